This is an optimization exercise on Yosys and OpenROAD, whose aim is small area and a short achievable clock period, not a production implementation. At most, simulation tests tie the RTL to the original design; equivalence was not proved. The runs stand in the order in which they began. Some may have run side by side, so a run need not build on the results above it, and the first need not be the original design. The series may have gaps, and a smaller design here may also do less where the tests do not look. No functional check of the RTL was part of runs 12 and 21.

<file path="design/flow/config.mk">
export PLATFORM = sky130hd
export DESIGN_NAME = ROTATING_VECTORING
export DESIGN_NICKNAME = ROTATING_VECTORING
export VERILOG_FILES = /design/flow/design.v
export SDC_FILE = /design/flow/constraint.sdc
export NUM_CORES = 4
export LEC_CHECK = 0
export CAP_MARGIN = 20
export CORE_MARGIN = 2
export CORE_UTILIZATION = 40
export SLEW_MARGIN = 20
</file>
<file path="design/flow/constraint.sdc">
create_clock -name core_clock -period 12.0 [get_ports {clk}]
set_input_delay 2.4000 -clock core_clock [delete_from_list [all_inputs] [get_ports {clk}]]
set_output_delay 2.4000 -clock core_clock [all_outputs]
set_load 0.01 [all_outputs]
</file>
<file path="design/flow/design.v">
module ROTATING_VECTORING(clk,xi,yi,xf,yf);
 input clk;
 input [15:0]xi,yi; 
 output [15:0] xf,yf;
 wire [15:0]theta,norm;
 VECTORING first(clk,xi,yi,theta,norm);
 ROTATING second(xi,yi,theta,xf,yf,clk);
endmodule
module ROTATING(x0, y0, theta, xf, yf, clk);
  input clk;
  input [15:0] x0, y0;
  input [15:0] theta;
  output [15:0] xf, yf;
  wire [15:0] xi [0:7]; 
  wire [15:0] yi [0:7];
  reg [2:0] stage;
  wire [15:0] outangle [0:7];
  cordics r0(clk, 3'd0, x0, y0, theta, 16'd45_00, 16'd0, xi[0], yi[0], outangle[0]);
  cordics r1(clk, 3'd1, xi[0], yi[0], theta, 16'd26_57, outangle[0], xi[1], yi[1], outangle[1]);
  cordics r2(clk, 3'd2, xi[1], yi[1], theta, 16'd14_04, outangle[1], xi[2], yi[2], outangle[2]); 
  cordics r3(clk, 3'd3, xi[2], yi[2], theta, 16'd7_13, outangle[2], xi[3], yi[3], outangle[3]);
  cordics r4(clk, 3'd4, xi[3], yi[3], theta, 16'd3_58, outangle[3], xi[4], yi[4], outangle[4]);  
  cordics r5(clk, 3'd5, xi[4], yi[4], theta, 16'd1_79, outangle[4], xi[5], yi[5], outangle[5]);
  cordics r6(clk, 3'd6, xi[5], yi[5], theta, 16'd89, outangle[5], xi[6], yi[6], outangle[6]);
  cordics r7(clk, 3'd7, xi[6], yi[6], theta, 16'd44, outangle[6], xi[7], yi[7], outangle[7]);
  assign xf = xi[7];
  assign yf = yi[7];
endmodule
module cordics(clk,stage,xi,yi,theta,uangle,inangle,xf,yf,outangle);
 input clk;
 input [2:0] stage;
 input [15:0] xi,yi,theta,inangle,uangle;
 output reg [15:0] xf,yf,outangle;
 always @(posedge clk)begin
   if((inangle)>theta)begin                                    
    case({xi[15],yi[15]})
       2'b00 : begin
          xf <= xi+(yi>>stage);
            yf <= yi - (xi>>stage);
       end
       2'b01 : begin
          xf <= xi-((16'hffff-yi+1)>>stage);
          yf <= -(16'hffff-yi+1) - (xi>>stage);
       end 
      2'b10 : begin
          xf <= -(16'hffff-xi+1)+(yi>>stage);
          yf <= yi +((16'hffff-xi+1)>>stage);
       end
      2'b11 : begin 
          xf <= -(16'hffff-xi+1)-((16'hffff-yi+1)>>stage);
          yf <= -(16'hffff-yi+1) + ((16'hffff-xi+1)>>stage);
       end
    endcase
    outangle <= inangle-uangle;
   end
   else begin 
    case({xi[15],yi[15]})
       2'b00 : begin                                         
          xf <= xi-(yi>>stage);
          yf <= yi + (xi>>stage);
        end
       2'b01 : begin
            xf <= xi + ((16'hffff-yi+1)>>stage);
            yf <= -(16'hffff-yi+1) + (xi>>stage);
        end 
       2'b10 : begin
          xf <= -((16'hffff-xi+1))-(yi>>stage);
          yf <= yi - ((16'hffff-xi+1)>>stage);
        end 
       2'b11 : begin
          xf <= -(16'hffff-xi+1)+((16'hffff-yi+1)>>stage);
          yf <= -(16'hffff-yi+1) - ((16'hffff-xi+1)>>stage);
        end
    endcase
         outangle <= inangle+uangle;
   end
  end
endmodule
module VECTORING(clk, xi, yi, theta, norm);
input clk;
input [15:0] xi, yi;
output [15:0] theta, norm;
reg [2:0] stage;
wire [15:0] x [0:7];
wire [15:0] y [0:7];
wire [15:0] outangle [0:7];
   cordicvec v0(clk,3'd0,xi,yi,16'd0,x[0],y[0],outangle[0],16'd45_00);
   cordicvec v1(clk,3'd1,x[0],y[0],outangle[0],x[1],y[1],outangle[1],16'd26_57); 
   cordicvec v2(clk,3'd2,x[1],y[1],outangle[1],x[2],y[2],outangle[2],16'd14_04);
   cordicvec v3(clk,3'd3,x[2],y[2],outangle[2],x[3],y[3],outangle[3],16'd7_13);
   cordicvec v4(clk,3'd4,x[3],y[3],outangle[3],x[4],y[4],outangle[4],16'd3_58); 
   cordicvec v5(clk,3'd5,x[4],y[4],outangle[4],x[5],y[5],outangle[5],16'd1_79); 
   cordicvec v6(clk,3'd6,x[5],y[5],outangle[5],x[6],y[6],outangle[6],16'd89);
   cordicvec v7(clk,3'd7,x[6],y[6],outangle[6],x[7],y[7],outangle[7],16'd44); 
    assign norm = x[7];
    assign theta = outangle[7];
endmodule
module cordicvec (clk, stage, xi, yi, inangle, xf, yf, outangle, uangle);
input clk;
input [2:0] stage;
input [15:0] xi, yi, inangle, uangle;
output reg [15:0] xf, yf, outangle;
 always @(posedge clk)
 begin
  if (yi[15])
   begin
   case({xi[15],yi[15]})
       2'b00 : begin                               
          xf <= xi-(yi>>stage);
          yf <= yi + (xi>>stage);
        end
       2'b01 : begin
            xf <= xi + ((16'hffff-yi+1)>>stage);
            yf <= -(16'hffff-yi+1) + (xi>>stage);
        end 
       2'b10 : begin
          xf <= -((16'hffff-xi+1))-(yi>>stage);
          yf <= yi - ((16'hffff-xi+1)>>stage);
        end 
       2'b11 : begin
          xf <= -(16'hffff-xi+1)+((16'hffff-yi+1)>>stage);
          yf <= -(16'hffff-yi+1) - ((16'hffff-xi+1)>>stage);
        end
    endcase
         outangle <= inangle-uangle;
   end
     else begin                                     
    case({xi[15],yi[15]})
       2'b00 : begin
          xf <= xi+(yi>>stage);
            yf <= yi - (xi>>stage);
       end
       2'b01 : begin
          xf <= xi-((16'hffff-yi+1)>>stage);
          yf <= -(16'hffff-yi+1) - (xi>>stage);
       end 
      2'b10 : begin
          xf <= -(16'hffff-xi+1)+(yi>>stage);
          yf <= yi +((16'hffff-xi+1)>>stage);
       end
      2'b11 : begin 
          xf <= -(16'hffff-xi+1)-((16'hffff-yi+1)>>stage);
          yf <= -(16'hffff-yi+1) + ((16'hffff-xi+1)>>stage);
       end
    endcase
    outangle <= inangle+uangle;
   end
 end
 endmodule
</file>
<file path="design/flow/run.sh">
#!/bin/bash
# synth_recipe.tcl (not shown) runs the flow's synth.tcl, then flattens the netlist and writes it again
# the make line also repeats each setting of config.mk as NAME=value (left out here)
make -C /OpenROAD-flow-scripts/flow DESIGN_CONFIG=/design/flow/config.mk WORK_HOME=/design/flow/orfs CLKGATE_MAP_FILE= SYNTH_SCRIPT=/design/flow/synth_recipe.tcl finish
</file>
==> results of run 1 <==
## path summary, 6_finish.rpt
kind	to	slack [ns]
min	first.v2.outangle[1]	0.33
max reg2reg	first.v2.xf[15]	6.36
max	first.v0.yf[15]	4.50
min reg2reg	first.v2.outangle[1]	0.33
## cell type report
class / instances / area share (%)
Sequential cell: 630 / 10.35
Timing Repair Buffer: 145 / 1.023
Tap cell: 3781 / 3.877
Multi-Input combinational cell: 13181 / 78.00
Antenna cell: 4 / 0.008204
Inverter: 1376 / 4.233
Clock inverter: 52 / 0.6399
Clock buffer: 104 / 1.868
## metal layers
metal  global-route usage, %  vias to the layer above  part of all wire, %
met4                   5.776                        0                  2.6
met2                   39.65                     2482                   47
met5                       0                        -                    0
li1                        -                    53627                    -
met1                   30.16                    49358                   46
met3                   1.935                      494                  4.5
## cell usage in the layout (no fill, tap or decap), types with 50 or more instances in the layout
cell                n
xnor2_1          1566
a211oi_1          142
fa_1              106
xor2_1            796
or4_1              50
nor2_1           1456
clkdlybuf4s50_1    64
mux2i_1           132
nand2b_1          177
o211ai_1          105
o31ai_1           101
and3_1             56
nor3b_1            80
clkbuf_16          86
and2_1             80
ha_1             1811
a21o_1            272
o41ai_1            56
o21bai_1          283
nand4_1            52
mux2_2             60
buf_4              81
nor4_1            123
a221oi_1           62
nand3_1           223
nand2_1          1430
or3_1             210
or2_2              88
a31oi_1           133
o21ai_0           797
nor3_1            510
inv_1            1359
nor2b_1           199
a21oi_1          1270
o21a_1             93
dfxtp_1           615
## kinds of logic after synthesis
logic type | synth area share (%)
xor gates and xnor gates | 17.94
and+or+nand+nor | 19.55
buffers and inverters | 6.793
DFF | 10.91
other | 0.003244
AOI/OAI and AO/OA | 20.83
adders and majority gates | 21.45
muxes | 2.519
## critical path: stages
cell and delay [ns]:
clkdlybuf4s50_1 0.68, inv_1 0.40, ha_1 0.31, inv_1 0.12
nor4_1 0.62, xnor2_1 0.27, nor4_1 0.47, and2_1 0.22
nand4_1 0.16, nor4_1 0.30, xnor2_1 0.18, ha_1 0.44
nor2_1 0.08, and3_1 0.18, a2111oi_0 0.51, xnor2_1 0.12
a21oi_1 0.17, a31oi_1 0.13, a221o_1 0.36
## through the flow
step | setup WS, ns | area [sq um]
after floorplan | 5.401 | 115600
after global placement | 3.794 | 118900
after detailed placement | 3.808 | 118900
after CTS | 4.625 | 122000
after global routing | 4.081 | 122000
final | 4.504 | 122000
==> reports/metrics.yaml, run 1 <==
status:
  outcome: "timing/DRC/antenna clean"
routing:
  final_antenna_net_count: 0
  vias: 105961
  totalWireLength_mm: 346.4
  routed_via_density: 5.498
  wl_per_cell_um: 17.97
  drc_errors: 0
  first_pass_iters: 6
  dr.first_iter.drc_count: 7066
yosys:
  postSynthCellCount: 15883
  ys_seq_area_share_pct: 10.91
  ys_ff_latch: 630
  synth_edf_count: 0
  synthFlopType: "dfxtp_1"
  synthDistinctLibCells: 106
  synth_area_leader_cell: "ha_1"
  synth.most_common_cell: "ha_1"
  yosysWarnings: 4
  synthArstFlopShare_pct: 0
  synthesis.area_sq_um: 115600
  avgSynthCellArea_sq_um: 7.278
  synth_top_area_share_pct: 19.60
  synth_common_cells: "ha_1, xnor2_1, nor2_1"
  ys_top_cells_by_area: "ha_1, xnor2_1, dfxtp_1"
cts:
  cts_root_buf: "clkbuf_16"
  cts_buffer_depth: 3
  clk_latency_ns: 0.75
  htree_levels: 3
  cts_setup_buffers: 0
  clk_pin_slew_ns: 0.06
  cts_tree: "built"
  cts_hold_buf: 0
  clkSinkCount: 630
  cts_resized: 0
  cts_buffers: 86
floorplanning:
  rows: 197
  die_area_sq_um: 293300
  die_x_um: 541.6
  die_h_um: 541.6
  start_util_pct: 40.15
  io-pin-count: 65
  core_area_sq_um: 287900
timing:
  timing.fmax_mhz: 133.4
  finalCritPeriodShare_pct: 62.46
  finalSetupTns_ns: 0
  min_period_ns: 7.496
  drv_slew: 0
  hold_viol: 0
  rsz0062_at_grt: "no"
  setup-violations-final: 0
  slew_headroom_pct: 28.39
  clock_skew_ns: 0.07610
  worst-slew-pin-transition_ns: 1.074
  hold_slack_ns: 0.3269
placement:
  hpwl_mm: 281.6
  port_buffers: 64
  dp_cells: 19113
  place_congestion: 0.9356
critical_path:
  cp_data_required_time_ns: 12.64
  r2r-start: "first.v1.xf[2]"
  crit_fanout: 9
  rr_worst_depth: 17
  crit_start: "yi[1]"
  crit_type: "in -> reg"
  cp-end-kind: "flip-flop"
  crit_arrival_ns: 8.13
  start_kind: "input port"
layout:
  fin_util_pct: 42.38
  drive_gt1_share_pct: 3.448
  num-nets-final: 17370
  multiInputGateArea_sq_um: 95170
  seqCellArea_sq_um: 12630
  n_fill_cell: 29920
  area_delta_synth_final_pct: 5.548
  final_cells: 19273
worst_hold_path:
  worstHoldStart: "first.v1.outangle[1]"
  hold_path_class: "reg -> reg"
  whs_path_depth: 0
global_routing:
  grt_pass1_vias: 100179
  grt_max_degree: 77
  grt_pass1_wl_mm: 549.1
  antenna_found_initial: 7
  track_usage_pct: 22.82
  grt-ovfl-total: 0
job:
  maxCapViolations: 0
Power of run 1 is left out: the tool's default activity adds up to more than one toggle a clock period on the data nets, which glitch-free logic cannot reach.
==> run 2, diff against run 1 <==
==> design/flow/design.v (replaced) <==
module ROTATING_VECTORING(clk,xi,yi,xf,yf);
 input clk;
 input [15:0] xi,yi;
 output [15:0] xf,yf;
 wire [14:0] theta;
 VECTORING first(.clk(clk), .xi(xi), .yi(yi), .theta(theta));
 ROTATING second(.clk(clk), .x0(xi), .y0(yi), .theta(theta), .xf(xf), .yf(yf));
endmodule
module cstep #(parameter K = 0) (
  input  [15:0] x, y,
  input         cw,
  output [15:0] xo, yo);
  wire [31:0] ex = {{16{x[15]}}, x} >> K;
  wire [15:0] sx = ex[15:0];
  wire [31:0] ey = {{16{y[15]}}, y} >> K;
  wire [15:0] sy = ey[15:0];
  wire cx, cy;
  generate
    if (K == 0) begin : g0
      assign cx = 1'b0;
      assign cy = 1'b0;
    end else begin : gk
      assign cx = x[15] & (|x[K-1:0]);
      assign cy = y[15] & (|y[K-1:0]);
    end
  endgenerate
  wire [16:0] xs = {x, 1'b1} + {sy ^ {16{~cw}}, cy ^ ~cw};
  wire [16:0] ys = {y, 1'b1} + {sx ^ {16{cw}},  cx ^ cw};
  assign xo = xs[16:1];
  assign yo = ys[16:1];
endmodule
module ROTATING(clk, x0, y0, theta, xf, yf);
  input clk;
  input [15:0] x0, y0;
  input [14:0] theta;
  output [15:0] xf, yf;
  localparam [8*15-1:0] UA = {15'd44, 15'd89, 15'd179, 15'd358, 15'd713, 15'd1404, 15'd2657, 15'd4500};
  reg  [15:0] xr [0:7];
  reg  [15:0] yr [0:7];
  reg  [14:0] ang [0:6];
  wire [15:0] xn [0:7];
  wire [15:0] yn [0:7];
  wire [14:0] ain [0:7];
  wire        cw [0:7];
  assign cw[0] = 1'b0;
  cstep #(0) s0(.x(x0), .y(y0), .cw(1'b0), .xo(xn[0]), .yo(yn[0]));
  always @(posedge clk) begin xr[0] <= xn[0]; yr[0] <= yn[0]; end
  genvar k;
  generate
    for (k = 1; k < 8; k = k + 1) begin : st
      if (k == 1) begin : a1
        assign ain[k] = 15'd4500;
      end else begin : ak
        assign ain[k] = ang[k-1];
      end
      assign cw[k] = ain[k] > theta;
      cstep #(k) s(.x(xr[k-1]), .y(yr[k-1]), .cw(cw[k]), .xo(xn[k]), .yo(yn[k]));
      always @(posedge clk) begin xr[k] <= xn[k]; yr[k] <= yn[k]; end
      if (k < 7) begin : an
        always @(posedge clk)
          ang[k] <= cw[k] ? ain[k] - UA[15*k +: 15] : ain[k] + UA[15*k +: 15];
      end
    end
  endgenerate
  assign xf = xr[7];
  assign yf = yr[7];
endmodule
module VECTORING(clk, xi, yi, theta);
  input clk;
  input [15:0] xi, yi;
  output [14:0] theta;
  localparam [8*15-1:0] UA = {15'd44, 15'd89, 15'd179, 15'd358, 15'd713, 15'd1404, 15'd2657, 15'd4500};
  reg  [15:0] xr [0:6];
  reg  [15:0] yr [0:6];
  reg  [14:0] ang [0:7];
  wire [15:0] xn [0:6];
  wire [15:0] yn [0:6];
  cstep #(0) s0(.x(xi), .y(yi), .cw(~yi[15]), .xo(xn[0]), .yo(yn[0]));
  always @(posedge clk) begin
    xr[0] <= xn[0]; yr[0] <= yn[0];
    ang[0] <= yi[15] ? -UA[0 +: 15] : UA[0 +: 15];
  end
  genvar k;
  generate
    for (k = 1; k < 7; k = k + 1) begin : st
      cstep #(k) s(.x(xr[k-1]), .y(yr[k-1]), .cw(~yr[k-1][15]), .xo(xn[k]), .yo(yn[k]));
      always @(posedge clk) begin
        xr[k] <= xn[k]; yr[k] <= yn[k];
        ang[k] <= yr[k-1][15] ? ang[k-1] - UA[15*k +: 15] : ang[k-1] + UA[15*k +: 15];
      end
    end
  endgenerate
  always @(posedge clk)
    ang[7] <= yr[6][15] ? ang[6] - UA[15*7 +: 15] : ang[6] + UA[15*7 +: 15];
  assign theta = ang[7];
endmodule
==> run 2 against run 1 <==
  * Flip-flop and latch count is 14 lower
  * Critical path depth is 4 lower
  * Still clean on timing, DRC and antenna
  * Non-clock buffer count is 67 lower
  * Wire length is 76% lower
  * Hold slack better by 0.0024 ns
  * Cell area is 63% lower
  * Sequential share of layout area is 17 points higher
==> reports/metrics.yaml, run 2 <==
routing:
  dr.first_iter.drc_count: 1321  # -81%
  routed_via_density: 4.904  # -11%
  wl_per_cell_um: 13.99  # -22%
  vias: 29524  # -72%
  final_antenna_net_count: 0  # unchanged
  first_pass_iters: 5  # -1
  totalWireLength_mm: 84.26  # -76%
  drc_errors: 0  # unchanged
yosys:
  avgSynthCellArea_sq_um: 9.088  # +25%
  synthFlopType: "dfxtp_1"
  synth_common_cells: "ha_1, dfxtp_1, xnor2_1"
  yosysWarnings: 14  # +10
  ys_ff_latch: 616  # -2.2%
  synth_area_leader_cell: "dfxtp_1"
  synthDistinctLibCells: 73  # -31%
  synth_edf_count: 0  # unchanged
  postSynthCellCount: 4500  # -72%
  ys_top_cells_by_area: "dfxtp_1, ha_1, xnor2_1"
  synth.most_common_cell: "ha_1"
  synth_top_area_share_pct: 30.15  # +11 points
  ys_seq_area_share_pct: 30.15  # +19 points
  synthArstFlopShare_pct: 0  # unchanged
  synthesis.area_sq_um: 40900  # -65%
placement:
  port_buffers: 64  # unchanged
  place_congestion: 0.8343  # -11%
  hpwl_mm: 68.30  # -76%
  placed_area_sq_um: 43210  # -64%
timing:
  finalCritPeriodShare_pct: 46.47  # -16 points
  clock_skew_ns: 0.02897  # -0.04713 ns
  finalSetupTns_ns: 0  # unchanged
  hold_viol: 0  # unchanged
  worst-slew-pin-transition_ns: 1.025  # -0.04863 ns
  timing.fmax_mhz: 179.3  # +34%
  setup-violations-final: 0  # unchanged
  min_period_ns: 5.576  # -1.920 ns
  rsz0062_at_grt: "no"
  drv_slew: 0  # unchanged
  slew_headroom_pct: 31.63  # +3.2 points
floorplanning:
  die_h_um: 323.7  # -40%
  die_area_sq_um: 104800  # -64%
  start_util_pct: 40.25  # +0.10 points
  die_x_um: 323.7  # -40%
  io-pin-count: 65  # unchanged
  core_area_sq_um: 101600  # -65%
  rows: 117  # -41%
cts:
  cts_buffers: 70  # -19%
  htree_levels: 3  # unchanged
  cts_resized: 0  # unchanged
  clk_pin_slew_ns: 0.05  # about the same
  clkSinkCount: 616  # -2.2%
  cts_hold_buf: 0  # unchanged
  cts_setup_buffers: 0  # unchanged
  cts_tree: "built"
  cts_root_buf: "clkbuf_16"
  clk_latency_ns: 0.63  # -0.12 ns
  cts_buffer_depth: 3  # unchanged
layout:
  final_cell_mix: "ha_1, dfxtp_1, xnor2_1"
  reg_top3: "second.xr x127, second.yr x127, first.ang x100"
  num-nets-final: 5303  # -69%
  area_delta_synth_final_pct: 11.28
  drive_gt1_share_pct: 3.675  # +0.23 points
  final_common_cell: "ha_1"
  final_area_sq_um: 45510  # -63%
  fin_util_pct: 44.80  # +2.4 points
  n_antenna_cell: 0  # -4
global_routing:
  antenna_found_initial: 0  # -7
  track_usage_pct: 16.26  # -6.6 points
  grt_pass1_wl_mm: 140.9  # -74%
  grt_max_degree: 43  # -44%
  grt_pass1_vias: 28933  # -71%
  grt-ovfl-total: 0  # unchanged
critical_path:
  regToRegSetupSlack_ns: 6.50  # +0.14 ns
  rr_endpoint: "second.yr[4][14]"
  crit_start: "yi[0]"
  cp_data_required_time_ns: 12.55  # -0.09 ns
  endpoint: "second.yr[0][14]"
  r2r-start: "first.ang[7][13]"
  rr_worst_depth: 19  # +2
  start_kind: "input port"
  crit_arrival_ns: 6.13  # -2.00 ns
  crit_fanout: 6  # -3
  crit_type: "in -> reg"
  cp-end-kind: "flip-flop"
job:
  maxCapViolations: 0  # unchanged
status:
  outcome: "timing/DRC/antenna clean"
worst_hold_path:
  hold_path_class: "reg -> reg"
run 2: changes by cell type after synthesis, sizes merged, moves of 514 or more:
cell	change
clkbuf	-553
xnor2	-1029
nor2	-1140
inv	-1039
o21ai	-558
xor2	-514
a21oi	-945
nand2	-1242
ha	-1179
run 2: stage by stage:
step / hold WS [ns] / instances / worst slack (ns)
final: 0.3293 / 6021 / 6.424
after global routing: 0.3316 / 6021 / 6.027
after CTS: 0.3282 / 6021 / 6.463
after detailed placement: 0.3150 / 5898 / 5.897
after global placement: 0.3139 / 5898 / 5.899
after floorplan: 0.3096 / 4500 / 6.534
run 2: critical path, stage by stage:
cell and delay, ns:
clkdlybuf4s50_1 0.62, ha_1 0.24, inv_1 0.07, fa_1 0.39, o21ba_2 0.21, o21ai_0 0.28, a21oi_1 0.12, o21ai_0 0.35
a21oi_1 0.16, o41ai_1 0.50, a21oi_1 0.16, o21bai_1 0.23, a21oi_1 0.10, o21bai_1 0.16, xnor2_1 0.14
run 2: layout make-up:
cell class / count / area [sq um]
fill: 9871 / 56090
multi-input combinational: 3506 / 27180
sequential: 616 / 12340
clock buffer: 90 / 1908
tap: 1368 / 1712
inverter: 330 / 1239
timing repair buffer: 78 / 740.7
clock inverter: 33 / 394.1
run 2: logic make-up after synthesis:
family	after synthesis	synth area share, %
flops	616	30.15
mux	10	0.2448
compound gates	1069	16.55
simple gates	937	10.87
buf+inv	378	3.473
fa+ha+maj	668	21.10
xor+xnor	822	17.60
run 2: metal layers:
layer / vias to the layer above / share of wire (%) / GRT usage (%)
li1: 15859 / - / -
met1: 13254 / 51 / 21.98
met2: 311 / 44 / 27.02
met3: 100 / 3.1 / 2.198
met4: 0 / 1.8 / 4.527
met5: - / 0 / 0
run 2: how the worst min path moves through the flow:
stage / from / to / cells past startpoint
after floorplan: first.ang[1][1] / first.ang[2][1] / 0
after global placement: first.ang[6][1] / first.ang[7][1] / 0
after detailed placement: first.ang[6][1] / first.ang[7][1] / 0
after CTS: first.ang[6][1] / first.ang[7][1] / 0
after global routing: first.ang[6][1] / first.ang[7][1] / 0
final: first.ang[1][1] / first.ang[2][1] / 0
Power of run 2 is left out for the same reason.
==> run 3, diff against run 2 <==
==> design/flow/design.v (replaced) <==
module ROTATING_VECTORING(clk,xi,yi,xf,yf);
 input clk;
 input [15:0] xi,yi;
 output [15:0] xf,yf;
  reg [15:0] a0, b0, c0;    
  reg        n0;            
  wire [15:0] a0n, b0n, c0n;
  addc u_a0(.a(xi), .b(~yi), .ci(1'b1), .s(a0n));
  addc u_b0(.a(xi), .b(yi),  .ci(1'b0), .s(b0n));
  addc u_c0(.a(yi), .b(~xi), .ci(1'b1), .s(c0n));
  always @(posedge clk) begin
    a0 <= a0n; b0 <= b0n; c0 <= c0n; n0 <= yi[15];
  end
  wire [15:0] vx0 = n0 ? a0 : b0;
  wire [15:0] vy0 = n0 ? b0 : c0;
  reg [15:0] vx1r, vy1r;
  wire [15:0] vx1n, vy1n;
  cstep #(1) v1(.x(vx0), .y(vy0), .cw(~vy0[15]), .xo(vx1n), .yo(vy1n));
  always @(posedge clk) begin vx1r <= vx1n; vy1r <= vy1n; end
  wire [15:0] vx1 = vx1r, vy1 = vy1r;
  reg [15:0] vx2r, vy2r;
  wire [15:0] vx2n, vy2n;
  cstep #(2) v2(.x(vx1), .y(vy1), .cw(~vy1[15]), .xo(vx2n), .yo(vy2n));
  always @(posedge clk) begin vx2r <= vx2n; vy2r <= vy2n; end
  wire [15:0] vx2 = vx2r, vy2 = vy2r;
  reg [15:0] vx3r, vy3r;
  wire [15:0] vx3n, vy3n;
  cstep #(3) v3(.x(vx2), .y(vy2), .cw(~vy2[15]), .xo(vx3n), .yo(vy3n));
  always @(posedge clk) begin vx3r <= vx3n; vy3r <= vy3n; end
  wire [15:0] vx3 = vx3r, vy3 = vy3r;
  reg [15:0] vx4r, vy4r;
  wire [15:0] vx4n, vy4n;
  cstep #(4) v4(.x(vx3), .y(vy3), .cw(~vy3[15]), .xo(vx4n), .yo(vy4n));
  always @(posedge clk) begin vx4r <= vx4n; vy4r <= vy4n; end
  wire [15:0] vx4 = vx4r, vy4 = vy4r;
  reg [15:0] vx5r, vy5r;
  wire [15:0] vx5n, vy5n;
  cstep #(5) v5(.x(vx4), .y(vy4), .cw(~vy4[15]), .xo(vx5n), .yo(vy5n));
  reg vx5l;   
  reg [15:6] vx5h;
  always @(posedge clk) begin vx5h <= vx5n[15:6]; vx5l <= |vx5n[5:0]; vy5r <= vy5n; end
  wire [15:0] vy5 = vy5r;
  wire [15:0] sx5 = {{6{vx5h[15]}}, vx5h};
  wire        cx5 = vx5h[15] & vx5l;
  wire [15:0] vy6n;
  addc v6(.a(vy5), .b(sx5 ^ {16{~vy5[15]}}), .ci(cx5 ^ ~vy5[15]), .s(vy6n));
  reg vs6;
  always @(posedge clk) vs6 <= vy6n[15];
  reg vd1_0, vd1_1;
  always @(posedge clk) begin vd1_0 <= n0; vd1_1 <= vy0[15]; end
  reg vd2_0, vd2_1, vd2_2;
  always @(posedge clk) begin vd2_0 <= vd1_0; vd2_1 <= vd1_1; vd2_2 <= vy1[15]; end
  reg vd3_0, vd3_1, vd3_2, vd3_3;
  always @(posedge clk) begin vd3_0 <= vd2_0; vd3_1 <= vd2_1; vd3_2 <= vd2_2; vd3_3 <= vy2[15]; end
  reg [14:0] vp4n;
  always @* begin
    case ({vd3_0, vd3_1, vd3_2, vd3_3, vy3[15]})
      5'd0: vp4n = 15'd9632;
      5'd1: vp4n = 15'd8916;
      5'd2: vp4n = 15'd8206;
      5'd3: vp4n = 15'd7490;
      5'd4: vp4n = 15'd6824;
      5'd5: vp4n = 15'd6108;
      5'd6: vp4n = 15'd5398;
      5'd7: vp4n = 15'd4682;
      5'd8: vp4n = 15'd4318;
      5'd9: vp4n = 15'd3602;
      5'd10: vp4n = 15'd2892;
      5'd11: vp4n = 15'd2176;
      5'd12: vp4n = 15'd1510;
      5'd13: vp4n = 15'd794;
      5'd14: vp4n = 15'd84;
      5'd15: vp4n = 15'd32136;
      5'd16: vp4n = 15'd632;
      5'd17: vp4n = 15'd32684;
      5'd18: vp4n = 15'd31974;
      5'd19: vp4n = 15'd31258;
      5'd20: vp4n = 15'd30592;
      5'd21: vp4n = 15'd29876;
      5'd22: vp4n = 15'd29166;
      5'd23: vp4n = 15'd28450;
      5'd24: vp4n = 15'd28086;
      5'd25: vp4n = 15'd27370;
      5'd26: vp4n = 15'd26660;
      5'd27: vp4n = 15'd25944;
      5'd28: vp4n = 15'd25278;
      5'd29: vp4n = 15'd24562;
      5'd30: vp4n = 15'd23852;
      5'd31: vp4n = 15'd23136;
      default: vp4n = 15'd0;
    endcase
  end
  reg [14:0] vp4;
  always @(posedge clk) vp4 <= vp4n;
  wire [15:0] ca1_s;
  addc u_ca1(.a({1'b0, vp4}), .b(16'd32589), .ci(1'b0), .s(ca1_s));
  wire [14:0] ca1 = ca1_s[14:0];
  wire [15:0] ca2_s;
  addc u_ca2(.a({1'b0, vp4}), .b(16'd179), .ci(1'b0), .s(ca2_s));
  wire [14:0] ca2 = ca2_s[14:0];
  reg [14:0] vp5;
  always @(posedge clk) vp5 <= vy4[15] ? ca1 : ca2;
  wire [15:0] ca3_s;
  addc u_ca3(.a({1'b0, vp5}), .b(16'd32679), .ci(1'b0), .s(ca3_s));
  wire [14:0] ca3 = ca3_s[14:0];
  wire [15:0] ca4_s;
  addc u_ca4(.a({1'b0, vp5}), .b(16'd89), .ci(1'b0), .s(ca4_s));
  wire [14:0] ca4 = ca4_s[14:0];
  reg [14:0] vp6;
  always @(posedge clk) vp6 <= vy5[15] ? ca3 : ca4;
  wire [15:0] ca5_s;
  addc u_ca5(.a({1'b0, vp6}), .b(16'd32724), .ci(1'b0), .s(ca5_s));
  wire [14:0] ca5 = ca5_s[14:0];
  wire [15:0] ca6_s;
  addc u_ca6(.a({1'b0, vp6}), .b(16'd44), .ci(1'b0), .s(ca6_s));
  wire [14:0] ca6 = ca6_s[14:0];
  wire [14:0] thn = vs6 ? ca5 : ca6;   
  wire [15:0] rx0 = a0, ry0 = b0;
  reg [7:1] cw;
  wire [14:0] rn0 = 15'd4500;
  reg [14:0] rn1;
  always @* begin
    case ({cw[1]})
      1'd0: rn1 = 15'd7157;
      1'd1: rn1 = 15'd1843;
      default: rn1 = 15'd0;
    endcase
  end
  reg rb1_1;
  always @(posedge clk) begin rb1_1 <= cw[1]; end
  reg [14:0] rn2;
  always @* begin
    case ({rb1_1, cw[2]})
      2'd0: rn2 = 15'd8561;
      2'd1: rn2 = 15'd5753;
      2'd2: rn2 = 15'd3247;
      2'd3: rn2 = 15'd439;
      default: rn2 = 15'd0;
    endcase
  end
  reg rb2_1, rb2_2;
  always @(posedge clk) begin rb2_1 <= rb1_1; rb2_2 <= cw[2]; end
  reg [14:0] rn3;
  always @* begin
    case ({rb2_1, rb2_2, cw[3]})
      3'd0: rn3 = 15'd9274;
      3'd1: rn3 = 15'd7848;
      3'd2: rn3 = 15'd6466;
      3'd3: rn3 = 15'd5040;
      3'd4: rn3 = 15'd3960;
      3'd5: rn3 = 15'd2534;
      3'd6: rn3 = 15'd1152;
      3'd7: rn3 = 15'd32494;
      default: rn3 = 15'd0;
    endcase
  end
  reg rb3_1, rb3_2, rb3_3;
  always @(posedge clk) begin rb3_1 <= rb2_1; rb3_2 <= rb2_2; rb3_3 <= cw[3]; end
  reg [14:0] rv3;
  always @(posedge clk) rv3 <= rn3;
  wire [15:0] ca7_s;
  addc u_ca7(.a({1'b0, rv3}), .b(16'd32410), .ci(1'b0), .s(ca7_s));
  wire [14:0] ca7 = ca7_s[14:0];
  wire [15:0] ca8_s;
  addc u_ca8(.a({1'b0, rv3}), .b(16'd358), .ci(1'b0), .s(ca8_s));
  wire [14:0] ca8 = ca8_s[14:0];
  wire [14:0] rn4 = cw[4] ? ca7 : ca8;
  reg [14:0] rv4;
  always @(posedge clk) rv4 <= rn4;
  wire [15:0] ca9_s;
  addc u_ca9(.a({1'b0, rv4}), .b(16'd32589), .ci(1'b0), .s(ca9_s));
  wire [14:0] ca9 = ca9_s[14:0];
  wire [15:0] ca10_s;
  addc u_ca10(.a({1'b0, rv4}), .b(16'd179), .ci(1'b0), .s(ca10_s));
  wire [14:0] ca10 = ca10_s[14:0];
  wire [14:0] rn5 = cw[5] ? ca9 : ca10;
  reg [14:0] rv5;
  always @(posedge clk) rv5 <= rn5;
  wire [15:0] ca11_s;
  addc u_ca11(.a({1'b0, rv5}), .b(16'd32679), .ci(1'b0), .s(ca11_s));
  wire [14:0] ca11 = ca11_s[14:0];
  wire [15:0] ca12_s;
  addc u_ca12(.a({1'b0, rv5}), .b(16'd89), .ci(1'b0), .s(ca12_s));
  wire [14:0] ca12 = ca12_s[14:0];
  wire [14:0] rn6 = cw[6] ? ca11 : ca12;
  always @(posedge clk) begin
    cw[1] <= rn0 > thn;
    cw[2] <= rn1 > thn;
    cw[3] <= rn2 > thn;
    cw[4] <= rn3 > thn;
    cw[5] <= rn4 > thn;
    cw[6] <= rn5 > thn;
    cw[7] <= rn6 > thn;
  end
  reg [15:0] rx1r, ry1r;
  wire [15:0] rx1n, ry1n;
  cstep #(1) r1(.x(rx0), .y(ry0), .cw(cw[1]), .xo(rx1n), .yo(ry1n));
  always @(posedge clk) begin rx1r <= rx1n; ry1r <= ry1n; end
  wire [15:0] rx1 = rx1r, ry1 = ry1r;
  reg [15:0] rx2r, ry2r;
  wire [15:0] rx2n, ry2n;
  cstep #(2) r2(.x(rx1), .y(ry1), .cw(cw[2]), .xo(rx2n), .yo(ry2n));
  always @(posedge clk) begin rx2r <= rx2n; ry2r <= ry2n; end
  wire [15:0] rx2 = rx2r, ry2 = ry2r;
  reg [15:0] rx3r, ry3r;
  wire [15:0] rx3n, ry3n;
  cstep #(3) r3(.x(rx2), .y(ry2), .cw(cw[3]), .xo(rx3n), .yo(ry3n));
  always @(posedge clk) begin rx3r <= rx3n; ry3r <= ry3n; end
  wire [15:0] rx3 = rx3r, ry3 = ry3r;
  reg [15:0] rx4r, ry4r;
  wire [15:0] rx4n, ry4n;
  cstep #(4) r4(.x(rx3), .y(ry3), .cw(cw[4]), .xo(rx4n), .yo(ry4n));
  always @(posedge clk) begin rx4r <= rx4n; ry4r <= ry4n; end
  wire [15:0] rx4 = rx4r, ry4 = ry4r;
  reg [15:0] rx5r, ry5r;
  wire [15:0] rx5n, ry5n;
  cstep #(5) r5(.x(rx4), .y(ry4), .cw(cw[5]), .xo(rx5n), .yo(ry5n));
  always @(posedge clk) begin rx5r <= rx5n; ry5r <= ry5n; end
  wire [15:0] rx5 = rx5r, ry5 = ry5r;
  reg [15:0] rx6r, ry6r;
  wire [15:0] rx6n, ry6n;
  cstep #(6) r6(.x(rx5), .y(ry5), .cw(cw[6]), .xo(rx6n), .yo(ry6n));
  always @(posedge clk) begin rx6r <= rx6n; ry6r <= ry6n; end
  wire [15:0] rx6 = rx6r, ry6 = ry6r;
  reg [15:0] rx7r, ry7r;
  wire [15:0] rx7n, ry7n;
  cstep #(7) r7(.x(rx6), .y(ry6), .cw(cw[7]), .xo(rx7n), .yo(ry7n));
  always @(posedge clk) begin rx7r <= rx7n; ry7r <= ry7n; end
  wire [15:0] rx7 = rx7r, ry7 = ry7r;
  assign xf = rx7;
  assign yf = ry7;
endmodule
module cstep #(parameter K = 1) (
  input  [15:0] x, y,
  input         cw,
  output [15:0] xo, yo);
  wire [31:0] ex = {{16{x[15]}}, x} >> K;
  wire [31:0] ey = {{16{y[15]}}, y} >> K;
  wire [15:0] sx = ex[15:0];
  wire [15:0] sy = ey[15:0];
  wire cx = x[15] & (|x[K-1:0]);
  wire cy = y[15] & (|y[K-1:0]);
  addc ax(.a(x), .b(sy ^ {16{~cw}}), .ci(cy ^ ~cw), .s(xo));
  addc ay(.a(y), .b(sx ^ {16{cw}}),  .ci(cx ^ cw),  .s(yo));
endmodule
module addc(input [15:0] a, input [15:0] b, input ci, output [15:0] s);
  wire [16:0] g0 = {a & b, ci};
  wire [16:0] p0 = {a ^ b, 1'b0};
  wire [16:0] g1, p1, g2, p2, g3, p3, g4, p4, g5, p5;
  sklev #(0) l0(.gi(g0), .pi(p0), .go(g1), .po(p1));
  sklev #(1) l1(.gi(g1), .pi(p1), .go(g2), .po(p2));
  sklev #(2) l2(.gi(g2), .pi(p2), .go(g3), .po(p3));
  sklev #(3) l3(.gi(g3), .pi(p3), .go(g4), .po(p4));
  sklev #(4) l4(.gi(g4), .pi(p4), .go(g5), .po(p5));
  assign s = a ^ b ^ g5[15:0];
endmodule
module sklev #(parameter L = 0) (input [16:0] gi, pi, output [16:0] go, po);
  genvar i;
  generate
    for (i = 0; i < 17; i = i + 1) begin : nd
      if ((i >> L) & 1) begin : c
        assign go[i] = gi[i] | (pi[i] & gi[((i >> L) << L) - 1]);
        assign po[i] = pi[i] & pi[((i >> L) << L) - 1];
      end else begin : t
        assign go[i] = gi[i];
        assign po[i] = pi[i];
      end
    end
  endgenerate
endmodule
==> run 3 against run 2 <==
  * Clock skew grew 0.0094 ns
  * Flip-flop and latch count fell by 74
  * Fmax rose by 12%
  * Non-clock buffer count rose by 11
  * Core utilization is 0.17 points higher
  * Largest cell class unchanged
==> reports/metrics.yaml, run 3 <==
timing:
  worst-slew-pin-transition_ns: 0.9734  # -0.05204 ns
  slew_headroom_pct: 35.01  # +3.4 points
  clock_skew_ns: 0.03836  # +0.009385 ns
  finalCritPeriodShare_pct: 41.55  # -4.9 points
  setup-violations-final: 0  # unchanged
  finalSetupTns_ns: 0  # unchanged
  drv_slew: 0  # unchanged
  rsz0062_at_grt: "no"
  min_period_ns: 4.986  # -0.5899 ns
  hold_viol: 0  # unchanged
  timing.fmax_mhz: 200.6  # +12%
cts:
  clk_latency_ns: 0.64  # about the same
  cts_buffer_depth: 3  # unchanged
  cts_setup_buffers: 0  # unchanged
  clk_pin_slew_ns: 0.06  # about the same
  cts_root_buf: "clkbuf_16"
  cts_hold_buf: 0  # unchanged
  cts_resized: 0  # unchanged
  clkSinkCount: 542  # -12%
  cts_buffers: 59  # -16%
  htree_levels: 2  # -1
  cts_tree: "built"
floorplanning:
  rows: 109  # -6.8%
  die_x_um: 303.0  # -6.4%
  die_area_sq_um: 91830  # -12%
  core_area_sq_um: 88510  # -13%
  start_util_pct: 40.41  # +0.16 points
  io-pin-count: 65  # unchanged
  die_h_um: 303.0  # -6.4%
critical_path:
  crit_fanout: 5  # -1
  start_kind: "input port"
  crit_arrival_ns: 5.51  # -0.62 ns
  crit_start: "xi[1]"
  crit_type: "in -> reg"
  cp-end-kind: "flip-flop"
  cp_data_required_time_ns: 12.52  # -0.03 ns
  r2r-start: "n0"
yosys:
  synthDistinctLibCells: 72  # -1.4%
  synth_area_leader_cell: "dfxtp_1"
  synthesis.area_sq_um: 35770  # -13%
  ys_ff_latch: 542  # -12%
  synth.most_common_cell: "dfxtp_1"
  yosysWarnings: 1  # -13
  postSynthCellCount: 3776  # -16%
  synthArstFlopShare_pct: 0  # unchanged
  synth_edf_count: 0  # unchanged
  synth_top_area_share_pct: 30.33  # +0.18 points
  ys_seq_area_share_pct: 30.33  # +0.18 points
  ys_top_cells_by_area: "dfxtp_1, ha_1, xnor2_1"
  avgSynthCellArea_sq_um: 9.473  # +4.2%
  synth_common_cells: "dfxtp_1, ha_1, xnor2_1"
  synthFlopType: "dfxtp_1"
routing:
  wl_per_cell_um: 13.38  # -4.4%
  dr.first_iter.drc_count: 880  # -33%
  drc_errors: 0  # unchanged
  vias: 23966  # -19%
  first_pass_iters: 5  # unchanged
  routed_via_density: 4.738  # -3.4%
  totalWireLength_mm: 67.66  # -20%
  final_antenna_net_count: 0  # unchanged
placement:
  hpwl_mm: 55.29  # -19%
  port_buffers: 64  # unchanged
  place_congestion: 0.8339  # about the same
layout:
  n_fill_cell: 8491  # -14%
  area_delta_synth_final_pct: 11.26  # about the same
  drive_gt1_share_pct: 4.906  # +1.2 points
  final_common_cell: "dfxtp_1"
  final_cell_mix: "dfxtp_1, ha_1, xnor2_1"
  num-nets-final: 4485  # -15%
  n_antenna_cell: 0  # unchanged
worst_hold_path:
  worstHoldStart: "vd1_1"
  hold_path_class: "reg -> reg"
status:
  outcome: "timing/DRC/antenna clean"
job:
  maxCapViolations: 0  # unchanged
global_routing:
  track_usage_pct: 14.92  # -1.3 points
  grt-ovfl-total: 0  # unchanged
  grt_pass1_vias: 23507  # -19%
  antenna_found_initial: 0  # unchanged
  grt_max_degree: 47  # +9.3%
  grt_pass1_wl_mm: 113.8  # -19%
-- run 3: cell types whose count changed after synthesis, moves of 63 or more --
cell	change
xnor2_1	-82
dfxtp_1	-74
a21oi_1	-151
o21bai_1	-66
nand2_1	-65
fa_1	+69
ha_1	-133
o21ai_0	-74
inv_1	+63
nor2_1	-103
-- run 3: cell families (layout without fill, tap and decap cells) --
family                     Yosys count  in the layout  share of synthesized area (%)
xor gates and xnor gates           694            694                          17.07
muxes                               54             54                          1.588
other                                1              2                        0.01048
buffers and inverters              472            588                          4.964
DFF                                542            542                          30.33
AOI/OAI and AO/OA                  728            728                          13.28
adders and majority gates          607            607                          23.42
and+or+nand+nor                    678            678                          9.340
-- run 3: worst max-delay path, cell delays in order --
cell             delay (ns)
clkdlybuf4s50_1        0.61
inv_1                  0.13
ha_1                   0.33
nor2b_1                0.05
o21bai_1               0.17
a21oi_1                0.11
o41ai_1                0.59
a211oi_1               0.21
o31ai_1                0.48
nand2_1                0.16
o311ai_1               0.26
-- run 3: final timing paths --
check	cells after the start	slack, ns	to
setup / recovery	11	7.01	b0[14]
hold reg to reg	0	0.33	vd2_1
hold / removal	0	0.33	vd2_1
setup reg to reg	14	7.92	vy1r[15]
-- run 3: cell type report --
cell class                      count  area (sq um)  area share, %
Tap cell                         1165          1458          3.663
Inverter                          393          1475          3.707
Clock inverter                     29         385.4         0.9683
Sequential cell                   542         10860          27.28
Timing Repair Buffer               89         828.3          2.081
Multi-Input combinational cell   2763         23160          58.19
Clock buffer                       77          1634          4.106
-- run 3: per-layer routing --
metal  share of wire (%)  global-route usage (%)  up-vias
li1                    -                       -    12821
met1                  48                   18.99    10783
met2                  47                   26.21      250
met3                 2.5                   1.762      112
met4                 3.0                   4.785        0
met5                   0                       0        -
-- run 3: through the flow --
stage,hold WS [ns],utilization [%],instances,instance area (sq um),setup slack [ns]
final,0.3274,44.96,5058,39800,7.014
after global routing,0.3298,44.96,5058,39800,6.737
after CTS,0.3276,44.96,5058,39800,6.962
after detailed placement,0.3128,42.68,4952,37780,6.298
after global placement,0.3112,42.68,4952,37780,6.384
after floorplan,0.3096,-,3777,35770,7.659
Power of run 3 is left out for the same reason.
==> run 4, diff against run 3 <==
==> design/flow/flow/run.sh (new file) <==
#!/bin/bash
# Own layout flow: the standard ORFS flow, with timing repair aimed at a
# slack margin below the clock period and stronger port buffers.
set -euo pipefail
export SETUP_SLACK_MARGIN=8.0
export BUFFER_PORTS_ARGS="-buffer_cell sky130_fd_sc_hd__buf_2"
bash standard.sh > standard_flow.log 2>&1
==> design/flow/standard.sh (new file) <==
#!/bin/bash
# synth_recipe.tcl (not shown) runs the flow's synth.tcl, then flattens the netlist and writes it again
# the make line also repeats each setting of config.mk as NAME=value (left out here)
make -C /OpenROAD-flow-scripts/flow DESIGN_CONFIG=/design/flow/config.mk WORK_HOME=/design/flow/orfs CLKGATE_MAP_FILE= SYNTH_SCRIPT=/design/flow/synth_recipe.tcl "${@:-finish}"
removed: design/flow/run.sh
==> run 4 against run 3 <==
  * Still clean on timing, DRC and antenna
  * Clock skew down 0.0040 ns
  * Cell area down 0.38%
  * Fmax up 29%
  * Flip-flop and latch count unchanged
  * Via count down 0.25%
  * Cell count up 0.14%
  * Core utilization down 0.17 points
  * Wire length up 0.33%
  * Register-to-register slack better by 0.39 ns
  * Global-route usage up 0.13 points
  * Sequential share of layout area up 0.12 points
  * Critical path depth unchanged
  * Largest cell class unchanged
  * Highest routed layer unchanged
==> reports/metrics.yaml, run 4 <==
yosys:
  synthFlopType: "dfxtp_1"
  synthesis.area_sq_um: 35770  # unchanged
  ys_top_cells_by_area: "dfxtp_1, ha_1, xnor2_1"
  ys_seq_area_share_pct: 30.33  # unchanged
  synth_area_leader_cell: "dfxtp_1"
  synth_edf_count: 0  # unchanged
  synth.most_common_cell: "dfxtp_1"
  avgSynthCellArea_sq_um: 9.473  # unchanged
  synthArstFlopShare_pct: 0  # unchanged
  synth_top_area_share_pct: 30.33  # unchanged
  synth_common_cells: "dfxtp_1, ha_1, xnor2_1"
  ys_ff_latch: 542  # unchanged
  yosysWarnings: 1  # unchanged
  synthDistinctLibCells: 72  # unchanged
  postSynthCellCount: 3776  # unchanged
routing:
  totalWireLength_mm: 67.88  # +0.33%
  drc_errors: 0  # unchanged
  dr.first_iter.drc_count: 1024  # +16%
  first_pass_iters: 5  # unchanged
  final_antenna_net_count: 0  # unchanged
  vias: 23905  # -0.25%
  routed_via_density: 4.720  # -0.39%
  wl_per_cell_um: 13.40  # +0.20%
global_routing:
  antenna_found_initial: 0  # unchanged
  grt_pass1_vias: 23667  # +0.68%
  grt_pass1_wl_mm: 115.1  # +1.1%
  grt-ovfl-total: 0  # unchanged
  track_usage_pct: 15.05  # +0.13 points
  grt_max_degree: 47  # unchanged
timing:
  finalCritPeriodShare_pct: 32.31  # -9.2 points
  setup-violations-final: 0  # unchanged
  timing.fmax_mhz: 257.9  # +29%
  finalSetupTns_ns: 0  # unchanged
  worst-slew-pin-transition_ns: 0.9017  # -0.07179 ns
  hold_viol: 0  # unchanged
  drv_slew: 0  # unchanged
  rsz0062_at_grt: "no"
  slew_headroom_pct: 39.81  # +4.8 points
  min_period_ns: 3.877  # -1.109 ns
  clock_skew_ns: 0.03431  # -0.004048 ns
critical_path:
  cp_data_required_time_ns: 12.49  # -0.03 ns
  start_kind: "input port"
  worstPathCellList: "buf_4 > inv_2 > ha_4 > nor2b_1 > o21ai_0 > a21o_1 > a21bo_2 > a31oi_1 > or3_1 > a31oi_1 > xnor2_1"
  cp_common_cell: "a31oi_1"
  crit_fanout: 5  # unchanged
  cp-end-kind: "flip-flop"
  slowest_delay_ns: 0.38  # -0.23 ns
  crit_arrival_ns: 4.37  # -1.14 ns
  crit_type: "in -> reg"
  crit_slowest_cell: "or3_1"
cts:
  cts_buffers: 58  # -1.7%
  cts_tree: "built"
  clkSinkCount: 542  # unchanged
  htree_levels: 2  # unchanged
  cts_buffer_depth: 3  # unchanged
  cts_root_buf: "clkbuf_16"
  clk_pin_slew_ns: 0.06  # about the same
  clk_latency_ns: 0.63  # about the same
  cts_hold_buf: 0  # unchanged
layout:
  area_delta_synth_final_pct: 10.84
  num-nets-final: 4489  # +0.089%
  final_cell_mix: "dfxtp_1, ha_1, xnor2_1"
  n_antenna_cell: 0  # unchanged
  final_common_cell: "dfxtp_1"
  drive_gt1_share_pct: 7.231  # +2.3 points
floorplanning:
  die_h_um: 303.0  # unchanged
  start_util_pct: 40.41  # unchanged
  rows: 109  # unchanged
  io-pin-count: 65  # unchanged
  die_area_sq_um: 91830  # unchanged
  core_area_sq_um: 88510  # unchanged
  die_x_um: 303.0  # unchanged
job:
  maxCapViolations: 0  # unchanged
worst_hold_path:
  hold_path_class: "reg -> reg"
placement:
  place_congestion: 0.8264  # -0.90%
  hpwl_mm: 55.45  # +0.30%
  port_buffers: 64  # unchanged
status:
  outcome: "timing/DRC/antenna clean"
-- run 4: repair_timing --
item                                   CTS  global route
pin swaps                                4             4
setup endpoints to repair                6            26
resized for setup                        8            14
buffers inserted                         2             4
endpoints found under the hold margin    0             0
-- run 4: final cells by class --
cell class / count / area, sq um
well taps: 1165 / 1458
fillers: 8509 / 48860
repair buffers: 94 / 568.0
multi-input cells: 2763 / 23270
clock buffers: 84 / 1719
clock inverters: 24 / 271.5
flip-flops and latches: 542 / 10860
inverters: 393 / 1496
-- run 4: worst paths after layout --
kind,from,endpoint,slack [ns],cells after the start
hold / removal,vd2_1,vd3_1,0.33,0
setup / recovery,xi[1],c0[14],8.12,11
setup reg to reg,n0,vy1r[15],8.31,14
hold reg to reg,vd2_1,vd3_1,0.33,0
-- run 4: logic make-up after synthesis --
| kind of cell | Yosys count | share of synthesized area [%] |
|---|---|---|
| AOI/OAI and AO/OA | 728 | 13.28 |
| buffers and inverters | 472 | 4.964 |
| adders and majority gates | 607 | 23.42 |
| DFF | 542 | 30.33 |
| xor gates and xnor gates | 694 | 17.07 |
| muxes | 54 | 1.588 |
| and+or+nand+nor | 678 | 9.340 |
| other | 1 | 0.01048 |
-- run 4: worst max-delay path, delay by kind of cell --
kind | cells | cell delay (ns)
buffers and inverters | 2 | 0.23
xor gates and xnor gates | 1 | 0.09
AOI/OAI and AO/OA | 5 | 0.94
and+or+nand+nor | 2 | 0.50
adders and majority gates | 1 | 0.21
-- run 4: per-layer routing --
metal / GRT usage (%) / up-vias / routed length (um)
met2: 26.20 / 240 / 31780
li1: - / 12814 / -
met3: 1.783 / 101 / 1704
met4: 4.457 / 0 / 1760
met5: 0 / - / 0
met1: 19.48 / 10750 / 32640
-- run 4: through the flow --
| step | util, % | cell area (sq um) | hold slack [ns] | setup slack [ns] | instances |
|---|---|---|---|---|---|
| final | 44.79 | 39650 | 0.3277 | 8.123 | 5065 |
| after CTS | 44.70 | 39560 | 0.3268 | 7.993 | 5061 |
| after floorplan | - | 35880 | 0.3096 | 7.838 | 3777 |
| after global placement | 42.40 | 37530 | 0.3124 | 7.194 | 4951 |
| after detailed placement | 42.40 | 37530 | 0.3121 | 7.089 | 4951 |
| after global routing | 44.79 | 39650 | 0.3326 | 8.015 | 5065 |
Power of run 4 is left out for the same reason.
==> run 5, diff against run 4 <==
==> design/flow/flow/run.sh (replaced) <==
#!/bin/bash
# Own layout flow: the standard ORFS flow, with timing repair aimed at a
# slack margin below the clock period and stronger port buffers.
set -euo pipefail
export SETUP_SLACK_MARGIN=9.2
export BUFFER_PORTS_ARGS="-buffer_cell sky130_fd_sc_hd__buf_2"
bash standard.sh > standard_flow.log 2>&1
==> run 5 against run 4 <==
  * Still clean
  * Global-route usage rose by 1.4 points
  * Critical path depth rose by 1
  * Cell area rose by 13%
  * Hold slack barely moved
  * First-iteration DRC count fell by 21%
  * Non-clock buffer count rose by 236
  * Critical endpoint unchanged
  * Highest routed layer unchanged
==> reports/metrics.yaml, run 5 <==
routing:
  totalWireLength_mm: 77.10  # +14%
  final_antenna_net_count: 0  # unchanged
  drc_errors: 0  # unchanged
  routed_via_density: 4.789  # +1.5%
  dr.first_iter.drc_count: 808  # -21%
  wl_per_cell_um: 14.55  # +8.6%
  vias: 25373  # +6.1%
  first_pass_iters: 5  # unchanged
cts:
  htree_levels: 2  # unchanged
  cts_tree: "built"
  cts_buffer_depth: 3  # unchanged
  clkSinkCount: 542  # unchanged
  cts_root_buf: "clkbuf_16"
  clk_pin_slew_ns: 0.06  # about the same
  clk_latency_ns: 0.63  # about the same
  cts_buffers: 58  # unchanged
floorplanning:
  start_util_pct: 40.41  # unchanged
  die_x_um: 303.0  # unchanged
  die_h_um: 303.0  # unchanged
  die_area_sq_um: 91830  # unchanged
  io-pin-count: 65  # unchanged
  core_area_sq_um: 88510  # unchanged
  rows: 109  # unchanged
timing:
  worst-slew-pin-transition_ns: 0.9386  # +0.03698 ns
  finalCritPeriodShare_pct: 31.44  # -0.86 points
  rsz0062_at_grt: "yes"
  setup-violations-final: 0  # unchanged
  hold_viol: 0  # unchanged
  timing.fmax_mhz: 265.0  # +2.7%
  finalSetupTns_ns: 0  # unchanged
  drv_slew: 0  # unchanged
  slew_headroom_pct: 37.34  # -2.5 points
  clock_skew_ns: 0.03267  # -0.001641 ns
  min_period_ns: 3.773  # -0.1037 ns
critical_path:
  slowest_delay_ns: 0.36  # -0.02 ns
  cp_data_required_time_ns: 12.48  # about the same
  crit_fanout: 3  # -2
  worstPathCellList: "buf_12 > inv_12 > ha_4 > buf_6 > nor2b_1 > o21ai_1 > a21o_1 > a21bo_4 > a31oi_4 > or3_4 > a31oi_2 > xnor2_1"
  cp-end-kind: "flip-flop"
  regToRegSetupSlack_ns: 8.82  # +0.51 ns
  path_buf_inv: 3  # +1
  crit_type: "in -> reg"
  start_kind: "input port"
  crit_arrival_ns: 4.26  # -0.11 ns
  worst-path-stages: 12  # +1
  rr_worst_depth: 13  # -1
  cpLargestDelayFamily: "compound AO/OA/AOI/OAI gates"
  crit_slowest_cell: "or3_4"
yosys:
  synth_common_cells: "dfxtp_1, ha_1, xnor2_1"
  postSynthCellCount: 3776  # unchanged
  synth.most_common_cell: "dfxtp_1"
  ys_seq_area_share_pct: 30.33  # unchanged
  synthesis.area_sq_um: 35770  # unchanged
  avgSynthCellArea_sq_um: 9.473  # unchanged
  synth_edf_count: 0  # unchanged
  synthArstFlopShare_pct: 0  # unchanged
  ys_top_cells_by_area: "dfxtp_1, ha_1, xnor2_1"
  ys_ff_latch: 542  # unchanged
  synth_top_area_share_pct: 30.33  # unchanged
  synthDistinctLibCells: 72  # unchanged
  synth_area_leader_cell: "dfxtp_1"
  yosysWarnings: 1  # unchanged
  synthFlopType: "dfxtp_1"
layout:
  num-nets-final: 4725  # +5.3%
  final_common_cell: "dfxtp_1"
  area_delta_synth_final_pct: 25.78
  n_antenna_cell: 0  # unchanged
  drive_gt1_share_pct: 23.64  # +16 points
  final_cell_mix: "dfxtp_1, ha_1, xnor2_1"
worst_hold_path:
  hold_path_class: "reg -> reg"
  whs_path_depth: 0  # unchanged
placement:
  hpwl_mm: 55.78  # +0.60%
  place_congestion: 0.8339  # +0.91%
  port_buffers: 64  # unchanged
global_routing:
  grt_max_degree: 41  # -13%
  track_usage_pct: 16.47  # +1.4 points
  grt_pass1_vias: 25209  # +6.5%
  antenna_found_initial: 0  # unchanged
  grt-ovfl-total: 0  # unchanged
  grt_pass1_wl_mm: 124.5  # +8.2%
job:
  maxCapViolations: 0  # unchanged
status:
  outcome: "timing/DRC/antenna clean"
-- run 5: cell counts after synthesis --
Identical to the previous run, type by type.
-- run 5: final timing paths --
| path | end | start |
|---|---|---|
| worst min register to register | vd3_2 | vd2_2 |
| worst max register to register | ry7r[15] | rx6r[2] |
| worst min-delay path | vd3_2 | vd2_2 |
| worst max-delay path | c0[14] | xi[1] |
-- run 5: layout make-up --
class                   instances  area (sq um)
clock inverters                26         325.3
inverters                     393          1548
clock buffers                  79          1692
repair buffers                330          3097
multi-input cells            2763         25920
flip-flops and latches        542         10950
fillers                      7895         43520
well taps                    1165          1458
-- run 5: through the flow --
step                worst slack (ns)  util, %  hold WS (ns)  instance area [sq um]  cells
floorplan                      7.840        -        0.3096                  36490   3777
global placement               7.144    42.87        0.3121                  37940   4948
detailed placement             7.072    42.87        0.3121                  37940   4948
CTS                            8.266    48.73        0.3275                  43130   5225
global route                   8.183    50.83        0.3402                  44990   5298
finish                         8.227    50.83        0.3278                  44990   5298
-- run 5: kinds of logic after synthesis --
| family | Yosys count | synth area share (%) |
|---|---|---|
| adder cells (fa/ha/maj) | 607 | 23.42 |
| AND/OR/NAND/NOR | 678 | 9.340 |
| other | 1 | 0.01048 |
| AO/OA/AOI/OAI | 728 | 13.28 |
| multiplexers | 54 | 1.588 |
| flip-flops | 542 | 30.33 |
| buffers and inverters | 472 | 4.964 |
| XOR/XNOR | 694 | 17.07 |
-- run 5: what timing repair did --
action,in CTS,in global routing
buffers inserted,162,72
cloned,10,1
pin swaps,180,214
endpoints found under the setup margin,311,266
hold buffers,0,0
resized for setup,367,297
-- run 5: routing by layer --
layer	vias to the layer above	share of wire [%]	GRT usage, %
met5	-	0	0
met4	0	3.0	5.090
met3	133	2.3	1.847
met2	275	49	29.44
met1	11664	46	20.66
li1	13301	-	-
Power of run 5 is left out for the same reason.
==> run 6, diff against run 5 <==
==> design/flow/flow/run.sh (replaced) <==
#!/bin/bash
# Own layout flow: the standard ORFS flow, with timing repair aimed at a
# slack margin below the clock period and stronger port buffers.
set -euo pipefail
export SETUP_SLACK_MARGIN=8.6
export BUFFER_PORTS_ARGS="-buffer_cell sky130_fd_sc_hd__buf_2"
bash standard.sh > standard_flow.log 2>&1
==> run 6 against run 5 <==
  * First-iteration DRC count rose by 15%
  * Cell area fell by 8.0%
  * Sequential share of layout area rose by 2.0 points
  * Fmax barely moved
  * Highest routed layer unchanged
  * Synthesized cell count did not move
  * Clock skew fell by 0.0046 ns
  * Still clean
  * Register-to-register slack got worse by 0.19 ns
  * Wire length fell by 8.3%
==> reports/metrics.yaml, run 6 <==
critical_path:
  cp_data_required_time_ns: 12.50  # +0.02 ns
  start_kind: "input port"
  crit_type: "in -> reg"
  regToRegSetupSlack_ns: 8.63  # -0.19 ns
  crit_fanout: 2  # -1
  cp-end-kind: "flip-flop"
  r2r-start: "b0[15]"
  crit_arrival_ns: 4.27  # about the same
  crit_start: "xi[1]"
worst_hold_path:
  worstHoldStart: "vd2_1"
  hold_path_class: "reg -> reg"
routing:
  wl_per_cell_um: 13.80  # -5.1%
  routed_via_density: 4.744  # -0.94%
  drc_errors: 0  # unchanged
  final_antenna_net_count: 0  # unchanged
  first_pass_iters: 5  # unchanged
  dr.first_iter.drc_count: 927  # +15%
  totalWireLength_mm: 70.69  # -8.3%
  vias: 24294  # -4.3%
layout:
  fin_util_pct: 46.77  # -4.1 points
  n_antenna_cell: 0  # unchanged
  seqCellArea_sq_um: 10900  # -0.46%
  n_fill_cell: 8207  # +4.0%
  final_cell_mix: "dfxtp_1, ha_1, xnor2_1"
  final_cells: 5121  # -3.3%
  final_area_sq_um: 41390  # -8.0%
  num-nets-final: 4543  # -3.9%
  drive_gt1_share_pct: 11.93  # -12 points
  multiInputGateArea_sq_um: 23920  # -7.7%
  area_delta_synth_final_pct: 15.72
  final_common_cell: "dfxtp_1"
timing:
  timing.fmax_mhz: 265.0  # about the same
  slew_headroom_pct: 39.74  # +2.4 points
  hold_viol: 0  # unchanged
  finalSetupTns_ns: 0  # unchanged
  clock_skew_ns: 0.02807  # -0.004596 ns
  worst-slew-pin-transition_ns: 0.9027  # -0.03596 ns
  rsz0062_at_grt: "yes"
  setup-violations-final: 0  # unchanged
  min_period_ns: 3.774  # +0.001190 ns
  finalCritPeriodShare_pct: 31.45  # about the same
  drv_slew: 0  # unchanged
yosys:
  synthMuxAreaShare_pct: 1.588  # unchanged
  avgSynthCellArea_sq_um: 9.473  # unchanged
  synthesis.area_sq_um: 35770  # unchanged
  synthDistinctLibCells: 72  # unchanged
  synthArstFlopShare_pct: 0  # unchanged
  synth.most_common_cell: "dfxtp_1"
  synth_top_family_by_area: "adder cells"
  synth-xor-area-share_pct: 17.07  # unchanged
  postSynthCellCount: 3776  # unchanged
  synth_top_area_share_pct: 30.33  # unchanged
  ys_seq_area_share_pct: 30.33  # unchanged
  yosysWarnings: 1  # unchanged
  yosys.area_share.adder_pct: 23.42  # unchanged
  synth-simple-area-share_pct: 9.340  # unchanged
  ys_top_cells_by_area: "dfxtp_1, ha_1, xnor2_1"
  synthFlopType: "dfxtp_1"
  synth_area_leader_cell: "dfxtp_1"
  ys_ff_latch: 542  # unchanged
  synth-compound-area-share_pct: 13.28  # unchanged
  synth_common_cells: "dfxtp_1, ha_1, xnor2_1"
  synth_edf_count: 0  # unchanged
placement:
  placed_area_sq_um: 37580  # -0.94%
  dp_cells: 4952  # +0.081%
  port_buffers: 64  # unchanged
  hpwl_mm: 55.36  # -0.76%
  place_congestion: 0.8348  # +0.11%
floorplanning:
  die_h_um: 303.0  # unchanged
  core_area_sq_um: 88510  # unchanged
  start_util_pct: 40.41  # unchanged
  io-pin-count: 65  # unchanged
  die_x_um: 303.0  # unchanged
  die_area_sq_um: 91830  # unchanged
  rows: 109  # unchanged
global_routing:
  grt-ovfl-total: 0  # unchanged
  grt_pass1_wl_mm: 115.8  # -7.0%
  track_usage_pct: 15.22  # -1.2 points
  grt_pass1_vias: 23779  # -5.7%
  grt_max_degree: 47  # +15%
  antenna_found_initial: 0  # unchanged
cts:
  htree_levels: 2  # unchanged
  cts_tree: "built"
  cts_root_buf: "clkbuf_16"
  cts_hold_buf: 0  # unchanged
  clkSinkCount: 542  # unchanged
  clk_latency_ns: 0.63  # about the same
  cts_buffers: 60  # +3.4%
  cts_buffer_depth: 3  # unchanged
  clk_pin_slew_ns: 0.06  # about the same
status:
  outcome: "timing/DRC/antenna clean"
job:
  maxCapViolations: 0  # unchanged
-- run 6: cell count changes in the layout (fill, tap and decap cells not counted), sizes merged --
cell      delta
buf        -181
bufbuf       -7
bufinv       +6
clkbuf       +3
clkinv       +3
clkinvlp     -2
inv          +1
-- run 6: critical path, stage by stage --
cell and delay (ns):
buf_12 0.11, inv_12 0.04, ha_4 0.19, buf_6 0.11, nor2b_4 0.12, o21ai_2 0.14, a21o_1 0.19, a21bo_2 0.22
a31oi_4 0.11, or3_4 0.38, a31oi_4 0.17, xnor2_1 0.08
-- run 6: through the flow --
step	worst slack [ns]	hold slack, ns
final	8.226	0.3270
after global routing	8.179	0.3319
after CTS	8.253	0.3290
after detailed placement	7.060	0.3143
after global placement	7.147	0.3105
after floorplan	7.840	0.3096
-- run 6: final cells by class --
type	count	share of cell area, %
multi-input combinational	2763	57.78
timing repair buffer	146	3.304
clock inverter	34	1.257
sequential	542	26.34
clock buffer	78	4.132
inverter	393	3.673
tap	1165	3.521
-- run 6: per-layer routing --
| metal | vias to the layer above | global-route usage [%] | routed length, um |
|---|---|---|---|
| met5 | - | 0 | 0 |
| met4 | 0 | 5.278 | 2207 |
| met3 | 122 | 1.933 | 1843 |
| met2 | 261 | 26.14 | 33230 |
| met1 | 10992 | 19.61 | 33400 |
| li1 | 12919 | - | - |
-- run 6: path summary, 6_finish.rpt --
kind / to / depth (start not counted)
worst max register to register: vy1r[15] / 13
worst max-delay path: a0[14] / 12
worst min-delay path: vd3_1 / 0
worst min register to register: vd3_1 / 0
-- run 6: cells by family after synthesis --
kind of cell             after synthesis
AO/OA/AOI/OAI                        728
XOR/XNOR                             694
AND/OR/NAND/NOR                      678
adder cells (fa/ha/maj)              607
flip-flops                           542
buffers and inverters                472
multiplexers                          54
other                                  1
-- run 6: what timing repair did --
action | in CTS | in global routing
resized for setup | 92 | 154
buffers inserted | 22 | 29
gates cloned | 1 | 5
pin swaps | 26 | 51
endpoints found under the setup margin | 147 | 128
Power of run 6 is left out for the same reason.
--- run 7: outline of the changes from run 6 ---
design/flow/design.v: 270 -> 6389 lines; modules unchanged: 0
  ROTATING_VECTORING: edited, 232 -> 6369 lines, shown in part
  addc0: new, 20 lines
  removed: cstep, addc, sklev
==> module ROTATING_VECTORING, changes in run 7, first 41 of 6358 lines <==
@@ -5,45 +5,2033 @@
   reg [15:0] a0, b0, c0;    
   reg        n0;            
   wire [15:0] a0n, b0n, c0n;
-  addc u_a0(.a(xi), .b(~yi), .ci(1'b1), .s(a0n));
-  addc u_b0(.a(xi), .b(yi),  .ci(1'b0), .s(b0n));
-  addc u_c0(.a(yi), .b(~xi), .ci(1'b1), .s(c0n));
+  addc0 u_a0(.a(xi), .b(~yi), .ci(1'b1), .s(a0n));
+  addc0 u_b0(.a(xi), .b(yi),  .ci(1'b0), .s(b0n));
+  addc0 u_c0(.a(yi), .b(~xi), .ci(1'b1), .s(c0n));
   always @(posedge clk) begin
     a0 <= a0n; b0 <= b0n; c0 <= c0n; n0 <= yi[15];
   end
   wire [15:0] vx0 = n0 ? a0 : b0;
   wire [15:0] vy0 = n0 ? b0 : c0;
   reg [15:0] vx1r, vy1r;
-  wire [15:0] vx1n, vy1n;
-  cstep #(1) v1(.x(vx0), .y(vy0), .cw(~vy0[15]), .xo(vx1n), .yo(vy1n));
+  wire [15:0] vx1n_op = {{1{vy0[15]}}, vy0[15:1]} ^ {16{~(~vy0[15])}};
+  wire [15:0] vy1n_op = {{1{vx0[15]}}, vx0[15:1]} ^ {16{~vy0[15]}};
+  wire vx1n_ci = (vy0[15] & (|vy0[0:0])) ^ ~(~vy0[15]);
+  wire vy1n_ci = (vx0[15] & (|vx0[0:0])) ^ (~vy0[15]);
+  wire [15:0] vx1n_a = vx0;
+  wire [15:0] vx1n_b = vx1n_op;
+  wire [16:0] vx1n_g0 = {vx1n_a & vx1n_b, vx1n_ci};
+  wire [16:0] vx1n_p0 = {vx1n_a ^ vx1n_b, 1'b0};
+  wire [16:0] vx1n_g1, vx1n_p1;
+  assign vx1n_g1[0] = vx1n_g0[0];
+  assign vx1n_p1[0] = vx1n_p0[0];
+  assign vx1n_g1[1] = vx1n_g0[1] | (vx1n_p0[1] & vx1n_g0[0]);
+  assign vx1n_p1[1] = vx1n_p0[1] & vx1n_p0[0];
+  assign vx1n_g1[2] = vx1n_g0[2];
+  assign vx1n_p1[2] = vx1n_p0[2];
+  assign vx1n_g1[3] = vx1n_g0[3] | (vx1n_p0[3] & vx1n_g0[2]);
+  assign vx1n_p1[3] = vx1n_p0[3] & vx1n_p0[2];
+  assign vx1n_g1[4] = vx1n_g0[4];
+  assign vx1n_p1[4] = vx1n_p0[4];
+  assign vx1n_g1[5] = vx1n_g0[5] | (vx1n_p0[5] & vx1n_g0[4]);
+  assign vx1n_p1[5] = vx1n_p0[5] & vx1n_p0[4];
+  assign vx1n_g1[6] = vx1n_g0[6];
+  assign vx1n_p1[6] = vx1n_p0[6];
==> module addc0 as of run 7 <==
module addc0(input [15:0] a, input [15:0] b, input ci, output [15:0] s);
  wire [6*17-1:0] g, p;
  assign g[16:0] = {a & b, ci};
  assign p[16:0] = {a ^ b, 1'b0};
  genvar i, l;
  generate
    for (l = 0; l < 5; l = l + 1) begin : lv
      for (i = 0; i < 17; i = i + 1) begin : nd
        if (i >= (1 << l)) begin : c
          assign g[(l+1)*17+i] = g[l*17+i] | (p[l*17+i] & g[l*17+i-(1<<l)]);
          assign p[(l+1)*17+i] = p[l*17+i] & p[l*17+i-(1<<l)];
        end else begin : t
          assign g[(l+1)*17+i] = g[l*17+i];
          assign p[(l+1)*17+i] = p[l*17+i];
        end
      end
    end
  endgenerate
  assign s = a ^ b ^ g[5*17+15:5*17];
endmodule
==> design/flow/flow/run.sh (replaced) <==
#!/bin/bash
# Own layout flow: the standard ORFS flow, with timing repair aimed at a
# slack margin below the clock period and stronger port buffers.
set -euo pipefail
export SETUP_SLACK_MARGIN=8.0
export BUFFER_PORTS_ARGS="-buffer_cell sky130_fd_sc_hd__buf_2"
bash standard.sh > standard_flow.log 2>&1
--- a/design/flow/config.mk
+++ b/design/flow/config.mk
@@ -9,3 +9,4 @@
 export CORE_MARGIN = 2
 export CORE_UTILIZATION = 40
 export SLEW_MARGIN = 20
+export SYNTH_HIERARCHICAL = 1
==> run 7 against run 6 <==
  * Cell area down 1.9%
  * Setup slack better by 0.0082 ns
  * Clock skew down 0.013 ns
  * Register-to-register slack worse by 0.40 ns
  * Core utilization down 2.3 points
  * First-iteration DRC count up 17%
  * Critical path depth up 1
  * Hold slack worse by 0.0048 ns
  * Flip-flop and latch count up 2
  * Sequential share of layout area up 0.52 points
  * Fmax up 0.22%
  * Global-route usage up 0.63 points
==> reports/metrics.yaml, run 7 <==
status:
  outcome: "timing/DRC/antenna clean"
cts:
  clkSinkCount: 544  # +0.37%
  clk_pin_slew_ns: 0.06  # about the same
  cts_buffer_depth: 3  # unchanged
  cts_buffers: 60  # unchanged
  cts_tree: "built"
  htree_levels: 2  # unchanged
  cts_root_buf: "clkbuf_16"
  clk_latency_ns: 0.62  # about the same
critical_path:
  crit_type: "reg -> reg"
  slowest_delay_ns: 0.33  # -0.05 ns
  start_kind: "flip-flop"
  rr_worst_depth: 13  # unchanged
  crit_slowest_cell: "or2_2"
  cpLargestDelayFamily: "adder cells"
  path_buf_inv: 3  # unchanged
  worstPathCellList: "buf_6 > inv_1 > ha_1 > or2_2 > ha_1 > a211oi_1 > o21ai_0 > o22a_1 > maj3_2 > o211ai_4 > buf_12 > ha_1 > mux2_2"
  r2r-start: "cw[2]"
  regToRegSetupSlack_ns: 8.23  # -0.40 ns
  rr_endpoint: "rn3[4]"
  crit_fanout: 37  # +35
  cp_data_required_time_ns: 12.50  # about the same
  cp-end-kind: "flip-flop"
  crit_arrival_ns: 4.27  # about the same
  cp_common_cell: "ha_1"
yosys:
  synth.most_common_cell: "dfxtp_1"
  postSynthCellCount: 3889  # +3.0%
  synth_edf_count: 0  # unchanged
  yosysWarnings: 21  # +20
  synthFlopType: "dfxtp_1"
  ys_ff_latch: 544  # +0.37%
  avgSynthCellArea_sq_um: 9.423  # -0.53%
  synth_area_leader_cell: "dfxtp_1"
  synth_common_cells: "dfxtp_1, ha_1, xnor2_1"
  synthesis.area_sq_um: 36650  # +2.4%
  synth_top_area_share_pct: 29.72  # -0.62 points
  ys_seq_area_share_pct: 29.72  # -0.62 points
  synthArstFlopShare_pct: 0  # unchanged
  ys_top_cells_by_area: "dfxtp_1, ha_1, xnor2_1"
  synthDistinctLibCells: 82  # +14%
worst_hold_path:
  worstHoldStart: "vd2_1"
  hold_path_class: "reg -> reg"
  whs_path_depth: 0  # unchanged
  hold_end: "vd3_1"
placement:
  hpwl_mm: 60.81  # +9.8%
  place_congestion: 0.8913  # +6.8%
  port_buffers: 64  # unchanged
routing:
  totalWireLength_mm: 75.25  # +6.5%
  vias: 25612  # +5.4%
  dr.first_iter.drc_count: 1086  # +17%
  first_pass_iters: 5  # unchanged
  wl_per_cell_um: 14.45  # +4.7%
  routed_via_density: 4.917  # +3.6%
  drc_errors: 0  # unchanged
  final_antenna_net_count: 0  # unchanged
layout:
  multiInputGateArea_sq_um: 24140  # +0.94%
  final_cell_mix: "dfxtp_1, ha_1, xnor2_1"
  num-nets-final: 4604  # +1.3%
  area_delta_synth_final_pct: 10.76
  seqCellArea_sq_um: 10900  # unchanged
  drive_gt1_share_pct: 6.786  # -5.1 points
  final_common_cell: "dfxtp_1"
  n_fill_cell: 8818  # +7.4%
  n_antenna_cell: 0  # unchanged
floorplanning:
  io-pin-count: 65  # unchanged
  die_area_sq_um: 94050  # +2.4%
  start_util_pct: 40.16  # -0.25 points
  rows: 111  # +1.8%
  die_x_um: 306.7  # +1.2%
  die_h_um: 306.7  # +1.2%
  core_area_sq_um: 91250  # +3.1%
global_routing:
  antenna_found_initial: 0  # unchanged
  grt_max_degree: 49  # +4.3%
  grt-ovfl-total: 0  # unchanged
  grt_pass1_wl_mm: 123.9  # +7.0%
  track_usage_pct: 15.85  # +0.63 points
  grt_pass1_vias: 25150  # +5.8%
timing:
  timing.fmax_mhz: 265.5  # +0.22%
  drv_slew: 0  # unchanged
  clock_skew_ns: 0.01539  # -0.01268 ns
  setup-violations-final: 0  # unchanged
  rsz0062_at_grt: "no"
  hold_viol: 0  # unchanged
  slew_headroom_pct: 30.85  # -8.9 points
  finalCritPeriodShare_pct: 31.38  # -0.068 points
  finalSetupTns_ns: 0  # unchanged
  min_period_ns: 3.766  # -0.008190 ns
  worst-slew-pin-transition_ns: 1.026  # +0.1237 ns
job:
  maxCapViolations: 0  # unchanged
[run 7: cell types whose count changed after synthesis, sizes merged, moves of 36 or more]
cell   delta
xor2     +40
o21ai    -52
xnor2    -43
nand4    +39
a21oi    +69
nand3    +41
nand2    +52
nor2b    -36
[run 7: worst max path at each step]
stage / start / slack (ns) / cells past startpoint / to
after global placement: xi[0] / 7.76 / 8 / c0[10]
after global routing: vp6[2] / 8.04 / 13 / rn3[4]
after floorplan: yi[1] / 8.16 / 7 / a0[15]
final: cw[2] / 8.23 / 13 / rn3[4]
after detailed placement: xi[0] / 7.73 / 8 / c0[10]
after CTS: vp6[2] / 7.99 / 14 / rn3[13]
[run 7: cell families (layout without fill, tap and decap cells)]
group,after synthesis,after routing,synth area share (%)
DFF,544,544,29.72
xor gates and xnor gates,691,691,16.52
other,2,11,0.02049
adders and majority gates,600,600,22.50
buffers and inverters,445,570,4.589
and+or+nand+nor,748,748,10.28
muxes,71,71,2.035
AOI/OAI and AO/OA,788,788,14.34
[run 7: cell type report]
cell class,count,area share [%]
well taps,1186,3.656
inverters,370,3.422
clock inverters,35,1.134
flip-flops and latches,544,26.86
repair buffers,88,1.292
clock buffers,77,4.156
multi-input cells,2909,59.48
[run 7: modules after synthesis (local to each module, per instance)]
module              cells inside  cell area [sq um]
ROTATING_VECTORING          3550              34040
addc0                        113              867.1
[run 7: worst register-to-register path, cell delays in order (launching register included)]
cell      delay (ns)
dfxtp_2         0.32
buf_6           0.32
inv_1           0.31
ha_1            0.29
or2_2           0.33
ha_1            0.28
a211oi_1        0.22
o21ai_0         0.13
o22a_1          0.20
maj3_2          0.33
o211ai_4        0.27
buf_12          0.15
ha_1            0.23
mux2_2          0.26
[run 7: timing repair]
action                                 CTS  global route
setup endpoints to repair                3            10
buffers inserted                         0             3
pin swaps                                0             1
gates cloned                             0             0
gates resized for setup                  3             6
hold buffers                             0             0
endpoints found under the hold margin    0             0
[run 7: per-stage QoR]
stage / hold slack [ns] / setup slack [ns] / cells / cell area [sq um] / utilization [%]
global placement: 0.3116 / 7.757 / 5094 / 38370 / 42.05
finish: 0.3223 / 8.234 / 5209 / 40590 / 44.48
detailed placement: 0.3121 / 7.728 / 5094 / 38370 / 42.05
floorplan: 0.3096 / 8.161 / 3898 / 36680 / -
global route: 0.3314 / 8.044 / 5209 / 40590 / 44.48
CTS: 0.3245 / 7.988 / 5206 / 40530 / 44.41
[run 7: metal layers]
| metal | vias to the layer above | global-route usage (%) | part of all wire, % |
|---|---|---|---|
| li1 | 13498 | - | - |
| met1 | 11622 | 20.74 | 48 |
| met2 | 353 | 26.90 | 46 |
| met3 | 139 | 1.950 | 3.2 |
| met4 | 0 | 5.472 | 3.2 |
| met5 | - | 0 | 0 |
Power of run 7 is left out for the same reason.
==> run 8, diff against run 7 <==
==> design/flow/flow/run.sh (replaced) <==
#!/bin/bash
# Own layout flow: the standard ORFS flow, with timing repair aimed at a
# slack margin below the clock period and stronger port buffers.
set -euo pipefail
export SETUP_SLACK_MARGIN=8.4
export BUFFER_PORTS_ARGS="-buffer_cell sky130_fd_sc_hd__buf_2"
bash standard.sh > standard_flow.log 2>&1
==> run 8 against run 7 <==
  * Area after synthesis is the same
  * First-iteration DRC count is 9.6% lower
  * Die area is the same
  * Core utilization is 0.57 points higher
  * Wire length down 0.79%
  * Cell count grew 0.19%
  * Clock-buffer cell count decreased by 4
  * Hold slack better by 0.0044 ns
  * Flip-flop and latch count unchanged
  * Setup slack better by 0.25 ns
  * Cell area up 1.3%
  * Sequential share of layout area shrank 0.31 points
  * Largest cell class unchanged
  * Highest routed layer unchanged
==> reports/metrics.yaml, run 8 <==
yosys:
  synthFlopType: "dfxtp_1"
  synthesis.area_sq_um: 36650  # unchanged
  synth.most_common_cell: "dfxtp_1"
  synth_common_cells: "dfxtp_1, ha_1, xnor2_1"
  synth_area_leader_cell: "dfxtp_1"
  synth_edf_count: 0  # unchanged
  synth_top_family_by_area: "adder cells"
  yosysWarnings: 21  # unchanged
  synthDistinctLibCells: 82  # unchanged
  postSynthCellCount: 3889  # unchanged
  avgSynthCellArea_sq_um: 9.423  # unchanged
  ys_ff_latch: 544  # unchanged
  synth_top_area_share_pct: 29.72  # unchanged
  yosys.area_share.adder_pct: 22.50  # unchanged
  ys_top_cells_by_area: "dfxtp_1, ha_1, xnor2_1"
  synth-xor-area-share_pct: 16.52  # unchanged
  ys_seq_area_share_pct: 29.72  # unchanged
  synth-simple-area-share_pct: 10.28  # unchanged
  synthArstFlopShare_pct: 0  # unchanged
  synth-compound-area-share_pct: 14.34  # unchanged
  synthMuxAreaShare_pct: 2.035  # unchanged
floorplanning:
  rows: 111  # unchanged
  start_util_pct: 40.16  # unchanged
  io-pin-count: 65  # unchanged
  die_h_um: 306.7  # unchanged
  core_area_sq_um: 91250  # unchanged
  die_area_sq_um: 94050  # unchanged
  die_x_um: 306.7  # unchanged
layout:
  final_cell_mix: "dfxtp_1, ha_1, xnor2_1"
  drive_gt1_share_pct: 8.530  # +1.7 points
  n_fill_cell: 8753  # -0.74%
  n_antenna_cell: 0  # unchanged
  multiInputGateArea_sq_um: 24540  # +1.7%
  seqCellArea_sq_um: 10920  # +0.13%
  area_delta_synth_final_pct: 12.18
  final_cells: 5219  # +0.19%
  final_common_cell: "dfxtp_1"
  num-nets-final: 4613  # +0.20%
routing:
  vias: 25671  # +0.23%
  first_pass_iters: 5  # unchanged
  wl_per_cell_um: 14.30  # -0.98%
  totalWireLength_mm: 74.65  # -0.79%
  routed_via_density: 4.919  # about the same
  final_antenna_net_count: 0  # unchanged
  dr.first_iter.drc_count: 982  # -9.6%
  drc_errors: 0  # unchanged
placement:
  pre_cts_slack_ns: 7.825  # +0.09669 ns
  dp_cells: 5094  # unchanged
  hpwl_mm: 60.73  # -0.13%
  place_congestion: 0.8579  # -3.7%
  port_buffers: 64  # unchanged
timing:
  drv_slew: 0  # unchanged
  timing.fmax_mhz: 284.4  # +7.1%
  finalCritPeriodShare_pct: 29.30  # -2.1 points
  clock_skew_ns: 0.03222  # +0.01683 ns
  hold_viol: 0  # unchanged
  min_period_ns: 3.517  # -0.2496 ns
  finalSetupTns_ns: 0  # unchanged
  worst-slew-pin-transition_ns: 0.9296  # -0.09679 ns
  rsz0062_at_grt: "yes"
  slew_headroom_pct: 37.94  # +7.1 points
  setup-violations-final: 0  # unchanged
  setup_slack_ns: 8.484  # +0.2496 ns
status:
  outcome: "timing/DRC/antenna clean"
critical_path:
  worstPathCellList: "buf_2 > inv_1 > ha_4 > o211ai_1 > o211ai_1 > nand3_1 > a21oi_1 > nand3b_1"
  cp_common_cell: "o211ai_1"
  crit_type: "in -> reg"
  slowest_delay_ns: 0.48  # +0.15 ns
  cp-end-kind: "flip-flop"
  start_kind: "input port"
  cpLargestDelayFamily: "compound AO/OA/AOI/OAI gates"
  cp_data_required_time_ns: 12.58  # +0.08 ns
  path_buf_inv: 2  # -1
  crit_arrival_ns: 4.10  # -0.17 ns
  crit_slowest_cell: "o211ai_1"
  crit_fanout: 5  # -86%
cts:
  clkSinkCount: 544  # unchanged
  cts_tree: "built"
  cts_hold_buf: 0  # unchanged
  cts_root_buf: "clkbuf_16"
  clk_pin_slew_ns: 0.06  # about the same
  htree_levels: 2  # unchanged
  cts_buffers: 60  # unchanged
  clk_latency_ns: 0.66  # +0.04 ns
  cts_buffer_depth: 3  # unchanged
global_routing:
  grt_pass1_wl_mm: 122.9  # -0.81%
  grt_max_degree: 49  # unchanged
  track_usage_pct: 15.72  # -0.13 points
  grt-ovfl-total: 0  # unchanged
  antenna_found_initial: 0  # unchanged
  grt_pass1_vias: 25031  # -0.47%
worst_hold_path:
  hold_path_class: "reg -> reg"
job:
  maxCapViolations: 0  # unchanged
==> run 8: cell counts after synthesis <==
No cell type changed its count.
==> run 8: repair_timing <==
item	4_1_cts	5_1_grt
gates resized for setup	13	25
pin swaps	3	3
cloned	0	0
setup buffers	3	9
setup endpoints to repair	21	17
==> run 8: modules after synthesis (local to each module, per instance) <==
module	times used	flip-flops and latches	cells inside
ROTATING_VECTORING	1	544	3550
addc0	3	0	113
==> run 8: cell families (layout without fill, tap and decap cells) <==
group,after synthesis,count (layout)
xor+xnor,691,691
buf+inv,445,580
simple gates,748,748
compound gates,788,788
flops,544,544
fa+ha+maj,600,600
mux,71,71
other cells,2,11
==> run 8: cell type report <==
class | count | area share (%)
Clock buffer | 73 | 3.966
Clock inverter | 40 | 1.272
Inverter | 370 | 3.418
Multi-Input combinational cell | 2909 | 59.70
Sequential cell | 544 | 26.55
Tap cell | 1186 | 3.610
Timing Repair Buffer | 97 | 1.485
==> run 8: final timing paths <==
| path | from | to | slack (ns) | cells past startpoint |
|---|---|---|---|---|
| setup / recovery | yi[3] | a0[12] | 8.48 | 8 |
| hold reg to reg | vd2_2 | vd3_2 | 0.33 | 0 |
| setup reg to reg | vp6[8] | rn3[4] | 8.54 | 12 |
| hold / removal | vd2_2 | vd3_2 | 0.33 | 0 |
==> run 8: layer usage <==
layer  global-route usage [%]  wire [um]  vias up
li1                         -          -    13544
met1                    19.67      34910    11689
met2                    28.04      35810      311
met3                    2.205       2166      127
met4                    4.412       1769        0
met5                        0          0        -
==> run 8: per-stage QoR <==
step / instance area (sq um) / hold slack, ns / util [%]
5_1_grt: 41110 / 0.3287 / 45.05
2_1_floorplan: 37060 / 0.3096 / -
3_3_place_gp: 38750 / 0.3110 / 42.47
6_report: 41110 / 0.3266 / 45.05
4_1_cts: 40960 / 0.3272 / 44.89
3_5_place_dp: 38750 / 0.3121 / 42.47
Power of run 8 is left out for the same reason.
==> run 9, diff against run 8 <==
--- a/design/flow/flow/run.sh
+++ b/design/flow/flow/run.sh
@@ -4,4 +4,5 @@
 set -euo pipefail
 export SETUP_SLACK_MARGIN=8.4
 export BUFFER_PORTS_ARGS="-buffer_cell sky130_fd_sc_hd__buf_2"
+export CTS_ARGS="-sink_clustering_enable -repair_clock_nets -dont_use_dummy_load"
 bash standard.sh > standard_flow.log 2>&1
==> run 9 against run 8 <==
  * Setup slack lost 0.031 ns
  * Core utilization shrank 0.69 points
  * Register-to-register slack is essentially flat
  * First-iteration DRC count grew 4.0%
  * Clock skew grew 0.041 ns
  * Critical endpoint is now a0[15]
  * Flip-flop and latch count is the same
  * Highest routed layer unchanged
  * Die area is the same
  * Fmax shrank 0.87%
  * Critical path depth is the same
  * Sequential share of layout area grew 0.41 points
  * Global-route usage shrank 0.10 points
  * Cell count shrank 1.0%
==> reports/metrics.yaml, run 9 <==
status:
  outcome: "timing/DRC/antenna clean"
yosys:
  synthArstFlopShare_pct: 0  # unchanged
  ys_ff_latch: 544  # unchanged
  avgSynthCellArea_sq_um: 9.423  # unchanged
  synth.most_common_cell: "dfxtp_1"
  synth_area_leader_cell: "dfxtp_1"
  ys_seq_area_share_pct: 29.72  # unchanged
  synth_edf_count: 0  # unchanged
  yosysWarnings: 21  # unchanged
  postSynthCellCount: 3889  # unchanged
  synth_common_cells: "dfxtp_1, ha_1, xnor2_1"
  synthDistinctLibCells: 82  # unchanged
  synth_top_area_share_pct: 29.72  # unchanged
  ys_top_cells_by_area: "dfxtp_1, ha_1, xnor2_1"
  synthesis.area_sq_um: 36650  # unchanged
  synthFlopType: "dfxtp_1"
layout:
  n_antenna_cell: 0  # unchanged
  area_delta_synth_final_pct: 10.46
  seqCellArea_sq_um: 10920  # unchanged
  n_fill_cell: 8798  # +0.51%
  final_common_cell: "dfxtp_1"
  drive_gt1_share_pct: 7.389  # -1.1 points
  multiInputGateArea_sq_um: 24540  # unchanged
  num-nets-final: 4612  # -0.022%
  final_cell_mix: "dfxtp_1, ha_1, xnor2_1"
routing:
  routed_via_density: 4.949  # +0.62%
  vias: 25564  # -0.42%
  final_antenna_net_count: 0  # unchanged
  totalWireLength_mm: 74.63  # about the same
  first_pass_iters: 5  # unchanged
  drc_errors: 0  # unchanged
  dr.first_iter.drc_count: 1021  # +4.0%
  wl_per_cell_um: 14.45  # +1.0%
global_routing:
  grt_pass1_vias: 24881  # -0.60%
  grt_pass1_wl_mm: 121.9  # -0.80%
  track_usage_pct: 15.61  # -0.10 points
  grt-ovfl-total: 0  # unchanged
  antenna_found_initial: 0  # unchanged
  grt_max_degree: 49  # unchanged
cts:
  clk_pin_slew_ns: 0.05  # about the same
  cts_buffers: 60  # unchanged
  clk_latency_ns: 0.66  # about the same
  cts_root_buf: "clkbuf_16"
  cts_buffer_depth: 3  # unchanged
  cts_hold_buf: 0  # unchanged
  clkSinkCount: 544  # unchanged
  htree_levels: 2  # unchanged
  cts_tree: "built"
critical_path:
  start_kind: "input port"
  cp_data_required_time_ns: 12.48  # -0.10 ns
  cp-end-kind: "flip-flop"
  crit_type: "in -> reg"
  crit_fanout: 6  # +1
  crit_arrival_ns: 4.03  # -0.07 ns
floorplanning:
  die_x_um: 306.7  # unchanged
  die_h_um: 306.7  # unchanged
  start_util_pct: 40.16  # unchanged
  io-pin-count: 65  # unchanged
  rows: 111  # unchanged
  die_area_sq_um: 94050  # unchanged
  core_area_sq_um: 91250  # unchanged
timing:
  finalSetupTns_ns: 0  # unchanged
  clock_skew_ns: 0.07324  # +0.04102 ns
  min_period_ns: 3.547  # +0.03095 ns
  rsz0062_at_grt: "yes"
  finalCritPeriodShare_pct: 29.56  # +0.26 points
  worst-slew-pin-transition_ns: 0.9276  # -0.001927 ns
  drv_slew: 0  # unchanged
  timing.fmax_mhz: 281.9  # -0.87%
  hold_viol: 0  # unchanged
  slew_headroom_pct: 38.07  # +0.13 points
  setup-violations-final: 0  # unchanged
placement:
  place_congestion: 0.8579  # unchanged
  hpwl_mm: 60.73  # unchanged
  port_buffers: 64  # unchanged
job:
  maxCapViolations: 0  # unchanged
worst_hold_path:
  hold_path_class: "reg -> reg"
run 9: path summary, 6_finish.rpt:
check / startpoint / endpoint / slack, ns / cells after the start
worst max-delay path: yi[6] / a0[15] / 8.45 / 8
worst min-delay path: rn3[12] / rv3[12] / 0.31 / 0
worst max register to register: vp6[8] / rn3[13] / 8.53 / 15
worst min register to register: rn3[12] / rv3[12] / 0.31 / 0
run 9: final cells by class:
| cell class | count | area share (%) |
|---|---|---|
| Inverter | 370 | 3.471 |
| Timing Repair Buffer | 96 | 1.558 |
| Multi-Input combinational cell | 2909 | 60.63 |
| Clock buffer | 60 | 3.709 |
| Tap cell | 1186 | 3.666 |
| Sequential cell | 544 | 26.97 |
run 9: kinds of logic (layout without fill, tap and decap cells):
| kind of cell | after synthesis | in the layout | synth area share (%) |
|---|---|---|---|
| AO/OA/AOI/OAI | 788 | 788 | 14.34 |
| AND/OR/NAND/NOR | 748 | 748 | 10.28 |
| XOR/XNOR | 691 | 691 | 16.52 |
| adder cells (fa/ha/maj) | 600 | 600 | 22.50 |
| flip-flops | 544 | 544 | 29.72 |
| buffers and inverters | 445 | 526 | 4.589 |
| multiplexers | 71 | 71 | 2.035 |
| other | 2 | 11 | 0.02049 |
run 9: routing by layer:
layer	up-vias	global-route usage [%]	part of all wire, %	wire, um
met5	-	0	0	0
met4	0	4.264	2.2	1667
met3	122	2.157	3.0	2222
met2	317	27.92	48	36030
met1	11639	19.55	47	34710
li1	13486	-	-	-
run 9: critical path, cell delays in order:
cell and delay (ns):
buf_2 0.14, inv_1 0.05, ha_1 0.36, a21o_1 0.19
a21oi_1 0.29, o21a_1 0.22, o221ai_1 0.11, a221o_1 0.26
run 9: per-stage QoR:
stage / hold WS [ns] / cells / area (sq um) / worst slack, ns / utilization, %
after floorplan: 0.3096 / 3898 / 37060 / 8.229 / -
after global placement: 0.3110 / 5094 / 38750 / 7.843 / 42.47
after detailed placement: 0.3121 / 5094 / 38750 / 7.825 / 42.47
after CTS: 0.3103 / 5157 / 40300 / 8.289 / 44.17
after global routing: 0.3266 / 5165 / 40480 / 8.335 / 44.36
final: 0.3094 / 5165 / 40480 / 8.453 / 44.36
run 9: repair_timing:
item | CTS | global route
pin swaps | 1 | 7
setup buffers | 3 | 7
resized for setup | 10 | 29
gates cloned | 0 | 1
endpoints found under the setup margin | 21 | 23
run 9: modules after synthesis (local to each module, per instance):
| module | cell area [sq um] | cells inside | flops+latches |
|---|---|---|---|
| ROTATING_VECTORING | 34040 | 3550 | 544 |
| addc0 | 867.1 | 113 | 0 |
Power of run 9 is left out for the same reason.
==> run 10, diff against run 9 <==
==> design/flow/flow/run.sh (replaced) <==
#!/bin/bash
# Own layout flow: the standard ORFS flow, with timing repair aimed at a
# slack margin below the clock period and stronger port buffers.
set -euo pipefail
export SETUP_SLACK_MARGIN=8.4
export BUFFER_PORTS_ARGS="-buffer_cell sky130_fd_sc_hd__buf_2"
export CTS_ARGS="-sink_clustering_enable -repair_clock_nets -dont_use_dummy_load -buf_list {sky130_fd_sc_hd__clkbuf_4 sky130_fd_sc_hd__clkbuf_8}"
bash standard.sh > standard_flow.log 2>&1
--- a/design/flow/config.mk
+++ b/design/flow/config.mk
@@ -7,6 +7,6 @@
 export LEC_CHECK = 0
 export CAP_MARGIN = 20
 export CORE_MARGIN = 2
-export CORE_UTILIZATION = 40
+export CORE_UTILIZATION = 55
 export SLEW_MARGIN = 20
 export SYNTH_HIERARCHICAL = 1
==> run 10 against run 9 <==
  * Still clean
  * Clock-buffer cell count is 31 higher
  * Synthesized cell count unchanged
  * Critical path type unchanged
  * Area after synthesis did not move
  * Highest routed layer unchanged
  * Register-to-register slack worse by 0.03 ns
==> reports/metrics.yaml, run 10 <==
yosys:
  synth_top_family_by_area: "adder cells"
  synth-simple-area-share_pct: 10.28  # unchanged
  postSynthCellCount: 3889  # unchanged
  synthArstFlopShare_pct: 0  # unchanged
  synth_top_area_share_pct: 29.72  # unchanged
  avgSynthCellArea_sq_um: 9.423  # unchanged
  synth.most_common_cell: "dfxtp_1"
  yosys.area_share.adder_pct: 22.50  # unchanged
  synthDistinctLibCells: 82  # unchanged
  synthesis.area_sq_um: 36650  # unchanged
  yosysWarnings: 21  # unchanged
  ys_seq_area_share_pct: 29.72  # unchanged
  ys_top_cells_by_area: "dfxtp_1, ha_1, xnor2_1"
  synth_common_cells: "dfxtp_1, ha_1, xnor2_1"
  synth-compound-area-share_pct: 14.34  # unchanged
  synth_edf_count: 0  # unchanged
  synth-xor-area-share_pct: 16.52  # unchanged
  synth_area_leader_cell: "dfxtp_1"
  synthMuxAreaShare_pct: 2.035  # unchanged
  ys_ff_latch: 544  # unchanged
  synthFlopType: "dfxtp_1"
critical_path:
  crit_arrival_ns: 4.11  # +0.08 ns
  cp-end-kind: "flip-flop"
  cp_common_cell: "o211ai_1"
  crit_slowest_cell: "o211ai_1"
  slowest_delay_ns: 0.55  # +0.19 ns
  cp_data_required_time_ns: 12.50  # +0.02 ns
  worstPathCellList: "buf_2 > inv_1 > ha_4 > o211ai_1 > o211ai_1 > nand3_2 > nand4_1 > nand3b_1"
  crit_fanout: 5  # -1
  start_kind: "input port"
  crit_type: "in -> reg"
layout:
  num-nets-final: 4647  # +0.76%
  final_area_sq_um: 39960  # -1.3%
  drive_gt1_share_pct: 8.396  # +1.0 points
  area_delta_synth_final_pct: 9.038
  final_cell_mix: "dfxtp_1, ha_1, xnor2_1"
  final_common_cell: "dfxtp_1"
  final_cells: 4879  # -5.5%
routing:
  vias: 26642  # +4.2%
  drc_errors: 0  # unchanged
  wl_per_cell_um: 16.96  # +17%
  final_antenna_net_count: 0  # unchanged
  totalWireLength_mm: 82.75  # +11%
  first_pass_iters: 5  # unchanged
  dr.first_iter.drc_count: 1112  # +8.9%
  routed_via_density: 5.461  # +10%
cts:
  cts_tree: "built"
  clk_latency_ns: 0.66  # about the same
  cts_hold_buf: 0  # unchanged
  clkSinkCount: 544  # unchanged
  cts_root_buf: "clkbuf_8"
  cts_buffers: 91  # +52%
  clk_pin_slew_ns: 0.06  # about the same
  htree_levels: 3  # +1
  cts_buffer_depth: 3  # unchanged
floorplanning:
  io-pin-count: 65  # unchanged
  rows: 94  # -15%
  die_h_um: 262.1  # -15%
  core_area_sq_um: 65860  # -28%
  die_x_um: 262.1  # -15%
  die_area_sq_um: 68710  # -27%
  start_util_pct: 55.64  # +15 points
global_routing:
  grt_pass1_wl_mm: 133.9  # +9.8%
  grt_pass1_vias: 26886  # +8.1%
  grt_max_degree: 49  # unchanged
  antenna_found_initial: 1  # +1
  grt-ovfl-total: 0  # unchanged
  track_usage_pct: 24.10  # +8.5 points
timing:
  slew_headroom_pct: 32.55  # -5.5 points
  drv_slew: 0  # unchanged
  setup_slack_ns: 8.391  # -0.06194 ns
  worst-slew-pin-transition_ns: 1.001  # +0.07349 ns
  hold_viol: 0  # unchanged
  finalSetupTns_ns: 0  # unchanged
  setup-violations-final: 0  # unchanged
  clock_skew_ns: 0.05527  # -0.01797 ns
  timing.fmax_mhz: 277.1  # -1.7%
  rsz0062_at_grt: "yes"
  finalCritPeriodShare_pct: 30.08  # +0.52 points
  min_period_ns: 3.609  # +0.06194 ns
placement:
  place_congestion: 0.9122  # +6.3%
  hpwl_mm: 66.99  # +10%
  port_buffers: 64  # unchanged
  pre_cts_slack_ns: 7.708  # -0.1164 ns
  placed_area_sq_um: 38310  # -1.1%
  dp_cells: 4767  # -6.4%
job:
  maxCapViolations: 0  # unchanged
worst_hold_path:
  hold_path_class: "reg -> reg"
status:
  outcome: "timing/DRC/antenna clean"
run 10: logic make-up after synthesis:
kind of cell / after synthesis
simple gates: 748
compound gates: 788
buf+inv: 445
mux: 71
xor+xnor: 691
other cells: 2
flops: 544
fa+ha+maj: 600
run 10: layout make-up:
cell class / count / area [sq um]
sequential: 544 / 10920
inverter: 370 / 1401
multi-input combinational: 2909 / 24610
tap: 864 / 1081
clock buffer: 91 / 1252
timing repair buffer: 100 / 683.2
fill: 5683 / 25910
antenna: 1 / 2.502
run 10: path summary, 6_finish.rpt:
path,start,to,slack [ns],depth (start not counted)
worst min-delay path,vd1_1,vd2_1,0.33,0
worst min register to register,vd1_1,vd2_1,0.33,0
worst max-delay path,yi[2],a0[12],8.39,8
worst max register to register,vp6[8],rn3[4],8.50,11
run 10: stage by stage:
stage | hold slack (ns) | util (%)
global route | 0.3275 | 60.67
global placement | 0.3357 | 58.16
CTS | 0.3182 | 60.25
finish | 0.3315 | 60.67
detailed placement | 0.3453 | 58.16
floorplan | 0.3096 | -
run 10: layer usage:
layer | GRT usage (%) | routed length [um] | vias up
met5 | 0 | 0 | -
met4 | 7.800 | 2426 | 0
met3 | 3.231 | 2716 | 155
met2 | 41.23 | 38760 | 483
met1 | 31.42 | 38850 | 12473
li1 | - | - | 13531
run 10: what timing repair did:
action                     in CTS  in global routing
pin swaps                       2                  8
setup endpoints to repair      28                 17
gates resized for setup        12                 32
setup buffers                   7                 13
run 10: critical path, delay by kind of cell:
kind                       cells  cell delay (ns)
AOI/OAI and AO/OA              2             0.66
and+or+nand+nor                3             0.49
adders and majority gates      1             0.30
buffers and inverters          2             0.26
run 10: per-module statistics from Yosys (local to each module, per instance):
module	cells inside	flops+latches
ROTATING_VECTORING	3550	544
addc0	113	0
Power of run 10 is left out for the same reason.
==> run 11, diff against run 10 <==
--- a/design/flow/config.mk
+++ b/design/flow/config.mk
@@ -7,6 +7,6 @@
 export LEC_CHECK = 0
 export CAP_MARGIN = 20
 export CORE_MARGIN = 2
-export CORE_UTILIZATION = 55
+export CORE_UTILIZATION = 40
 export SLEW_MARGIN = 20
 export SYNTH_HIERARCHICAL = 1
==> run 11 against run 10 <==
  * Clock-buffer cell count grew 2
  * Synthesized cell count is the same
  * Non-clock buffer count shrank 6
  * Still clean
==> reports/metrics.yaml, run 11 <==
critical_path:
  regToRegSetupSlack_ns: 8.58  # +0.08 ns
  cp_data_required_time_ns: 9.60  # -2.90 ns
  crit_start: "rx7r[0]"
  r2r-start: "n0"
  cpLargestDelayFamily: "flip-flops"
  rr_endpoint: "vy1r[15]"
  path_buf_inv: 1  # -1
  crit_type: "reg -> out"
  crit_arrival_ns: 1.11  # -3.00 ns
  worstPathCellList: "buf_2"
  crit_fanout: 1  # -4
  slowest_delay_ns: 0.31  # -0.24 ns
  crit_slowest_cell: "dfxtp_1"
  start_kind: "flip-flop"
  rr_worst_depth: 11  # unchanged
  cp-end-kind: "primary output"
global_routing:
  antenna_found_initial: 1  # unchanged
  grt_max_degree: 49  # unchanged
  grt_pass1_wl_mm: 121.9  # -9.0%
  track_usage_pct: 15.69  # -8.4 points
  grt_pass1_vias: 25140  # -6.5%
  grt-ovfl-total: 0  # unchanged
routing:
  drc_errors: 0  # unchanged
  first_pass_iters: 5  # unchanged
  routed_via_density: 4.927  # -9.8%
  vias: 25606  # -3.9%
  totalWireLength_mm: 74.43  # -10%
  dr.first_iter.drc_count: 985  # -11%
  wl_per_cell_um: 14.32  # -16%
  final_antenna_net_count: 0  # unchanged
layout:
  num-nets-final: 4643  # -0.086%
  area_delta_synth_final_pct: 9.748
  n_fill_cell: 8862  # +56%
  multiInputGateArea_sq_um: 24530  # -0.32%
  final_common_cell: "dfxtp_1"
  seqCellArea_sq_um: 10910  # -0.10%
  final_cell_mix: "dfxtp_1, ha_1, xnor2_1"
  final_area_sq_um: 40220  # +0.65%
  fin_util_pct: 44.08  # -17 points
  drive_gt1_share_pct: 8.005  # -0.39 points
yosys:
  ys_seq_area_share_pct: 29.72  # unchanged
  yosysWarnings: 21  # unchanged
  synth_top_area_share_pct: 29.72  # unchanged
  synthArstFlopShare_pct: 0  # unchanged
  avgSynthCellArea_sq_um: 9.423  # unchanged
  synth_edf_count: 0  # unchanged
  synthFlopType: "dfxtp_1"
  synth_area_leader_cell: "dfxtp_1"
  ys_ff_latch: 544  # unchanged
  synth.most_common_cell: "dfxtp_1"
  synthDistinctLibCells: 82  # unchanged
  ys_top_cells_by_area: "dfxtp_1, ha_1, xnor2_1"
  synth_common_cells: "dfxtp_1, ha_1, xnor2_1"
  synthesis.area_sq_um: 36650  # unchanged
  postSynthCellCount: 3889  # unchanged
placement:
  placed_area_sq_um: 38750  # +1.1%
  port_buffers: 64  # unchanged
  place_congestion: 0.8579  # -6.0%
  pre_cts_slack_ns: 7.825  # +0.1164 ns
  hpwl_mm: 60.73  # -9.3%
timing:
  finalSetupTns_ns: 0  # unchanged
  finalCritPeriodShare_pct: 29.23  # -0.85 points
  setup_slack_ns: 8.492  # +0.1016 ns
  rsz0062_at_grt: "yes"
  worst-slew-pin-transition_ns: 0.9198  # -0.08131 ns
  timing.fmax_mhz: 285.1  # +2.9%
  setup-violations-final: 0  # unchanged
  clock_skew_ns: 0.08091  # +0.02564 ns
  hold_viol: 0  # unchanged
  slew_headroom_pct: 38.60  # +6.0 points
  min_period_ns: 3.508  # -0.1016 ns
  drv_slew: 0  # unchanged
floorplanning:
  start_util_pct: 40.16  # -15 points
  die_h_um: 306.7  # +17%
  core_area_sq_um: 91250  # +39%
  io-pin-count: 65  # unchanged
  die_area_sq_um: 94050  # +37%
  die_x_um: 306.7  # +17%
  rows: 111  # +18%
cts:
  cts_tree: "built"
  clk_latency_ns: 0.68  # +0.02 ns
  cts_buffers: 93  # +2.2%
  cts_buffer_depth: 3  # unchanged
  clk_pin_slew_ns: 0.06  # about the same
  cts_root_buf: "clkbuf_8"
  htree_levels: 3  # unchanged
  clkSinkCount: 544  # unchanged
worst_hold_path:
  worstHoldStart: "vd2_0"
  hold_path_class: "reg -> reg"
  hold_end: "vd3_0"
  whs_path_depth: 0  # unchanged
status:
  outcome: "timing/DRC/antenna clean"
job:
  maxCapViolations: 0  # unchanged
## run 11: cell types whose count changed in the layout (fill, tap and decap cells not counted), moves of 2 or more
cell / delta
a21oi_1: +2
buf_6: +2
buf_16: -2
dfxtp_4: -3
xor2_1: +2
a21oi_2: -2
ha_1: +2
xor2_2: -2
dfxtp_1: +3
clkbuf_8: +2
buf_4: -4
## run 11: Yosys stat by module, one instance, submodules excluded
module	area, sq um	flip-flops and latches	cells	copies in the design
ROTATING_VECTORING	34040	544	3550	1
addc0	867.1	0	113	3
## run 11: kinds of logic (layout without fill, tap and decap cells)
group	after synthesis	in the layout	share of synthesized area [%]
and+or+nand+nor	748	748	10.28
adders and majority gates	600	600	22.50
xor gates and xnor gates	691	691	16.52
AOI/OAI and AO/OA	788	788	14.34
buffers and inverters	445	557	4.589
muxes	71	71	2.035
DFF	544	544	29.72
other	2	12	0.02049
## run 11: through the flow
stage,std cells,hold slack (ns)
6_report,5197,0.3229
3_5_place_dp,5094,0.3121
2_1_floorplan,3898,0.3096
3_3_place_gp,5094,0.3110
5_1_grt,5197,0.3264
4_1_cts,5191,0.3238
## run 11: what timing repair did
action,4_1_cts,5_1_grt
gates cloned,0,0
pin swaps,1,1
hold buffers,0,0
endpoints found under the setup margin,24,14
buffers inserted,4,5
resized for setup,14,21
## run 11: per-layer routing
layer  GRT usage (%)  part of all wire [%]  vias up
li1                -                     -    13532
met3           2.529                   3.2      143
met4           5.404                   2.7        0
met2           27.59                    48      333
met1           19.38                    46    11598
met5               0                     0        -
## run 11: worst max-delay path by stage
| stage | endpoint | cells after the start | slack, ns |
|---|---|---|---|
| 3_5_place_dp | c0[12] | 8 | 7.82 |
| 3_3_place_gp | c0[12] | 8 | 7.84 |
| 2_1_floorplan | a0[15] | 7 | 8.23 |
| 5_1_grt | vy1r[15] | 11 | 8.40 |
| 4_1_cts | vy1r[15] | 11 | 8.39 |
| 6_report | xf[0] | 1 | 8.49 |
## run 11: cell type report
cell class	instances	area share (%)
Tap cell	1186	3.690
Multi-Input combinational cell	2909	61.01
Antenna cell	1	0.006222
Inverter	370	3.494
Timing Repair Buffer	94	1.487
Clock buffer	93	3.183
Sequential cell	544	27.14
Power of run 11 is left out for the same reason.
==> run 12, diff against run 11 <==
--- a/design/flow/design.v
+++ b/design/flow/design.v
@@ -5,9 +5,10 @@
   reg [15:0] a0, b0, c0;    
   reg        n0;            
   wire [15:0] a0n, b0n, c0n;
-  addc0 u_a0(.a(xi), .b(~yi), .ci(1'b1), .s(a0n));
-  addc0 u_b0(.a(xi), .b(yi),  .ci(1'b0), .s(b0n));
-  addc0 u_c0(.a(yi), .b(~xi), .ci(1'b1), .s(c0n));
+  wire [15:0] d0n;
+  addc0 u_b0(.a(xi), .b(yi), .ci(1'b0), .s(b0n));
+  add01 u_a0(.a(xi), .b(~yi), .s0(d0n), .s1(a0n));
+  assign c0n = ~d0n;
   always @(posedge clk) begin
     a0 <= a0n; b0 <= b0n; c0 <= c0n; n0 <= yi[15];
   end
@@ -6387,3 +6388,26 @@
   endgenerate
   assign s = a ^ b ^ g[5*17+15:5*17];
 endmodule
+module add01(input [15:0] a, input [15:0] b, output [15:0] s0, output [15:0] s1);
+  wire [5*16-1:0] g, p;
+  assign g[15:0] = a & b;
+  assign p[15:0] = a ^ b;
+  genvar i, l;
+  generate
+    for (l = 0; l < 4; l = l + 1) begin : lv
+      for (i = 0; i < 16; i = i + 1) begin : nd
+        if (i >= (1 << l)) begin : c
+          assign g[(l+1)*16+i] = g[l*16+i] | (p[l*16+i] & g[l*16+i-(1<<l)]);
+          assign p[(l+1)*16+i] = p[l*16+i] & p[l*16+i-(1<<l)];
+        end else begin : t
+          assign g[(l+1)*16+i] = g[l*16+i];
+          assign p[(l+1)*16+i] = p[l*16+i];
+        end
+      end
+    end
+  endgenerate
+  wire [15:0] c0 = {g[4*16+14:4*16], 1'b0};
+  wire [15:0] c1 = {g[4*16+14:4*16] | p[4*16+14:4*16], 1'b1};
+  assign s0 = p[15:0] ^ c0;
+  assign s1 = p[15:0] ^ c1;
+endmodule
==> design/flow/flow/run.sh (replaced) <==
#!/bin/bash
# Own layout flow: the standard ORFS flow, with timing repair aimed at a
# slack margin below the clock period and stronger port buffers.
set -euo pipefail
export SETUP_SLACK_MARGIN=8.4
export BUFFER_PORTS_ARGS="-buffer_cell sky130_fd_sc_hd__buf_2"
export CTS_ARGS="-sink_clustering_enable -repair_clock_nets -dont_use_dummy_load -sink_clustering_size 20 -sink_clustering_max_diameter 50 -buf_list {sky130_fd_sc_hd__clkbuf_8 sky130_fd_sc_hd__clkbuf_16}"
bash standard.sh > standard_flow.log 2>&1
==> run 12 against run 11 <==
  * Setup slack got worse by 0.033 ns
  * Global-route usage about the same
  * Core utilization increased by 1.4 points
  * Via count decreased by 0.55%
  * Critical path depth increased by 7
  * Clock-buffer cell count decreased by 23
  * Fmax decreased by 0.94%
  * Non-clock buffer count increased by 31
  * First-iteration DRC count decreased by 5.8%
  * Synthesized cell count decreased by 0.41%
  * Cell count decreased by 0.73%
==> reports/metrics.yaml, run 12 <==
timing:
  timing.fmax_mhz: 282.4  # -0.94%
  drv_slew: 0  # unchanged
  slew_headroom_pct: 31.19  # -7.4 points
  worst-slew-pin-transition_ns: 1.031  # +0.1110 ns
  finalCritPeriodShare_pct: 29.51  # +0.28 points
  hold_viol: 0  # unchanged
  rsz0062_at_grt: "yes"
  finalSetupTns_ns: 0  # unchanged
  setup-violations-final: 0  # unchanged
  min_period_ns: 3.541  # +0.03330 ns
  clock_skew_ns: 0.07411  # -0.006799 ns
yosys:
  synth_edf_count: 0  # unchanged
  avgSynthCellArea_sq_um: 9.380  # -0.45%
  synth_common_cells: "dfxtp_1, ha_1, xnor2_1"
  synth_top_area_share_pct: 29.98  # +0.26 points
  synth.most_common_cell: "dfxtp_1"
  synth_area_leader_cell: "dfxtp_1"
  yosysWarnings: 21  # unchanged
  ys_top_cells_by_area: "dfxtp_1, ha_1, xnor2_1"
  ys_ff_latch: 544  # unchanged
  synthesis.area_sq_um: 36330  # -0.86%
  postSynthCellCount: 3873  # -0.41%
  synthFlopType: "dfxtp_1"
  synthDistinctLibCells: 87  # +6.1%
  synthArstFlopShare_pct: 0  # unchanged
  ys_seq_area_share_pct: 29.98  # +0.26 points
status:
  outcome: "timing/DRC/antenna clean"
global_routing:
  antenna_found_initial: 0  # -1
  track_usage_pct: 15.66  # -0.025 points
  grt_max_degree: 47  # -4.1%
  grt-ovfl-total: 0  # unchanged
  grt_pass1_wl_mm: 121.8  # -0.14%
  grt_pass1_vias: 25076  # -0.25%
floorplanning:
  start_util_pct: 40.36  # +0.20 points
  rows: 110  # -0.90%
  die_h_um: 305.4  # -0.43%
  core_area_sq_um: 90010  # -1.4%
  die_x_um: 305.4  # -0.43%
  die_area_sq_um: 93250  # -0.85%
  io-pin-count: 65  # unchanged
placement:
  hpwl_mm: 59.15  # -2.6%
  port_buffers: 64  # unchanged
  place_congestion: 0.8900  # +3.7%
layout:
  area_delta_synth_final_pct: 12.64
  final_cell_mix: "dfxtp_1, ha_1, xnor2_1"
  num-nets-final: 4601  # -0.90%
  n_antenna_cell: 0  # -1
  n_fill_cell: 8641  # -2.5%
  final_common_cell: "dfxtp_1"
  drive_gt1_share_pct: 9.942  # +1.9 points
  fin_util_pct: 45.46  # +1.4 points
critical_path:
  start_kind: "input port"
  cp_data_required_time_ns: 12.49  # +2.89 ns
  crit_fanout: 6  # +5
  crit_type: "in -> reg"
  cp-end-kind: "flip-flop"
  crit_arrival_ns: 4.03  # +2.92 ns
routing:
  drc_errors: 0  # unchanged
  routed_via_density: 4.936  # +0.18%
  dr.first_iter.drc_count: 928  # -5.8%
  final_antenna_net_count: 0  # unchanged
  wl_per_cell_um: 14.30  # -0.14%
  vias: 25464  # -0.55%
  totalWireLength_mm: 73.78  # -0.87%
  first_pass_iters: 4  # -1
cts:
  cts_root_buf: "clkbuf_16"
  htree_levels: 3  # unchanged
  clk_latency_ns: 0.62  # -0.06 ns
  cts_buffer_depth: 3  # unchanged
  cts_tree: "built"
  clkSinkCount: 544  # unchanged
  cts_buffers: 70  # -25%
  clk_pin_slew_ns: 0.07  # about the same
worst_hold_path:
  hold_path_class: "reg -> reg"
job:
  maxCapViolations: 0  # unchanged
## run 12: cell count changes after synthesis, moves of 23 or more
cell,before,now
o21a_1,101,57
o211ai_1,39,14
nor3_1,62,39
xor2_1,278,255
nor2_1,184,252
nand2_1,178,103
nor2b_1,41,67
a21boi_0,9,34
nand3b_1,25,1
## run 12: critical path, stage by stage
cell and delay, ns:
buf_2 0.09, inv_1 0.04, ha_1 0.42, nand2_1 0.17
o21ai_1 0.32, nor3b_1 0.09, a21boi_1 0.13, or3b_1 0.37
## run 12: repair_timing
item / CTS / global route
setup endpoints to repair: 45 / 45
gates cloned: 0 / 2
hold buffers: 0 / 0
buffers inserted: 14 / 25
endpoints found under the hold margin: 0 / 0
pin swaps: 18 / 34
gates resized for setup: 49 / 76
## run 12: layer usage
layer | routed length, um | global-route usage [%] | vias up
li1 | - | - | 13397
met2 | 35120 | 27.52 | 282
met3 | 2132 | 2.135 | 130
met4 | 2096 | 5.281 | 0
met5 | 0 | 0 | -
met1 | 34430 | 19.65 | 11655
## run 12: modules after synthesis, one instance, submodules excluded
| module | flip-flops and latches | copies in the design | cells inside | area (sq um) |
|---|---|---|---|---|
| add01 | 0 | 1 | 165 | 1171 |
| ROTATING_VECTORING | 544 | 1 | 3595 | 34290 |
| addc0 | 0 | 1 | 113 | 867.1 |
## run 12: layout make-up
type	instances	area (sq um)	share of cell area (%)
Multi-Input combinational cell	2873	24450	59.74
Sequential cell	544	10920	26.69
Clock buffer	70	1752	4.281
Tap cell	1176	1471	3.596
Inverter	371	1425	3.483
Timing Repair Buffer	125	904.6	2.211
## run 12: cell families (layout without fill, tap and decap cells)
family	count (synthesis)	after routing	share of synthesized area, %
AND/OR/NAND/NOR	766	766	10.72
other	2	5	0.02067
flip-flops	544	544	29.98
buffers and inverters	459	566	4.822
AO/OA/AOI/OAI	777	777	14.12
XOR/XNOR	675	675	16.29
multiplexers	63	63	1.829
adder cells (fa/ha/maj)	587	587	22.21
## run 12: final timing paths
| path | from | to | slack (ns) | cells past startpoint |
|---|---|---|---|---|
| setup / recovery | yi[10] | a0[15] | 8.46 | 8 |
| hold reg to reg | vd2_2 | vd3_2 | 0.33 | 0 |
| setup reg to reg | ry6r[2] | rx7r[15] | 8.49 | 12 |
| hold / removal | vd2_2 | vd3_2 | 0.33 | 0 |
## run 12: per-stage QoR
step | worst slack [ns] | hold slack, ns | area (sq um) | instances
after floorplan | 8.122 | 0.3096 | 36750 | 3876
after global placement | 7.751 | 0.3101 | 38310 | 5048
after detailed placement | 7.724 | 0.3135 | 38310 | 5048
after CTS | 8.339 | 0.3300 | 40370 | 5132
after global routing | 8.346 | 0.3364 | 40920 | 5159
final | 8.459 | 0.3291 | 40920 | 5159
Power of run 12 is left out for the same reason.
==> run 13, diff against run 12 <==
--- a/design/flow/design.v
+++ b/design/flow/design.v
@@ -2041,44 +2041,7 @@
   always @(posedge clk) begin vd2_0 <= vd1_0; vd2_1 <= vd1_1; vd2_2 <= vy1[15]; end
   reg vd3_0, vd3_1, vd3_2, vd3_3;
   always @(posedge clk) begin vd3_0 <= vd2_0; vd3_1 <= vd2_1; vd3_2 <= vd2_2; vd3_3 <= vy2[15]; end
-  reg [14:0] vp4n;
-  always @* begin
-    case ({vd3_0, vd3_1, vd3_2, vd3_3, vy3[15]})
-      5'd0: vp4n = 15'd9632;
-      5'd1: vp4n = 15'd8916;
-      5'd2: vp4n = 15'd8206;
-      5'd3: vp4n = 15'd7490;
-      5'd4: vp4n = 15'd6824;
-      5'd5: vp4n = 15'd6108;
-      5'd6: vp4n = 15'd5398;
-      5'd7: vp4n = 15'd4682;
-      5'd8: vp4n = 15'd4318;
-      5'd9: vp4n = 15'd3602;
-      5'd10: vp4n = 15'd2892;
-      5'd11: vp4n = 15'd2176;
-      5'd12: vp4n = 15'd1510;
-      5'd13: vp4n = 15'd794;
-      5'd14: vp4n = 15'd84;
-      5'd15: vp4n = 15'd32136;
-      5'd16: vp4n = 15'd632;
-      5'd17: vp4n = 15'd32684;
-      5'd18: vp4n = 15'd31974;
-      5'd19: vp4n = 15'd31258;
-      5'd20: vp4n = 15'd30592;
-      5'd21: vp4n = 15'd29876;
-      5'd22: vp4n = 15'd29166;
-      5'd23: vp4n = 15'd28450;
-      5'd24: vp4n = 15'd28086;
-      5'd25: vp4n = 15'd27370;
-      5'd26: vp4n = 15'd26660;
-      5'd27: vp4n = 15'd25944;
-      5'd28: vp4n = 15'd25278;
-      5'd29: vp4n = 15'd24562;
-      5'd30: vp4n = 15'd23852;
-      5'd31: vp4n = 15'd23136;
-      default: vp4n = 15'd0;
-    endcase
-  end
+  wire [14:0] vp4n = (vd3_0 ? (vd3_1 ? (vd3_2 ? (vd3_3 ? (vy3[15] ? 15'd23136 : 15'd23852) : (vy3[15] ? 15'd24562 : 15'd25278)) : (vd3_3 ? (vy3[15] ? 15'd25944 : 15'd26660) : (vy3[15] ? 15'd27370 : 15'd28086))) : (vd3_2 ? (vd3_3 ? (vy3[15] ? 15'd28450 : 15'd29166) : (vy3[15] ? 15'd29876 : 15'd30592)) : (vd3_3 ? (vy3[15] ? 15'd31258 : 15'd31974) : (vy3[15] ? 15'd32684 : 15'd632)))) : (vd3_1 ? (vd3_2 ? (vd3_3 ? (vy3[15] ? 15'd32136 : 15'd84) : (vy3[15] ? 15'd794 : 15'd1510)) : (vd3_3 ? (vy3[15] ? 15'd2176 : 15'd2892) : (vy3[15] ? 15'd3602 : 15'd4318))) : (vd3_2 ? (vd3_3 ? (vy3[15] ? 15'd4682 : 15'd5398) : (vy3[15] ? 15'd6108 : 15'd6824)) : (vd3_3 ? (vy3[15] ? 15'd7490 : 15'd8206) : (vy3[15] ? 15'd8916 : 15'd9632)))));
   reg [14:0] vp4;
   always @(posedge clk) vp4 <= vp4n;
   wire [14:0] ca1_a = vp4;
@@ -2910,883 +2873,30 @@
   wire [14:0] thn = vs6 ? ca5 : ca6;   
   wire [15:0] rx0 = a0, ry0 = b0;
   reg [7:1] cw;
-  wire [14:0] rn0 = 15'd4500;
-  reg [14:0] rn1;
-  always @* begin
-    case ({cw[1]})
-      1'd0: rn1 = 15'd7157;
-      1'd1: rn1 = 15'd1843;
-      default: rn1 = 15'd0;
-    endcase
-  end
+  wire [9:0] rn0 = 10'd140;
+  wire [9:0] rn1 = (cw[1] ? 10'd58 : 10'd224);
   reg rb1_1;
   always @(posedge clk) begin rb1_1 <= cw[1]; end
-  reg [14:0] rn2;
-  always @* begin
-    case ({rb1_1, cw[2]})
-      2'd0: rn2 = 15'd8561;
-      2'd1: rn2 = 15'd5753;
-      2'd2: rn2 = 15'd3247;
-      2'd3: rn2 = 15'd439;
-      default: rn2 = 15'd0;
-    endcase
-  end
+  wire [9:0] rn2 = (rb1_1 ? (cw[2] ? 10'd14 : 10'd101) : (cw[2] ? 10'd180 : 10'd268));
   reg rb2_1, rb2_2;
   always @(posedge clk) begin rb2_1 <= rb1_1; rb2_2 <= cw[2]; end
-  reg [14:0] rn3;
-  always @* begin
-    case ({rb2_1, rb2_2, cw[3]})
-      3'd0: rn3 = 15'd9274;
-      3'd1: rn3 = 15'd7848;
-      3'd2: rn3 = 15'd6466;
-      3'd3: rn3 = 15'd5040;
-      3'd4: rn3 = 15'd3960;
-      3'd5: rn3 = 15'd2534;
-      3'd6: rn3 = 15'd1152;
-      3'd7: rn3 = 15'd32494;
-      default: rn3 = 15'd0;
-    endcase
-  end
+  wire [9:0] rn3 = (rb2_1 ? (rb2_2 ? (cw[3] ? 10'd1015 : 10'd36) : (cw[3] ? 10'd79 : 10'd124)) : (rb2_2 ? (cw[3] ? 10'd158 : 10'd202) : (cw[3] ? 10'd245 : 10'd290)));
   reg rb3_1, rb3_2, rb3_3;
   always @(posedge clk) begin rb3_1 <= rb2_1; rb3_2 <= rb2_2; rb3_3 <= cw[3]; end
-  reg [14:0] rv3;
-  always @(posedge clk) rv3 <= rn3;
-  wire [14:0] ca7_a = rv3;
-  wire [14:0] ca7_b = 15'd32410;
-  wire [15:0] ca7_g0 = {ca7_a & ca7_b, 1'b0};
-  wire [15:0] ca7_p0 = {ca7_a ^ ca7_b, 1'b0};
-  wire [15:0] ca7_g1, ca7_p1;
-  assign ca7_g1[0] = ca7_g0[0];
-  assign ca7_p1[0] = ca7_p0[0];
-  assign ca7_g1[1] = ca7_g0[1] | (ca7_p0[1] & ca7_g0[0]);
-  assign ca7_p1[1] = ca7_p0[1] & ca7_p0[0];
-  assign ca7_g1[2] = ca7_g0[2];
-  assign ca7_p1[2] = ca7_p0[2];
-  assign ca7_g1[3] = ca7_g0[3] | (ca7_p0[3] & ca7_g0[2]);
-  assign ca7_p1[3] = ca7_p0[3] & ca7_p0[2];
-  assign ca7_g1[4] = ca7_g0[4];
-  assign ca7_p1[4] = ca7_p0[4];
-  assign ca7_g1[5] = ca7_g0[5] | (ca7_p0[5] & ca7_g0[4]);
-  assign ca7_p1[5] = ca7_p0[5] & ca7_p0[4];
-  assign ca7_g1[6] = ca7_g0[6];
-  assign ca7_p1[6] = ca7_p0[6];
-  assign ca7_g1[7] = ca7_g0[7] | (ca7_p0[7] & ca7_g0[6]);
-  assign ca7_p1[7] = ca7_p0[7] & ca7_p0[6];
-  assign ca7_g1[8] = ca7_g0[8];
-  assign ca7_p1[8] = ca7_p0[8];
-  assign ca7_g1[9] = ca7_g0[9] | (ca7_p0[9] & ca7_g0[8]);
-  assign ca7_p1[9] = ca7_p0[9] & ca7_p0[8];
-  assign ca7_g1[10] = ca7_g0[10];
-  assign ca7_p1[10] = ca7_p0[10];
-  assign ca7_g1[11] = ca7_g0[11] | (ca7_p0[11] & ca7_g0[10]);
-  assign ca7_p1[11] = ca7_p0[11] & ca7_p0[10];
-  assign ca7_g1[12] = ca7_g0[12];
-  assign ca7_p1[12] = ca7_p0[12];
-  assign ca7_g1[13] = ca7_g0[13] | (ca7_p0[13] & ca7_g0[12]);
-  assign ca7_p1[13] = ca7_p0[13] & ca7_p0[12];
-  assign ca7_g1[14] = ca7_g0[14];
-  assign ca7_p1[14] = ca7_p0[14];
-  assign ca7_g1[15] = ca7_g0[15] | (ca7_p0[15] & ca7_g0[14]);
-  assign ca7_p1[15] = ca7_p0[15] & ca7_p0[14];
-  wire [15:0] ca7_g2, ca7_p2;
-  assign ca7_g2[0] = ca7_g1[0];
-  assign ca7_p2[0] = ca7_p1[0];
-  assign ca7_g2[1] = ca7_g1[1];
-  assign ca7_p2[1] = ca7_p1[1];
-  assign ca7_g2[2] = ca7_g1[2] | (ca7_p1[2] & ca7_g1[1]);
-  assign ca7_p2[2] = ca7_p1[2] & ca7_p1[1];
-  assign ca7_g2[3] = ca7_g1[3] | (ca7_p1[3] & ca7_g1[1]);
-  assign ca7_p2[3] = ca7_p1[3] & ca7_p1[1];
-  assign ca7_g2[4] = ca7_g1[4];
-  assign ca7_p2[4] = ca7_p1[4];
-  assign ca7_g2[5] = ca7_g1[5];
-  assign ca7_p2[5] = ca7_p1[5];
-  assign ca7_g2[6] = ca7_g1[6] | (ca7_p1[6] & ca7_g1[5]);
-  assign ca7_p2[6] = ca7_p1[6] & ca7_p1[5];
-  assign ca7_g2[7] = ca7_g1[7] | (ca7_p1[7] & ca7_g1[5]);
-  assign ca7_p2[7] = ca7_p1[7] & ca7_p1[5];
-  assign ca7_g2[8] = ca7_g1[8];
-  assign ca7_p2[8] = ca7_p1[8];
-  assign ca7_g2[9] = ca7_g1[9];
-  assign ca7_p2[9] = ca7_p1[9];
-  assign ca7_g2[10] = ca7_g1[10] | (ca7_p1[10] & ca7_g1[9]);
-  assign ca7_p2[10] = ca7_p1[10] & ca7_p1[9];
-  assign ca7_g2[11] = ca7_g1[11] | (ca7_p1[11] & ca7_g1[9]);
-  assign ca7_p2[11] = ca7_p1[11] & ca7_p1[9];
-  assign ca7_g2[12] = ca7_g1[12];
-  assign ca7_p2[12] = ca7_p1[12];
-  assign ca7_g2[13] = ca7_g1[13];
-  assign ca7_p2[13] = ca7_p1[13];
-  assign ca7_g2[14] = ca7_g1[14] | (ca7_p1[14] & ca7_g1[13]);
-  assign ca7_p2[14] = ca7_p1[14] & ca7_p1[13];
-  assign ca7_g2[15] = ca7_g1[15] | (ca7_p1[15] & ca7_g1[13]);
-  assign ca7_p2[15] = ca7_p1[15] & ca7_p1[13];
-  wire [15:0] ca7_g3, ca7_p3;
-  assign ca7_g3[0] = ca7_g2[0];
-  assign ca7_p3[0] = ca7_p2[0];
-  assign ca7_g3[1] = ca7_g2[1];
-  assign ca7_p3[1] = ca7_p2[1];
-  assign ca7_g3[2] = ca7_g2[2];
-  assign ca7_p3[2] = ca7_p2[2];
-  assign ca7_g3[3] = ca7_g2[3];
-  assign ca7_p3[3] = ca7_p2[3];
-  assign ca7_g3[4] = ca7_g2[4] | (ca7_p2[4] & ca7_g2[3]);
-  assign ca7_p3[4] = ca7_p2[4] & ca7_p2[3];
-  assign ca7_g3[5] = ca7_g2[5] | (ca7_p2[5] & ca7_g2[3]);
-  assign ca7_p3[5] = ca7_p2[5] & ca7_p2[3];
-  assign ca7_g3[6] = ca7_g2[6] | (ca7_p2[6] & ca7_g2[3]);
-  assign ca7_p3[6] = ca7_p2[6] & ca7_p2[3];
-  assign ca7_g3[7] = ca7_g2[7] | (ca7_p2[7] & ca7_g2[3]);
-  assign ca7_p3[7] = ca7_p2[7] & ca7_p2[3];
-  assign ca7_g3[8] = ca7_g2[8];
-  assign ca7_p3[8] = ca7_p2[8];
-  assign ca7_g3[9] = ca7_g2[9];
-  assign ca7_p3[9] = ca7_p2[9];
-  assign ca7_g3[10] = ca7_g2[10];
-  assign ca7_p3[10] = ca7_p2[10];
-  assign ca7_g3[11] = ca7_g2[11];
-  assign ca7_p3[11] = ca7_p2[11];
-  assign ca7_g3[12] = ca7_g2[12] | (ca7_p2[12] & ca7_g2[11]);
-  assign ca7_p3[12] = ca7_p2[12] & ca7_p2[11];
-  assign ca7_g3[13] = ca7_g2[13] | (ca7_p2[13] & ca7_g2[11]);
-  assign ca7_p3[13] = ca7_p2[13] & ca7_p2[11];
-  assign ca7_g3[14] = ca7_g2[14] | (ca7_p2[14] & ca7_g2[11]);
-  assign ca7_p3[14] = ca7_p2[14] & ca7_p2[11];
-  assign ca7_g3[15] = ca7_g2[15] | (ca7_p2[15] & ca7_g2[11]);
-  assign ca7_p3[15] = ca7_p2[15] & ca7_p2[11];
-  wire [15:0] ca7_g4, ca7_p4;
-  assign ca7_g4[0] = ca7_g3[0];
-  assign ca7_p4[0] = ca7_p3[0];
-  assign ca7_g4[1] = ca7_g3[1];
-  assign ca7_p4[1] = ca7_p3[1];
-  assign ca7_g4[2] = ca7_g3[2];
-  assign ca7_p4[2] = ca7_p3[2];
-  assign ca7_g4[3] = ca7_g3[3];
-  assign ca7_p4[3] = ca7_p3[3];
-  assign ca7_g4[4] = ca7_g3[4];
-  assign ca7_p4[4] = ca7_p3[4];
-  assign ca7_g4[5] = ca7_g3[5];
-  assign ca7_p4[5] = ca7_p3[5];
-  assign ca7_g4[6] = ca7_g3[6];
-  assign ca7_p4[6] = ca7_p3[6];
-  assign ca7_g4[7] = ca7_g3[7];
-  assign ca7_p4[7] = ca7_p3[7];
-  assign ca7_g4[8] = ca7_g3[8] | (ca7_p3[8] & ca7_g3[7]);
-  assign ca7_p4[8] = ca7_p3[8] & ca7_p3[7];
-  assign ca7_g4[9] = ca7_g3[9] | (ca7_p3[9] & ca7_g3[7]);
-  assign ca7_p4[9] = ca7_p3[9] & ca7_p3[7];
-  assign ca7_g4[10] = ca7_g3[10] | (ca7_p3[10] & ca7_g3[7]);
-  assign ca7_p4[10] = ca7_p3[10] & ca7_p3[7];
-  assign ca7_g4[11] = ca7_g3[11] | (ca7_p3[11] & ca7_g3[7]);
-  assign ca7_p4[11] = ca7_p3[11] & ca7_p3[7];
-  assign ca7_g4[12] = ca7_g3[12] | (ca7_p3[12] & ca7_g3[7]);
-  assign ca7_p4[12] = ca7_p3[12] & ca7_p3[7];
-  assign ca7_g4[13] = ca7_g3[13] | (ca7_p3[13] & ca7_g3[7]);
-  assign ca7_p4[13] = ca7_p3[13] & ca7_p3[7];
-  assign ca7_g4[14] = ca7_g3[14] | (ca7_p3[14] & ca7_g3[7]);
-  assign ca7_p4[14] = ca7_p3[14] & ca7_p3[7];
-  assign ca7_g4[15] = ca7_g3[15] | (ca7_p3[15] & ca7_g3[7]);
-  assign ca7_p4[15] = ca7_p3[15] & ca7_p3[7];
-  wire [14:0] ca7 = ca7_a ^ ca7_b ^ ca7_g4[14:0];
-  wire [14:0] ca8_a = rv3;
-  wire [14:0] ca8_b = 15'd358;
-  wire [15:0] ca8_g0 = {ca8_a & ca8_b, 1'b0};
-  wire [15:0] ca8_p0 = {ca8_a ^ ca8_b, 1'b0};
-  wire [15:0] ca8_g1, ca8_p1;
-  assign ca8_g1[0] = ca8_g0[0];
-  assign ca8_p1[0] = ca8_p0[0];
-  assign ca8_g1[1] = ca8_g0[1] | (ca8_p0[1] & ca8_g0[0]);
-  assign ca8_p1[1] = ca8_p0[1] & ca8_p0[0];
-  assign ca8_g1[2] = ca8_g0[2];
-  assign ca8_p1[2] = ca8_p0[2];
-  assign ca8_g1[3] = ca8_g0[3] | (ca8_p0[3] & ca8_g0[2]);
-  assign ca8_p1[3] = ca8_p0[3] & ca8_p0[2];
-  assign ca8_g1[4] = ca8_g0[4];
-  assign ca8_p1[4] = ca8_p0[4];
-  assign ca8_g1[5] = ca8_g0[5] | (ca8_p0[5] & ca8_g0[4]);
-  assign ca8_p1[5] = ca8_p0[5] & ca8_p0[4];
-  assign ca8_g1[6] = ca8_g0[6];
-  assign ca8_p1[6] = ca8_p0[6];
-  assign ca8_g1[7] = ca8_g0[7] | (ca8_p0[7] & ca8_g0[6]);
-  assign ca8_p1[7] = ca8_p0[7] & ca8_p0[6];
-  assign ca8_g1[8] = ca8_g0[8];
-  assign ca8_p1[8] = ca8_p0[8];
-  assign ca8_g1[9] = ca8_g0[9] | (ca8_p0[9] & ca8_g0[8]);
-  assign ca8_p1[9] = ca8_p0[9] & ca8_p0[8];
-  assign ca8_g1[10] = ca8_g0[10];
-  assign ca8_p1[10] = ca8_p0[10];
-  assign ca8_g1[11] = ca8_g0[11] | (ca8_p0[11] & ca8_g0[10]);
-  assign ca8_p1[11] = ca8_p0[11] & ca8_p0[10];
-  assign ca8_g1[12] = ca8_g0[12];
-  assign ca8_p1[12] = ca8_p0[12];
-  assign ca8_g1[13] = ca8_g0[13] | (ca8_p0[13] & ca8_g0[12]);
-  assign ca8_p1[13] = ca8_p0[13] & ca8_p0[12];
-  assign ca8_g1[14] = ca8_g0[14];
-  assign ca8_p1[14] = ca8_p0[14];
-  assign ca8_g1[15] = ca8_g0[15] | (ca8_p0[15] & ca8_g0[14]);
-  assign ca8_p1[15] = ca8_p0[15] & ca8_p0[14];
-  wire [15:0] ca8_g2, ca8_p2;
-  assign ca8_g2[0] = ca8_g1[0];
-  assign ca8_p2[0] = ca8_p1[0];
-  assign ca8_g2[1] = ca8_g1[1];
-  assign ca8_p2[1] = ca8_p1[1];
-  assign ca8_g2[2] = ca8_g1[2] | (ca8_p1[2] & ca8_g1[1]);
-  assign ca8_p2[2] = ca8_p1[2] & ca8_p1[1];
-  assign ca8_g2[3] = ca8_g1[3] | (ca8_p1[3] & ca8_g1[1]);
-  assign ca8_p2[3] = ca8_p1[3] & ca8_p1[1];
-  assign ca8_g2[4] = ca8_g1[4];
-  assign ca8_p2[4] = ca8_p1[4];
-  assign ca8_g2[5] = ca8_g1[5];
-  assign ca8_p2[5] = ca8_p1[5];
-  assign ca8_g2[6] = ca8_g1[6] | (ca8_p1[6] & ca8_g1[5]);
-  assign ca8_p2[6] = ca8_p1[6] & ca8_p1[5];
-  assign ca8_g2[7] = ca8_g1[7] | (ca8_p1[7] & ca8_g1[5]);
-  assign ca8_p2[7] = ca8_p1[7] & ca8_p1[5];
-  assign ca8_g2[8] = ca8_g1[8];
-  assign ca8_p2[8] = ca8_p1[8];
-  assign ca8_g2[9] = ca8_g1[9];
-  assign ca8_p2[9] = ca8_p1[9];
-  assign ca8_g2[10] = ca8_g1[10] | (ca8_p1[10] & ca8_g1[9]);
-  assign ca8_p2[10] = ca8_p1[10] & ca8_p1[9];
-  assign ca8_g2[11] = ca8_g1[11] | (ca8_p1[11] & ca8_g1[9]);
-  assign ca8_p2[11] = ca8_p1[11] & ca8_p1[9];
-  assign ca8_g2[12] = ca8_g1[12];
-  assign ca8_p2[12] = ca8_p1[12];
-  assign ca8_g2[13] = ca8_g1[13];
-  assign ca8_p2[13] = ca8_p1[13];
-  assign ca8_g2[14] = ca8_g1[14] | (ca8_p1[14] & ca8_g1[13]);
-  assign ca8_p2[14] = ca8_p1[14] & ca8_p1[13];
-  assign ca8_g2[15] = ca8_g1[15] | (ca8_p1[15] & ca8_g1[13]);
-  assign ca8_p2[15] = ca8_p1[15] & ca8_p1[13];
-  wire [15:0] ca8_g3, ca8_p3;
-  assign ca8_g3[0] = ca8_g2[0];
-  assign ca8_p3[0] = ca8_p2[0];
-  assign ca8_g3[1] = ca8_g2[1];
-  assign ca8_p3[1] = ca8_p2[1];
-  assign ca8_g3[2] = ca8_g2[2];
-  assign ca8_p3[2] = ca8_p2[2];
-  assign ca8_g3[3] = ca8_g2[3];
-  assign ca8_p3[3] = ca8_p2[3];
-  assign ca8_g3[4] = ca8_g2[4] | (ca8_p2[4] & ca8_g2[3]);
-  assign ca8_p3[4] = ca8_p2[4] & ca8_p2[3];
-  assign ca8_g3[5] = ca8_g2[5] | (ca8_p2[5] & ca8_g2[3]);
-  assign ca8_p3[5] = ca8_p2[5] & ca8_p2[3];
-  assign ca8_g3[6] = ca8_g2[6] | (ca8_p2[6] & ca8_g2[3]);
-  assign ca8_p3[6] = ca8_p2[6] & ca8_p2[3];
-  assign ca8_g3[7] = ca8_g2[7] | (ca8_p2[7] & ca8_g2[3]);
-  assign ca8_p3[7] = ca8_p2[7] & ca8_p2[3];
-  assign ca8_g3[8] = ca8_g2[8];
-  assign ca8_p3[8] = ca8_p2[8];
-  assign ca8_g3[9] = ca8_g2[9];
-  assign ca8_p3[9] = ca8_p2[9];
-  assign ca8_g3[10] = ca8_g2[10];
-  assign ca8_p3[10] = ca8_p2[10];
-  assign ca8_g3[11] = ca8_g2[11];
-  assign ca8_p3[11] = ca8_p2[11];
-  assign ca8_g3[12] = ca8_g2[12] | (ca8_p2[12] & ca8_g2[11]);
-  assign ca8_p3[12] = ca8_p2[12] & ca8_p2[11];
-  assign ca8_g3[13] = ca8_g2[13] | (ca8_p2[13] & ca8_g2[11]);
-  assign ca8_p3[13] = ca8_p2[13] & ca8_p2[11];
-  assign ca8_g3[14] = ca8_g2[14] | (ca8_p2[14] & ca8_g2[11]);
-  assign ca8_p3[14] = ca8_p2[14] & ca8_p2[11];
-  assign ca8_g3[15] = ca8_g2[15] | (ca8_p2[15] & ca8_g2[11]);
-  assign ca8_p3[15] = ca8_p2[15] & ca8_p2[11];
-  wire [15:0] ca8_g4, ca8_p4;
-  assign ca8_g4[0] = ca8_g3[0];
-  assign ca8_p4[0] = ca8_p3[0];
-  assign ca8_g4[1] = ca8_g3[1];
-  assign ca8_p4[1] = ca8_p3[1];
-  assign ca8_g4[2] = ca8_g3[2];
-  assign ca8_p4[2] = ca8_p3[2];
-  assign ca8_g4[3] = ca8_g3[3];
-  assign ca8_p4[3] = ca8_p3[3];
-  assign ca8_g4[4] = ca8_g3[4];
-  assign ca8_p4[4] = ca8_p3[4];
-  assign ca8_g4[5] = ca8_g3[5];
-  assign ca8_p4[5] = ca8_p3[5];
-  assign ca8_g4[6] = ca8_g3[6];
-  assign ca8_p4[6] = ca8_p3[6];
-  assign ca8_g4[7] = ca8_g3[7];
-  assign ca8_p4[7] = ca8_p3[7];
-  assign ca8_g4[8] = ca8_g3[8] | (ca8_p3[8] & ca8_g3[7]);
-  assign ca8_p4[8] = ca8_p3[8] & ca8_p3[7];
-  assign ca8_g4[9] = ca8_g3[9] | (ca8_p3[9] & ca8_g3[7]);
-  assign ca8_p4[9] = ca8_p3[9] & ca8_p3[7];
-  assign ca8_g4[10] = ca8_g3[10] | (ca8_p3[10] & ca8_g3[7]);
-  assign ca8_p4[10] = ca8_p3[10] & ca8_p3[7];
-  assign ca8_g4[11] = ca8_g3[11] | (ca8_p3[11] & ca8_g3[7]);
-  assign ca8_p4[11] = ca8_p3[11] & ca8_p3[7];
-  assign ca8_g4[12] = ca8_g3[12] | (ca8_p3[12] & ca8_g3[7]);
-  assign ca8_p4[12] = ca8_p3[12] & ca8_p3[7];
-  assign ca8_g4[13] = ca8_g3[13] | (ca8_p3[13] & ca8_g3[7]);
-  assign ca8_p4[13] = ca8_p3[13] & ca8_p3[7];
-  assign ca8_g4[14] = ca8_g3[14] | (ca8_p3[14] & ca8_g3[7]);
-  assign ca8_p4[14] = ca8_p3[14] & ca8_p3[7];
-  assign ca8_g4[15] = ca8_g3[15] | (ca8_p3[15] & ca8_g3[7]);
-  assign ca8_p4[15] = ca8_p3[15] & ca8_p3[7];
-  wire [14:0] ca8 = ca8_a ^ ca8_b ^ ca8_g4[14:0];
-  wire [14:0] rn4 = cw[4] ? ca7 : ca8;
-  reg [14:0] rv4;
-  always @(posedge clk) rv4 <= rn4;
-  wire [14:0] ca9_a = rv4;
-  wire [14:0] ca9_b = 15'd32589;
-  wire [15:0] ca9_g0 = {ca9_a & ca9_b, 1'b0};
-  wire [15:0] ca9_p0 = {ca9_a ^ ca9_b, 1'b0};
-  wire [15:0] ca9_g1, ca9_p1;
-  assign ca9_g1[0] = ca9_g0[0];
-  assign ca9_p1[0] = ca9_p0[0];
-  assign ca9_g1[1] = ca9_g0[1] | (ca9_p0[1] & ca9_g0[0]);
-  assign ca9_p1[1] = ca9_p0[1] & ca9_p0[0];
-  assign ca9_g1[2] = ca9_g0[2];
-  assign ca9_p1[2] = ca9_p0[2];
-  assign ca9_g1[3] = ca9_g0[3] | (ca9_p0[3] & ca9_g0[2]);
-  assign ca9_p1[3] = ca9_p0[3] & ca9_p0[2];
-  assign ca9_g1[4] = ca9_g0[4];
-  assign ca9_p1[4] = ca9_p0[4];
-  assign ca9_g1[5] = ca9_g0[5] | (ca9_p0[5] & ca9_g0[4]);
-  assign ca9_p1[5] = ca9_p0[5] & ca9_p0[4];
-  assign ca9_g1[6] = ca9_g0[6];
-  assign ca9_p1[6] = ca9_p0[6];
-  assign ca9_g1[7] = ca9_g0[7] | (ca9_p0[7] & ca9_g0[6]);
-  assign ca9_p1[7] = ca9_p0[7] & ca9_p0[6];
-  assign ca9_g1[8] = ca9_g0[8];
-  assign ca9_p1[8] = ca9_p0[8];
-  assign ca9_g1[9] = ca9_g0[9] | (ca9_p0[9] & ca9_g0[8]);
-  assign ca9_p1[9] = ca9_p0[9] & ca9_p0[8];
-  assign ca9_g1[10] = ca9_g0[10];
-  assign ca9_p1[10] = ca9_p0[10];
-  assign ca9_g1[11] = ca9_g0[11] | (ca9_p0[11] & ca9_g0[10]);
-  assign ca9_p1[11] = ca9_p0[11] & ca9_p0[10];
-  assign ca9_g1[12] = ca9_g0[12];
-  assign ca9_p1[12] = ca9_p0[12];
-  assign ca9_g1[13] = ca9_g0[13] | (ca9_p0[13] & ca9_g0[12]);
-  assign ca9_p1[13] = ca9_p0[13] & ca9_p0[12];
-  assign ca9_g1[14] = ca9_g0[14];
-  assign ca9_p1[14] = ca9_p0[14];
-  assign ca9_g1[15] = ca9_g0[15] | (ca9_p0[15] & ca9_g0[14]);
-  assign ca9_p1[15] = ca9_p0[15] & ca9_p0[14];
-  wire [15:0] ca9_g2, ca9_p2;
-  assign ca9_g2[0] = ca9_g1[0];
-  assign ca9_p2[0] = ca9_p1[0];
-  assign ca9_g2[1] = ca9_g1[1];
-  assign ca9_p2[1] = ca9_p1[1];
-  assign ca9_g2[2] = ca9_g1[2] | (ca9_p1[2] & ca9_g1[1]);
-  assign ca9_p2[2] = ca9_p1[2] & ca9_p1[1];
-  assign ca9_g2[3] = ca9_g1[3] | (ca9_p1[3] & ca9_g1[1]);
-  assign ca9_p2[3] = ca9_p1[3] & ca9_p1[1];
-  assign ca9_g2[4] = ca9_g1[4];
-  assign ca9_p2[4] = ca9_p1[4];
-  assign ca9_g2[5] = ca9_g1[5];
-  assign ca9_p2[5] = ca9_p1[5];
-  assign ca9_g2[6] = ca9_g1[6] | (ca9_p1[6] & ca9_g1[5]);
-  assign ca9_p2[6] = ca9_p1[6] & ca9_p1[5];
-  assign ca9_g2[7] = ca9_g1[7] | (ca9_p1[7] & ca9_g1[5]);
-  assign ca9_p2[7] = ca9_p1[7] & ca9_p1[5];
-  assign ca9_g2[8] = ca9_g1[8];
-  assign ca9_p2[8] = ca9_p1[8];
-  assign ca9_g2[9] = ca9_g1[9];
-  assign ca9_p2[9] = ca9_p1[9];
-  assign ca9_g2[10] = ca9_g1[10] | (ca9_p1[10] & ca9_g1[9]);
-  assign ca9_p2[10] = ca9_p1[10] & ca9_p1[9];
-  assign ca9_g2[11] = ca9_g1[11] | (ca9_p1[11] & ca9_g1[9]);
-  assign ca9_p2[11] = ca9_p1[11] & ca9_p1[9];
-  assign ca9_g2[12] = ca9_g1[12];
-  assign ca9_p2[12] = ca9_p1[12];
-  assign ca9_g2[13] = ca9_g1[13];
-  assign ca9_p2[13] = ca9_p1[13];
-  assign ca9_g2[14] = ca9_g1[14] | (ca9_p1[14] & ca9_g1[13]);
-  assign ca9_p2[14] = ca9_p1[14] & ca9_p1[13];
-  assign ca9_g2[15] = ca9_g1[15] | (ca9_p1[15] & ca9_g1[13]);
-  assign ca9_p2[15] = ca9_p1[15] & ca9_p1[13];
-  wire [15:0] ca9_g3, ca9_p3;
-  assign ca9_g3[0] = ca9_g2[0];
-  assign ca9_p3[0] = ca9_p2[0];
-  assign ca9_g3[1] = ca9_g2[1];
-  assign ca9_p3[1] = ca9_p2[1];
-  assign ca9_g3[2] = ca9_g2[2];
-  assign ca9_p3[2] = ca9_p2[2];
-  assign ca9_g3[3] = ca9_g2[3];
-  assign ca9_p3[3] = ca9_p2[3];
-  assign ca9_g3[4] = ca9_g2[4] | (ca9_p2[4] & ca9_g2[3]);
-  assign ca9_p3[4] = ca9_p2[4] & ca9_p2[3];
-  assign ca9_g3[5] = ca9_g2[5] | (ca9_p2[5] & ca9_g2[3]);
-  assign ca9_p3[5] = ca9_p2[5] & ca9_p2[3];
-  assign ca9_g3[6] = ca9_g2[6] | (ca9_p2[6] & ca9_g2[3]);
-  assign ca9_p3[6] = ca9_p2[6] & ca9_p2[3];
-  assign ca9_g3[7] = ca9_g2[7] | (ca9_p2[7] & ca9_g2[3]);
-  assign ca9_p3[7] = ca9_p2[7] & ca9_p2[3];
-  assign ca9_g3[8] = ca9_g2[8];
-  assign ca9_p3[8] = ca9_p2[8];
-  assign ca9_g3[9] = ca9_g2[9];
-  assign ca9_p3[9] = ca9_p2[9];
-  assign ca9_g3[10] = ca9_g2[10];
-  assign ca9_p3[10] = ca9_p2[10];
-  assign ca9_g3[11] = ca9_g2[11];
-  assign ca9_p3[11] = ca9_p2[11];
-  assign ca9_g3[12] = ca9_g2[12] | (ca9_p2[12] & ca9_g2[11]);
-  assign ca9_p3[12] = ca9_p2[12] & ca9_p2[11];
-  assign ca9_g3[13] = ca9_g2[13] | (ca9_p2[13] & ca9_g2[11]);
-  assign ca9_p3[13] = ca9_p2[13] & ca9_p2[11];
-  assign ca9_g3[14] = ca9_g2[14] | (ca9_p2[14] & ca9_g2[11]);
-  assign ca9_p3[14] = ca9_p2[14] & ca9_p2[11];
-  assign ca9_g3[15] = ca9_g2[15] | (ca9_p2[15] & ca9_g2[11]);
-  assign ca9_p3[15] = ca9_p2[15] & ca9_p2[11];
-  wire [15:0] ca9_g4, ca9_p4;
-  assign ca9_g4[0] = ca9_g3[0];
-  assign ca9_p4[0] = ca9_p3[0];
-  assign ca9_g4[1] = ca9_g3[1];
-  assign ca9_p4[1] = ca9_p3[1];
-  assign ca9_g4[2] = ca9_g3[2];
-  assign ca9_p4[2] = ca9_p3[2];
-  assign ca9_g4[3] = ca9_g3[3];
-  assign ca9_p4[3] = ca9_p3[3];
-  assign ca9_g4[4] = ca9_g3[4];
-  assign ca9_p4[4] = ca9_p3[4];
-  assign ca9_g4[5] = ca9_g3[5];
-  assign ca9_p4[5] = ca9_p3[5];
-  assign ca9_g4[6] = ca9_g3[6];
-  assign ca9_p4[6] = ca9_p3[6];
-  assign ca9_g4[7] = ca9_g3[7];
-  assign ca9_p4[7] = ca9_p3[7];
-  assign ca9_g4[8] = ca9_g3[8] | (ca9_p3[8] & ca9_g3[7]);
-  assign ca9_p4[8] = ca9_p3[8] & ca9_p3[7];
-  assign ca9_g4[9] = ca9_g3[9] | (ca9_p3[9] & ca9_g3[7]);
-  assign ca9_p4[9] = ca9_p3[9] & ca9_p3[7];
-  assign ca9_g4[10] = ca9_g3[10] | (ca9_p3[10] & ca9_g3[7]);
-  assign ca9_p4[10] = ca9_p3[10] & ca9_p3[7];
-  assign ca9_g4[11] = ca9_g3[11] | (ca9_p3[11] & ca9_g3[7]);
-  assign ca9_p4[11] = ca9_p3[11] & ca9_p3[7];
-  assign ca9_g4[12] = ca9_g3[12] | (ca9_p3[12] & ca9_g3[7]);
-  assign ca9_p4[12] = ca9_p3[12] & ca9_p3[7];
-  assign ca9_g4[13] = ca9_g3[13] | (ca9_p3[13] & ca9_g3[7]);
-  assign ca9_p4[13] = ca9_p3[13] & ca9_p3[7];
-  assign ca9_g4[14] = ca9_g3[14] | (ca9_p3[14] & ca9_g3[7]);
-  assign ca9_p4[14] = ca9_p3[14] & ca9_p3[7];
-  assign ca9_g4[15] = ca9_g3[15] | (ca9_p3[15] & ca9_g3[7]);
-  assign ca9_p4[15] = ca9_p3[15] & ca9_p3[7];
-  wire [14:0] ca9 = ca9_a ^ ca9_b ^ ca9_g4[14:0];
-  wire [14:0] ca10_a = rv4;
-  wire [14:0] ca10_b = 15'd179;
-  wire [15:0] ca10_g0 = {ca10_a & ca10_b, 1'b0};
-  wire [15:0] ca10_p0 = {ca10_a ^ ca10_b, 1'b0};
-  wire [15:0] ca10_g1, ca10_p1;
-  assign ca10_g1[0] = ca10_g0[0];
-  assign ca10_p1[0] = ca10_p0[0];
-  assign ca10_g1[1] = ca10_g0[1] | (ca10_p0[1] & ca10_g0[0]);
-  assign ca10_p1[1] = ca10_p0[1] & ca10_p0[0];
-  assign ca10_g1[2] = ca10_g0[2];
-  assign ca10_p1[2] = ca10_p0[2];
-  assign ca10_g1[3] = ca10_g0[3] | (ca10_p0[3] & ca10_g0[2]);
-  assign ca10_p1[3] = ca10_p0[3] & ca10_p0[2];
-  assign ca10_g1[4] = ca10_g0[4];
-  assign ca10_p1[4] = ca10_p0[4];
-  assign ca10_g1[5] = ca10_g0[5] | (ca10_p0[5] & ca10_g0[4]);
-  assign ca10_p1[5] = ca10_p0[5] & ca10_p0[4];
-  assign ca10_g1[6] = ca10_g0[6];
-  assign ca10_p1[6] = ca10_p0[6];
-  assign ca10_g1[7] = ca10_g0[7] | (ca10_p0[7] & ca10_g0[6]);
-  assign ca10_p1[7] = ca10_p0[7] & ca10_p0[6];
-  assign ca10_g1[8] = ca10_g0[8];
-  assign ca10_p1[8] = ca10_p0[8];
-  assign ca10_g1[9] = ca10_g0[9] | (ca10_p0[9] & ca10_g0[8]);
-  assign ca10_p1[9] = ca10_p0[9] & ca10_p0[8];
-  assign ca10_g1[10] = ca10_g0[10];
-  assign ca10_p1[10] = ca10_p0[10];
-  assign ca10_g1[11] = ca10_g0[11] | (ca10_p0[11] & ca10_g0[10]);
-  assign ca10_p1[11] = ca10_p0[11] & ca10_p0[10];
-  assign ca10_g1[12] = ca10_g0[12];
-  assign ca10_p1[12] = ca10_p0[12];
-  assign ca10_g1[13] = ca10_g0[13] | (ca10_p0[13] & ca10_g0[12]);
-  assign ca10_p1[13] = ca10_p0[13] & ca10_p0[12];
-  assign ca10_g1[14] = ca10_g0[14];
-  assign ca10_p1[14] = ca10_p0[14];
-  assign ca10_g1[15] = ca10_g0[15] | (ca10_p0[15] & ca10_g0[14]);
-  assign ca10_p1[15] = ca10_p0[15] & ca10_p0[14];
-  wire [15:0] ca10_g2, ca10_p2;
-  assign ca10_g2[0] = ca10_g1[0];
-  assign ca10_p2[0] = ca10_p1[0];
-  assign ca10_g2[1] = ca10_g1[1];
-  assign ca10_p2[1] = ca10_p1[1];
-  assign ca10_g2[2] = ca10_g1[2] | (ca10_p1[2] & ca10_g1[1]);
-  assign ca10_p2[2] = ca10_p1[2] & ca10_p1[1];
-  assign ca10_g2[3] = ca10_g1[3] | (ca10_p1[3] & ca10_g1[1]);
-  assign ca10_p2[3] = ca10_p1[3] & ca10_p1[1];
-  assign ca10_g2[4] = ca10_g1[4];
-  assign ca10_p2[4] = ca10_p1[4];
-  assign ca10_g2[5] = ca10_g1[5];
-  assign ca10_p2[5] = ca10_p1[5];
-  assign ca10_g2[6] = ca10_g1[6] | (ca10_p1[6] & ca10_g1[5]);
-  assign ca10_p2[6] = ca10_p1[6] & ca10_p1[5];
-  assign ca10_g2[7] = ca10_g1[7] | (ca10_p1[7] & ca10_g1[5]);
-  assign ca10_p2[7] = ca10_p1[7] & ca10_p1[5];
-  assign ca10_g2[8] = ca10_g1[8];
-  assign ca10_p2[8] = ca10_p1[8];
-  assign ca10_g2[9] = ca10_g1[9];
-  assign ca10_p2[9] = ca10_p1[9];
-  assign ca10_g2[10] = ca10_g1[10] | (ca10_p1[10] & ca10_g1[9]);
-  assign ca10_p2[10] = ca10_p1[10] & ca10_p1[9];
-  assign ca10_g2[11] = ca10_g1[11] | (ca10_p1[11] & ca10_g1[9]);
-  assign ca10_p2[11] = ca10_p1[11] & ca10_p1[9];
-  assign ca10_g2[12] = ca10_g1[12];
-  assign ca10_p2[12] = ca10_p1[12];
-  assign ca10_g2[13] = ca10_g1[13];
-  assign ca10_p2[13] = ca10_p1[13];
-  assign ca10_g2[14] = ca10_g1[14] | (ca10_p1[14] & ca10_g1[13]);
-  assign ca10_p2[14] = ca10_p1[14] & ca10_p1[13];
-  assign ca10_g2[15] = ca10_g1[15] | (ca10_p1[15] & ca10_g1[13]);
-  assign ca10_p2[15] = ca10_p1[15] & ca10_p1[13];
-  wire [15:0] ca10_g3, ca10_p3;
-  assign ca10_g3[0] = ca10_g2[0];
-  assign ca10_p3[0] = ca10_p2[0];
-  assign ca10_g3[1] = ca10_g2[1];
-  assign ca10_p3[1] = ca10_p2[1];
-  assign ca10_g3[2] = ca10_g2[2];
-  assign ca10_p3[2] = ca10_p2[2];
-  assign ca10_g3[3] = ca10_g2[3];
-  assign ca10_p3[3] = ca10_p2[3];
-  assign ca10_g3[4] = ca10_g2[4] | (ca10_p2[4] & ca10_g2[3]);
-  assign ca10_p3[4] = ca10_p2[4] & ca10_p2[3];
-  assign ca10_g3[5] = ca10_g2[5] | (ca10_p2[5] & ca10_g2[3]);
-  assign ca10_p3[5] = ca10_p2[5] & ca10_p2[3];
-  assign ca10_g3[6] = ca10_g2[6] | (ca10_p2[6] & ca10_g2[3]);
-  assign ca10_p3[6] = ca10_p2[6] & ca10_p2[3];
-  assign ca10_g3[7] = ca10_g2[7] | (ca10_p2[7] & ca10_g2[3]);
-  assign ca10_p3[7] = ca10_p2[7] & ca10_p2[3];
-  assign ca10_g3[8] = ca10_g2[8];
-  assign ca10_p3[8] = ca10_p2[8];
-  assign ca10_g3[9] = ca10_g2[9];
-  assign ca10_p3[9] = ca10_p2[9];
-  assign ca10_g3[10] = ca10_g2[10];
-  assign ca10_p3[10] = ca10_p2[10];
-  assign ca10_g3[11] = ca10_g2[11];
-  assign ca10_p3[11] = ca10_p2[11];
-  assign ca10_g3[12] = ca10_g2[12] | (ca10_p2[12] & ca10_g2[11]);
-  assign ca10_p3[12] = ca10_p2[12] & ca10_p2[11];
-  assign ca10_g3[13] = ca10_g2[13] | (ca10_p2[13] & ca10_g2[11]);
-  assign ca10_p3[13] = ca10_p2[13] & ca10_p2[11];
-  assign ca10_g3[14] = ca10_g2[14] | (ca10_p2[14] & ca10_g2[11]);
-  assign ca10_p3[14] = ca10_p2[14] & ca10_p2[11];
-  assign ca10_g3[15] = ca10_g2[15] | (ca10_p2[15] & ca10_g2[11]);
-  assign ca10_p3[15] = ca10_p2[15] & ca10_p2[11];
-  wire [15:0] ca10_g4, ca10_p4;
-  assign ca10_g4[0] = ca10_g3[0];
-  assign ca10_p4[0] = ca10_p3[0];
-  assign ca10_g4[1] = ca10_g3[1];
-  assign ca10_p4[1] = ca10_p3[1];
-  assign ca10_g4[2] = ca10_g3[2];
-  assign ca10_p4[2] = ca10_p3[2];
-  assign ca10_g4[3] = ca10_g3[3];
-  assign ca10_p4[3] = ca10_p3[3];
-  assign ca10_g4[4] = ca10_g3[4];
-  assign ca10_p4[4] = ca10_p3[4];
-  assign ca10_g4[5] = ca10_g3[5];
-  assign ca10_p4[5] = ca10_p3[5];
-  assign ca10_g4[6] = ca10_g3[6];
-  assign ca10_p4[6] = ca10_p3[6];
-  assign ca10_g4[7] = ca10_g3[7];
-  assign ca10_p4[7] = ca10_p3[7];
-  assign ca10_g4[8] = ca10_g3[8] | (ca10_p3[8] & ca10_g3[7]);
-  assign ca10_p4[8] = ca10_p3[8] & ca10_p3[7];
-  assign ca10_g4[9] = ca10_g3[9] | (ca10_p3[9] & ca10_g3[7]);
-  assign ca10_p4[9] = ca10_p3[9] & ca10_p3[7];
-  assign ca10_g4[10] = ca10_g3[10] | (ca10_p3[10] & ca10_g3[7]);
-  assign ca10_p4[10] = ca10_p3[10] & ca10_p3[7];
-  assign ca10_g4[11] = ca10_g3[11] | (ca10_p3[11] & ca10_g3[7]);
-  assign ca10_p4[11] = ca10_p3[11] & ca10_p3[7];
-  assign ca10_g4[12] = ca10_g3[12] | (ca10_p3[12] & ca10_g3[7]);
-  assign ca10_p4[12] = ca10_p3[12] & ca10_p3[7];
-  assign ca10_g4[13] = ca10_g3[13] | (ca10_p3[13] & ca10_g3[7]);
-  assign ca10_p4[13] = ca10_p3[13] & ca10_p3[7];
-  assign ca10_g4[14] = ca10_g3[14] | (ca10_p3[14] & ca10_g3[7]);
-  assign ca10_p4[14] = ca10_p3[14] & ca10_p3[7];
-  assign ca10_g4[15] = ca10_g3[15] | (ca10_p3[15] & ca10_g3[7]);
-  assign ca10_p4[15] = ca10_p3[15] & ca10_p3[7];
-  wire [14:0] ca10 = ca10_a ^ ca10_b ^ ca10_g4[14:0];
-  wire [14:0] rn5 = cw[5] ? ca9 : ca10;
-  reg [14:0] rv5;
-  always @(posedge clk) rv5 <= rn5;
-  wire [14:0] ca11_a = rv5;
-  wire [14:0] ca11_b = 15'd32679;
-  wire [15:0] ca11_g0 = {ca11_a & ca11_b, 1'b0};
-  wire [15:0] ca11_p0 = {ca11_a ^ ca11_b, 1'b0};
-  wire [15:0] ca11_g1, ca11_p1;
-  assign ca11_g1[0] = ca11_g0[0];
-  assign ca11_p1[0] = ca11_p0[0];
-  assign ca11_g1[1] = ca11_g0[1] | (ca11_p0[1] & ca11_g0[0]);
-  assign ca11_p1[1] = ca11_p0[1] & ca11_p0[0];
-  assign ca11_g1[2] = ca11_g0[2];
-  assign ca11_p1[2] = ca11_p0[2];
-  assign ca11_g1[3] = ca11_g0[3] | (ca11_p0[3] & ca11_g0[2]);
-  assign ca11_p1[3] = ca11_p0[3] & ca11_p0[2];
-  assign ca11_g1[4] = ca11_g0[4];
-  assign ca11_p1[4] = ca11_p0[4];
-  assign ca11_g1[5] = ca11_g0[5] | (ca11_p0[5] & ca11_g0[4]);
-  assign ca11_p1[5] = ca11_p0[5] & ca11_p0[4];
-  assign ca11_g1[6] = ca11_g0[6];
-  assign ca11_p1[6] = ca11_p0[6];
-  assign ca11_g1[7] = ca11_g0[7] | (ca11_p0[7] & ca11_g0[6]);
-  assign ca11_p1[7] = ca11_p0[7] & ca11_p0[6];
-  assign ca11_g1[8] = ca11_g0[8];
-  assign ca11_p1[8] = ca11_p0[8];
-  assign ca11_g1[9] = ca11_g0[9] | (ca11_p0[9] & ca11_g0[8]);
-  assign ca11_p1[9] = ca11_p0[9] & ca11_p0[8];
-  assign ca11_g1[10] = ca11_g0[10];
-  assign ca11_p1[10] = ca11_p0[10];
-  assign ca11_g1[11] = ca11_g0[11] | (ca11_p0[11] & ca11_g0[10]);
-  assign ca11_p1[11] = ca11_p0[11] & ca11_p0[10];
-  assign ca11_g1[12] = ca11_g0[12];
-  assign ca11_p1[12] = ca11_p0[12];
-  assign ca11_g1[13] = ca11_g0[13] | (ca11_p0[13] & ca11_g0[12]);
-  assign ca11_p1[13] = ca11_p0[13] & ca11_p0[12];
-  assign ca11_g1[14] = ca11_g0[14];
-  assign ca11_p1[14] = ca11_p0[14];
-  assign ca11_g1[15] = ca11_g0[15] | (ca11_p0[15] & ca11_g0[14]);
-  assign ca11_p1[15] = ca11_p0[15] & ca11_p0[14];
-  wire [15:0] ca11_g2, ca11_p2;
-  assign ca11_g2[0] = ca11_g1[0];
-  assign ca11_p2[0] = ca11_p1[0];
-  assign ca11_g2[1] = ca11_g1[1];
-  assign ca11_p2[1] = ca11_p1[1];
-  assign ca11_g2[2] = ca11_g1[2] | (ca11_p1[2] & ca11_g1[1]);
-  assign ca11_p2[2] = ca11_p1[2] & ca11_p1[1];
-  assign ca11_g2[3] = ca11_g1[3] | (ca11_p1[3] & ca11_g1[1]);
-  assign ca11_p2[3] = ca11_p1[3] & ca11_p1[1];
-  assign ca11_g2[4] = ca11_g1[4];
-  assign ca11_p2[4] = ca11_p1[4];
-  assign ca11_g2[5] = ca11_g1[5];
-  assign ca11_p2[5] = ca11_p1[5];
-  assign ca11_g2[6] = ca11_g1[6] | (ca11_p1[6] & ca11_g1[5]);
-  assign ca11_p2[6] = ca11_p1[6] & ca11_p1[5];
-  assign ca11_g2[7] = ca11_g1[7] | (ca11_p1[7] & ca11_g1[5]);
-  assign ca11_p2[7] = ca11_p1[7] & ca11_p1[5];
-  assign ca11_g2[8] = ca11_g1[8];
-  assign ca11_p2[8] = ca11_p1[8];
-  assign ca11_g2[9] = ca11_g1[9];
-  assign ca11_p2[9] = ca11_p1[9];
-  assign ca11_g2[10] = ca11_g1[10] | (ca11_p1[10] & ca11_g1[9]);
-  assign ca11_p2[10] = ca11_p1[10] & ca11_p1[9];
-  assign ca11_g2[11] = ca11_g1[11] | (ca11_p1[11] & ca11_g1[9]);
-  assign ca11_p2[11] = ca11_p1[11] & ca11_p1[9];
-  assign ca11_g2[12] = ca11_g1[12];
-  assign ca11_p2[12] = ca11_p1[12];
-  assign ca11_g2[13] = ca11_g1[13];
-  assign ca11_p2[13] = ca11_p1[13];
-  assign ca11_g2[14] = ca11_g1[14] | (ca11_p1[14] & ca11_g1[13]);
-  assign ca11_p2[14] = ca11_p1[14] & ca11_p1[13];
-  assign ca11_g2[15] = ca11_g1[15] | (ca11_p1[15] & ca11_g1[13]);
-  assign ca11_p2[15] = ca11_p1[15] & ca11_p1[13];
-  wire [15:0] ca11_g3, ca11_p3;
-  assign ca11_g3[0] = ca11_g2[0];
-  assign ca11_p3[0] = ca11_p2[0];
-  assign ca11_g3[1] = ca11_g2[1];
-  assign ca11_p3[1] = ca11_p2[1];
-  assign ca11_g3[2] = ca11_g2[2];
-  assign ca11_p3[2] = ca11_p2[2];
-  assign ca11_g3[3] = ca11_g2[3];
-  assign ca11_p3[3] = ca11_p2[3];
-  assign ca11_g3[4] = ca11_g2[4] | (ca11_p2[4] & ca11_g2[3]);
-  assign ca11_p3[4] = ca11_p2[4] & ca11_p2[3];
-  assign ca11_g3[5] = ca11_g2[5] | (ca11_p2[5] & ca11_g2[3]);
-  assign ca11_p3[5] = ca11_p2[5] & ca11_p2[3];
-  assign ca11_g3[6] = ca11_g2[6] | (ca11_p2[6] & ca11_g2[3]);
-  assign ca11_p3[6] = ca11_p2[6] & ca11_p2[3];
-  assign ca11_g3[7] = ca11_g2[7] | (ca11_p2[7] & ca11_g2[3]);
-  assign ca11_p3[7] = ca11_p2[7] & ca11_p2[3];
-  assign ca11_g3[8] = ca11_g2[8];
-  assign ca11_p3[8] = ca11_p2[8];
-  assign ca11_g3[9] = ca11_g2[9];
-  assign ca11_p3[9] = ca11_p2[9];
-  assign ca11_g3[10] = ca11_g2[10];
-  assign ca11_p3[10] = ca11_p2[10];
-  assign ca11_g3[11] = ca11_g2[11];
-  assign ca11_p3[11] = ca11_p2[11];
-  assign ca11_g3[12] = ca11_g2[12] | (ca11_p2[12] & ca11_g2[11]);
-  assign ca11_p3[12] = ca11_p2[12] & ca11_p2[11];
-  assign ca11_g3[13] = ca11_g2[13] | (ca11_p2[13] & ca11_g2[11]);
-  assign ca11_p3[13] = ca11_p2[13] & ca11_p2[11];
-  assign ca11_g3[14] = ca11_g2[14] | (ca11_p2[14] & ca11_g2[11]);
-  assign ca11_p3[14] = ca11_p2[14] & ca11_p2[11];
-  assign ca11_g3[15] = ca11_g2[15] | (ca11_p2[15] & ca11_g2[11]);
-  assign ca11_p3[15] = ca11_p2[15] & ca11_p2[11];
-  wire [15:0] ca11_g4, ca11_p4;
-  assign ca11_g4[0] = ca11_g3[0];
-  assign ca11_p4[0] = ca11_p3[0];
-  assign ca11_g4[1] = ca11_g3[1];
-  assign ca11_p4[1] = ca11_p3[1];
-  assign ca11_g4[2] = ca11_g3[2];
-  assign ca11_p4[2] = ca11_p3[2];
-  assign ca11_g4[3] = ca11_g3[3];
-  assign ca11_p4[3] = ca11_p3[3];
-  assign ca11_g4[4] = ca11_g3[4];
-  assign ca11_p4[4] = ca11_p3[4];
-  assign ca11_g4[5] = ca11_g3[5];
-  assign ca11_p4[5] = ca11_p3[5];
-  assign ca11_g4[6] = ca11_g3[6];
-  assign ca11_p4[6] = ca11_p3[6];
-  assign ca11_g4[7] = ca11_g3[7];
-  assign ca11_p4[7] = ca11_p3[7];
-  assign ca11_g4[8] = ca11_g3[8] | (ca11_p3[8] & ca11_g3[7]);
-  assign ca11_p4[8] = ca11_p3[8] & ca11_p3[7];
-  assign ca11_g4[9] = ca11_g3[9] | (ca11_p3[9] & ca11_g3[7]);
-  assign ca11_p4[9] = ca11_p3[9] & ca11_p3[7];
-  assign ca11_g4[10] = ca11_g3[10] | (ca11_p3[10] & ca11_g3[7]);
-  assign ca11_p4[10] = ca11_p3[10] & ca11_p3[7];
-  assign ca11_g4[11] = ca11_g3[11] | (ca11_p3[11] & ca11_g3[7]);
-  assign ca11_p4[11] = ca11_p3[11] & ca11_p3[7];
-  assign ca11_g4[12] = ca11_g3[12] | (ca11_p3[12] & ca11_g3[7]);
-  assign ca11_p4[12] = ca11_p3[12] & ca11_p3[7];
-  assign ca11_g4[13] = ca11_g3[13] | (ca11_p3[13] & ca11_g3[7]);
-  assign ca11_p4[13] = ca11_p3[13] & ca11_p3[7];
-  assign ca11_g4[14] = ca11_g3[14] | (ca11_p3[14] & ca11_g3[7]);
-  assign ca11_p4[14] = ca11_p3[14] & ca11_p3[7];
-  assign ca11_g4[15] = ca11_g3[15] | (ca11_p3[15] & ca11_g3[7]);
-  assign ca11_p4[15] = ca11_p3[15] & ca11_p3[7];
-  wire [14:0] ca11 = ca11_a ^ ca11_b ^ ca11_g4[14:0];
-  wire [14:0] ca12_a = rv5;
-  wire [14:0] ca12_b = 15'd89;
-  wire [15:0] ca12_g0 = {ca12_a & ca12_b, 1'b0};
-  wire [15:0] ca12_p0 = {ca12_a ^ ca12_b, 1'b0};
-  wire [15:0] ca12_g1, ca12_p1;
-  assign ca12_g1[0] = ca12_g0[0];
-  assign ca12_p1[0] = ca12_p0[0];
-  assign ca12_g1[1] = ca12_g0[1] | (ca12_p0[1] & ca12_g0[0]);
-  assign ca12_p1[1] = ca12_p0[1] & ca12_p0[0];
-  assign ca12_g1[2] = ca12_g0[2];
-  assign ca12_p1[2] = ca12_p0[2];
-  assign ca12_g1[3] = ca12_g0[3] | (ca12_p0[3] & ca12_g0[2]);
-  assign ca12_p1[3] = ca12_p0[3] & ca12_p0[2];
-  assign ca12_g1[4] = ca12_g0[4];
-  assign ca12_p1[4] = ca12_p0[4];
-  assign ca12_g1[5] = ca12_g0[5] | (ca12_p0[5] & ca12_g0[4]);
-  assign ca12_p1[5] = ca12_p0[5] & ca12_p0[4];
-  assign ca12_g1[6] = ca12_g0[6];
-  assign ca12_p1[6] = ca12_p0[6];
-  assign ca12_g1[7] = ca12_g0[7] | (ca12_p0[7] & ca12_g0[6]);
-  assign ca12_p1[7] = ca12_p0[7] & ca12_p0[6];
-  assign ca12_g1[8] = ca12_g0[8];
-  assign ca12_p1[8] = ca12_p0[8];
-  assign ca12_g1[9] = ca12_g0[9] | (ca12_p0[9] & ca12_g0[8]);
-  assign ca12_p1[9] = ca12_p0[9] & ca12_p0[8];
-  assign ca12_g1[10] = ca12_g0[10];
-  assign ca12_p1[10] = ca12_p0[10];
-  assign ca12_g1[11] = ca12_g0[11] | (ca12_p0[11] & ca12_g0[10]);
-  assign ca12_p1[11] = ca12_p0[11] & ca12_p0[10];
-  assign ca12_g1[12] = ca12_g0[12];
-  assign ca12_p1[12] = ca12_p0[12];
-  assign ca12_g1[13] = ca12_g0[13] | (ca12_p0[13] & ca12_g0[12]);
-  assign ca12_p1[13] = ca12_p0[13] & ca12_p0[12];
-  assign ca12_g1[14] = ca12_g0[14];
-  assign ca12_p1[14] = ca12_p0[14];
-  assign ca12_g1[15] = ca12_g0[15] | (ca12_p0[15] & ca12_g0[14]);
-  assign ca12_p1[15] = ca12_p0[15] & ca12_p0[14];
-  wire [15:0] ca12_g2, ca12_p2;
-  assign ca12_g2[0] = ca12_g1[0];
-  assign ca12_p2[0] = ca12_p1[0];
-  assign ca12_g2[1] = ca12_g1[1];
-  assign ca12_p2[1] = ca12_p1[1];
-  assign ca12_g2[2] = ca12_g1[2] | (ca12_p1[2] & ca12_g1[1]);
-  assign ca12_p2[2] = ca12_p1[2] & ca12_p1[1];
-  assign ca12_g2[3] = ca12_g1[3] | (ca12_p1[3] & ca12_g1[1]);
-  assign ca12_p2[3] = ca12_p1[3] & ca12_p1[1];
-  assign ca12_g2[4] = ca12_g1[4];
-  assign ca12_p2[4] = ca12_p1[4];
-  assign ca12_g2[5] = ca12_g1[5];
-  assign ca12_p2[5] = ca12_p1[5];
-  assign ca12_g2[6] = ca12_g1[6] | (ca12_p1[6] & ca12_g1[5]);
-  assign ca12_p2[6] = ca12_p1[6] & ca12_p1[5];
-  assign ca12_g2[7] = ca12_g1[7] | (ca12_p1[7] & ca12_g1[5]);
-  assign ca12_p2[7] = ca12_p1[7] & ca12_p1[5];
-  assign ca12_g2[8] = ca12_g1[8];
-  assign ca12_p2[8] = ca12_p1[8];
-  assign ca12_g2[9] = ca12_g1[9];
-  assign ca12_p2[9] = ca12_p1[9];
-  assign ca12_g2[10] = ca12_g1[10] | (ca12_p1[10] & ca12_g1[9]);
-  assign ca12_p2[10] = ca12_p1[10] & ca12_p1[9];
-  assign ca12_g2[11] = ca12_g1[11] | (ca12_p1[11] & ca12_g1[9]);
-  assign ca12_p2[11] = ca12_p1[11] & ca12_p1[9];
-  assign ca12_g2[12] = ca12_g1[12];
-  assign ca12_p2[12] = ca12_p1[12];
-  assign ca12_g2[13] = ca12_g1[13];
-  assign ca12_p2[13] = ca12_p1[13];
-  assign ca12_g2[14] = ca12_g1[14] | (ca12_p1[14] & ca12_g1[13]);
-  assign ca12_p2[14] = ca12_p1[14] & ca12_p1[13];
-  assign ca12_g2[15] = ca12_g1[15] | (ca12_p1[15] & ca12_g1[13]);
-  assign ca12_p2[15] = ca12_p1[15] & ca12_p1[13];
-  wire [15:0] ca12_g3, ca12_p3;
-  assign ca12_g3[0] = ca12_g2[0];
-  assign ca12_p3[0] = ca12_p2[0];
-  assign ca12_g3[1] = ca12_g2[1];
-  assign ca12_p3[1] = ca12_p2[1];
-  assign ca12_g3[2] = ca12_g2[2];
-  assign ca12_p3[2] = ca12_p2[2];
-  assign ca12_g3[3] = ca12_g2[3];
-  assign ca12_p3[3] = ca12_p2[3];
-  assign ca12_g3[4] = ca12_g2[4] | (ca12_p2[4] & ca12_g2[3]);
-  assign ca12_p3[4] = ca12_p2[4] & ca12_p2[3];
-  assign ca12_g3[5] = ca12_g2[5] | (ca12_p2[5] & ca12_g2[3]);
-  assign ca12_p3[5] = ca12_p2[5] & ca12_p2[3];
-  assign ca12_g3[6] = ca12_g2[6] | (ca12_p2[6] & ca12_g2[3]);
-  assign ca12_p3[6] = ca12_p2[6] & ca12_p2[3];
-  assign ca12_g3[7] = ca12_g2[7] | (ca12_p2[7] & ca12_g2[3]);
-  assign ca12_p3[7] = ca12_p2[7] & ca12_p2[3];
-  assign ca12_g3[8] = ca12_g2[8];
-  assign ca12_p3[8] = ca12_p2[8];
-  assign ca12_g3[9] = ca12_g2[9];
-  assign ca12_p3[9] = ca12_p2[9];
-  assign ca12_g3[10] = ca12_g2[10];
-  assign ca12_p3[10] = ca12_p2[10];
-  assign ca12_g3[11] = ca12_g2[11];
-  assign ca12_p3[11] = ca12_p2[11];
-  assign ca12_g3[12] = ca12_g2[12] | (ca12_p2[12] & ca12_g2[11]);
-  assign ca12_p3[12] = ca12_p2[12] & ca12_p2[11];
-  assign ca12_g3[13] = ca12_g2[13] | (ca12_p2[13] & ca12_g2[11]);
-  assign ca12_p3[13] = ca12_p2[13] & ca12_p2[11];
-  assign ca12_g3[14] = ca12_g2[14] | (ca12_p2[14] & ca12_g2[11]);
-  assign ca12_p3[14] = ca12_p2[14] & ca12_p2[11];
-  assign ca12_g3[15] = ca12_g2[15] | (ca12_p2[15] & ca12_g2[11]);
-  assign ca12_p3[15] = ca12_p2[15] & ca12_p2[11];
-  wire [15:0] ca12_g4, ca12_p4;
-  assign ca12_g4[0] = ca12_g3[0];
-  assign ca12_p4[0] = ca12_p3[0];
-  assign ca12_g4[1] = ca12_g3[1];
-  assign ca12_p4[1] = ca12_p3[1];
-  assign ca12_g4[2] = ca12_g3[2];
-  assign ca12_p4[2] = ca12_p3[2];
-  assign ca12_g4[3] = ca12_g3[3];
-  assign ca12_p4[3] = ca12_p3[3];
-  assign ca12_g4[4] = ca12_g3[4];
-  assign ca12_p4[4] = ca12_p3[4];
-  assign ca12_g4[5] = ca12_g3[5];
-  assign ca12_p4[5] = ca12_p3[5];
-  assign ca12_g4[6] = ca12_g3[6];
-  assign ca12_p4[6] = ca12_p3[6];
-  assign ca12_g4[7] = ca12_g3[7];
-  assign ca12_p4[7] = ca12_p3[7];
-  assign ca12_g4[8] = ca12_g3[8] | (ca12_p3[8] & ca12_g3[7]);
-  assign ca12_p4[8] = ca12_p3[8] & ca12_p3[7];
-  assign ca12_g4[9] = ca12_g3[9] | (ca12_p3[9] & ca12_g3[7]);
-  assign ca12_p4[9] = ca12_p3[9] & ca12_p3[7];
-  assign ca12_g4[10] = ca12_g3[10] | (ca12_p3[10] & ca12_g3[7]);
-  assign ca12_p4[10] = ca12_p3[10] & ca12_p3[7];
-  assign ca12_g4[11] = ca12_g3[11] | (ca12_p3[11] & ca12_g3[7]);
-  assign ca12_p4[11] = ca12_p3[11] & ca12_p3[7];
-  assign ca12_g4[12] = ca12_g3[12] | (ca12_p3[12] & ca12_g3[7]);
-  assign ca12_p4[12] = ca12_p3[12] & ca12_p3[7];
-  assign ca12_g4[13] = ca12_g3[13] | (ca12_p3[13] & ca12_g3[7]);
-  assign ca12_p4[13] = ca12_p3[13] & ca12_p3[7];
-  assign ca12_g4[14] = ca12_g3[14] | (ca12_p3[14] & ca12_g3[7]);
-  assign ca12_p4[14] = ca12_p3[14] & ca12_p3[7];
-  assign ca12_g4[15] = ca12_g3[15] | (ca12_p3[15] & ca12_g3[7]);
-  assign ca12_p4[15] = ca12_p3[15] & ca12_p3[7];
-  wire [14:0] ca12 = ca12_a ^ ca12_b ^ ca12_g4[14:0];
-  wire [14:0] rn6 = cw[6] ? ca11 : ca12;
-  wire gt1 = rn0 > thn;
-  wire gt2 = rn1 > thn;
-  wire gt3 = rn2 > thn;
-  wire gt4 = rn3 > thn;
-  wire gt5 = rn4 > thn;
-  wire gt6 = rn5 > thn;
-  wire gt7 = rn6 > thn;
+  wire [9:0] rn4 = (rb3_1 ? (rb3_2 ? (rb3_3 ? (cw[4] ? 10'd1004 : 10'd3) : (cw[4] ? 10'd25 : 10'd47)) : (rb3_3 ? (cw[4] ? 10'd68 : 10'd91) : (cw[4] ? 10'd113 : 10'd135))) : (rb3_2 ? (rb3_3 ? (cw[4] ? 10'd146 : 10'd169) : (cw[4] ? 10'd191 : 10'd213)) : (rb3_3 ? (cw[4] ? 10'd234 : 10'd257) : (cw[4] ? 10'd279 : 10'd301))));
+  reg rb4_1, rb4_2, rb4_3, rb4_4;
+  always @(posedge clk) begin rb4_1 <= rb3_1; rb4_2 <= rb3_2; rb4_3 <= rb3_3; rb4_4 <= cw[4]; end
+  wire [9:0] rn5 = (rb4_1 ? (rb4_2 ? (rb4_3 ? (rb4_4 ? (cw[5] ? 10'd999 : 10'd1010) : (cw[5] ? 10'd1021 : 10'd8)) : (rb4_4 ? (cw[5] ? 10'd19 : 10'd30) : (cw[5] ? 10'd42 : 10'd53))) : (rb4_3 ? (rb4_4 ? (cw[5] ? 10'd62 : 10'd74) : (cw[5] ? 10'd85 : 10'd96)) : (rb4_4 ? (cw[5] ? 10'd107 : 10'd118) : (cw[5] ? 10'd129 : 10'd141)))) : (rb4_2 ? (rb4_3 ? (rb4_4 ? (cw[5] ? 10'd141 : 10'd152) : (cw[5] ? 10'd163 : 10'd174)) : (rb4_4 ? (cw[5] ? 10'd185 : 10'd196) : (cw[5] ? 10'd208 : 10'd219))) : (rb4_3 ? (rb4_4 ? (cw[5] ? 10'd228 : 10'd240) : (cw[5] ? 10'd251 : 10'd262)) : (rb4_4 ? (cw[5] ? 10'd273 : 10'd284) : (cw[5] ? 10'd295 : 10'd307)))));
+  reg rb5_1, rb5_2, rb5_3, rb5_4, rb5_5;
+  always @(posedge clk) begin rb5_1 <= rb4_1; rb5_2 <= rb4_2; rb5_3 <= rb4_3; rb5_4 <= rb4_4; rb5_5 <= cw[5]; end
+  wire [9:0] rn6 = (rb5_1 ? (rb5_2 ? (rb5_3 ? (rb5_4 ? (rb5_5 ? (cw[6] ? 10'd996 : 10'd1001) : (cw[6] ? 10'd1007 : 10'd1012)) : (rb5_5 ? (cw[6] ? 10'd1018 : 10'd1023) : (cw[6] ? 10'd5 : 10'd11))) : (rb5_4 ? (rb5_5 ? (cw[6] ? 10'd16 : 10'd22) : (cw[6] ? 10'd27 : 10'd33)) : (rb5_5 ? (cw[6] ? 10'd38 : 10'd44) : (cw[6] ? 10'd50 : 10'd55)))) : (rb5_3 ? (rb5_4 ? (rb5_5 ? (cw[6] ? 10'd59 : 10'd65) : (cw[6] ? 10'd70 : 10'd76)) : (rb5_5 ? (cw[6] ? 10'd82 : 10'd87) : (cw[6] ? 10'd93 : 10'd98))) : (rb5_4 ? (rb5_5 ? (cw[6] ? 10'd104 : 10'd109) : (cw[6] ? 10'd115 : 10'd121)) : (rb5_5 ? (cw[6] ? 10'd126 : 10'd132) : (cw[6] ? 10'd137 : 10'd143))))) : (rb5_2 ? (rb5_3 ? (rb5_4 ? (rb5_5 ? (cw[6] ? 10'd138 : 10'd143) : (cw[6] ? 10'd149 : 10'd154)) : (rb5_5 ? (cw[6] ? 10'd160 : 10'd166) : (cw[6] ? 10'd171 : 10'd177))) : (rb5_4 ? (rb5_5 ? (cw[6] ? 10'd182 : 10'd188) : (cw[6] ? 10'd193 : 10'd199)) : (rb5_5 ? (cw[6] ? 10'd205 : 10'd210) : (cw[6] ? 10'd216 : 10'd221)))) : (rb5_3 ? (rb5_4 ? (rb5_5 ? (cw[6] ? 10'd225 : 10'd231) : (cw[6] ? 10'd237 : 10'd242)) : (rb5_5 ? (cw[6] ? 10'd248 : 10'd253) : (cw[6] ? 10'd259 : 10'd264))) : (rb5_4 ? (rb5_5 ? (cw[6] ? 10'd270 : 10'd275) : (cw[6] ? 10'd281 : 10'd287)) : (rb5_5 ? (cw[6] ? 10'd292 : 10'd298) : (cw[6] ? 10'd303 : 10'd309))))));
+  wire gt1 = rn0 > thn[14:5];
+  wire gt2 = rn1 > thn[14:5];
+  wire gt3 = rn2 > thn[14:5];
+  wire gt4 = rn3 > thn[14:5];
+  wire gt5 = rn4 > thn[14:5];
+  wire gt6 = rn5 > thn[14:5];
+  wire gt7 = rn6 > thn[14:5];
   always @(posedge clk) begin
     cw[1] <= gt1;
     cw[2] <= gt2;
==> design/flow/flow/run.sh (replaced) <==
#!/bin/bash
# Own layout flow: the standard ORFS flow, with timing repair aimed at a
# slack margin below the clock period and stronger port buffers.
set -euo pipefail
export SETUP_SLACK_MARGIN=8.4
export BUFFER_PORTS_ARGS="-buffer_cell sky130_fd_sc_hd__buf_2"
export CTS_ARGS="-sink_clustering_enable -repair_clock_nets -dont_use_dummy_load -buf_list {sky130_fd_sc_hd__clkbuf_4 sky130_fd_sc_hd__clkbuf_8}"
bash standard.sh > standard_flow.log 2>&1
==> run 13 against run 12 <==
  * Area after synthesis decreased by 4.5%
  * Cell count down 3.9%
  * Global-route usage barely moved
  * Critical path depth shrank 7
  * Clock-buffer cell count grew 20
  * Via count fell by 6.3%
  * Die area decreased by 4.4%
  * Synthesized cell count down 4.2%
  * Flip-flop and latch count is 43 lower
  * Critical path type is now reg -> out
==> reports/metrics.yaml, run 13 <==
placement:
  pre_cts_slack_ns: 7.712  # -0.01242 ns
  dp_cells: 4852  # -3.9%
  hpwl_mm: 55.99  # -5.3%
  port_buffers: 64  # unchanged
  place_congestion: 0.8298  # -6.8%
cts:
  cts_buffer_depth: 3  # unchanged
  clk_latency_ns: 0.68  # +0.06 ns
  clk_pin_slew_ns: 0.06  # about the same
  cts_tree: "built"
  cts_buffers: 90  # +29%
  cts_root_buf: "clkbuf_8"
  clkSinkCount: 501  # -7.9%
  htree_levels: 3  # unchanged
yosys:
  synthDistinctLibCells: 104  # +20%
  synth_common_cells: "dfxtp_1, ha_1, xnor2_1"
  synth_edf_count: 0  # unchanged
  ys_top_cells_by_area: "dfxtp_1, ha_1, xnor2_1"
  synth_top_area_share_pct: 28.91  # -1.1 points
  ys_ff_latch: 501  # -7.9%
  synth_area_leader_cell: "dfxtp_1"
  postSynthCellCount: 3709  # -4.2%
  yosysWarnings: 7  # -67%
  avgSynthCellArea_sq_um: 9.354  # -0.28%
  synthesis.area_sq_um: 34690  # -4.5%
  synthFlopType: "dfxtp_1"
  synthArstFlopShare_pct: 0  # unchanged
  synth.most_common_cell: "dfxtp_1"
  ys_seq_area_share_pct: 28.91  # -1.1 points
routing:
  vias: 23869  # -6.3%
  final_antenna_net_count: 0  # unchanged
  drc_errors: 0  # unchanged
  routed_via_density: 4.815  # -2.4%
  first_pass_iters: 5  # +1
  dr.first_iter.drc_count: 799  # -14%
  totalWireLength_mm: 69.74  # -5.5%
  wl_per_cell_um: 14.07  # -1.6%
floorplanning:
  die_h_um: 298.5  # -2.2%
  die_x_um: 298.5  # -2.2%
  rows: 108  # -1.8%
  die_area_sq_um: 89110  # -4.4%
  core_area_sq_um: 86350  # -4.1%
  io-pin-count: 65  # unchanged
  start_util_pct: 40.18  # -0.18 points
global_routing:
  antenna_found_initial: 2  # +2
  track_usage_pct: 15.69  # +0.027 points
  grt_pass1_wl_mm: 116.7  # -4.1%
  grt-ovfl-total: 0  # unchanged
  grt_pass1_vias: 23568  # -6.0%
  grt_max_degree: 39  # -17%
timing:
  worst-slew-pin-transition_ns: 0.9335  # -0.09729 ns
  hold_viol: 0  # unchanged
  min_period_ns: 3.499  # -0.04165 ns
  setup-violations-final: 0  # unchanged
  rsz0062_at_grt: "yes"
  setup_slack_ns: 8.501  # +0.04165 ns
  finalSetupTns_ns: 0  # unchanged
  slew_headroom_pct: 37.68  # +6.5 points
  drv_slew: 0  # unchanged
  clock_skew_ns: 0.07093  # -0.003180 ns
  finalCritPeriodShare_pct: 29.16  # -0.35 points
  timing.fmax_mhz: 285.8  # +1.2%
critical_path:
  crit_type: "reg -> out"
  cp_data_required_time_ns: 9.60  # -2.89 ns
  start_kind: "flip-flop"
  r2r-start: "ry5r[1]"
  crit_slowest_cell: "dfxtp_1"
  cp-end-kind: "primary output"
  cpLargestDelayFamily: "flip-flops"
  slowest_delay_ns: 0.32  # -0.10 ns
  crit_arrival_ns: 1.10  # -2.93 ns
  path_buf_inv: 1  # -1
  crit_fanout: 1  # -5
  worstPathCellList: "buf_2"
  crit_start: "ry7r[2]"
layout:
  final_common_cell: "dfxtp_1"
  final_cell_mix: "dfxtp_1, ha_1, xnor2_1"
  drive_gt1_share_pct: 8.735  # -1.2 points
  area_delta_synth_final_pct: 9.795
  num-nets-final: 4391  # -4.6%
  final_cells: 4957  # -3.9%
worst_hold_path:
  hold_path_class: "reg -> reg"
  worstHoldStart: "vd1_1"
status:
  outcome: "timing/DRC/antenna clean"
job:
  maxCapViolations: 0  # unchanged
## run 13: cell count changes after synthesis, sizes merged, moves of 16 or more
cell	change
nor2	-79
nor2b	-31
dfxtp	-43
nand2	+37
or4	-17
o21a	+16
nand2b	-30
xor2	+32
a21oi	-21
a211o	+16
ha	-28
## run 13: metrics by stage
| step | util (%) | instance area (sq um) | hold slack (ns) |
|---|---|---|---|
| 6_report | 44.12 | 38090 | 0.3174 |
| 5_1_grt | 44.12 | 38090 | 0.3246 |
| 4_1_cts | 43.86 | 37870 | 0.3181 |
| 3_5_place_dp | 42.37 | 36580 | 0.3168 |
| 3_3_place_gp | 42.37 | 36580 | 0.3122 |
| 2_1_floorplan | - | 35100 | 0.3096 |
## run 13: worst paths after layout
check	cells after the start	endpoint	slack, ns
min reg2reg	0	vd2_1	0.32
max	1	yf[2]	8.50
max reg2reg	12	rx6r[15]	8.56
min	0	vd2_1	0.32
## run 13: per-module statistics from Yosys, one instance, submodules excluded
module,flip-flops and latches,cell area (sq um)
addc0,0,867.1
add01,0,1171
ROTATING_VECTORING,501,32660
## run 13: timing repair
action                                  CTS  global route
pin swaps                                 0             3
hold buffers                              0             0
resized for setup                        13            26
gates cloned                              0             1
endpoints found under the setup margin   37            47
setup buffers                             1            12
## run 13: cell type report
class                           count  area (sq um)
Sequential cell                   501         10040
Inverter                          382          1465
Timing Repair Buffer               94         630.6
Antenna cell                        1         2.502
Multi-Input combinational cell   2734         23270
Clock buffer                       90          1239
Fill cell                        8380         48260
Tap cell                         1155          1445
## run 13: cells by family (layout without fill, tap and decap cells)
group | Yosys count | count (layout) | synth area share, %
AO/OA/AOI/OAI | 750 | 750 | 14.26
XOR/XNOR | 696 | 696 | 17.72
AND/OR/NAND/NOR | 666 | 666 | 9.625
adder cells (fa/ha/maj) | 560 | 560 | 22.29
flip-flops | 501 | 501 | 28.91
buffers and inverters | 476 | 566 | 5.258
multiplexers | 58 | 58 | 1.919
other | 2 | 5 | 0.02165
## run 13: metal layers
layer  up-vias  part of all wire (%)  global-route usage, %
met5         -                     0                      0
met4         0                   2.8                  5.348
met3       111                   3.3                  2.268
met2       307                    46                  26.92
met1     10715                    48                  20.13
li1      12736                     -                      -
Power of run 13 is left out for the same reason.
==> run 14, diff against run 13 <==
==> design/flow/flow/run.sh (replaced) <==
#!/bin/bash
# Own layout flow: the standard ORFS flow, with timing repair aimed at a
# slack margin below the clock period and stronger port buffers.
set -euo pipefail
export SETUP_SLACK_MARGIN=8.6
export BUFFER_PORTS_ARGS="-buffer_cell sky130_fd_sc_hd__buf_2"
export CTS_ARGS="-sink_clustering_enable -repair_clock_nets -dont_use_dummy_load -buf_list {sky130_fd_sc_hd__clkbuf_4 sky130_fd_sc_hd__clkbuf_8}"
bash standard.sh > standard_flow.log 2>&1
==> run 14 against run 13 <==
  * Via count is 1.6% higher
  * Clock-buffer cell count stayed put
  * Still clean on timing, DRC and antenna
  * Wire length is 1.2% higher
  * Non-clock buffer count is 27 higher
  * Highest routed layer unchanged
  * Hold slack better by 0.0093 ns
  * Area after synthesis stayed put
  * First-iteration DRC count is 8.4% higher
  * Flip-flop and latch count stayed put
  * Register-to-register slack better by 0.16 ns
==> reports/metrics.yaml, run 14 <==
critical_path:
  crit_fanout: 1  # unchanged
  crit_slowest_cell: "dfxtp_2"
  path_buf_inv: 1  # unchanged
  cp_data_required_time_ns: 9.60  # about the same
  crit_start: "rx7r[5]"
  worstPathCellList: "buf_6"
  start_kind: "flip-flop"
  cpLargestDelayFamily: "flip-flops"
  r2r-start: "ry5r[1]"
  crit_arrival_ns: 1.08  # -0.02 ns
  crit_type: "reg -> out"
  cp-end-kind: "primary output"
  slowest_delay_ns: 0.32  # about the same
layout:
  n_fill_cell: 8270  # -1.3%
  seqCellArea_sq_um: 10070  # +0.25%
  drive_gt1_share_pct: 10.82  # +2.1 points
  area_delta_synth_final_pct: 11.68
  multiInputGateArea_sq_um: 23470  # +0.87%
  num-nets-final: 4418  # +0.61%
  final_area_sq_um: 38750  # +1.7%
  final_common_cell: "dfxtp_1"
  final_cell_mix: "dfxtp_1, ha_1, xnor2_1"
timing:
  clock_skew_ns: 0.1085  # +0.03752 ns
  finalCritPeriodShare_pct: 29.02  # -0.14 points
  slew_headroom_pct: 40.35  # +2.7 points
  timing.fmax_mhz: 287.2  # +0.50%
  finalSetupTns_ns: 0  # unchanged
  drv_slew: 0  # unchanged
  rsz0062_at_grt: "yes"
  setup_slack_ns: 8.518  # +0.01735 ns
  setup-violations-final: 0  # unchanged
  worst-slew-pin-transition_ns: 0.8936  # -0.03997 ns
  min_period_ns: 3.482  # -0.01735 ns
  hold_viol: 0  # unchanged
yosys:
  avgSynthCellArea_sq_um: 9.354  # unchanged
  synth_edf_count: 0  # unchanged
  synth_common_cells: "dfxtp_1, ha_1, xnor2_1"
  synthesis.area_sq_um: 34690  # unchanged
  ys_top_cells_by_area: "dfxtp_1, ha_1, xnor2_1"
  synthFlopType: "dfxtp_1"
  synth_area_leader_cell: "dfxtp_1"
  postSynthCellCount: 3709  # unchanged
  yosysWarnings: 7  # unchanged
  synth_top_area_share_pct: 28.91  # unchanged
  synthArstFlopShare_pct: 0  # unchanged
  ys_seq_area_share_pct: 28.91  # unchanged
  ys_ff_latch: 501  # unchanged
  synth.most_common_cell: "dfxtp_1"
  synthDistinctLibCells: 104  # unchanged
status:
  outcome: "timing/DRC/antenna clean"
job:
  maxCapViolations: 0  # unchanged
global_routing:
  grt_pass1_vias: 23887  # +1.4%
  track_usage_pct: 15.83  # +0.14 points
  antenna_found_initial: 2  # unchanged
  grt_pass1_wl_mm: 118.0  # +1.1%
  grt_max_degree: 39  # unchanged
  grt-ovfl-total: 0  # unchanged
cts:
  cts_root_buf: "clkbuf_8"
  clkSinkCount: 501  # unchanged
  clk_latency_ns: 0.72  # +0.04 ns
  cts_tree: "built"
  htree_levels: 3  # unchanged
  clk_pin_slew_ns: 0.06  # about the same
  cts_buffers: 90  # unchanged
  cts_buffer_depth: 3  # unchanged
placement:
  place_congestion: 0.8364  # +0.80%
  placed_area_sq_um: 36600  # about the same
  port_buffers: 64  # unchanged
  hpwl_mm: 55.98  # about the same
  pre_cts_slack_ns: 7.742  # +0.02985 ns
routing:
  final_antenna_net_count: 0  # unchanged
  drc_errors: 0  # unchanged
  wl_per_cell_um: 14.17  # +0.68%
  first_pass_iters: 5  # unchanged
  totalWireLength_mm: 70.60  # +1.2%
  routed_via_density: 4.866  # +1.0%
  vias: 24250  # +1.6%
  dr.first_iter.drc_count: 866  # +8.4%
floorplanning:
  die_x_um: 298.5  # unchanged
  die_h_um: 298.5  # unchanged
  start_util_pct: 40.18  # unchanged
  die_area_sq_um: 89110  # unchanged
  rows: 108  # unchanged
  io-pin-count: 65  # unchanged
  core_area_sq_um: 86350  # unchanged
worst_hold_path:
  worstHoldStart: "vd2_1"
  hold_path_class: "reg -> reg"
## run 14: cell counts after synthesis
No cell type changed its count.
## run 14: modules after synthesis, one instance, submodules excluded
module              cells  flops+latches
add01                 165              0
addc0                 113              0
ROTATING_VECTORING   3431            501
## run 14: logic make-up (layout without fill, tap and decap cells)
family	Yosys count	count (layout)	share of synthesized area (%)
compound gates	750	750	14.26
xor+xnor	696	696	17.72
simple gates	666	666	9.625
fa+ha+maj	560	560	22.29
flops	501	501	28.91
buf+inv	476	593	5.258
mux	58	58	1.919
other cells	2	5	0.02165
## run 14: worst paths after layout
path / slack [ns] / cells after the start / endpoint
setup / recovery: 8.52 / 1 / xf[5]
hold / removal: 0.33 / 0 / vd3_1
setup reg to reg: 8.72 / 12 / rx6r[15]
hold reg to reg: 0.33 / 0 / vd3_1
## run 14: per-stage QoR
step | cells | hold slack (ns) | util (%)
floorplan | 3711 | 0.3096 | -
global placement | 4852 | 0.3129 | 42.39
detailed placement | 4852 | 0.3135 | 42.39
CTS | 4948 | 0.3259 | 44.13
global route | 4984 | 0.3414 | 44.87
finish | 4984 | 0.3267 | 44.87
## run 14: routing by layer
metal | global-route usage (%) | wire length (um) | part of all wire, % | vias up
met4 | 5.121 | 1930 | 2.7 | 0
li1 | - | - | - | 12793
met3 | 2.203 | 2235 | 3.2 | 120
met5 | 0 | 0 | 0 | -
met2 | 27.41 | 33300 | 47 | 342
met1 | 20.26 | 33130 | 47 | 10995
## run 14: area by class of cell
cell class	count	share of cell area, %
well taps	1155	3.730
clock buffers	90	3.197
diodes	1	0.006458
flip-flops and latches	501	25.98
repair buffers	121	2.735
inverters	382	3.781
multi-input cells	2734	60.57
## run 14: repair_timing
action / in CTS / in global routing
hold buffers: 0 / 0
setup buffers: 5 / 32
gates resized for setup: 55 / 84
gates cloned: 1 / 3
setup endpoints to repair: 98 / 107
pin swaps: 8 / 19
endpoints found under the hold margin: 0 / 0
Power of run 14 is left out for the same reason.
==> run 15, diff against run 14 <==
==> design/flow/flow/run.sh (replaced) <==
#!/bin/bash
# Own layout flow: the standard ORFS flow, with timing repair aimed at a
# slack margin below the clock period and stronger port buffers.
set -euo pipefail
export SETUP_SLACK_MARGIN=8.4
export BUFFER_PORTS_ARGS="-buffer_cell sky130_fd_sc_hd__buf_2"
export CTS_ARGS="-sink_clustering_enable -repair_clock_nets -dont_use_dummy_load -sink_clustering_size 16 -sink_clustering_max_diameter 50 -buf_list {sky130_fd_sc_hd__clkbuf_4 sky130_fd_sc_hd__clkbuf_8}"
bash standard.sh > standard_flow.log 2>&1
==> run 15 against run 14 <==
  * Die area did not move
  * First-iteration DRC count fell by 5.4%
  * Cell area down 2.6%
  * Fmax fell by 1.8%
  * Largest cell class unchanged
  * Clock-buffer cell count is 21 lower
  * Clock skew decreased by 0.031 ns
  * Global-route usage is 0.28 points lower
  * Sequential share of layout area up 0.63 points
  * Core utilization down 1.2 points
  * Still clean on timing, DRC and antenna
  * Wire length down 2.2%
  * Critical path type is now in -> reg
==> reports/metrics.yaml, run 15 <==
cts:
  clk_latency_ns: 0.63  # -0.09 ns
  cts_root_buf: "clkbuf_8"
  clk_pin_slew_ns: 0.06  # about the same
  cts_buffer_depth: 3  # unchanged
  htree_levels: 3  # unchanged
  cts_tree: "built"
  clkSinkCount: 501  # unchanged
  cts_buffers: 69  # -23%
  cts_hold_buf: 0  # unchanged
timing:
  finalCritPeriodShare_pct: 29.54  # +0.52 points
  drv_slew: 0  # unchanged
  hold_slack_ns: 0.2802  # -0.04649 ns
  setup-violations-final: 0  # unchanged
  clock_skew_ns: 0.07733  # -0.03112 ns
  finalSetupTns_ns: 0  # unchanged
  slew_headroom_pct: 35.29  # -5.1 points
  hold_viol: 0  # unchanged
  rsz0062_at_grt: "yes"
  min_period_ns: 3.544  # +0.06230 ns
  timing.fmax_mhz: 282.1  # -1.8%
  worst-slew-pin-transition_ns: 0.9637  # +0.07015 ns
job:
  maxCapViolations: 0  # unchanged
yosys:
  synth.most_common_cell: "dfxtp_1"
  synth_area_leader_cell: "dfxtp_1"
  synth-simple-area-share_pct: 9.625  # unchanged
  yosysWarnings: 7  # unchanged
  synthesis.area_sq_um: 34690  # unchanged
  avgSynthCellArea_sq_um: 9.354  # unchanged
  synth_edf_count: 0  # unchanged
  synth_top_family_by_area: "adder cells"
  synthFlopType: "dfxtp_1"
  synthDistinctLibCells: 104  # unchanged
  synthMuxAreaShare_pct: 1.919  # unchanged
  postSynthCellCount: 3709  # unchanged
  ys_ff_latch: 501  # unchanged
  synthArstFlopShare_pct: 0  # unchanged
  yosys.area_share.adder_pct: 22.29  # unchanged
  synth_common_cells: "dfxtp_1, ha_1, xnor2_1"
  ys_seq_area_share_pct: 28.91  # unchanged
  synth-xor-area-share_pct: 17.72  # unchanged
  synth_top_area_share_pct: 28.91  # unchanged
  synth-compound-area-share_pct: 14.26  # unchanged
  ys_top_cells_by_area: "dfxtp_1, ha_1, xnor2_1"
layout:
  final_cells: 4929  # -1.1%
  n_fill_cell: 8387  # +1.4%
  final_cell_mix: "dfxtp_1, ha_1, xnor2_1"
  drive_gt1_share_pct: 8.059  # -2.8 points
  final_common_cell: "dfxtp_1"
  area_delta_synth_final_pct: 8.756
  final_area_sq_um: 37730  # -2.6%
  num-nets-final: 4362  # -1.3%
global_routing:
  grt_pass1_wl_mm: 116.1  # -1.6%
  grt-ovfl-total: 0  # unchanged
  antenna_found_initial: 2  # unchanged
  grt_max_degree: 39  # unchanged
  grt_pass1_vias: 23419  # -2.0%
  track_usage_pct: 15.55  # -0.28 points
critical_path:
  crit_type: "in -> reg"
  path_buf_inv: 2  # +1
  cp_data_required_time_ns: 12.54  # +2.94 ns
  crit_fanout: 7  # +6
  crit_arrival_ns: 4.08  # +3.00 ns
  worstPathCellList: "buf_2 > inv_1 > ha_1 > a21oi_2 > o21ai_1 > nor2b_1 > a31oi_1 > or3b_1"
  crit_slowest_cell: "ha_1"
  start_kind: "input port"
  slowest_delay_ns: 0.40  # +0.08 ns
  cp-end-kind: "flip-flop"
  cpLargestDelayFamily: "compound AO/OA/AOI/OAI gates"
floorplanning:
  io-pin-count: 65  # unchanged
  rows: 108  # unchanged
  start_util_pct: 40.18  # unchanged
  die_area_sq_um: 89110  # unchanged
  die_x_um: 298.5  # unchanged
  core_area_sq_um: 86350  # unchanged
  die_h_um: 298.5  # unchanged
worst_hold_path:
  hold_path_class: "reg -> reg"
routing:
  wl_met2_mm: 31.89  # -4.2%
  wl_met1_mm: 33.35  # +0.66%
  wl_met3_mm: 1.742  # -22%
  totalWireLength_mm: 69.06  # -2.2%
  final_antenna_net_count: 0  # unchanged
  routed_via_density: 4.832  # -0.69%
  top_layer_used: "met4"
  first_pass_iters: 5  # unchanged
  wl_per_cell_um: 14.01  # -1.1%
  drc_errors: 0  # unchanged
  dr.first_iter.drc_count: 819  # -5.4%
  vias: 23817  # -1.8%
status:
  outcome: "timing/DRC/antenna clean"
placement:
  placed_area_sq_um: 36580  # about the same
  place_congestion: 0.8298  # -0.79%
  dp_cells: 4852  # unchanged
  port_buffers: 64  # unchanged
  hpwl_mm: 55.99  # about the same
-- run 15: path summary, 6_finish.rpt --
| check | depth (start not counted) | from | slack (ns) | end |
|---|---|---|---|---|
| worst min register to register | 0 | vd2_2 | 0.28 | vd3_2 |
| worst max-delay path | 8 | yi[12] | 8.46 | a0[15] |
| worst max register to register | 12 | ry5r[1] | 8.58 | rx6r[15] |
| worst min-delay path | 0 | vd2_2 | 0.28 | vd3_2 |
-- run 15: metal layers --
layer / global-route usage (%) / vias to the layer above
met5: 0 / -
met4: 5.001 / 0
met3: 2.057 / 108
met1: 20.03 / 10752
met2: 26.87 / 275
li1: - / 12682
-- run 15: logic make-up (layout without fill, tap and decap cells) --
logic type	after synthesis	after routing
muxes	58	58
buffers and inverters	476	537
xor gates and xnor gates	696	696
other	2	6
DFF	501	501
and+or+nand+nor	666	666
adders and majority gates	560	560
AOI/OAI and AO/OA	750	750
-- run 15: repair_timing --
action                                  CTS  global route
endpoints found under the setup margin   39            42
gates resized for setup                  15            26
pin swaps                                 0             4
endpoints found under the hold margin     0             0
buffers inserted                          1             5
-- run 15: layout make-up --
type	count	area, sq um	area share, %
Clock buffer	69	949.7	2.517
Tap cell	1155	1445	3.830
Inverter	382	1465	3.883
Multi-Input combinational cell	2734	23270	61.68
Antenna cell	2	5.005	0.01326
Sequential cell	501	10040	26.61
Timing Repair Buffer	86	553.0	1.466
-- run 15: metrics by stage --
step / util [%] / worst slack [ns]
floorplan: - / 8.122
global placement: 42.37 / 7.732
detailed placement: 42.37 / 7.712
CTS: 43.53 / 8.402
global route: 43.70 / 8.278
finish: 43.70 / 8.456
-- run 15: modules after synthesis, one instance, submodules excluded --
module              copies in the design  cell area, sq um  flip-flops and latches  cells inside
ROTATING_VECTORING                     1             32660                     501          3431
add01                                  1              1171                       0           165
addc0                                  1             867.1                       0           113
Power of run 15 is left out for the same reason.
==> run 16, diff against run 15 <==
==> design/flow/flow/run.sh (replaced) <==
#!/bin/bash
# Own layout flow: the standard ORFS flow, with timing repair aimed at a
# slack margin below the clock period and stronger port buffers.
set -euo pipefail
export SETUP_SLACK_MARGIN=8.4
export BUFFER_PORTS_ARGS="-buffer_cell sky130_fd_sc_hd__buf_2"
export CTS_ARGS="-sink_clustering_enable -repair_clock_nets -dont_use_dummy_load -sink_clustering_size 12 -sink_clustering_max_diameter 50 -buf_list {sky130_fd_sc_hd__clkbuf_4 sky130_fd_sc_hd__clkbuf_8}"
bash standard.sh > standard_flow.log 2>&1
==> run 16 against run 15 <==
  * Flip-flop and latch count unchanged
  * Cell area hardly changed
  * Core utilization about the same
  * Sequential share of layout area is essentially flat
  * Clock-buffer cell count increased by 2
  * Wire length up 0.30%
==> reports/metrics.yaml, run 16 <==
placement:
  port_buffers: 64  # unchanged
  place_congestion: 0.8298  # unchanged
  hpwl_mm: 55.99  # unchanged
routing:
  drc_errors: 0  # unchanged
  dr.first_iter.drc_count: 797  # -2.7%
  first_pass_iters: 5  # unchanged
  final_antenna_net_count: 0  # unchanged
  wl_per_cell_um: 14.05  # +0.26%
  vias: 23785  # -0.13%
  totalWireLength_mm: 69.26  # +0.30%
  routed_via_density: 4.824  # -0.17%
cts:
  clk_pin_slew_ns: 0.07  # about the same
  clkSinkCount: 501  # unchanged
  cts_root_buf: "clkbuf_8"
  cts_buffers: 71  # +2.9%
  htree_levels: 3  # unchanged
  cts_tree: "built"
  cts_buffer_depth: 3  # unchanged
  clk_latency_ns: 0.67  # +0.04 ns
  cts_hold_buf: 0  # unchanged
floorplanning:
  die_h_um: 298.5  # unchanged
  die_x_um: 298.5  # unchanged
  die_area_sq_um: 89110  # unchanged
  io-pin-count: 65  # unchanged
  rows: 108  # unchanged
  core_area_sq_um: 86350  # unchanged
  start_util_pct: 40.18  # unchanged
timing:
  finalSetupTns_ns: 0  # unchanged
  clock_skew_ns: 0.08423  # +0.006895 ns
  timing.fmax_mhz: 282.5  # +0.14%
  setup-violations-final: 0  # unchanged
  slew_headroom_pct: 35.32  # about the same
  min_period_ns: 3.539  # -0.004890 ns
  hold_viol: 0  # unchanged
  rsz0062_at_grt: "yes"
  drv_slew: 0  # unchanged
  finalCritPeriodShare_pct: 29.50  # -0.041 points
  worst-slew-pin-transition_ns: 0.9633  # -0.0004452 ns
worst_hold_path:
  hold_path_class: "reg -> reg"
global_routing:
  gr-max-usage-layer: "met2"
  met2_usage_pct: 26.91  # +0.039 points
  grt_max_degree: 39  # unchanged
  antenna_found_initial: 2  # unchanged
  track_usage_pct: 15.60  # +0.050 points
  grt-ovfl-total: 0  # unchanged
  grt.met1_usage_pct: 20.09  # +0.064 points
  grt_pass1_wl_mm: 116.4  # +0.23%
  grt_pass1_vias: 23466  # +0.20%
  met3_usage_pct: 2.130  # +0.073 points
yosys:
  synthFlopType: "dfxtp_1"
  synth_common_cells: "dfxtp_1, ha_1, xnor2_1"
  ys_ff_latch: 501  # unchanged
  synthDistinctLibCells: 104  # unchanged
  synth_edf_count: 0  # unchanged
  ys_top_cells_by_area: "dfxtp_1, ha_1, xnor2_1"
  postSynthCellCount: 3709  # unchanged
  synth.most_common_cell: "dfxtp_1"
  synthesis.area_sq_um: 34690  # unchanged
  synthArstFlopShare_pct: 0  # unchanged
  avgSynthCellArea_sq_um: 9.354  # unchanged
  ys_seq_area_share_pct: 28.91  # unchanged
  yosysWarnings: 7  # unchanged
  synth_top_area_share_pct: 28.91  # unchanged
  synth_area_leader_cell: "dfxtp_1"
critical_path:
  endpoint: "a0[15]"
  cp-end-kind: "flip-flop"
  cp_data_required_time_ns: 12.54  # about the same
  crit_fanout: 7  # unchanged
  rr_endpoint: "ry7r[15]"
  crit_type: "in -> reg"
  crit_arrival_ns: 4.08  # about the same
  start_kind: "input port"
  r2r-start: "rx6r[4]"
  regToRegSetupSlack_ns: 8.59  # about the same
  rr_worst_depth: 13  # +1
  crit_start: "yi[12]"
layout:
  multiInputGateArea_sq_um: 23270  # about the same
  n_fill_cell: 8391  # +0.048%
  seqCellArea_sq_um: 10040  # unchanged
  area_delta_synth_final_pct: 8.825  # about the same
  drive_gt1_share_pct: 8.082  # +0.022 points
  num-nets-final: 4364  # +0.046%
  final_cell_mix: "dfxtp_1, ha_1, xnor2_1"
  final_common_cell: "dfxtp_1"
job:
  maxCapViolations: 0  # unchanged
status:
  outcome: "timing/DRC/antenna clean"
-- run 16: Yosys stat by module (local to each module, per instance) --
module	copies in the design	area (sq um)	cells inside
ROTATING_VECTORING	1	32660	3431
add01	1	1171	165
addc0	1	867.1	113
-- run 16: per-layer routing --
metal  up-vias  routed length (um)
li1      12682                   -
met4         0                2055
met3       107                1734
met2       270               31960
met5         -                   0
met1     10726               33510
-- run 16: logic make-up after synthesis --
kind of cell / share of synthesized area (%)
compound gates: 14.26
xor+xnor: 17.72
fa+ha+maj: 22.29
buf+inv: 5.258
flops: 28.91
mux: 1.919
other cells: 0.02165
simple gates: 9.625
-- run 16: worst min path at each step --
stage                        to  cells after the start  slack (ns)  startpoint
after floorplan           vd2_0                      0        0.31       vd1_0
after global placement    vd3_2                      0        0.31       vd2_2
after detailed placement  vd3_2                      0        0.32       vd2_2
after CTS                 vd3_2                      0        0.30       vd2_2
after global routing      vd3_2                      0        0.31       vd2_2
final                     vd3_2                      0        0.30       vd2_2
-- run 16: stage by stage --
| step | setup WS (ns) | utilization, % | hold slack, ns | area [sq um] | cells |
|---|---|---|---|---|---|
| after floorplan | 8.122 | - | 0.3096 | 35100 | 3711 |
| after global placement | 7.732 | 42.37 | 0.3122 | 36580 | 4852 |
| after detailed placement | 7.712 | 42.37 | 0.3168 | 36580 | 4852 |
| after CTS | 8.401 | 43.56 | 0.2996 | 37610 | 4924 |
| after global routing | 8.329 | 43.73 | 0.3103 | 37760 | 4931 |
| final | 8.461 | 43.73 | 0.3049 | 37760 | 4931 |
-- run 16: worst max-delay path, stage by stage --
cell     delay (ns)
buf_2          0.11
inv_1          0.05
ha_1           0.40
a21oi_2        0.22
o21ai_1        0.14
nor2b_1        0.16
a31oi_1        0.24
or3b_1         0.37
-- run 16: area by class of cell --
cell class                      instances  area share (%)
Antenna cell                            2         0.01326
Timing Repair Buffer                   86           1.465
Tap cell                             1155           3.828
Inverter                              382           3.881
Sequential cell                       501           26.60
Multi-Input combinational cell       2734           61.63
Clock buffer                           71           2.588
-- run 16: timing repair --
item,CTS,global route
pin swaps,0,4
cloned,0,0
setup endpoints to repair,37,45
resized for setup,14,25
setup buffers,1,5
Power of run 16 is left out for the same reason.
==> run 17, diff against run 16 <==
==> design/flow/flow/run.sh (replaced) <==
#!/bin/bash
# Own layout flow: the standard ORFS flow, with timing repair aimed at a
# slack margin below the clock period and stronger port buffers.
set -euo pipefail
export SETUP_SLACK_MARGIN=8.6
export BUFFER_PORTS_ARGS="-buffer_cell sky130_fd_sc_hd__buf_2"
export CTS_ARGS="-sink_clustering_enable -repair_clock_nets -dont_use_dummy_load -buf_list {sky130_fd_sc_hd__clkbuf_4 sky130_fd_sc_hd__clkbuf_8}"
bash standard.sh > standard_flow.log 2>&1
--- a/design/flow/config.mk
+++ b/design/flow/config.mk
@@ -7,6 +7,6 @@
 export LEC_CHECK = 0
 export CAP_MARGIN = 20
 export CORE_MARGIN = 2
-export CORE_UTILIZATION = 40
+export CORE_UTILIZATION = 50
 export SLEW_MARGIN = 20
 export SYNTH_HIERARCHICAL = 1
==> run 17 against run 16 <==
  * Wire length up 1.1%
  * Non-clock buffer count up 40
  * Clock-buffer cell count up 16
  * Setup slack better by 0.049 ns
  * Critical path type is now reg -> out
  * Die area down 20%
  * Synthesized cell count unchanged
  * Fmax up 1.4%
  * Via count up 1.3%
  * Register-to-register slack better by 0.09 ns
  * Critical path depth down 7
==> reports/metrics.yaml, run 17 <==
floorplanning:
  die_h_um: 267.4  # -10%
  die_area_sq_um: 71510  # -20%
  start_util_pct: 50.50  # +10 points
  rows: 96  # -11%
  die_x_um: 267.4  # -10%
  core_area_sq_um: 68710  # -20%
  io-pin-count: 65  # unchanged
critical_path:
  worstPathCellList: "buf_6"
  cpLargestDelayFamily: "flip-flops"
  start_kind: "flip-flop"
  slowest_delay_ns: 0.31  # -0.09 ns
  crit_arrival_ns: 1.09  # -2.99 ns
  cp-end-kind: "primary output"
  cp_data_required_time_ns: 9.60  # -2.94 ns
  crit_type: "reg -> out"
  path_buf_inv: 1  # -1
  crit_fanout: 1  # -6
  crit_slowest_cell: "dfxtp_2"
timing:
  worst-slew-pin-transition_ns: 0.9617  # -0.001521 ns
  clock_skew_ns: 0.06265  # -0.02158 ns
  setup-violations-final: 0  # unchanged
  rsz0062_at_grt: "yes"
  timing.fmax_mhz: 286.5  # +1.4%
  finalSetupTns_ns: 0  # unchanged
  min_period_ns: 3.491  # -0.04883 ns
  hold_viol: 0  # unchanged
  slew_headroom_pct: 35.21  # -0.11 points
  drv_slew: 0  # unchanged
  finalCritPeriodShare_pct: 29.09  # -0.41 points
global_routing:
  grt_max_degree: 39  # unchanged
  grt_pass1_vias: 23772  # +1.3%
  antenna_found_initial: 1  # -1
  track_usage_pct: 19.61  # +4.0 points
  met2_usage_pct: 34.47  # +7.6 points
  grt_pass1_wl_mm: 115.1  # -1.1%
  met3_usage_pct: 2.611  # +0.48 points
  gr-max-usage-layer: "met2"
  grt-ovfl-total: 0  # unchanged
  grt.met1_usage_pct: 24.51  # +4.4 points
yosys:
  synthesis.area_sq_um: 34690  # unchanged
  yosysWarnings: 7  # unchanged
  synthFlopType: "dfxtp_1"
  synth_edf_count: 0  # unchanged
  avgSynthCellArea_sq_um: 9.354  # unchanged
  synthDistinctLibCells: 104  # unchanged
  ys_ff_latch: 501  # unchanged
  synthArstFlopShare_pct: 0  # unchanged
  synth_top_area_share_pct: 28.91  # unchanged
  ys_seq_area_share_pct: 28.91  # unchanged
  synth_area_leader_cell: "dfxtp_1"
  synth_common_cells: "dfxtp_1, ha_1, xnor2_1"
  postSynthCellCount: 3709  # unchanged
  synth.most_common_cell: "dfxtp_1"
  ys_top_cells_by_area: "dfxtp_1, ha_1, xnor2_1"
cts:
  cts_buffer_depth: 3  # unchanged
  cts_tree: "built"
  htree_levels: 3  # unchanged
  clk_latency_ns: 0.68  # about the same
  clk_pin_slew_ns: 0.05  # -0.02 ns
  cts_buffers: 87  # +23%
  clkSinkCount: 501  # unchanged
  cts_root_buf: "clkbuf_8"
layout:
  area_delta_synth_final_pct: 11.08
  n_fill_cell: 6325  # -25%
  final_cell_mix: "dfxtp_1, ha_1, xnor2_1"
  final_common_cell: "dfxtp_1"
  drive_gt1_share_pct: 11.12  # +3.0 points
  num-nets-final: 4420  # +1.3%
routing:
  first_pass_iters: 5  # unchanged
  dr.first_iter.drc_count: 943  # +18%
  final_antenna_net_count: 0  # unchanged
  wl_per_cell_um: 14.71  # +4.7%
  vias: 24089  # +1.3%
  totalWireLength_mm: 70.05  # +1.1%
  routed_via_density: 5.059  # +4.9%
  drc_errors: 0  # unchanged
placement:
  place_congestion: 0.8744  # +5.4%
  port_buffers: 64  # unchanged
  hpwl_mm: 55.72  # -0.48%
status:
  outcome: "timing/DRC/antenna clean"
worst_hold_path:
  hold_path_class: "reg -> reg"
job:
  maxCapViolations: 0  # unchanged
run 17: cell counts after synthesis:
No cell type changed its count.
run 17: path summary, 6_finish.rpt:
| path | from | endpoint | slack (ns) | cells past startpoint |
|---|---|---|---|---|
| min reg2reg | vd2_1 | vd3_1 | 0.32 | 0 |
| max reg2reg | rx6r[6] | ry7r[14] | 8.68 | 12 |
| max | rx7r[12] | xf[12] | 8.51 | 1 |
| min | vd2_1 | vd3_1 | 0.32 | 0 |
run 17: logic make-up after synthesis:
| family | Yosys count | share of synthesized area, % |
|---|---|---|
| flip-flops | 501 | 28.91 |
| multiplexers | 58 | 1.919 |
| buffers and inverters | 476 | 5.258 |
| AO/OA/AOI/OAI | 750 | 14.26 |
| other | 2 | 0.02165 |
| AND/OR/NAND/NOR | 666 | 9.625 |
| adder cells (fa/ha/maj) | 560 | 22.29 |
| XOR/XNOR | 696 | 17.72 |
run 17: layout make-up:
class / count / area, sq um / area share, %
multi-input combinational: 2734 / 23580 / 61.17
tap: 931 / 1165 / 3.023
timing repair buffer: 126 / 1060 / 2.750
sequential: 501 / 10070 / 26.12
clock buffer: 87 / 1197 / 3.107
antenna: 1 / 2.502 / 0.006493
inverter: 382 / 1473 / 3.821
run 17: what timing repair did:
action,4_1_cts,5_1_grt
pin swaps,8,31
hold buffers,0,0
gates cloned,0,4
resized for setup,46,102
setup endpoints to repair,109,96
buffers inserted,10,32
run 17: per-module statistics from Yosys, one instance, submodules excluded:
module / cells / times used
add01: 165 / 1
addc0: 113 / 1
ROTATING_VECTORING: 3431 / 1
run 17: routing by layer:
metal / vias to the layer above / routed length [um]
li1: 12783 / -
met4: 0 / 1925
met3: 109 / 2098
met2: 337 / 33310
met5: - / 0
met1: 10860 / 32710
run 17: through the flow:
stage / utilization [%] / hold WS, ns / instance area, sq um / std cells / setup WS [ns]
finish: 56.09 / 0.3199 / 38540 / 4762 / 8.509
global placement: 52.87 / 0.3109 / 36320 / 4628 / 7.736
detailed placement: 52.87 / 0.3121 / 36320 / 4628 / 7.716
global route: 56.09 / 0.3243 / 38540 / 4762 / 8.427
CTS: 54.96 / 0.3204 / 37760 / 4725 / 8.423
floorplan: - / 0.3096 / 35130 / 3711 / 8.122
Power of run 17 is left out for the same reason.
==> run 18, diff against run 17 <==
==> design/flow/flow/run.sh (replaced) <==
#!/bin/bash
# Own layout flow: the standard ORFS flow, with timing repair aimed at a
# slack margin below the clock period and stronger port buffers.
set -euo pipefail
export SETUP_SLACK_MARGIN=8.6
export BUFFER_PORTS_ARGS="-buffer_cell sky130_fd_sc_hd__buf_2"
export CTS_ARGS="-sink_clustering_enable -repair_clock_nets -dont_use_dummy_load -sink_clustering_size 12 -sink_clustering_max_diameter 50 -buf_list {sky130_fd_sc_hd__clkbuf_4 sky130_fd_sc_hd__clkbuf_8}"
bash standard.sh > standard_flow.log 2>&1
--- a/design/flow/config.mk
+++ b/design/flow/config.mk
@@ -7,6 +7,6 @@
 export LEC_CHECK = 0
 export CAP_MARGIN = 20
 export CORE_MARGIN = 2
-export CORE_UTILIZATION = 50
+export CORE_UTILIZATION = 40
 export SLEW_MARGIN = 20
 export SYNTH_HIERARCHICAL = 1
==> run 18 against run 17 <==
  * Die area up 25%
  * Fmax increased by 0.21%
  * Flip-flop and latch count stayed put
  * Synthesized cell count stayed put
  * Non-clock buffer count shrank 6
  * Critical path depth stayed put
  * First-iteration DRC count down 20%
  * Area after synthesis unchanged
  * Via count decreased by 0.15%
  * Cell count grew 4.2%
  * Setup slack gained 0.0073 ns
==> reports/metrics.yaml, run 18 <==
status:
  outcome: "timing/DRC/antenna clean"
cts:
  clk_latency_ns: 0.66  # -0.02 ns
  clkSinkCount: 501  # unchanged
  cts_buffer_depth: 3  # unchanged
  cts_buffers: 68  # -22%
  cts_tree: "built"
  cts_root_buf: "clkbuf_8"
  clk_pin_slew_ns: 0.07  # +0.02 ns
  htree_levels: 3  # unchanged
  cts_hold_buf: 0  # unchanged
yosys:
  yosysWarnings: 7  # unchanged
  ys_ff_latch: 501  # unchanged
  ys_seq_area_share_pct: 28.91  # unchanged
  synth_edf_count: 0  # unchanged
  synth.most_common_cell: "dfxtp_1"
  synth_area_leader_cell: "dfxtp_1"
  synthMuxAreaShare_pct: 1.919  # unchanged
  avgSynthCellArea_sq_um: 9.354  # unchanged
  synth-xor-area-share_pct: 17.72  # unchanged
  synth_top_area_share_pct: 28.91  # unchanged
  ys_top_cells_by_area: "dfxtp_1, ha_1, xnor2_1"
  synthDistinctLibCells: 104  # unchanged
  postSynthCellCount: 3709  # unchanged
  synth_top_family_by_area: "adder cells"
  synthFlopType: "dfxtp_1"
  synthArstFlopShare_pct: 0  # unchanged
  yosys.area_share.adder_pct: 22.29  # unchanged
  synth-simple-area-share_pct: 9.625  # unchanged
  synthesis.area_sq_um: 34690  # unchanged
  synth_common_cells: "dfxtp_1, ha_1, xnor2_1"
  synth-compound-area-share_pct: 14.26  # unchanged
placement:
  dp_cells: 4852  # +4.8%
  place_congestion: 0.8364  # -4.3%
  hpwl_mm: 55.98  # +0.48%
  port_buffers: 64  # unchanged
  placed_area_sq_um: 36600  # +0.77%
routing:
  dr.first_iter.drc_count: 756  # -20%
  wl_met2_mm: 32.45  # -2.6%
  wl_met1_mm: 33.17  # +1.4%
  top_layer_used: "met4"
  routed_via_density: 4.846  # -4.2%
  wl_per_cell_um: 14.02  # -4.7%
  drc_errors: 0  # unchanged
  wl_met3_mm: 1.922  # -8.4%
  final_antenna_net_count: 0  # unchanged
  vias: 24052  # -0.15%
  first_pass_iters: 5  # unchanged
  totalWireLength_mm: 69.57  # -0.68%
layout:
  num-nets-final: 4395  # -0.57%
  seqCellArea_sq_um: 10070  # about the same
  final_cell_mix: "dfxtp_1, ha_1, xnor2_1"
  drive_gt1_share_pct: 10.14  # -0.98 points
  final_cells: 4963  # +4.2%
  area_delta_synth_final_pct: 10.60
  multiInputGateArea_sq_um: 23460  # -0.50%
  final_common_cell: "dfxtp_1"
  n_fill_cell: 8294  # +31%
  final_area_sq_um: 38370  # -0.43%
global_routing:
  antenna_found_initial: 2  # +1
  track_usage_pct: 15.65  # -4.0 points
  grt_max_degree: 39  # unchanged
  grt_pass1_wl_mm: 116.7  # +1.4%
  grt-ovfl-total: 0  # unchanged
  grt_pass1_vias: 23606  # -0.70%
critical_path:
  crit_arrival_ns: 1.08  # about the same
  cpLargestDelayFamily: "flip-flops"
  cp-end-kind: "primary output"
  rr_endpoint: "ry7r[15]"
  slowest_delay_ns: 0.32  # about the same
  worstPathCellList: "buf_6"
  r2r-start: "rx6r[5]"
  crit_slowest_cell: "dfxtp_2"
  path_buf_inv: 1  # unchanged
  cp_data_required_time_ns: 9.60  # about the same
  crit_fanout: 1  # unchanged
  regToRegSetupSlack_ns: 8.73  # +0.05 ns
  rr_worst_depth: 13  # +1
  crit_type: "reg -> out"
  worst-path-stages: 1  # unchanged
  start_kind: "flip-flop"
timing:
  min_period_ns: 3.483  # -0.007330 ns
  clock_skew_ns: 0.1155  # +0.05284 ns
  hold_slack_ns: 0.3037  # -0.01623 ns
  finalCritPeriodShare_pct: 29.03  # -0.061 points
  hold_viol: 0  # unchanged
  finalSetupTns_ns: 0  # unchanged
  timing.fmax_mhz: 287.1  # +0.21%
  drv_slew: 0  # unchanged
  slew_headroom_pct: 40.65  # +5.4 points
  worst-slew-pin-transition_ns: 0.8890  # -0.07275 ns
  setup-violations-final: 0  # unchanged
  rsz0062_at_grt: "yes"
worst_hold_path:
  worstHoldStart: "vd2_2"
  whs_path_depth: 0  # unchanged
  hold_path_class: "reg -> reg"
  hold_end: "vd3_2"
floorplanning:
  die_h_um: 298.5  # +12%
  die_area_sq_um: 89110  # +25%
  die_x_um: 298.5  # +12%
  start_util_pct: 40.18  # -10 points
  core_area_sq_um: 86350  # +26%
  rows: 108  # +13%
  io-pin-count: 65  # unchanged
job:
  maxCapViolations: 0  # unchanged
## run 18: cell counts after synthesis
No cell type changed its count.
## run 18: per-stage QoR
stage / utilization (%) / setup WS (ns)
finish: 44.44 / 8.517
global route: 44.44 / 8.450
CTS: 43.76 / 8.435
detailed placement: 42.39 / 7.742
global placement: 42.39 / 7.745
floorplan: - / 8.122
## run 18: metal layers
layer | global-route usage (%) | vias up
met1 | 20.21 | 10912
met3 | 1.941 | 109
li1 | - | 12751
met2 | 27.04 | 280
met5 | 0 | -
met4 | 5.049 | 0
## run 18: cell type report
type                    count  area share, %
well taps                1155          3.766
flip-flops and latches    501          26.25
multi-input cells        2734          61.13
diodes                      3        0.01956
repair buffers            120          2.582
inverters                 382          3.818
clock buffers              68          2.439
## run 18: cell families (layout without fill, tap and decap cells)
| family | Yosys count | count (layout) |
|---|---|---|
| fa+ha+maj | 560 | 560 |
| simple gates | 666 | 666 |
| compound gates | 750 | 750 |
| mux | 58 | 58 |
| flops | 501 | 501 |
| xor+xnor | 696 | 696 |
| other cells | 2 | 7 |
| buf+inv | 476 | 570 |
## run 18: worst max-delay path by stage
stage / slack [ns] / start / to
global route: 8.45 / rx7r[7] / xf[7]
global placement: 7.75 / yi[0] / c0[10]
CTS: 8.44 / ry7r[13] / yf[13]
floorplan: 8.12 / yi[0] / c0[10]
finish: 8.52 / ry7r[2] / yf[2]
detailed placement: 7.74 / yi[0] / c0[14]
## run 18: what timing repair did
item / 4_1_cts / 5_1_grt
buffers inserted: 6 / 32
pin swaps: 8 / 17
hold endpoints to repair: 0 / 0
resized for setup: 59 / 77
setup endpoints to repair: 102 / 105
cloned: 0 / 2
## run 18: modules after synthesis (local to each module, per instance)
module / times used / area (sq um)
ROTATING_VECTORING: 1 / 32660
add01: 1 / 1171
addc0: 1 / 867.1
Power of run 18 is left out for the same reason.
==> run 19, diff against run 18 <==
==> design/flow/flow/run.sh (replaced) <==
#!/bin/bash
# Own layout flow: the standard ORFS flow, with timing repair aimed at a
# slack margin below the clock period and stronger port buffers.
set -euo pipefail
export SETUP_SLACK_MARGIN=8.6
export BUFFER_PORTS_ARGS="-buffer_cell sky130_fd_sc_hd__buf_2"
export CTS_ARGS="-sink_clustering_enable -repair_clock_nets -dont_use_dummy_load -root_buf sky130_fd_sc_hd__clkbuf_16 -tree_buf sky130_fd_sc_hd__clkbuf_16 -sink_clustering_size 12 -sink_clustering_max_diameter 50 -buf_list {sky130_fd_sc_hd__clkbuf_4 sky130_fd_sc_hd__clkbuf_8}"
bash standard.sh > standard_flow.log 2>&1
==> run 19 against run 18 <==
  * Area after synthesis is the same
  * Hold slack is essentially flat
  * Global-route usage is essentially flat
  * Wire length grew 1.3%
  * Clock-buffer cell count is the same
  * Core utilization grew 0.49 points
  * Synthesized cell count is the same
  * Setup slack lost 0.034 ns
  * Largest cell class unchanged
==> reports/metrics.yaml, run 19 <==
placement:
  hpwl_mm: 55.98  # unchanged
  place_congestion: 0.8364  # unchanged
  port_buffers: 64  # unchanged
yosys:
  yosysWarnings: 7  # unchanged
  synth_area_leader_cell: "dfxtp_1"
  synthDistinctLibCells: 104  # unchanged
  ys_top_cells_by_area: "dfxtp_1, ha_1, xnor2_1"
  synthArstFlopShare_pct: 0  # unchanged
  synth_edf_count: 0  # unchanged
  postSynthCellCount: 3709  # unchanged
  synth.most_common_cell: "dfxtp_1"
  synth_top_area_share_pct: 28.91  # unchanged
  synth_common_cells: "dfxtp_1, ha_1, xnor2_1"
  synthesis.area_sq_um: 34690  # unchanged
  ys_seq_area_share_pct: 28.91  # unchanged
  synthFlopType: "dfxtp_1"
  avgSynthCellArea_sq_um: 9.354  # unchanged
  ys_ff_latch: 501  # unchanged
critical_path:
  cp_data_required_time_ns: 12.50  # +2.90 ns
  rr_endpoint: "ry7r[15]"
  crit_slowest_cell: "fa_2"
  crit_type: "in -> reg"
  cp-end-kind: "flip-flop"
  r2r-start: "rx6r[5]"
  crit_arrival_ns: 4.02  # +2.94 ns
  start_kind: "input port"
  regToRegSetupSlack_ns: 8.74  # about the same
  rr_worst_depth: 13  # unchanged
  worstPathCellList: "buf_12 > inv_12 > ha_4 > inv_2 > fa_2 > nor2b_2 > nor3_1 > o31a_1 > o21bai_1 > xor2_1 > inv_1"
  crit_fanout: 3  # +2
  slowest_delay_ns: 0.37  # +0.05 ns
timing:
  finalSetupTns_ns: 0  # unchanged
  worst-slew-pin-transition_ns: 0.8893  # +0.0003501 ns
  rsz0062_at_grt: "yes"
  timing.fmax_mhz: 284.3  # -0.95%
  drv_slew: 0  # unchanged
  setup-violations-final: 0  # unchanged
  finalCritPeriodShare_pct: 29.31  # +0.28 points
  hold_viol: 0  # unchanged
  clock_skew_ns: 0.08482  # -0.03066 ns
  slew_headroom_pct: 40.63  # about the same
  min_period_ns: 3.517  # +0.03350 ns
floorplanning:
  io-pin-count: 65  # unchanged
  start_util_pct: 40.18  # unchanged
  rows: 108  # unchanged
  die_x_um: 298.5  # unchanged
  die_h_um: 298.5  # unchanged
  core_area_sq_um: 86350  # unchanged
  die_area_sq_um: 89110  # unchanged
global_routing:
  grt_pass1_wl_mm: 117.1  # +0.31%
  antenna_found_initial: 0  # -2
  track_usage_pct: 15.69  # +0.042 points
  grt-ovfl-total: 0  # unchanged
  grt_max_degree: 39  # unchanged
  grt_pass1_vias: 23676  # +0.30%
layout:
  area_delta_synth_final_pct: 11.81
  final_common_cell: "dfxtp_1"
  drive_gt1_share_pct: 11.08  # +0.94 points
  seqCellArea_sq_um: 10070  # unchanged
  num-nets-final: 4415  # +0.46%
  multiInputGateArea_sq_um: 23580  # +0.54%
  fin_util_pct: 44.92  # +0.49 points
  final_cell_mix: "dfxtp_1, ha_1, xnor2_1"
  n_antenna_cell: 0  # -3
  n_fill_cell: 8257  # -0.45%
worst_hold_path:
  whs_path_depth: 0  # unchanged
  worstHoldStart: "vd2_2"
  hold_path_class: "reg -> reg"
  hold_end: "vd3_2"
routing:
  top_layer_used: "met4"
  drc_errors: 0  # unchanged
  routed_via_density: 4.866  # +0.40%
  wl_per_cell_um: 14.15  # +0.93%
  dr.first_iter.drc_count: 777  # +2.8%
  totalWireLength_mm: 70.45  # +1.3%
  wl_met1_mm: 33.19  # about the same
  vias: 24231  # +0.74%
  wl_met2_mm: 33.28  # +2.5%
  wl_met3_mm: 2.125  # +11%
  final_antenna_net_count: 0  # unchanged
  first_pass_iters: 5  # unchanged
job:
  maxCapViolations: 0  # unchanged
status:
  outcome: "timing/DRC/antenna clean"
cts:
  cts_buffers: 68  # unchanged
  cts_tree: "built"
  cts_hold_buf: 0  # unchanged
  cts_buffer_depth: 3  # unchanged
  clkSinkCount: 501  # unchanged
  clk_latency_ns: 0.58  # -0.08 ns
  htree_levels: 3  # unchanged
  cts_root_buf: "clkbuf_16"
  clk_pin_slew_ns: 0.08  # about the same
## run 19: cell counts after synthesis
Identical to the previous run, type by type.
## run 19: through the flow
stage	cell area [sq um]	std cells	hold slack, ns	setup slack, ns
after floorplan	35130	3711	0.3096	8.122
after global placement	36600	4852	0.3129	7.745
after detailed placement	36600	4852	0.3135	7.742
after CTS	38000	4937	0.3082	8.472
after global routing	38790	4980	0.3138	8.443
final	38790	4980	0.3038	8.483
## run 19: layout make-up
type	count	share of cell area, %
multi-input cells	2734	60.80
flip-flops and latches	501	25.96
inverters	382	3.777
well taps	1155	3.725
repair buffers	140	3.064
clock buffers	68	2.674
## run 19: what timing repair did
item                       4_1_cts  5_1_grt
setup endpoints to repair      107      112
setup buffers                   17       39
gates cloned                     0        4
pin swaps                       15       29
gates resized for setup         68       97
## run 19: modules after synthesis (local to each module, per instance)
module,flip-flops and latches,copies in the design,cells
addc0,0,1,113
add01,0,1,165
ROTATING_VECTORING,501,1,3431
## run 19: logic make-up (layout without fill, tap and decap cells)
family          Yosys count  count (layout)  synth area share, %
compound gates          750             750                14.26
xor+xnor                696             696                17.72
simple gates            666             666                9.625
fa+ha+maj               560             560                22.29
flops                   501             501                28.91
buf+inv                 476             590                5.258
mux                      58              58                1.919
other cells               2               4              0.02165
## run 19: per-layer routing
metal,vias to the layer above,GRT usage (%)
met5,-,0
met4,0,4.846
met3,105,2.116
met2,284,27.15
met1,11057,20.21
li1,12785,-
## run 19: worst max path at each step
stage | startpoint | end | slack [ns] | depth (start not counted)
floorplan | yi[0] | c0[10] | 8.12 | 10
global placement | yi[0] | c0[10] | 7.75 | 11
detailed placement | yi[0] | c0[14] | 7.74 | 11
CTS | yi[0] | c0[14] | 8.47 | 11
global route | yi[0] | c0[10] | 8.44 | 11
finish | yi[0] | c0[10] | 8.48 | 11
## run 19: worst max-delay path, delay by kind of cell
family	cells	cell delay (ns)
xor+xnor	1	0.16
fa+ha+maj	2	0.49
compound gates	2	0.54
buf+inv	4	0.24
simple gates	2	0.20
Power of run 19 is left out for the same reason.
==> run 20, diff against run 19 <==
==> design/flow/flow/run.sh (replaced) <==
#!/bin/bash
# Own layout flow: the standard ORFS flow, with timing repair aimed at a
# slack margin below the clock period and stronger port buffers.
set -euo pipefail
export SETUP_SLACK_MARGIN=8.6
export BUFFER_PORTS_ARGS="-buffer_cell sky130_fd_sc_hd__buf_2"
export CTS_ARGS="-sink_clustering_enable -repair_clock_nets -dont_use_dummy_load -root_buf sky130_fd_sc_hd__clkbuf_16 -sink_clustering_size 12 -sink_clustering_max_diameter 50 -buf_list {sky130_fd_sc_hd__clkbuf_4 sky130_fd_sc_hd__clkbuf_8}"
bash standard.sh > standard_flow.log 2>&1
==> run 20 against run 19 <==
  * Still clean on timing, DRC and antenna
  * Flip-flop and latch count is the same
  * Via count is the same
  * Setup slack is the same
==> reports/metrics.yaml, run 20 <==
timing:
  worst-slew-pin-transition_ns: 0.8893  # unchanged
  slew_headroom_pct: 40.63  # unchanged
  drv_slew: 0  # unchanged
  hold_slack_ns: 0.3038  # unchanged
  setup_slack_ns: 8.483  # unchanged
  rsz0062_at_grt: "yes"
  finalCritPeriodShare_pct: 29.31  # unchanged
  finalSetupTns_ns: 0  # unchanged
  setup-violations-final: 0  # unchanged
  hold_viol: 0  # unchanged
  timing.fmax_mhz: 284.3  # unchanged
  min_period_ns: 3.517  # unchanged
  clock_skew_ns: 0.08482  # unchanged
global_routing:
  grt-ovfl-total: 0  # unchanged
  track_usage_pct: 15.69  # unchanged
  grt_pass1_wl_mm: 117.1  # unchanged
  grt_pass1_vias: 23676  # unchanged
  antenna_found_initial: 0  # unchanged
  grt_max_degree: 39  # unchanged
critical_path:
  crit_arrival_ns: 4.02  # about the same
  cp-end-kind: "flip-flop"
  start_kind: "input port"
  crit_fanout: 3  # unchanged
  crit_type: "in -> reg"
  cp_data_required_time_ns: 12.50  # about the same
worst_hold_path:
  hold_path_class: "reg -> reg"
yosys:
  synth_top_area_share_pct: 28.91  # unchanged
  ys_ff_latch: 501  # unchanged
  synthesis.area_sq_um: 34690  # unchanged
  synthArstFlopShare_pct: 0  # unchanged
  ys_seq_area_share_pct: 28.91  # unchanged
  ys_top_cells_by_area: "dfxtp_1, ha_1, xnor2_1"
  synthFlopType: "dfxtp_1"
  synthDistinctLibCells: 104  # unchanged
  synth.most_common_cell: "dfxtp_1"
  postSynthCellCount: 3709  # unchanged
  yosysWarnings: 7  # unchanged
  synth_edf_count: 0  # unchanged
  synth_common_cells: "dfxtp_1, ha_1, xnor2_1"
  synth_area_leader_cell: "dfxtp_1"
  avgSynthCellArea_sq_um: 9.354  # unchanged
floorplanning:
  core_area_sq_um: 86350  # unchanged
  die_area_sq_um: 89110  # unchanged
  die_h_um: 298.5  # unchanged
  die_x_um: 298.5  # unchanged
  rows: 108  # unchanged
  start_util_pct: 40.18  # unchanged
  io-pin-count: 65  # unchanged
layout:
  area_delta_synth_final_pct: 11.81  # unchanged
  n_antenna_cell: 0  # unchanged
  final_common_cell: "dfxtp_1"
  seqCellArea_sq_um: 10070  # unchanged
  fin_util_pct: 44.92  # unchanged
  final_cell_mix: "dfxtp_1, ha_1, xnor2_1"
  drive_gt1_share_pct: 11.08  # unchanged
  multiInputGateArea_sq_um: 23580  # unchanged
  num-nets-final: 4415  # unchanged
  n_fill_cell: 8257  # unchanged
routing:
  first_pass_iters: 5  # unchanged
  dr.first_iter.drc_count: 777  # unchanged
  drc_errors: 0  # unchanged
  totalWireLength_mm: 70.45  # unchanged
  routed_via_density: 4.866  # unchanged
  final_antenna_net_count: 0  # unchanged
  wl_per_cell_um: 14.15  # unchanged
  vias: 24231  # unchanged
cts:
  htree_levels: 3  # unchanged
  clk_pin_slew_ns: 0.08  # about the same
  clkSinkCount: 501  # unchanged
  cts_buffer_depth: 3  # unchanged
  cts_root_buf: "clkbuf_16"
  clk_latency_ns: 0.58  # about the same
  cts_hold_buf: 0  # unchanged
  cts_tree: "built"
  cts_buffers: 68  # unchanged
placement:
  hpwl_mm: 55.98  # unchanged
  place_congestion: 0.8364  # unchanged
  pre_cts_slack_ns: 7.742  # unchanged
  port_buffers: 64  # unchanged
status:
  outcome: "timing/DRC/antenna clean"
job:
  maxCapViolations: 0  # unchanged
## run 20: cell counts after synthesis
No cell type changed its count.
## run 20: final timing paths
kind | cells after the start | endpoint | from | slack (ns)
setup / recovery | 11 | c0[10] | yi[0] | 8.48
hold / removal | 0 | vd3_2 | vd2_2 | 0.30
setup reg to reg | 13 | ry7r[15] | rx6r[5] | 8.74
hold reg to reg | 0 | vd3_2 | vd2_2 | 0.30
## run 20: cell families (layout without fill, tap and decap cells)
logic type | count (synthesis) | in the layout | synth area share (%)
AO/OA/AOI/OAI | 750 | 750 | 14.26
XOR/XNOR | 696 | 696 | 17.72
AND/OR/NAND/NOR | 666 | 666 | 9.625
adder cells (fa/ha/maj) | 560 | 560 | 22.29
flip-flops | 501 | 501 | 28.91
buffers and inverters | 476 | 590 | 5.258
multiplexers | 58 | 58 | 1.919
other | 2 | 4 | 0.02165
## run 20: critical path, stage by stage
cell	delay, ns
buf_12	0.11
inv_12	0.04
ha_4	0.12
inv_2	0.03
fa_2	0.37
nor2b_2	0.14
nor3_1	0.06
o31a_1	0.34
o21bai_1	0.20
xor2_1	0.16
inv_1	0.06
## run 20: per-module statistics from Yosys (local to each module, per instance)
| module | copies in the design | cell area (sq um) |
|---|---|---|
| ROTATING_VECTORING | 1 | 32660 |
| add01 | 1 | 1171 |
| addc0 | 1 | 867.1 |
## run 20: what timing repair did
action,CTS,global route
pin swaps,15,29
gates resized for setup,68,97
setup endpoints to repair,107,112
cloned,0,4
buffers inserted,17,39
## run 20: final cells by class
type | instances | share of cell area [%]
multi-input cells | 2734 | 60.80
flip-flops and latches | 501 | 25.96
inverters | 382 | 3.777
well taps | 1155 | 3.725
repair buffers | 140 | 3.064
clock buffers | 68 | 2.674
## run 20: routing by layer
| layer | part of all wire (%) | wire (um) | GRT usage [%] |
|---|---|---|---|
| met5 | 0 | 0 | 0 |
| met4 | 2.6 | 1861 | 4.846 |
| met3 | 3.0 | 2125 | 2.116 |
| met2 | 47 | 33280 | 27.15 |
| met1 | 47 | 33190 | 20.21 |
## run 20: through the flow
stage,area (sq um),cells
2_1_floorplan,35130,3711
3_3_place_gp,36600,4852
3_5_place_dp,36600,4852
4_1_cts,38000,4937
5_1_grt,38790,4980
6_report,38790,4980
Power of run 20 is left out for the same reason.
==> run 21, diff against run 20 <==
--- a/design/flow/design.v
+++ b/design/flow/design.v
@@ -2,16 +2,15 @@
  input clk;
  input [15:0] xi,yi;
  output [15:0] xf,yf;
-  reg [15:0] a0, b0, c0;    
+  reg [15:0] a0, b0, d0;    
   reg        n0;            
-  wire [15:0] a0n, b0n, c0n;
-  wire [15:0] d0n;
+  wire [15:0] a0n, b0n, d0n;
   addc0 u_b0(.a(xi), .b(yi), .ci(1'b0), .s(b0n));
-  add01 u_a0(.a(xi), .b(~yi), .s0(d0n), .s1(a0n));
-  assign c0n = ~d0n;
+  sub01 u_a0(.a(xi), .b(yi), .s0(d0n), .s1(a0n));
   always @(posedge clk) begin
-    a0 <= a0n; b0 <= b0n; c0 <= c0n; n0 <= yi[15];
+    a0 <= a0n; b0 <= b0n; d0 <= d0n; n0 <= yi[15];
   end
+  wire [15:0] c0 = ~d0;     
   wire [15:0] vx0 = n0 ? a0 : b0;
   wire [15:0] vy0 = n0 ? b0 : c0;
   reg [15:0] vx1r, vy1r;
@@ -5498,10 +5497,10 @@
   endgenerate
   assign s = a ^ b ^ g[5*17+15:5*17];
 endmodule
-module add01(input [15:0] a, input [15:0] b, output [15:0] s0, output [15:0] s1);
+module sub01(input [15:0] a, input [15:0] b, output [15:0] s0, output [15:0] s1);
   wire [5*16-1:0] g, p;
-  assign g[15:0] = a & b;
-  assign p[15:0] = a ^ b;
+  assign g[15:0] = a & ~b;
+  assign p[15:0] = ~(a ^ b);
   genvar i, l;
   generate
     for (l = 0; l < 4; l = l + 1) begin : lv
==> design/flow/flow/run.sh (replaced) <==
#!/bin/bash
# Own layout flow: the standard ORFS flow, with timing repair aimed at a
# slack margin below the clock period and stronger port buffers.
set -euo pipefail
export SETUP_SLACK_MARGIN=8.6
export BUFFER_PORTS_ARGS="-buffer_cell sky130_fd_sc_hd__buf_2"
export CTS_ARGS="-sink_clustering_enable -repair_clock_nets -dont_use_dummy_load -sink_clustering_size 12 -sink_clustering_max_diameter 50 -buf_list {sky130_fd_sc_hd__clkbuf_4 sky130_fd_sc_hd__clkbuf_8}"
bash standard.sh > standard_flow.log 2>&1
==> run 21 against run 20 <==
  * Cell area decreased by 0.58%
  * Area after synthesis increased by 0.68%
  * Via count increased by 0.19%
  * Sequential share of layout area increased by 0.14 points
  * Synthesized cell count about the same
  * First-iteration DRC count increased by 8.1%
  * Cell count decreased by 0.70%
  * Critical path depth decreased by 10
  * Core utilization decreased by 0.40 points
  * Critical path type is now reg -> out
  * Critical endpoint is now yf[8]
  * Largest cell class unchanged
  * Highest routed layer unchanged
==> reports/metrics.yaml, run 21 <==
placement:
  dp_cells: 4855  # +0.062%
  place_congestion: 0.8417  # +0.63%
  port_buffers: 64  # unchanged
  hpwl_mm: 57.16  # +2.1%
yosys:
  avgSynthCellArea_sq_um: 9.412  # +0.62%
  synthesis.area_sq_um: 34930  # +0.68%
  synthFlopType: "dfxtp_1"
  synth_top_area_share_pct: 28.71  # -0.19 points
  ys_ff_latch: 501  # unchanged
  synth_common_cells: "dfxtp_1, ha_1, xnor2_1"
  synth_area_leader_cell: "dfxtp_1"
  yosysWarnings: 7  # unchanged
  synth.most_common_cell: "dfxtp_1"
  postSynthCellCount: 3711  # +0.054%
  ys_top_cells_by_area: "dfxtp_1, ha_1, xnor2_1"
  synth_edf_count: 0  # unchanged
  ys_seq_area_share_pct: 28.71  # -0.19 points
  synthArstFlopShare_pct: 0  # unchanged
  synthDistinctLibCells: 98  # -5.8%
critical_path:
  regToRegSetupSlack_ns: 8.57  # -0.17 ns
  worstPathCellList: "buf_2"
  cpLargestDelayFamily: "flip-flops"
  cp-end-kind: "primary output"
  slowest_delay_ns: 0.31  # -0.06 ns
  start_kind: "flip-flop"
  crit_fanout: 1  # -2
  crit_arrival_ns: 1.10  # -2.92 ns
  cp_data_required_time_ns: 9.60  # -2.90 ns
  crit_type: "reg -> out"
  crit_slowest_cell: "dfxtp_1"
  path_buf_inv: 1  # -3
timing:
  finalSetupTns_ns: 0  # unchanged
  setup-violations-final: 0  # unchanged
  drv_slew: 0  # unchanged
  hold_viol: 0  # unchanged
  slew_headroom_pct: 38.78  # -1.8 points
  finalCritPeriodShare_pct: 29.15  # -0.15 points
  min_period_ns: 3.498  # -0.01841 ns
  worst-slew-pin-transition_ns: 0.9170  # +0.02768 ns
  timing.fmax_mhz: 285.8  # +0.53%
  rsz0062_at_grt: "yes"
  hold_slack_ns: 0.3284  # +0.02453 ns
  clock_skew_ns: 0.07720  # -0.007624 ns
layout:
  drive_gt1_share_pct: 10.69  # -0.39 points
  num-nets-final: 4378  # -0.84%
  final_cell_mix: "dfxtp_1, xnor2_1, ha_1"
  n_fill_cell: 8385  # +1.6%
  final_common_cell: "dfxtp_1"
  seqCellArea_sq_um: 10070  # about the same
  final_cells: 4945  # -0.70%
  area_delta_synth_final_pct: 10.41
  fin_util_pct: 44.53  # -0.40 points
  multiInputGateArea_sq_um: 23790  # +0.88%
cts:
  cts_hold_buf: 0  # unchanged
  htree_levels: 3  # unchanged
  clk_pin_slew_ns: 0.07  # about the same
  clk_latency_ns: 0.66  # +0.08 ns
  cts_buffer_depth: 3  # unchanged
  cts_buffers: 67  # -1.5%
  cts_tree: "built"
  clkSinkCount: 501  # unchanged
  cts_root_buf: "clkbuf_8"
floorplanning:
  io-pin-count: 65  # unchanged
  rows: 108  # unchanged
  die_area_sq_um: 89700  # +0.67%
  die_x_um: 299.5  # +0.33%
  core_area_sq_um: 86620  # +0.31%
  die_h_um: 299.5  # +0.33%
  start_util_pct: 40.33  # +0.15 points
routing:
  first_pass_iters: 5  # unchanged
  final_antenna_net_count: 0  # unchanged
  wl_per_cell_um: 14.34  # +1.4%
  dr.first_iter.drc_count: 840  # +8.1%
  drc_errors: 0  # unchanged
  totalWireLength_mm: 70.91  # +0.65%
  vias: 24278  # +0.19%
  routed_via_density: 4.910  # +0.90%
worst_hold_path:
  hold_path_class: "reg -> reg"
global_routing:
  track_usage_pct: 15.88  # +0.19 points
  grt_pass1_vias: 24476  # +3.4%
  grt_max_degree: 37  # -5.1%
  grt_pass1_wl_mm: 119.2  # +1.9%
  antenna_found_initial: 1  # +1
  grt-ovfl-total: 0  # unchanged
job:
  maxCapViolations: 0  # unchanged
status:
  outcome: "timing/DRC/antenna clean"
## run 21: cell types whose count changed after synthesis, sizes merged, moves of 31 or more
| cell | previous run | this run |
|---|---|---|
| nor2 | 173 | 268 |
| o21a | 73 | 167 |
| xor2 | 287 | 208 |
| a21oi | 222 | 172 |
| o21ai | 146 | 99 |
| nor2b | 36 | 78 |
| nand2 | 141 | 101 |
| xnor2 | 408 | 439 |
## run 21: cell families after synthesis
family / Yosys count / share of synthesized area [%]
flip-flops: 501 / 28.71
other: 2 / 0.02150
buffers and inverters: 474 / 5.355
XOR/XNOR: 647 / 16.30
adder cells (fa/ha/maj): 563 / 22.22
multiplexers: 49 / 1.465
AND/OR/NAND/NOR: 707 / 10.06
AO/OA/AOI/OAI: 768 / 15.86
## run 21: area by class of cell
| class | count | area share (%) |
|---|---|---|
| antenna | 2 | 0.01298 |
| clock buffer | 67 | 2.391 |
| multi-input combinational | 2738 | 61.69 |
| tap | 1155 | 3.747 |
| timing repair buffer | 102 | 2.183 |
| inverter | 380 | 3.874 |
| sequential | 501 | 26.10 |
## run 21: what timing repair did
action,in CTS,in global routing
pin swaps,1,14
setup buffers,6,13
cloned,1,1
gates resized for setup,38,92
setup endpoints to repair,70,77
endpoints found under the hold margin,0,0
## run 21: modules after synthesis, one instance, submodules excluded
module	cells inside	flops+latches	copies in the design	area, sq um
addc0	113	0	1	867.1
sub01	162	0	1	1267
ROTATING_VECTORING	3436	501	1	32800
## run 21: layer usage
layer	vias to the layer above	GRT usage (%)	share of wire (%)	wire, um
met5	-	0	0	0
met4	0	5.786	3.1	2214
met3	131	1.877	2.5	1788
met2	262	27.88	47	33680
met1	11128	19.96	47	33230
li1	12757	-	-	-
## run 21: path summary, 6_finish.rpt
path | start | to | cells after the start
max reg2reg | n0 | vy1r[14] | 12
max | ry7r[8] | yf[8] | 1
min reg2reg | vd2_2 | vd3_2 | 0
min | vd2_2 | vd3_2 | 0
## run 21: per-stage QoR
step / setup slack, ns / cell area, sq um
2_1_floorplan: 8.293 / 35480
3_3_place_gp: 7.663 / 36900
3_5_place_dp: 7.633 / 36900
4_1_cts: 8.428 / 38060
5_1_grt: 8.421 / 38560
6_report: 8.502 / 38570
Power of run 21 is left out for the same reason.
==> run 22, diff against run 21 <==
--- a/design/flow/design.v
+++ b/design/flow/design.v
@@ -2040,11 +2040,13 @@
   always @(posedge clk) begin vd2_0 <= vd1_0; vd2_1 <= vd1_1; vd2_2 <= vy1[15]; end
   reg vd3_0, vd3_1, vd3_2, vd3_3;
   always @(posedge clk) begin vd3_0 <= vd2_0; vd3_1 <= vd2_1; vd3_2 <= vd2_2; vd3_3 <= vy2[15]; end
-  wire [14:0] vp4n = (vd3_0 ? (vd3_1 ? (vd3_2 ? (vd3_3 ? (vy3[15] ? 15'd23136 : 15'd23852) : (vy3[15] ? 15'd24562 : 15'd25278)) : (vd3_3 ? (vy3[15] ? 15'd25944 : 15'd26660) : (vy3[15] ? 15'd27370 : 15'd28086))) : (vd3_2 ? (vd3_3 ? (vy3[15] ? 15'd28450 : 15'd29166) : (vy3[15] ? 15'd29876 : 15'd30592)) : (vd3_3 ? (vy3[15] ? 15'd31258 : 15'd31974) : (vy3[15] ? 15'd32684 : 15'd632)))) : (vd3_1 ? (vd3_2 ? (vd3_3 ? (vy3[15] ? 15'd32136 : 15'd84) : (vy3[15] ? 15'd794 : 15'd1510)) : (vd3_3 ? (vy3[15] ? 15'd2176 : 15'd2892) : (vy3[15] ? 15'd3602 : 15'd4318))) : (vd3_2 ? (vd3_3 ? (vy3[15] ? 15'd4682 : 15'd5398) : (vy3[15] ? 15'd6108 : 15'd6824)) : (vd3_3 ? (vy3[15] ? 15'd7490 : 15'd8206) : (vy3[15] ? 15'd8916 : 15'd9632)))));
-  reg [14:0] vp4;
-  always @(posedge clk) vp4 <= vp4n;
-  wire [14:0] ca1_a = vp4;
-  wire [14:0] ca1_b = 15'd32589;
+  reg vd4_0, vd4_1, vd4_2, vd4_3, vd4_4;
+  always @(posedge clk) begin vd4_0 <= vd3_0; vd4_1 <= vd3_1; vd4_2 <= vd3_2; vd4_3 <= vd3_3; vd4_4 <= vy3[15]; end
+  wire [14:0] vp5n = (vd4_0 ? (vd4_1 ? (vd4_2 ? (vd4_3 ? (vd4_4 ? (vy4[15] ? 15'd22957 : 15'd23315) : (vy4[15] ? 15'd23673 : 15'd24031)) : (vd4_4 ? (vy4[15] ? 15'd24383 : 15'd24741) : (vy4[15] ? 15'd25099 : 15'd25457))) : (vd4_3 ? (vd4_4 ? (vy4[15] ? 15'd25765 : 15'd26123) : (vy4[15] ? 15'd26481 : 15'd26839)) : (vd4_4 ? (vy4[15] ? 15'd27191 : 15'd27549) : (vy4[15] ? 15'd27907 : 15'd28265)))) : (vd4_2 ? (vd4_3 ? (vd4_4 ? (vy4[15] ? 15'd28271 : 15'd28629) : (vy4[15] ? 15'd28987 : 15'd29345)) : (vd4_4 ? (vy4[15] ? 15'd29697 : 15'd30055) : (vy4[15] ? 15'd30413 : 15'd30771))) : (vd4_3 ? (vd4_4 ? (vy4[15] ? 15'd31079 : 15'd31437) : (vy4[15] ? 15'd31795 : 15'd32153)) : (vd4_4 ? (vy4[15] ? 15'd32505 : 15'd95) : (vy4[15] ? 15'd453 : 15'd811))))) : (vd4_1 ? (vd4_2 ? (vd4_3 ? (vd4_4 ? (vy4[15] ? 15'd31957 : 15'd32315) : (vy4[15] ? 15'd32673 : 15'd263)) : (vd4_4 ? (vy4[15] ? 15'd615 : 15'd973) : (vy4[15] ? 15'd1331 : 15'd1689))) : (vd4_3 ? (vd4_4 ? (vy4[15] ? 15'd1997 : 15'd2355) : (vy4[15] ? 15'd2713 : 15'd3071)) : (vd4_4 ? (vy4[15] ? 15'd3423 : 15'd3781) : (vy4[15] ? 15'd4139 : 15'd4497)))) : (vd4_2 ? (vd4_3 ? (vd4_4 ? (vy4[15] ? 15'd4503 : 15'd4861) : (vy4[15] ? 15'd5219 : 15'd5577)) : (vd4_4 ? (vy4[15] ? 15'd5929 : 15'd6287) : (vy4[15] ? 15'd6645 : 15'd7003))) : (vd4_3 ? (vd4_4 ? (vy4[15] ? 15'd7311 : 15'd7669) : (vy4[15] ? 15'd8027 : 15'd8385)) : (vd4_4 ? (vy4[15] ? 15'd8737 : 15'd9095) : (vy4[15] ? 15'd9453 : 15'd9811))))));
+  reg [14:0] vp5;
+  always @(posedge clk) vp5 <= vp5n;
+  wire [14:0] ca1_a = vp5;
+  wire [14:0] ca1_b = 15'd32679;
   wire [15:0] ca1_g0 = {ca1_a & ca1_b, 1'b0};
   wire [15:0] ca1_p0 = {ca1_a ^ ca1_b, 1'b0};
   wire [15:0] ca1_g1, ca1_p1;
@@ -2180,8 +2182,8 @@
   assign ca1_g4[15] = ca1_g3[15] | (ca1_p3[15] & ca1_g3[7]);
   assign ca1_p4[15] = ca1_p3[15] & ca1_p3[7];
   wire [14:0] ca1 = ca1_a ^ ca1_b ^ ca1_g4[14:0];
-  wire [14:0] ca2_a = vp4;
-  wire [14:0] ca2_b = 15'd179;
+  wire [14:0] ca2_a = vp5;
+  wire [14:0] ca2_b = 15'd89;
   wire [15:0] ca2_g0 = {ca2_a & ca2_b, 1'b0};
   wire [15:0] ca2_p0 = {ca2_a ^ ca2_b, 1'b0};
   wire [15:0] ca2_g1, ca2_p1;
@@ -2317,10 +2319,10 @@
   assign ca2_g4[15] = ca2_g3[15] | (ca2_p3[15] & ca2_g3[7]);
   assign ca2_p4[15] = ca2_p3[15] & ca2_p3[7];
   wire [14:0] ca2 = ca2_a ^ ca2_b ^ ca2_g4[14:0];
-  reg [14:0] vp5;
-  always @(posedge clk) vp5 <= vy4[15] ? ca1 : ca2;
-  wire [14:0] ca3_a = vp5;
-  wire [14:0] ca3_b = 15'd32679;
+  reg [14:0] vp6;
+  always @(posedge clk) vp6 <= vy5[15] ? ca1 : ca2;
+  wire [14:0] ca3_a = vp6;
+  wire [14:0] ca3_b = 15'd32724;
   wire [15:0] ca3_g0 = {ca3_a & ca3_b, 1'b0};
   wire [15:0] ca3_p0 = {ca3_a ^ ca3_b, 1'b0};
   wire [15:0] ca3_g1, ca3_p1;
@@ -2456,8 +2458,8 @@
   assign ca3_g4[15] = ca3_g3[15] | (ca3_p3[15] & ca3_g3[7]);
   assign ca3_p4[15] = ca3_p3[15] & ca3_p3[7];
   wire [14:0] ca3 = ca3_a ^ ca3_b ^ ca3_g4[14:0];
-  wire [14:0] ca4_a = vp5;
-  wire [14:0] ca4_b = 15'd89;
+  wire [14:0] ca4_a = vp6;
+  wire [14:0] ca4_b = 15'd44;
   wire [15:0] ca4_g0 = {ca4_a & ca4_b, 1'b0};
   wire [15:0] ca4_p0 = {ca4_a ^ ca4_b, 1'b0};
   wire [15:0] ca4_g1, ca4_p1;
@@ -2593,283 +2595,7 @@
   assign ca4_g4[15] = ca4_g3[15] | (ca4_p3[15] & ca4_g3[7]);
   assign ca4_p4[15] = ca4_p3[15] & ca4_p3[7];
   wire [14:0] ca4 = ca4_a ^ ca4_b ^ ca4_g4[14:0];
-  reg [14:0] vp6;
-  always @(posedge clk) vp6 <= vy5[15] ? ca3 : ca4;
-  wire [14:0] ca5_a = vp6;
-  wire [14:0] ca5_b = 15'd32724;
-  wire [15:0] ca5_g0 = {ca5_a & ca5_b, 1'b0};
-  wire [15:0] ca5_p0 = {ca5_a ^ ca5_b, 1'b0};
-  wire [15:0] ca5_g1, ca5_p1;
-  assign ca5_g1[0] = ca5_g0[0];
-  assign ca5_p1[0] = ca5_p0[0];
-  assign ca5_g1[1] = ca5_g0[1] | (ca5_p0[1] & ca5_g0[0]);
-  assign ca5_p1[1] = ca5_p0[1] & ca5_p0[0];
-  assign ca5_g1[2] = ca5_g0[2];
-  assign ca5_p1[2] = ca5_p0[2];
-  assign ca5_g1[3] = ca5_g0[3] | (ca5_p0[3] & ca5_g0[2]);
-  assign ca5_p1[3] = ca5_p0[3] & ca5_p0[2];
-  assign ca5_g1[4] = ca5_g0[4];
-  assign ca5_p1[4] = ca5_p0[4];
-  assign ca5_g1[5] = ca5_g0[5] | (ca5_p0[5] & ca5_g0[4]);
-  assign ca5_p1[5] = ca5_p0[5] & ca5_p0[4];
-  assign ca5_g1[6] = ca5_g0[6];
-  assign ca5_p1[6] = ca5_p0[6];
-  assign ca5_g1[7] = ca5_g0[7] | (ca5_p0[7] & ca5_g0[6]);
-  assign ca5_p1[7] = ca5_p0[7] & ca5_p0[6];
-  assign ca5_g1[8] = ca5_g0[8];
-  assign ca5_p1[8] = ca5_p0[8];
-  assign ca5_g1[9] = ca5_g0[9] | (ca5_p0[9] & ca5_g0[8]);
-  assign ca5_p1[9] = ca5_p0[9] & ca5_p0[8];
-  assign ca5_g1[10] = ca5_g0[10];
-  assign ca5_p1[10] = ca5_p0[10];
-  assign ca5_g1[11] = ca5_g0[11] | (ca5_p0[11] & ca5_g0[10]);
-  assign ca5_p1[11] = ca5_p0[11] & ca5_p0[10];
-  assign ca5_g1[12] = ca5_g0[12];
-  assign ca5_p1[12] = ca5_p0[12];
-  assign ca5_g1[13] = ca5_g0[13] | (ca5_p0[13] & ca5_g0[12]);
-  assign ca5_p1[13] = ca5_p0[13] & ca5_p0[12];
-  assign ca5_g1[14] = ca5_g0[14];
-  assign ca5_p1[14] = ca5_p0[14];
-  assign ca5_g1[15] = ca5_g0[15] | (ca5_p0[15] & ca5_g0[14]);
-  assign ca5_p1[15] = ca5_p0[15] & ca5_p0[14];
-  wire [15:0] ca5_g2, ca5_p2;
-  assign ca5_g2[0] = ca5_g1[0];
-  assign ca5_p2[0] = ca5_p1[0];
-  assign ca5_g2[1] = ca5_g1[1];
-  assign ca5_p2[1] = ca5_p1[1];
-  assign ca5_g2[2] = ca5_g1[2] | (ca5_p1[2] & ca5_g1[1]);
-  assign ca5_p2[2] = ca5_p1[2] & ca5_p1[1];
-  assign ca5_g2[3] = ca5_g1[3] | (ca5_p1[3] & ca5_g1[1]);
-  assign ca5_p2[3] = ca5_p1[3] & ca5_p1[1];
-  assign ca5_g2[4] = ca5_g1[4];
-  assign ca5_p2[4] = ca5_p1[4];
-  assign ca5_g2[5] = ca5_g1[5];
-  assign ca5_p2[5] = ca5_p1[5];
-  assign ca5_g2[6] = ca5_g1[6] | (ca5_p1[6] & ca5_g1[5]);
-  assign ca5_p2[6] = ca5_p1[6] & ca5_p1[5];
-  assign ca5_g2[7] = ca5_g1[7] | (ca5_p1[7] & ca5_g1[5]);
-  assign ca5_p2[7] = ca5_p1[7] & ca5_p1[5];
-  assign ca5_g2[8] = ca5_g1[8];
-  assign ca5_p2[8] = ca5_p1[8];
-  assign ca5_g2[9] = ca5_g1[9];
-  assign ca5_p2[9] = ca5_p1[9];
-  assign ca5_g2[10] = ca5_g1[10] | (ca5_p1[10] & ca5_g1[9]);
-  assign ca5_p2[10] = ca5_p1[10] & ca5_p1[9];
-  assign ca5_g2[11] = ca5_g1[11] | (ca5_p1[11] & ca5_g1[9]);
-  assign ca5_p2[11] = ca5_p1[11] & ca5_p1[9];
-  assign ca5_g2[12] = ca5_g1[12];
-  assign ca5_p2[12] = ca5_p1[12];
-  assign ca5_g2[13] = ca5_g1[13];
-  assign ca5_p2[13] = ca5_p1[13];
-  assign ca5_g2[14] = ca5_g1[14] | (ca5_p1[14] & ca5_g1[13]);
-  assign ca5_p2[14] = ca5_p1[14] & ca5_p1[13];
-  assign ca5_g2[15] = ca5_g1[15] | (ca5_p1[15] & ca5_g1[13]);
-  assign ca5_p2[15] = ca5_p1[15] & ca5_p1[13];
-  wire [15:0] ca5_g3, ca5_p3;
-  assign ca5_g3[0] = ca5_g2[0];
-  assign ca5_p3[0] = ca5_p2[0];
-  assign ca5_g3[1] = ca5_g2[1];
-  assign ca5_p3[1] = ca5_p2[1];
-  assign ca5_g3[2] = ca5_g2[2];
-  assign ca5_p3[2] = ca5_p2[2];
-  assign ca5_g3[3] = ca5_g2[3];
-  assign ca5_p3[3] = ca5_p2[3];
-  assign ca5_g3[4] = ca5_g2[4] | (ca5_p2[4] & ca5_g2[3]);
-  assign ca5_p3[4] = ca5_p2[4] & ca5_p2[3];
-  assign ca5_g3[5] = ca5_g2[5] | (ca5_p2[5] & ca5_g2[3]);
-  assign ca5_p3[5] = ca5_p2[5] & ca5_p2[3];
-  assign ca5_g3[6] = ca5_g2[6] | (ca5_p2[6] & ca5_g2[3]);
-  assign ca5_p3[6] = ca5_p2[6] & ca5_p2[3];
-  assign ca5_g3[7] = ca5_g2[7] | (ca5_p2[7] & ca5_g2[3]);
-  assign ca5_p3[7] = ca5_p2[7] & ca5_p2[3];
-  assign ca5_g3[8] = ca5_g2[8];
-  assign ca5_p3[8] = ca5_p2[8];
-  assign ca5_g3[9] = ca5_g2[9];
-  assign ca5_p3[9] = ca5_p2[9];
-  assign ca5_g3[10] = ca5_g2[10];
-  assign ca5_p3[10] = ca5_p2[10];
-  assign ca5_g3[11] = ca5_g2[11];
-  assign ca5_p3[11] = ca5_p2[11];
-  assign ca5_g3[12] = ca5_g2[12] | (ca5_p2[12] & ca5_g2[11]);
-  assign ca5_p3[12] = ca5_p2[12] & ca5_p2[11];
-  assign ca5_g3[13] = ca5_g2[13] | (ca5_p2[13] & ca5_g2[11]);
-  assign ca5_p3[13] = ca5_p2[13] & ca5_p2[11];
-  assign ca5_g3[14] = ca5_g2[14] | (ca5_p2[14] & ca5_g2[11]);
-  assign ca5_p3[14] = ca5_p2[14] & ca5_p2[11];
-  assign ca5_g3[15] = ca5_g2[15] | (ca5_p2[15] & ca5_g2[11]);
-  assign ca5_p3[15] = ca5_p2[15] & ca5_p2[11];
-  wire [15:0] ca5_g4, ca5_p4;
-  assign ca5_g4[0] = ca5_g3[0];
-  assign ca5_p4[0] = ca5_p3[0];
-  assign ca5_g4[1] = ca5_g3[1];
-  assign ca5_p4[1] = ca5_p3[1];
-  assign ca5_g4[2] = ca5_g3[2];
-  assign ca5_p4[2] = ca5_p3[2];
-  assign ca5_g4[3] = ca5_g3[3];
-  assign ca5_p4[3] = ca5_p3[3];
-  assign ca5_g4[4] = ca5_g3[4];
-  assign ca5_p4[4] = ca5_p3[4];
-  assign ca5_g4[5] = ca5_g3[5];
-  assign ca5_p4[5] = ca5_p3[5];
-  assign ca5_g4[6] = ca5_g3[6];
-  assign ca5_p4[6] = ca5_p3[6];
-  assign ca5_g4[7] = ca5_g3[7];
-  assign ca5_p4[7] = ca5_p3[7];
-  assign ca5_g4[8] = ca5_g3[8] | (ca5_p3[8] & ca5_g3[7]);
-  assign ca5_p4[8] = ca5_p3[8] & ca5_p3[7];
-  assign ca5_g4[9] = ca5_g3[9] | (ca5_p3[9] & ca5_g3[7]);
-  assign ca5_p4[9] = ca5_p3[9] & ca5_p3[7];
-  assign ca5_g4[10] = ca5_g3[10] | (ca5_p3[10] & ca5_g3[7]);
-  assign ca5_p4[10] = ca5_p3[10] & ca5_p3[7];
-  assign ca5_g4[11] = ca5_g3[11] | (ca5_p3[11] & ca5_g3[7]);
-  assign ca5_p4[11] = ca5_p3[11] & ca5_p3[7];
-  assign ca5_g4[12] = ca5_g3[12] | (ca5_p3[12] & ca5_g3[7]);
-  assign ca5_p4[12] = ca5_p3[12] & ca5_p3[7];
-  assign ca5_g4[13] = ca5_g3[13] | (ca5_p3[13] & ca5_g3[7]);
-  assign ca5_p4[13] = ca5_p3[13] & ca5_p3[7];
-  assign ca5_g4[14] = ca5_g3[14] | (ca5_p3[14] & ca5_g3[7]);
-  assign ca5_p4[14] = ca5_p3[14] & ca5_p3[7];
-  assign ca5_g4[15] = ca5_g3[15] | (ca5_p3[15] & ca5_g3[7]);
-  assign ca5_p4[15] = ca5_p3[15] & ca5_p3[7];
-  wire [14:0] ca5 = ca5_a ^ ca5_b ^ ca5_g4[14:0];
-  wire [14:0] ca6_a = vp6;
-  wire [14:0] ca6_b = 15'd44;
-  wire [15:0] ca6_g0 = {ca6_a & ca6_b, 1'b0};
-  wire [15:0] ca6_p0 = {ca6_a ^ ca6_b, 1'b0};
-  wire [15:0] ca6_g1, ca6_p1;
-  assign ca6_g1[0] = ca6_g0[0];
-  assign ca6_p1[0] = ca6_p0[0];
-  assign ca6_g1[1] = ca6_g0[1] | (ca6_p0[1] & ca6_g0[0]);
-  assign ca6_p1[1] = ca6_p0[1] & ca6_p0[0];
-  assign ca6_g1[2] = ca6_g0[2];
-  assign ca6_p1[2] = ca6_p0[2];
-  assign ca6_g1[3] = ca6_g0[3] | (ca6_p0[3] & ca6_g0[2]);
-  assign ca6_p1[3] = ca6_p0[3] & ca6_p0[2];
-  assign ca6_g1[4] = ca6_g0[4];
-  assign ca6_p1[4] = ca6_p0[4];
-  assign ca6_g1[5] = ca6_g0[5] | (ca6_p0[5] & ca6_g0[4]);
-  assign ca6_p1[5] = ca6_p0[5] & ca6_p0[4];
-  assign ca6_g1[6] = ca6_g0[6];
-  assign ca6_p1[6] = ca6_p0[6];
-  assign ca6_g1[7] = ca6_g0[7] | (ca6_p0[7] & ca6_g0[6]);
-  assign ca6_p1[7] = ca6_p0[7] & ca6_p0[6];
-  assign ca6_g1[8] = ca6_g0[8];
-  assign ca6_p1[8] = ca6_p0[8];
-  assign ca6_g1[9] = ca6_g0[9] | (ca6_p0[9] & ca6_g0[8]);
-  assign ca6_p1[9] = ca6_p0[9] & ca6_p0[8];
-  assign ca6_g1[10] = ca6_g0[10];
-  assign ca6_p1[10] = ca6_p0[10];
-  assign ca6_g1[11] = ca6_g0[11] | (ca6_p0[11] & ca6_g0[10]);
-  assign ca6_p1[11] = ca6_p0[11] & ca6_p0[10];
-  assign ca6_g1[12] = ca6_g0[12];
-  assign ca6_p1[12] = ca6_p0[12];
-  assign ca6_g1[13] = ca6_g0[13] | (ca6_p0[13] & ca6_g0[12]);
-  assign ca6_p1[13] = ca6_p0[13] & ca6_p0[12];
-  assign ca6_g1[14] = ca6_g0[14];
-  assign ca6_p1[14] = ca6_p0[14];
-  assign ca6_g1[15] = ca6_g0[15] | (ca6_p0[15] & ca6_g0[14]);
-  assign ca6_p1[15] = ca6_p0[15] & ca6_p0[14];
-  wire [15:0] ca6_g2, ca6_p2;
-  assign ca6_g2[0] = ca6_g1[0];
-  assign ca6_p2[0] = ca6_p1[0];
-  assign ca6_g2[1] = ca6_g1[1];
-  assign ca6_p2[1] = ca6_p1[1];
-  assign ca6_g2[2] = ca6_g1[2] | (ca6_p1[2] & ca6_g1[1]);
-  assign ca6_p2[2] = ca6_p1[2] & ca6_p1[1];
-  assign ca6_g2[3] = ca6_g1[3] | (ca6_p1[3] & ca6_g1[1]);
-  assign ca6_p2[3] = ca6_p1[3] & ca6_p1[1];
-  assign ca6_g2[4] = ca6_g1[4];
-  assign ca6_p2[4] = ca6_p1[4];
-  assign ca6_g2[5] = ca6_g1[5];
-  assign ca6_p2[5] = ca6_p1[5];
-  assign ca6_g2[6] = ca6_g1[6] | (ca6_p1[6] & ca6_g1[5]);
-  assign ca6_p2[6] = ca6_p1[6] & ca6_p1[5];
-  assign ca6_g2[7] = ca6_g1[7] | (ca6_p1[7] & ca6_g1[5]);
-  assign ca6_p2[7] = ca6_p1[7] & ca6_p1[5];
-  assign ca6_g2[8] = ca6_g1[8];
-  assign ca6_p2[8] = ca6_p1[8];
-  assign ca6_g2[9] = ca6_g1[9];
-  assign ca6_p2[9] = ca6_p1[9];
-  assign ca6_g2[10] = ca6_g1[10] | (ca6_p1[10] & ca6_g1[9]);
-  assign ca6_p2[10] = ca6_p1[10] & ca6_p1[9];
-  assign ca6_g2[11] = ca6_g1[11] | (ca6_p1[11] & ca6_g1[9]);
-  assign ca6_p2[11] = ca6_p1[11] & ca6_p1[9];
-  assign ca6_g2[12] = ca6_g1[12];
-  assign ca6_p2[12] = ca6_p1[12];
-  assign ca6_g2[13] = ca6_g1[13];
-  assign ca6_p2[13] = ca6_p1[13];
-  assign ca6_g2[14] = ca6_g1[14] | (ca6_p1[14] & ca6_g1[13]);
-  assign ca6_p2[14] = ca6_p1[14] & ca6_p1[13];
-  assign ca6_g2[15] = ca6_g1[15] | (ca6_p1[15] & ca6_g1[13]);
-  assign ca6_p2[15] = ca6_p1[15] & ca6_p1[13];
-  wire [15:0] ca6_g3, ca6_p3;
-  assign ca6_g3[0] = ca6_g2[0];
-  assign ca6_p3[0] = ca6_p2[0];
-  assign ca6_g3[1] = ca6_g2[1];
-  assign ca6_p3[1] = ca6_p2[1];
-  assign ca6_g3[2] = ca6_g2[2];
-  assign ca6_p3[2] = ca6_p2[2];
-  assign ca6_g3[3] = ca6_g2[3];
-  assign ca6_p3[3] = ca6_p2[3];
-  assign ca6_g3[4] = ca6_g2[4] | (ca6_p2[4] & ca6_g2[3]);
-  assign ca6_p3[4] = ca6_p2[4] & ca6_p2[3];
-  assign ca6_g3[5] = ca6_g2[5] | (ca6_p2[5] & ca6_g2[3]);
-  assign ca6_p3[5] = ca6_p2[5] & ca6_p2[3];
-  assign ca6_g3[6] = ca6_g2[6] | (ca6_p2[6] & ca6_g2[3]);
-  assign ca6_p3[6] = ca6_p2[6] & ca6_p2[3];
-  assign ca6_g3[7] = ca6_g2[7] | (ca6_p2[7] & ca6_g2[3]);
-  assign ca6_p3[7] = ca6_p2[7] & ca6_p2[3];
-  assign ca6_g3[8] = ca6_g2[8];
-  assign ca6_p3[8] = ca6_p2[8];
-  assign ca6_g3[9] = ca6_g2[9];
-  assign ca6_p3[9] = ca6_p2[9];
-  assign ca6_g3[10] = ca6_g2[10];
-  assign ca6_p3[10] = ca6_p2[10];
-  assign ca6_g3[11] = ca6_g2[11];
-  assign ca6_p3[11] = ca6_p2[11];
-  assign ca6_g3[12] = ca6_g2[12] | (ca6_p2[12] & ca6_g2[11]);
-  assign ca6_p3[12] = ca6_p2[12] & ca6_p2[11];
-  assign ca6_g3[13] = ca6_g2[13] | (ca6_p2[13] & ca6_g2[11]);
-  assign ca6_p3[13] = ca6_p2[13] & ca6_p2[11];
-  assign ca6_g3[14] = ca6_g2[14] | (ca6_p2[14] & ca6_g2[11]);
-  assign ca6_p3[14] = ca6_p2[14] & ca6_p2[11];
-  assign ca6_g3[15] = ca6_g2[15] | (ca6_p2[15] & ca6_g2[11]);
-  assign ca6_p3[15] = ca6_p2[15] & ca6_p2[11];
-  wire [15:0] ca6_g4, ca6_p4;
-  assign ca6_g4[0] = ca6_g3[0];
-  assign ca6_p4[0] = ca6_p3[0];
-  assign ca6_g4[1] = ca6_g3[1];
-  assign ca6_p4[1] = ca6_p3[1];
-  assign ca6_g4[2] = ca6_g3[2];
-  assign ca6_p4[2] = ca6_p3[2];
-  assign ca6_g4[3] = ca6_g3[3];
-  assign ca6_p4[3] = ca6_p3[3];
-  assign ca6_g4[4] = ca6_g3[4];
-  assign ca6_p4[4] = ca6_p3[4];
-  assign ca6_g4[5] = ca6_g3[5];
-  assign ca6_p4[5] = ca6_p3[5];
-  assign ca6_g4[6] = ca6_g3[6];
-  assign ca6_p4[6] = ca6_p3[6];
-  assign ca6_g4[7] = ca6_g3[7];
-  assign ca6_p4[7] = ca6_p3[7];
-  assign ca6_g4[8] = ca6_g3[8] | (ca6_p3[8] & ca6_g3[7]);
-  assign ca6_p4[8] = ca6_p3[8] & ca6_p3[7];
-  assign ca6_g4[9] = ca6_g3[9] | (ca6_p3[9] & ca6_g3[7]);
-  assign ca6_p4[9] = ca6_p3[9] & ca6_p3[7];
-  assign ca6_g4[10] = ca6_g3[10] | (ca6_p3[10] & ca6_g3[7]);
-  assign ca6_p4[10] = ca6_p3[10] & ca6_p3[7];
-  assign ca6_g4[11] = ca6_g3[11] | (ca6_p3[11] & ca6_g3[7]);
-  assign ca6_p4[11] = ca6_p3[11] & ca6_p3[7];
-  assign ca6_g4[12] = ca6_g3[12] | (ca6_p3[12] & ca6_g3[7]);
-  assign ca6_p4[12] = ca6_p3[12] & ca6_p3[7];
-  assign ca6_g4[13] = ca6_g3[13] | (ca6_p3[13] & ca6_g3[7]);
-  assign ca6_p4[13] = ca6_p3[13] & ca6_p3[7];
-  assign ca6_g4[14] = ca6_g3[14] | (ca6_p3[14] & ca6_g3[7]);
-  assign ca6_p4[14] = ca6_p3[14] & ca6_p3[7];
-  assign ca6_g4[15] = ca6_g3[15] | (ca6_p3[15] & ca6_g3[7]);
-  assign ca6_p4[15] = ca6_p3[15] & ca6_p3[7];
-  wire [14:0] ca6 = ca6_a ^ ca6_b ^ ca6_g4[14:0];
-  wire [14:0] thn = vs6 ? ca5 : ca6;   
+  wire [14:0] thn = vs6 ? ca3 : ca4;   
   wire [15:0] rx0 = a0, ry0 = b0;
   reg [7:1] cw;
   wire [9:0] rn0 = 10'd140;
==> run 22 against run 21 <==
  * Area after synthesis down 0.56%
  * Critical path type unchanged
  * Die area shrank 0.55%
  * Largest cell class unchanged
  * Core utilization fell by 0.32 points
  * Register-to-register slack gained 0.19 ns
  * Critical path depth unchanged
  * Cell count is 1.9% higher
  * Highest routed layer unchanged
  * Fmax rose by 0.28%
  * Via count is 2.0% higher
  * Sequential share of layout area fell by 0.18 points
  * Cell area is 1.0% lower
  * Synthesized cell count rose by 2.8%
==> reports/metrics.yaml, run 22 <==
status:
  outcome: "timing/DRC/antenna clean"
placement:
  place_congestion: 0.8791  # +4.4%
  hpwl_mm: 58.00  # +1.5%
  port_buffers: 64  # unchanged
  placed_area_sq_um: 36650  # -0.67%
  pre_cts_slack_ns: 7.725  # +0.09146 ns
timing:
  min_period_ns: 3.489  # -0.009880 ns
  hold_viol: 0  # unchanged
  setup_slack_ns: 8.511  # +0.009880 ns
  rsz0062_at_grt: "yes"
  setup-violations-final: 0  # unchanged
  timing.fmax_mhz: 286.7  # +0.28%
  slew_headroom_pct: 42.90  # +4.1 points
  finalSetupTns_ns: 0  # unchanged
  drv_slew: 0  # unchanged
  finalCritPeriodShare_pct: 29.07  # -0.082 points
  worst-slew-pin-transition_ns: 0.8553  # -0.06169 ns
  clock_skew_ns: 0.1182  # +0.04099 ns
floorplanning:
  die_h_um: 298.7  # -0.28%
  die_x_um: 298.7  # -0.28%
  core_area_sq_um: 86350  # -0.31%
  rows: 108  # unchanged
  die_area_sq_um: 89210  # -0.55%
  io-pin-count: 65  # unchanged
  start_util_pct: 40.23  # -0.10 points
routing:
  wl_per_cell_um: 14.27  # -0.48%
  totalWireLength_mm: 71.89  # +1.4%
  drc_errors: 0  # unchanged
  final_antenna_net_count: 0  # unchanged
  routed_via_density: 4.916  # +0.14%
  dr.first_iter.drc_count: 1085  # +29%
  vias: 24764  # +2.0%
  first_pass_iters: 5  # unchanged
yosys:
  synthesis.area_sq_um: 34730  # -0.56%
  postSynthCellCount: 3815  # +2.8%
  synth_common_cells: "dfxtp_1, ha_1, xnor2_1"
  synth.most_common_cell: "dfxtp_1"
  yosysWarnings: 7  # unchanged
  ys_top_cells_by_area: "dfxtp_1, ha_1, xnor2_1"
  synth_top_area_share_pct: 28.36  # -0.36 points
  ys_ff_latch: 492  # -1.8%
  ys_seq_area_share_pct: 28.36  # -0.36 points
  synth_edf_count: 0  # unchanged
  synthDistinctLibCells: 104  # +6.1%
  synthFlopType: "dfxtp_1"
  synth_area_leader_cell: "dfxtp_1"
  synthArstFlopShare_pct: 0  # unchanged
  avgSynthCellArea_sq_um: 9.105  # -3.3%
critical_path:
  cp-end-kind: "primary output"
  crit_arrival_ns: 1.09  # about the same
  crit_type: "reg -> out"
  worstPathCellList: "buf_6"
  path_buf_inv: 1  # unchanged
  cpLargestDelayFamily: "flip-flops"
  crit_slowest_cell: "dfxtp_2"
  start_kind: "flip-flop"
  slowest_delay_ns: 0.33  # +0.02 ns
  crit_fanout: 1  # unchanged
  cp_data_required_time_ns: 9.60  # about the same
global_routing:
  grt_pass1_vias: 24440  # -0.15%
  grt_pass1_wl_mm: 120.5  # +1.1%
  track_usage_pct: 16.19  # +0.31 points
  antenna_found_initial: 1  # unchanged
  grt-ovfl-total: 0  # unchanged
  grt_max_degree: 43  # +16%
cts:
  clk_pin_slew_ns: 0.08  # about the same
  clk_latency_ns: 0.69  # +0.03 ns
  cts_root_buf: "clkbuf_8"
  clkSinkCount: 492  # -1.8%
  cts_buffer_depth: 3  # unchanged
  cts_tree: "built"
  htree_levels: 3  # unchanged
  cts_buffers: 66  # -1.5%
layout:
  area_delta_synth_final_pct: 9.902
  final_area_sq_um: 38170  # -1.0%
  drive_gt1_share_pct: 8.967  # -1.7 points
  final_cell_mix: "dfxtp_1, xnor2_1, ha_1"
  final_common_cell: "dfxtp_1"
  fin_util_pct: 44.21  # -0.32 points
  num-nets-final: 4465  # +2.0%
worst_hold_path:
  hold_path_class: "reg -> reg"
job:
  maxCapViolations: 0  # unchanged
-- run 22: logic make-up (layout without fill, tap and decap cells) --
family	count (synthesis)	in the layout	share of synthesized area [%]
mux	47	47	1.405
simple gates	830	830	11.84
flops	492	492	28.36
xor+xnor	660	660	16.72
buf+inv	484	548	5.522
other cells	2	5	0.02162
fa+ha+maj	555	555	22.08
compound gates	745	745	14.06
-- run 22: repair_timing --
action	4_1_cts	5_1_grt
pin swaps	2	11
endpoints found under the setup margin	70	74
gates cloned	0	1
setup buffers	3	13
hold buffers	0	0
hold endpoints to repair	0	0
gates resized for setup	48	68
-- run 22: modules after synthesis (local to each module, per instance) --
| module | copies in the design | cell area (sq um) | flops+latches |
|---|---|---|---|
| sub01 | 1 | 1267 | 0 |
| ROTATING_VECTORING | 1 | 32600 | 492 |
| addc0 | 1 | 867.1 | 0 |
-- run 22: path summary, 6_finish.rpt --
kind / depth (start not counted) / endpoint / slack [ns] / start
worst min-delay path: 0 / vd4_0 / 0.29 / vd3_0
worst max-delay path: 1 / yf[4] / 8.51 / ry7r[4]
worst max register to register: 12 / vx1r[15] / 8.76 / n0
worst min register to register: 0 / vd4_0 / 0.29 / vd3_0
-- run 22: stage by stage --
step                      instances  hold slack [ns]
after floorplan                3817           0.3096
after global placement         4953           0.3107
after detailed placement       4953           0.3121
after CTS                      5022           0.2858
after global routing           5037           0.2912
final                          5037           0.2945
-- run 22: cell type report --
class	instances	area [sq um]
clock buffer	66	908.4
inverter	385	1519
tap	1155	1445
sequential	492	9894
multi-input combinational	2841	23610
timing repair buffer	97	792.0
antenna	1	2.502
fill	8365	48170
-- run 22: layer usage --
layer	share of wire, %	vias to the layer above	GRT usage (%)
li1	-	13088	-
met1	48	11215	21.32
met2	46	328	27.31
met3	2.8	133	1.832
met4	3.1	0	5.958
met5	0	-	0
Power of run 22 is left out for the same reason.
==> run 23, diff against run 22 <==
==> design/flow/flow/run.sh (replaced) <==
#!/bin/bash
# Own layout flow: the standard ORFS flow, with timing repair aimed at a
# slack margin below the clock period and stronger port buffers.
set -euo pipefail
export SETUP_SLACK_MARGIN=8.8
export BUFFER_PORTS_ARGS="-buffer_cell sky130_fd_sc_hd__buf_2"
export CTS_ARGS="-sink_clustering_enable -repair_clock_nets -dont_use_dummy_load -sink_clustering_size 12 -sink_clustering_max_diameter 50 -buf_list {sky130_fd_sc_hd__clkbuf_4 sky130_fd_sc_hd__clkbuf_8}"
bash standard.sh > standard_flow.log 2>&1
==> run 23 against run 22 <==
  * Sequential share of layout area fell by 0.87 points
  * Fmax rose by 0.32%
  * Synthesized cell count did not move
  * Core utilization rose by 1.6 points
  * Wire length rose by 3.7%
  * Die area did not move
  * Setup slack improved by 0.011 ns
  * Critical path depth did not move
  * Register-to-register slack improved by 0.05 ns
  * Highest routed layer unchanged
  * Via count rose by 1.7%
  * Still clean
  * Critical endpoint is now yf[12]
  * Area after synthesis did not move
==> reports/metrics.yaml, run 23 <==
status:
  outcome: "timing/DRC/antenna clean"
placement:
  place_congestion: 0.8779  # -0.14%
  port_buffers: 64  # unchanged
  pre_cts_slack_ns: 7.829  # +0.1038 ns
  hpwl_mm: 58.30  # +0.51%
timing:
  setup_slack_ns: 8.522  # +0.01098 ns
  finalSetupTns_ns: 0  # unchanged
  setup-violations-final: 0  # unchanged
  worst-slew-pin-transition_ns: 0.8836  # +0.02832 ns
  clock_skew_ns: 0.09691  # -0.02127 ns
  slew_headroom_pct: 41.01  # -1.9 points
  hold_viol: 0  # unchanged
  min_period_ns: 3.478  # -0.01098 ns
  timing.fmax_mhz: 287.6  # +0.32%
  finalCritPeriodShare_pct: 28.98  # -0.091 points
  rsz0062_at_grt: "yes"
  drv_slew: 0  # unchanged
cts:
  cts_root_buf: "clkbuf_8"
  cts_buffer_depth: 3  # unchanged
  htree_levels: 3  # unchanged
  cts_tree: "built"
  clk_latency_ns: 0.67  # -0.02 ns
  clkSinkCount: 492  # unchanged
  clk_pin_slew_ns: 0.07  # about the same
  cts_buffers: 68  # +3.0%
critical_path:
  rr_endpoint: "rx7r[8]"
  crit_fanout: 1  # unchanged
  worstPathCellList: "buf_6"
  crit_slowest_cell: "dfxtp_2"
  cp-end-kind: "primary output"
  r2r-start: "ry6r[2]"
  path_buf_inv: 1  # unchanged
  start_kind: "flip-flop"
  regToRegSetupSlack_ns: 8.81  # +0.05 ns
  cp_data_required_time_ns: 9.60  # about the same
  rr_worst_depth: 11  # -1
  crit_type: "reg -> out"
  crit_start: "ry7r[12]"
  cpLargestDelayFamily: "flip-flops"
  slowest_delay_ns: 0.32  # about the same
  crit_arrival_ns: 1.08  # about the same
yosys:
  synth-xor-area-share_pct: 16.72  # unchanged
  synthFlopType: "dfxtp_1"
  synth_common_cells: "dfxtp_1, ha_1, xnor2_1"
  synthMuxAreaShare_pct: 1.405  # unchanged
  ys_top_cells_by_area: "dfxtp_1, ha_1, xnor2_1"
  synthArstFlopShare_pct: 0  # unchanged
  synth-simple-area-share_pct: 11.84  # unchanged
  ys_ff_latch: 492  # unchanged
  synthDistinctLibCells: 104  # unchanged
  yosys.area_share.adder_pct: 22.08  # unchanged
  synth_top_area_share_pct: 28.36  # unchanged
  synth.most_common_cell: "dfxtp_1"
  synth-compound-area-share_pct: 14.06  # unchanged
  synth_area_leader_cell: "dfxtp_1"
  yosysWarnings: 7  # unchanged
  postSynthCellCount: 3815  # unchanged
  avgSynthCellArea_sq_um: 9.105  # unchanged
  ys_seq_area_share_pct: 28.36  # unchanged
  synth_edf_count: 0  # unchanged
  synthesis.area_sq_um: 34730  # unchanged
  synth_top_family_by_area: "adder cells"
floorplanning:
  die_x_um: 298.7  # unchanged
  start_util_pct: 40.23  # unchanged
  io-pin-count: 65  # unchanged
  core_area_sq_um: 86350  # unchanged
  die_area_sq_um: 89210  # unchanged
  rows: 108  # unchanged
  die_h_um: 298.7  # unchanged
global_routing:
  grt_max_degree: 43  # unchanged
  grt_pass1_vias: 25027  # +2.4%
  grt-ovfl-total: 0  # unchanged
  antenna_found_initial: 1  # unchanged
  track_usage_pct: 16.62  # +0.42 points
  grt_pass1_wl_mm: 123.8  # +2.7%
routing:
  wl_per_cell_um: 14.60  # +2.3%
  final_antenna_net_count: 0  # unchanged
  routed_via_density: 4.933  # +0.33%
  dr.first_iter.drc_count: 1073  # -1.1%
  vias: 25192  # +1.7%
  drc_errors: 0  # unchanged
  totalWireLength_mm: 74.58  # +3.7%
  first_pass_iters: 7  # +2
worst_hold_path:
  whs_path_depth: 0  # unchanged
  worstHoldStart: "vd1_0"
  hold_end: "vd2_0"
  hold_path_class: "reg -> reg"
layout:
  drive_gt1_share_pct: 12.86  # +3.9 points
  area_delta_synth_final_pct: 13.82
  final_common_cell: "dfxtp_1"
  num-nets-final: 4534  # +1.5%
  final_cell_mix: "dfxtp_1, xnor2_1, ha_1"
  fin_util_pct: 45.79  # +1.6 points
job:
  maxCapViolations: 0  # unchanged
-- run 23: routing by layer --
layer / GRT usage [%] / wire, um / part of all wire [%] / vias to the layer above
met4: 5.456 / 2121 / 2.8 / 0
met2: 28.64 / 35000 / 47 / 344
li1: - / - / - / 13221
met5: 0 / 0 / 0 / -
met1: 21.45 / 35280 / 47 / 11511
met3: 2.137 / 2182 / 2.9 / 116
-- run 23: logic make-up (layout without fill, tap and decap cells) --
logic type	after synthesis	count (layout)
AO/OA/AOI/OAI	745	745
XOR/XNOR	660	660
adder cells (fa/ha/maj)	555	555
buffers and inverters	484	617
flip-flops	492	492
multiplexers	47	47
other	2	6
AND/OR/NAND/NOR	830	830
-- run 23: what timing repair did --
item	in CTS	in global routing
gates cloned	4	1
setup buffers	30	47
hold buffers	0	0
pin swaps	30	78
resized for setup	114	155
setup endpoints to repair	118	115
-- run 23: worst max path at each step --
| stage | slack [ns] | endpoint | cells past startpoint |
|---|---|---|---|
| 2_1_floorplan | 8.29 | a0[8] | 8 |
| 4_1_cts | 8.45 | xf[6] | 1 |
| 3_3_place_gp | 7.85 | b0[12] | 7 |
| 3_5_place_dp | 7.83 | b0[12] | 7 |
| 6_report | 8.52 | yf[12] | 1 |
| 5_1_grt | 8.46 | yf[14] | 1 |
-- run 23: modules after synthesis (local to each module, per instance) --
module              cells  area (sq um)  times used
ROTATING_VECTORING   3540         32600           1
addc0                 113         867.1           1
sub01                 162          1267           1
-- run 23: stage by stage --
stage          instances  hold WS (ns)  instance area (sq um)
5_1_grt             5107        0.3324                  39540
4_1_cts             5057        0.3229                  38430
3_3_place_gp        4955        0.3111                  36680
2_1_floorplan       3817        0.3096                  35280
3_5_place_dp        4955        0.3121                  36680
6_report            5107        0.3290                  39540
-- run 23: layout make-up --
class,instances,area (sq um)
fillers,8333,46810
multi-input cells,2841,24200
flip-flops and latches,492,9903
inverters,385,1530
repair buffers,164,1518
well taps,1155,1445
clock buffers,68,935.9
diodes,2,5.005
Power of run 23 is left out for the same reason.
==> run 24, diff against run 23 <==
==> design/flow/flow/run.sh (replaced) <==
#!/bin/bash
# Own layout flow: the standard ORFS flow, with timing repair aimed at a
# slack margin below the clock period and stronger port buffers.
set -euo pipefail
export SETUP_SLACK_MARGIN=8.6
export BUFFER_PORTS_ARGS="-buffer_cell sky130_fd_sc_hd__buf_2"
export CTS_ARGS="-sink_clustering_enable -repair_clock_nets -dont_use_dummy_load -sink_clustering_size 12 -sink_clustering_max_diameter 50 -buf_list {sky130_fd_sc_hd__clkbuf_4 sky130_fd_sc_hd__clkbuf_8}"
bash standard.sh > standard_flow.log 2>&1
--- a/design/flow/config.mk
+++ b/design/flow/config.mk
@@ -8,5 +8,6 @@
 export CAP_MARGIN = 20
 export CORE_MARGIN = 2
 export CORE_UTILIZATION = 40
+export PLACE_DENSITY = 0.75
 export SLEW_MARGIN = 20
 export SYNTH_HIERARCHICAL = 1
==> run 24 against run 23 <==
  * Synthesized cell count is the same
  * Wire length is 7.4% lower
  * Setup slack lost 0.026 ns
  * Fmax down 0.73%
  * Area after synthesis is the same
  * Sequential share of layout area increased by 1.0 points
  * Register-to-register slack worse by 0.15 ns
  * First-iteration DRC count increased by 11%
  * Core utilization fell by 1.9 points
  * Critical path depth unchanged
  * Highest routed layer unchanged
  * Cell area is 4.0% lower
==> reports/metrics.yaml, run 24 <==
layout:
  drive_gt1_share_pct: 8.370  # -4.5 points
  final_common_cell: "dfxtp_1"
  n_fill_cell: 8196  # -1.6%
  num-nets-final: 4455  # -1.7%
  area_delta_synth_final_pct: 9.218
  final_cell_mix: "dfxtp_1, xnor2_1, ha_1"
global_routing:
  grt_pass1_vias: 25207  # +0.72%
  grt_pass1_wl_mm: 117.4  # -5.1%
  track_usage_pct: 15.39  # -1.2 points
  grt_max_degree: 43  # unchanged
  grt-ovfl-total: 0  # unchanged
  antenna_found_initial: 1  # unchanged
timing:
  finalCritPeriodShare_pct: 29.19  # +0.21 points
  clock_skew_ns: 0.09181  # -0.005103 ns
  min_period_ns: 3.503  # +0.02561 ns
  finalSetupTns_ns: 0  # unchanged
  rsz0062_at_grt: "yes"
  drv_slew: 0  # unchanged
  slew_headroom_pct: 33.67  # -7.3 points
  timing.fmax_mhz: 285.5  # -0.73%
  setup-violations-final: 0  # unchanged
  hold_viol: 0  # unchanged
  worst-slew-pin-transition_ns: 0.9879  # +0.1043 ns
  hold_slack_ns: 0.3284  # -0.0006690 ns
critical_path:
  cp-end-kind: "primary output"
  path_buf_inv: 1  # unchanged
  rr_endpoint: "cw[7]"
  worstPathCellList: "buf_6"
  crit_start: "ry7r[8]"
  crit_arrival_ns: 1.10  # +0.02 ns
  worst-path-stages: 1  # unchanged
  regToRegSetupSlack_ns: 8.66  # -0.15 ns
  slowest_delay_ns: 0.33  # about the same
  cpLargestDelayFamily: "flip-flops"
  crit_type: "reg -> out"
  rr_worst_depth: 13  # +2
  endpoint: "yf[8]"
  crit_fanout: 1  # unchanged
  start_kind: "flip-flop"
  cp_data_required_time_ns: 9.60  # about the same
  r2r-start: "cw[6]"
  crit_slowest_cell: "dfxtp_2"
yosys:
  synthDistinctLibCells: 104  # unchanged
  synthArstFlopShare_pct: 0  # unchanged
  ys_ff_latch: 492  # unchanged
  yosysWarnings: 7  # unchanged
  synthFlopType: "dfxtp_1"
  synthesis.area_sq_um: 34730  # unchanged
  synth_top_area_share_pct: 28.36  # unchanged
  ys_top_cells_by_area: "dfxtp_1, ha_1, xnor2_1"
  synth_area_leader_cell: "dfxtp_1"
  synth_edf_count: 0  # unchanged
  ys_seq_area_share_pct: 28.36  # unchanged
  synth.most_common_cell: "dfxtp_1"
  avgSynthCellArea_sq_um: 9.105  # unchanged
  synth_common_cells: "dfxtp_1, ha_1, xnor2_1"
  postSynthCellCount: 3815  # unchanged
cts:
  cts_tree: "built"
  cts_root_buf: "clkbuf_8"
  clkSinkCount: 492  # unchanged
  clk_latency_ns: 0.68  # about the same
  htree_levels: 2  # -1
  cts_buffers: 61  # -10%
  clk_pin_slew_ns: 0.07  # about the same
  cts_buffer_depth: 3  # unchanged
floorplanning:
  die_h_um: 298.7  # unchanged
  die_x_um: 298.7  # unchanged
  io-pin-count: 65  # unchanged
  start_util_pct: 40.23  # unchanged
  rows: 108  # unchanged
  core_area_sq_um: 86350  # unchanged
  die_area_sq_um: 89210  # unchanged
routing:
  final_antenna_net_count: 0  # unchanged
  routed_via_density: 5.023  # +1.8%
  dr.first_iter.drc_count: 1196  # +11%
  vias: 25250  # +0.23%
  totalWireLength_mm: 69.06  # -7.4%
  wl_per_cell_um: 13.74  # -5.9%
  first_pass_iters: 7  # unchanged
  drc_errors: 0  # unchanged
placement:
  port_buffers: 64  # unchanged
  place_congestion: 0.8951  # +2.0%
  hpwl_mm: 55.88  # -4.2%
worst_hold_path:
  hold_path_class: "reg -> reg"
job:
  maxCapViolations: 0  # unchanged
status:
  outcome: "timing/DRC/antenna clean"
## run 24: layout make-up
cell class	count	area (sq um)	area share, %
multi-input cells	2841	23570	62.13
inverters	385	1519	4.004
flip-flops and latches	492	9881	26.05
clock buffers	61	839.6	2.213
repair buffers	92	680.7	1.794
well taps	1155	1445	3.809
diodes	1	2.502	0.006596
## run 24: stage by stage
| step | util (%) | std cells | area (sq um) | setup slack (ns) |
|---|---|---|---|---|
| floorplan | - | 3817 | 35250 | 8.293 |
| finish | 43.93 | 5027 | 37940 | 8.497 |
| global placement | 42.43 | 4951 | 36640 | 7.808 |
| CTS | 43.63 | 5016 | 37670 | 8.434 |
| detailed placement | 42.43 | 4951 | 36640 | 7.769 |
| global route | 43.93 | 5027 | 37940 | 8.386 |
## run 24: metal layers
layer / vias to the layer above / GRT usage [%] / share of wire, %
met1: 11569 / 19.31 / 46
met5: - / 0 / 0
li1: 13067 / - / -
met2: 456 / 26.95 / 48
met3: 158 / 1.992 / 3.5
met4: 0 / 5.599 / 3.2
## run 24: timing repair
action / CTS / global route
hold buffers: 0 / 0
resized for setup: 42 / 47
buffers inserted: 4 / 9
endpoints found under the setup margin: 68 / 93
pin swaps: 2 / 7
## run 24: worst min-delay path by stage
stage / cells past startpoint / slack [ns] / start / end
after global placement: 0 / 0.31 / vd3_3 / vd4_3
after detailed placement: 0 / 0.31 / vd3_3 / vd4_3
after CTS: 0 / 0.32 / vd1_0 / vd2_0
after floorplan: 0 / 0.31 / vd1_0 / vd2_0
after global routing: 0 / 0.32 / vd1_0 / vd2_0
final: 0 / 0.33 / vd3_2 / vd4_2
## run 24: cell families after synthesis
family                   after synthesis  synth area share [%]
XOR/XNOR                             660                 16.72
adder cells (fa/ha/maj)              555                 22.08
multiplexers                          47                 1.405
AO/OA/AOI/OAI                        745                 14.06
other                                  2               0.02162
AND/OR/NAND/NOR                      830                 11.84
flip-flops                           492                 28.36
buffers and inverters                484                 5.522
## run 24: Yosys stat by module (local to each module, per instance)
module / cells inside / flops+latches
addc0: 113 / 0
ROTATING_VECTORING: 3540 / 492
sub01: 162 / 0
Power of run 24 is left out for the same reason.
==> run 25, diff against run 24 <==
--- a/design/flow/config.mk
+++ b/design/flow/config.mk
@@ -8,6 +8,6 @@
 export CAP_MARGIN = 20
 export CORE_MARGIN = 2
 export CORE_UTILIZATION = 40
-export PLACE_DENSITY = 0.75
+export PLACE_DENSITY = 0.9
 export SLEW_MARGIN = 20
 export SYNTH_HIERARCHICAL = 1
==> run 25 against run 24 <==
  * Global-route usage increased by 0.64 points
  * First-iteration DRC count increased by 26%
  * Clock-buffer cell count fell by 2
  * Largest cell class unchanged
  * Clock skew grew 0.040 ns
  * Sequential share of layout area is essentially flat
  * Register-to-register slack gained 0.05 ns
  * Non-clock buffer count did not move
  * Setup slack worse by 0.030 ns
  * Flip-flop and latch count is the same
==> reports/metrics.yaml, run 25 <==
yosys:
  synthesis.area_sq_um: 34730  # unchanged
  synth-simple-area-share_pct: 11.84  # unchanged
  ys_top_cells_by_area: "dfxtp_1, ha_1, xnor2_1"
  synth_area_leader_cell: "dfxtp_1"
  synthDistinctLibCells: 104  # unchanged
  synthMuxAreaShare_pct: 1.405  # unchanged
  synth_common_cells: "dfxtp_1, ha_1, xnor2_1"
  ys_seq_area_share_pct: 28.36  # unchanged
  synth_top_area_share_pct: 28.36  # unchanged
  avgSynthCellArea_sq_um: 9.105  # unchanged
  synth_top_family_by_area: "adder cells"
  synthArstFlopShare_pct: 0  # unchanged
  synth-compound-area-share_pct: 14.06  # unchanged
  yosysWarnings: 7  # unchanged
  synth_edf_count: 0  # unchanged
  synth-xor-area-share_pct: 16.72  # unchanged
  yosys.area_share.adder_pct: 22.08  # unchanged
  synth.most_common_cell: "dfxtp_1"
  ys_ff_latch: 492  # unchanged
  postSynthCellCount: 3815  # unchanged
  synthFlopType: "dfxtp_1"
critical_path:
  crit_type: "reg -> out"
  start_kind: "flip-flop"
  crit_arrival_ns: 1.13  # +0.03 ns
  path_buf_inv: 1  # unchanged
  cpLargestDelayFamily: "flip-flops"
  worstPathCellList: "buf_6"
  slowest_delay_ns: 0.33  # about the same
  cp_data_required_time_ns: 9.60  # about the same
  crit_slowest_cell: "dfxtp_2"
  regToRegSetupSlack_ns: 8.71  # +0.05 ns
  rr_worst_depth: 12  # -1
  crit_fanout: 1  # unchanged
  cp-end-kind: "primary output"
  rr_endpoint: "ry7r[15]"
  r2r-start: "rx6r[4]"
timing:
  timing.fmax_mhz: 283.0  # -0.86%
  clock_skew_ns: 0.1315  # +0.03973 ns
  finalSetupTns_ns: 0  # unchanged
  slew_headroom_pct: 27.50  # -6.2 points
  worst-slew-pin-transition_ns: 1.086  # +0.09813 ns
  finalCritPeriodShare_pct: 29.45  # +0.25 points
  drv_slew: 0  # unchanged
  setup-violations-final: 0  # unchanged
  hold_viol: 0  # unchanged
  setup_slack_ns: 8.467  # -0.03027 ns
  min_period_ns: 3.533  # +0.03027 ns
  rsz0062_at_grt: "yes"
floorplanning:
  io-pin-count: 65  # unchanged
  rows: 108  # unchanged
  die_x_um: 298.7  # unchanged
  core_area_sq_um: 86350  # unchanged
  die_h_um: 298.7  # unchanged
  die_area_sq_um: 89210  # unchanged
  start_util_pct: 40.23  # unchanged
global_routing:
  antenna_found_initial: 1  # unchanged
  grt-ovfl-total: 0  # unchanged
  grt_max_degree: 43  # unchanged
  grt_pass1_vias: 26497  # +5.1%
  track_usage_pct: 16.04  # +0.64 points
  grt_pass1_wl_mm: 122.4  # +4.2%
cts:
  clk_pin_slew_ns: 0.07  # about the same
  cts_tree: "built"
  cts_buffers: 59  # -3.3%
  cts_buffer_depth: 3  # unchanged
  clk_latency_ns: 0.71  # +0.03 ns
  cts_root_buf: "clkbuf_8"
  cts_hold_buf: 0  # unchanged
  clkSinkCount: 492  # unchanged
  htree_levels: 2  # unchanged
placement:
  hpwl_mm: 57.98  # +3.8%
  place_congestion: 0.9119  # +1.9%
  port_buffers: 64  # unchanged
  pre_cts_slack_ns: 7.742  # -0.02738 ns
  dp_cells: 4951  # unchanged
routing:
  totalWireLength_mm: 73.61  # +6.6%
  drc_errors: 0  # unchanged
  first_pass_iters: 5  # -2
  vias: 26148  # +3.6%
  wl_per_cell_um: 14.65  # +6.6%
  routed_via_density: 5.204  # +3.6%
  dr.first_iter.drc_count: 1510  # +26%
  final_antenna_net_count: 0  # unchanged
worst_hold_path:
  whs_path_depth: 0  # unchanged
  hold_path_class: "reg -> reg"
  hold_end: "vd4_1"
  worstHoldStart: "vd3_1"
layout:
  area_delta_synth_final_pct: 9.376
  drive_gt1_share_pct: 8.710  # +0.34 points
  final_cells: 5025  # -0.040%
  final_cell_mix: "dfxtp_1, xnor2_1, ha_1"
  num-nets-final: 4453  # -0.045%
  final_common_cell: "dfxtp_1"
job:
  maxCapViolations: 0  # unchanged
status:
  outcome: "timing/DRC/antenna clean"
[run 25: cell types whose count changed in the layout (fill, tap and decap cells not counted), sizes merged]
cell / before / now
buf: 92 / 91
clkbuf: 61 / 60
[run 25: worst reg2reg max path: cells and delay by family, from the launching register on]
kind,cells,cell delay [ns]
AO/OA/AOI/OAI,6,1.18
XOR/XNOR,2,0.33
adder cells (fa/ha/maj),1,0.46
flip-flops,1,0.33
AND/OR/NAND/NOR,3,0.85
[run 25: worst max-delay path by stage]
stage / start / to / slack, ns / depth (start not counted)
after detailed placement: n0 / vy1r[12] / 7.74 / 12
after CTS: rx7r[10] / xf[10] / 8.42 / 1
after global routing: ry7r[0] / yf[0] / 8.41 / 1
after global placement: n0 / vy1r[12] / 7.83 / 12
final: ry7r[0] / yf[0] / 8.47 / 1
after floorplan: yi[0] / a0[8] / 8.29 / 8
[run 25: per-stage QoR]
stage / area, sq um / utilization (%) / hold WS, ns
global placement: 36640 / 42.43 / 0.3105
floorplan: 35250 / - / 0.3096
detailed placement: 36640 / 42.43 / 0.3121
finish: 37990 / 44.00 / 0.2789
CTS: 37620 / 43.57 / 0.2535
global route: 37990 / 44.00 / 0.2958
[run 25: layout make-up]
type,instances,area (sq um)
antenna,1,2.502
sequential,492,9887
fill,7763,48360
multi-input combinational,2841,23630
clock buffer,59,812.0
timing repair buffer,92,700.7
inverter,385,1519
tap,1155,1445
[run 25: per-module statistics from Yosys (local to each module, per instance)]
module / times used / cells inside / flip-flops and latches / area (sq um)
addc0: 1 / 113 / 0 / 867.1
sub01: 1 / 162 / 0 / 1267
ROTATING_VECTORING: 1 / 3540 / 492 / 32600
[run 25: logic make-up after synthesis]
kind of cell | Yosys count
muxes | 47
AOI/OAI and AO/OA | 745
adders and majority gates | 555
other | 2
buffers and inverters | 484
xor gates and xnor gates | 660
DFF | 492
and+or+nand+nor | 830
[run 25: metal layers]
metal / GRT usage (%) / routed length, um / up-vias
li1: - / - / 13073
met1: 18.56 / 31230 / 12246
met2: 29.51 / 36670 / 629
met3: 2.152 / 2997 / 200
met4: 6.712 / 2712 / 0
met5: 0 / 0 / -
[run 25: timing repair]
item                       4_1_cts  5_1_grt
pin swaps                        1       10
resized for setup               44       70
setup endpoints to repair       64       84
gates cloned                     0        1
buffers inserted                 3       10
Power of run 25 is left out for the same reason.
==> run 26, diff against run 25 <==
==> design/flow/flow/run.sh (replaced) <==
#!/bin/bash
# Own layout flow: the standard ORFS flow, with timing repair aimed at a
# slack margin below the clock period and stronger port buffers.
set -euo pipefail
export SETUP_SLACK_MARGIN=8.6
export BUFFER_PORTS_ARGS="-buffer_cell sky130_fd_sc_hd__buf_2"
export CTS_ARGS="-sink_clustering_enable -repair_clock_nets -dont_use_dummy_load -root_buf sky130_fd_sc_hd__clkbuf_16 -sink_clustering_size 12 -sink_clustering_max_diameter 50 -buf_list {sky130_fd_sc_hd__clkbuf_4 sky130_fd_sc_hd__clkbuf_8}"
bash standard.sh > standard_flow.log 2>&1
--- a/design/flow/config.mk
+++ b/design/flow/config.mk
@@ -8,6 +8,6 @@
 export CAP_MARGIN = 20
 export CORE_MARGIN = 2
 export CORE_UTILIZATION = 40
-export PLACE_DENSITY = 0.9
+export PLACE_DENSITY = 0.75
 export SLEW_MARGIN = 20
 export SYNTH_HIERARCHICAL = 1
==> run 26 against run 25 <==
  * Critical path type unchanged
  * Clock-buffer cell count is 2 higher
  * Largest cell class unchanged
  * Highest routed layer unchanged
  * Synthesized cell count did not move
  * Die area did not move
  * Core utilization is 0.28 points higher
==> reports/metrics.yaml, run 26 <==
critical_path:
  r2r-start: "rb5_5"
  crit_start: "ry7r[8]"
  rr_worst_depth: 12  # unchanged
  crit_fanout: 1  # unchanged
  slowest_delay_ns: 0.33  # about the same
  endpoint: "yf[8]"
  worst-path-stages: 1  # unchanged
  crit_slowest_cell: "dfxtp_2"
  cp_data_required_time_ns: 9.60  # about the same
  rr_endpoint: "cw[7]"
  cpLargestDelayFamily: "flip-flops"
  crit_arrival_ns: 1.00  # -0.13 ns
  crit_type: "reg -> out"
  cp-end-kind: "primary output"
  path_buf_inv: 1  # unchanged
  regToRegSetupSlack_ns: 8.65  # -0.06 ns
  start_kind: "flip-flop"
  worstPathCellList: "buf_6"
timing:
  clock_skew_ns: 0.06967  # -0.06186 ns
  slew_headroom_pct: 39.33  # +12 points
  timing.fmax_mhz: 294.1  # +3.9%
  worst-slew-pin-transition_ns: 0.9088  # -0.1772 ns
  finalCritPeriodShare_pct: 28.33  # -1.1 points
  finalSetupTns_ns: 0  # unchanged
  hold_viol: 0  # unchanged
  setup-violations-final: 0  # unchanged
  min_period_ns: 3.400  # -0.1335 ns
  drv_slew: 0  # unchanged
  rsz0062_at_grt: "yes"
placement:
  hpwl_mm: 55.88  # -3.6%
  port_buffers: 64  # unchanged
  place_congestion: 0.8951  # -1.8%
yosys:
  synth_edf_count: 0  # unchanged
  ys_top_cells_by_area: "dfxtp_1, ha_1, xnor2_1"
  postSynthCellCount: 3815  # unchanged
  synth_area_leader_cell: "dfxtp_1"
  synthesis.area_sq_um: 34730  # unchanged
  ys_ff_latch: 492  # unchanged
  synthFlopType: "dfxtp_1"
  synth_top_area_share_pct: 28.36  # unchanged
  avgSynthCellArea_sq_um: 9.105  # unchanged
  synth.most_common_cell: "dfxtp_1"
  synth_common_cells: "dfxtp_1, ha_1, xnor2_1"
  ys_seq_area_share_pct: 28.36  # unchanged
  yosysWarnings: 7  # unchanged
  synthArstFlopShare_pct: 0  # unchanged
  synthDistinctLibCells: 104  # unchanged
cts:
  cts_buffer_depth: 3  # unchanged
  cts_root_buf: "clkbuf_16"
  cts_hold_buf: 0  # unchanged
  clkSinkCount: 492  # unchanged
  htree_levels: 2  # unchanged
  cts_tree: "built"
  clk_pin_slew_ns: 0.07  # about the same
  clk_latency_ns: 0.59  # -0.12 ns
  cts_buffers: 61  # +3.4%
status:
  outcome: "timing/DRC/antenna clean"
routing:
  final_antenna_net_count: 0  # unchanged
  first_pass_iters: 8  # +3
  totalWireLength_mm: 69.76  # -5.2%
  drc_errors: 0  # unchanged
  wl_per_cell_um: 13.85  # -5.4%
  routed_via_density: 5.036  # -3.2%
  dr.first_iter.drc_count: 1304  # -14%
  vias: 25358  # -3.0%
floorplanning:
  rows: 108  # unchanged
  start_util_pct: 40.23  # unchanged
  core_area_sq_um: 86350  # unchanged
  io-pin-count: 65  # unchanged
  die_area_sq_um: 89210  # unchanged
  die_x_um: 298.7  # unchanged
  die_h_um: 298.7  # unchanged
global_routing:
  grt_pass1_wl_mm: 117.5  # -4.0%
  grt_max_degree: 43  # unchanged
  track_usage_pct: 15.42  # -0.62 points
  antenna_found_initial: 0  # -1
  grt-ovfl-total: 0  # unchanged
  grt_pass1_vias: 25219  # -4.8%
layout:
  n_fill_cell: 8156  # +5.1%
  num-nets-final: 4464  # +0.25%
  final_cell_mix: "dfxtp_1, xnor2_1, ha_1"
  drive_gt1_share_pct: 8.892  # +0.18 points
  n_antenna_cell: 0  # -1
  final_common_cell: "dfxtp_1"
  area_delta_synth_final_pct: 10.06
job:
  maxCapViolations: 0  # unchanged
worst_hold_path:
  hold_path_class: "reg -> reg"
[run 26: cell counts after synthesis]
Identical to the previous run, type by type.
[run 26: modules after synthesis, one instance, submodules excluded]
module	cells	flip-flops and latches
ROTATING_VECTORING	3540	492
sub01	162	0
addc0	113	0
[run 26: worst min path at each step]
stage | endpoint | slack, ns | depth (start not counted) | from
CTS | vd2_0 | 0.32 | 0 | vd1_0
global route | vd2_0 | 0.32 | 0 | vd1_0
global placement | vd4_3 | 0.31 | 0 | vd3_3
floorplan | vd2_0 | 0.31 | 0 | vd1_0
finish | vd4_2 | 0.33 | 0 | vd3_2
detailed placement | vd4_3 | 0.31 | 0 | vd3_3
[run 26: cell families (layout without fill, tap and decap cells)]
logic type,Yosys count,count (layout),share of synthesized area (%)
AOI/OAI and AO/OA,745,745,14.06
buffers and inverters,484,547,5.522
DFF,492,492,28.36
adders and majority gates,555,555,22.08
muxes,47,47,1.405
and+or+nand+nor,830,830,11.84
other,2,4,0.02162
xor gates and xnor gates,660,660,16.72
[run 26: layout make-up]
type | instances | area (sq um) | area share, %
inverter | 385 | 1519 | 3.973
sequential | 492 | 9883 | 25.85
timing repair buffer | 101 | 812.0 | 2.124
multi-input combinational | 2841 | 23680 | 61.93
clock buffer | 61 | 895.9 | 2.343
tap | 1155 | 1445 | 3.780
[run 26: timing repair]
action	CTS	global route
pin swaps	3	18
gates resized for setup	45	74
setup endpoints to repair	71	96
cloned	0	2
endpoints found under the hold margin	0	0
buffers inserted	5	15
[run 26: per-layer routing]
layer	global-route usage, %	up-vias	wire length, um
met2	26.96	433	33510
li1	-	13095	-
met5	0	-	0
met1	19.32	11682	31850
met4	5.827	0	2186
met3	1.941	148	2208
[run 26: through the flow]
stage	worst slack [ns]	std cells	utilization (%)	cell area (sq um)	hold slack, ns
finish	8.600	5035	44.27	38230	0.3280
global route	8.387	5035	44.27	38230	0.3169
CTS	8.552	5017	43.71	37740	0.3198
detailed placement	7.769	4951	42.43	36640	0.3121
global placement	7.808	4951	42.43	36640	0.3103
floorplan	8.293	3817	-	35250	0.3096
Power of run 26 is left out for the same reason.
==> run 27, diff against run 26 <==
==> design/flow/flow/run.sh (replaced) <==
#!/bin/bash
# Own layout flow: the standard ORFS flow, with timing repair aimed at a
# slack margin below the clock period and stronger port buffers.
set -euo pipefail
export SETUP_SLACK_MARGIN=8.5
export BUFFER_PORTS_ARGS="-buffer_cell sky130_fd_sc_hd__buf_2"
export CTS_ARGS="-sink_clustering_enable -repair_clock_nets -dont_use_dummy_load -root_buf sky130_fd_sc_hd__clkbuf_16 -sink_clustering_size 12 -sink_clustering_max_diameter 50 -buf_list {sky130_fd_sc_hd__clkbuf_4 sky130_fd_sc_hd__clkbuf_8}"
bash standard.sh > standard_flow.log 2>&1
==> run 27 against run 26 <==
  * Still clean on timing, DRC and antenna
  * Cell area decreased by 1.3%
  * Hold slack got worse by 0.0096 ns
  * Flip-flop and latch count unchanged
  * Critical path depth stayed put
  * Non-clock buffer count down 18
==> reports/metrics.yaml, run 27 <==
floorplanning:
  io-pin-count: 65  # unchanged
  die_x_um: 298.7  # unchanged
  core_area_sq_um: 86350  # unchanged
  die_h_um: 298.7  # unchanged
  rows: 108  # unchanged
  die_area_sq_um: 89210  # unchanged
  start_util_pct: 40.23  # unchanged
worst_hold_path:
  whs_path_depth: 0  # unchanged
  hold_end: "vd4_0"
  worstHoldStart: "vd3_0"
  hold_path_class: "reg -> reg"
yosys:
  synthFlopType: "dfxtp_1"
  synth.most_common_cell: "dfxtp_1"
  avgSynthCellArea_sq_um: 9.105  # unchanged
  synth_edf_count: 0  # unchanged
  synth_area_leader_cell: "dfxtp_1"
  ys_top_cells_by_area: "dfxtp_1, ha_1, xnor2_1"
  postSynthCellCount: 3815  # unchanged
  yosysWarnings: 7  # unchanged
  ys_seq_area_share_pct: 28.36  # unchanged
  synthesis.area_sq_um: 34730  # unchanged
  synth_common_cells: "dfxtp_1, ha_1, xnor2_1"
  synth_top_area_share_pct: 28.36  # unchanged
  synthDistinctLibCells: 104  # unchanged
  ys_ff_latch: 492  # unchanged
  synthArstFlopShare_pct: 0  # unchanged
layout:
  final_cell_mix: "dfxtp_1, xnor2_1, ha_1"
  final_cells: 5017  # -0.36%
  area_delta_synth_final_pct: 8.620
  drive_gt1_share_pct: 7.535  # -1.4 points
  fin_util_pct: 43.69  # -0.58 points
  n_antenna_cell: 0  # unchanged
  num-nets-final: 4446  # -0.40%
  final_common_cell: "dfxtp_1"
routing:
  totalWireLength_mm: 69.04  # -1.0%
  dr.first_iter.drc_count: 1292  # -0.92%
  drc_errors: 0  # unchanged
  first_pass_iters: 8  # unchanged
  final_antenna_net_count: 0  # unchanged
  vias: 25311  # -0.19%
  routed_via_density: 5.045  # +0.17%
  wl_per_cell_um: 13.76  # -0.66%
cts:
  cts_hold_buf: 0  # unchanged
  clk_latency_ns: 0.58  # about the same
  htree_levels: 2  # unchanged
  clkSinkCount: 492  # unchanged
  cts_root_buf: "clkbuf_16"
  cts_tree: "built"
  clk_pin_slew_ns: 0.08  # about the same
  cts_buffers: 61  # unchanged
  cts_buffer_depth: 3  # unchanged
global_routing:
  grt-ovfl-total: 0  # unchanged
  track_usage_pct: 15.43  # +0.016 points
  grt_pass1_wl_mm: 117.4  # about the same
  antenna_found_initial: 1  # +1
  grt_pass1_vias: 24985  # -0.93%
  grt_max_degree: 43  # unchanged
critical_path:
  worstPathCellList: "buf_2"
  path_buf_inv: 1  # unchanged
  regToRegSetupSlack_ns: 8.57  # -0.08 ns
  crit_slowest_cell: "dfxtp_1"
  rr_endpoint: "cw[6]"
  cp-end-kind: "primary output"
  rr_worst_depth: 12  # unchanged
  crit_fanout: 1  # unchanged
  crit_arrival_ns: 1.04  # +0.04 ns
  r2r-start: "vp6[2]"
  cp_data_required_time_ns: 9.60  # about the same
  start_kind: "flip-flop"
  cpLargestDelayFamily: "flip-flops"
  slowest_delay_ns: 0.33  # about the same
  crit_type: "reg -> out"
timing:
  rsz0062_at_grt: "yes"
  setup-violations-final: 0  # unchanged
  drv_slew: 0  # unchanged
  worst-slew-pin-transition_ns: 0.9738  # +0.06500 ns
  hold_viol: 0  # unchanged
  setup_slack_ns: 8.559  # -0.04161 ns
  finalSetupTns_ns: 0  # unchanged
  finalCritPeriodShare_pct: 28.68  # +0.35 points
  min_period_ns: 3.441  # +0.04161 ns
  timing.fmax_mhz: 290.6  # -1.2%
  clock_skew_ns: 0.06159  # -0.008086 ns
  slew_headroom_pct: 34.61  # -4.7 points
placement:
  place_congestion: 0.8940  # -0.12%
  hpwl_mm: 56.09  # +0.38%
  port_buffers: 64  # unchanged
  dp_cells: 4951  # unchanged
  pre_cts_slack_ns: 7.761  # -0.008400 ns
status:
  outcome: "timing/DRC/antenna clean"
job:
  maxCapViolations: 0  # unchanged
-- run 27: routing by layer --
| layer | up-vias | track usage (%) | share of wire (%) |
|---|---|---|---|
| met4 | 2 | 6.437 | 3.9 |
| met2 | 462 | 26.99 | 47 |
| met1 | 11627 | 19.21 | 46 |
| met3 | 180 | 1.774 | 3.4 |
| li1 | 13040 | - | - |
| met5 | - | 0 | 0.019 |
-- run 27: area by class of cell --
cell class | instances | area, sq um
well taps | 1155 | 1445
multi-input cells | 2841 | 23510
fillers | 8195 | 48620
flip-flops and latches | 492 | 9864
clock buffers | 61 | 895.9
inverters | 385 | 1515
repair buffers | 83 | 500.5
-- run 27: kinds of logic (layout without fill, tap and decap cells) --
logic type	Yosys count	after routing	share of synthesized area (%)
fa+ha+maj	555	555	22.08
buf+inv	484	529	5.522
compound gates	745	745	14.06
simple gates	830	830	11.84
flops	492	492	28.36
other cells	2	4	0.02162
xor+xnor	660	660	16.72
mux	47	47	1.405
-- run 27: timing repair --
| action | CTS | global route |
|---|---|---|
| pin swaps | 0 | 6 |
| endpoints found under the setup margin | 21 | 40 |
| buffers inserted | 2 | 3 |
| resized for setup | 12 | 30 |
-- run 27: worst max path at each step --
stage,depth (start not counted),startpoint,endpoint,slack (ns)
floorplan,8,yi[0],a0[8],8.29
global placement,12,n0,vy1r[12],7.81
detailed placement,12,n0,vy1r[12],7.76
CTS,7,yi[3],a0[8],8.52
global route,12,cw[6],cw[7],8.36
finish,1,ry7r[1],yf[1],8.56
-- run 27: through the flow --
stage | instance area [sq um] | hold slack (ns)
after floorplan | 35250 | 0.3096
after global placement | 36640 | 0.3116
after detailed placement | 36640 | 0.3121
after CTS | 37610 | 0.3086
after global routing | 37730 | 0.3275
final | 37730 | 0.3184
-- run 27: Yosys stat by module (local to each module, per instance) --
module | cells inside | cell area [sq um]
ROTATING_VECTORING | 3540 | 32600
sub01 | 162 | 1267
addc0 | 113 | 867.1
Power of run 27 is left out for the same reason.
==> run 28, diff against run 27 <==
==> design/flow/flow/run.sh (replaced) <==
#!/bin/bash
# Own layout flow: the standard ORFS flow (standard.sh, unchanged synthesis),
# with these changes to how the layout is made:
#  - every port still gets a buffer, a buf_2 instead of the default delay buffer;
#  - clock tree: no dummy loads, clusters of up to 12 flip-flops, a clkbuf_16 root
#    and clkbuf_4/8 elsewhere (one balanced tree for all registers).
# The make output goes to standard_flow.log, each tool's log to orfs/logs/.
set -euo pipefail
export SETUP_SLACK_MARGIN=8.6
export BUFFER_PORTS_ARGS="-buffer_cell sky130_fd_sc_hd__buf_2"
export CTS_ARGS="-sink_clustering_enable -repair_clock_nets -dont_use_dummy_load -root_buf sky130_fd_sc_hd__clkbuf_16 -sink_clustering_size 12 -sink_clustering_max_diameter 50 -buf_list {sky130_fd_sc_hd__clkbuf_4 sky130_fd_sc_hd__clkbuf_8}"
bash standard.sh > standard_flow.log 2>&1
==> run 28 against run 27 <==
  * Core utilization increased by 0.58 points
  * Synthesized cell count unchanged
  * Flip-flop and latch count unchanged
  * Still clean
==> reports/metrics.yaml, run 28 <==
yosys:
  synth_edf_count: 0  # unchanged
  synthFlopType: "dfxtp_1"
  synth-simple-area-share_pct: 11.84  # unchanged
  synth-compound-area-share_pct: 14.06  # unchanged
  synth_common_cells: "dfxtp_1, ha_1, xnor2_1"
  synthArstFlopShare_pct: 0  # unchanged
  synth_top_area_share_pct: 28.36  # unchanged
  yosys.area_share.adder_pct: 22.08  # unchanged
  synthMuxAreaShare_pct: 1.405  # unchanged
  postSynthCellCount: 3815  # unchanged
  avgSynthCellArea_sq_um: 9.105  # unchanged
  ys_top_cells_by_area: "dfxtp_1, ha_1, xnor2_1"
  ys_seq_area_share_pct: 28.36  # unchanged
  synthDistinctLibCells: 104  # unchanged
  synth.most_common_cell: "dfxtp_1"
  synth-xor-area-share_pct: 16.72  # unchanged
  synthesis.area_sq_um: 34730  # unchanged
  yosysWarnings: 7  # unchanged
  synth_area_leader_cell: "dfxtp_1"
  synth_top_family_by_area: "adder cells"
  ys_ff_latch: 492  # unchanged
critical_path:
  crit_slowest_cell: "dfxtp_2"
  crit_fanout: 1  # unchanged
  cpLargestDelayFamily: "flip-flops"
  cp-end-kind: "primary output"
  crit_start: "ry7r[8]"
  worstPathCellList: "buf_6"
  crit_type: "reg -> out"
  r2r-start: "rb5_5"
  crit_arrival_ns: 1.00  # -0.04 ns
  slowest_delay_ns: 0.33  # about the same
  start_kind: "flip-flop"
  path_buf_inv: 1  # unchanged
  cp_data_required_time_ns: 9.60  # about the same
timing:
  hold_slack_ns: 0.3280  # +0.009639 ns
  slew_headroom_pct: 39.33  # +4.7 points
  min_period_ns: 3.400  # -0.04161 ns
  finalSetupTns_ns: 0  # unchanged
  drv_slew: 0  # unchanged
  worst-slew-pin-transition_ns: 0.9088  # -0.06500 ns
  rsz0062_at_grt: "yes"
  hold_viol: 0  # unchanged
  setup-violations-final: 0  # unchanged
  timing.fmax_mhz: 294.1  # +1.2%
  clock_skew_ns: 0.06967  # +0.008086 ns
  finalCritPeriodShare_pct: 28.33  # -0.35 points
global_routing:
  met3_usage_pct: 1.941  # +0.17 points
  grt_pass1_wl_mm: 117.5  # about the same
  gr-max-usage-layer: "met2"
  track_usage_pct: 15.42  # -0.016 points
  grt_max_degree: 43  # unchanged
  met2_usage_pct: 26.96  # -0.028 points
  grt.met1_usage_pct: 19.32  # +0.11 points
  grt-ovfl-total: 0  # unchanged
  antenna_found_initial: 0  # -1
  grt_pass1_vias: 25219  # +0.94%
routing:
  dr.first_iter.drc_count: 1304  # +0.93%
  final_antenna_net_count: 0  # unchanged
  drc_errors: 0  # unchanged
  routed_via_density: 5.036  # -0.17%
  wl_per_cell_um: 13.85  # +0.67%
  vias: 25358  # +0.19%
  first_pass_iters: 8  # unchanged
  totalWireLength_mm: 69.76  # +1.0%
cts:
  cts_buffers: 61  # unchanged
  cts_buffer_depth: 3  # unchanged
  clk_latency_ns: 0.59  # about the same
  clkSinkCount: 492  # unchanged
  cts_hold_buf: 0  # unchanged
  clk_pin_slew_ns: 0.07  # about the same
  cts_tree: "built"
  htree_levels: 2  # unchanged
  cts_root_buf: "clkbuf_16"
layout:
  final_common_cell: "dfxtp_1"
  drive_gt1_share_pct: 8.892  # +1.4 points
  n_antenna_cell: 0  # unchanged
  fin_util_pct: 44.27  # +0.58 points
  n_fill_cell: 8156  # -0.48%
  final_cell_mix: "dfxtp_1, xnor2_1, ha_1"
  num-nets-final: 4464  # +0.40%
  area_delta_synth_final_pct: 10.06
floorplanning:
  start_util_pct: 40.23  # unchanged
  core_area_sq_um: 86350  # unchanged
  die_x_um: 298.7  # unchanged
  die_h_um: 298.7  # unchanged
  rows: 108  # unchanged
  die_area_sq_um: 89210  # unchanged
  io-pin-count: 65  # unchanged
worst_hold_path:
  worstHoldStart: "vd3_2"
  hold_path_class: "reg -> reg"
job:
  maxCapViolations: 0  # unchanged
status:
  outcome: "timing/DRC/antenna clean"
placement:
  place_congestion: 0.8951  # +0.12%
  port_buffers: 64  # unchanged
  hpwl_mm: 55.88  # -0.38%
run 28: logic make-up (layout without fill, tap and decap cells):
kind of cell,Yosys count,count (layout)
simple gates,830,830
fa+ha+maj,555,555
other cells,2,4
compound gates,745,745
mux,47,47
flops,492,492
buf+inv,484,547
xor+xnor,660,660
run 28: final timing paths:
path	slack (ns)	depth (start not counted)	endpoint
min reg2reg	0.33	0	vd4_2
min	0.33	0	vd4_2
max reg2reg	8.65	12	cw[7]
max	8.60	1	yf[8]
run 28: per-layer routing:
| metal | share of wire (%) | wire length [um] |
|---|---|---|
| met1 | 46 | 31850 |
| met2 | 48 | 33510 |
| met3 | 3.2 | 2208 |
| met4 | 3.1 | 2186 |
| met5 | 0 | 0 |
run 28: modules after synthesis (local to each module, per instance):
module / cells inside / area, sq um / copies in the design / flops+latches
sub01: 162 / 1267 / 1 / 0
addc0: 113 / 867.1 / 1 / 0
ROTATING_VECTORING: 3540 / 32600 / 1 / 492
run 28: cell type report:
type	count	area [sq um]	area share, %
Clock buffer	61	895.9	2.343
Inverter	385	1519	3.973
Timing Repair Buffer	101	812.0	2.124
Multi-Input combinational cell	2841	23680	61.93
Sequential cell	492	9883	25.85
Tap cell	1155	1445	3.780
run 28: what timing repair did:
action                     CTS  global route
buffers inserted             5            15
pin swaps                    3            18
gates cloned                 0             2
setup endpoints to repair   71            96
resized for setup           45            74
run 28: through the flow:
step	area (sq um)	setup WS (ns)	cells
after floorplan	35250	8.293	3817
after detailed placement	36640	7.769	4951
after global placement	36640	7.808	4951
after global routing	38230	8.387	5035
final	38230	8.600	5035
after CTS	37740	8.552	5017
Power of run 28 is left out for the same reason.
==> run 29, diff against run 28 <==
--- a/design/flow/config.mk
+++ b/design/flow/config.mk
@@ -7,7 +7,7 @@
 export LEC_CHECK = 0
 export CAP_MARGIN = 20
 export CORE_MARGIN = 2
-export CORE_UTILIZATION = 40
+export CORE_UTILIZATION = 33
 export PLACE_DENSITY = 0.75
 export SLEW_MARGIN = 20
 export SYNTH_HIERARCHICAL = 1
==> run 29 against run 28 <==
  * Cell count up 4.8%
  * Area after synthesis did not move
  * Still clean
  * Critical path depth grew 7
  * Setup slack got worse by 0.057 ns
==> reports/metrics.yaml, run 29 <==
routing:
  wl_per_cell_um: 13.56  # -2.1%
  routed_via_density: 4.869  # -3.3%
  final_antenna_net_count: 0  # unchanged
  first_pass_iters: 5  # -3
  dr.first_iter.drc_count: 1368  # +4.9%
  drc_errors: 0  # unchanged
  vias: 25688  # +1.3%
  totalWireLength_mm: 71.56  # +2.6%
job:
  maxCapViolations: 0  # unchanged
worst_hold_path:
  whs_path_depth: 0  # unchanged
  hold_end: "vd4_3"
  worstHoldStart: "vd3_3"
  hold_path_class: "reg -> reg"
critical_path:
  r2r-start: "n0"
  worstPathCellList: "buf_8 > ha_4 > buf_6 > o211ai_1 > o211ai_1 > nand3_1 > a21oi_1 > nand3b_1"
  rr_endpoint: "vx1r[15]"
  crit_arrival_ns: 3.95  # +2.95 ns
  cp_common_cell: "o211ai_1"
  crit_type: "in -> reg"
  cp_data_required_time_ns: 12.49  # +2.89 ns
  crit_fanout: 5  # +4
  start_kind: "input port"
  rr_worst_depth: 12  # unchanged
  crit_start: "xi[1]"
  slowest_delay_ns: 0.45  # +0.12 ns
  cp-end-kind: "flip-flop"
  crit_slowest_cell: "o211ai_1"
  regToRegSetupSlack_ns: 8.70  # +0.05 ns
global_routing:
  grt_max_degree: 43  # unchanged
  grt_pass1_vias: 25711  # +2.0%
  grt-ovfl-total: 0  # unchanged
  grt_pass1_wl_mm: 120.6  # +2.6%
  antenna_found_initial: 0  # unchanged
  track_usage_pct: 13.16  # -2.3 points
yosys:
  ys_seq_area_share_pct: 28.36  # unchanged
  postSynthCellCount: 3815  # unchanged
  avgSynthCellArea_sq_um: 9.105  # unchanged
  synth_common_cells: "dfxtp_1, ha_1, xnor2_1"
  synthesis.area_sq_um: 34730  # unchanged
  ys_ff_latch: 492  # unchanged
  synthFlopType: "dfxtp_1"
  synth_top_area_share_pct: 28.36  # unchanged
  synth.most_common_cell: "dfxtp_1"
  yosysWarnings: 7  # unchanged
  synth_area_leader_cell: "dfxtp_1"
  synth_edf_count: 0  # unchanged
  synthArstFlopShare_pct: 0  # unchanged
  synthDistinctLibCells: 104  # unchanged
  ys_top_cells_by_area: "dfxtp_1, ha_1, xnor2_1"
floorplanning:
  die_x_um: 328.4  # +10%
  rows: 119  # +10%
  die_area_sq_um: 107900  # +21%
  die_h_um: 328.4  # +10%
  core_area_sq_um: 104800  # +21%
  io-pin-count: 65  # unchanged
  start_util_pct: 33.14  # -7.1 points
timing:
  hold_slack_ns: 0.2803  # -0.04770 ns
  worst-slew-pin-transition_ns: 1.088  # +0.1792 ns
  setup_slack_ns: 8.543  # -0.05725 ns
  finalSetupTns_ns: 0  # unchanged
  clock_skew_ns: 0.08143  # +0.01175 ns
  setup-violations-final: 0  # unchanged
  slew_headroom_pct: 27.37  # -12 points
  rsz0062_at_grt: "yes"
  drv_slew: 0  # unchanged
  hold_viol: 0  # unchanged
  timing.fmax_mhz: 289.3  # -1.7%
  min_period_ns: 3.457  # +0.05725 ns
  finalCritPeriodShare_pct: 28.81  # +0.48 points
layout:
  final_cell_mix: "dfxtp_1, xnor2_1, ha_1"
  drive_gt1_share_pct: 9.318  # +0.43 points
  n_fill_cell: 10422  # +28%
  num-nets-final: 4469  # +0.11%
  final_common_cell: "dfxtp_1"
  n_antenna_cell: 0  # unchanged
  fin_util_pct: 36.89  # -7.4 points
  area_delta_synth_final_pct: 11.33
cts:
  cts_root_buf: "clkbuf_16"
  cts_buffers: 66  # +8.2%
  clk_latency_ns: 0.58  # about the same
  cts_hold_buf: 0  # unchanged
  cts_tree: "built"
  clk_pin_slew_ns: 0.07  # about the same
  htree_levels: 3  # +1
  cts_buffer_depth: 3  # unchanged
  clkSinkCount: 492  # unchanged
placement:
  hpwl_mm: 57.27  # +2.5%
  pre_cts_slack_ns: 7.797  # +0.02834 ns
  port_buffers: 64  # unchanged
  place_congestion: 0.8881  # -0.78%
status:
  outcome: "timing/DRC/antenna clean"
run 29: cell counts after synthesis:
No cell type changed its count.
run 29: Yosys stat by module (local to each module, per instance):
| module | flops+latches | cells inside |
|---|---|---|
| ROTATING_VECTORING | 492 | 3540 |
| addc0 | 0 | 113 |
| sub01 | 0 | 162 |
run 29: worst max path at each step:
| stage | to | slack (ns) |
|---|---|---|
| 2_1_floorplan | a0[8] | 8.29 |
| 3_3_place_gp | vy1r[12] | 7.81 |
| 3_5_place_dp | vy1r[12] | 7.80 |
| 4_1_cts | xf[11] | 8.54 |
| 5_1_grt | vx1r[15] | 8.50 |
| 6_report | b0[12] | 8.54 |
run 29: through the flow:
stage / area [sq um] / std cells
2_1_floorplan: 35250 / 3817
3_5_place_dp: 36930 / 5187
6_report: 38670 / 5276
5_1_grt: 38670 / 5276
3_3_place_gp: 36930 / 5187
4_1_cts: 38150 / 5259
run 29: layout make-up:
cell class	count	area, sq um	area share [%]
Multi-Input combinational cell	2841	23690	61.27
Inverter	385	1519	3.928
Clock buffer	66	1010	2.611
Timing Repair Buffer	101	819.5	2.119
Sequential cell	492	9889	25.57
Tap cell	1391	1740	4.501
run 29: layer usage:
metal / global-route usage, % / vias up / part of all wire, %
met1: 16.30 / 11965 / 46
met4: 4.467 / 0 / 3.0
met3: 1.875 / 137 / 3.6
li1: - / 13088 / -
met2: 23.27 / 498 / 48
met5: 0 / - / 0
run 29: cells by family (layout without fill, tap and decap cells):
group | after synthesis | count (layout) | synth area share, %
compound gates | 745 | 745 | 14.06
xor+xnor | 660 | 660 | 16.72
fa+ha+maj | 555 | 555 | 22.08
buf+inv | 484 | 552 | 5.522
flops | 492 | 492 | 28.36
mux | 47 | 47 | 1.405
other cells | 2 | 4 | 0.02162
simple gates | 830 | 830 | 11.84
run 29: worst max-delay path, delay by kind of cell:
kind                       cells  cell delay [ns]
adders and majority gates      1             0.27
and+or+nand+nor                2             0.33
AOI/OAI and AO/OA              3             0.74
buffers and inverters          2             0.19
run 29: repair_timing:
action / CTS / global route
gates resized for setup: 39 / 96
setup endpoints to repair: 67 / 91
pin swaps: 9 / 14
gates cloned: 0 / 1
buffers inserted: 6 / 16
Power of run 29 is left out for the same reason.
==> run 30, diff against run 29 <==
--- a/design/flow/config.mk
+++ b/design/flow/config.mk
@@ -7,7 +7,7 @@
 export LEC_CHECK = 0
 export CAP_MARGIN = 20
 export CORE_MARGIN = 2
-export CORE_UTILIZATION = 33
+export CORE_UTILIZATION = 50
 export PLACE_DENSITY = 0.75
 export SLEW_MARGIN = 20
 export SYNTH_HIERARCHICAL = 1
==> run 30 against run 29 <==
  * Sequential share of layout area is 0.59 points higher
  * Cell count is 9.0% lower
  * Fmax is 2.3% higher
  * Critical path depth is 7 lower
  * Wire length is 3.1% lower
  * Highest routed layer unchanged
==> reports/metrics.yaml, run 30 <==
timing:
  worst-slew-pin-transition_ns: 0.9456  # -0.1424 ns
  hold_viol: 0  # unchanged
  min_period_ns: 3.379  # -0.07764 ns
  rsz0062_at_grt: "yes"
  timing.fmax_mhz: 295.9  # +2.3%
  finalSetupTns_ns: 0  # unchanged
  finalCritPeriodShare_pct: 28.16  # -0.65 points
  setup-violations-final: 0  # unchanged
  hold_slack_ns: 0.3004  # +0.02013 ns
  clock_skew_ns: 0.04989  # -0.03153 ns
  drv_slew: 0  # unchanged
  slew_headroom_pct: 36.51  # +9.1 points
cts:
  cts_tree: "built"
  cts_root_buf: "clkbuf_16"
  cts_buffer_depth: 3  # unchanged
  clk_latency_ns: 0.57  # about the same
  htree_levels: 2  # -1
  clkSinkCount: 492  # unchanged
  clk_pin_slew_ns: 0.07  # about the same
  cts_buffers: 58  # -12%
  cts_hold_buf: 0  # unchanged
yosys:
  ys_ff_latch: 492  # unchanged
  yosysWarnings: 7  # unchanged
  synthesis.area_sq_um: 34730  # unchanged
  ys_seq_area_share_pct: 28.36  # unchanged
  synth_top_family_by_area: "adder cells"
  yosys.area_share.adder_pct: 22.08  # unchanged
  synth-xor-area-share_pct: 16.72  # unchanged
  synthDistinctLibCells: 104  # unchanged
  synthMuxAreaShare_pct: 1.405  # unchanged
  synth_top_area_share_pct: 28.36  # unchanged
  ys_top_cells_by_area: "dfxtp_1, ha_1, xnor2_1"
  synth.most_common_cell: "dfxtp_1"
  synth-simple-area-share_pct: 11.84  # unchanged
  avgSynthCellArea_sq_um: 9.105  # unchanged
  synthFlopType: "dfxtp_1"
  synth_common_cells: "dfxtp_1, ha_1, xnor2_1"
  synth_area_leader_cell: "dfxtp_1"
  postSynthCellCount: 3815  # unchanged
  synthArstFlopShare_pct: 0  # unchanged
  synth_edf_count: 0  # unchanged
  synth-compound-area-share_pct: 14.06  # unchanged
layout:
  num-nets-final: 4454  # -0.34%
  final_cell_mix: "dfxtp_1, xnor2_1, ha_1"
  area_delta_synth_final_pct: 8.689
  drive_gt1_share_pct: 8.346  # -0.97 points
  final_area_sq_um: 37750  # -2.4%
  final_cells: 4801  # -9.0%
  final_common_cell: "dfxtp_1"
  n_antenna_cell: 0  # unchanged
placement:
  hpwl_mm: 55.31  # -3.4%
  dp_cells: 4728  # -8.8%
  place_congestion: 0.9175  # +3.3%
  port_buffers: 64  # unchanged
  placed_area_sq_um: 36360  # -1.5%
critical_path:
  regToRegSetupSlack_ns: 8.76  # +0.06 ns
  rr_worst_depth: 12  # unchanged
  worstPathCellList: "buf_2"
  rr_endpoint: "ry7r[15]"
  cp_data_required_time_ns: 9.60  # -2.89 ns
  path_buf_inv: 1  # -1
  start_kind: "flip-flop"
  crit_start: "ry7r[4]"
  crit_arrival_ns: 0.98  # -2.97 ns
  crit_type: "reg -> out"
  cpLargestDelayFamily: "flip-flops"
  slowest_delay_ns: 0.31  # -0.14 ns
  worst-path-stages: 1  # -7
  crit_slowest_cell: "dfxtp_1"
  cp-end-kind: "primary output"
  endpoint: "yf[4]"
  crit_fanout: 1  # -4
  r2r-start: "rx6r[4]"
global_routing:
  grt-ovfl-total: 0  # unchanged
  grt_pass1_vias: 24637  # -4.2%
  grt_max_degree: 42  # -2.3%
  grt_pass1_wl_mm: 116.4  # -3.5%
  track_usage_pct: 19.31  # +6.1 points
  antenna_found_initial: 0  # unchanged
job:
  maxCapViolations: 0  # unchanged
floorplanning:
  core_area_sq_um: 68710  # -34%
  die_h_um: 267.6  # -19%
  start_util_pct: 50.56  # +17 points
  die_area_sq_um: 71590  # -34%
  io-pin-count: 65  # unchanged
  die_x_um: 267.6  # -19%
  rows: 96  # -19%
worst_hold_path:
  hold_path_class: "reg -> reg"
routing:
  dr.first_iter.drc_count: 1125  # -18%
  routed_via_density: 5.259  # +8.0%
  totalWireLength_mm: 69.33  # -3.1%
  wl_per_cell_um: 14.44  # +6.5%
  drc_errors: 0  # unchanged
  final_antenna_net_count: 0  # unchanged
  vias: 25247  # -1.7%
  first_pass_iters: 9  # +4
status:
  outcome: "timing/DRC/antenna clean"
run 30: how the worst min path moves through the flow:
stage,startpoint,end,slack (ns),depth (start not counted)
after floorplan,vd1_0,vd2_0,0.31,0
after global placement,vd3_3,vd4_3,0.31,0
after detailed placement,vd2_2,vd3_2,0.31,0
after CTS,vd1_0,vd2_0,0.30,0
after global routing,vd1_0,vd2_0,0.30,0
final,vd1_0,vd2_0,0.30,0
run 30: kinds of logic (layout without fill, tap and decap cells):
group / count (synthesis) / after routing
buffers and inverters: 484 / 537
AOI/OAI and AO/OA: 745 / 745
adders and majority gates: 555 / 555
other: 2 / 4
DFF: 492 / 492
xor gates and xnor gates: 660 / 660
muxes: 47 / 47
and+or+nand+nor: 830 / 830
run 30: metrics by stage:
| stage | setup WS (ns) | util [%] |
|---|---|---|
| final | 8.621 | 54.95 |
| after global routing | 8.454 | 54.95 |
| after CTS | 8.565 | 54.42 |
| after detailed placement | 7.733 | 52.93 |
| after global placement | 7.737 | 52.93 |
| after floorplan | 8.293 | - |
run 30: timing repair:
item / CTS / global route
gates cloned: 0 / 1
endpoints found under the setup margin: 65 / 78
resized for setup: 32 / 65
buffers inserted: 4 / 10
pin swaps: 8 / 11
run 30: cell type report:
| cell class | instances | area, sq um |
|---|---|---|
| fillers | 6208 | 30950 |
| inverters | 385 | 1519 |
| repair buffers | 94 | 694.4 |
| flip-flops and latches | 492 | 9877 |
| multi-input cells | 2841 | 23640 |
| well taps | 931 | 1165 |
| clock buffers | 58 | 854.6 |
run 30: layer usage:
layer	vias to the layer above	routed length, um	global-route usage, %	part of all wire, %
met1	11576	31570	24.24	46
met3	150	2298	2.400	3.3
met2	467	33090	33.84	48
met4	0	2375	7.096	3.4
li1	13054	-	-	-
met5	-	0	0	0
run 30: per-module statistics from Yosys, one instance, submodules excluded:
module	area (sq um)	flip-flops and latches	cells inside
sub01	1267	0	162
addc0	867.1	0	113
ROTATING_VECTORING	32600	492	3540
Power of run 30 is left out for the same reason.
==> run 31, diff against run 30 <==
--- a/design/flow/config.mk
+++ b/design/flow/config.mk
@@ -7,7 +7,7 @@
 export LEC_CHECK = 0
 export CAP_MARGIN = 20
 export CORE_MARGIN = 2
-export CORE_UTILIZATION = 50
+export CORE_UTILIZATION = 60
 export PLACE_DENSITY = 0.75
 export SLEW_MARGIN = 20
 export SYNTH_HIERARCHICAL = 1
==> run 31 against run 30 <==
  * Die area is 16% lower
  * Wire length fell by 2.2%
  * Largest cell class unchanged
  * Setup slack got worse by 0.025 ns
  * Via count shrank 0.72%
  * Fmax shrank 0.73%
  * Critical path type is now in -> reg
  * Synthesized cell count did not move
  * Clock-buffer cell count decreased by 1
  * Critical path depth rose by 6
  * Sequential share of layout area up 0.096 points
  * Register-to-register slack is essentially flat
==> reports/metrics.yaml, run 31 <==
yosys:
  synthFlopType: "dfxtp_1"
  synthesis.area_sq_um: 34730  # unchanged
  synth-simple-area-share_pct: 11.84  # unchanged
  synthDistinctLibCells: 104  # unchanged
  yosysWarnings: 7  # unchanged
  synthMuxAreaShare_pct: 1.405  # unchanged
  synth_area_leader_cell: "dfxtp_1"
  synthArstFlopShare_pct: 0  # unchanged
  synth-compound-area-share_pct: 14.06  # unchanged
  ys_seq_area_share_pct: 28.36  # unchanged
  postSynthCellCount: 3815  # unchanged
  synth-xor-area-share_pct: 16.72  # unchanged
  yosys.area_share.adder_pct: 22.08  # unchanged
  synth.most_common_cell: "dfxtp_1"
  ys_ff_latch: 492  # unchanged
  synth_common_cells: "dfxtp_1, ha_1, xnor2_1"
  synth_edf_count: 0  # unchanged
  synth_top_family_by_area: "adder cells"
  ys_top_cells_by_area: "dfxtp_1, ha_1, xnor2_1"
  avgSynthCellArea_sq_um: 9.105  # unchanged
  synth_top_area_share_pct: 28.36  # unchanged
critical_path:
  crit_fanout: 5  # +4
  cp-end-kind: "flip-flop"
  cp_data_required_time_ns: 12.45  # +2.85 ns
  rr_endpoint: "rx6r[15]"
  crit_arrival_ns: 3.85  # +2.87 ns
  start_kind: "input port"
  crit_type: "in -> reg"
  regToRegSetupSlack_ns: 8.75  # about the same
  r2r-start: "ry5r[1]"
  rr_worst_depth: 12  # unchanged
layout:
  seqCellArea_sq_um: 9881  # about the same
  n_fill_cell: 4717  # -24%
  num-nets-final: 4458  # +0.090%
  final_common_cell: "dfxtp_1"
  multiInputGateArea_sq_um: 23640  # about the same
  n_antenna_cell: 0  # unchanged
  final_cell_mix: "dfxtp_1, xnor2_1, ha_1"
  area_delta_synth_final_pct: 8.332
  drive_gt1_share_pct: 8.647  # +0.30 points
routing:
  first_pass_iters: 5  # -4
  drc_errors: 0  # unchanged
  vias: 25065  # -0.72%
  wl_met3_mm: 2.020  # -12%
  routed_via_density: 5.403  # +2.7%
  dr.first_iter.drc_count: 1124  # -0.089%
  totalWireLength_mm: 67.80  # -2.2%
  wl_met1_mm: 32.30  # +2.3%
  wl_met2_mm: 32.01  # -3.3%
  top_layer_used: "met4"
  final_antenna_net_count: 0  # unchanged
  wl_per_cell_um: 14.62  # +1.2%
floorplanning:
  die_area_sq_um: 59830  # -16%
  core_area_sq_um: 57480  # -16%
  die_h_um: 244.6  # -8.6%
  start_util_pct: 60.43  # +9.9 points
  die_x_um: 244.6  # -8.6%
  rows: 88  # -8.3%
  io-pin-count: 65  # unchanged
status:
  outcome: "timing/DRC/antenna clean"
cts:
  clkSinkCount: 492  # unchanged
  cts_hold_buf: 0  # unchanged
  cts_buffer_depth: 3  # unchanged
  clk_pin_slew_ns: 0.07  # about the same
  cts_tree: "built"
  htree_levels: 2  # unchanged
  cts_root_buf: "clkbuf_16"
  clk_latency_ns: 0.57  # about the same
  cts_buffers: 57  # -1.7%
worst_hold_path:
  hold_end: "vd4_3"
  hold_path_class: "reg -> reg"
  worstHoldStart: "vd3_3"
  whs_path_depth: 0  # unchanged
timing:
  drv_slew: 0  # unchanged
  min_period_ns: 3.404  # +0.02486 ns
  hold_viol: 0  # unchanged
  worst-slew-pin-transition_ns: 0.8285  # -0.1171 ns
  finalSetupTns_ns: 0  # unchanged
  rsz0062_at_grt: "yes"
  finalCritPeriodShare_pct: 28.37  # +0.21 points
  slew_headroom_pct: 44.69  # +8.2 points
  clock_skew_ns: 0.03989  # -0.01000 ns
  timing.fmax_mhz: 293.7  # -0.73%
  setup-violations-final: 0  # unchanged
global_routing:
  track_usage_pct: 22.74  # +3.4 points
  grt_max_degree: 43  # +2.4%
  grt_pass1_wl_mm: 115.0  # -1.2%
  antenna_found_initial: 0  # unchanged
  grt_pass1_vias: 24378  # -1.1%
  grt-ovfl-total: 0  # unchanged
placement:
  port_buffers: 64  # unchanged
  place_congestion: 0.9418  # +2.6%
  hpwl_mm: 53.98  # -2.4%
job:
  maxCapViolations: 0  # unchanged
==> run 31: cell counts after synthesis <==
Identical to the previous run, type by type.
==> run 31: layout make-up <==
cell class | instances | share of cell area (%)
Clock buffer | 57 | 2.234
Inverter | 385 | 4.037
Multi-Input combinational cell | 2841 | 62.83
Tap cell | 765 | 2.544
Sequential cell | 492 | 26.26
Timing Repair Buffer | 99 | 2.092
==> run 31: timing repair <==
| item | CTS | global route |
|---|---|---|
| resized for setup | 37 | 78 |
| gates cloned | 0 | 2 |
| endpoints found under the setup margin | 72 | 78 |
| pin swaps | 1 | 19 |
| buffers inserted | 1 | 14 |
==> run 31: through the flow <==
| stage | hold WS, ns | cell area, sq um | setup WS [ns] | instances | utilization (%) |
|---|---|---|---|---|---|
| after global routing | 0.3340 | 37630 | 8.540 | 4639 | 65.47 |
| after CTS | 0.3301 | 37180 | 8.551 | 4623 | 64.69 |
| after global placement | 0.3115 | 36180 | 7.953 | 4565 | 62.95 |
| after detailed placement | 0.3136 | 36180 | 7.925 | 4565 | 62.95 |
| final | 0.3258 | 37630 | 8.596 | 4639 | 65.47 |
| after floorplan | 0.3096 | 35250 | 8.293 | 3817 | - |
==> run 31: logic make-up after synthesis <==
group	count (synthesis)
other	2
XOR/XNOR	660
flip-flops	492
buffers and inverters	484
AND/OR/NAND/NOR	830
AO/OA/AOI/OAI	745
multiplexers	47
adder cells (fa/ha/maj)	555
==> run 31: critical path, stage by stage <==
cell	delay [ns]
buf_2	0.14
ha_4	0.31
a21o_1	0.15
a21oi_4	0.08
a211oi_4	0.32
o221ai_1	0.18
a221o_1	0.27
==> run 31: modules after synthesis, one instance, submodules excluded <==
module / copies in the design / cell area [sq um] / cells inside
addc0: 1 / 867.1 / 113
ROTATING_VECTORING: 1 / 32600 / 3540
sub01: 1 / 1267 / 162
==> run 31: worst max-delay path by stage <==
stage	slack (ns)	startpoint	end	depth (start not counted)
CTS	8.55	ry7r[5]	yf[5]	1
finish	8.60	xi[3]	b0[15]	7
global route	8.54	rx7r[15]	xf[15]	1
floorplan	8.29	yi[0]	a0[8]	8
detailed placement	7.92	yi[0]	a0[14]	9
global placement	7.95	yi[0]	a0[8]	9
==> run 31: routing by layer <==
layer | up-vias | global-route usage (%)
met1 | 11512 | 30.22
li1 | 13077 | -
met3 | 99 | 2.667
met2 | 377 | 39.09
met4 | 0 | 5.954
met5 | - | 0
Power of run 31 is left out for the same reason.
==> run 32, diff against run 31 <==
--- a/design/flow/config.mk
+++ b/design/flow/config.mk
@@ -7,7 +7,7 @@
 export LEC_CHECK = 0
 export CAP_MARGIN = 20
 export CORE_MARGIN = 2
-export CORE_UTILIZATION = 60
-export PLACE_DENSITY = 0.75
+export CORE_UTILIZATION = 50
+export PLACE_DENSITY = 0.85
 export SLEW_MARGIN = 20
 export SYNTH_HIERARCHICAL = 1
==> run 32 against run 31 <==
  * Global-route usage fell by 3.2 points
  * Non-clock buffer count rose by 3
  * Register-to-register slack about the same
  * Cell count up 3.6%
  * Clock skew up 0.012 ns
  * Critical path type unchanged
  * Highest routed layer unchanged
==> reports/metrics.yaml, run 32 <==
yosys:
  synthArstFlopShare_pct: 0  # unchanged
  synth_top_area_share_pct: 28.36  # unchanged
  synthesis.area_sq_um: 34730  # unchanged
  ys_top_cells_by_area: "dfxtp_1, ha_1, xnor2_1"
  ys_ff_latch: 492  # unchanged
  avgSynthCellArea_sq_um: 9.105  # unchanged
  ys_seq_area_share_pct: 28.36  # unchanged
  synth_edf_count: 0  # unchanged
  synth_common_cells: "dfxtp_1, ha_1, xnor2_1"
  synth_area_leader_cell: "dfxtp_1"
  postSynthCellCount: 3815  # unchanged
  synthDistinctLibCells: 104  # unchanged
  synthFlopType: "dfxtp_1"
  yosysWarnings: 7  # unchanged
  synth.most_common_cell: "dfxtp_1"
timing:
  timing.fmax_mhz: 288.6  # -1.8%
  clock_skew_ns: 0.05233  # +0.01243 ns
  min_period_ns: 3.465  # +0.06088 ns
  setup-violations-final: 0  # unchanged
  hold_viol: 0  # unchanged
  finalSetupTns_ns: 0  # unchanged
  finalCritPeriodShare_pct: 28.88  # +0.51 points
  slew_headroom_pct: 29.36  # -15 points
  drv_slew: 0  # unchanged
  worst-slew-pin-transition_ns: 1.058  # +0.2297 ns
  rsz0062_at_grt: "yes"
layout:
  n_antenna_cell: 0  # unchanged
  area_delta_synth_final_pct: 8.616
  drive_gt1_share_pct: 8.540  # -0.11 points
  num-nets-final: 4460  # +0.045%
  final_cell_mix: "dfxtp_1, xnor2_1, ha_1"
  final_cells: 4807  # +3.6%
  final_common_cell: "dfxtp_1"
floorplanning:
  die_h_um: 267.6  # +9.4%
  start_util_pct: 50.56  # -9.9 points
  core_area_sq_um: 68710  # +20%
  rows: 96  # +9.1%
  die_x_um: 267.6  # +9.4%
  io-pin-count: 65  # unchanged
  die_area_sq_um: 71590  # +20%
routing:
  dr.first_iter.drc_count: 1432  # +27%
  wl_met1_mm: 30.70  # -5.0%
  totalWireLength_mm: 70.84  # +4.5%
  final_antenna_net_count: 0  # unchanged
  wl_met2_mm: 34.71  # +8.4%
  vias: 25827  # +3.0%
  top_layer_used: "met4"
  wl_per_cell_um: 14.74  # +0.83%
  drc_errors: 0  # unchanged
  first_pass_iters: 7  # +2
  routed_via_density: 5.373  # -0.56%
  wl_met3_mm: 2.571  # +27%
global_routing:
  track_usage_pct: 19.56  # -3.2 points
  grt-ovfl-total: 0  # unchanged
  grt_pass1_wl_mm: 117.8  # +2.4%
  antenna_found_initial: 0  # unchanged
  grt_max_degree: 43  # unchanged
  grt_pass1_vias: 25565  # +4.9%
critical_path:
  start_kind: "input port"
  cp_data_required_time_ns: 12.44  # about the same
  crit_fanout: 4  # -1
  r2r-start: "ry6r[2]"
  regToRegSetupSlack_ns: 8.74  # about the same
  cp-end-kind: "flip-flop"
  crit_arrival_ns: 3.91  # +0.06 ns
  crit_type: "in -> reg"
  crit_start: "xi[0]"
cts:
  clk_latency_ns: 0.56  # about the same
  clkSinkCount: 492  # unchanged
  htree_levels: 2  # unchanged
  cts_tree: "built"
  cts_root_buf: "clkbuf_16"
  clk_pin_slew_ns: 0.07  # about the same
  cts_buffers: 56  # -1.8%
  cts_buffer_depth: 3  # unchanged
worst_hold_path:
  worstHoldStart: "vd1_0"
  hold_path_class: "reg -> reg"
placement:
  hpwl_mm: 55.64  # +3.1%
  place_congestion: 0.9455  # +0.39%
  port_buffers: 64  # unchanged
  dp_cells: 4729  # +3.6%
status:
  outcome: "timing/DRC/antenna clean"
job:
  maxCapViolations: 0  # unchanged
==> run 32: area by class of cell <==
type	count	area, sq um
tap	931	1165
fill	5854	30980
clock buffer	56	827.0
inverter	385	1519
sequential	492	9878
multi-input combinational	2841	23620
timing repair buffer	102	721.9
==> run 32: cell families after synthesis <==
group	synth area share [%]
AOI/OAI and AO/OA	14.06
muxes	1.405
adders and majority gates	22.08
other	0.02162
xor gates and xnor gates	16.72
DFF	28.36
buffers and inverters	5.522
and+or+nand+nor	11.84
==> run 32: per-stage QoR <==
| step | cell area [sq um] | util (%) | worst slack [ns] | hold slack [ns] |
|---|---|---|---|---|
| 6_report | 37730 | 54.91 | 8.535 | 0.3099 |
| 3_5_place_dp | 36370 | 52.94 | 7.779 | 0.3121 |
| 4_1_cts | 37380 | 54.40 | 8.553 | 0.3070 |
| 2_1_floorplan | 35250 | - | 8.293 | 0.3096 |
| 5_1_grt | 37730 | 54.91 | 8.537 | 0.3154 |
| 3_3_place_gp | 36370 | 52.94 | 7.824 | 0.3104 |
==> run 32: layer usage <==
layer / GRT usage (%) / up-vias
li1: - / 13067
met1: 23.36 / 11969
met2: 35.34 / 588
met3: 2.308 / 203
met4: 8.169 / 0
met5: 0 / -
==> run 32: worst max-delay path, stage by stage <==
cell      delay [ns]
buf_2           0.14
fa_2            0.40
a21o_4          0.23
nand4_4         0.12
buf_4           0.13
a21boi_2        0.07
a221oi_2        0.29
xnor2_1         0.11
==> run 32: path summary, 6_finish.rpt <==
| kind | depth (start not counted) | endpoint |
|---|---|---|
| worst max-delay path | 8 | b0[9] |
| worst min register to register | 0 | vd2_0 |
| worst max register to register | 12 | rx7r[14] |
| worst min-delay path | 0 | vd2_0 |
==> run 32: repair_timing <==
item,in CTS,in global routing
pin swaps,3,17
gates resized for setup,36,57
setup endpoints to repair,68,83
hold endpoints to repair,0,0
buffers inserted,5,17
hold buffers,0,0
==> run 32: modules after synthesis (local to each module, per instance) <==
| module | times used | cell area (sq um) | flops+latches | cells inside |
|---|---|---|---|---|
| ROTATING_VECTORING | 1 | 32600 | 492 | 3540 |
| addc0 | 1 | 867.1 | 0 | 113 |
| sub01 | 1 | 1267 | 0 | 162 |
Power of run 32 is left out for the same reason.

[what the ideal ports hide]
The results above use ideal ports. As a check the final layouts listed here were re-extracted and re-timed, cells and wires unchanged. Step 1: set_driving_cell puts a clkbuf_16 on clk and a buf_2 on each other input, an assumption about the parent block. Step 2 moves the port delays by t, midway between the first and last clock arrival at a register: inputs arrive t later, outputs are due t later. That takes back most of the time a late clock gives input paths. Slacks: ideal ports / drivers / drivers and shift; pairs: ideal ports / drivers.
| run | t (ns) | setup WS [ns] | latest minus earliest clock arrival (ns) |
|---|---|---|---|
| run 1 | 0.821 | 4.504 / 4.586 / 3.765 | 0.085 / 0.084 |
| run 2 | 0.683 | 6.424 / 6.455 / 5.772 | 0.029 / 0.030 |
| run 3 | 0.672 | 7.014 / 7.025 / 6.353 | 0.041 / 0.041 |
| run 4 | 0.674 | 8.123 / 8.145 / 7.471 | 0.038 / 0.038 |
| run 5 | 0.674 | 8.227 / 8.218 / 7.543 | 0.039 / 0.039 |
| run 6 | 0.677 | 8.226 / 8.215 / 7.537 | 0.029 / 0.029 |
| run 7 | 0.677 | 8.234 / 8.234 / 7.735 | 0.019 / 0.019 |
| run 8 | 0.710 | 8.483 / 8.438 / 7.818 | 0.036 / 0.035 |
| run 9 | 0.684 | 8.453 / 8.446 / 7.813 | 0.078 / 0.078 |
| run 10 | 0.701 | 8.391 / 8.433 / 7.733 | 0.056 / 0.055 |
| run 11 | 0.706 | 8.492 / 8.430 / 7.839 | 0.081 / 0.081 |
| run 12 | 0.647 | 8.459 / 8.488 / 7.854 | 0.079 / 0.079 |
| run 13 | 0.714 | 8.501 / 8.438 / 7.828 | 0.096 / 0.096 |
| run 14 | 0.715 | 8.518 / 8.455 / 7.905 | 0.125 / 0.126 |
| run 15 | 0.675 | 8.456 / 8.451 / 7.823 | 0.118 / 0.118 |
| run 16 | 0.678 | 8.461 / 8.429 / 7.825 | 0.114 / 0.114 |
| run 17 | 0.697 | 8.509 / 8.455 / 7.859 | 0.066 / 0.066 |
| run 18 | 0.689 | 8.517 / 8.452 / 7.920 | 0.151 / 0.152 |
| run 19 | 0.616 | 8.483 / 8.503 / 7.887 | 0.105 / 0.104 |
| run 20 | 0.616 | 8.483 / 8.503 / 7.887 | 0.105 / 0.104 |
| run 21 | 0.682 | 8.502 / 8.445 / 7.954 | 0.080 / 0.079 |
| run 22 | 0.686 | 8.511 / 8.450 / 7.991 | 0.121 / 0.121 |
| run 23 | 0.684 | 8.522 / 8.462 / 8.006 | 0.101 / 0.101 |
| run 24 | 0.694 | 8.497 / 8.438 / 7.995 | 0.095 / 0.094 |
| run 25 | 0.706 | 8.467 / 8.404 / 7.952 | 0.136 / 0.136 |
| run 26 | 0.609 | 8.600 / 8.540 / 8.031 | 0.073 / 0.073 |
| run 27 | 0.615 | 8.559 / 8.496 / 7.989 | 0.066 / 0.066 |
| run 28 | 0.609 | 8.600 / 8.540 / 8.031 | 0.073 / 0.073 |
| run 29 | 0.605 | 8.543 / 8.518 / 7.964 | 0.087 / 0.086 |
| run 30 | 0.596 | 8.621 / 8.562 / 8.072 | 0.064 / 0.064 |
| run 31 | 0.612 | 8.596 / 8.539 / 8.009 | 0.040 / 0.040 |
| run 32 | 0.603 | 8.535 / 8.527 / 7.973 | 0.061 / 0.062 |
After both steps setup and hold are still met in every run listed. For run 1, which loses most, drivers alone change the setup slack by +0.082 ns; drivers and shift together by -0.739 ns.
